Context: an optimization exercise on an open-source flow, tuned for small area, a short achievable clock period and few clock cycles. The choices shown serve that exercise and are no tape-out recipe.
At most, simulation tests tie the RTL to the original design; equivalence was not proved.
Runs are listed by start time; runs that overlapped did not see each other's results, and the first one shown may already differ from the original design.
The series may have gaps, and a smaller design here may also do less where the tests do not look.
The RTL of runs 8, 10, 13, 15, 17, 19, 20 and 24 was laid out without a check of its function.
No driver is modelled on the clock port, so clocking that relies on it looks cheaper here than on a real chip.
No activity file was given, so power comes from the tool's default toggle rates.

[flow/design.v]
module ram_dp_async_read
#(parameter WIDTH = 8, 
  parameter DEPTH = 16, 
  parameter DEPTH_LOG = $clog2(DEPTH))
(
 input clk, 
 input wr_n,
 input [DEPTH_LOG-1:0] addr_wr, 
 input [DEPTH_LOG-1:0] addr_rd,
 input [WIDTH-1:0] data_wr, 
 output [WIDTH-1:0] data_rd 
);
    reg [WIDTH-1:0] ram [0:DEPTH-1];
    always @(posedge clk) begin 
        if(wr_n) begin
            ram[addr_wr] <= data_wr;
        end
    end
    assign data_rd = ram[addr_rd];
endmodule
module top_fsm(
        input clk,
        input rst_n,
		input        ram_in_we,
		input [4 :0] ram_in_addr_wr, 
		input [7 :0] ram_in_data_wr,
		input [3 :0] ram_out_addr_rd, 
		output [15:0] ram_out_data_rd,     
        input opmode_in,
        output reg done_out
);
    parameter [3:0]  
                   IDLE           = 4'b0001,
                   READ_BYTE0     = 4'b0010,
	  			   READ_BYTE1     = 4'b0100,
                   WRITE_BYTE12   = 4'b1000;
    reg [3:0] state, next_state;
    reg [4:0] ram_pointer;
    reg [4:0]   fsm_mem_in_addr_rd;
    wire [7:0] fsm_mem_in_data_rd;
    reg [7:0]  read_byte0_buffer, read_byte1_buffer;
    reg [3:0]  fsm_mem_out_addr_wr;
    reg ram_out_we;
    ram_dp_async_read 
        #(.WIDTH(8), .DEPTH(32))
        RAM_IN
        (.clk    (clk), 
		 .wr_n   (ram_in_we), 
		 .addr_wr(ram_in_addr_wr), 
		 .data_wr(ram_in_data_wr),
         .addr_rd(fsm_mem_in_addr_rd),
		 .data_rd(fsm_mem_in_data_rd)
		);
    ram_dp_async_read 
        #(.WIDTH(16), .DEPTH(16))
        RAM_OUT
        (.clk    (clk), 
		 .wr_n   (ram_out_we), 
		 .addr_wr(fsm_mem_out_addr_wr), 
		 .data_wr({read_byte1_buffer, read_byte0_buffer}),
         .addr_rd(ram_out_addr_rd),
		 .data_rd(ram_out_data_rd)
		);
    always @(*)
        begin
        next_state = IDLE;
        fsm_mem_in_addr_rd = 0;
        ram_out_we = 0;
        case(state) 
			IDLE        :begin
						    if (opmode_in == 1'b1)
						        next_state = READ_BYTE0;
						end
			READ_BYTE0  :begin
							fsm_mem_in_addr_rd = ram_pointer;
							next_state = READ_BYTE1;
						end   
			READ_BYTE1  :begin
							fsm_mem_in_addr_rd = ram_pointer;
							next_state = WRITE_BYTE12;
						end 			   
			WRITE_BYTE12: begin
							if (done_out == 1) begin
								next_state = IDLE;
							end else begin
								next_state = READ_BYTE0;                     
							end
							ram_out_we = 1;
						end     
			default: begin 
					   next_state = IDLE;
					end
        endcase
    end
	always @(posedge clk or negedge rst_n)
	begin
		if(!rst_n)
		    state <= IDLE;
		else
		    state <= next_state;
	end    
    always @(posedge clk or negedge rst_n)
    begin
        if (!rst_n)
            ram_pointer <= 0;
        else if ((state == READ_BYTE0) || (state == READ_BYTE1))
            ram_pointer <= ram_pointer + 1'b1;
    end
   always @(posedge clk or negedge rst_n)
    begin
        if (!rst_n)
            fsm_mem_out_addr_wr <= 0;
        else if (state == READ_BYTE0)
		    fsm_mem_out_addr_wr <= (ram_pointer >> 1);
    end 
    always @(posedge clk or negedge rst_n)
    begin
        if(!rst_n)
            done_out <= 0;
	    else if (opmode_in == 1)
		    done_out <= 0;
        else if (ram_pointer == 5'd31)
            done_out <= 1;
    end
    always @(posedge clk or negedge rst_n)
    begin
        if(!rst_n) begin
            read_byte0_buffer <= 0;
	        read_byte1_buffer <= 0;
        end else begin
            read_byte0_buffer <= fsm_mem_in_data_rd;
	        read_byte1_buffer <= read_byte0_buffer;
	    end
    end 
endmodule
[flow/constraint.sdc]
create_clock -name core_clock -period 4.5 [get_ports {clk}]
set_input_delay 0.9000 -clock core_clock [delete_from_list [all_inputs] [get_ports {clk}]]
set_output_delay 0.9000 -clock core_clock [all_outputs]
set_load 0.01 [all_outputs]
[flow/run.sh]
#!/bin/bash
# synth_recipe.tcl (not shown) runs the flow's synth.tcl, then flattens the netlist and writes it again
# the make line also repeats each setting of config.mk as NAME=value (left out here)
make -C /OpenROAD-flow-scripts/flow DESIGN_CONFIG=/design/flow/config.mk WORK_HOME=/design/flow/orfs CLKGATE_MAP_FILE= SYNTH_SCRIPT=/design/flow/synth_recipe.tcl finish
[flow/config.mk]
export PLATFORM = sky130hd
export DESIGN_NAME = top_fsm
export DESIGN_NICKNAME = top_fsm
export VERILOG_FILES = /design/flow/design.v
export SDC_FILE = /design/flow/constraint.sdc
export NUM_CORES = 4
export LEC_CHECK = 0
export CAP_MARGIN = 20
export CORE_MARGIN = 2
export CORE_UTILIZATION = 40
export SLEW_MARGIN = 20
==> load_flow_metrics.sql, run 1 <==
INSERT INTO impl_metrics (metric_group, metric, value, unit) VALUES
('clock_tree', 'hold_buffers', '0', ''),
('layout', 'most-common-layout-cells', '512 x sky130_fd_sc_hd__edfxtp_1, 88 x sky130_fd_sc_hd__mux4_2, 55 x sky130_fd_sc_hd__clkbuf_16', ''),
('placed_design', 'place.port_buffers', '37', ''),
('floorplanning', 'die-area', '54700', 'um^2'),
('grt', 'grt_first_pass_wirelength', '69.3', 'mm'),
('logic_synthesis', 'post_synth_instance_area', '21100', 'um^2'),
('grt', 'grt_max_degree', '65', ''),
('logic_synthesis', 'synth-edff-count', '512', ''),
('clock_tree', 'cts_root_buffer', 'sky130_fd_sc_hd__clkbuf_16', ''),
('sta', 'setup_tns', '0', 'ps'),
('hold_path', 'min-delay-path-class', 'input port to async pin', ''),
('logic_synthesis', 'ys_types', '58', ''),
('floorplanning', 'dieHeight', '234', 'um'),
('floorplanning', 'rows', '84', ''),
('job', 'max_cap_violations', '0', ''),
('clock_tree', 'worst_skew_pair.late_latency', '620', 'ps'),
('detailed_routing', 'routed-via-count', '10600', ''),
('floorplanning', 'core-area', '52400', 'um^2'),
('critical_path', 'critPathCaptureType', 'primary output', ''),
('layout', 'regArea', '16100', 'um^2'),
('critical_path', 'crit_path_max_incr_delay', '540', 'ps'),
('detailed_routing', 'routed_wire_length_per_instance', '24.5', 'um'),
('logic_synthesis', 'yosys_warnings', '3', ''),
('grt', 'global_route.usage.total', '0.173', ''),
('sta', 'finalHoldViolations', '0', ''),
('status', 'status', 'complete, no violations', ''),
('pwr', 'irDropWorstVdd', '364', 'uV'),
('grt', 'grt_pass1_vias', '10600', ''),
('clock_tree', 'numClockSinks', '542', ''),
('clock_tree', 'numCtsBuffers', '54', ''),
('clock_tree', 'cts_htree_levels', '2', ''),
('logic_synthesis', 'synth_seq_cells', '542', ''),
('floorplanning', 'ioPinCount', '38', ''),
('clock_tree', 'post_cts.resized_instances', '0', ''),
('sta', 'timing.slew.headroom', '0.341', ''),
('critical_path', 'number_of_buffers_and_inverters_on_the_critical_path', '3', ''),
('critical_path', 'worst_r2r_path_depth', '6', ''),
('detailed_routing', 'ant_nets', '0', ''),
('critical_path', 'required', '3600', 'ps'),
('pwr', 'power.density', '507', 'nW/um^2'),
('layout', 'post-route-util', '0.463', ''),
('logic_synthesis', 'dominantRegCellSynth', 'sky130_fd_sc_hd__edfxtp_1', ''),
('grt', 'antenna_found_initial', '0', ''),
('sta', 'rsz_0062_raised_after_global_routing', 'false', ''),
('pwr', 'total_leakage_power', '7.64', 'nW'),
('sta', 'fmaxAchievable', '263', 'MHz'),
('logic_synthesis', 'netlist_instances', '1079', ''),
('layout', 'layout-area-overhead-vs-synth', '15.0', '%'),
('critical_path', 'timing.critical_path.from_type', 'input port', ''),
('sta', 'final.setup_skew', '39.5', 'ps'),
('detailed_routing', 'drc', '0', ''),
('sta', 'worst_slew_pin_slew', '983', 'ps'),
('placed_design', 'gp_congestion', '0.832', ''),
('floorplanning', 'start_util', '0.403', ''),
('layout', 'design.final.nets', '1173', ''),
('critical_path', 'critical_path.cell_chain', 'buf_4 -> buf_4 -> mux4_2 -> mux4_2 -> clkdlybuf4s50_1', ''),
('logic_synthesis', 'synth.net_count', '1102', ''),
('detailed_routing', 'detail_route.wirelength', '46.2', 'mm'),
('critical_path', 'worstSetupPathDepth', '5', ''),
('sta', 'final_slew_viol_count', '0', ''),
('detailed_routing', 'drt_first_pass_iters', '5', ''),
('placed_design', 'dp_hpwl', '27.1', 'mm'),
('clock_tree', 'clk_pin_slew', '60', 'ps'),
('logic_synthesis', 'avgSynthCellArea', '19.6', 'um^2'),
('detailed_routing', 'dr.first_iter.drc_count', '985', ''),
('critical_path', 'crit_family', 'multiplexers', ''),
('sta', 'setup_violations', '0', ''),
('layout', 'antenna-diode-count', '0', ''),
('critical_path', 'timing.critical_path.arrival', '2900', 'ps'),
('critical_path', 'criticalPathCategory', 'input port to primary output', ''),
('critical_path', 'critPathSlowestCell', 'sky130_fd_sc_hd__mux4_2', '');
[cells by family (layout without fill, tap and decap cells)]
logic type / after synthesis / count (layout) / share of synthesized area
xor+xnor: 5 / 5 / 0.00331
buf+inv: 64 / 180 / 0.0157
fa+ha+maj: 2 / 2 / 0.00118
mux: 147 / 147 / 0.123
flops: 542 / 542 / 0.763
simple gates: 180 / 180 / 0.0448
compound gates: 139 / 139 / 0.0494
[synthesized netlist by cell type (4+ instances only)]
| library cell | number | area, um^2 |
|---|---|---|
| sky130_fd_sc_hd__nand4_1 | 9 | 56.3 |
| sky130_fd_sc_hd__nor2_1 | 61 | 229 |
| sky130_fd_sc_hd__o21ai_0 | 34 | 170 |
| sky130_fd_sc_hd__dfrtp_1 | 29 | 726 |
| sky130_fd_sc_hd__a32oi_1 | 10 | 87.6 |
| sky130_fd_sc_hd__edfxtp_1 | 512 | 15400 |
| sky130_fd_sc_hd__nor3_1 | 16 | 80.1 |
| sky130_fd_sc_hd__nand3_1 | 20 | 100 |
| sky130_fd_sc_hd__o32ai_1 | 9 | 78.8 |
| sky130_fd_sc_hd__mux4_2 | 88 | 1980 |
| sky130_fd_sc_hd__o211a_1 | 7 | 70.1 |
| sky130_fd_sc_hd__a31oi_1 | 10 | 62.6 |
| sky130_fd_sc_hd__buf_6 | 4 | 45.0 |
| sky130_fd_sc_hd__mux2_2 | 20 | 225 |
| sky130_fd_sc_hd__buf_2 | 19 | 95.1 |
| sky130_fd_sc_hd__nand2b_1 | 13 | 81.3 |
| sky130_fd_sc_hd__or3b_2 | 4 | 35.0 |
| sky130_fd_sc_hd__nand3b_1 | 6 | 45.0 |
| sky130_fd_sc_hd__a221o_1 | 22 | 220 |
| sky130_fd_sc_hd__o21bai_1 | 7 | 52.6 |
| sky130_fd_sc_hd__mux2i_1 | 39 | 390 |
| sky130_fd_sc_hd__a21o_1 | 7 | 52.6 |
| sky130_fd_sc_hd__a21oi_1 | 8 | 40.0 |
| sky130_fd_sc_hd__a221oi_1 | 7 | 61.3 |
| sky130_fd_sc_hd__o2111ai_1 | 8 | 70.1 |
| sky130_fd_sc_hd__buf_4 | 7 | 52.6 |
| sky130_fd_sc_hd__nand2_1 | 22 | 82.6 |
| sky130_fd_sc_hd__clkbuf_1 | 27 | 101 |
| sky130_fd_sc_hd__and2_1 | 7 | 43.8 |
[area by class of cell]
class / instances / share of cell area
sequential: 542 / 0.664
multi-input combinational: 473 / 0.195
clock buffer: 64 / 0.0593
tap: 688 / 0.0354
timing repair buffer: 76 / 0.0281
clock inverter: 37 / 0.0184
inverter: 3 / 0.000463
[through the flow]
stage / area, um^2 / hold WS, ps / power, mW / worst slack (ps) / instances
after floorplan: 21100 / 528 / 7.18 / 986 / 1079
after global placement: 22400 / 551 / 7.71 / 685 / 1782
after detailed placement: 22400 / 561 / 7.74 / 675 / 1782
after CTS: 24300 / 438 / 12.4 / 673 / 1883
after global routing: 24300 / 475 / 12.8 / 591 / 1883
final: 24300 / 440 / 12.3 / 701 / 1883
[worst register-to-register path, stage by stage (launching register included)]
cell and delay [ps]:
sky130_fd_sc_hd__dfrtp_1 530, sky130_fd_sc_hd__xnor2_4 830, sky130_fd_sc_hd__buf_4 390, sky130_fd_sc_hd__o32ai_1 130, sky130_fd_sc_hd__a221o_1 380, sky130_fd_sc_hd__a221o_1 270
sky130_fd_sc_hd__a32oi_1 380
[state kept, by name (all words and copies together) (netlist names)]
| signal | flops |
|---|---|
| RAM_IN.ram | 256 |
| RAM_OUT.ram | 256 |
| done_out | 1 |
| fsm_mem_out_addr_wr | 4 |
| ram_pointer | 5 |
| read_byte0_buffer | 8 |
| read_byte1_buffer | 8 |
| state | 4 |
[worst paths after layout]
kind | start | endpoint | slack [ps]
worst max-delay path | ram_out_addr_rd[0] | ram_out_data_rd[1] | 700
min in group core_clock | fsm_mem_out_addr_wr[0] | fsm_mem_out_addr_wr[0] | 570
worst min-delay path | rst_n | read_byte0_buffer[2] | 440
worst min register to register | fsm_mem_out_addr_wr[0] | fsm_mem_out_addr_wr[0] | 570
max in group asynchronous | rst_n | ram_pointer[0] | 3350
worst max register to register | state[2] | read_byte0_buffer[0] | 1410
[metal layers]
metal	wire [um]	part of all wire	track usage
met1	20400	0.44	0.248
met2	22100	0.48	0.274
met3	2460	0.053	0.0253
met4	1210	0.026	0.0542
met5	0	0	0
[where the power goes]
part	switching, mW	internal (mW)	leakage, nW	total [mW]
Sequential	0.313	5.86	4.97	6.17
Clock	1.93	2.77	0.907	4.70
Combinational	0.905	0.542	1.76	1.45
Testbench counts, summed over its fixed seeds: cycles 14,607.
==> run 2, diff against run 1 <==
==> flow/design.v (replaced) <==
module ram_dp_async_read
#(parameter WIDTH = 8,
  parameter DEPTH = 16,
  parameter DEPTH_LOG = $clog2(DEPTH))
(
 input clk,
 input wr_n,
 input [DEPTH_LOG-1:0] addr_wr,
 input [DEPTH_LOG-1:0] addr_rd,
 input [WIDTH-1:0] data_wr,
 output [WIDTH-1:0] data_rd
);
    reg [WIDTH-1:0] ram [0:DEPTH-1];
    always @(posedge clk) begin
        if(wr_n) begin
            ram[addr_wr] <= data_wr;
        end
    end
    assign data_rd = ram[addr_rd];
endmodule
module top_fsm(
        input clk,
        input rst_n,
        input        ram_in_we,
        input [4 :0] ram_in_addr_wr,
        input [7 :0] ram_in_data_wr,
        input [3 :0] ram_out_addr_rd,
        output [15:0] ram_out_data_rd,
        input opmode_in,
        output reg done_out
);
    reg [7:0] ram_in [0:31];
    reg [15:0] ram_out [0:15];
    integer i;
    always @(posedge clk) begin
        if (ram_in_we)
            ram_in[ram_in_addr_wr] <= ram_in_data_wr;
    end
    always @(posedge clk) begin
        if (opmode_in)
            for (i = 0; i < 16; i = i + 1)
                ram_out[i] <= {ram_in[2*i], ram_in[2*i+1]};
    end
    assign ram_out_data_rd = ram_out[ram_out_addr_rd];
    always @(posedge clk or negedge rst_n) begin
        if (!rst_n)
            done_out <= 1'b0;
        else if (opmode_in)
            done_out <= 1'b1;
    end
endmodule
==> load_flow_metrics.sql, run 2 <==
INSERT INTO impl_metrics (metric_group, metric, value, unit) VALUES
('clock_tree', 'worst_skew_pair.late_latency', '560', 'ps'),
('detailed_routing', 'route.detailed.vias_per_inst', '5.17', ''),
('placed_design', 'placed_cells', '1567', ''),
('sta', 'finalWorstSetupSlack', '149', 'ps'),
('placed_design', 'gp_congestion', '0.796', ''),
('grt', 'global_route.usage.total', '0.161', ''),
('clock_tree', 'cts.path.max_buffers', '3', ''),
('logic_synthesis', 'synth_top_cell_by_area', 'sky130_fd_sc_hd__edfxtp_1', ''),
('detailed_routing', 'dr.first_iter.drc_count', '887', ''),
('clock_tree', 'cts_htree_levels', '2', ''),
('sta', 'setup_violations', '0', ''),
('floorplanning', 'die_x_extent', '215', 'um'),
('critical_path', 'required', '3600', 'ps'),
('floorplanning', 'start_util', '0.404', ''),
('grt', 'grt_first_pass_wirelength', '54.8', 'mm'),
('sta', 'finalHoldViolations', '0', ''),
('placed_design', 'dp_worst_setup_slack', '25.1', 'ps'),
('logic_synthesis', 'synth.area.top_cells', 'sky130_fd_sc_hd__edfxtp_1 86%, sky130_fd_sc_hd__a22oi_1 1.6%, sky130_fd_sc_hd__nand2_1 1.3%', ''),
('clock_tree', 'hold_buffers', '0', ''),
('status', 'status', 'complete, no violations', ''),
('sta', 'rsz_0062_raised_after_global_routing', 'false', ''),
('critical_path', 'worst_r2r_path_depth', '1', ''),
('logic_synthesis', 'yosys_warnings', '2', ''),
('sta', 'setup_tns', '0', 'ps'),
('sta', 'fmaxAchievable', '230', 'MHz'),
('sta', 'final.min_clock_period', '4350', 'ps'),
('layout', 'antenna-diode-count', '0', ''),
('detailed_routing', 'routed-via-count', '8546', ''),
('grt', 'antenna_found_initial', '0', ''),
('layout', 'most-common-layout-cells', '512 x sky130_fd_sc_hd__edfxtp_1, 61 x sky130_fd_sc_hd__nand2_1, 56 x sky130_fd_sc_hd__buf_4', ''),
('job', 'max_cap_violations', '0', ''),
('layout', 'post-route-util', '0.468', ''),
('layout', 'multiInputGateArea', '2180', 'um^2'),
('critical_path', 'timing.critical_path.from_type', 'input port', ''),
('logic_synthesis', 'synthDominantCellAreaShare', '0.862', ''),
('clock_tree', 'numClockSinks', '513', ''),
('detailed_routing', 'drt_first_pass_iters', '5', ''),
('clock_tree', 'post_cts.resized_instances', '0', ''),
('sta', 'final.setup_skew', '18.0', 'ps'),
('layout', 'finalNonFillerCells', '1653', ''),
('logic_synthesis', 'netlist_instances', '914', ''),
('logic_synthesis', 'post_synth_instance_area', '17800', 'um^2'),
('placed_design', 'dp_hpwl', '23.1', 'mm'),
('sta', 'timing.slew.headroom', '0.288', ''),
('detailed_routing', 'drc', '0', ''),
('layout', 'post_route_cells_drive_above_1_share', '0.138', ''),
('clock_tree', 'cts_root_buffer', 'sky130_fd_sc_hd__clkbuf_16', ''),
('floorplanning', 'rows', '77', ''),
('clock_tree', 'clk_pin_slew', '60', 'ps'),
('pwr', 'irDropWorstVdd', '233', 'uV'),
('sta', 'final_slew_viol_count', '0', ''),
('critical_path', 'critPathCaptureType', 'primary output', ''),
('logic_synthesis', 'avgSynthCellArea', '19.5', 'um^2'),
('layout', 'layout-area-overhead-vs-synth', '15.8', '%'),
('clock_tree', 'tritoncts_clock_tree', 'done', ''),
('floorplanning', 'dieHeight', '215', 'um'),
('sta', 'min_period_over_period', '0.967', ''),
('grt', 'grt_max_degree', '113', ''),
('logic_synthesis', 'dominantRegCellSynth', 'sky130_fd_sc_hd__edfxtp_1', ''),
('hold_path', 'min-delay-path-class', 'flop to flop', ''),
('placed_design', 'place.port_buffers', '37', ''),
('clock_tree', 'numCtsBuffers', '47', ''),
('layout', 'fillers', '3740', ''),
('logic_synthesis', 'synth_async_sr_flop_share', '0.00195', ''),
('pwr', 'power.density', '459', 'nW/um^2'),
('layout', 'design.final.nets', '1045', ''),
('logic_synthesis', 'post-synth-top-count-cell', 'sky130_fd_sc_hd__edfxtp_1', ''),
('logic_synthesis', 'synth_common_cells', '512 x sky130_fd_sc_hd__edfxtp_1, 61 x sky130_fd_sc_hd__nand2_1, 56 x sky130_fd_sc_hd__nor2_1', ''),
('detailed_routing', 'detail_route.wirelength', '37.4', 'mm'),
('layout', 'postLayoutCellArea', '20700', 'um^2'),
('floorplanning', 'core-area', '44100', 'um^2'),
('logic_synthesis', 'seq_area_frac_synth', '0.863', ''),
('detailed_routing', 'routed_wire_length_per_instance', '22.6', 'um'),
('layout', 'regArea', '15400', 'um^2'),
('floorplanning', 'ioPinCount', '38', ''),
('grt', 'grt_pass1_vias', '8557', ''),
('critical_path', 'timing.critical_path.arrival', '3450', 'ps'),
('critical_path', 'worstPathMaxFanout', '13', ''),
('pwr', 'total_leakage_power', '6.65', 'nW'),
('grt', 'globalRoute.totalOverflow', '0', ''),
('logic_synthesis', 'synth_seq_cells', '513', ''),
('clock_tree', 'post_cts_buffers', '0', ''),
('sta', 'worst_slew_pin_slew', '1060', 'ps'),
('detailed_routing', 'ant_nets', '0', ''),
('logic_synthesis', 'synth-edff-count', '512', ''),
('layout', 'reg_top3', 'ram_in x256, ram_out x256, done_out x1', ''),
('placed_design', 'post_dp_cell_area', '19300', 'um^2'),
('layout', 'final_common_cell', 'sky130_fd_sc_hd__edfxtp_1', ''),
('floorplanning', 'die-area', '46300', 'um^2'),
('logic_synthesis', 'ys_types', '51', ''),
('hold_path', 'timing.hold.worst_path_depth', '0', ''),
('critical_path', 'criticalPathCategory', 'input port to primary output', ''),
('logic_synthesis', 'synth.net_count', '935', '');
[run 2: critical path: stages]
cell                              delay [ps]
sky130_fd_sc_hd__clkdlybuf4s50_1         510
sky130_fd_sc_hd__buf_4                   230
sky130_fd_sc_hd__buf_4                   190
sky130_fd_sc_hd__and2_1                  160
sky130_fd_sc_hd__and2_1                  130
sky130_fd_sc_hd__buf_4                   190
sky130_fd_sc_hd__nand2_1                  70
sky130_fd_sc_hd__a32o_1                  290
sky130_fd_sc_hd__a31oi_1                 190
sky130_fd_sc_hd__clkdlybuf4s50_1         570
[run 2: area by class of cell]
| class | count | area share |
|---|---|---|
| Inverter | 11 | 0.00200 |
| Clock buffer | 61 | 0.0605 |
| Timing Repair Buffer | 99 | 0.0438 |
| Multi-Input combinational cell | 352 | 0.105 |
| Clock inverter | 25 | 0.00751 |
| Sequential cell | 513 | 0.745 |
| Tap cell | 592 | 0.0358 |
[run 2: power breakdown]
group          total [mW]  internal (mW)  leakage (nW)  switching [mW]
logic               0.438          0.155          1.15           0.283
clock network        3.66           2.02         0.683            1.64
registers            5.38           5.36          4.82          0.0271
[run 2: logic make-up after synthesis]
group / after synthesis / share of synthesized area
and+or+nand+nor: 170 / 0.0445
buffers and inverters: 49 / 0.0156
DFF: 513 / 0.863
muxes: 11 / 0.00659
AOI/OAI and AO/OA: 171 / 0.0703
[run 2: path summary, 6_finish.rpt]
check,start,endpoint,slack [ps]
max in group asynchronous,rst_n,done_out,3920
worst min register to register,ram_in[15][6],ram_out[7][6],410
min in group asynchronous,rst_n,done_out,480
worst min-delay path,ram_in[15][6],ram_out[7][6],410
worst max register to register,done_out,done_out,3720
worst max-delay path,ram_out_addr_rd[1],ram_out_data_rd[6],150
[run 2: through the flow]
step / hold slack [ps] / power, mW
floorplan: 400 / 5.65
finish: 411 / 9.48
detailed placement: 405 / 5.93
CTS: 415 / 9.55
global route: 420 / 9.76
global placement: 400 / 5.92
[run 2: metal layers]
layer | track usage | share of wire | vias up
met5 | 0 | 0 | -
li1 | - | - | 3869
met1 | 0.218 | 0.43 | 4344
met2 | 0.266 | 0.49 | 276
met3 | 0.0304 | 0.065 | 57
met4 | 0.0485 | 0.021 | 0
Testbench counts for the RTL of run 2, summed over its fixed seeds: cycles 5,207.
==> run 3, diff against run 2 <==
--- a/flow/config.mk
+++ b/flow/config.mk
@@ -8,4 +8,5 @@
 export CAP_MARGIN = 20
 export CORE_MARGIN = 2
 export CORE_UTILIZATION = 40
+export SETUP_SLACK_MARGIN = 1.5
 export SLEW_MARGIN = 20
==> load_flow_metrics.sql, run 3 <==
INSERT INTO impl_metrics (metric_group, metric, value, unit) VALUES
('layout', 'antenna-diode-count', '0', ''),
('logic_synthesis', 'synth.net_count', '935', ''),
('placed_design', 'dp_hpwl', '23.1', 'mm'),
('logic_synthesis', 'synth-edff-count', '512', ''),
('grt', 'gr-usage-met2', '0.275', ''),
('layout', 'layout-area-overhead-vs-synth', '21.3', '%'),
('critical_path', 'criticalPathCategory', 'input port to primary output', ''),
('grt', 'globalRoute.totalOverflow', '0', ''),
('critical_path', 'critPathSlowestCell', 'sky130_fd_sc_hd__a221oi_1', ''),
('hold_path', 'min-delay-path-class', 'flop to flop', ''),
('logic_synthesis', 'synth_common_cells', '512 x sky130_fd_sc_hd__edfxtp_1, 61 x sky130_fd_sc_hd__nand2_1, 56 x sky130_fd_sc_hd__nor2_1', ''),
('placed_design', 'placed_cells', '1567', ''),
('floorplanning', 'ioPinCount', '38', ''),
('clock_tree', 'worst_skew_pair.late_latency', '570', 'ps'),
('grt', 'global_route.usage.total', '0.170', ''),
('grt', 'grt_max_degree', '113', ''),
('layout', 'multiInputGateArea', '2690', 'um^2'),
('sta', 'final.setup_skew', '20.0', 'ps'),
('logic_synthesis', 'avgSynthCellArea', '19.5', 'um^2'),
('clock_tree', 'cts_root_buffer', 'sky130_fd_sc_hd__clkbuf_16', ''),
('sta', 'rsz_0062_raised_after_global_routing', 'true', ''),
('logic_synthesis', 'synth_top_cell_by_area', 'sky130_fd_sc_hd__edfxtp_1', ''),
('critical_path', 'crit_path_max_incr_delay', '250', 'ps'),
('detailed_routing', 'routed_wire_length_per_instance', '23.3', 'um'),
('sta', 'fmaxAchievable', '297', 'MHz'),
('logic_synthesis', 'synthDominantCellAreaShare', '0.862', ''),
('detailed_routing', 'ant_nets', '0', ''),
('clock_tree', 'tritoncts_clock_tree', 'done', ''),
('floorplanning', 'die_x_extent', '215', 'um'),
('logic_synthesis', 'synth.area.top_cells', 'sky130_fd_sc_hd__edfxtp_1 86%, sky130_fd_sc_hd__a22oi_1 1.6%, sky130_fd_sc_hd__nand2_1 1.3%', ''),
('sta', 'final.min_clock_period', '3370', 'ps'),
('sta', 'final_slew_viol_count', '0', ''),
('sta', 'finalHoldViolations', '0', ''),
('detailed_routing', 'drt_first_pass_iters', '5', ''),
('logic_synthesis', 'synth_seq_cells', '513', ''),
('floorplanning', 'start_util', '0.404', ''),
('pwr', 'total_leakage_power', '7.04', 'nW'),
('logic_synthesis', 'dominantRegCellSynth', 'sky130_fd_sc_hd__edfxtp_1', ''),
('grt', 'global_route.usage.met1', '0.229', ''),
('grt', 'globalRoute.busiestLayer', 'met2', ''),
('logic_synthesis', 'synth_async_sr_flop_share', '0.00195', ''),
('logic_synthesis', 'yosys_warnings', '2', ''),
('clock_tree', 'hold_buffers', '0', ''),
('critical_path', 'critical_path.cell_chain', 'buf_8 -> buf_12 -> nor2b_4 -> buf_6 -> buf_6 -> a22oi_2 -> o22ai_1 -> a221oi_1 -> buf_4 -> a31oi_4 -> buf_6', ''),
('status', 'status', 'complete, no violations', ''),
('critical_path', 'required', '3600', 'ps'),
('layout', 'fillers', '3633', ''),
('pwr', 'irDropWorstVdd', '234', 'uV'),
('floorplanning', 'rows', '77', ''),
('layout', 'reg_top3', 'ram_in x256, ram_out x256, done_out x1', ''),
('layout', 'design.final.nets', '1081', ''),
('grt', 'grt_first_pass_wirelength', '57.5', 'mm'),
('layout', 'post_route_cells_drive_above_1_share', '0.249', ''),
('clock_tree', 'cts_htree_levels', '2', ''),
('layout', 'final_common_cell', 'sky130_fd_sc_hd__edfxtp_1', ''),
('sta', 'timing.slew.headroom', '0.273', ''),
('logic_synthesis', 'ys_types', '51', ''),
('detailed_routing', 'route.detailed.vias_per_inst', '5.24', ''),
('placed_design', 'place.port_buffers', '37', ''),
('detailed_routing', 'detail_route.wirelength', '39.4', 'mm'),
('floorplanning', 'core-area', '44100', 'um^2'),
('grt', 'antenna_found_initial', '0', ''),
('clock_tree', 'numClockSinks', '513', ''),
('critical_path', 'critPathCaptureType', 'primary output', ''),
('grt', 'grt_pass1_vias', '8835', ''),
('layout', 'finalNonFillerCells', '1689', ''),
('sta', 'setup_tns', '0', 'ps'),
('sta', 'worst_slew_pin_slew', '1090', 'ps'),
('sta', 'min_period_over_period', '0.749', ''),
('sta', 'setup_violations', '0', ''),
('logic_synthesis', 'post_synth_instance_area', '17800', 'um^2'),
('pwr', 'power.density', '443', 'nW/um^2'),
('floorplanning', 'die-area', '46300', 'um^2'),
('clock_tree', 'clk_pin_slew', '60', 'ps'),
('detailed_routing', 'drc', '0', ''),
('critical_path', 'worstPathMaxFanout', '6', ''),
('logic_synthesis', 'netlist_instances', '914', ''),
('detailed_routing', 'dr.first_iter.drc_count', '954', ''),
('layout', 'most-common-layout-cells', '512 x sky130_fd_sc_hd__edfxtp_1, 60 x sky130_fd_sc_hd__buf_4, 58 x sky130_fd_sc_hd__nand2_1', ''),
('grt', 'global_route.usage.met3', '0.0324', ''),
('placed_design', 'gp_congestion', '0.796', ''),
('clock_tree', 'cts.path.max_buffers', '3', ''),
('critical_path', 'timing.critical_path.from_type', 'input port', ''),
('logic_synthesis', 'post-synth-top-count-cell', 'sky130_fd_sc_hd__edfxtp_1', ''),
('job', 'max_cap_violations', '0', ''),
('logic_synthesis', 'seq_area_frac_synth', '0.863', ''),
('layout', 'regArea', '15400', 'um^2'),
('critical_path', 'crit_path_frequent_cell', 'sky130_fd_sc_hd__buf_6', ''),
('clock_tree', 'numCtsBuffers', '47', ''),
('floorplanning', 'dieHeight', '215', 'um'),
('critical_path', 'timing.critical_path.arrival', '2470', 'ps'),
('detailed_routing', 'routed-via-count', '8846', '');
[run 3: routing by layer]
metal  wire (um)  vias to the layer above  share of wire
li1            -                     3947              -
met1       16400                     4501           0.42
met2       18900                      323           0.48
met3        2760                       75          0.070
met4        1330                        0          0.034
met5           0                        -              0
[run 3: cell type report]
class / instances / share of cell area
timing repair buffer: 132 / 0.0630
sequential: 513 / 0.712
inverter: 11 / 0.00208
tap: 592 / 0.0342
clock buffer: 61 / 0.0578
multi-input combinational: 355 / 0.124
clock inverter: 25 / 0.00717
[run 3: power breakdown]
part,internal [mW],switching (mW)
combinational,0.207,0.322
sequential,5.36,0.0302
clock,2.02,1.65
total,7.58,2.00
[run 3: worst paths after layout]
check                      slack (ps)  depth (start not counted)          startpoint                 end
min in group asynchronous         480                          1               rst_n            done_out
min reg2reg                       410                          0       ram_in[26][2]     ram_out[13][10]
min                               410                          0       ram_in[26][2]     ram_out[13][10]
max reg2reg                      3720                          1            done_out            done_out
max in group asynchronous        3930                          1               rst_n            done_out
max                              1130                         11  ram_out_addr_rd[2]  ram_out_data_rd[9]
[run 3: timing repair]
action                                  CTS  global route
pin swaps                                38            20
endpoints found under the setup margin   16            16
setup buffers                            28             2
gates resized for setup                 201            28
gates cloned                              6             0
[run 3: worst max-delay path, delay by kind of cell]
kind,cells,cell delay [ps]
simple gates,1,130
compound gates,4,630
buf+inv,6,810
[run 3: logic make-up after synthesis]
group | synth area share
DFF | 0.863
and+or+nand+nor | 0.0445
muxes | 0.00659
AOI/OAI and AO/OA | 0.0703
buffers and inverters | 0.0156
[run 3: through the flow]
| stage | power [mW] | hold slack, ps | util | worst slack (ps) | cell area (um^2) |
|---|---|---|---|---|---|
| final | 9.58 | 408 | 0.490 | 1130 | 21600 |
| after global routing | 9.86 | 420 | 0.490 | 1100 | 21600 |
| after CTS | 9.63 | 415 | 0.487 | 1120 | 21500 |
| after detailed placement | 5.93 | 405 | 0.436 | 25.1 | 19300 |
| after global placement | 5.92 | 400 | 0.436 | 66.8 | 19300 |
| after floorplan | 5.65 | 400 | - | 1560 | 17800 |
==> run 4, diff against run 3 <==
--- a/flow/config.mk
+++ b/flow/config.mk
@@ -7,6 +7,7 @@
 export LEC_CHECK = 0
 export CAP_MARGIN = 20
 export CORE_MARGIN = 2
-export CORE_UTILIZATION = 40
+export CORE_UTILIZATION = 60
+export CTS_BUF_LIST = sky130_fd_sc_hd__clkbuf_4 sky130_fd_sc_hd__clkbuf_8
 export SETUP_SLACK_MARGIN = 1.5
 export SLEW_MARGIN = 20
==> load_flow_metrics.sql, run 4 <==
INSERT INTO impl_metrics (metric_group, metric, value, unit) VALUES
('status', 'status', 'complete, no violations', ''),
('floorplanning', 'core-area', '29500', 'um^2'),
('logic_synthesis', 'post_synth_instance_area', '17800', 'um^2'),
('critical_path', 'critical_path.cell_chain', 'buf_8 -> buf_12 -> buf_4 -> nand2b_4 -> nor2_2 -> buf_4 -> and3_4 -> a311oi_2 -> a41oi_2 -> buf_2', ''),
('logic_synthesis', 'synth-edff-count', '512', ''),
('sta', 'finalHoldWorstSlack', '405', 'ps'),
('critical_path', 'r2r_slack', '3730', 'ps'),
('logic_synthesis', 'synth_top_cell_by_area', 'sky130_fd_sc_hd__edfxtp_1', ''),
('clock_tree', 'tritoncts_clock_tree', 'done', ''),
('layout', 'layout-area-overhead-vs-synth', '20.0', '%'),
('sta', 'final.setup_skew', '28.1', 'ps'),
('logic_synthesis', 'netlist_instances', '914', ''),
('pwr', 'power.density', '447', 'nW/um^2'),
('critical_path', 'criticalPathCategory', 'input port to primary output', ''),
('logic_synthesis', 'dominantRegCellSynth', 'sky130_fd_sc_hd__edfxtp_1', ''),
('logic_synthesis', 'synthDominantCellAreaShare', '0.862', ''),
('sta', 'final_slew_viol_count', '0', ''),
('critical_path', 'regToRegEndpoint', 'done_out', ''),
('job', 'max_cap_violations', '0', ''),
('layout', 'postLayoutCellArea', '21400', 'um^2'),
('logic_synthesis', 'seq_area_frac_synth', '0.863', ''),
('sta', 'setup_tns', '0', 'ps'),
('clock_tree', 'numClockSinks', '513', ''),
('sta', 'fmaxAchievable', '298', 'MHz'),
('layout', 'final_common_cell', 'sky130_fd_sc_hd__edfxtp_1', ''),
('floorplanning', 'die_x_extent', '176', 'um'),
('logic_synthesis', 'synth.area.top_cells', 'sky130_fd_sc_hd__edfxtp_1 86%, sky130_fd_sc_hd__a22oi_1 1.6%, sky130_fd_sc_hd__nand2_1 1.3%', ''),
('logic_synthesis', 'synth_common_cells', '512 x sky130_fd_sc_hd__edfxtp_1, 61 x sky130_fd_sc_hd__nand2_1, 56 x sky130_fd_sc_hd__nor2_1', ''),
('layout', 'antenna-diode-count', '0', ''),
('clock_tree', 'cts_root_buffer', 'sky130_fd_sc_hd__clkbuf_8', ''),
('logic_synthesis', 'synth.net_count', '935', ''),
('sta', 'setup_violations', '0', ''),
('critical_path', 'crit_path_max_incr_delay', '280', 'ps'),
('grt', 'grt_first_pass_wirelength', '57.3', 'mm'),
('clock_tree', 'cts_htree_levels', '3', ''),
('grt', 'global_route.usage.total', '0.260', ''),
('logic_synthesis', 'synth.mux.area_fraction', '0.00659', ''),
('layout', 'design.final.nets', '1098', ''),
('logic_synthesis', 'yosys.area_share.simple', '0.0445', ''),
('logic_synthesis', 'ys_types', '51', ''),
('pwr', 'total_leakage_power', '7.10', 'nW'),
('clock_tree', 'hold_buffers', '0', ''),
('logic_synthesis', 'avgSynthCellArea', '19.5', 'um^2'),
('placed_design', 'post_dp_cell_area', '19000', 'um^2'),
('clock_tree', 'clk_pin_slew', '60', 'ps'),
('detailed_routing', 'detail_route.wirelength', '39.6', 'mm'),
('pwr', 'irDropWorstVdd', '308', 'uV'),
('critical_path', 'r2r_start', 'done_out', ''),
('placed_design', 'gp_congestion', '0.820', ''),
('placed_design', 'dp_worst_setup_slack', '140', 'ps'),
('layout', 'post_route_cells_drive_above_1_share', '0.302', ''),
('floorplanning', 'dieHeight', '176', 'um'),
('sta', 'timing.slew.headroom', '0.278', ''),
('clock_tree', 'cts.path.max_buffers', '3', ''),
('logic_synthesis', 'synth-adder-area-share', '0', ''),
('grt', 'grt_pass1_vias', '9339', ''),
('critical_path', 'worstPathMaxFanout', '7', ''),
('detailed_routing', 'ant_nets', '0', ''),
('floorplanning', 'start_util', '0.605', ''),
('sta', 'worst_slew_pin_slew', '1080', 'ps'),
('sta', 'min_period_over_period', '0.746', ''),
('critical_path', 'required', '3600', 'ps'),
('critical_path', 'crit_path_frequent_cell', 'sky130_fd_sc_hd__buf_4', ''),
('clock_tree', 'worst_skew_pair.late_latency', '590', 'ps'),
('critical_path', 'critPathSlowestCell', 'sky130_fd_sc_hd__a311oi_2', ''),
('sta', 'rsz_0062_raised_after_global_routing', 'true', ''),
('logic_synthesis', 'post-synth-top-count-cell', 'sky130_fd_sc_hd__edfxtp_1', ''),
('logic_synthesis', 'synth_top_family_by_area', 'compound AO/OA/AOI/OAI gates', ''),
('logic_synthesis', 'synth_seq_cells', '513', ''),
('logic_synthesis', 'synth_async_sr_flop_share', '0.00195', ''),
('placed_design', 'dp_hpwl', '23.5', 'mm'),
('hold_path', 'min-delay-path-class', 'flop to flop', ''),
('logic_synthesis', 'synth-compound-area-share', '0.0703', ''),
('detailed_routing', 'drt_first_pass_iters', '7', ''),
('grt', 'antenna_found_initial', '0', ''),
('floorplanning', 'rows', '63', ''),
('logic_synthesis', 'yosys_warnings', '2', ''),
('floorplanning', 'die-area', '31100', 'um^2'),
('detailed_routing', 'dr.first_iter.drc_count', '949', ''),
('detailed_routing', 'routed-via-count', '9127', ''),
('critical_path', 'critical_path.endpoint', 'ram_out_data_rd[13]', ''),
('detailed_routing', 'route.detailed.vias_per_inst', '5.99', ''),
('layout', 'reg_top3', 'ram_in x256, ram_out x256, done_out x1', ''),
('layout', 'most-common-layout-cells', '512 x sky130_fd_sc_hd__edfxtp_1, 81 x sky130_fd_sc_hd__clkbuf_8, 56 x sky130_fd_sc_hd__nand2_1', ''),
('critical_path', 'worst_r2r_path_depth', '1', ''),
('sta', 'finalWorstSetupSlack', '1140', 'ps'),
('critical_path', 'crit_path_start', 'ram_out_addr_rd[2]', ''),
('detailed_routing', 'drc', '0', ''),
('critical_path', 'critPathCaptureType', 'primary output', ''),
('grt', 'globalRoute.totalOverflow', '0', ''),
('grt', 'grt_max_degree', '108', ''),
('hold_path', 'worst_hold_startpoint', 'ram_in[28][6]', ''),
('critical_path', 'timing.critical_path.arrival', '2460', 'ps'),
('sta', 'finalHoldViolations', '0', ''),
('detailed_routing', 'routed_wire_length_per_instance', '26.0', 'um'),
('placed_design', 'place.port_buffers', '37', ''),
('sta', 'final.min_clock_period', '3360', 'ps'),
('floorplanning', 'ioPinCount', '38', ''),
('clock_tree', 'numCtsBuffers', '79', ''),
('logic_synthesis', 'post_synth_xor_area_fraction', '0', ''),
('critical_path', 'timing.critical_path.from_type', 'input port', '');
## run 4: cell counts after synthesis
Identical to the previous run, type by type.
## run 4: logic make-up (layout without fill, tap and decap cells)
group | Yosys count | after routing
DFF | 513 | 513
muxes | 11 | 11
and+or+nand+nor | 170 | 171
AOI/OAI and AO/OA | 171 | 171
buffers and inverters | 49 | 267
## run 4: repair_timing
item                                    CTS  global route
endpoints found under the setup margin   16            16
gates resized for setup                 173            70
pin swaps                                31            34
setup buffers                            16             5
gates cloned                              4             1
## run 4: cell type report
| class | count | area [um^2] |
|---|---|---|
| multi-input combinational | 353 | 2760 |
| inverter | 11 | 45.0 |
| sequential | 513 | 15400 |
| timing repair buffer | 119 | 1230 |
| clock buffer | 104 | 1290 |
| clock inverter | 33 | 200 |
| tap | 390 | 488 |
| fill | 1808 | 8070 |
## run 4: where the power goes
group	internal [mW]	leakage, nW	switching (mW)
Sequential	5.36	4.82	0.0330
Combinational	0.204	1.48	0.330
Clock	1.93	0.801	1.71
Total	7.50	7.10	2.07
## run 4: how the worst min path moves through the flow
stage / to / slack (ps) / depth (start not counted)
floorplan: ram_out[0][0] / 400 / 0
global placement: ram_out[5][12] / 400 / 0
detailed placement: ram_out[0][9] / 400 / 0
CTS: ram_out[3][6] / 390 / 0
global route: ram_out[6][2] / 400 / 0
finish: ram_out[14][14] / 410 / 0
## run 4: worst max-delay path, delay by kind of cell
kind | cells | cell delay [ps]
buffers and inverters | 5 | 740
AND/OR/NAND/NOR | 3 | 330
AO/OA/AOI/OAI | 2 | 480
## run 4: stage by stage
stage                      util  power, mW  cells
after floorplan               -       5.65    914
after global placement    0.643       5.92   1360
after detailed placement  0.643       5.93   1360
after CTS                 0.712       9.59   1517
after global routing      0.726       9.88   1523
final                     0.726       9.57   1523
## run 4: layer usage
layer	routed length (um)	share of wire	track usage	up-vias
met3	2890	0.073	0.0444	75
li1	-	-	-	3998
met5	0	0	0	-
met2	19400	0.49	0.419	414
met1	16000	0.41	0.356	4640
met4	1280	0.032	0.110	0
==> run 5, diff against run 4 <==
==> flow/config.mk (replaced) <==
export PLATFORM = sky130hd
export DESIGN_NAME = top_fsm
export DESIGN_NICKNAME = top_fsm
export VERILOG_FILES = /design/flow/design.v
export SDC_FILE = /design/flow/constraint.sdc
export NUM_CORES = 4
export LEC_CHECK = 0
export ABC_CLOCK_PERIOD_IN_PS = 1000
export CAP_MARGIN = 20
export CORE_MARGIN = 2
export CORE_UTILIZATION = 60
export SETUP_SLACK_MARGIN = 2.5
export SLEW_MARGIN = 20
==> load_flow_metrics.sql, run 5 <==
INSERT INTO impl_metrics (metric_group, metric, value, unit) VALUES
('logic_synthesis', 'yosys_warnings', '2', ''),
('detailed_routing', 'route.detailed.vias_per_inst', '6.19', ''),
('critical_path', 'required', '3600', 'ps'),
('detailed_routing', 'drc', '0', ''),
('sta', 'finalHoldViolations', '0', ''),
('critical_path', 'critPathSlowestCell', 'sky130_fd_sc_hd__a221oi_4', ''),
('sta', 'final.min_clock_period', '3360', 'ps'),
('grt', 'global_route.usage.total', '0.282', ''),
('layout', 'postLayoutCellArea', '22500', 'um^2'),
('floorplanning', 'die_x_extent', '176', 'um'),
('layout', 'antenna-diode-count', '0', ''),
('clock_tree', 'numClockSinks', '513', ''),
('logic_synthesis', 'synth_async_sr_flop_share', '0.00195', ''),
('detailed_routing', 'top_layer_used', 'met4', ''),
('detailed_routing', 'met2_length', '21.6', 'mm'),
('critical_path', 'critPathCaptureType', 'primary output', ''),
('sta', 'final_slew_viol_count', '0', ''),
('clock_tree', 'worst_skew_pair.late_latency', '560', 'ps'),
('pwr', 'irDropWorstVdd', '473', 'uV'),
('logic_synthesis', 'post_synth_instance_area', '17800', 'um^2'),
('detailed_routing', 'detail_route.wirelength', '43.4', 'mm'),
('detailed_routing', 'ant_nets', '0', ''),
('critical_path', 'r2r_slack', '3720', 'ps'),
('logic_synthesis', 'synth_common_cells', '512 x sky130_fd_sc_hd__edfxtp_1, 61 x sky130_fd_sc_hd__nand2_1, 56 x sky130_fd_sc_hd__nor2_1', ''),
('logic_synthesis', 'dominantRegCellSynth', 'sky130_fd_sc_hd__edfxtp_1', ''),
('floorplanning', 'ioPinCount', '38', ''),
('critical_path', 'worstPathMaxFanout', '6', ''),
('sta', 'final.setup_skew', '19.6', 'ps'),
('placed_design', 'place.port_buffers', '37', ''),
('sta', 'min_period_over_period', '0.747', ''),
('sta', 'rsz_0062_raised_after_global_routing', 'true', ''),
('floorplanning', 'core-area', '29500', 'um^2'),
('pwr', 'total_leakage_power', '7.40', 'nW'),
('logic_synthesis', 'seq_area_frac_synth', '0.863', ''),
('detailed_routing', 'm1WireLength', '16.7', 'mm'),
('logic_synthesis', 'synthDominantCellAreaShare', '0.862', ''),
('pwr', 'report.power.total', '10.0', 'mW'),
('critical_path', 'worst_r2r_path_depth', '1', ''),
('logic_synthesis', 'synth_seq_cells', '513', ''),
('placed_design', 'placed_cells', '1351', ''),
('logic_synthesis', 'synth_top_cell_by_area', 'sky130_fd_sc_hd__edfxtp_1', ''),
('sta', 'timing.slew.headroom', '0.487', ''),
('clock_tree', 'tritoncts_clock_tree', 'done', ''),
('detailed_routing', 'drt_first_pass_iters', '5', ''),
('critical_path', 'regToRegEndpoint', 'done_out', ''),
('layout', 'finalNonFillerCells', '1518', ''),
('detailed_routing', 'routed-via-count', '9397', ''),
('grt', 'grt_first_pass_wirelength', '61.3', 'mm'),
('layout', 'post_route_cells_drive_above_1_share', '0.340', ''),
('logic_synthesis', 'avgSynthCellArea', '19.5', 'um^2'),
('grt', 'globalRoute.totalOverflow', '0', ''),
('logic_synthesis', 'ys_types', '51', ''),
('critical_path', 'crit_path_start', 'ram_out_addr_rd[2]', ''),
('sta', 'fmaxAchievable', '298', 'MHz'),
('critical_path', 'criticalPathCategory', 'input port to primary output', ''),
('sta', 'finalHoldWorstSlack', '407', 'ps'),
('layout', 'most-common-layout-cells', '512 x sky130_fd_sc_hd__edfxtp_1, 66 x sky130_fd_sc_hd__buf_4, 59 x sky130_fd_sc_hd__nand2_1', ''),
('critical_path', 'critical_path.cell_chain', 'buf_8 -> buf_12 -> nor2b_4 -> buf_6 -> a22oi_2 -> o22ai_2 -> a221oi_4 -> buf_4 -> a31oi_2 -> buf_2', ''),
('logic_synthesis', 'netlist_instances', '914', ''),
('detailed_routing', 'dr.first_iter.drc_count', '985', ''),
('floorplanning', 'rows', '63', ''),
('clock_tree', 'cts.path.max_buffers', '3', ''),
('detailed_routing', 'met3_layer_wire_length_in_the_routed_design', '3.31', 'mm'),
('grt', 'antenna_found_initial', '0', ''),
('logic_synthesis', 'synth-edff-count', '512', ''),
('critical_path', 'critical_path.endpoint', 'ram_out_data_rd[11]', ''),
('logic_synthesis', 'synth.net_count', '935', ''),
('layout', 'fillers', '1638', ''),
('grt', 'grt_pass1_vias', '9309', ''),
('critical_path', 'timing.critical_path.from_type', 'input port', ''),
('placed_design', 'dp_hpwl', '24.6', 'mm'),
('floorplanning', 'start_util', '0.605', ''),
('critical_path', 'r2r_start', 'done_out', ''),
('critical_path', 'timing.critical_path.arrival', '2460', 'ps'),
('sta', 'worst_slew_pin_slew', '769', 'ps'),
('layout', 'reg_top3', 'ram_in x256, ram_out x256, done_out x1', ''),
('logic_synthesis', 'post-synth-top-count-cell', 'sky130_fd_sc_hd__edfxtp_1', ''),
('clock_tree', 'numCtsBuffers', '49', ''),
('detailed_routing', 'routed_wire_length_per_instance', '28.6', 'um'),
('critical_path', 'crit_path_max_incr_delay', '270', 'ps'),
('clock_tree', 'cts_root_buffer', 'sky130_fd_sc_hd__clkbuf_16', ''),
('floorplanning', 'die-area', '31100', 'um^2'),
('layout', 'final_common_cell', 'sky130_fd_sc_hd__edfxtp_1', ''),
('layout', 'layout-area-overhead-vs-synth', '26.2', '%'),
('floorplanning', 'dieHeight', '176', 'um'),
('placed_design', 'post_dp_cell_area', '19200', 'um^2'),
('status', 'status', 'complete, no violations', ''),
('logic_synthesis', 'synth.area.top_cells', 'sky130_fd_sc_hd__edfxtp_1 86%, sky130_fd_sc_hd__a22oi_1 1.6%, sky130_fd_sc_hd__nand2_1 1.3%', ''),
('grt', 'grt_max_degree', '126', ''),
('job', 'max_cap_violations', '0', ''),
('pwr', 'power.density', '446', 'nW/um^2'),
('sta', 'setup_violations', '0', ''),
('layout', 'design.final.nets', '1109', ''),
('clock_tree', 'clk_pin_slew', '60', 'ps'),
('clock_tree', 'cts_htree_levels', '2', ''),
('placed_design', 'gp_congestion', '0.847', ''),
('clock_tree', 'hold_buffers', '0', ''),
('hold_path', 'min-delay-path-class', 'flop to flop', '');
==> run 5: cell counts after synthesis <==
No cell type changed its count.
==> run 5: power breakdown <==
part | total [mW] | switching, mW | internal [mW]
combinational | 0.621 | 0.374 | 0.247
clock | 4.03 | 1.68 | 2.34
sequential | 5.39 | 0.0367 | 5.36
==> run 5: routing by layer <==
layer  vias up  track usage
met5         -            0
met4         0        0.106
met3       123       0.0500
met2       487        0.472
met1      4766        0.375
li1       4021            -
==> run 5: worst max-delay path: cells and delay by family <==
family / cells / cell delay, ps
AO/OA/AOI/OAI: 4 / 740
AND/OR/NAND/NOR: 1 / 130
buffers and inverters: 5 / 690
==> run 5: metrics by stage <==
step                      TNS, ps   util  setup WS, ps
after global placement          0  0.651          51.7
final                           0  0.764          1140
after detailed placement    -28.0  0.651         -28.0
after CTS                       0  0.754          1140
after global routing            0  0.764          1120
after floorplan                 0      -          1600
==> run 5: final cells by class <==
| cell class | count | area [um^2] | area share |
|---|---|---|---|
| tap | 390 | 488 | 0.0217 |
| timing repair buffer | 159 | 1780 | 0.0790 |
| clock buffer | 61 | 1300 | 0.0579 |
| clock inverter | 30 | 292 | 0.0130 |
| inverter | 11 | 45.0 | 0.00200 |
| sequential | 513 | 15400 | 0.684 |
| multi-input combinational | 354 | 3210 | 0.142 |
==> run 5: cells by family after synthesis <==
| logic type | after synthesis | synth area share |
|---|---|---|
| AOI/OAI and AO/OA | 171 | 0.0703 |
| buffers and inverters | 49 | 0.0156 |
| DFF | 513 | 0.863 |
| muxes | 11 | 0.00659 |
| and+or+nand+nor | 170 | 0.0445 |
==> run 5: worst min-delay path by stage <==
stage / startpoint / to / slack (ps) / depth (start not counted)
after floorplan: ram_in[1][0] / ram_out[0][0] / 400 / 0
after global placement: ram_in[13][7] / ram_out[6][7] / 400 / 0
after detailed placement: ram_in[0][0] / ram_out[0][8] / 400 / 0
after CTS: ram_in[16][3] / ram_out[8][11] / 420 / 0
after global routing: ram_in[0][2] / ram_out[0][10] / 420 / 0
final: ram_in[16][3] / ram_out[8][11] / 410 / 0
==> run 5: what timing repair did <==
action | in CTS | in global routing
setup buffers | 58 | 7
pin swaps | 69 | 34
endpoints found under the setup margin | 273 | 119
resized for setup | 264 | 42
gates cloned | 9 | 2
==> run 6, diff against run 5 <==
==> flow/config.mk (replaced) <==
export PLATFORM = sky130hd
export DESIGN_NAME = top_fsm
export DESIGN_NICKNAME = top_fsm
export VERILOG_FILES = /design/flow/design.v
export SDC_FILE = /design/flow/constraint.sdc
export NUM_CORES = 4
export LEC_CHECK = 0
export CAP_MARGIN = 20
export CORE_MARGIN = 2
export CORE_UTILIZATION = 60
export CTS_CLUSTER_DIAMETER = 60
export CTS_CLUSTER_SIZE = 24
export SETUP_SLACK_MARGIN = 1.5
export SLEW_MARGIN = 20
==> load_flow_metrics.sql, run 6 <==
INSERT INTO impl_metrics (metric_group, metric, value, unit) VALUES
('grt', 'grt_pass1_vias', '9053', ''),
('sta', 'rsz_0062_raised_after_global_routing', 'true', ''),
('sta', 'worst_slew_pin_slew', '1040', 'ps'),
('clock_tree', 'numClockSinks', '513', ''),
('grt', 'antenna_found_initial', '0', ''),
('hold_path', 'timing.hold.worst_path_depth', '0', ''),
('logic_synthesis', 'avgSynthCellArea', '19.5', 'um^2'),
('status', 'status', 'complete, no violations', ''),
('critical_path', 'criticalPathCategory', 'input port to primary output', ''),
('detailed_routing', 'detail_route.wirelength', '39.2', 'mm'),
('logic_synthesis', 'ys_types', '51', ''),
('floorplanning', 'ioPinCount', '38', ''),
('grt', 'global_route.usage.total', '0.257', ''),
('detailed_routing', 'dr.first_iter.drc_count', '1000', ''),
('detailed_routing', 'ant_nets', '0', ''),
('pwr', 'report.power.total', '9.30', 'mW'),
('logic_synthesis', 'seq_area_frac_synth', '0.863', ''),
('critical_path', 'timing.critical_path.arrival', '2440', 'ps'),
('placed_design', 'place.port_buffers', '37', ''),
('clock_tree', 'cts.path.max_buffers', '3', ''),
('floorplanning', 'core-area', '29500', 'um^2'),
('sta', 'final.setup_skew', '16.3', 'ps'),
('clock_tree', 'clk_pin_slew', '80', 'ps'),
('pwr', 'power.density', '439', 'nW/um^2'),
('sta', 'fmaxAchievable', '299', 'MHz'),
('floorplanning', 'die-area', '31100', 'um^2'),
('detailed_routing', 'route.detailed.vias_per_inst', '6.12', ''),
('layout', 'layout-area-overhead-vs-synth', '18.7', '%'),
('logic_synthesis', 'dominantRegCellSynth', 'sky130_fd_sc_hd__edfxtp_1', ''),
('detailed_routing', 'drc', '0', ''),
('logic_synthesis', 'synth.area.top_cells', 'sky130_fd_sc_hd__edfxtp_1 86%, sky130_fd_sc_hd__a22oi_1 1.6%, sky130_fd_sc_hd__nand2_1 1.3%', ''),
('floorplanning', 'start_util', '0.605', ''),
('sta', 'min_period_over_period', '0.743', ''),
('sta', 'final_slew_viol_count', '0', ''),
('grt', 'globalRoute.totalOverflow', '0', ''),
('detailed_routing', 'routed-via-count', '8885', ''),
('critical_path', 'r2r_slack', '3720', 'ps'),
('logic_synthesis', 'synth_common_cells', '512 x sky130_fd_sc_hd__edfxtp_1, 61 x sky130_fd_sc_hd__nand2_1, 56 x sky130_fd_sc_hd__nor2_1', ''),
('clock_tree', 'cts_root_buffer', 'sky130_fd_sc_hd__clkbuf_16', ''),
('clock_tree', 'cts_htree_levels', '2', ''),
('layout', 'fillers', '1820', ''),
('critical_path', 'worst_r2r_path_depth', '1', ''),
('layout', 'post_route_cells_drive_above_1_share', '0.263', ''),
('pwr', 'irDropWorstVdd', '390', 'uV'),
('layout', 'most-common-layout-cells', '512 x sky130_fd_sc_hd__edfxtp_1, 57 x sky130_fd_sc_hd__nand2_1, 53 x sky130_fd_sc_hd__nor2_1, 53 x sky130_fd_sc_hd__buf_4, 38 x sky130_fd_sc_hd__clkbuf_16', ''),
('clock_tree', 'hold_buffers', '0', ''),
('logic_synthesis', 'yosys_warnings', '2', ''),
('detailed_routing', 'drt_first_pass_iters', '5', ''),
('logic_synthesis', 'netlist_instances', '914', ''),
('grt', 'grt_max_degree', '108', ''),
('sta', 'setup_violations', '0', ''),
('sta', 'final.min_clock_period', '3340', 'ps'),
('logic_synthesis', 'synth_async_sr_flop_share', '0.00195', ''),
('pwr', 'total_leakage_power', '6.92', 'nW'),
('critical_path', 'worstPathMaxFanout', '6', ''),
('placed_design', 'gp_congestion', '0.820', ''),
('sta', 'timing.slew.headroom', '0.307', ''),
('clock_tree', 'tritoncts_clock_tree', 'done', ''),
('floorplanning', 'dieHeight', '176', 'um'),
('clock_tree', 'worst_skew_pair.late_latency', '540', 'ps'),
('sta', 'finalHoldViolations', '0', ''),
('logic_synthesis', 'synthDominantCellAreaShare', '0.862', ''),
('clock_tree', 'numCtsBuffers', '35', ''),
('layout', 'reg_top3', 'ram_in x256, ram_out x256, done_out x1', ''),
('job', 'max_cap_violations', '0', ''),
('logic_synthesis', 'synth-edff-count', '512', ''),
('logic_synthesis', 'synth.net_count', '935', ''),
('floorplanning', 'die_x_extent', '176', 'um'),
('logic_synthesis', 'post_synth_instance_area', '17800', 'um^2'),
('logic_synthesis', 'synth_top_cell_by_area', 'sky130_fd_sc_hd__edfxtp_1', ''),
('layout', 'final_common_cell', 'sky130_fd_sc_hd__edfxtp_1', ''),
('critical_path', 'critPathCaptureType', 'primary output', ''),
('hold_path', 'min-delay-path-class', 'flop to flop', ''),
('critical_path', 'timing.critical_path.from_type', 'input port', ''),
('sta', 'setup_tns', '0', 'ps'),
('layout', 'design.final.nets', '1057', ''),
('placed_design', 'dp_hpwl', '23.5', 'mm'),
('logic_synthesis', 'synth_seq_cells', '513', ''),
('logic_synthesis', 'post-synth-top-count-cell', 'sky130_fd_sc_hd__edfxtp_1', ''),
('critical_path', 'required', '3600', 'ps'),
('detailed_routing', 'routed_wire_length_per_instance', '27.0', 'um'),
('grt', 'grt_first_pass_wirelength', '56.6', 'mm'),
('floorplanning', 'rows', '63', '');
==> run 6: power breakdown <==
| part | internal [mW] | switching (mW) |
|---|---|---|
| clock | 1.71 | 1.67 |
| combinational | 0.208 | 0.330 |
| sequential | 5.35 | 0.0337 |
==> run 6: cells by family (layout without fill, tap and decap cells) <==
family                 count (synthesis)  in the layout  synth area share
other                                  0              1                 0
DFF                                  513            513             0.863
buffers and inverters                 49            194            0.0156
and+or+nand+nor                      170            172            0.0445
AOI/OAI and AO/OA                    171            171            0.0703
muxes                                 11             11           0.00659
==> run 6: worst paths after layout <==
check | start | end
setup / recovery | ram_out_addr_rd[2] | ram_out_data_rd[2]
hold / removal | ram_in[13][6] | ram_out[6][6]
setup reg to reg | done_out | done_out
hold reg to reg | ram_in[13][6] | ram_out[6][6]
max in group asynchronous | rst_n | done_out
min in group asynchronous | rst_n | done_out
==> run 6: worst max-delay path: stages <==
cell and delay (ps):
sky130_fd_sc_hd__buf_8 110, sky130_fd_sc_hd__buf_12 120, sky130_fd_sc_hd__and2_4 190, sky130_fd_sc_hd__buf_12 150, sky130_fd_sc_hd__a22oi_2 190, sky130_fd_sc_hd__o22ai_2 100, sky130_fd_sc_hd__a221oi_2 230, sky130_fd_sc_hd__buf_4 180
sky130_fd_sc_hd__a31oi_1 100, sky130_fd_sc_hd__buf_2 150
==> run 6: repair_timing <==
| action | 4_1_cts | 5_1_grt |
|---|---|---|
| gates resized for setup | 197 | 51 |
| setup endpoints to repair | 16 | 16 |
| pin swaps | 38 | 29 |
| buffers inserted | 15 | 8 |
| gates cloned | 5 | 1 |
==> run 6: layout make-up <==
type / count / area (um^2) / area share
flip-flops and latches: 513 / 15400 / 0.727
well taps: 390 / 488 / 0.0230
clock inverters: 24 / 295 / 0.0139
diodes: 1 / 2.50 / 0.000118
multi-input cells: 354 / 2770 / 0.131
repair buffers: 121 / 1250 / 0.0592
inverters: 11 / 45.0 / 0.00213
clock buffers: 38 / 930 / 0.0439
==> run 6: metrics by stage <==
stage                     hold WS (ps)  utilization  setup WS, ps  std cells  cell area (um^2)
after floorplan                    400            -          1560        914             17800
after global placement             401        0.643           188       1360             19000
after detailed placement           405        0.643           140       1360             19000
after CTS                          415        0.707          1150       1442             20800
after global routing               422        0.719          1100       1451             21200
final                              413        0.719          1160       1452             21200
==> run 6: per-layer routing <==
metal,up-vias,share of wire,global-route usage
met5,-,0,0
met3,69,0.063,0.0362
li1,3905,-,-
met4,0,0.034,0.0961
met1,4570,0.41,0.361
met2,341,0.49,0.419
==> run 7, diff against run 6 <==
--- a/flow/design.v
+++ b/flow/design.v
@@ -31,7 +31,7 @@
 );
     reg [7:0] ram_in [0:31];
     reg [15:0] ram_out [0:15];
-    integer i;
+    integer i, j;
     always @(posedge clk) begin
         if (ram_in_we)
             ram_in[ram_in_addr_wr] <= ram_in_data_wr;
@@ -41,7 +41,24 @@
             for (i = 0; i < 16; i = i + 1)
                 ram_out[i] <= {ram_in[2*i], ram_in[2*i+1]};
     end
-    assign ram_out_data_rd = ram_out[ram_out_addr_rd];
+    reg [3:0]  sel_lo, sel_hi;
+    reg [15:0] grp [0:3];
+    reg [15:0] rd;
+    always @(*) begin
+        for (j = 0; j < 4; j = j + 1) begin
+            sel_lo[j] = (ram_out_addr_rd[1:0] == j);
+            sel_hi[j] = (ram_out_addr_rd[3:2] == j);
+        end
+        for (i = 0; i < 4; i = i + 1) begin
+            grp[i] = 16'd0;
+            for (j = 0; j < 4; j = j + 1)
+                grp[i] = grp[i] | ({16{sel_lo[j]}} & ram_out[4*i+j]);
+        end
+        rd = 16'd0;
+        for (i = 0; i < 4; i = i + 1)
+            rd = rd | ({16{sel_hi[i]}} & grp[i]);
+    end
+    assign ram_out_data_rd = rd;
     always @(posedge clk or negedge rst_n) begin
         if (!rst_n)
             done_out <= 1'b0;
--- a/flow/config.mk
+++ b/flow/config.mk
@@ -8,7 +8,5 @@
 export CAP_MARGIN = 20
 export CORE_MARGIN = 2
 export CORE_UTILIZATION = 60
-export CTS_CLUSTER_DIAMETER = 60
-export CTS_CLUSTER_SIZE = 24
 export SETUP_SLACK_MARGIN = 1.5
 export SLEW_MARGIN = 20
==> load_flow_metrics.sql, run 7 <==
INSERT INTO impl_metrics (metric_group, metric, value, unit) VALUES
('status', 'status', 'complete, no violations', ''),
('detailed_routing', 'drt_first_pass_iters', '4', ''),
('logic_synthesis', 'synth-adder-area-share', '0', ''),
('clock_tree', 'tritoncts_clock_tree', 'done', ''),
('pwr', 'clkPwrFrac', '0.406', ''),
('clock_tree', 'numClockSinks', '513', ''),
('layout', 'reg_top3', 'ram_in x256, ram_out x256, done_out x1', ''),
('placed_design', 'dp_worst_setup_slack', '551', 'ps'),
('logic_synthesis', 'seq_area_frac_synth', '0.876', ''),
('sta', 'timing.slew.headroom', '0.313', ''),
('pwr', 'cellInternalPower', '7.89', 'mW'),
('logic_synthesis', 'synth_top_family_by_area', 'multiplexers', ''),
('layout', 'final_common_cell', 'sky130_fd_sc_hd__edfxtp_1', ''),
('logic_synthesis', 'post_synth_instance_area', '17600', 'um^2'),
('sta', 'finalHoldWorstSlack', '404', 'ps'),
('floorplanning', 'ioPinCount', '38', ''),
('placed_design', 'dp_hpwl', '17.6', 'mm'),
('layout', 'post_route_cells_drive_above_1_share', '0.271', ''),
('pwr', 'switching_power', '1.89', 'mW'),
('sta', 'rsz_0062_raised_after_global_routing', 'true', ''),
('layout', 'layout-area-overhead-vs-synth', '16.9', '%'),
('floorplanning', 'rows', '62', ''),
('layout', 'most-common-layout-cells', '512 x sky130_fd_sc_hd__edfxtp_1, 59 x sky130_fd_sc_hd__mux4_2, 51 x sky130_fd_sc_hd__clkbuf_16', ''),
('sta', 'final.min_clock_period', '3250', 'ps'),
('detailed_routing', 'drc', '0', ''),
('logic_synthesis', 'netlist_instances', '697', ''),
('logic_synthesis', 'synth-compound-area-share', '0.0137', ''),
('logic_synthesis', 'synth.mux.area_fraction', '0.0841', ''),
('logic_synthesis', 'dominantRegCellSynth', 'sky130_fd_sc_hd__edfxtp_1', ''),
('clock_tree', 'hold_buffers', '0', ''),
('logic_synthesis', 'yosys_warnings', '3', ''),
('floorplanning', 'die_x_extent', '175', 'um'),
('logic_synthesis', 'avgSynthCellArea', '25.2', 'um^2'),
('critical_path', 'timing.critical_path.from_type', 'input port', ''),
('logic_synthesis', 'synth-edff-count', '512', ''),
('detailed_routing', 'ant_nets', '0', ''),
('detailed_routing', 'routed_wire_length_per_instance', '26.2', 'um'),
('clock_tree', 'numCtsBuffers', '49', ''),
('detailed_routing', 'detail_route.wirelength', '32.5', 'mm'),
('sta', 'worst_slew_pin_slew', '1030', 'ps'),
('clock_tree', 'clk_pin_slew', '60', 'ps'),
('logic_synthesis', 'synth_common_cells', '512 x sky130_fd_sc_hd__edfxtp_1, 54 x sky130_fd_sc_hd__mux4_2, 34 x sky130_fd_sc_hd__nor2_1', ''),
('clock_tree', 'cts_htree_levels', '2', ''),
('layout', 'postLayoutCellArea', '20600', 'um^2'),
('pwr', 'share_seq_of_total_power', '0.551', ''),
('floorplanning', 'core-area', '28800', 'um^2'),
('layout', 'antenna-diode-count', '0', ''),
('logic_synthesis', 'synth_seq_cells', '513', ''),
('placed_design', 'placed_cells', '1117', ''),
('floorplanning', 'die-area', '30700', 'um^2'),
('floorplanning', 'start_util', '0.611', ''),
('grt', 'antenna_found_initial', '0', ''),
('logic_synthesis', 'yosys.area_share.simple', '0.0169', ''),
('grt', 'globalRoute.totalOverflow', '0', ''),
('sta', 'finalWorstSetupSlack', '1250', 'ps'),
('clock_tree', 'cts_root_buffer', 'sky130_fd_sc_hd__clkbuf_16', ''),
('sta', 'setup_tns', '0', 'ps'),
('logic_synthesis', 'synth_async_sr_flop_share', '0.00195', ''),
('critical_path', 'timing.critical_path.arrival', '2350', 'ps'),
('logic_synthesis', 'synth_top_cell_by_area', 'sky130_fd_sc_hd__edfxtp_1', ''),
('pwr', 'report.power.total', '9.78', 'mW'),
('layout', 'finalNonFillerCells', '1240', ''),
('logic_synthesis', 'synth.area.top_cells', 'sky130_fd_sc_hd__edfxtp_1 87%, sky130_fd_sc_hd__mux4_2 6.9%, sky130_fd_sc_hd__mux4_1 1.5%', ''),
('placed_design', 'post_dp_cell_area', '18500', 'um^2'),
('hold_path', 'min-delay-path-class', 'flop to flop', ''),
('pwr', 'irDropWorstVdd', '483', 'uV'),
('critical_path', 'criticalPathCategory', 'input port to primary output', ''),
('placed_design', 'place.port_buffers', '37', ''),
('job', 'max_cap_violations', '0', ''),
('critical_path', 'required', '3600', 'ps'),
('grt', 'grt_max_degree', '135', ''),
('pwr', 'total_leakage_power', '6.76', 'nW'),
('layout', 'post-route-util', '0.714', ''),
('detailed_routing', 'routed-via-count', '7238', ''),
('logic_synthesis', 'synth.net_count', '718', ''),
('sta', 'final.setup_skew', '21.4', 'ps'),
('logic_synthesis', 'post-synth-top-count-cell', 'sky130_fd_sc_hd__edfxtp_1', ''),
('grt', 'global_route.usage.total', '0.221', ''),
('clock_tree', 'worst_skew_pair.late_latency', '550', 'ps'),
('placed_design', 'gp_congestion', '0.723', ''),
('sta', 'finalHoldViolations', '0', ''),
('logic_synthesis', 'post_synth_xor_area_fraction', '0', ''),
('grt', 'grt_pass1_vias', '7628', ''),
('critical_path', 'critPathCaptureType', 'primary output', ''),
('sta', 'final_slew_viol_count', '0', ''),
('sta', 'fmaxAchievable', '308', 'MHz'),
('logic_synthesis', 'synthDominantCellAreaShare', '0.874', ''),
('clock_tree', 'cts.path.max_buffers', '3', ''),
('layout', 'design.final.nets', '840', ''),
('detailed_routing', 'dr.first_iter.drc_count', '739', ''),
('grt', 'grt_first_pass_wirelength', '48.2', 'mm'),
('floorplanning', 'dieHeight', '175', 'um'),
('logic_synthesis', 'ys_types', '22', ''),
('pwr', 'power.density', '476', 'nW/um^2'),
('detailed_routing', 'route.detailed.vias_per_inst', '5.84', ''),
('pwr', 'power.switching_fraction', '0.193', ''),
('pwr', 'power.share.combinational', '0.044', ''),
('sta', 'setup_violations', '0', ''),
('critical_path', 'worstPathMaxFanout', '7', ''),
('sta', 'min_period_over_period', '0.722', '');
==> run 7: kinds of logic after synthesis <==
| kind of cell | count (synthesis) |
|---|---|
| simple gates | 66 |
| mux | 64 |
| compound gates | 32 |
| flops | 513 |
| buf+inv | 22 |
==> run 7: worst max-delay path: stages <==
cell and delay, ps:
sky130_fd_sc_hd__buf_16 160, sky130_fd_sc_hd__buf_16 140, sky130_fd_sc_hd__buf_8 100, sky130_fd_sc_hd__mux4_2 510, sky130_fd_sc_hd__a22oi_2 240, sky130_fd_sc_hd__nand2_1 130, sky130_fd_sc_hd__buf_2 150
==> run 7: power by group through the flow <==
| stage | Sequential (mW) | Clock, mW | Combinational [mW] |
|---|---|---|---|
| finish | 5.38 | 3.97 | 0.430 |
| global route | 5.39 | 4.24 | 0.459 |
| CTS | 5.38 | 4.04 | 0.432 |
| detailed placement | 5.48 | 0 | 0.381 |
| global placement | 5.48 | 0 | 0.375 |
| floorplan | 5.47 | 0 | 0.166 |
==> run 7: path summary, 6_finish.rpt <==
| path | cells after the start | start | slack (ps) | to |
|---|---|---|---|---|
| setup / recovery | 7 | ram_out_addr_rd[0] | 1250 | ram_out_data_rd[10] |
| hold / removal | 0 | ram_in[18][3] | 400 | ram_out[9][11] |
| setup reg to reg | 1 | done_out | 3710 | done_out |
| hold reg to reg | 0 | ram_in[18][3] | 400 | ram_out[9][11] |
| max in group asynchronous | 1 | rst_n | 3900 | done_out |
| min in group asynchronous | 1 | rst_n | 500 | done_out |
==> run 7: layout make-up <==
class	instances	area (um^2)
timing repair buffer	93	996
clock buffer	63	1320
sequential	513	15400
fill	1698	8220
multi-input combinational	162	2110
clock inverter	25	246
tap	384	480
==> run 7: layer usage <==
layer	vias to the layer above	global-route usage	routed length [um]
met2	207	0.361	16300
met4	0	0.0580	606
met5	-	0	0
li1	3159	-	-
met1	3826	0.319	14100
met3	46	0.0372	1540
==> run 7: timing repair <==
item                                    4_1_cts  5_1_grt
hold endpoints to repair                      0        0
buffers inserted                             26        4
endpoints found under the setup margin       16       16
pin swaps                                    26        6
gates resized for setup                     107       10
cloned                                        5        0
Testbench counts for the RTL of run 7, summed over its fixed seeds: cycles 5,207.
==> run 8, diff against run 7 <==
==> flow/design.v (replaced) <==
module ram_dp_async_read
#(parameter WIDTH = 8,
  parameter DEPTH = 16,
  parameter DEPTH_LOG = $clog2(DEPTH))
(
 input clk,
 input wr_n,
 input [DEPTH_LOG-1:0] addr_wr,
 input [DEPTH_LOG-1:0] addr_rd,
 input [WIDTH-1:0] data_wr,
 output [WIDTH-1:0] data_rd
);
    reg [WIDTH-1:0] ram [0:DEPTH-1];
    always @(posedge clk) begin
        if(wr_n) begin
            ram[addr_wr] <= data_wr;
        end
    end
    assign data_rd = ram[addr_rd];
endmodule
module dec2to4(
        input  [1:0] a,
        output [3:0] y
);
    assign y[0] = ~a[1] & ~a[0];
    assign y[1] = ~a[1] &  a[0];
    assign y[2] =  a[1] & ~a[0];
    assign y[3] =  a[1] &  a[0];
endmodule
module sel4x16(
        input  [3:0]  s,
        input  [15:0] d0,
        input  [15:0] d1,
        input  [15:0] d2,
        input  [15:0] d3,
        output [15:0] y
);
    assign y = ({16{s[0]}} & d0) | ({16{s[1]}} & d1) |
               ({16{s[2]}} & d2) | ({16{s[3]}} & d3);
endmodule
module top_fsm(
        input clk,
        input rst_n,
        input        ram_in_we,
        input [4 :0] ram_in_addr_wr,
        input [7 :0] ram_in_data_wr,
        input [3 :0] ram_out_addr_rd,
        output [15:0] ram_out_data_rd,
        input opmode_in,
        output reg done_out
);
    reg [7:0] ram_in [0:31];
    reg [15:0] ram_out [0:15];
    integer i;
    always @(posedge clk) begin
        if (ram_in_we)
            ram_in[ram_in_addr_wr] <= ram_in_data_wr;
    end
    always @(posedge clk) begin
        if (opmode_in)
            for (i = 0; i < 16; i = i + 1)
                ram_out[i] <= {ram_in[2*i], ram_in[2*i+1]};
    end
    wire [3:0]  sel_lo, sel_hi;
    wire [15:0] grp0, grp1, grp2, grp3;
    dec2to4 u_dec_lo (.a(ram_out_addr_rd[1:0]), .y(sel_lo));
    dec2to4 u_dec_hi (.a(ram_out_addr_rd[3:2]), .y(sel_hi));
    sel4x16 u_grp0 (.s(sel_lo), .d0(ram_out[0]),  .d1(ram_out[1]),  .d2(ram_out[2]),  .d3(ram_out[3]),  .y(grp0));
    sel4x16 u_grp1 (.s(sel_lo), .d0(ram_out[4]),  .d1(ram_out[5]),  .d2(ram_out[6]),  .d3(ram_out[7]),  .y(grp1));
    sel4x16 u_grp2 (.s(sel_lo), .d0(ram_out[8]),  .d1(ram_out[9]),  .d2(ram_out[10]), .d3(ram_out[11]), .y(grp2));
    sel4x16 u_grp3 (.s(sel_lo), .d0(ram_out[12]), .d1(ram_out[13]), .d2(ram_out[14]), .d3(ram_out[15]), .y(grp3));
    sel4x16 u_word (.s(sel_hi), .d0(grp0), .d1(grp1), .d2(grp2), .d3(grp3), .y(ram_out_data_rd));
    always @(posedge clk or negedge rst_n) begin
        if (!rst_n)
            done_out <= 1'b0;
        else if (opmode_in)
            done_out <= 1'b1;
    end
endmodule
--- a/flow/config.mk
+++ b/flow/config.mk
@@ -10,3 +10,4 @@
 export CORE_UTILIZATION = 60
 export SETUP_SLACK_MARGIN = 1.5
 export SLEW_MARGIN = 20
+export SYNTH_HIERARCHICAL = 1
==> load_flow_metrics.sql, run 8 <==
INSERT INTO impl_metrics (metric_group, metric, value, unit) VALUES
('clock_tree', 'numClockSinks', '513', ''),
('critical_path', 'timing.critical_path.from_type', 'input port', ''),
('clock_tree', 'cts_htree_levels', '2', ''),
('clock_tree', 'worst_skew_pair.late_latency', '550', 'ps'),
('hold_path', 'worst_hold_startpoint', 'ram_in[15][0]', ''),
('placed_design', 'place.port_buffers', '37', ''),
('logic_synthesis', 'seq_area_frac_synth', '0.853', ''),
('detailed_routing', 'drt_first_pass_iters', '5', ''),
('logic_synthesis', 'post-synth-top-count-cell', 'sky130_fd_sc_hd__edfxtp_1', ''),
('critical_path', 'critPathCaptureType', 'primary output', ''),
('grt', 'grt_max_degree', '96', ''),
('logic_synthesis', 'dominantRegCellSynth', 'sky130_fd_sc_hd__edfxtp_1', ''),
('grt', 'grt_first_pass_wirelength', '55.4', 'mm'),
('sta', 'finalWorstSetupSlack', '1240', 'ps'),
('critical_path', 'worst_r2r_path_depth', '1', ''),
('logic_synthesis', 'synth_async_sr_flop_share', '0.00195', ''),
('sta', 'setup_tns', '0', 'ps'),
('grt', 'antenna_found_initial', '0', ''),
('sta', 'rsz_0062_raised_after_global_routing', 'true', ''),
('sta', 'finalHoldWorstSlack', '410', 'ps'),
('pwr', 'total_leakage_power', '7.04', 'nW'),
('clock_tree', 'numCtsBuffers', '49', ''),
('logic_synthesis', 'synth_seq_cells', '513', ''),
('sta', 'min_period_over_period', '0.725', ''),
('floorplanning', 'dieHeight', '177', 'um'),
('floorplanning', 'die_x_extent', '177', 'um'),
('critical_path', 'r2r_start', 'done_out', ''),
('detailed_routing', 'detail_route.wirelength', '38.8', 'mm'),
('floorplanning', 'start_util', '0.609', ''),
('hold_path', 'min-delay-path-class', 'flop to flop', ''),
('status', 'status', 'complete, no violations', ''),
('grt', 'globalRoute.totalOverflow', '0', ''),
('placed_design', 'dp_hpwl', '19.5', 'mm'),
('pwr', 'power.density', '462', 'nW/um^2'),
('floorplanning', 'ioPinCount', '38', ''),
('placed_design', 'post_dp_cell_area', '18800', 'um^2'),
('layout', 'reg_top3', 'ram_in x256, ram_out x256, done_out x1', ''),
('grt', 'grt_pass1_vias', '8454', ''),
('logic_synthesis', 'synth_top_cell_by_area', 'sky130_fd_sc_hd__edfxtp_1', ''),
('detailed_routing', 'ant_nets', '0', ''),
('logic_synthesis', 'yosys_warnings', '9', ''),
('layout', 'most-common-layout-cells', '512 x sky130_fd_sc_hd__edfxtp_1, 114 x sky130_fd_sc_hd__a22oi_2, 76 x sky130_fd_sc_hd__nand2_1', ''),
('critical_path', 'timing.critical_path.arrival', '2360', 'ps'),
('detailed_routing', 'routed_wire_length_per_instance', '27.8', 'um'),
('placed_design', 'gp_congestion', '0.761', ''),
('sta', 'worst_slew_pin_slew', '1070', 'ps'),
('logic_synthesis', 'synth_common_cells', '512 x sky130_fd_sc_hd__edfxtp_1, 90 x sky130_fd_sc_hd__a22oi_1, 82 x sky130_fd_sc_hd__nand2_1', ''),
('clock_tree', 'cts.path.max_buffers', '3', ''),
('detailed_routing', 'route.detailed.vias_per_inst', '6.08', ''),
('sta', 'final_slew_viol_count', '0', ''),
('logic_synthesis', 'ys_types', '21', ''),
('critical_path', 'regToRegEndpoint', 'done_out', ''),
('floorplanning', 'rows', '63', ''),
('detailed_routing', 'drc', '0', ''),
('grt', 'global_route.usage.total', '0.252', ''),
('sta', 'finalHoldViolations', '0', ''),
('logic_synthesis', 'synth-edff-count', '512', ''),
('floorplanning', 'die-area', '31500', 'um^2'),
('logic_synthesis', 'avgSynthCellArea', '21.2', 'um^2'),
('logic_synthesis', 'post_synth_instance_area', '18100', 'um^2'),
('logic_synthesis', 'netlist_instances', '852', ''),
('critical_path', 'r2r_slack', '3730', 'ps'),
('floorplanning', 'core-area', '29600', 'um^2'),
('logic_synthesis', 'synth.net_count', '873', ''),
('logic_synthesis', 'synth.area.top_cells', 'sky130_fd_sc_hd__edfxtp_1 85%, sky130_fd_sc_hd__a22oi_2 4.9%, sky130_fd_sc_hd__a22oi_1 3.7%', ''),
('pwr', 'irDropWorstVdd', '405', 'uV'),
('layout', 'postLayoutCellArea', '21200', 'um^2'),
('job', 'max_cap_violations', '0', ''),
('clock_tree', 'hold_buffers', '0', ''),
('layout', 'antenna-diode-count', '0', ''),
('sta', 'final.setup_skew', '12.2', 'ps'),
('clock_tree', 'tritoncts_clock_tree', 'done', ''),
('sta', 'timing.slew.headroom', '0.283', ''),
('clock_tree', 'clk_pin_slew', '60', 'ps'),
('layout', 'fillers', '1791', ''),
('layout', 'design.final.nets', '992', ''),
('critical_path', 'worstPathMaxFanout', '6', ''),
('detailed_routing', 'dr.first_iter.drc_count', '935', ''),
('hold_path', 'hold_end', 'ram_out[7][0]', ''),
('detailed_routing', 'routed-via-count', '8463', ''),
('sta', 'fmaxAchievable', '306', 'MHz'),
('clock_tree', 'cts_root_buffer', 'sky130_fd_sc_hd__clkbuf_16', ''),
('layout', 'final_common_cell', 'sky130_fd_sc_hd__edfxtp_1', ''),
('critical_path', 'required', '3600', 'ps'),
('hold_path', 'timing.hold.worst_path_depth', '0', ''),
('layout', 'layout-area-overhead-vs-synth', '17.2', '%'),
('sta', 'final.min_clock_period', '3260', 'ps'),
('critical_path', 'criticalPathCategory', 'input port to primary output', ''),
('sta', 'setup_violations', '0', ''),
('layout', 'post_route_cells_drive_above_1_share', '0.286', ''),
('placed_design', 'dp_worst_setup_slack', '323', 'ps'),
('logic_synthesis', 'synthDominantCellAreaShare', '0.852', '');
-- run 8: cell count changes in the layout (fill, tap and decap cells not counted), sizes merged, moves of 4 or more --
cell    before  now
nor3         0    8
nand3b       5    0
buf         76   88
a22oi       32  160
clkbuf      64   69
nand2b       0    4
mux4        64    0
nor2        34   26
clkinv      18   13
nand2       17   82
-- run 8: power by group --
part           total, mW  internal (mW)  switching (mW)
clock network       3.85           2.25            1.60
logic              0.537          0.202           0.335
registers           5.39           5.36          0.0350
total               9.78           7.81            1.97
-- run 8: kinds of logic after synthesis --
family	after synthesis	share of synthesized area
simple gates	135	0.0336
buf+inv	44	0.0273
flops	513	0.853
compound gates	160	0.0860
-- run 8: final cells by class --
cell class / count / area, um^2 / area share
Timing Repair Buffer: 109 / 1330 / 0.0627
Tap cell: 390 / 488 / 0.0231
Clock inverter: 16 / 124 / 0.00585
Sequential cell: 513 / 15400 / 0.728
Clock buffer: 66 / 1380 / 0.0653
Multi-Input combinational cell: 298 / 2440 / 0.115
-- run 8: layer usage --
layer  global-route usage  vias up  routed length [um]  share of wire
met5                    0        -                   0              0
met4               0.0915        0                1140          0.029
met3               0.0518       59                2940          0.076
met2                0.402      327               19100           0.49
met1                0.349     4393               15600           0.40
li1                     -     3684                   -              -
-- run 8: worst max path at each step --
stage / to / slack [ps] / startpoint / cells after the start
after global routing: ram_out_data_rd[14] / 1190 / ram_out_addr_rd[1] / 9
after global placement: ram_out_data_rd[8] / 350 / ram_out_addr_rd[0] / 8
after detailed placement: ram_out_data_rd[10] / 320 / ram_out_addr_rd[0] / 8
final: ram_out_data_rd[14] / 1240 / ram_out_addr_rd[1] / 9
after CTS: ram_out_data_rd[4] / 1250 / ram_out_addr_rd[1] / 9
after floorplan: ram_out_data_rd[10] / 1720 / ram_out_addr_rd[1] / 7
-- run 8: worst max-delay path, cell delays in order --
cell	delay, ps
sky130_fd_sc_hd__buf_12	110
sky130_fd_sc_hd__nor2b_4	150
sky130_fd_sc_hd__buf_6	150
sky130_fd_sc_hd__buf_16	140
sky130_fd_sc_hd__a22oi_2	180
sky130_fd_sc_hd__nand2_1	90
sky130_fd_sc_hd__a22oi_2	330
sky130_fd_sc_hd__nand2_1	140
sky130_fd_sc_hd__buf_2	170
-- run 8: through the flow --
stage	total power, mW	util	std cells
after floorplan	5.70	-	852
after global placement	5.91	0.634	1270
after detailed placement	5.93	0.634	1270
after CTS	9.82	0.709	1385
after global routing	10.1	0.714	1392
final	9.78	0.714	1392
-- run 8: what timing repair did --
action / in CTS / in global routing
hold endpoints to repair: 0 / 0
pin swaps: 68 / 29
gates resized for setup: 152 / 19
setup buffers: 20 / 3
cloned: 13 / 3
setup endpoints to repair: 16 / 16
-- run 8: Yosys stat by module, one instance, submodules excluded --
module,flip-flops and latches,cells,copies in the design,cell area (um^2)
dec2to4,0,4,2,26.3
sel4x16,0,56,5,464
top_fsm,513,564,1,15700
==> run 9, diff against run 8 <==
==> flow/design.v (replaced) <==
module ram_dp_async_read
#(parameter WIDTH = 8,
  parameter DEPTH = 16,
  parameter DEPTH_LOG = $clog2(DEPTH))
(
 input clk,
 input wr_n,
 input [DEPTH_LOG-1:0] addr_wr,
 input [DEPTH_LOG-1:0] addr_rd,
 input [WIDTH-1:0] data_wr,
 output [WIDTH-1:0] data_rd
);
    reg [WIDTH-1:0] ram [0:DEPTH-1];
    always @(posedge clk) begin
        if(wr_n) begin
            ram[addr_wr] <= data_wr;
        end
    end
    assign data_rd = ram[addr_rd];
endmodule
module top_fsm(
        input clk,
        input rst_n,
        input        ram_in_we,
        input [4 :0] ram_in_addr_wr,
        input [7 :0] ram_in_data_wr,
        input [3 :0] ram_out_addr_rd,
        output [15:0] ram_out_data_rd,
        input opmode_in,
        output reg done_out
);
    reg [7:0] ram_in [0:31];
    reg [15:0] ram_out [0:15];
    integer i, j;
    always @(posedge clk) begin
        if (ram_in_we)
            ram_in[ram_in_addr_wr] <= ram_in_data_wr;
    end
    always @(posedge clk) begin
        if (opmode_in)
            for (i = 0; i < 16; i = i + 1)
                ram_out[i] <= {ram_in[2*i], ram_in[2*i+1]};
    end
    reg [3:0]  sel_lo, sel_hi;
    reg [15:0] grp [0:3];
    reg [15:0] rd;
    always @(*) begin
        for (j = 0; j < 4; j = j + 1) begin
            sel_lo[j] = (ram_out_addr_rd[1:0] == j);
            sel_hi[j] = (ram_out_addr_rd[3:2] == j);
        end
        for (i = 0; i < 4; i = i + 1) begin
            grp[i] = 16'd0;
            for (j = 0; j < 4; j = j + 1)
                grp[i] = grp[i] | ({16{sel_lo[j]}} & ram_out[4*i+j]);
        end
        rd = 16'd0;
        for (i = 0; i < 4; i = i + 1)
            rd = rd | ({16{sel_hi[i]}} & grp[i]);
    end
    assign ram_out_data_rd = rd;
    always @(posedge clk or negedge rst_n) begin
        if (!rst_n)
            done_out <= 1'b0;
        else if (opmode_in)
            done_out <= 1'b1;
    end
endmodule
--- a/flow/config.mk
+++ b/flow/config.mk
@@ -8,6 +8,7 @@
 export CAP_MARGIN = 20
 export CORE_MARGIN = 2
 export CORE_UTILIZATION = 60
+export CTS_CLUSTER_DIAMETER = 80
+export CTS_CLUSTER_SIZE = 30
 export SETUP_SLACK_MARGIN = 1.5
 export SLEW_MARGIN = 20
-export SYNTH_HIERARCHICAL = 1
==> load_flow_metrics.sql, run 9 <==
INSERT INTO impl_metrics (metric_group, metric, value, unit) VALUES
('sta', 'timing.slew.headroom', '0.298', ''),
('layout', 'layout-area-overhead-vs-synth', '12.0', '%'),
('layout', 'design.final.nets', '815', ''),
('floorplanning', 'die-area', '30700', 'um^2'),
('grt', 'grt_pass1_vias', '7255', ''),
('logic_synthesis', 'synth-edff-count', '512', ''),
('clock_tree', 'worst_skew_pair.late_latency', '550', 'ps'),
('hold_path', 'min-delay-path-class', 'flop to flop', ''),
('logic_synthesis', 'synth.area.top_cells', 'sky130_fd_sc_hd__edfxtp_1 87%, sky130_fd_sc_hd__mux4_2 6.9%, sky130_fd_sc_hd__mux4_1 1.5%', ''),
('sta', 'setup_violations', '0', ''),
('critical_path', 'timing.critical_path.from_type', 'input port', ''),
('pwr', 'irDropWorstVdd', '338', 'uV'),
('clock_tree', 'clk_pin_slew', '110', 'ps'),
('grt', 'grt_first_pass_wirelength', '47.0', 'mm'),
('detailed_routing', 'drt_first_pass_iters', '5', ''),
('logic_synthesis', 'post_synth_instance_area', '17600', 'um^2'),
('logic_synthesis', 'dominantRegCellSynth', 'sky130_fd_sc_hd__edfxtp_1', ''),
('logic_synthesis', 'ys_types', '22', ''),
('detailed_routing', 'ant_nets', '0', ''),
('critical_path', 'required', '3600', 'ps'),
('sta', 'min_period_over_period', '0.730', ''),
('clock_tree', 'tritoncts_clock_tree', 'done', ''),
('floorplanning', 'core-area', '28800', 'um^2'),
('grt', 'globalRoute.totalOverflow', '0', ''),
('layout', 'most-common-layout-cells', '512 x sky130_fd_sc_hd__edfxtp_1, 60 x sky130_fd_sc_hd__mux4_2, 33 x sky130_fd_sc_hd__nor2_1', ''),
('logic_synthesis', 'synth_common_cells', '512 x sky130_fd_sc_hd__edfxtp_1, 54 x sky130_fd_sc_hd__mux4_2, 34 x sky130_fd_sc_hd__nor2_1', ''),
('critical_path', 'timing.critical_path.arrival', '2380', 'ps'),
('sta', 'final_slew_viol_count', '0', ''),
('logic_synthesis', 'synth_top_cell_by_area', 'sky130_fd_sc_hd__edfxtp_1', ''),
('logic_synthesis', 'netlist_instances', '697', ''),
('clock_tree', 'numClockSinks', '513', ''),
('detailed_routing', 'dr.first_iter.drc_count', '757', ''),
('sta', 'finalHoldViolations', '0', ''),
('floorplanning', 'die_x_extent', '175', 'um'),
('floorplanning', 'dieHeight', '175', 'um'),
('placed_design', 'gp_congestion', '0.723', ''),
('grt', 'grt_max_degree', '135', ''),
('pwr', 'total_leakage_power', '6.31', 'nW'),
('clock_tree', 'cts_htree_levels', '1', ''),
('logic_synthesis', 'post-synth-top-count-cell', 'sky130_fd_sc_hd__edfxtp_1', ''),
('grt', 'antenna_found_initial', '0', ''),
('placed_design', 'placed_cells', '1117', ''),
('logic_synthesis', 'synth_async_sr_flop_share', '0.00195', ''),
('logic_synthesis', 'avgSynthCellArea', '25.2', 'um^2'),
('clock_tree', 'numCtsBuffers', '21', ''),
('sta', 'finalHoldWorstSlack', '421', 'ps'),
('layout', 'finalNonFillerCells', '1186', ''),
('grt', 'global_route.usage.total', '0.216', ''),
('detailed_routing', 'route.detailed.vias_per_inst', '5.91', ''),
('pwr', 'report.power.total', '8.05', 'mW'),
('floorplanning', 'start_util', '0.611', ''),
('detailed_routing', 'detail_route.wirelength', '32.0', 'mm'),
('sta', 'fmaxAchievable', '304', 'MHz'),
('sta', 'worst_slew_pin_slew', '1050', 'ps'),
('logic_synthesis', 'synth.net_count', '718', ''),
('logic_synthesis', 'seq_area_frac_synth', '0.876', ''),
('sta', 'setup_tns', '0', 'ps'),
('sta', 'rsz_0062_raised_after_global_routing', 'true', ''),
('floorplanning', 'ioPinCount', '38', ''),
('critical_path', 'worstPathMaxFanout', '7', ''),
('detailed_routing', 'routed_wire_length_per_instance', '27.0', 'um'),
('detailed_routing', 'routed-via-count', '7007', ''),
('placed_design', 'dp_hpwl', '17.6', 'mm'),
('placed_design', 'place.port_buffers', '37', ''),
('clock_tree', 'cts.path.max_buffers', '3', ''),
('pwr', 'power.density', '409', 'nW/um^2'),
('status', 'status', 'complete, no violations', ''),
('layout', 'final_common_cell', 'sky130_fd_sc_hd__edfxtp_1', ''),
('logic_synthesis', 'yosys_warnings', '3', ''),
('sta', 'final.setup_skew', '14.3', 'ps'),
('layout', 'antenna-diode-count', '0', ''),
('clock_tree', 'cts_root_buffer', 'sky130_fd_sc_hd__clkbuf_16', ''),
('job', 'max_cap_violations', '0', ''),
('floorplanning', 'rows', '62', ''),
('critical_path', 'criticalPathCategory', 'input port to primary output', ''),
('layout', 'post_route_cells_drive_above_1_share', '0.248', ''),
('logic_synthesis', 'synthDominantCellAreaShare', '0.874', ''),
('logic_synthesis', 'synth_seq_cells', '513', ''),
('clock_tree', 'hold_buffers', '0', ''),
('layout', 'reg_top3', 'ram_in x256, ram_out x256, done_out x1', ''),
('critical_path', 'critPathCaptureType', 'primary output', ''),
('sta', 'final.min_clock_period', '3280', 'ps'),
('detailed_routing', 'drc', '0', '');
run 9: changes by cell type after synthesis, moves of 7 or more:
cell | previous run | this run
sky130_fd_sc_hd__nor3_1 | 7 | 0
sky130_fd_sc_hd__nand2_1 | 82 | 17
sky130_fd_sc_hd__mux4_1 | 0 | 10
sky130_fd_sc_hd__a22oi_1 | 90 | 32
sky130_fd_sc_hd__nor2_1 | 26 | 34
sky130_fd_sc_hd__buf_6 | 36 | 4
sky130_fd_sc_hd__a22oi_2 | 70 | 0
sky130_fd_sc_hd__mux4_2 | 0 | 54
run 9: path summary, 6_finish.rpt:
kind | end | start | slack, ps | depth (start not counted)
hold / removal | ram_out[7][4] | ram_in[15][4] | 420 | 0
setup reg to reg | done_out | done_out | 3700 | 1
setup / recovery | ram_out_data_rd[10] | ram_out_addr_rd[0] | 1220 | 7
hold reg to reg | ram_out[7][4] | ram_in[15][4] | 420 | 0
max in group asynchronous | done_out | rst_n | 3910 | 1
min in group asynchronous | done_out | rst_n | 490 | 1
run 9: repair_timing:
| action | in CTS | in global routing |
|---|---|---|
| resized for setup | 120 | 11 |
| pin swaps | 32 | 6 |
| setup endpoints to repair | 16 | 16 |
| setup buffers | 24 | 7 |
| cloned | 7 | 0 |
run 9: layer usage:
metal	vias up	GRT usage	wire, um
met2	169	0.355	16000
met4	0	0.0385	473
met1	3725	0.317	14000
met3	37	0.0342	1600
li1	3076	-	-
met5	-	0	0
run 9: stage by stage:
step / utilization / setup WS (ps) / area (um^2)
floorplan: - / 1570 / 17600
global placement: 0.642 / 623 / 18500
detailed placement: 0.642 / 551 / 18500
CTS: 0.681 / 1210 / 19600
global route: 0.684 / 1170 / 19700
finish: 0.684 / 1220 / 19700
run 9: cells by family (layout without fill, tap and decap cells):
group / Yosys count / count (layout) / share of synthesized area
flops: 513 / 513 / 0.876
simple gates: 66 / 66 / 0.0169
mux: 64 / 64 / 0.0841
compound gates: 32 / 32 / 0.0137
buf+inv: 22 / 127 / 0.00968
run 9: report_power, final:
part / switching (mW) / total [mW] / internal [mW]
Combinational: 0.254 / 0.445 / 0.191
Clock: 1.33 / 2.23 / 0.899
Sequential: 0.0254 / 5.37 / 5.35
run 9: critical path, stage by stage:
cell and delay [ps]:
sky130_fd_sc_hd__buf_16 160, sky130_fd_sc_hd__buf_16 140, sky130_fd_sc_hd__buf_6 100, sky130_fd_sc_hd__mux4_2 510
sky130_fd_sc_hd__a22oi_2 270, sky130_fd_sc_hd__nand2_1 130, sky130_fd_sc_hd__buf_2 160
run 9: area by class of cell:
type,instances,area [um^2]
Sequential cell,513,15400
Fill cell,1779,9090
Multi-Input combinational cell,162,2140
Timing Repair Buffer,96,1080
Clock buffer,28,562
Tap cell,384,480
Clock inverter,3,32.5
Testbench counts for the RTL of run 9, summed over its fixed seeds: cycles 5,207.
==> run 10, diff against run 9 <==
==> flow/design.v: back to that of run 8 <==
--- a/flow/config.mk
+++ b/flow/config.mk
@@ -7,8 +7,9 @@
 export LEC_CHECK = 0
 export CAP_MARGIN = 20
 export CORE_MARGIN = 2
-export CORE_UTILIZATION = 60
+export CORE_UTILIZATION = 75
 export CTS_CLUSTER_DIAMETER = 80
 export CTS_CLUSTER_SIZE = 30
 export SETUP_SLACK_MARGIN = 1.5
 export SLEW_MARGIN = 20
+export SYNTH_HIERARCHICAL = 1
==> load_flow_metrics.sql, run 10 <==
INSERT INTO impl_metrics (metric_group, metric, value, unit) VALUES
('status', 'status', 'complete, no violations', ''),
('sta', 'rsz_0062_raised_after_global_routing', 'true', ''),
('pwr', 'share_seq_of_total_power', '0.667', ''),
('critical_path', 'critPathCaptureType', 'primary output', ''),
('sta', 'final.min_clock_period', '3310', 'ps'),
('detailed_routing', 'detail_route.wirelength', '36.9', 'mm'),
('logic_synthesis', 'synth_async_sr_flop_share', '0.00195', ''),
('grt', 'global_route.usage.total', '0.294', ''),
('pwr', 'power.switching_fraction', '0.206', ''),
('pwr', 'power.density', '407', 'nW/um^2'),
('logic_synthesis', 'synth_common_cells', '512 x sky130_fd_sc_hd__edfxtp_1, 90 x sky130_fd_sc_hd__a22oi_1, 82 x sky130_fd_sc_hd__nand2_1', ''),
('sta', 'finalHoldViolations', '0', ''),
('critical_path', 'worstPathMaxFanout', '8', ''),
('grt', 'grt_max_degree', '113', ''),
('clock_tree', 'numCtsBuffers', '21', ''),
('clock_tree', 'numClockSinks', '513', ''),
('logic_synthesis', 'netlist_instances', '852', ''),
('clock_tree', 'hold_buffers', '0', ''),
('logic_synthesis', 'ys_types', '21', ''),
('critical_path', 'timing.critical_path.arrival', '2410', 'ps'),
('clock_tree', 'clk_pin_slew', '100', 'ps'),
('detailed_routing', 'dr.first_iter.drc_count', '1113', ''),
('grt', 'global_route.usage.met3', '0.0498', ''),
('placed_design', 'place.port_buffers', '37', ''),
('clock_tree', 'cts_root_buffer', 'sky130_fd_sc_hd__clkbuf_16', ''),
('layout', 'layout-area-overhead-vs-synth', '10.1', '%'),
('detailed_routing', 'ant_nets', '0', ''),
('job', 'max_cap_violations', '0', ''),
('layout', 'post_route_cells_drive_above_1_share', '0.251', ''),
('floorplanning', 'start_util', '0.767', ''),
('pwr', 'power.share.combinational', '0.063', ''),
('pwr', 'cellInternalPower', '6.41', 'mW'),
('logic_synthesis', 'synth_top_cell_by_area', 'sky130_fd_sc_hd__edfxtp_1', ''),
('sta', 'final_slew_viol_count', '0', ''),
('clock_tree', 'cts.path.max_buffers', '3', ''),
('grt', 'antenna_found_initial', '1', ''),
('logic_synthesis', 'seq_area_frac_synth', '0.853', ''),
('logic_synthesis', 'avgSynthCellArea', '21.2', 'um^2'),
('logic_synthesis', 'synth.area.top_cells', 'sky130_fd_sc_hd__edfxtp_1 85%, sky130_fd_sc_hd__a22oi_2 4.9%, sky130_fd_sc_hd__a22oi_1 3.7%', ''),
('clock_tree', 'cts_htree_levels', '1', ''),
('logic_synthesis', 'synth-edff-count', '512', ''),
('sta', 'timing.slew.headroom', '0.289', ''),
('sta', 'setup_violations', '0', ''),
('floorplanning', 'die_x_extent', '159', 'um'),
('sta', 'min_period_over_period', '0.735', ''),
('floorplanning', 'die-area', '25300', 'um^2'),
('floorplanning', 'rows', '56', ''),
('layout', 'final_common_cell', 'sky130_fd_sc_hd__edfxtp_1', ''),
('hold_path', 'min-delay-path-class', 'flop to flop', ''),
('detailed_routing', 'route.detailed.vias_per_inst', '6.74', ''),
('logic_synthesis', 'synthDominantCellAreaShare', '0.852', ''),
('grt', 'globalRoute.busiestLayer', 'met2', ''),
('grt', 'globalRoute.totalOverflow', '0', ''),
('placed_design', 'dp_hpwl', '19.9', 'mm'),
('critical_path', 'timing.critical_path.from_type', 'input port', ''),
('grt', 'gr-usage-met2', '0.486', ''),
('detailed_routing', 'drc', '0', ''),
('layout', 'design.final.nets', '940', ''),
('pwr', 'total_leakage_power', '6.43', 'nW'),
('floorplanning', 'core-area', '23500', 'um^2'),
('sta', 'final.setup_skew', '27.9', 'ps'),
('grt', 'grt_pass1_vias', '8419', ''),
('layout', 'most-common-layout-cells', '512 x sky130_fd_sc_hd__edfxtp_1, 111 x sky130_fd_sc_hd__a22oi_2, 65 x sky130_fd_sc_hd__nand2_1', ''),
('pwr', 'clkPwrFrac', '0.270', ''),
('sta', 'worst_slew_pin_slew', '1060', 'ps'),
('critical_path', 'required', '3600', 'ps'),
('grt', 'global_route.usage.met1', '0.424', ''),
('placed_design', 'gp_congestion', '0.881', ''),
('floorplanning', 'dieHeight', '159', 'um'),
('floorplanning', 'ioPinCount', '38', ''),
('layout', 'fillers', '1018', ''),
('sta', 'finalHoldWorstSlack', '423', 'ps'),
('detailed_routing', 'routed_wire_length_per_instance', '29.7', 'um'),
('pwr', 'report.power.total', '8.08', 'mW'),
('logic_synthesis', 'synth_seq_cells', '513', ''),
('critical_path', 'criticalPathCategory', 'input port to primary output', ''),
('logic_synthesis', 'dominantRegCellSynth', 'sky130_fd_sc_hd__edfxtp_1', ''),
('logic_synthesis', 'synth.net_count', '873', ''),
('clock_tree', 'worst_skew_pair.late_latency', '540', 'ps'),
('sta', 'setup_tns', '0', 'ps'),
('pwr', 'irDropWorstVdd', '601', 'uV'),
('detailed_routing', 'drt_first_pass_iters', '5', ''),
('layout', 'reg_top3', 'ram_in x256, ram_out x256, done_out x1', ''),
('logic_synthesis', 'yosys_warnings', '9', ''),
('clock_tree', 'tritoncts_clock_tree', 'done', ''),
('logic_synthesis', 'post-synth-top-count-cell', 'sky130_fd_sc_hd__edfxtp_1', ''),
('sta', 'fmaxAchievable', '303', 'MHz'),
('logic_synthesis', 'post_synth_instance_area', '18100', 'um^2'),
('detailed_routing', 'routed-via-count', '8397', ''),
('grt', 'grt_first_pass_wirelength', '53.6', 'mm'),
('pwr', 'switching_power', '1.67', 'mW');
## run 10: worst paths after layout
kind | startpoint | endpoint | slack (ps) | depth (start not counted)
min in group asynchronous | rst_n | done_out | 490 | 1
worst min register to register | ram_in[31][0] | ram_out[15][0] | 420 | 0
worst min-delay path | ram_in[31][0] | ram_out[15][0] | 420 | 0
max in group asynchronous | rst_n | done_out | 3910 | 1
worst max register to register | done_out | done_out | 3720 | 1
worst max-delay path | ram_out_addr_rd[1] | ram_out_data_rd[14] | 1190 | 10
## run 10: power groups by stage
stage               logic, mW  registers, mW  clock network, mW
floorplan               0.218           5.48                  0
global placement        0.405           5.48                  0
detailed placement      0.420           5.49                  0
CTS                     0.490           5.39               2.19
global route            0.531           5.40               2.33
finish                  0.507           5.39               2.18
## run 10: final cells by class
| type | instances | area [um^2] | share of cell area |
|---|---|---|---|
| Clock buffer | 28 | 552 | 0.0278 |
| Sequential cell | 513 | 15400 | 0.775 |
| Clock inverter | 1 | 30.0 | 0.00151 |
| Timing Repair Buffer | 88 | 1060 | 0.0532 |
| Antenna cell | 1 | 2.50 | 0.000126 |
| Tap cell | 319 | 399 | 0.0201 |
| Multi-Input combinational cell | 295 | 2430 | 0.122 |
## run 10: repair_timing
item,CTS,global route
setup endpoints to repair,16,16
resized for setup,139,17
endpoints found under the hold margin,0,0
cloned,9,0
buffers inserted,14,4
pin swaps,56,30
## run 10: metrics by stage
step	setup slack [ps]	cell area [um^2]	util	instances
6_report	1190	19900	0.844	1245
5_1_grt	1200	19900	0.844	1245
4_1_cts	1270	19800	0.839	1240
3_5_place_dp	277	18600	0.790	1188
3_3_place_gp	365	18600	0.790	1188
2_1_floorplan	1720	18100	-	852
## run 10: kinds of logic (layout without fill, tap and decap cells)
logic type	after synthesis	count (layout)	share of synthesized area
buffers and inverters	44	117	0.0273
AOI/OAI and AO/OA	160	160	0.0860
and+or+nand+nor	135	135	0.0336
DFF	513	513	0.853
other	0	1	0
## run 10: routing by layer
layer / part of all wire / wire length [um]
met3: 0.11 / 4040
met2: 0.50 / 18400
met1: 0.37 / 13500
met5: 0 / 0
met4: 0.027 / 1010
## run 10: worst max-delay path: stages
cell and delay, ps:
sky130_fd_sc_hd__buf_8 100, sky130_fd_sc_hd__nor2b_4 130, sky130_fd_sc_hd__buf_12 150, sky130_fd_sc_hd__buf_6 130
sky130_fd_sc_hd__buf_16 150, sky130_fd_sc_hd__a22oi_2 200, sky130_fd_sc_hd__nand2_1 130, sky130_fd_sc_hd__a22oi_1 210
sky130_fd_sc_hd__nand2_1 130, sky130_fd_sc_hd__buf_2 160
## run 10: Yosys stat by module, one instance, submodules excluded
module   area, um^2  times used  flops+latches
top_fsm       15700           1            513
dec2to4        26.3           2              0
sel4x16         464           5              0
==> run 11, diff against run 10 <==
==> flow/design.v (replaced) <==
module ram_dp_async_read
#(parameter WIDTH = 8,
  parameter DEPTH = 16,
  parameter DEPTH_LOG = $clog2(DEPTH))
(
 input clk,
 input wr_n,
 input [DEPTH_LOG-1:0] addr_wr,
 input [DEPTH_LOG-1:0] addr_rd,
 input [WIDTH-1:0] data_wr,
 output [WIDTH-1:0] data_rd
);
    reg [WIDTH-1:0] ram [0:DEPTH-1];
    always @(posedge clk) begin
        if(wr_n) begin
            ram[addr_wr] <= data_wr;
        end
    end
    assign data_rd = ram[addr_rd];
endmodule
module top_fsm(
        input clk,
        input rst_n,
        input        ram_in_we,
        input [4 :0] ram_in_addr_wr,
        input [7 :0] ram_in_data_wr,
        input [3 :0] ram_out_addr_rd,
        output [15:0] ram_out_data_rd,
        input opmode_in,
        output reg done_out
);
    reg [7:0] ram_in [0:31];
    reg [15:0] ram_out [0:15];
    integer i, j;
    always @(posedge clk) begin
        if (ram_in_we)
            ram_in[ram_in_addr_wr] <= ram_in_data_wr;
    end
    always @(posedge clk) begin
        if (opmode_in)
            for (i = 0; i < 16; i = i + 1)
                ram_out[i] <= {ram_in[2*i], ram_in[2*i+1]};
    end
    reg [3:0]  sel_lo, sel_hi;
    reg [15:0] grp [0:3];
    reg [15:0] rd;
    always @(*) begin
        for (j = 0; j < 4; j = j + 1) begin
            sel_lo[j] = (ram_out_addr_rd[1:0] == j);
            sel_hi[j] = (ram_out_addr_rd[3:2] == j);
        end
        for (i = 0; i < 4; i = i + 1) begin
            grp[i] = 16'd0;
            for (j = 0; j < 4; j = j + 1)
                grp[i] = grp[i] | ({16{sel_lo[j]}} & ram_out[4*i+j]);
        end
        rd = 16'd0;
        for (i = 0; i < 4; i = i + 1)
            rd = rd | ({16{sel_hi[i]}} & grp[i]);
    end
    assign ram_out_data_rd = rd;
    always @(posedge clk or negedge rst_n) begin
        if (!rst_n)
            done_out <= 1'b0;
        else if (opmode_in)
            done_out <= 1'b1;
    end
endmodule
--- a/flow/config.mk
+++ b/flow/config.mk
@@ -12,4 +12,3 @@
 export CTS_CLUSTER_SIZE = 30
 export SETUP_SLACK_MARGIN = 1.5
 export SLEW_MARGIN = 20
-export SYNTH_HIERARCHICAL = 1
==> load_flow_metrics.sql, run 11 <==
INSERT INTO impl_metrics (metric_group, metric, value, unit) VALUES
('sta', 'finalHoldWorstSlack', '424', 'ps'),
('detailed_routing', 'drt_first_pass_iters', '5', ''),
('floorplanning', 'dieHeight', '157', 'um'),
('layout', 'design.final.nets', '806', ''),
('clock_tree', 'tritoncts_clock_tree', 'done', ''),
('sta', 'setup_tns', '0', 'ps'),
('detailed_routing', 'routed_wire_length_per_instance', '30.8', 'um'),
('clock_tree', 'cts.path.max_buffers', '3', ''),
('critical_path', 'criticalPathCategory', 'input port to primary output', ''),
('pwr', 'clkPwrFrac', '0.274', ''),
('status', 'status', 'complete, no violations', ''),
('clock_tree', 'hold_buffers', '0', ''),
('layout', 'post-route-util', '0.839', ''),
('detailed_routing', 'drc', '0', ''),
('logic_synthesis', 'synth.net_count', '718', ''),
('grt', 'globalRoute.totalOverflow', '0', ''),
('logic_synthesis', 'seq_area_frac_synth', '0.876', ''),
('floorplanning', 'die-area', '24700', 'um^2'),
('logic_synthesis', 'synth_top_cell_by_area', 'sky130_fd_sc_hd__edfxtp_1', ''),
('layout', 'most-common-layout-cells', '512 x sky130_fd_sc_hd__edfxtp_1, 63 x sky130_fd_sc_hd__mux4_2, 34 x sky130_fd_sc_hd__nor2_1', ''),
('pwr', 'power.switching_fraction', '0.199', ''),
('layout', 'layout-area-overhead-vs-synth', '10.9', '%'),
('sta', 'fmaxAchievable', '310', 'MHz'),
('detailed_routing', 'detail_route.wirelength', '34.2', 'mm'),
('placed_design', 'gp_congestion', '0.739', ''),
('critical_path', 'timing.critical_path.from_type', 'input port', ''),
('grt', 'global_route.usage.total', '0.290', ''),
('sta', 'rsz_0062_raised_after_global_routing', 'true', ''),
('clock_tree', 'cts_htree_levels', '1', ''),
('logic_synthesis', 'dominantRegCellSynth', 'sky130_fd_sc_hd__edfxtp_1', ''),
('critical_path', 'critPathSlowestCell', 'sky130_fd_sc_hd__mux4_2', ''),
('layout', 'final_common_cell', 'sky130_fd_sc_hd__edfxtp_1', ''),
('critical_path', 'worstPathMaxFanout', '8', ''),
('grt', 'grt_max_degree', '128', ''),
('pwr', 'power.density', '411', 'nW/um^2'),
('detailed_routing', 'dr.first_iter.drc_count', '951', ''),
('pwr', 'report.power.total', '8.02', 'mW'),
('logic_synthesis', 'synth_async_sr_flop_share', '0.00195', ''),
('pwr', 'cellInternalPower', '6.42', 'mW'),
('sta', 'final.setup_skew', '33.6', 'ps'),
('floorplanning', 'rows', '56', ''),
('logic_synthesis', 'yosys_warnings', '3', ''),
('logic_synthesis', 'netlist_instances', '697', ''),
('clock_tree', 'numClockSinks', '513', ''),
('sta', 'setup_violations', '0', ''),
('critical_path', 'critPathCaptureType', 'primary output', ''),
('pwr', 'power.share.combinational', '0.055', ''),
('clock_tree', 'worst_skew_pair.late_latency', '560', 'ps'),
('logic_synthesis', 'ys_types', '22', ''),
('pwr', 'irDropWorstVdd', '473', 'uV'),
('floorplanning', 'die_x_extent', '157', 'um'),
('layout', 'post_route_cells_drive_above_1_share', '0.243', ''),
('sta', 'timing.slew.headroom', '0.311', ''),
('grt', 'grt_first_pass_wirelength', '49.8', 'mm'),
('detailed_routing', 'routed-via-count', '7382', ''),
('sta', 'finalHoldViolations', '0', ''),
('sta', 'final_slew_viol_count', '0', ''),
('critical_path', 'critical_path.cell_chain', 'buf_16 -> buf_16 -> buf_12 -> mux4_2 -> a22oi_2 -> nand2_1 -> buf_2', ''),
('placed_design', 'dp_hpwl', '17.7', 'mm'),
('floorplanning', 'ioPinCount', '38', ''),
('logic_synthesis', 'synth_common_cells', '512 x sky130_fd_sc_hd__edfxtp_1, 54 x sky130_fd_sc_hd__mux4_2, 34 x sky130_fd_sc_hd__nor2_1', ''),
('logic_synthesis', 'synth-edff-count', '512', ''),
('sta', 'final.min_clock_period', '3220', 'ps'),
('logic_synthesis', 'synth_seq_cells', '513', ''),
('logic_synthesis', 'post-synth-top-count-cell', 'sky130_fd_sc_hd__edfxtp_1', ''),
('critical_path', 'crit_path_max_incr_delay', '550', 'ps'),
('floorplanning', 'start_util', '0.756', ''),
('placed_design', 'place.port_buffers', '37', ''),
('grt', 'antenna_found_initial', '0', ''),
('layout', 'antenna-diode-count', '0', ''),
('logic_synthesis', 'avgSynthCellArea', '25.2', 'um^2'),
('floorplanning', 'core-area', '23300', 'um^2'),
('pwr', 'share_seq_of_total_power', '0.671', ''),
('detailed_routing', 'route.detailed.vias_per_inst', '6.64', ''),
('clock_tree', 'numCtsBuffers', '21', ''),
('logic_synthesis', 'post_synth_instance_area', '17600', 'um^2'),
('critical_path', 'crit_path_frequent_cell', 'sky130_fd_sc_hd__buf_16', ''),
('logic_synthesis', 'synth.area.top_cells', 'sky130_fd_sc_hd__edfxtp_1 87%, sky130_fd_sc_hd__mux4_2 6.9%, sky130_fd_sc_hd__mux4_1 1.5%', ''),
('clock_tree', 'clk_pin_slew', '100', 'ps'),
('pwr', 'switching_power', '1.60', 'mW'),
('logic_synthesis', 'synthDominantCellAreaShare', '0.874', ''),
('hold_path', 'min-delay-path-class', 'flop to flop', ''),
('pwr', 'total_leakage_power', '6.25', 'nW'),
('job', 'max_cap_violations', '0', ''),
('critical_path', 'required', '3600', 'ps'),
('grt', 'grt_pass1_vias', '7448', ''),
('sta', 'min_period_over_period', '0.717', ''),
('layout', 'reg_top3', 'ram_in x256, ram_out x256, done_out x1', ''),
('detailed_routing', 'ant_nets', '0', ''),
('clock_tree', 'cts_root_buffer', 'sky130_fd_sc_hd__clkbuf_16', ''),
('critical_path', 'timing.critical_path.arrival', '2320', 'ps'),
('sta', 'worst_slew_pin_slew', '1030', 'ps');
run 11: cell type report:
type / count / area [um^2]
Sequential cell: 513 / 15400
Tap cell: 319 / 399
Timing Repair Buffer: 87 / 986
Multi-Input combinational cell: 162 / 2130
Fill cell: 984 / 3750
Clock inverter: 2 / 38.8
Clock buffer: 29 / 556
run 11: what timing repair did:
item                                    4_1_cts  5_1_grt
pin swaps                                    31        2
resized for setup                           131        3
gates cloned                                  6        0
endpoints found under the setup margin       16       16
buffers inserted                             26        1
run 11: through the flow:
stage / worst slack (ps) / std cells / instance area [um^2]
after global routing: 1250 / 1112 / 19500
after global placement: 488 / 1048 / 18400
after floorplan: 1570 / 697 / 17600
after CTS: 1300 / 1111 / 19500
final: 1280 / 1112 / 19500
after detailed placement: 493 / 1048 / 18400
run 11: cells by family (layout without fill, tap and decap cells):
kind of cell           Yosys count  in the layout  share of synthesized area
AOI/OAI and AO/OA               32             32                     0.0137
buffers and inverters           22            118                    0.00968
DFF                            513            513                      0.876
muxes                           64             64                     0.0841
and+or+nand+nor                 66             66                     0.0169
run 11: path summary, 6_finish.rpt:
| kind | to | from | slack, ps | depth (start not counted) |
|---|---|---|---|---|
| min in group asynchronous | done_out | rst_n | 480 | 1 |
| min | ram_out[0][1] | ram_in[1][1] | 420 | 0 |
| min reg2reg | ram_out[0][1] | ram_in[1][1] | 420 | 0 |
| max | ram_out_data_rd[5] | ram_out_addr_rd[0] | 1280 | 7 |
| max in group asynchronous | done_out | rst_n | 3920 | 1 |
| max reg2reg | done_out | done_out | 3680 | 1 |
run 11: per-layer routing:
metal / GRT usage / vias up / share of wire / routed length [um]
met3: 0.0416 / 57 / 0.084 / 2870
met2: 0.489 / 460 / 0.51 / 17500
met5: 0 / - / 0 / 0
li1: - / 3054 / - / -
met1: 0.423 / 3811 / 0.38 / 13000
met4: 0.0623 / 0 / 0.024 / 830
run 11: worst max-delay path, delay by kind of cell:
| kind | cells | cell delay [ps] |
|---|---|---|
| AOI/OAI and AO/OA | 1 | 170 |
| muxes | 1 | 550 |
| and+or+nand+nor | 1 | 110 |
| buffers and inverters | 4 | 570 |
run 11: power groups by stage:
| stage | clock network, mW | logic [mW] | registers [mW] |
|---|---|---|---|
| after floorplan | 0 | 0.166 | 5.47 |
| after global placement | 0 | 0.360 | 5.48 |
| after detailed placement | 0 | 0.371 | 5.49 |
| final | 2.20 | 0.444 | 5.38 |
| after CTS | 2.22 | 0.436 | 5.38 |
| after global routing | 2.35 | 0.466 | 5.39 |
Testbench counts for the RTL of run 11, summed over its fixed seeds: cycles 5,207.
==> run 12, diff against run 11 <==
--- a/flow/config.mk
+++ b/flow/config.mk
@@ -7,7 +7,7 @@
 export LEC_CHECK = 0
 export CAP_MARGIN = 20
 export CORE_MARGIN = 2
-export CORE_UTILIZATION = 75
+export CORE_UTILIZATION = 88
 export CTS_CLUSTER_DIAMETER = 80
 export CTS_CLUSTER_SIZE = 30
 export SETUP_SLACK_MARGIN = 1.5
==> load_flow_metrics.sql, run 12 <==
INSERT INTO impl_metrics (metric_group, metric, value, unit) VALUES
('logic_synthesis', 'synth-edff-count', '512', ''),
('logic_synthesis', 'synth_async_sr_flop_share', '0.00195', ''),
('logic_synthesis', 'seq_area_frac_synth', '0.876', ''),
('logic_synthesis', 'post-synth-top-count-cell', 'sky130_fd_sc_hd__edfxtp_1', ''),
('logic_synthesis', 'synth_common_cells', '512 x sky130_fd_sc_hd__edfxtp_1, 54 x sky130_fd_sc_hd__mux4_2, 34 x sky130_fd_sc_hd__nor2_1', ''),
('logic_synthesis', 'netlist_instances', '697', ''),
('logic_synthesis', 'synthDominantCellAreaShare', '0.874', ''),
('logic_synthesis', 'dominantRegCellSynth', 'sky130_fd_sc_hd__edfxtp_1', ''),
('placed_design', 'gp_congestion', '0.772', ''),
('logic_synthesis', 'ys_types', '22', ''),
('logic_synthesis', 'synth_top_cell_by_area', 'sky130_fd_sc_hd__edfxtp_1', ''),
('placed_design', 'place.port_buffers', '37', ''),
('placed_design', 'dp_hpwl', '25.3', 'mm'),
('status', 'stop_stage', '3_5_place_dp', ''),
('logic_synthesis', 'synth.net_count', '718', ''),
('floorplanning', 'ioPinCount', '38', ''),
('floorplanning', 'rows', '51', ''),
('logic_synthesis', 'synth_seq_cells', '513', ''),
('floorplanning', 'start_util', '0.901', ''),
('logic_synthesis', 'avgSynthCellArea', '25.2', 'um^2'),
('floorplanning', 'dieHeight', '145', 'um'),
('logic_synthesis', 'post_synth_instance_area', '17600', 'um^2'),
('logic_synthesis', 'yosys_warnings', '3', ''),
('logic_synthesis', 'synth.area.top_cells', 'sky130_fd_sc_hd__edfxtp_1 87%, sky130_fd_sc_hd__mux4_2 6.9%, sky130_fd_sc_hd__mux4_1 1.5%', ''),
('floorplanning', 'die_x_extent', '145', 'um'),
('status', 'status', 'aborted with a tool error', ''),
('status', 'run.stop_error', '[ERROR DPL-0033] detailed placement checks failed during check placement.', '');
[run 12: cell counts after synthesis]
Identical to the previous run, type by type.
[run 12: cell families after synthesis]
group                  Yosys count  synth area share
buffers and inverters           22           0.00968
AO/OA/AOI/OAI                   32            0.0137
flip-flops                     513             0.876
multiplexers                    64            0.0841
AND/OR/NAND/NOR                 66            0.0169
[run 12: how the worst min path moves through the flow]
stage / startpoint / to / slack (ps)
after floorplan: ram_in[1][0] / ram_out[0][0] / 400
after global placement: ram_in[25][6] / ram_out[12][6] / 400
[run 12: metrics by stage]
stage / std cells / hold WS [ps]
global placement: 993 / 400
floorplan: 697 / 400
[run 12: power by group through the flow]
stage | Combinational, mW | Sequential (mW) | Clock (mW)
3_3_place_gp | 0.348 | 5.48 | 0
2_1_floorplan | 0.166 | 5.47 | 0
==> run 13, diff against run 12 <==
--- a/flow/design.v
+++ b/flow/design.v
@@ -18,6 +18,24 @@
     end
     assign data_rd = ram[addr_rd];
 endmodule
+module dec4to16(
+        input  [3:0]  a,
+        output [15:0] y
+);
+    genvar k;
+    generate
+        for (k = 0; k < 16; k = k + 1) begin : g_dec
+            assign y[k] = (a == k);
+        end
+    endgenerate
+endmodule
+module andor16(
+        input  [15:0] s,
+        input  [15:0] d,
+        output        y
+);
+    assign y = |(s & d);
+endmodule
 module top_fsm(
         input clk,
         input rst_n,
@@ -31,7 +49,7 @@
 );
     reg [7:0] ram_in [0:31];
     reg [15:0] ram_out [0:15];
-    integer i, j;
+    integer i;
     always @(posedge clk) begin
         if (ram_in_we)
             ram_in[ram_in_addr_wr] <= ram_in_data_wr;
@@ -41,24 +59,18 @@
             for (i = 0; i < 16; i = i + 1)
                 ram_out[i] <= {ram_in[2*i], ram_in[2*i+1]};
     end
-    reg [3:0]  sel_lo, sel_hi;
-    reg [15:0] grp [0:3];
-    reg [15:0] rd;
-    always @(*) begin
-        for (j = 0; j < 4; j = j + 1) begin
-            sel_lo[j] = (ram_out_addr_rd[1:0] == j);
-            sel_hi[j] = (ram_out_addr_rd[3:2] == j);
+    wire [15:0] sel;
+    dec4to16 u_dec (.a(ram_out_addr_rd), .y(sel));
+    genvar b, w;
+    generate
+        for (b = 0; b < 16; b = b + 1) begin : g_bit
+            wire [15:0] col;
+            for (w = 0; w < 16; w = w + 1) begin : g_word
+                assign col[w] = ram_out[w][b];
+            end
+            andor16 u_bit (.s(sel), .d(col), .y(ram_out_data_rd[b]));
         end
-        for (i = 0; i < 4; i = i + 1) begin
-            grp[i] = 16'd0;
-            for (j = 0; j < 4; j = j + 1)
-                grp[i] = grp[i] | ({16{sel_lo[j]}} & ram_out[4*i+j]);
-        end
-        rd = 16'd0;
-        for (i = 0; i < 4; i = i + 1)
-            rd = rd | ({16{sel_hi[i]}} & grp[i]);
-    end
-    assign ram_out_data_rd = rd;
+    endgenerate
     always @(posedge clk or negedge rst_n) begin
         if (!rst_n)
             done_out <= 1'b0;
--- a/flow/config.mk
+++ b/flow/config.mk
@@ -7,8 +7,9 @@
 export LEC_CHECK = 0
 export CAP_MARGIN = 20
 export CORE_MARGIN = 2
-export CORE_UTILIZATION = 88
+export CORE_UTILIZATION = 75
 export CTS_CLUSTER_DIAMETER = 80
 export CTS_CLUSTER_SIZE = 30
 export SETUP_SLACK_MARGIN = 1.5
 export SLEW_MARGIN = 20
+export SYNTH_HIERARCHICAL = 1
==> load_flow_metrics.sql, run 13 <==
INSERT INTO impl_metrics (metric_group, metric, value, unit) VALUES
('pwr', 'power.switching_fraction', '0.204', ''),
('detailed_routing', 'routed_wire_length_per_instance', '32.4', 'um'),
('grt', 'global_route.usage.total', '0.313', ''),
('logic_synthesis', 'seq_area_frac_synth', '0.876', ''),
('layout', 'post-route-util', '0.865', ''),
('hold_path', 'timing.hold.worst_path_depth', '0', ''),
('pwr', 'clkPwrFrac', '0.276', ''),
('critical_path', 'worstPathMaxFanout', '8', ''),
('detailed_routing', 'route.detailed.vias_per_inst', '6.94', ''),
('logic_synthesis', 'ys_types', '23', ''),
('layout', 'fillers', '917', ''),
('clock_tree', 'clk_pin_slew', '100', 'ps'),
('pwr', 'switching_power', '1.64', 'mW'),
('grt', 'grt_first_pass_wirelength', '53.9', 'mm'),
('logic_synthesis', 'synth.net_count', '749', ''),
('critical_path', 'worst_r2r_path_depth', '1', ''),
('layout', 'most-common-layout-cells', '512 x sky130_fd_sc_hd__edfxtp_1, 54 x sky130_fd_sc_hd__a22o_1, 38 x sky130_fd_sc_hd__a221oi_2', ''),
('pwr', 'cellInternalPower', '6.39', 'mW'),
('logic_synthesis', 'synthDominantCellAreaShare', '0.875', ''),
('placed_design', 'placed_cells', '1114', ''),
('clock_tree', 'cts_htree_levels', '1', ''),
('critical_path', 'r2r_start', 'done_out', ''),
('critical_path', 'crit_path_frequent_cell', 'sky130_fd_sc_hd__buf_8', ''),
('sta', 'finalWorstSetupSlack', '1110', 'ps'),
('hold_path', 'min-delay-path-class', 'flop to flop', ''),
('logic_synthesis', 'post-synth-top-count-cell', 'sky130_fd_sc_hd__edfxtp_1', ''),
('floorplanning', 'ioPinCount', '38', ''),
('critical_path', 'number_of_buffers_and_inverters_on_the_critical_path', '5', ''),
('layout', 'final_common_cell', 'sky130_fd_sc_hd__edfxtp_1', ''),
('critical_path', 'required', '3600', 'ps'),
('logic_synthesis', 'synth_common_cells', '512 x sky130_fd_sc_hd__edfxtp_1, 64 x sky130_fd_sc_hd__a221oi_2, 64 x sky130_fd_sc_hd__a22o_1', ''),
('layout', 'regArea', '15400', 'um^2'),
('grt', 'grt_max_degree', '96', ''),
('critical_path', 'timing.critical_path.arrival', '2490', 'ps'),
('critical_path', 'critPathSlowestCell', 'sky130_fd_sc_hd__nor4_4', ''),
('pwr', 'power.density', '399', 'nW/um^2'),
('detailed_routing', 'drc', '0', ''),
('logic_synthesis', 'synth.area.top_cells', 'sky130_fd_sc_hd__edfxtp_1 87%, sky130_fd_sc_hd__a221oi_2 5.5%, sky130_fd_sc_hd__a22o_1 3.2%', ''),
('critical_path', 'critPathCaptureType', 'primary output', ''),
('critical_path', 'critical_path.cell_chain', 'buf_8 -> buf_8 -> buf_6 -> nor4_4 -> buf_12 -> a22o_1 -> a221oi_2 -> nand4_1 -> buf_2', ''),
('grt', 'grt_pass1_vias', '8098', ''),
('sta', 'worst_slew_pin_slew', '986', 'ps'),
('floorplanning', 'die_x_extent', '157', 'um'),
('sta', 'final_slew_viol_count', '0', ''),
('job', 'max_cap_violations', '0', ''),
('critical_path', 'timing.critical_path.from_type', 'input port', ''),
('detailed_routing', 'ant_nets', '0', ''),
('sta', 'rsz_0062_raised_after_global_routing', 'true', ''),
('pwr', 'total_leakage_power', '6.49', 'nW'),
('critical_path', 'crit_path_max_incr_delay', '450', 'ps'),
('hold_path', 'worst_hold_startpoint', 'ram_in[14][5]', ''),
('critical_path', 'criticalPathCategory', 'input port to primary output', ''),
('logic_synthesis', 'dominantRegCellSynth', 'sky130_fd_sc_hd__edfxtp_1', ''),
('logic_synthesis', 'post_synth_instance_area', '17600', 'um^2'),
('sta', 'final.min_clock_period', '3390', 'ps'),
('layout', 'reg_top3', 'ram_in x256, ram_out x256, done_out x1', ''),
('floorplanning', 'start_util', '0.756', ''),
('logic_synthesis', 'synth_async_sr_flop_share', '0.00195', ''),
('floorplanning', 'die-area', '24700', 'um^2'),
('clock_tree', 'worst_skew_pair.late_latency', '550', 'ps'),
('critical_path', 'regToRegEndpoint', 'done_out', ''),
('layout', 'multiInputGateArea', '2570', 'um^2'),
('logic_synthesis', 'synth-edff-count', '512', ''),
('detailed_routing', 'routed-via-count', '8178', ''),
('sta', 'finalHoldViolations', '0', ''),
('clock_tree', 'cts_root_buffer', 'sky130_fd_sc_hd__clkbuf_16', ''),
('layout', 'design.final.nets', '874', ''),
('placed_design', 'dp_hpwl', '19.8', 'mm'),
('placed_design', 'place.port_buffers', '37', ''),
('floorplanning', 'dieHeight', '157', 'um'),
('sta', 'fmaxAchievable', '295', 'MHz'),
('logic_synthesis', 'synth_top_cell_by_area', 'sky130_fd_sc_hd__edfxtp_1', ''),
('detailed_routing', 'drt_first_pass_iters', '6', ''),
('layout', 'post_route_cells_drive_above_1_share', '0.247', ''),
('layout', 'postLayoutCellArea', '20100', 'um^2'),
('grt', 'antenna_found_initial', '1', ''),
('placed_design', 'dp_worst_setup_slack', '-40.7', 'ps'),
('logic_synthesis', 'avgSynthCellArea', '24.1', 'um^2'),
('clock_tree', 'tritoncts_clock_tree', 'done', ''),
('clock_tree', 'numCtsBuffers', '21', ''),
('pwr', 'report.power.total', '8.03', 'mW'),
('critical_path', 'r2r_slack', '3670', 'ps'),
('status', 'status', 'complete, no violations', ''),
('clock_tree', 'numClockSinks', '513', ''),
('layout', 'finalNonFillerCells', '1179', ''),
('critical_path', 'crit_family', 'buffers and inverters', ''),
('sta', 'setup_violations', '0', ''),
('layout', 'layout-area-overhead-vs-synth', '14.5', '%'),
('placed_design', 'gp_congestion', '0.793', ''),
('sta', 'final.setup_skew', '21.8', 'ps'),
('floorplanning', 'rows', '56', ''),
('floorplanning', 'core-area', '23300', 'um^2'),
('detailed_routing', 'detail_route.wirelength', '38.2', 'mm'),
('pwr', 'share_seq_of_total_power', '0.672', ''),
('logic_synthesis', 'synth_seq_cells', '513', ''),
('grt', 'globalRoute.totalOverflow', '0', ''),
('pwr', 'power.share.combinational', '0.052', ''),
('clock_tree', 'cts.path.max_buffers', '3', ''),
('logic_synthesis', 'netlist_instances', '728', ''),
('sta', 'timing.slew.headroom', '0.340', ''),
('sta', 'min_period_over_period', '0.752', ''),
('pwr', 'irDropWorstVdd', '420', 'uV'),
('hold_path', 'hold_end', 'ram_out[7][13]', ''),
('logic_synthesis', 'yosys_warnings', '8', ''),
('placed_design', 'post_dp_cell_area', '18600', 'um^2'),
('detailed_routing', 'dr.first_iter.drc_count', '1031', '');
[run 13: cell count changes after synthesis, moves of 5 or more]
cell                       previous run  this run
sky130_fd_sc_hd__a221oi_2             0        64
sky130_fd_sc_hd__a22o_1               0        64
sky130_fd_sc_hd__a22oi_1             32         0
sky130_fd_sc_hd__and4bb_1             0         5
sky130_fd_sc_hd__mux4_1              10         0
sky130_fd_sc_hd__mux4_2              54         0
sky130_fd_sc_hd__nand2_1             17         2
sky130_fd_sc_hd__nand3b_1             5         0
sky130_fd_sc_hd__nand4_1              0        17
sky130_fd_sc_hd__nor2_1              34        24
sky130_fd_sc_hd__nor3_1               0         7
[run 13: metrics by stage]
| stage | TNS (ps) | hold WS (ps) |
|---|---|---|
| 2_1_floorplan | 0 | 400 |
| 3_3_place_gp | -0.191 | 400 |
| 3_5_place_dp | -89.6 | 405 |
| 4_1_cts | 0 | 412 |
| 5_1_grt | 0 | 428 |
| 6_report | 0 | 407 |
[run 13: worst max-delay path by stage]
stage	from	end	depth (start not counted)
floorplan	ram_out_addr_rd[2]	ram_out_data_rd[0]	4
detailed placement	ram_out_addr_rd[3]	ram_out_data_rd[12]	7
finish	ram_out_addr_rd[0]	ram_out_data_rd[12]	9
CTS	ram_out_addr_rd[0]	ram_out_data_rd[12]	8
global route	ram_out_addr_rd[0]	ram_out_data_rd[1]	10
global placement	ram_out_addr_rd[3]	ram_out_data_rd[12]	7
[run 13: timing repair]
action | in CTS | in global routing
pin swaps | 43 | 18
hold buffers | 0 | 0
setup endpoints to repair | 16 | 16
gates resized for setup | 168 | 22
cloned | 11 | 1
setup buffers | 19 | 4
[run 13: power by group through the flow]
stage                     Combinational, mW  Clock, mW  Sequential, mW
final                                 0.415       2.22            5.40
after global routing                  0.432       2.35            5.41
after CTS                             0.389       2.21            5.39
after detailed placement              0.344          0            5.50
after global placement                0.331          0            5.49
after floorplan                       0.129          0            5.48
[run 13: modules after synthesis, one instance, submodules excluded]
| module | flip-flops and latches | cell area (um^2) | cells inside |
|---|---|---|---|
| andor16 | 0 | 101 | 9 |
| top_fsm | 513 | 15700 | 564 |
| dec4to16 | 0 | 277 | 20 |
[run 13: metal layers]
layer	routed length [um]	share of wire	GRT usage
met3	3540	0.092	0.0559
met1	14300	0.37	0.441
met2	19400	0.51	0.523
met5	0	0	0
met4	955	0.025	0.0823
[run 13: final cells by class]
cell class / instances / area share
Tap cell: 319 / 0.0198
Timing Repair Buffer: 107 / 0.0579
Antenna cell: 1 / 0.000124
Sequential cell: 513 / 0.765
Clock inverter: 2 / 0.00174
Multi-Input combinational cell: 210 / 0.128
Clock buffer: 27 / 0.0272
[run 13: logic make-up (layout without fill, tap and decap cells)]
kind of cell | Yosys count | after routing | share of synthesized area
other cells | 0 | 1 | 0
compound gates | 128 | 128 | 0.0866
buf+inv | 8 | 136 | 0.00392
simple gates | 79 | 82 | 0.0333
flops | 513 | 513 | 0.876
==> run 14, diff against run 13 <==
==> flow/design.v (replaced) <==
module ram_dp_async_read
#(parameter WIDTH = 8,
  parameter DEPTH = 16,
  parameter DEPTH_LOG = $clog2(DEPTH))
(
 input clk,
 input wr_n,
 input [DEPTH_LOG-1:0] addr_wr,
 input [DEPTH_LOG-1:0] addr_rd,
 input [WIDTH-1:0] data_wr,
 output [WIDTH-1:0] data_rd
);
    reg [WIDTH-1:0] ram [0:DEPTH-1];
    always @(posedge clk) begin
        if(wr_n) begin
            ram[addr_wr] <= data_wr;
        end
    end
    assign data_rd = ram[addr_rd];
endmodule
module top_fsm(
        input clk,
        input rst_n,
        input        ram_in_we,
        input [4 :0] ram_in_addr_wr,
        input [7 :0] ram_in_data_wr,
        input [3 :0] ram_out_addr_rd,
        output [15:0] ram_out_data_rd,
        input opmode_in,
        output reg done_out
);
    reg [7:0] ram_in [0:31];
    reg [15:0] ram_out [0:15];
    integer i, j;
    always @(posedge clk) begin
        if (ram_in_we)
            ram_in[ram_in_addr_wr] <= ram_in_data_wr;
    end
    always @(posedge clk) begin
        if (opmode_in)
            for (i = 0; i < 16; i = i + 1)
                ram_out[i] <= {ram_in[2*i], ram_in[2*i+1]};
    end
    reg [3:0]  sel_lo, sel_hi;
    reg [15:0] grp [0:3];
    reg [15:0] rd;
    always @(*) begin
        for (j = 0; j < 4; j = j + 1) begin
            sel_lo[j] = (ram_out_addr_rd[1:0] == j);
            sel_hi[j] = (ram_out_addr_rd[3:2] == j);
        end
        for (i = 0; i < 4; i = i + 1) begin
            grp[i] = 16'd0;
            for (j = 0; j < 4; j = j + 1)
                grp[i] = grp[i] | ({16{sel_lo[j]}} & ram_out[4*i+j]);
        end
        rd = 16'd0;
        for (i = 0; i < 4; i = i + 1)
            rd = rd | ({16{sel_hi[i]}} & grp[i]);
    end
    assign ram_out_data_rd = rd;
    always @(posedge clk or negedge rst_n) begin
        if (!rst_n)
            done_out <= 1'b0;
        else if (opmode_in)
            done_out <= 1'b1;
    end
endmodule
==> flow/config.mk (replaced) <==
export PLATFORM = sky130hd
export DESIGN_NAME = top_fsm
export DESIGN_NICKNAME = top_fsm
export VERILOG_FILES = /design/flow/design.v
export SDC_FILE = /design/flow/constraint.sdc
export NUM_CORES = 4
export LEC_CHECK = 0
export CAP_MARGIN = 0
export CORE_MARGIN = 2
export CORE_UTILIZATION = 75
export CTS_CLUSTER_DIAMETER = 80
export CTS_CLUSTER_SIZE = 30
export SETUP_SLACK_MARGIN = 1.5
export SLEW_MARGIN = 0
==> load_flow_metrics.sql, run 14 <==
INSERT INTO impl_metrics (metric_group, metric, value, unit) VALUES
('status', 'status', 'complete, no violations', ''),
('critical_path', 'worstPathMaxFanout', '8', ''),
('clock_tree', 'cts.path.max_buffers', '3', ''),
('layout', 'post_route_cells_drive_above_1_share', '0.238', ''),
('clock_tree', 'tritoncts_clock_tree', 'done', ''),
('logic_synthesis', 'synth_seq_cells', '513', ''),
('sta', 'final.min_clock_period', '3220', 'ps'),
('critical_path', 'criticalPathCategory', 'input port to primary output', ''),
('logic_synthesis', 'synth.net_count', '718', ''),
('logic_synthesis', 'dominantRegCellSynth', 'sky130_fd_sc_hd__edfxtp_1', ''),
('floorplanning', 'rows', '56', ''),
('grt', 'global_route.usage.total', '0.290', ''),
('sta', 'fmaxAchievable', '310', 'MHz'),
('detailed_routing', 'routed-via-count', '7438', ''),
('critical_path', 'number_of_buffers_and_inverters_on_the_critical_path', '4', ''),
('detailed_routing', 'ant_nets', '0', ''),
('clock_tree', 'worst_skew_pair.late_latency', '560', 'ps'),
('detailed_routing', 'drt_first_pass_iters', '6', ''),
('logic_synthesis', 'netlist_instances', '697', ''),
('logic_synthesis', 'synthDominantCellAreaShare', '0.874', ''),
('grt', 'grt_pass1_vias', '7448', ''),
('critical_path', 'crit_family', 'buffers and inverters', ''),
('pwr', 'power.density', '411', 'nW/um^2'),
('sta', 'min_period_over_period', '0.716', ''),
('logic_synthesis', 'post-synth-top-count-cell', 'sky130_fd_sc_hd__edfxtp_1', ''),
('critical_path', 'critical_path.cell_chain', 'buf_16 -> buf_16 -> buf_12 -> mux4_2 -> a22oi_2 -> nand2_1 -> buf_2', ''),
('floorplanning', 'die_x_extent', '157', 'um'),
('detailed_routing', 'drc', '0', ''),
('pwr', 'total_leakage_power', '6.25', 'nW'),
('critical_path', 'crit_path_frequent_cell', 'sky130_fd_sc_hd__buf_16', ''),
('layout', 'layout-area-overhead-vs-synth', '11.0', '%'),
('clock_tree', 'numCtsBuffers', '21', ''),
('critical_path', 'required', '3600', 'ps'),
('sta', 'setup_tns', '0', 'ps'),
('layout', 'design.final.nets', '806', ''),
('logic_synthesis', 'ys_types', '22', ''),
('floorplanning', 'die-area', '24700', 'um^2'),
('placed_design', 'placed_cells', '1048', ''),
('clock_tree', 'cts_htree_levels', '1', ''),
('detailed_routing', 'route.detailed.vias_per_inst', '6.69', ''),
('detailed_routing', 'detail_route.wirelength', '34.2', 'mm'),
('logic_synthesis', 'yosys_warnings', '3', ''),
('floorplanning', 'ioPinCount', '38', ''),
('layout', 'post-route-util', '0.840', ''),
('sta', 'finalHoldViolations', '0', ''),
('detailed_routing', 'routed_wire_length_per_instance', '30.7', 'um'),
('logic_synthesis', 'post_synth_instance_area', '17600', 'um^2'),
('critical_path', 'timing.critical_path.arrival', '2320', 'ps'),
('clock_tree', 'cts_root_buffer', 'sky130_fd_sc_hd__clkbuf_16', ''),
('grt', 'grt_max_degree', '128', ''),
('hold_path', 'hold_end', 'ram_out[0][1]', ''),
('sta', 'final.setup_skew', '34.7', 'ps'),
('hold_path', 'worst_hold_startpoint', 'ram_in[1][1]', ''),
('sta', 'timing.slew.headroom', '0.161', ''),
('logic_synthesis', 'avgSynthCellArea', '25.2', 'um^2'),
('layout', 'antenna-diode-count', '0', ''),
('critical_path', 'regToRegEndpoint', 'done_out', ''),
('layout', 'final_common_cell', 'sky130_fd_sc_hd__edfxtp_1', ''),
('pwr', 'irDropWorstVdd', '468', 'uV'),
('critical_path', 'critPathCaptureType', 'primary output', ''),
('layout', 'reg_top3', 'ram_in x256, ram_out x256, done_out x1', ''),
('sta', 'rsz_0062_raised_after_global_routing', 'true', ''),
('sta', 'setup_violations', '0', ''),
('grt', 'grt_first_pass_wirelength', '49.8', 'mm'),
('floorplanning', 'core-area', '23300', 'um^2'),
('logic_synthesis', 'synth_common_cells', '512 x sky130_fd_sc_hd__edfxtp_1, 54 x sky130_fd_sc_hd__mux4_2, 34 x sky130_fd_sc_hd__nor2_1', ''),
('critical_path', 'r2r_start', 'done_out', ''),
('sta', 'final_slew_viol_count', '0', ''),
('placed_design', 'gp_congestion', '0.739', ''),
('logic_synthesis', 'synth_async_sr_flop_share', '0.00195', ''),
('layout', 'fillers', '981', ''),
('hold_path', 'timing.hold.worst_path_depth', '0', ''),
('logic_synthesis', 'seq_area_frac_synth', '0.876', ''),
('logic_synthesis', 'synth_top_cell_by_area', 'sky130_fd_sc_hd__edfxtp_1', ''),
('critical_path', 'timing.critical_path.from_type', 'input port', ''),
('placed_design', 'place.port_buffers', '37', ''),
('hold_path', 'min-delay-path-class', 'flop to flop', ''),
('logic_synthesis', 'synth-edff-count', '512', ''),
('detailed_routing', 'dr.first_iter.drc_count', '934', ''),
('job', 'max_cap_violations', '0', ''),
('logic_synthesis', 'synth.area.top_cells', 'sky130_fd_sc_hd__edfxtp_1 87%, sky130_fd_sc_hd__mux4_2 6.9%, sky130_fd_sc_hd__mux4_1 1.5%', ''),
('floorplanning', 'dieHeight', '157', 'um'),
('clock_tree', 'clk_pin_slew', '100', 'ps'),
('critical_path', 'critPathSlowestCell', 'sky130_fd_sc_hd__mux4_2', ''),
('placed_design', 'dp_hpwl', '17.7', 'mm'),
('critical_path', 'r2r_slack', '3670', 'ps'),
('grt', 'antenna_found_initial', '0', ''),
('layout', 'most-common-layout-cells', '512 x sky130_fd_sc_hd__edfxtp_1, 63 x sky130_fd_sc_hd__mux4_2, 34 x sky130_fd_sc_hd__nor2_1', ''),
('grt', 'globalRoute.totalOverflow', '0', ''),
('floorplanning', 'start_util', '0.756', ''),
('layout', 'finalNonFillerCells', '1112', ''),
('sta', 'worst_slew_pin_slew', '1250', 'ps'),
('critical_path', 'worst_r2r_path_depth', '1', ''),
('clock_tree', 'numClockSinks', '513', ''),
('critical_path', 'crit_path_max_incr_delay', '540', 'ps');
[run 14: cell count changes in the layout (fill, tap and decap cells not counted), sizes merged, moves of 10 or more]
cell    delta
a221oi    -64
nor2      +10
a22oi     +32
buf       -23
nand2     +15
mux4      +64
nand4     -17
a22o      -64
[run 14: cell families (layout without fill, tap and decap cells)]
kind of cell           count (synthesis)  after routing  synth area share
AO/OA/AOI/OAI                         32             32            0.0137
buffers and inverters                 22            118           0.00968
flip-flops                           513            513             0.876
multiplexers                          64             64            0.0841
AND/OR/NAND/NOR                       66             66            0.0169
[run 14: layout make-up]
type,instances,area [um^2],share of cell area
clock buffer,29,556,0.0284
tap,319,399,0.0204
clock inverter,2,38.8,0.00199
timing repair buffer,87,1010,0.0515
multi-input combinational,162,2130,0.109
sequential,513,15400,0.789
[run 14: stage by stage]
step / hold slack (ps) / instance area [um^2] / power, mW / setup slack, ps
2_1_floorplan: 400 / 17600 / 5.64 / 1570
3_3_place_gp: 400 / 18400 / 5.84 / 488
3_5_place_dp: 405 / 18400 / 5.86 / 493
4_1_cts: 424 / 19500 / 8.04 / 1300
5_1_grt: 432 / 19500 / 8.21 / 1250
6_report: 423 / 19500 / 8.03 / 1280
[run 14: repair_timing]
| action | in CTS | in global routing |
|---|---|---|
| endpoints found under the setup margin | 16 | 16 |
| resized for setup | 131 | 3 |
| pin swaps | 31 | 2 |
| cloned | 6 | 0 |
| buffers inserted | 26 | 1 |
| endpoints found under the hold margin | 0 | 0 |
| hold buffers | 0 | 0 |
[run 14: worst max-delay path by stage]
stage / from / end / slack (ps) / cells after the start
after CTS: ram_out_addr_rd[0] / ram_out_data_rd[9] / 1300 / 7
after global placement: ram_out_addr_rd[0] / ram_out_data_rd[1] / 490 / 6
final: ram_out_addr_rd[0] / ram_out_data_rd[5] / 1280 / 7
after global routing: ram_out_addr_rd[0] / ram_out_data_rd[5] / 1250 / 7
after detailed placement: ram_out_addr_rd[0] / ram_out_data_rd[11] / 490 / 6
after floorplan: ram_out_addr_rd[0] / ram_out_data_rd[10] / 1570 / 5
[run 14: per-layer routing]
metal | GRT usage | vias up | share of wire
li1 | - | 3048 | -
met1 | 0.423 | 3872 | 0.39
met2 | 0.489 | 451 | 0.51
met3 | 0.0416 | 67 | 0.078
met4 | 0.0623 | 0 | 0.026
met5 | 0 | - | 0
[run 14: report_power, final]
part	switching, mW	internal [mW]	total, mW
clock	1.31	0.889	2.20
combinational	0.258	0.187	0.445
sequential	0.0337	5.35	5.38
Testbench counts for the RTL of run 14, summed over its fixed seeds: cycles 5,207.
==> run 15, diff against run 14 <==
==> flow/design.v (replaced) <==
module ram_dp_async_read
#(parameter WIDTH = 8,
  parameter DEPTH = 16,
  parameter DEPTH_LOG = $clog2(DEPTH))
(
 input clk,
 input wr_n,
 input [DEPTH_LOG-1:0] addr_wr,
 input [DEPTH_LOG-1:0] addr_rd,
 input [WIDTH-1:0] data_wr,
 output [WIDTH-1:0] data_rd
);
    reg [WIDTH-1:0] ram [0:DEPTH-1];
    always @(posedge clk) begin
        if(wr_n) begin
            ram[addr_wr] <= data_wr;
        end
    end
    assign data_rd = ram[addr_rd];
endmodule
module dec2to4(
        input  [1:0] a,
        output [3:0] y
);
    assign y[0] = ~a[1] & ~a[0];
    assign y[1] = ~a[1] &  a[0];
    assign y[2] =  a[1] & ~a[0];
    assign y[3] =  a[1] &  a[0];
endmodule
module sel4(
        input  [3:0] s,
        input  [3:0] d,
        output       y
);
    assign y = |(s & d);
endmodule
module top_fsm(
        input clk,
        input rst_n,
        input        ram_in_we,
        input [4 :0] ram_in_addr_wr,
        input [7 :0] ram_in_data_wr,
        input [3 :0] ram_out_addr_rd,
        output [15:0] ram_out_data_rd,
        input opmode_in,
        output reg done_out
);
    reg [7:0] ram_in [0:31];
    reg [15:0] ram_out [0:15];
    integer i;
    always @(posedge clk) begin
        if (ram_in_we)
            ram_in[ram_in_addr_wr] <= ram_in_data_wr;
    end
    always @(posedge clk) begin
        if (opmode_in)
            for (i = 0; i < 16; i = i + 1)
                ram_out[i] <= {ram_in[2*i], ram_in[2*i+1]};
    end
    wire [3:0] sel_lo, sel_hi;
    dec2to4 u_dec_lo (.a(ram_out_addr_rd[1:0]), .y(sel_lo));
    dec2to4 u_dec_hi (.a(ram_out_addr_rd[3:2]), .y(sel_hi));
    genvar b, g;
    generate
        for (b = 0; b < 16; b = b + 1) begin : g_bit
            wire [3:0] grp;
            for (g = 0; g < 4; g = g + 1) begin : g_grp
                sel4 u_lo (.s(sel_lo),
                           .d({ram_out[4*g+3][b], ram_out[4*g+2][b],
                               ram_out[4*g+1][b], ram_out[4*g][b]}),
                           .y(grp[g]));
            end
            sel4 u_hi (.s(sel_hi), .d(grp), .y(ram_out_data_rd[b]));
        end
    endgenerate
    always @(posedge clk or negedge rst_n) begin
        if (!rst_n)
            done_out <= 1'b0;
        else if (opmode_in)
            done_out <= 1'b1;
    end
endmodule
--- a/flow/config.mk
+++ b/flow/config.mk
@@ -5,10 +5,11 @@
 export SDC_FILE = /design/flow/constraint.sdc
 export NUM_CORES = 4
 export LEC_CHECK = 0
-export CAP_MARGIN = 0
+export CAP_MARGIN = 20
 export CORE_MARGIN = 2
 export CORE_UTILIZATION = 75
 export CTS_CLUSTER_DIAMETER = 80
 export CTS_CLUSTER_SIZE = 30
 export SETUP_SLACK_MARGIN = 1.5
-export SLEW_MARGIN = 0
+export SLEW_MARGIN = 20
+export SYNTH_HIERARCHICAL = 1
==> load_flow_metrics.sql, run 15 <==
INSERT INTO impl_metrics (metric_group, metric, value, unit) VALUES
('critical_path', 'crit_path_frequent_cell', 'sky130_fd_sc_hd__buf_12', ''),
('grt', 'grt_max_degree', '105', ''),
('pwr', 'irDropWorstVdd', '458', 'uV'),
('detailed_routing', 'drt_first_pass_iters', '5', ''),
('pwr', 'total_leakage_power', '6.38', 'nW'),
('detailed_routing', 'detail_route.wirelength', '36.5', 'mm'),
('sta', 'final.setup_skew', '24.7', 'ps'),
('layout', 'most-common-layout-cells', '512 x sky130_fd_sc_hd__edfxtp_1, 97 x sky130_fd_sc_hd__a22oi_1, 75 x sky130_fd_sc_hd__nand2_1', ''),
('critical_path', 'regToRegEndpoint', 'done_out', ''),
('critical_path', 'crit_family', 'buffers and inverters', ''),
('critical_path', 'criticalPathCategory', 'input port to primary output', ''),
('layout', 'final_common_cell', 'sky130_fd_sc_hd__edfxtp_1', ''),
('hold_path', 'worst_hold_startpoint', 'ram_in[0][6]', ''),
('placed_design', 'post_dp_cell_area', '18200', 'um^2'),
('logic_synthesis', 'avgSynthCellArea', '21.2', 'um^2'),
('critical_path', 'r2r_start', 'done_out', ''),
('critical_path', 'critPathCaptureType', 'primary output', ''),
('pwr', 'power.density', '413', 'nW/um^2'),
('layout', 'postLayoutCellArea', '19500', 'um^2'),
('grt', 'global_route.usage.total', '0.308', ''),
('pwr', 'clkPwrFrac', '0.272', ''),
('clock_tree', 'numCtsBuffers', '21', ''),
('sta', 'fmaxAchievable', '304', 'MHz'),
('floorplanning', 'die_x_extent', '156', 'um'),
('critical_path', 'crit_path_max_incr_delay', '230', 'ps'),
('logic_synthesis', 'synth_async_sr_flop_share', '0.00195', ''),
('critical_path', 'number_of_buffers_and_inverters_on_the_critical_path', '5', ''),
('placed_design', 'dp_hpwl', '18.4', 'mm'),
('sta', 'final_slew_viol_count', '0', ''),
('clock_tree', 'cts_htree_levels', '1', ''),
('floorplanning', 'dieHeight', '156', 'um'),
('pwr', 'share_seq_of_total_power', '0.669', ''),
('grt', 'antenna_found_initial', '0', ''),
('layout', 'post_route_cells_drive_above_1_share', '0.181', ''),
('floorplanning', 'die-area', '24200', 'um^2'),
('critical_path', 'r2r_slack', '3730', 'ps'),
('critical_path', 'critical_path.cell_chain', 'buf_12 -> and2b_4 -> buf_12 -> buf_12 -> buf_16 -> a22oi_2 -> nand2_1 -> a22oi_1 -> nand2_1 -> buf_2', ''),
('critical_path', 'worstPathMaxFanout', '8', ''),
('detailed_routing', 'ant_nets', '0', ''),
('logic_synthesis', 'netlist_instances', '812', ''),
('hold_path', 'hold_end', 'ram_out[0][14]', ''),
('hold_path', 'timing.hold.worst_path_depth', '0', ''),
('sta', 'rsz_0062_raised_after_global_routing', 'true', ''),
('logic_synthesis', 'ys_types', '19', ''),
('logic_synthesis', 'post_synth_instance_area', '17200', 'um^2'),
('logic_synthesis', 'synth_common_cells', '512 x sky130_fd_sc_hd__edfxtp_1, 160 x sky130_fd_sc_hd__a22oi_1, 82 x sky130_fd_sc_hd__nand2_1', ''),
('clock_tree', 'cts_root_buffer', 'sky130_fd_sc_hd__clkbuf_16', ''),
('floorplanning', 'start_util', '0.763', ''),
('pwr', 'power.switching_fraction', '0.205', ''),
('sta', 'setup_tns', '0', 'ps'),
('detailed_routing', 'dr.first_iter.drc_count', '1170', ''),
('detailed_routing', 'route.detailed.vias_per_inst', '6.97', ''),
('placed_design', 'gp_congestion', '0.781', ''),
('sta', 'setup_violations', '0', ''),
('sta', 'min_period_over_period', '0.731', ''),
('grt', 'grt_first_pass_wirelength', '52.4', 'mm'),
('job', 'max_cap_violations', '0', ''),
('critical_path', 'worst_r2r_path_depth', '1', ''),
('layout', 'antenna-diode-count', '0', ''),
('clock_tree', 'clk_pin_slew', '100', 'ps'),
('hold_path', 'min-delay-path-class', 'flop to flop', ''),
('grt', 'grt_pass1_vias', '8242', ''),
('logic_synthesis', 'synth_top_cell_by_area', 'sky130_fd_sc_hd__edfxtp_1', ''),
('sta', 'final.min_clock_period', '3290', 'ps'),
('floorplanning', 'rows', '55', ''),
('sta', 'timing.slew.headroom', '0.296', ''),
('critical_path', 'critPathSlowestCell', 'sky130_fd_sc_hd__and2b_4', ''),
('grt', 'globalRoute.totalOverflow', '0', ''),
('critical_path', 'worstSetupPathDepth', '10', ''),
('layout', 'design.final.nets', '936', ''),
('logic_synthesis', 'synthDominantCellAreaShare', '0.892', ''),
('pwr', 'switching_power', '1.65', 'mW'),
('logic_synthesis', 'synth-edff-count', '512', ''),
('logic_synthesis', 'seq_area_frac_synth', '0.894', ''),
('critical_path', 'timing.critical_path.from_type', 'input port', ''),
('pwr', 'report.power.total', '8.05', 'mW'),
('layout', 'reg_top3', 'ram_in x256, ram_out x256, done_out x1', ''),
('clock_tree', 'cts.path.max_buffers', '3', ''),
('sta', 'worst_slew_pin_slew', '1050', 'ps'),
('status', 'status', 'complete, no violations', ''),
('clock_tree', 'hold_buffers', '0', ''),
('layout', 'layout-area-overhead-vs-synth', '13.1', '%'),
('logic_synthesis', 'yosys_warnings', '8', ''),
('detailed_routing', 'routed_wire_length_per_instance', '30.2', 'um'),
('clock_tree', 'worst_skew_pair.late_latency', '530', 'ps'),
('logic_synthesis', 'synth.area.top_cells', 'sky130_fd_sc_hd__edfxtp_1 89%, sky130_fd_sc_hd__a22oi_1 7.0%, sky130_fd_sc_hd__nand2_1 1.8%', ''),
('clock_tree', 'numClockSinks', '513', ''),
('sta', 'finalHoldViolations', '0', ''),
('clock_tree', 'tritoncts_clock_tree', 'done', ''),
('logic_synthesis', 'synth_seq_cells', '513', ''),
('detailed_routing', 'drc', '0', ''),
('detailed_routing', 'routed-via-count', '8409', ''),
('logic_synthesis', 'dominantRegCellSynth', 'sky130_fd_sc_hd__edfxtp_1', ''),
('pwr', 'power.share.combinational', '0.059', ''),
('logic_synthesis', 'synth.net_count', '833', ''),
('logic_synthesis', 'post-synth-top-count-cell', 'sky130_fd_sc_hd__edfxtp_1', ''),
('pwr', 'cellInternalPower', '6.40', 'mW'),
('critical_path', 'timing.critical_path.arrival', '2390', 'ps'),
('floorplanning', 'core-area', '22600', 'um^2'),
('critical_path', 'required', '3600', 'ps'),
('placed_design', 'place.port_buffers', '37', ''),
('floorplanning', 'ioPinCount', '38', '');
==> run 15: cell types whose count changed after synthesis, sizes merged, moves of 5 or more <==
| cell | delta |
|---|---|
| a22oi | +128 |
| buf | -10 |
| mux4 | -64 |
| nand2 | +65 |
| nand3b | -5 |
| nor2 | -8 |
| nor3 | +8 |
==> run 15: per-module statistics from Yosys (local to each module, per instance) <==
module | cells | cell area, um^2 | times used | flip-flops and latches
dec2to4 | 4 | 26.3 | 2 | 0
sel4 | 3 | 18.8 | 80 | 0
top_fsm | 564 | 15700 | 1 | 513
==> run 15: how the worst max path moves through the flow <==
stage / startpoint / endpoint / slack (ps)
after CTS: ram_out_addr_rd[0] / ram_out_data_rd[7] / 1240
final: ram_out_addr_rd[0] / ram_out_data_rd[11] / 1210
after global placement: ram_out_addr_rd[1] / ram_out_data_rd[1] / 390
after detailed placement: ram_out_addr_rd[1] / ram_out_data_rd[1] / 310
after floorplan: ram_out_addr_rd[1] / ram_out_data_rd[0] / 1440
after global routing: ram_out_addr_rd[1] / ram_out_data_rd[7] / 1150
==> run 15: layout make-up <==
cell class	instances	area, um^2
Fill cell	868	3080
Tap cell	285	357
Multi-Input combinational cell	295	2160
Clock buffer	29	556
Clock inverter	1	30.0
Timing Repair Buffer	84	991
Sequential cell	513	15400
==> run 15: kinds of logic (layout without fill, tap and decap cells) <==
logic type / after synthesis / in the layout / synth area share
AOI/OAI and AO/OA: 160 / 160 / 0.0697
buffers and inverters: 4 / 114 / 0.00138
DFF: 513 / 513 / 0.894
and+or+nand+nor: 135 / 135 / 0.0352
==> run 15: power by group through the flow <==
stage          logic (mW)  registers [mW]  clock network (mW)
2_1_floorplan       0.147            5.48                   0
3_3_place_gp        0.371            5.48                   0
3_5_place_dp        0.384            5.49                   0
4_1_cts             0.458            5.38                2.19
5_1_grt             0.498            5.39                2.34
6_report            0.474            5.39                2.19
==> run 15: layer usage <==
layer	vias to the layer above	routed length (um)	global-route usage
li1	3522	-	-
met1	4242	13700	0.452
met2	585	18000	0.495
met3	60	3740	0.0542
met4	0	981	0.0900
met5	-	0	0
==> run 15: repair_timing <==
| action | in CTS | in global routing |
|---|---|---|
| pin swaps | 62 | 37 |
| setup buffers | 12 | 2 |
| cloned | 8 | 0 |
| endpoints found under the hold margin | 0 | 0 |
| gates resized for setup | 157 | 8 |
| setup endpoints to repair | 16 | 16 |
==> run 15: metrics by stage <==
step / setup WS (ps) / instances / hold slack (ps) / util
5_1_grt: 1150 / 1207 / 406 / 0.864
6_report: 1210 / 1207 / 399 / 0.864
3_3_place_gp: 394 / 1155 / 400 / 0.807
4_1_cts: 1240 / 1205 / 401 / 0.861
3_5_place_dp: 313 / 1155 / 405 / 0.806
2_1_floorplan: 1440 / 812 / 400 / -
==> run 16, diff against run 15 <==
==> flow/design.v (replaced) <==
module ram_dp_async_read
#(parameter WIDTH = 8,
  parameter DEPTH = 16,
  parameter DEPTH_LOG = $clog2(DEPTH))
(
 input clk,
 input wr_n,
 input [DEPTH_LOG-1:0] addr_wr,
 input [DEPTH_LOG-1:0] addr_rd,
 input [WIDTH-1:0] data_wr,
 output [WIDTH-1:0] data_rd
);
    reg [WIDTH-1:0] ram [0:DEPTH-1];
    always @(posedge clk) begin
        if(wr_n) begin
            ram[addr_wr] <= data_wr;
        end
    end
    assign data_rd = ram[addr_rd];
endmodule
module top_fsm(
        input clk,
        input rst_n,
        input        ram_in_we,
        input [4 :0] ram_in_addr_wr,
        input [7 :0] ram_in_data_wr,
        input [3 :0] ram_out_addr_rd,
        output [15:0] ram_out_data_rd,
        input opmode_in,
        output reg done_out
);
    reg [7:0] ram_in [0:31];
    reg [15:0] ram_out [0:15];
    integer i, j;
    always @(posedge clk) begin
        if (ram_in_we)
            ram_in[ram_in_addr_wr] <= ram_in_data_wr;
    end
    always @(posedge clk) begin
        if (opmode_in)
            for (i = 0; i < 16; i = i + 1)
                ram_out[i] <= {ram_in[2*i], ram_in[2*i+1]};
    end
    reg [3:0]  sel_lo, sel_hi;
    reg [15:0] grp [0:3];
    reg [15:0] rd;
    always @(*) begin
        for (j = 0; j < 4; j = j + 1) begin
            sel_lo[j] = (ram_out_addr_rd[1:0] == j);
            sel_hi[j] = (ram_out_addr_rd[3:2] == j);
        end
        for (i = 0; i < 4; i = i + 1) begin
            grp[i] = 16'd0;
            for (j = 0; j < 4; j = j + 1)
                grp[i] = grp[i] | ({16{sel_lo[j]}} & ram_out[4*i+j]);
        end
        rd = 16'd0;
        for (i = 0; i < 4; i = i + 1)
            rd = rd | ({16{sel_hi[i]}} & grp[i]);
    end
    assign ram_out_data_rd = rd;
    always @(posedge clk or negedge rst_n) begin
        if (!rst_n)
            done_out <= 1'b0;
        else if (opmode_in)
            done_out <= 1'b1;
    end
endmodule
--- a/flow/config.mk
+++ b/flow/config.mk
@@ -10,6 +10,6 @@
 export CORE_UTILIZATION = 75
 export CTS_CLUSTER_DIAMETER = 80
 export CTS_CLUSTER_SIZE = 30
+export PLACE_DENSITY = 0.88
 export SETUP_SLACK_MARGIN = 1.5
 export SLEW_MARGIN = 20
-export SYNTH_HIERARCHICAL = 1
==> load_flow_metrics.sql, run 16 <==
INSERT INTO impl_metrics (metric_group, metric, value, unit) VALUES
('layout', 'final_common_cell', 'sky130_fd_sc_hd__edfxtp_1', ''),
('clock_tree', 'tritoncts_clock_tree', 'done', ''),
('detailed_routing', 'met3_layer_wire_length_in_the_routed_design', '4.08', 'mm'),
('logic_synthesis', 'post_synth_instance_area', '17600', 'um^2'),
('critical_path', 'criticalPathCategory', 'input port to primary output', ''),
('pwr', 'power.share.combinational', '0.059', ''),
('layout', 'most-common-layout-cells', '512 x sky130_fd_sc_hd__edfxtp_1, 61 x sky130_fd_sc_hd__mux4_2, 34 x sky130_fd_sc_hd__nor2_1', ''),
('critical_path', 'crit_family', 'buffers and inverters', ''),
('floorplanning', 'die-area', '24700', 'um^2'),
('sta', 'finalHoldWorstSlack', '427', 'ps'),
('layout', 'antenna-diode-count', '0', ''),
('logic_synthesis', 'synth_top_cell_by_area', 'sky130_fd_sc_hd__edfxtp_1', ''),
('layout', 'layout-area-overhead-vs-synth', '11.7', '%'),
('floorplanning', 'die_x_extent', '157', 'um'),
('clock_tree', 'cts_root_buffer', 'sky130_fd_sc_hd__clkbuf_16', ''),
('placed_design', 'place.port_buffers', '37', ''),
('logic_synthesis', 'synth.area.top_cells', 'sky130_fd_sc_hd__edfxtp_1 87%, sky130_fd_sc_hd__mux4_2 6.9%, sky130_fd_sc_hd__mux4_1 1.5%', ''),
('critical_path', 'timing.critical_path.from_type', 'input port', ''),
('clock_tree', 'numCtsBuffers', '21', ''),
('critical_path', 'crit_path_max_incr_delay', '530', 'ps'),
('grt', 'antenna_found_initial', '0', ''),
('logic_synthesis', 'synth_async_sr_flop_share', '0.00195', ''),
('detailed_routing', 'drc', '0', ''),
('sta', 'setup_violations', '0', ''),
('floorplanning', 'core-area', '23300', 'um^2'),
('critical_path', 'critPathCaptureType', 'primary output', ''),
('grt', 'grt_max_degree', '107', ''),
('floorplanning', 'dieHeight', '157', 'um'),
('critical_path', 'critPathSlowestCell', 'sky130_fd_sc_hd__mux4_2', ''),
('logic_synthesis', 'dominantRegCellSynth', 'sky130_fd_sc_hd__edfxtp_1', ''),
('logic_synthesis', 'seq_area_frac_synth', '0.876', ''),
('sta', 'worst_slew_pin_slew', '1190', 'ps'),
('pwr', 'clkPwrFrac', '0.277', ''),
('sta', 'final.setup_skew', '28.3', 'ps'),
('detailed_routing', 'drt_first_pass_iters', '5', ''),
('sta', 'rsz_0062_raised_after_global_routing', 'true', ''),
('critical_path', 'critical_path.cell_chain', 'buf_16 -> buf_16 -> buf_12 -> buf_16 -> mux4_2 -> a22oi_2 -> nand2_1 -> buf_2', ''),
('detailed_routing', 'dr.first_iter.drc_count', '1129', ''),
('detailed_routing', 'routed_wire_length_per_instance', '35.9', 'um'),
('sta', 'final_slew_viol_count', '0', ''),
('sta', 'fmaxAchievable', '296', 'MHz'),
('grt', 'globalRoute.totalOverflow', '0', ''),
('floorplanning', 'rows', '56', ''),
('sta', 'setup_tns', '0', 'ps'),
('logic_synthesis', 'synth.net_count', '718', ''),
('sta', 'finalHoldViolations', '0', ''),
('clock_tree', 'worst_skew_pair.late_latency', '540', 'ps'),
('logic_synthesis', 'post-synth-top-count-cell', 'sky130_fd_sc_hd__edfxtp_1', ''),
('clock_tree', 'numClockSinks', '513', ''),
('critical_path', 'worstPathMaxFanout', '7', ''),
('logic_synthesis', 'netlist_instances', '697', ''),
('grt', 'global_route.usage.total', '0.345', ''),
('pwr', 'switching_power', '1.69', 'mW'),
('pwr', 'power.switching_fraction', '0.208', ''),
('floorplanning', 'start_util', '0.756', ''),
('detailed_routing', 'ant_nets', '0', ''),
('status', 'status', 'complete, no violations', ''),
('detailed_routing', 'detail_route.wirelength', '40.4', 'mm'),
('layout', 'post_route_cells_drive_above_1_share', '0.259', ''),
('floorplanning', 'ioPinCount', '38', ''),
('clock_tree', 'clk_pin_slew', '110', 'ps'),
('logic_synthesis', 'synth_seq_cells', '513', ''),
('detailed_routing', 'top_layer_used', 'met4', ''),
('placed_design', 'dp_hpwl', '19.6', 'mm'),
('clock_tree', 'cts.path.max_buffers', '3', ''),
('detailed_routing', 'routed-via-count', '8097', ''),
('pwr', 'irDropWorstVdd', '458', 'uV'),
('logic_synthesis', 'synth-edff-count', '512', ''),
('detailed_routing', 'm1WireLength', '13.7', 'mm'),
('logic_synthesis', 'avgSynthCellArea', '25.2', 'um^2'),
('logic_synthesis', 'ys_types', '22', ''),
('layout', 'reg_top3', 'ram_in x256, ram_out x256, done_out x1', ''),
('grt', 'grt_pass1_vias', '7863', ''),
('pwr', 'power.density', '414', 'nW/um^2'),
('detailed_routing', 'route.detailed.vias_per_inst', '7.19', ''),
('detailed_routing', 'met2_length', '21.0', 'mm'),
('logic_synthesis', 'synth_common_cells', '512 x sky130_fd_sc_hd__edfxtp_1, 54 x sky130_fd_sc_hd__mux4_2, 34 x sky130_fd_sc_hd__nor2_1', ''),
('logic_synthesis', 'synthDominantCellAreaShare', '0.874', ''),
('placed_design', 'gp_congestion', '0.741', ''),
('logic_synthesis', 'yosys_warnings', '3', ''),
('grt', 'grt_first_pass_wirelength', '57.5', 'mm'),
('clock_tree', 'hold_buffers', '0', ''),
('pwr', 'share_seq_of_total_power', '0.664', ''),
('critical_path', 'timing.critical_path.arrival', '2480', 'ps'),
('layout', 'design.final.nets', '822', ''),
('pwr', 'report.power.total', '8.12', 'mW'),
('critical_path', 'number_of_buffers_and_inverters_on_the_critical_path', '5', ''),
('critical_path', 'crit_path_frequent_cell', 'sky130_fd_sc_hd__buf_16', ''),
('pwr', 'cellInternalPower', '6.43', 'mW'),
('clock_tree', 'cts_htree_levels', '1', ''),
('critical_path', 'required', '3600', 'ps'),
('sta', 'min_period_over_period', '0.751', ''),
('sta', 'finalWorstSetupSlack', '1120', 'ps'),
('pwr', 'total_leakage_power', '6.33', 'nW'),
('hold_path', 'min-delay-path-class', 'flop to flop', ''),
('job', 'max_cap_violations', '0', ''),
('sta', 'final.min_clock_period', '3380', 'ps'),
('placed_design', 'dp_worst_setup_slack', '721', 'ps'),
('sta', 'timing.slew.headroom', '0.207', '');
-- run 16: changes by cell type in the layout (fill, tap and decap cells not counted), sizes merged, moves of 5 or more --
cell	delta
nand2	-65
mux4	+64
buf	+24
nor2	+8
a22oi	-128
nand3b	+5
nor3	-8
-- run 16: path summary, 6_finish.rpt --
kind	cells after the start	slack [ps]	start	to
worst max-delay path	8	1120	ram_out_addr_rd[0]	ram_out_data_rd[11]
worst min-delay path	0	430	ram_in[7][0]	ram_out[3][0]
worst max register to register	1	3630	done_out	done_out
worst min register to register	0	430	ram_in[7][0]	ram_out[3][0]
max in group asynchronous	1	3840	rst_n	done_out
min in group asynchronous	1	520	rst_n	done_out
-- run 16: cell families after synthesis --
| family | Yosys count | synth area share |
|---|---|---|
| simple gates | 66 | 0.0169 |
| mux | 64 | 0.0841 |
| buf+inv | 22 | 0.00968 |
| flops | 513 | 0.876 |
| compound gates | 32 | 0.0137 |
-- run 16: area by class of cell --
class | count | area (um^2)
Sequential cell | 513 | 15400
Fill cell | 883 | 3620
Multi-Input combinational cell | 162 | 2140
Timing Repair Buffer | 103 | 1120
Clock buffer | 28 | 552
Tap cell | 319 | 399
Clock inverter | 1 | 30.0
-- run 16: power by group through the flow --
stage	combinational (mW)	clock (mW)	sequential (mW)
after global placement	0.352	0	5.48
after detailed placement	0.373	0	5.49
after global routing	0.493	2.38	5.40
final	0.478	2.25	5.40
after floorplan	0.166	0	5.47
after CTS	0.458	2.23	5.39
-- run 16: repair_timing --
action / CTS / global route
endpoints found under the setup margin: 16 / 16
resized for setup: 135 / 11
setup buffers: 42 / 4
cloned: 4 / 0
pin swaps: 27 / 15
-- run 16: through the flow --
stage                      util  area (um^2)  instances
after floorplan               -        17600        697
after global placement    0.789        18400       1047
after detailed placement  0.789        18300       1047
after CTS                 0.842        19600       1122
after global routing      0.845        19600       1126
final                     0.845        19600       1126
-- run 16: metal layers --
metal,vias to the layer above,global-route usage
li1,3083,-
met1,4163,0.482
met2,736,0.588
met3,115,0.0507
met4,0,0.106
met5,-,0
Testbench counts for the RTL of run 16, summed over its fixed seeds: cycles 5,207.
==> run 17, diff against run 16 <==
==> flow/design.v (replaced) <==
module ram_dp_async_read
#(parameter WIDTH = 8,
  parameter DEPTH = 16,
  parameter DEPTH_LOG = $clog2(DEPTH))
(
 input clk,
 input wr_n,
 input [DEPTH_LOG-1:0] addr_wr,
 input [DEPTH_LOG-1:0] addr_rd,
 input [WIDTH-1:0] data_wr,
 output [WIDTH-1:0] data_rd
);
    reg [WIDTH-1:0] ram [0:DEPTH-1];
    always @(posedge clk) begin
        if(wr_n) begin
            ram[addr_wr] <= data_wr;
        end
    end
    assign data_rd = ram[addr_rd];
endmodule
module dec2to4(
        input  [1:0] a,
        output [3:0] y
);
    assign y[0] = ~a[1] & ~a[0];
    assign y[1] = ~a[1] &  a[0];
    assign y[2] =  a[1] & ~a[0];
    assign y[3] =  a[1] &  a[0];
endmodule
module sel4(
        input  [3:0] s,
        input  [3:0] d,
        output       y
);
    assign y = |(s & d);
endmodule
module top_fsm(
        input clk,
        input rst_n,
        input        ram_in_we,
        input [4 :0] ram_in_addr_wr,
        input [7 :0] ram_in_data_wr,
        input [3 :0] ram_out_addr_rd,
        output [15:0] ram_out_data_rd,
        input opmode_in,
        output reg done_out
);
    reg [7:0] ram_in [0:31];
    reg [15:0] ram_out [0:15];
    integer i;
    always @(posedge clk) begin
        if (ram_in_we)
            ram_in[ram_in_addr_wr] <= ram_in_data_wr;
    end
    always @(posedge clk) begin
        if (opmode_in)
            for (i = 0; i < 16; i = i + 1)
                ram_out[i] <= {ram_in[2*i], ram_in[2*i+1]};
    end
    genvar b, g, q;
    generate
        for (q = 0; q < 4; q = q + 1) begin : g_quad
            wire [3:0] sel_lo, sel_hi;
            dec2to4 u_dec_lo (.a(ram_out_addr_rd[1:0]), .y(sel_lo));
            dec2to4 u_dec_hi (.a(ram_out_addr_rd[3:2]), .y(sel_hi));
            for (b = 4*q; b < 4*q + 4; b = b + 1) begin : g_bit
                wire [3:0] grp;
                for (g = 0; g < 4; g = g + 1) begin : g_grp
                    sel4 u_lo (.s(sel_lo),
                               .d({ram_out[4*g+3][b], ram_out[4*g+2][b],
                                   ram_out[4*g+1][b], ram_out[4*g][b]}),
                               .y(grp[g]));
                end
                sel4 u_hi (.s(sel_hi), .d(grp), .y(ram_out_data_rd[b]));
            end
        end
    endgenerate
    always @(posedge clk or negedge rst_n) begin
        if (!rst_n)
            done_out <= 1'b0;
        else if (opmode_in)
            done_out <= 1'b1;
    end
endmodule
--- a/flow/config.mk
+++ b/flow/config.mk
@@ -10,6 +10,6 @@
 export CORE_UTILIZATION = 75
 export CTS_CLUSTER_DIAMETER = 80
 export CTS_CLUSTER_SIZE = 30
-export PLACE_DENSITY = 0.88
 export SETUP_SLACK_MARGIN = 1.5
 export SLEW_MARGIN = 20
+export SYNTH_HIERARCHICAL = 1
==> load_flow_metrics.sql, run 17 <==
INSERT INTO impl_metrics (metric_group, metric, value, unit) VALUES
('detailed_routing', 'ant_nets', '0', ''),
('floorplanning', 'dieHeight', '156', 'um'),
('clock_tree', 'worst_skew_pair.late_latency', '550', 'ps'),
('sta', 'setup_tns', '0', 'ps'),
('layout', 'fillers', '834', ''),
('layout', 'antenna-diode-count', '0', ''),
('layout', 'reg_top3', 'ram_in x256, ram_out x256, done_out x1', ''),
('logic_synthesis', 'synth.area.top_cells', 'sky130_fd_sc_hd__edfxtp_1 88%, sky130_fd_sc_hd__a22oi_1 6.9%, sky130_fd_sc_hd__nand2_1 1.8%', ''),
('logic_synthesis', 'synth.mux.area_fraction', '0', ''),
('clock_tree', 'numCtsBuffers', '21', ''),
('clock_tree', 'hold_buffers', '0', ''),
('floorplanning', 'start_util', '0.766', ''),
('logic_synthesis', 'synth_seq_cells', '513', ''),
('detailed_routing', 'dr.first_iter.drc_count', '1189', ''),
('logic_synthesis', 'post_synth_instance_area', '17400', 'um^2'),
('placed_design', 'dp_hpwl', '19.7', 'mm'),
('grt', 'grt_pass1_vias', '8392', ''),
('placed_design', 'dp_worst_setup_slack', '-164', 'ps'),
('clock_tree', 'cts.path.max_buffers', '3', ''),
('logic_synthesis', 'dominantRegCellSynth', 'sky130_fd_sc_hd__edfxtp_1', ''),
('floorplanning', 'die_x_extent', '156', 'um'),
('critical_path', 'critical_path.cell_chain', 'buf_16 -> buf_16 -> buf_4 -> nor2_4 -> buf_12 -> a22oi_1 -> nand2_1 -> a22oi_2 -> nand2_1 -> buf_2', ''),
('critical_path', 'crit_path_max_incr_delay', '350', 'ps'),
('critical_path', 'timing.critical_path.from_type', 'input port', ''),
('clock_tree', 'clk_pin_slew', '110', 'ps'),
('logic_synthesis', 'synth_async_sr_flop_share', '0.00195', ''),
('sta', 'timing.slew.headroom', '0.273', ''),
('grt', 'antenna_found_initial', '0', ''),
('logic_synthesis', 'post-synth-top-count-cell', 'sky130_fd_sc_hd__edfxtp_1', ''),
('sta', 'setup_violations', '0', ''),
('grt', 'globalRoute.totalOverflow', '0', ''),
('clock_tree', 'cts_htree_levels', '1', ''),
('logic_synthesis', 'synth.net_count', '857', ''),
('sta', 'final_slew_viol_count', '0', ''),
('logic_synthesis', 'netlist_instances', '836', ''),
('floorplanning', 'core-area', '22700', 'um^2'),
('layout', 'finalNonFillerCells', '1237', ''),
('sta', 'rsz_0062_raised_after_global_routing', 'true', ''),
('detailed_routing', 'routed-via-count', '8588', ''),
('sta', 'finalHoldViolations', '0', ''),
('clock_tree', 'tritoncts_clock_tree', 'done', ''),
('grt', 'global_route.usage.total', '0.299', ''),
('detailed_routing', 'routed_wire_length_per_instance', '29.4', 'um'),
('logic_synthesis', 'post_synth_xor_area_fraction', '0', ''),
('pwr', 'total_leakage_power', '6.52', 'nW'),
('logic_synthesis', 'seq_area_frac_synth', '0.886', ''),
('layout', 'design.final.nets', '965', ''),
('sta', 'finalWorstSetupSlack', '1190', 'ps'),
('status', 'status', 'complete, no violations', ''),
('critical_path', 'criticalPathCategory', 'input port to primary output', ''),
('layout', 'post_route_cells_drive_above_1_share', '0.246', ''),
('hold_path', 'min-delay-path-class', 'flop to flop', ''),
('job', 'max_cap_violations', '0', ''),
('logic_synthesis', 'synth-adder-area-share', '0', ''),
('pwr', 'power.density', '406', 'nW/um^2'),
('layout', 'layout-area-overhead-vs-synth', '14.5', '%'),
('logic_synthesis', 'synth_common_cells', '512 x sky130_fd_sc_hd__edfxtp_1, 160 x sky130_fd_sc_hd__a22oi_1, 82 x sky130_fd_sc_hd__nand2_1', ''),
('critical_path', 'critPathSlowestCell', 'sky130_fd_sc_hd__a22oi_1', ''),
('critical_path', 'worstPathMaxFanout', '16', ''),
('pwr', 'irDropWorstVdd', '635', 'uV'),
('grt', 'grt_first_pass_wirelength', '52.0', 'mm'),
('floorplanning', 'die-area', '24400', 'um^2'),
('grt', 'grt_max_degree', '119', ''),
('logic_synthesis', 'synth_top_family_by_area', 'compound AO/OA/AOI/OAI gates', ''),
('logic_synthesis', 'yosys.area_share.simple', '0.0440', ''),
('placed_design', 'placed_cells', '1172', ''),
('sta', 'final.min_clock_period', '3310', 'ps'),
('critical_path', 'required', '3600', 'ps'),
('detailed_routing', 'route.detailed.vias_per_inst', '6.94', ''),
('logic_synthesis', 'synth-edff-count', '512', ''),
('logic_synthesis', 'yosys_warnings', '8', ''),
('logic_synthesis', 'synthDominantCellAreaShare', '0.884', ''),
('clock_tree', 'numClockSinks', '513', ''),
('logic_synthesis', 'synth-compound-area-share', '0.0691', ''),
('detailed_routing', 'drc', '0', ''),
('detailed_routing', 'detail_route.wirelength', '36.4', 'mm'),
('floorplanning', 'ioPinCount', '38', ''),
('logic_synthesis', 'synth_top_cell_by_area', 'sky130_fd_sc_hd__edfxtp_1', ''),
('sta', 'final.setup_skew', '25.4', 'ps'),
('placed_design', 'place.port_buffers', '37', ''),
('critical_path', 'critPathCaptureType', 'primary output', ''),
('placed_design', 'gp_congestion', '0.891', ''),
('sta', 'worst_slew_pin_slew', '1090', 'ps'),
('layout', 'final_common_cell', 'sky130_fd_sc_hd__edfxtp_1', ''),
('detailed_routing', 'drt_first_pass_iters', '5', ''),
('critical_path', 'timing.critical_path.arrival', '2410', 'ps'),
('clock_tree', 'cts_root_buffer', 'sky130_fd_sc_hd__clkbuf_16', ''),
('layout', 'most-common-layout-cells', '512 x sky130_fd_sc_hd__edfxtp_1, 97 x sky130_fd_sc_hd__a22oi_2, 80 x sky130_fd_sc_hd__nand2_1', ''),
('floorplanning', 'rows', '55', ''),
('sta', 'min_period_over_period', '0.735', ''),
('logic_synthesis', 'avgSynthCellArea', '20.8', 'um^2'),
('sta', 'fmaxAchievable', '302', 'MHz'),
('logic_synthesis', 'ys_types', '19', '');
## run 17: cells by family after synthesis
group	Yosys count
simple gates	159
compound gates	160
flops	513
buf+inv	4
## run 17: per-layer routing
layer  wire (um)  track usage  share of wire
met1       13500        0.426           0.37
met5           0            0              0
met3        3360       0.0432          0.092
met4        1130       0.0799          0.031
met2       18400        0.506           0.51
## run 17: path summary, 6_finish.rpt
kind                                      end  cells after the start  slack, ps                from
max reg2reg                          done_out                      1       3720            done_out
min reg2reg                    ram_out[12][4]                      0        410       ram_in[25][4]
min                            ram_out[12][4]                      0        410       ram_in[25][4]
min in group asynchronous            done_out                      1        480               rst_n
max in group asynchronous            done_out                      1       3930               rst_n
max                        ram_out_data_rd[5]                     10       1190  ram_out_addr_rd[1]
## run 17: power by group
group	internal [mW]	switching, mW	leakage, nW
Combinational	0.184	0.307	1.42
Clock	0.889	1.31	0.284
Sequential	5.35	0.0436	4.82
Total	6.42	1.66	6.52
## run 17: final cells by class
class / count / area (um^2) / area share
Tap cell: 285 / 357 / 0.0179
Sequential cell: 513 / 15400 / 0.773
Clock inverter: 2 / 38.8 / 0.00195
Multi-Input combinational cell: 325 / 2600 / 0.130
Clock buffer: 29 / 556 / 0.0279
Timing Repair Buffer: 83 / 966 / 0.0485
## run 17: metrics by stage
step           utilization  hold slack [ps]  cell area, um^2  power [mW]
2_1_floorplan            -              400            17400        5.63
3_3_place_gp         0.805              400            18300        5.84
3_5_place_dp         0.804              405            18300        5.86
4_1_cts              0.868              409            19700        8.05
5_1_grt              0.877              423            19900        8.28
6_report             0.877              413            19900        8.08
## run 17: modules after synthesis, one instance, submodules excluded
module,flops+latches,cells,times used,area (um^2)
top_fsm,513,564,1,15700
dec2to4,0,4,8,26.3
sel4,0,3,80,18.8
## run 17: timing repair
item                                    CTS  global route
endpoints found under the setup margin   16            16
pin swaps                                61            59
setup buffers                            20             1
cloned                                   12             1
resized for setup                       202            42
## run 17: worst max-delay path: cells and delay by family
family / cells / cell delay (ps)
and+or+nand+nor: 3 / 280
buffers and inverters: 5 / 670
AOI/OAI and AO/OA: 2 / 560
==> run 18, diff against run 17 <==
==> flow/design.v (replaced) <==
module ram_dp_async_read
#(parameter WIDTH = 8,
  parameter DEPTH = 16,
  parameter DEPTH_LOG = $clog2(DEPTH))
(
 input clk,
 input wr_n,
 input [DEPTH_LOG-1:0] addr_wr,
 input [DEPTH_LOG-1:0] addr_rd,
 input [WIDTH-1:0] data_wr,
 output [WIDTH-1:0] data_rd
);
    reg [WIDTH-1:0] ram [0:DEPTH-1];
    always @(posedge clk) begin
        if(wr_n) begin
            ram[addr_wr] <= data_wr;
        end
    end
    assign data_rd = ram[addr_rd];
endmodule
module top_fsm(
        input clk,
        input rst_n,
        input        ram_in_we,
        input [4 :0] ram_in_addr_wr,
        input [7 :0] ram_in_data_wr,
        input [3 :0] ram_out_addr_rd,
        output [15:0] ram_out_data_rd,
        input opmode_in,
        output reg done_out
);
    reg [7:0] ram_in [0:31];
    reg [15:0] ram_out [0:15];
    integer i, j;
    always @(posedge clk) begin
        if (ram_in_we)
            ram_in[ram_in_addr_wr] <= ram_in_data_wr;
    end
    always @(posedge clk) begin
        if (opmode_in)
            for (i = 0; i < 16; i = i + 1)
                ram_out[i] <= {ram_in[2*i], ram_in[2*i+1]};
    end
    reg [3:0]  sel_lo, sel_hi;
    reg [15:0] grp [0:3];
    reg [15:0] rd;
    always @(*) begin
        for (j = 0; j < 4; j = j + 1) begin
            sel_lo[j] = (ram_out_addr_rd[1:0] == j);
            sel_hi[j] = (ram_out_addr_rd[3:2] == j);
        end
        for (i = 0; i < 4; i = i + 1) begin
            grp[i] = 16'd0;
            for (j = 0; j < 4; j = j + 1)
                grp[i] = grp[i] | ({16{sel_lo[j]}} & ram_out[4*i+j]);
        end
        rd = 16'd0;
        for (i = 0; i < 4; i = i + 1)
            rd = rd | ({16{sel_hi[i]}} & grp[i]);
    end
    assign ram_out_data_rd = rd;
    always @(posedge clk or negedge rst_n) begin
        if (!rst_n)
            done_out <= 1'b0;
        else if (opmode_in)
            done_out <= 1'b1;
    end
endmodule
==> flow/flow/run.sh (new file) <==
#!/bin/bash
# The standard layout (standard synthesis included), with the read port's
# pins grouped by flow/io.tcl. Make's full output goes to flow_make.log.
set -euo pipefail
W=$(pwd)
bash standard.sh IO_CONSTRAINTS="$W/flow/io.tcl" finish > "$W/flow_make.log" 2>&1
==> flow/flow/io.tcl (new file) <==
# Keep the read port's address inputs and data outputs together in the
# middle of the top edge, so that the combinational read path is short.
set names {}
for {set i 0} {$i < 4} {incr i} { lappend names "ram_out_addr_rd\[$i\]" }
for {set i 0} {$i < 16} {incr i} { lappend names "ram_out_data_rd\[$i\]" }
set_io_pin_constraint -pin_names $names -region top:60-100
==> flow/standard.sh (new file) <==
#!/bin/bash
# synth_recipe.tcl (not shown) runs the flow's synth.tcl, then flattens the netlist and writes it again
# the make line also repeats each setting of config.mk as NAME=value (left out here)
make -C /OpenROAD-flow-scripts/flow DESIGN_CONFIG=/design/flow/config.mk WORK_HOME=/design/flow/orfs CLKGATE_MAP_FILE= SYNTH_SCRIPT=/design/flow/synth_recipe.tcl "${@:-finish}"
--- a/flow/config.mk
+++ b/flow/config.mk
@@ -12,4 +12,3 @@
 export CTS_CLUSTER_SIZE = 30
 export SETUP_SLACK_MARGIN = 1.5
 export SLEW_MARGIN = 20
-export SYNTH_HIERARCHICAL = 1
removed: flow/run.sh
==> load_flow_metrics.sql, run 18 <==
INSERT INTO impl_metrics (metric_group, metric, value, unit) VALUES
('logic_synthesis', 'synth-edff-count', '512', ''),
('clock_tree', 'numClockSinks', '513', ''),
('layout', 'postLayoutCellArea', '19700', 'um^2'),
('detailed_routing', 'dr.first_iter.drc_count', '1095', ''),
('sta', 'final.setup_skew', '36.2', 'ps'),
('layout', 'most-common-layout-cells', '512 x sky130_fd_sc_hd__edfxtp_1, 61 x sky130_fd_sc_hd__mux4_2, 34 x sky130_fd_sc_hd__nor2_1', ''),
('layout', 'post_route_cells_drive_above_1_share', '0.252', ''),
('layout', 'fillers', '985', ''),
('grt', 'global_route.usage.total', '0.334', ''),
('sta', 'fmaxAchievable', '304', 'MHz'),
('layout', 'reg_top3', 'ram_in x256, ram_out x256, done_out x1', ''),
('sta', 'min_period_over_period', '0.730', ''),
('detailed_routing', 'drc', '0', ''),
('logic_synthesis', 'yosys_warnings', '3', ''),
('critical_path', 'crit_path_max_incr_delay', '570', 'ps'),
('sta', 'worst_slew_pin_slew', '1110', 'ps'),
('critical_path', 'timing.critical_path.arrival', '2390', 'ps'),
('logic_synthesis', 'seq_area_frac_synth', '0.876', ''),
('clock_tree', 'cts.path.max_buffers', '3', ''),
('grt', 'grt_first_pass_wirelength', '55.5', 'mm'),
('critical_path', 'crit_family', 'buffers and inverters', ''),
('logic_synthesis', 'netlist_instances', '697', ''),
('critical_path', 'critPathCaptureType', 'primary output', ''),
('pwr', 'report.power.total', '8.11', 'mW'),
('critical_path', 'crit_path_frequent_cell', 'sky130_fd_sc_hd__buf_16', ''),
('job', 'max_cap_violations', '0', ''),
('sta', 'setup_violations', '0', ''),
('clock_tree', 'numCtsBuffers', '21', ''),
('placed_design', 'place.port_buffers', '37', ''),
('critical_path', 'worstPathMaxFanout', '8', ''),
('logic_synthesis', 'dominantRegCellSynth', 'sky130_fd_sc_hd__edfxtp_1', ''),
('detailed_routing', 'ant_nets', '0', ''),
('logic_synthesis', 'synth_common_cells', '512 x sky130_fd_sc_hd__edfxtp_1, 54 x sky130_fd_sc_hd__mux4_2, 34 x sky130_fd_sc_hd__nor2_1', ''),
('clock_tree', 'worst_skew_pair.late_latency', '560', 'ps'),
('placed_design', 'placed_cells', '1049', ''),
('layout', 'layout-area-overhead-vs-synth', '11.8', '%'),
('critical_path', 'timing.critical_path.from_type', 'input port', ''),
('floorplanning', 'start_util', '0.756', ''),
('critical_path', 'critical_path.cell_chain', 'buf_16 -> buf_16 -> buf_12 -> mux4_2 -> a22oi_2 -> nand2_1 -> buf_2', ''),
('placed_design', 'gp_congestion', '0.782', ''),
('logic_synthesis', 'synth.area.top_cells', 'sky130_fd_sc_hd__edfxtp_1 87%, sky130_fd_sc_hd__mux4_2 6.9%, sky130_fd_sc_hd__mux4_1 1.5%', ''),
('floorplanning', 'die-area', '24700', 'um^2'),
('detailed_routing', 'drt_first_pass_iters', '5', ''),
('sta', 'rsz_0062_raised_after_global_routing', 'true', ''),
('floorplanning', 'dieHeight', '157', 'um'),
('detailed_routing', 'routed-via-count', '7703', ''),
('grt', 'antenna_found_initial', '0', ''),
('layout', 'final_common_cell', 'sky130_fd_sc_hd__edfxtp_1', ''),
('floorplanning', 'core-area', '23300', 'um^2'),
('pwr', 'total_leakage_power', '6.30', 'nW'),
('placed_design', 'dp_worst_setup_slack', '659', 'ps'),
('logic_synthesis', 'synth_seq_cells', '513', ''),
('layout', 'design.final.nets', '810', ''),
('floorplanning', 'rows', '56', ''),
('status', 'status', 'complete, no violations', ''),
('grt', 'grt_pass1_vias', '7862', ''),
('sta', 'final_slew_viol_count', '0', ''),
('clock_tree', 'hold_buffers', '0', ''),
('critical_path', 'required', '3600', 'ps'),
('placed_design', 'post_dp_cell_area', '18400', 'um^2'),
('pwr', 'irDropWorstVdd', '389', 'uV'),
('critical_path', 'number_of_buffers_and_inverters_on_the_critical_path', '4', ''),
('logic_synthesis', 'avgSynthCellArea', '25.2', 'um^2'),
('critical_path', 'criticalPathCategory', 'input port to primary output', ''),
('pwr', 'power.density', '413', 'nW/um^2'),
('layout', 'finalNonFillerCells', '1116', ''),
('clock_tree', 'cts_htree_levels', '1', ''),
('detailed_routing', 'routed_wire_length_per_instance', '34.8', 'um'),
('clock_tree', 'cts_root_buffer', 'sky130_fd_sc_hd__clkbuf_16', ''),
('critical_path', 'critPathSlowestCell', 'sky130_fd_sc_hd__mux4_2', ''),
('sta', 'setup_tns', '0', 'ps'),
('logic_synthesis', 'post_synth_instance_area', '17600', 'um^2'),
('logic_synthesis', 'synth_top_cell_by_area', 'sky130_fd_sc_hd__edfxtp_1', ''),
('layout', 'regArea', '15400', 'um^2'),
('hold_path', 'min-delay-path-class', 'flop to flop', ''),
('clock_tree', 'tritoncts_clock_tree', 'done', ''),
('grt', 'grt_max_degree', '98', ''),
('detailed_routing', 'route.detailed.vias_per_inst', '6.90', ''),
('logic_synthesis', 'synthDominantCellAreaShare', '0.874', ''),
('placed_design', 'dp_hpwl', '19.6', 'mm'),
('logic_synthesis', 'ys_types', '22', ''),
('floorplanning', 'ioPinCount', '38', ''),
('grt', 'globalRoute.totalOverflow', '0', ''),
('logic_synthesis', 'synth_async_sr_flop_share', '0.00195', ''),
('floorplanning', 'die_x_extent', '157', 'um'),
('detailed_routing', 'detail_route.wirelength', '38.8', 'mm'),
('logic_synthesis', 'post-synth-top-count-cell', 'sky130_fd_sc_hd__edfxtp_1', ''),
('layout', 'antenna-diode-count', '0', ''),
('sta', 'final.min_clock_period', '3290', 'ps'),
('sta', 'timing.slew.headroom', '0.259', ''),
('clock_tree', 'clk_pin_slew', '110', 'ps'),
('layout', 'multiInputGateArea', '2160', 'um^2'),
('sta', 'finalHoldViolations', '0', ''),
('sta', 'finalWorstSetupSlack', '1210', 'ps'),
('logic_synthesis', 'synth.net_count', '718', '');
-- run 18: cell type report --
| type | instances | area share |
|---|---|---|
| Tap cell | 319 | 0.0203 |
| Timing Repair Buffer | 91 | 0.0561 |
| Sequential cell | 513 | 0.783 |
| Multi-Input combinational cell | 162 | 0.110 |
| Clock inverter | 2 | 0.00197 |
| Clock buffer | 29 | 0.0283 |
-- run 18: logic make-up (layout without fill, tap and decap cells) --
kind of cell | after synthesis | count (layout) | synth area share
AO/OA/AOI/OAI | 32 | 32 | 0.0137
buffers and inverters | 22 | 122 | 0.00968
AND/OR/NAND/NOR | 66 | 66 | 0.0169
multiplexers | 64 | 64 | 0.0841
flip-flops | 513 | 513 | 0.876
-- run 18: worst paths after layout --
check,cells past startpoint,slack [ps],startpoint,to
min,0,390,ram_in[10][4],ram_out[5][12]
min in group asynchronous,1,480,rst_n,done_out
max reg2reg,1,3690,done_out,done_out
max in group asynchronous,1,3920,rst_n,done_out
max,7,1210,ram_out_addr_rd[0],ram_out_data_rd[8]
min reg2reg,0,390,ram_in[10][4],ram_out[5][12]
-- run 18: per-layer routing --
metal	GRT usage	wire [um]
met2	0.577	20500
met4	0.148	2010
met3	0.0452	3100
met5	0	0
met1	0.435	13200
-- run 18: timing repair --
action | 4_1_cts | 5_1_grt
buffers inserted | 27 | 2
resized for setup | 138 | 8
pin swaps | 35 | 12
cloned | 7 | 0
endpoints found under the setup margin | 16 | 16
-- run 18: metrics by stage --
step                 util  hold slack [ps]
global placement    0.790              400
finish              0.845              395
CTS                 0.843              402
floorplan               -              400
detailed placement  0.790              405
global route        0.845              394
-- run 18: report_power, final --
group	total, mW	internal, mW	switching [mW]
clock network	2.23	0.890	1.34
registers	5.39	5.35	0.0400
logic	0.490	0.202	0.288
Testbench counts for the RTL of run 18, summed over its fixed seeds: cycles 5,207.
==> run 19, diff against run 18 <==
==> flow/design.v (replaced) <==
module ram_dp_async_read
#(parameter WIDTH = 8,
  parameter DEPTH = 16,
  parameter DEPTH_LOG = $clog2(DEPTH))
(
 input clk,
 input wr_n,
 input [DEPTH_LOG-1:0] addr_wr,
 input [DEPTH_LOG-1:0] addr_rd,
 input [WIDTH-1:0] data_wr,
 output [WIDTH-1:0] data_rd
);
    reg [WIDTH-1:0] ram [0:DEPTH-1];
    always @(posedge clk) begin
        if(wr_n) begin
            ram[addr_wr] <= data_wr;
        end
    end
    assign data_rd = ram[addr_rd];
endmodule
module rd_inv(input a, output y);
    assign y = ~a;
endmodule
module rd_nand2(input a, input b, output y);
    assign y = ~(a & b);
endmodule
module rd_nor2(input a, input b, output y);
    assign y = ~(a | b);
endmodule
module rd_aoi22(input a1, input a2, input b1, input b2, output y);
    assign y = ~((a1 & a2) | (b1 & b2));
endmodule
module rd_nand4(input a, input b, input c, input d, output y);
    assign y = ~(a & b & c & d);
endmodule
module rd_or2(input a, input b, output y);
    assign y = a | b;
endmodule
module top_fsm(
        input clk,
        input rst_n,
        input        ram_in_we,
        input [4 :0] ram_in_addr_wr,
        input [7 :0] ram_in_data_wr,
        input [3 :0] ram_out_addr_rd,
        output [15:0] ram_out_data_rd,
        input opmode_in,
        output reg done_out
);
    reg [7:0] ram_in [0:31];
    reg [15:0] ram_out [0:15];
    integer i;
    always @(posedge clk) begin
        if (ram_in_we)
            ram_in[ram_in_addr_wr] <= ram_in_data_wr;
    end
    always @(posedge clk) begin
        if (opmode_in)
            for (i = 0; i < 16; i = i + 1)
                ram_out[i] <= {ram_in[2*i], ram_in[2*i+1]};
    end
    wire [3:0]  a = ram_out_addr_rd;
    wire [3:0]  an;
    wire [3:0]  pre_lo_n, pre_hi_n;
    wire [15:0] sel;
    genvar k, b, p;
    generate
        for (k = 0; k < 4; k = k + 1) begin : g_inv
            rd_inv u_inv (.a(a[k]), .y(an[k]));
        end
        for (k = 0; k < 4; k = k + 1) begin : g_pre
            rd_nand2 u_lo (.a(k[1] ? a[1] : an[1]), .b(k[0] ? a[0] : an[0]), .y(pre_lo_n[k]));
            rd_nand2 u_hi (.a(k[1] ? a[3] : an[3]), .b(k[0] ? a[2] : an[2]), .y(pre_hi_n[k]));
        end
        for (k = 0; k < 16; k = k + 1) begin : g_sel
            rd_nor2 u_sel (.a(pre_hi_n[k / 4]), .b(pre_lo_n[k % 4]), .y(sel[k]));
        end
        for (b = 0; b < 16; b = b + 1) begin : g_bit
            wire [7:0] pair_n;
            wire [1:0] half;
            for (p = 0; p < 8; p = p + 1) begin : g_pair
                rd_aoi22 u_pair (.a1(sel[2*p]),   .a2(ram_out[2*p][b]),
                                 .b1(sel[2*p+1]), .b2(ram_out[2*p+1][b]),
                                 .y(pair_n[p]));
            end
            rd_nand4 u_h0 (.a(pair_n[0]), .b(pair_n[1]), .c(pair_n[2]), .d(pair_n[3]), .y(half[0]));
            rd_nand4 u_h1 (.a(pair_n[4]), .b(pair_n[5]), .c(pair_n[6]), .d(pair_n[7]), .y(half[1]));
            rd_or2   u_out (.a(half[0]), .b(half[1]), .y(ram_out_data_rd[b]));
        end
    endgenerate
    always @(posedge clk or negedge rst_n) begin
        if (!rst_n)
            done_out <= 1'b0;
        else if (opmode_in)
            done_out <= 1'b1;
    end
endmodule
==> flow/run.sh (new file) <==
#!/bin/bash
# synth_recipe.tcl (not shown) runs the flow's synth.tcl, then flattens the netlist and writes it again
# the make line also repeats each setting of config.mk as NAME=value (left out here)
make -C /OpenROAD-flow-scripts/flow DESIGN_CONFIG=/design/flow/config.mk WORK_HOME=/design/flow/orfs CLKGATE_MAP_FILE= SYNTH_SCRIPT=/design/flow/synth_recipe.tcl finish
--- a/flow/config.mk
+++ b/flow/config.mk
@@ -12,3 +12,4 @@
 export CTS_CLUSTER_SIZE = 30
 export SETUP_SLACK_MARGIN = 1.5
 export SLEW_MARGIN = 20
+export SYNTH_HIERARCHICAL = 1
removed: flow/flow/run.sh
removed: flow/flow/io.tcl
removed: flow/standard.sh
==> load_flow_metrics.sql, run 19 <==
INSERT INTO impl_metrics (metric_group, metric, value, unit) VALUES
('clock_tree', 'cts_htree_levels', '1', ''),
('floorplanning', 'start_util', '0.758', ''),
('sta', 'finalWorstSetupSlack', '1250', 'ps'),
('critical_path', 'critical_path.cell_chain', 'buf_12 -> inv_8 -> nand2_8 -> buf_12 -> nor2_4 -> buf_6 -> a22oi_2 -> nand4_1 -> or2_1 -> buf_2', ''),
('sta', 'final.setup_skew', '27.8', 'ps'),
('critical_path', 'timing.critical_path.arrival', '2350', 'ps'),
('critical_path', 'crit_path_start', 'ram_out_addr_rd[0]', ''),
('detailed_routing', 'ant_nets', '0', ''),
('logic_synthesis', 'dominantRegCellSynth', 'sky130_fd_sc_hd__edfxtp_1', ''),
('logic_synthesis', 'synth.area.top_cells', 'sky130_fd_sc_hd__edfxtp_1 87%, sky130_fd_sc_hd__a22oi_2 9.1%, sky130_fd_sc_hd__nand4_1 1.2%', ''),
('sta', 'timing.slew.headroom', '0.232', ''),
('clock_tree', 'numClockSinks', '513', ''),
('sta', 'setup_violations', '0', ''),
('layout', 'reg_top3', 'ram_in x256, ram_out x256, done_out x1', ''),
('placed_design', 'post_dp_cell_area', '18700', 'um^2'),
('detailed_routing', 'drt_first_pass_iters', '8', ''),
('logic_synthesis', 'synth_top_cell_by_area', 'sky130_fd_sc_hd__edfxtp_1', ''),
('layout', 'layout-area-overhead-vs-synth', '13.2', '%'),
('hold_path', 'min-delay-path-class', 'flop to flop', ''),
('sta', 'final.min_clock_period', '3250', 'ps'),
('critical_path', 'crit_path_frequent_cell', 'sky130_fd_sc_hd__buf_12', ''),
('logic_synthesis', 'post_synth_instance_area', '17700', 'um^2'),
('pwr', 'power.density', '399', 'nW/um^2'),
('critical_path', 'critPathSlowestCell', 'sky130_fd_sc_hd__or2_1', ''),
('layout', 'post_route_cells_drive_above_1_share', '0.304', ''),
('sta', 'finalHoldViolations', '0', ''),
('placed_design', 'dp_hpwl', '19.8', 'mm'),
('pwr', 'total_leakage_power', '6.23', 'nW'),
('status', 'status', 'complete, no violations', ''),
('pwr', 'irDropWorstVdd', '404', 'uV'),
('logic_synthesis', 'seq_area_frac_synth', '0.871', ''),
('floorplanning', 'ioPinCount', '38', ''),
('layout', 'most-common-layout-cells', '512 x sky130_fd_sc_hd__edfxtp_1, 128 x sky130_fd_sc_hd__a22oi_2, 33 x sky130_fd_sc_hd__nand4_1', ''),
('detailed_routing', 'drc', '0', ''),
('critical_path', 'r2r_start', 'done_out', ''),
('floorplanning', 'die-area', '24800', 'um^2'),
('critical_path', 'criticalPathCategory', 'input port to primary output', ''),
('clock_tree', 'numCtsBuffers', '21', ''),
('critical_path', 'worstPathMaxFanout', '5', ''),
('hold_path', 'worst_hold_startpoint', 'ram_in[14][5]', ''),
('floorplanning', 'die_x_extent', '158', 'um'),
('logic_synthesis', 'avgSynthCellArea', '23.0', 'um^2'),
('logic_synthesis', 'synth.net_count', '789', ''),
('layout', 'finalNonFillerCells', '1214', ''),
('sta', 'rsz_0062_raised_after_global_routing', 'true', ''),
('grt', 'grt_first_pass_wirelength', '53.5', 'mm'),
('critical_path', 'timing.critical_path.from_type', 'input port', ''),
('clock_tree', 'tritoncts_clock_tree', 'done', ''),
('clock_tree', 'worst_skew_pair.late_latency', '530', 'ps'),
('sta', 'worst_slew_pin_slew', '1150', 'ps'),
('grt', 'grt_pass1_vias', '8164', ''),
('grt', 'global_route.usage.total', '0.310', ''),
('clock_tree', 'cts.path.max_buffers', '3', ''),
('placed_design', 'gp_congestion', '0.821', ''),
('layout', 'multiInputGateArea', '2430', 'um^2'),
('floorplanning', 'dieHeight', '158', 'um'),
('detailed_routing', 'routed_wire_length_per_instance', '30.4', 'um'),
('sta', 'fmaxAchievable', '307', 'MHz'),
('layout', 'postLayoutCellArea', '20000', 'um^2'),
('critical_path', 'crit_path_max_incr_delay', '290', 'ps'),
('floorplanning', 'rows', '56', ''),
('layout', 'design.final.nets', '909', ''),
('placed_design', 'dp_worst_setup_slack', '57.7', 'ps'),
('logic_synthesis', 'synth_seq_cells', '513', ''),
('layout', 'fillers', '903', ''),
('floorplanning', 'core-area', '23300', 'um^2'),
('grt', 'grt_max_degree', '97', ''),
('placed_design', 'place.port_buffers', '37', ''),
('detailed_routing', 'dr.first_iter.drc_count', '942', ''),
('logic_synthesis', 'yosys_warnings', '9', ''),
('grt', 'globalRoute.totalOverflow', '0', ''),
('critical_path', 'required', '3600', 'ps'),
('logic_synthesis', 'post-synth-top-count-cell', 'sky130_fd_sc_hd__edfxtp_1', ''),
('layout', 'regArea', '15400', 'um^2'),
('sta', 'final_slew_viol_count', '0', ''),
('layout', 'antenna-diode-count', '0', ''),
('logic_synthesis', 'synth_async_sr_flop_share', '0.00195', ''),
('detailed_routing', 'detail_route.wirelength', '36.9', 'mm'),
('logic_synthesis', 'synth_common_cells', '512 x sky130_fd_sc_hd__edfxtp_1, 128 x sky130_fd_sc_hd__a22oi_2, 40 x sky130_fd_sc_hd__nor2_1', ''),
('detailed_routing', 'routed-via-count', '8153', ''),
('layout', 'final_common_cell', 'sky130_fd_sc_hd__edfxtp_1', ''),
('clock_tree', 'cts_root_buffer', 'sky130_fd_sc_hd__clkbuf_16', ''),
('logic_synthesis', 'synth-edff-count', '512', ''),
('detailed_routing', 'route.detailed.vias_per_inst', '6.72', ''),
('logic_synthesis', 'synthDominantCellAreaShare', '0.869', ''),
('critical_path', 'critPathCaptureType', 'primary output', ''),
('clock_tree', 'clk_pin_slew', '100', 'ps'),
('placed_design', 'placed_cells', '1144', ''),
('grt', 'antenna_found_initial', '1', ''),
('logic_synthesis', 'ys_types', '18', ''),
('sta', 'min_period_over_period', '0.723', ''),
('logic_synthesis', 'netlist_instances', '768', ''),
('job', 'max_cap_violations', '0', '');
[run 19: cell count changes after synthesis, moves of 10 or more]
cell,change
sky130_fd_sc_hd__mux4_2,-54
sky130_fd_sc_hd__or2_1,+16
sky130_fd_sc_hd__nand4_1,+33
sky130_fd_sc_hd__mux4_1,-10
sky130_fd_sc_hd__a22oi_1,-32
sky130_fd_sc_hd__a22oi_2,+128
[run 19: critical path, delay by kind of cell]
| family | cells | cell delay (ps) |
|---|---|---|
| AOI/OAI and AO/OA | 1 | 210 |
| and+or+nand+nor | 4 | 690 |
| buffers and inverters | 5 | 530 |
[run 19: area by class of cell]
cell class / count / share of cell area
clock buffer: 29 / 0.0278
timing repair buffer: 101 / 0.0584
tap: 319 / 0.0199
multi-input combinational: 247 / 0.121
clock inverter: 1 / 0.00150
inverter: 4 / 0.00163
sequential: 513 / 0.769
[run 19: kinds of logic (layout without fill, tap and decap cells)]
family | after synthesis | after routing | share of synthesized area
flip-flops | 513 | 513 | 0.871
AO/OA/AOI/OAI | 128 | 128 | 0.0906
AND/OR/NAND/NOR | 119 | 119 | 0.0364
buffers and inverters | 8 | 135 | 0.00219
[run 19: final timing paths]
check	depth (start not counted)	end	slack, ps
max in group asynchronous	1	done_out	3920
worst min-delay path	0	ram_out[7][13]	390
worst max register to register	1	done_out	3720
worst max-delay path	10	ram_out_data_rd[4]	1250
worst min register to register	0	ram_out[7][13]	390
min in group asynchronous	1	done_out	490
[run 19: routing by layer]
metal | vias up | wire (um) | GRT usage
li1 | 3421 | - | -
met1 | 4188 | 14200 | 0.442
met2 | 468 | 18900 | 0.527
met3 | 76 | 2900 | 0.0352
met4 | 0 | 919 | 0.0779
met5 | - | 0 | 0
[run 19: what timing repair did]
| action | CTS | global route |
|---|---|---|
| endpoints found under the hold margin | 0 | 0 |
| cloned | 6 | 0 |
| buffers inserted | 34 | 0 |
| setup endpoints to repair | 16 | 16 |
| pin swaps | 95 | 21 |
| hold buffers | 0 | 0 |
| gates resized for setup | 149 | 4 |
[run 19: Yosys stat by module (local to each module, per instance)]
module / flip-flops and latches / cells inside
rd_aoi22: 0 / 1
rd_inv: 0 / 1
rd_nand2: 0 / 1
rd_nand4: 0 / 1
rd_nor2: 0 / 1
rd_or2: 0 / 1
top_fsm: 513 / 564
[run 19: power by group]
part	leakage (nW)	switching, mW	internal (mW)
Clock	0.280	1.31	0.886
Combinational	1.13	0.253	0.136
Sequential	4.82	0.0434	5.35
[run 19: through the flow]
step	setup TNS (ps)	hold WS, ps	power [mW]	util
after detailed placement	0	405	5.84	0.802
after global routing	0	407	8.16	0.858
final	0	392	7.98	0.858
after floorplan	0	400	5.62	-
after CTS	0	392	7.97	0.858
after global placement	-5.08	400	5.82	0.802
==> run 20, diff against run 19 <==
==> flow/flow/run.sh (new file) <==
#!/bin/bash
# The standard layout (standard synthesis included), with an extra gate
# sizing pass on the worst setup paths after CTS and after global routing
# (flow/post_cts.tcl, flow/post_grt.tcl, flow/sizeopt.tcl). Make's full
# output goes to flow_make.log; each step's own log is under orfs/logs.
set -euo pipefail
W=$(pwd)
bash standard.sh POST_CTS_TCL="$W/flow/post_cts.tcl" POST_GLOBAL_ROUTE_TCL="$W/flow/post_grt.tcl" finish > "$W/flow_make.log" 2>&1
==> flow/flow/post_cts.tcl (new file) <==
# After CTS: greedy sizing of the cells on the worst setup paths, then
# legalize the placement again.
source [file join [file dirname [info script]] sizeopt.tcl]
log_cmd estimate_parasitics -placement
so_run 8 40
log_cmd detailed_placement
check_placement -verbose
log_cmd estimate_parasitics -placement
report_worst_slack -max
report_design_area
==> flow/flow/post_grt.tcl (new file) <==
# After global routing: the same sizing with global-route parasitics, then
# legalize, update the global routes and rewrite the route guides.
source [file join [file dirname [info script]] sizeopt.tcl]
log_cmd global_route -start_incremental
log_cmd estimate_parasitics -global_routing
so_run 6 40
log_cmd detailed_placement
log_cmd global_route -end_incremental \
  -congestion_report_file $::env(REPORTS_DIR)/congestion_post_sizeopt.rpt
log_cmd estimate_parasitics -global_routing
report_worst_slack -max
report_design_area
write_guides $::env(RESULTS_DIR)/route.guide
==> flow/flow/sizeopt.tcl (new file) <==
# Greedy gate sizing on the worst paths: try each same-function size of
# every cell on the worst paths and keep the one that helps most.
proc so_metric {} {
  set ws [sta::worst_slack_cmd max]
  set tot 0.0
  foreach p [get_ports -filter "direction == output"] {
    set s [get_property $p slack_max]
    if {$s ne "" && $s < 1e10} { set tot [expr {$tot + $s}] }
  }
  return [expr {$ws + 0.02 * $tot}]
}
proc so_candidates {master} {
  if {![regexp {^(sky130_fd_sc_hd__[a-z0-9]+)_([0-9]+)$} $master -> base drv]} { return {} }
  set out {}
  foreach lc [get_lib_cells ${base}_*] {
    set n [get_name $lc]
    if {[regexp "^${base}_\[0-9\]+\$" $n]} { lappend out $n }
  }
  return $out
}
proc so_run {passes npaths} {
  for {set pass 0} {$pass < $passes} {incr pass} {
    set insts {}
    foreach path [find_timing_paths -path_delay max -group_path_count $npaths -endpoint_path_count 4 -unique_paths_to_endpoint] {
      foreach pt [get_property $path points] {
        set pname [get_full_name [get_property $pt pin]]
        set k [string last "/" $pname]
        if {$k < 0} continue
        set iname [string range $pname 0 [expr {$k - 1}]]
        if {[regexp {[\[\]$\\]} $iname]} continue
        if {[lsearch -exact $insts $iname] < 0} { lappend insts $iname }
      }
    }
    set changed 0
    foreach iname $insts {
      set inst [get_cells $iname]
      set master [get_property $inst ref_name]
      if {[string match "*df*" $master] || [string match "*clkbuf*" $master]} continue
      set cands [so_candidates $master]
      if {[llength $cands] < 2} continue
      set best $master
      set bestm [so_metric]
      foreach c $cands {
        if {$c eq $master} continue
        replace_cell $iname $c
        set m [so_metric]
        if {$m > $bestm + 1e-4} { set bestm $m; set best $c }
      }
      replace_cell $iname $best
      if {$best ne $master} { incr changed }
    }
    puts "sizeopt pass $pass: [llength $insts] cells, $changed changed, worst slack [sta::worst_slack_cmd max]"
    if {$changed == 0} break
  }
}
==> flow/standard.sh (new file) <==
#!/bin/bash
# synth_recipe.tcl (not shown) runs the flow's synth.tcl, then flattens the netlist and writes it again
# the make line also repeats each setting of config.mk as NAME=value (left out here)
make -C /OpenROAD-flow-scripts/flow DESIGN_CONFIG=/design/flow/config.mk WORK_HOME=/design/flow/orfs CLKGATE_MAP_FILE= SYNTH_SCRIPT=/design/flow/synth_recipe.tcl "${@:-finish}"
removed: flow/run.sh
==> load_flow_metrics.sql, run 20 <==
INSERT INTO impl_metrics (metric_group, metric, value, unit) VALUES
('detailed_routing', 'top_layer_used', 'met4', ''),
('sta', 'min_period_over_period', '0.748', ''),
('critical_path', 'timing.critical_path.from_type', 'input port', ''),
('clock_tree', 'worst_skew_pair.late_latency', '560', 'ps'),
('floorplanning', 'die-area', '24800', 'um^2'),
('detailed_routing', 'ant_nets', '0', ''),
('detailed_routing', 'drt_first_pass_iters', '5', ''),
('layout', 'post_route_cells_drive_above_1_share', '0.313', ''),
('sta', 'timing.slew.headroom', '0.235', ''),
('detailed_routing', 'routed_wire_length_per_instance', '32.0', 'um'),
('grt', 'grt_max_degree', '97', ''),
('layout', 'reg_top3', 'ram_in x256, ram_out x256, done_out x1', ''),
('critical_path', 'r2r_start', 'done_out', ''),
('logic_synthesis', 'synth_async_sr_flop_share', '0.00195', ''),
('layout', 'layout-area-overhead-vs-synth', '14.7', '%'),
('sta', 'setup_violations', '0', ''),
('detailed_routing', 'm1WireLength', '14.1', 'mm'),
('pwr', 'power.density', '396', 'nW/um^2'),
('detailed_routing', 'drc', '0', ''),
('pwr', 'report.power.total', '8.03', 'mW'),
('layout', 'antenna-diode-count', '0', ''),
('detailed_routing', 'routed-via-count', '8357', ''),
('grt', 'global_route.usage.total', '0.313', ''),
('detailed_routing', 'met3_layer_wire_length_in_the_routed_design', '3.46', 'mm'),
('sta', 'finalWorstSetupSlack', '1130', 'ps'),
('critical_path', 'critPathCaptureType', 'primary output', ''),
('critical_path', 'required', '3600', 'ps'),
('logic_synthesis', 'yosys_warnings', '9', ''),
('grt', 'grt_first_pass_wirelength', '54.0', 'mm'),
('status', 'status', 'complete, no violations', ''),
('logic_synthesis', 'post-synth-top-count-cell', 'sky130_fd_sc_hd__edfxtp_1', ''),
('logic_synthesis', 'netlist_instances', '768', ''),
('logic_synthesis', 'synth.net_count', '789', ''),
('detailed_routing', 'met2_length', '20.3', 'mm'),
('logic_synthesis', 'synth.area.top_cells', 'sky130_fd_sc_hd__edfxtp_1 87%, sky130_fd_sc_hd__a22oi_2 9.1%, sky130_fd_sc_hd__nand4_1 1.2%', ''),
('grt', 'globalRoute.totalOverflow', '0', ''),
('pwr', 'total_leakage_power', '6.51', 'nW'),
('grt', 'grt_pass1_vias', '8217', ''),
('clock_tree', 'clk_pin_slew', '100', 'ps'),
('layout', 'final_common_cell', 'sky130_fd_sc_hd__edfxtp_1', ''),
('critical_path', 'worstPathMaxFanout', '6', ''),
('logic_synthesis', 'seq_area_frac_synth', '0.871', ''),
('logic_synthesis', 'synth_common_cells', '512 x sky130_fd_sc_hd__edfxtp_1, 128 x sky130_fd_sc_hd__a22oi_2, 40 x sky130_fd_sc_hd__nor2_1', ''),
('job', 'max_cap_violations', '0', ''),
('layout', 'regArea', '15400', 'um^2'),
('layout', 'most-common-layout-cells', '512 x sky130_fd_sc_hd__edfxtp_1, 109 x sky130_fd_sc_hd__a22oi_2, 23 x sky130_fd_sc_hd__nor2_1, 23 x sky130_fd_sc_hd__nand4_1, 23 x sky130_fd_sc_hd__buf_6', ''),
('sta', 'worst_slew_pin_slew', '1140', 'ps'),
('logic_synthesis', 'avgSynthCellArea', '23.0', 'um^2'),
('layout', 'multiInputGateArea', '2630', 'um^2'),
('layout', 'design.final.nets', '916', ''),
('placed_design', 'dp_hpwl', '19.8', 'mm'),
('detailed_routing', 'route.detailed.vias_per_inst', '6.84', ''),
('logic_synthesis', 'synth-edff-count', '512', ''),
('layout', 'post-route-util', '0.869', ''),
('sta', 'final_slew_viol_count', '0', ''),
('critical_path', 'criticalPathCategory', 'input port to primary output', ''),
('sta', 'fmaxAchievable', '297', 'MHz'),
('critical_path', 'crit_path_start', 'ram_out_addr_rd[2]', ''),
('hold_path', 'min-delay-path-class', 'flop to flop', ''),
('hold_path', 'worst_hold_startpoint', 'ram_in[14][5]', ''),
('logic_synthesis', 'ys_types', '18', ''),
('sta', 'final.setup_skew', '31.2', 'ps'),
('logic_synthesis', 'post_synth_instance_area', '17700', 'um^2'),
('detailed_routing', 'dr.first_iter.drc_count', '1010', ''),
('floorplanning', 'dieHeight', '158', 'um'),
('logic_synthesis', 'synth_top_cell_by_area', 'sky130_fd_sc_hd__edfxtp_1', ''),
('placed_design', 'place.port_buffers', '37', ''),
('floorplanning', 'start_util', '0.758', ''),
('placed_design', 'gp_congestion', '0.821', ''),
('sta', 'finalHoldViolations', '0', ''),
('clock_tree', 'numClockSinks', '513', ''),
('detailed_routing', 'detail_route.wirelength', '39.1', 'mm'),
('floorplanning', 'ioPinCount', '38', ''),
('floorplanning', 'rows', '56', ''),
('logic_synthesis', 'dominantRegCellSynth', 'sky130_fd_sc_hd__edfxtp_1', ''),
('floorplanning', 'core-area', '23300', 'um^2'),
('layout', 'fillers', '860', ''),
('grt', 'antenna_found_initial', '1', ''),
('logic_synthesis', 'synthDominantCellAreaShare', '0.869', ''),
('clock_tree', 'tritoncts_clock_tree', 'done', ''),
('sta', 'final.min_clock_period', '3370', 'ps'),
('pwr', 'irDropWorstVdd', '390', 'uV'),
('placed_design', 'dp_worst_setup_slack', '57.7', 'ps'),
('floorplanning', 'die_x_extent', '158', 'um'),
('critical_path', 'timing.critical_path.arrival', '2470', 'ps'),
('logic_synthesis', 'synth_seq_cells', '513', '');
-- run 20: cell types whose count changed in the layout (fill, tap and decap cells not counted), sizes merged --
| cell | before | now |
|---|---|---|
| clkbuf | 30 | 37 |
-- run 20: worst max-delay path, cell delays in order --
cell,delay [ps]
sky130_fd_sc_hd__buf_12,120
sky130_fd_sc_hd__inv_6,60
sky130_fd_sc_hd__nand2_4,50
sky130_fd_sc_hd__buf_8,120
sky130_fd_sc_hd__nor2_2,310
sky130_fd_sc_hd__buf_8,210
sky130_fd_sc_hd__a22oi_2,120
sky130_fd_sc_hd__nand4_1,150
sky130_fd_sc_hd__or2_0,200
sky130_fd_sc_hd__buf_1,210
-- run 20: final timing paths --
kind                       cells after the start  slack [ps]                 end
hold reg to reg                                0         390      ram_out[7][13]
hold / removal                                 0         390      ram_out[7][13]
setup / recovery                              10        1130  ram_out_data_rd[1]
max in group asynchronous                      1        3910            done_out
min in group asynchronous                      1         490            done_out
setup reg to reg                               1        3710            done_out
-- run 20: final cells by class --
type	instances	share of cell area
clock buffers	29	0.0274
clock inverters	1	0.00148
inverters	4	0.00210
multi-input cells	247	0.130
flip-flops and latches	513	0.759
well taps	319	0.0197
repair buffers	108	0.0604
-- run 20: where the power goes --
group	internal, mW	switching (mW)	leakage [nW]
Sequential	5.35	0.0485	4.82
Combinational	0.144	0.265	1.41
Clock	0.886	1.33	0.280
Total	6.38	1.64	6.51
-- run 20: through the flow --
step | hold slack (ps) | instance area (um^2) | instances | setup TNS [ps]
2_1_floorplan | 400 | 17800 | 768 | 0
3_3_place_gp | 400 | 18700 | 1144 | -5.08
3_5_place_dp | 405 | 18700 | 1144 | 0
6_report | 393 | 20300 | 1221 | 0
-- run 20: cells by family (layout without fill, tap and decap cells) --
family          Yosys count  after routing  synth area share
flops                   513            513             0.871
simple gates            119            119            0.0364
compound gates          128            128            0.0906
buf+inv                   8            142           0.00219
-- run 20: Yosys stat by module (local to each module, per instance) --
| module | times used | flops+latches | cells |
|---|---|---|---|
| rd_inv | 4 | 0 | 1 |
| rd_or2 | 16 | 0 | 1 |
| top_fsm | 1 | 513 | 564 |
| rd_aoi22 | 128 | 0 | 1 |
| rd_nand2 | 8 | 0 | 1 |
| rd_nand4 | 32 | 0 | 1 |
| rd_nor2 | 16 | 0 | 1 |
-- run 20: metal layers --
metal | up-vias | global-route usage
met5 | - | 0
met4 | 0 | 0.0810
met3 | 92 | 0.0427
met2 | 568 | 0.540
met1 | 4268 | 0.434
li1 | 3429 | -
==> run 21, diff against run 20 <==
==> flow/design.v (replaced) <==
module ram_dp_async_read
#(parameter WIDTH = 8,
  parameter DEPTH = 16,
  parameter DEPTH_LOG = $clog2(DEPTH))
(
 input clk,
 input wr_n,
 input [DEPTH_LOG-1:0] addr_wr,
 input [DEPTH_LOG-1:0] addr_rd,
 input [WIDTH-1:0] data_wr,
 output [WIDTH-1:0] data_rd
);
    reg [WIDTH-1:0] ram [0:DEPTH-1];
    always @(posedge clk) begin
        if(wr_n) begin
            ram[addr_wr] <= data_wr;
        end
    end
    assign data_rd = ram[addr_rd];
endmodule
module top_fsm(
        input clk,
        input rst_n,
        input        ram_in_we,
        input [4 :0] ram_in_addr_wr,
        input [7 :0] ram_in_data_wr,
        input [3 :0] ram_out_addr_rd,
        output [15:0] ram_out_data_rd,
        input opmode_in,
        output reg done_out
);
    reg [7:0] ram_in [0:31];
    reg [15:0] ram_out [0:15];
    integer i, j;
    always @(posedge clk) begin
        if (ram_in_we)
            ram_in[ram_in_addr_wr] <= ram_in_data_wr;
    end
    always @(posedge clk) begin
        if (opmode_in)
            for (i = 0; i < 16; i = i + 1)
                ram_out[i] <= {ram_in[2*i], ram_in[2*i+1]};
    end
    reg [3:0]  sel_lo, sel_hi;
    reg [15:0] grp [0:3];
    reg [15:0] rd;
    always @(*) begin
        for (j = 0; j < 4; j = j + 1) begin
            sel_lo[j] = (ram_out_addr_rd[1:0] == j);
            sel_hi[j] = (ram_out_addr_rd[3:2] == j);
        end
        for (i = 0; i < 4; i = i + 1) begin
            grp[i] = 16'd0;
            for (j = 0; j < 4; j = j + 1)
                grp[i] = grp[i] | ({16{sel_lo[j]}} & ram_out[4*i+j]);
        end
        rd = 16'd0;
        for (i = 0; i < 4; i = i + 1)
            rd = rd | ({16{sel_hi[i]}} & grp[i]);
    end
    assign ram_out_data_rd = rd;
    always @(posedge clk or negedge rst_n) begin
        if (!rst_n)
            done_out <= 1'b0;
        else if (opmode_in)
            done_out <= 1'b1;
    end
endmodule
--- a/flow/config.mk
+++ b/flow/config.mk
@@ -12,4 +12,3 @@
 export CTS_CLUSTER_SIZE = 30
 export SETUP_SLACK_MARGIN = 1.5
 export SLEW_MARGIN = 20
-export SYNTH_HIERARCHICAL = 1
==> load_flow_metrics.sql, run 21 <==
INSERT INTO impl_metrics (metric_group, metric, value, unit) VALUES
('detailed_routing', 'dr.first_iter.drc_count', '945', ''),
('placed_design', 'place.port_buffers', '37', ''),
('grt', 'globalRoute.totalOverflow', '0', ''),
('sta', 'fmaxAchievable', '310', 'MHz'),
('sta', 'setup_violations', '0', ''),
('detailed_routing', 'route.detailed.vias_per_inst', '6.72', ''),
('logic_synthesis', 'avgSynthCellArea', '25.2', 'um^2'),
('detailed_routing', 'routed_wire_length_per_instance', '30.9', 'um'),
('critical_path', 'critical_path.endpoint', 'ram_out_data_rd[15]', ''),
('floorplanning', 'rows', '56', ''),
('logic_synthesis', 'ys_types', '22', ''),
('pwr', 'power.switching_fraction', '0.200', ''),
('critical_path', 'timing.critical_path.from_type', 'input port', ''),
('job', 'max_cap_violations', '0', ''),
('critical_path', 'criticalPathCategory', 'input port to primary output', ''),
('detailed_routing', 'routed-via-count', '7461', ''),
('critical_path', 'crit_path_start', 'ram_out_addr_rd[0]', ''),
('critical_path', 'worstPathMaxFanout', '8', ''),
('sta', 'finalHoldViolations', '0', ''),
('grt', 'antenna_found_initial', '0', ''),
('floorplanning', 'die_x_extent', '157', 'um'),
('layout', 'antenna-diode-count', '0', ''),
('clock_tree', 'worst_skew_pair.late_latency', '560', 'ps'),
('grt', 'global_route.usage.met1', '0.427', ''),
('logic_synthesis', 'yosys_warnings', '3', ''),
('floorplanning', 'die-area', '24700', 'um^2'),
('logic_synthesis', 'synthDominantCellAreaShare', '0.874', ''),
('sta', 'final.min_clock_period', '3230', 'ps'),
('clock_tree', 'clk_pin_slew', '100', 'ps'),
('critical_path', 'r2r_start', 'done_out', ''),
('logic_synthesis', 'post-synth-top-count-cell', 'sky130_fd_sc_hd__edfxtp_1', ''),
('logic_synthesis', 'yosys.area_share.simple', '0.0169', ''),
('grt', 'global_route.usage.total', '0.292', ''),
('logic_synthesis', 'synth-compound-area-share', '0.0137', ''),
('detailed_routing', 'drc', '0', ''),
('detailed_routing', 'drt_first_pass_iters', '5', ''),
('logic_synthesis', 'post_synth_xor_area_fraction', '0', ''),
('pwr', 'irDropWorstVdd', '470', 'uV'),
('hold_path', 'min-delay-path-class', 'flop to flop', ''),
('layout', 'final_common_cell', 'sky130_fd_sc_hd__edfxtp_1', ''),
('detailed_routing', 'detail_route.wirelength', '34.3', 'mm'),
('grt', 'grt_first_pass_wirelength', '50.1', 'mm'),
('floorplanning', 'start_util', '0.756', ''),
('grt', 'global_route.usage.met3', '0.0380', ''),
('grt', 'gr-usage-met2', '0.485', ''),
('sta', 'timing.slew.headroom', '0.309', ''),
('floorplanning', 'core-area', '23300', 'um^2'),
('pwr', 'power.density', '413', 'nW/um^2'),
('logic_synthesis', 'seq_area_frac_synth', '0.876', ''),
('status', 'status', 'complete, no violations', ''),
('sta', 'worst_slew_pin_slew', '1030', 'ps'),
('pwr', 'share_seq_of_total_power', '0.672', ''),
('logic_synthesis', 'post_synth_instance_area', '17600', 'um^2'),
('logic_synthesis', 'synth_common_cells', '512 x sky130_fd_sc_hd__edfxtp_1, 54 x sky130_fd_sc_hd__mux4_2, 34 x sky130_fd_sc_hd__nor2_1', ''),
('floorplanning', 'dieHeight', '157', 'um'),
('layout', 'post_route_cells_drive_above_1_share', '0.223', ''),
('critical_path', 'timing.critical_path.arrival', '2330', 'ps'),
('critical_path', 'r2r_slack', '3670', 'ps'),
('logic_synthesis', 'synth_async_sr_flop_share', '0.00195', ''),
('logic_synthesis', 'netlist_instances', '697', ''),
('layout', 'fillers', '1005', ''),
('grt', 'grt_max_degree', '128', ''),
('sta', 'finalHoldWorstSlack', '424', 'ps'),
('placed_design', 'gp_congestion', '0.739', ''),
('pwr', 'cellInternalPower', '6.41', 'mW'),
('grt', 'grt_pass1_vias', '7500', ''),
('pwr', 'clkPwrFrac', '0.274', ''),
('pwr', 'total_leakage_power', '6.18', 'nW'),
('pwr', 'power.share.combinational', '0.054', ''),
('critical_path', 'regToRegEndpoint', 'done_out', ''),
('floorplanning', 'ioPinCount', '38', ''),
('layout', 'layout-area-overhead-vs-synth', '10.2', '%'),
('clock_tree', 'tritoncts_clock_tree', 'done', ''),
('logic_synthesis', 'synth-adder-area-share', '0', ''),
('grt', 'globalRoute.busiestLayer', 'met2', ''),
('placed_design', 'dp_hpwl', '17.7', 'mm'),
('layout', 'design.final.nets', '805', ''),
('layout', 'most-common-layout-cells', '512 x sky130_fd_sc_hd__edfxtp_1, 60 x sky130_fd_sc_hd__mux4_2, 34 x sky130_fd_sc_hd__nor2_1', ''),
('logic_synthesis', 'synth.mux.area_fraction', '0.0841', ''),
('logic_synthesis', 'synth_top_family_by_area', 'multiplexers', ''),
('sta', 'final.setup_skew', '33.2', 'ps'),
('sta', 'setup_tns', '0', 'ps'),
('sta', 'min_period_over_period', '0.718', ''),
('layout', 'reg_top3', 'ram_in x256, ram_out x256, done_out x1', ''),
('critical_path', 'critPathCaptureType', 'primary output', ''),
('logic_synthesis', 'synth_top_cell_by_area', 'sky130_fd_sc_hd__edfxtp_1', ''),
('logic_synthesis', 'synth.net_count', '718', ''),
('logic_synthesis', 'synth_seq_cells', '513', ''),
('critical_path', 'worst_r2r_path_depth', '1', ''),
('clock_tree', 'numClockSinks', '513', ''),
('logic_synthesis', 'synth.area.top_cells', 'sky130_fd_sc_hd__edfxtp_1 87%, sky130_fd_sc_hd__mux4_2 6.9%, sky130_fd_sc_hd__mux4_1 1.5%', ''),
('detailed_routing', 'ant_nets', '0', ''),
('pwr', 'switching_power', '1.60', 'mW'),
('critical_path', 'required', '3600', 'ps'),
('logic_synthesis', 'synth-edff-count', '512', ''),
('sta', 'final_slew_viol_count', '0', ''),
('logic_synthesis', 'dominantRegCellSynth', 'sky130_fd_sc_hd__edfxtp_1', '');
==> run 21: layer usage <==
layer / vias up / part of all wire
met5: - / 0
met4: 0 / 0.031
met3: 71 / 0.082
met2: 481 / 0.51
met1: 3861 / 0.38
li1: 3048 / -
==> run 21: final cells by class <==
class                           count  area (um^2)  share of cell area
Clock buffer                       29          556              0.0287
Tap cell                          319          399              0.0206
Timing Repair Buffer               86          860              0.0444
Sequential cell                   513        15400               0.795
Clock inverter                      2         38.8             0.00200
Multi-Input combinational cell    162         2130               0.110
==> run 21: cells by family (layout without fill, tap and decap cells) <==
kind of cell / count (synthesis) / after routing
simple gates: 66 / 66
compound gates: 32 / 32
mux: 64 / 64
buf+inv: 22 / 117
flops: 513 / 513
==> run 21: how the worst min path moves through the flow <==
stage	cells after the start	end	startpoint
detailed placement	0	ram_out[0][1]	ram_in[1][1]
floorplan	0	ram_out[0][0]	ram_in[1][0]
finish	0	ram_out[0][1]	ram_in[1][1]
global placement	0	ram_out[4][8]	ram_in[8][0]
==> run 21: critical path, stage by stage <==
cell,delay [ps]
sky130_fd_sc_hd__buf_12,120
sky130_fd_sc_hd__buf_4,190
sky130_fd_sc_hd__mux4_2,540
sky130_fd_sc_hd__a22oi_1,320
sky130_fd_sc_hd__nand2_1,100
sky130_fd_sc_hd__buf_1,140
==> run 21: power by group through the flow <==
stage	clock network [mW]	logic, mW	registers, mW
2_1_floorplan	0	0.166	5.47
3_3_place_gp	0	0.360	5.48
3_5_place_dp	0	0.371	5.49
6_report	2.20	0.429	5.38
==> run 21: per-stage QoR <==
step	instances	setup slack, ps	utilization	power [mW]	area (um^2)
2_1_floorplan	697	1570	-	5.64	17600
3_5_place_dp	1048	493	0.790	5.86	18400
3_3_place_gp	1048	488	0.790	5.84	18400
6_report	1111	1270	0.833	8.01	19400
Testbench counts for the RTL of run 21, summed over its fixed seeds: cycles 5,207.
==> run 22, diff against run 21 <==
==> flow/design.v (replaced) <==
module ram_dp_async_read
#(parameter WIDTH = 8,
  parameter DEPTH = 16,
  parameter DEPTH_LOG = $clog2(DEPTH))
(
 input clk,
 input wr_n,
 input [DEPTH_LOG-1:0] addr_wr,
 input [DEPTH_LOG-1:0] addr_rd,
 input [WIDTH-1:0] data_wr,
 output [WIDTH-1:0] data_rd
);
    reg [WIDTH-1:0] ram [0:DEPTH-1];
    always @(posedge clk) begin
        if(wr_n) begin
            ram[addr_wr] <= data_wr;
        end
    end
    assign data_rd = ram[addr_rd];
endmodule
module rd_inv(input a, output y);
    assign y = ~a;
endmodule
module rd_nand2(input a, input b, output y);
    assign y = ~(a & b);
endmodule
module rd_nor2(input a, input b, output y);
    assign y = ~(a | b);
endmodule
module rd_aoi22(input a1, input a2, input b1, input b2, output y);
    assign y = ~((a1 & a2) | (b1 & b2));
endmodule
module top_fsm(
        input clk,
        input rst_n,
        input        ram_in_we,
        input [4 :0] ram_in_addr_wr,
        input [7 :0] ram_in_data_wr,
        input [3 :0] ram_out_addr_rd,
        output [15:0] ram_out_data_rd,
        input opmode_in,
        output reg done_out
);
    reg [7:0] ram_in [0:31];
    reg [15:0] ram_out [0:15];
    integer i;
    always @(posedge clk) begin
        if (ram_in_we)
            ram_in[ram_in_addr_wr] <= ram_in_data_wr;
    end
    always @(posedge clk) begin
        if (opmode_in)
            for (i = 0; i < 16; i = i + 1)
                ram_out[i] <= {ram_in[2*i], ram_in[2*i+1]};
    end
    wire [3:0]  a = ram_out_addr_rd;
    wire [3:0]  an;
    wire [3:0]  pre_lo_n, pre_hi_n;
    wire [15:0] sel;
    genvar k, b, p;
    generate
        for (k = 0; k < 4; k = k + 1) begin : g_inv
            rd_inv u_inv (.a(a[k]), .y(an[k]));
        end
        for (k = 0; k < 4; k = k + 1) begin : g_pre
            rd_nand2 u_lo (.a(k[1] ? a[1] : an[1]), .b(k[0] ? a[0] : an[0]), .y(pre_lo_n[k]));
            rd_nand2 u_hi (.a(k[1] ? a[3] : an[3]), .b(k[0] ? a[2] : an[2]), .y(pre_hi_n[k]));
        end
        for (k = 0; k < 16; k = k + 1) begin : g_sel
            rd_nor2 u_sel (.a(pre_hi_n[k / 4]), .b(pre_lo_n[k % 4]), .y(sel[k]));
        end
        for (b = 0; b < 16; b = b + 1) begin : g_bit
            wire [7:0] pair_n;
            wire [3:0] quad;
            wire [1:0] half_n;
            for (p = 0; p < 8; p = p + 1) begin : g_pair
                rd_aoi22 u_pair (.a1(sel[2*p]),   .a2(ram_out[2*p][b]),
                                 .b1(sel[2*p+1]), .b2(ram_out[2*p+1][b]),
                                 .y(pair_n[p]));
            end
            for (p = 0; p < 4; p = p + 1) begin : g_quad
                rd_nand2 u_quad (.a(pair_n[2*p]), .b(pair_n[2*p+1]), .y(quad[p]));
            end
            for (p = 0; p < 2; p = p + 1) begin : g_half
                rd_nor2 u_half (.a(quad[2*p]), .b(quad[2*p+1]), .y(half_n[p]));
            end
            rd_nand2 u_out (.a(half_n[0]), .b(half_n[1]), .y(ram_out_data_rd[b]));
        end
    endgenerate
    always @(posedge clk or negedge rst_n) begin
        if (!rst_n)
            done_out <= 1'b0;
        else if (opmode_in)
            done_out <= 1'b1;
    end
endmodule
==> flow/run.sh (new file) <==
#!/bin/bash
# synth_recipe.tcl (not shown) runs the flow's synth.tcl, then flattens the netlist and writes it again
# the make line also repeats each setting of config.mk as NAME=value (left out here)
make -C /OpenROAD-flow-scripts/flow DESIGN_CONFIG=/design/flow/config.mk WORK_HOME=/design/flow/orfs CLKGATE_MAP_FILE= SYNTH_SCRIPT=/design/flow/synth_recipe.tcl finish
--- a/flow/config.mk
+++ b/flow/config.mk
@@ -12,3 +12,4 @@
 export CTS_CLUSTER_SIZE = 30
 export SETUP_SLACK_MARGIN = 1.5
 export SLEW_MARGIN = 20
+export SYNTH_HIERARCHICAL = 1
removed: flow/flow/run.sh
removed: flow/flow/post_cts.tcl
removed: flow/flow/post_grt.tcl
removed: flow/flow/sizeopt.tcl
removed: flow/standard.sh
==> load_flow_metrics.sql, run 22 <==
INSERT INTO impl_metrics (metric_group, metric, value, unit) VALUES
('placed_design', 'post_dp_cell_area', '18900', 'um^2'),
('critical_path', 'timing.critical_path.from_type', 'input port', ''),
('pwr', 'cellInternalPower', '6.38', 'mW'),
('job', 'max_cap_violations', '0', ''),
('critical_path', 'crit_path_max_incr_delay', '280', 'ps'),
('layout', 'postLayoutCellArea', '20400', 'um^2'),
('grt', 'global_route.usage.total', '0.296', ''),
('logic_synthesis', 'synth.net_count', '853', ''),
('layout', 'most-common-layout-cells', '512 x sky130_fd_sc_hd__edfxtp_1, 128 x sky130_fd_sc_hd__a22oi_2, 65 x sky130_fd_sc_hd__nand2_1', ''),
('detailed_routing', 'detail_route.wirelength', '36.3', 'mm'),
('clock_tree', 'worst_skew_pair.late_latency', '550', 'ps'),
('floorplanning', 'core-area', '23400', 'um^2'),
('logic_synthesis', 'synth-edff-count', '512', ''),
('sta', 'finalHoldViolations', '0', ''),
('logic_synthesis', 'yosys_warnings', '9', ''),
('critical_path', 'critical_path.cell_chain', 'buf_12 -> inv_8 -> nand2_4 -> buf_6 -> nor2_4 -> bufbuf_16 -> a22oi_2 -> nand2_1 -> nor2_2 -> nand2_1 -> buf_6', ''),
('pwr', 'clkPwrFrac', '0.275', ''),
('logic_synthesis', 'post-synth-top-count-cell', 'sky130_fd_sc_hd__edfxtp_1', ''),
('sta', 'timing.slew.headroom', '0.280', ''),
('pwr', 'power.switching_fraction', '0.204', ''),
('detailed_routing', 'routed_wire_length_per_instance', '28.2', 'um'),
('pwr', 'power.density', '393', 'nW/um^2'),
('floorplanning', 'die_x_extent', '158', 'um'),
('clock_tree', 'cts_root_buffer', 'sky130_fd_sc_hd__clkbuf_16', ''),
('critical_path', 'critPathSlowestCell', 'sky130_fd_sc_hd__bufbuf_16', ''),
('critical_path', 'timing.critical_path.arrival', '2260', 'ps'),
('grt', 'antenna_found_initial', '0', ''),
('layout', 'design.final.nets', '982', ''),
('critical_path', 'required', '3600', 'ps'),
('floorplanning', 'die-area', '25000', 'um^2'),
('sta', 'rsz_0062_raised_after_global_routing', 'true', ''),
('sta', 'final_slew_viol_count', '0', ''),
('status', 'status', 'complete, no violations', ''),
('critical_path', 'criticalPathCategory', 'input port to primary output', ''),
('logic_synthesis', 'dominantRegCellSynth', 'sky130_fd_sc_hd__edfxtp_1', ''),
('clock_tree', 'clk_pin_slew', '70', 'ps'),
('pwr', 'switching_power', '1.63', 'mW'),
('floorplanning', 'rows', '56', ''),
('logic_synthesis', 'netlist_instances', '832', ''),
('sta', 'final.min_clock_period', '3160', 'ps'),
('clock_tree', 'cts_htree_levels', '1', ''),
('detailed_routing', 'drc', '0', ''),
('logic_synthesis', 'synth.area.top_cells', 'sky130_fd_sc_hd__edfxtp_1 86%, sky130_fd_sc_hd__a22oi_2 9.0%, sky130_fd_sc_hd__nand2_1 1.9%', ''),
('detailed_routing', 'ant_nets', '0', ''),
('detailed_routing', 'drt_first_pass_iters', '5', ''),
('placed_design', 'place.port_buffers', '37', ''),
('floorplanning', 'dieHeight', '158', 'um'),
('critical_path', 'critPathCaptureType', 'primary output', ''),
('clock_tree', 'numClockSinks', '513', ''),
('pwr', 'irDropWorstVdd', '500', 'uV'),
('pwr', 'share_seq_of_total_power', '0.673', ''),
('detailed_routing', 'route.detailed.vias_per_inst', '6.51', ''),
('layout', 'final_common_cell', 'sky130_fd_sc_hd__edfxtp_1', ''),
('sta', 'final.setup_skew', '30.6', 'ps'),
('critical_path', 'crit_family', 'buffers and inverters', ''),
('logic_synthesis', 'synth_seq_cells', '513', ''),
('sta', 'setup_violations', '0', ''),
('logic_synthesis', 'synth_async_sr_flop_share', '0.00195', ''),
('grt', 'globalRoute.totalOverflow', '0', ''),
('grt', 'grt_first_pass_wirelength', '52.2', 'mm'),
('layout', 'reg_top3', 'ram_in x256, ram_out x256, done_out x1', ''),
('placed_design', 'dp_hpwl', '21.1', 'mm'),
('placed_design', 'gp_congestion', '0.850', ''),
('logic_synthesis', 'seq_area_frac_synth', '0.865', ''),
('grt', 'grt_pass1_vias', '8408', ''),
('critical_path', 'worstPathMaxFanout', '6', ''),
('floorplanning', 'ioPinCount', '38', ''),
('floorplanning', 'start_util', '0.761', ''),
('hold_path', 'min-delay-path-class', 'flop to flop', ''),
('sta', 'worst_slew_pin_slew', '1080', 'ps'),
('pwr', 'total_leakage_power', '6.64', 'nW'),
('layout', 'antenna-diode-count', '0', ''),
('layout', 'fillers', '922', ''),
('clock_tree', 'cts.path.max_buffers', '3', ''),
('detailed_routing', 'routed-via-count', '8381', ''),
('sta', 'finalHoldWorstSlack', '422', 'ps'),
('logic_synthesis', 'synth_top_cell_by_area', 'sky130_fd_sc_hd__edfxtp_1', ''),
('clock_tree', 'numCtsBuffers', '21', ''),
('logic_synthesis', 'avgSynthCellArea', '21.4', 'um^2'),
('placed_design', 'placed_cells', '1210', ''),
('sta', 'fmaxAchievable', '316', 'MHz'),
('logic_synthesis', 'synthDominantCellAreaShare', '0.864', ''),
('sta', 'min_period_over_period', '0.702', ''),
('layout', 'layout-area-overhead-vs-synth', '14.5', '%'),
('logic_synthesis', 'ys_types', '17', ''),
('clock_tree', 'tritoncts_clock_tree', 'done', ''),
('layout', 'post_route_cells_drive_above_1_share', '0.323', ''),
('grt', 'grt_max_degree', '100', ''),
('detailed_routing', 'dr.first_iter.drc_count', '1108', ''),
('logic_synthesis', 'synth_common_cells', '512 x sky130_fd_sc_hd__edfxtp_1, 128 x sky130_fd_sc_hd__a22oi_2, 90 x sky130_fd_sc_hd__nand2_1', ''),
('layout', 'post-route-util', '0.871', ''),
('layout', 'finalNonFillerCells', '1287', ''),
('pwr', 'power.share.combinational', '0.052', ''),
('logic_synthesis', 'post_synth_instance_area', '17800', 'um^2'),
('critical_path', 'number_of_buffers_and_inverters_on_the_critical_path', '5', '');
## run 22: changes by cell type after synthesis, moves of 5 or more
cell	delta
sky130_fd_sc_hd__a22oi_2	+128
sky130_fd_sc_hd__nand2_1	+73
sky130_fd_sc_hd__mux4_2	-54
sky130_fd_sc_hd__nor3_1	+7
sky130_fd_sc_hd__a22oi_1	-32
sky130_fd_sc_hd__nor2_1	+38
sky130_fd_sc_hd__mux4_1	-10
sky130_fd_sc_hd__nand3b_1	-5
## run 22: path summary, 6_finish.rpt
kind	startpoint	to	slack, ps	depth (start not counted)
min	ram_in[2][3]	ram_out[1][11]	420	0
max	ram_out_addr_rd[2]	ram_out_data_rd[5]	1340	11
max in group asynchronous	rst_n	done_out	3890	1
min in group asynchronous	rst_n	done_out	510	1
min reg2reg	ram_in[2][3]	ram_out[1][11]	420	0
max reg2reg	done_out	done_out	3720	1
## run 22: metrics by stage
| step | setup slack, ps | TNS (ps) | power (mW) |
|---|---|---|---|
| after floorplan | 1530 | 0 | 5.62 |
| after global placement | -20.0 | -20.0 | 5.83 |
| after detailed placement | 0.655 | 0 | 5.85 |
| after CTS | 1400 | 0 | 7.99 |
| after global routing | 1320 | 0 | 8.20 |
| final | 1340 | 0 | 8.02 |
## run 22: cells by family (layout without fill, tap and decap cells)
| logic type | Yosys count | count (layout) | share of synthesized area |
|---|---|---|---|
| AO/OA/AOI/OAI | 128 | 128 | 0.0900 |
| buffers and inverters | 8 | 144 | 0.00218 |
| flip-flops | 513 | 513 | 0.865 |
| AND/OR/NAND/NOR | 183 | 183 | 0.0429 |
## run 22: what timing repair did
item	4_1_cts	5_1_grt
hold buffers	0	0
setup buffers	42	3
gates cloned	1	1
gates resized for setup	179	25
endpoints found under the setup margin	16	16
pin swaps	79	39
## run 22: final cells by class
cell class,count,area [um^2],share of cell area
Sequential cell,513,15400,0.756
Multi-Input combinational cell,311,2680,0.132
Timing Repair Buffer,110,1270,0.0624
Clock buffer,28,552,0.0271
Tap cell,319,399,0.0196
Clock inverter,2,38.8,0.00190
Inverter,4,35.0,0.00172
## run 22: metal layers
metal  routed length, um  part of all wire  track usage  vias to the layer above
met5                   0                 0            0                        -
met4                 956             0.026       0.0905                        0
met3                3110             0.086       0.0285                       59
met2               18700              0.52        0.500                      485
met1               13500              0.37        0.425                     4265
li1                    -                 -            -                     3572
## run 22: power groups by stage
stage                     logic [mW]  registers [mW]  clock network (mW)
after floorplan                0.133            5.49                   0
after global placement         0.341            5.49                   0
after detailed placement       0.353            5.50                   0
after CTS                      0.393            5.39                2.21
after global routing           0.439            5.40                2.36
final                          0.416            5.39                2.21
## run 22: per-module statistics from Yosys (local to each module, per instance)
| module | times used | cells |
|---|---|---|
| top_fsm | 1 | 564 |
| rd_aoi22 | 128 | 1 |
| rd_inv | 4 | 1 |
| rd_nand2 | 88 | 1 |
| rd_nor2 | 48 | 1 |
Testbench counts for the RTL of run 22, summed over its fixed seeds: cycles 5,207.
==> run 23, diff against run 22 <==
==> flow/design.v (replaced) <==
module ram_dp_async_read
#(parameter WIDTH = 8,
  parameter DEPTH = 16,
  parameter DEPTH_LOG = $clog2(DEPTH))
(
 input clk,
 input wr_n,
 input [DEPTH_LOG-1:0] addr_wr,
 input [DEPTH_LOG-1:0] addr_rd,
 input [WIDTH-1:0] data_wr,
 output [WIDTH-1:0] data_rd
);
    reg [WIDTH-1:0] ram [0:DEPTH-1];
    always @(posedge clk) begin
        if(wr_n) begin
            ram[addr_wr] <= data_wr;
        end
    end
    assign data_rd = ram[addr_rd];
endmodule
module top_fsm(
        input clk,
        input rst_n,
        input        ram_in_we,
        input [4 :0] ram_in_addr_wr,
        input [7 :0] ram_in_data_wr,
        input [3 :0] ram_out_addr_rd,
        output [15:0] ram_out_data_rd,
        input opmode_in,
        output reg done_out
);
    reg [7:0] ram_in [0:31];
    reg [15:0] ram_out [0:15];
    integer i, j;
    always @(posedge clk) begin
        if (ram_in_we)
            ram_in[ram_in_addr_wr] <= ram_in_data_wr;
    end
    always @(posedge clk) begin
        if (opmode_in)
            for (i = 0; i < 16; i = i + 1)
                ram_out[i] <= {ram_in[2*i], ram_in[2*i+1]};
    end
    reg [3:0]  sel_lo, sel_hi;
    reg [15:0] grp [0:3];
    reg [15:0] rd;
    always @(*) begin
        for (j = 0; j < 4; j = j + 1) begin
            sel_lo[j] = (ram_out_addr_rd[1:0] == j);
            sel_hi[j] = (ram_out_addr_rd[3:2] == j);
        end
        for (i = 0; i < 4; i = i + 1) begin
            grp[i] = 16'd0;
            for (j = 0; j < 4; j = j + 1)
                grp[i] = grp[i] | ({16{sel_lo[j]}} & ram_out[4*i+j]);
        end
        rd = 16'd0;
        for (i = 0; i < 4; i = i + 1)
            rd = rd | ({16{sel_hi[i]}} & grp[i]);
    end
    assign ram_out_data_rd = rd;
    always @(posedge clk or negedge rst_n) begin
        if (!rst_n)
            done_out <= 1'b0;
        else if (opmode_in)
            done_out <= 1'b1;
    end
endmodule
==> flow/flow/run.sh (new file) <==
#!/bin/bash
# The standard layout (standard synthesis included), with one extra step
# after floorplan (flow/downsize.tcl): every logic cell starts from the
# smallest size of its function before placement and timing repair.
# Make's full output goes to flow_make.log; each step's own log is under
# orfs/logs.
set -euo pipefail
W=$(pwd)
bash standard.sh POST_FLOORPLAN_TCL="$W/flow/downsize.tcl" finish > "$W/flow_make.log" 2>&1
==> flow/flow/downsize.tcl (new file) <==
# After floorplan: move every logic cell (not the flip-flops) to the
# smallest-area cell of the same function, so that the timing repair that
# follows starts from minimum sizes and upsizes only where timing needs it.
set n 0
set saved 0.0
foreach inst [get_cells *] {
  set master [get_property $inst ref_name]
  if {[string match "*df*" $master]} continue
  if {![regexp {^(sky130_fd_sc_hd__[a-z0-9]+)_([0-9]+)$} $master -> base drv]} continue
  set a0 [get_property [get_lib_cells $master] area]
  set best $master
  set besta $a0
  foreach lc [get_lib_cells ${base}_*] {
    set c [get_name $lc]
    if {![regexp "^${base}_\[0-9\]+\$" $c]} continue
    set a [get_property $lc area]
    if {$a < $besta} { set besta $a; set best $c }
  }
  if {$best ne $master} {
    replace_cell [get_full_name $inst] $best
    incr n
    set saved [expr {$saved + $a0 - $besta}]
  }
}
puts "downsize: $n cells moved to their smallest size, [format %.1f $saved] um2"
==> flow/standard.sh (new file) <==
#!/bin/bash
# synth_recipe.tcl (not shown) runs the flow's synth.tcl, then flattens the netlist and writes it again
# the make line also repeats each setting of config.mk as NAME=value (left out here)
make -C /OpenROAD-flow-scripts/flow DESIGN_CONFIG=/design/flow/config.mk WORK_HOME=/design/flow/orfs CLKGATE_MAP_FILE= SYNTH_SCRIPT=/design/flow/synth_recipe.tcl "${@:-finish}"
--- a/flow/config.mk
+++ b/flow/config.mk
@@ -12,4 +12,3 @@
 export CTS_CLUSTER_SIZE = 30
 export SETUP_SLACK_MARGIN = 1.5
 export SLEW_MARGIN = 20
-export SYNTH_HIERARCHICAL = 1
removed: flow/run.sh
==> load_flow_metrics.sql, run 23 <==
INSERT INTO impl_metrics (metric_group, metric, value, unit) VALUES
('status', 'status', 'complete, no violations', ''),
('grt', 'globalRoute.totalOverflow', '0', ''),
('logic_synthesis', 'synth_common_cells', '512 x sky130_fd_sc_hd__edfxtp_1, 54 x sky130_fd_sc_hd__mux4_2, 34 x sky130_fd_sc_hd__nor2_1', ''),
('critical_path', 'criticalPathCategory', 'input port to primary output', ''),
('floorplanning', 'die-area', '24700', 'um^2'),
('sta', 'rsz_0062_raised_after_global_routing', 'true', ''),
('critical_path', 'worstPathMaxFanout', '8', ''),
('layout', 'antenna-diode-count', '0', ''),
('layout', 'most-common-layout-cells', '512 x sky130_fd_sc_hd__edfxtp_1, 64 x sky130_fd_sc_hd__mux4_2, 34 x sky130_fd_sc_hd__nor2_1', ''),
('sta', 'final.setup_skew', '29.0', 'ps'),
('critical_path', 'critPathCaptureType', 'primary output', ''),
('pwr', 'irDropWorstVdd', '464', 'uV'),
('layout', 'reg_top3', 'ram_in x256, ram_out x256, done_out x1', ''),
('logic_synthesis', 'yosys_warnings', '3', ''),
('clock_tree', 'cts_root_buffer', 'sky130_fd_sc_hd__clkbuf_16', ''),
('floorplanning', 'die_x_extent', '157', 'um'),
('sta', 'timing.slew.headroom', '0.262', ''),
('hold_path', 'min-delay-path-class', 'flop to flop', ''),
('critical_path', 'timing.critical_path.arrival', '2390', 'ps'),
('floorplanning', 'dieHeight', '157', 'um'),
('detailed_routing', 'drc', '0', ''),
('detailed_routing', 'dr.first_iter.drc_count', '851', ''),
('sta', 'final.min_clock_period', '3290', 'ps'),
('pwr', 'power.density', '412', 'nW/um^2'),
('sta', 'finalHoldViolations', '0', ''),
('logic_synthesis', 'netlist_instances', '697', ''),
('grt', 'grt_first_pass_wirelength', '49.5', 'mm'),
('grt', 'grt_max_degree', '135', ''),
('pwr', 'total_leakage_power', '6.20', 'nW'),
('critical_path', 'number_of_buffers_and_inverters_on_the_critical_path', '3', ''),
('clock_tree', 'clk_pin_slew', '100', 'ps'),
('critical_path', 'crit_path_max_incr_delay', '520', 'ps'),
('detailed_routing', 'met3_layer_wire_length_in_the_routed_design', '3.07', 'mm'),
('logic_synthesis', 'synth.area.top_cells', 'sky130_fd_sc_hd__edfxtp_1 87%, sky130_fd_sc_hd__mux4_2 6.9%, sky130_fd_sc_hd__mux4_1 1.5%', ''),
('detailed_routing', 'routed-via-count', '7377', ''),
('sta', 'finalWorstSetupSlack', '1210', 'ps'),
('sta', 'fmaxAchievable', '304', 'MHz'),
('logic_synthesis', 'ys_types', '22', ''),
('clock_tree', 'numClockSinks', '513', ''),
('clock_tree', 'tritoncts_clock_tree', 'done', ''),
('logic_synthesis', 'post-synth-top-count-cell', 'sky130_fd_sc_hd__edfxtp_1', ''),
('sta', 'min_period_over_period', '0.730', ''),
('grt', 'antenna_found_initial', '0', ''),
('critical_path', 'critPathSlowestCell', 'sky130_fd_sc_hd__mux4_2', ''),
('critical_path', 'crit_family', 'multiplexers', ''),
('clock_tree', 'numCtsBuffers', '21', ''),
('logic_synthesis', 'synth_seq_cells', '513', ''),
('logic_synthesis', 'synthDominantCellAreaShare', '0.874', ''),
('job', 'max_cap_violations', '0', ''),
('detailed_routing', 'm1WireLength', '12.3', 'mm'),
('critical_path', 'required', '3600', 'ps'),
('placed_design', 'dp_hpwl', '17.2', 'mm'),
('critical_path', 'timing.critical_path.from_type', 'input port', ''),
('sta', 'setup_violations', '0', ''),
('logic_synthesis', 'avgSynthCellArea', '25.2', 'um^2'),
('placed_design', 'place.port_buffers', '37', ''),
('logic_synthesis', 'synth.net_count', '718', ''),
('logic_synthesis', 'dominantRegCellSynth', 'sky130_fd_sc_hd__edfxtp_1', ''),
('sta', 'final_slew_viol_count', '0', ''),
('sta', 'finalHoldWorstSlack', '410', 'ps'),
('layout', 'design.final.nets', '801', ''),
('logic_synthesis', 'synth_top_cell_by_area', 'sky130_fd_sc_hd__edfxtp_1', ''),
('floorplanning', 'core-area', '23300', 'um^2'),
('critical_path', 'critical_path.cell_chain', 'buf_16 -> buf_12 -> mux4_2 -> a22oi_2 -> nand2_1 -> buf_2', ''),
('detailed_routing', 'ant_nets', '0', ''),
('detailed_routing', 'detail_route.wirelength', '34.0', 'mm'),
('layout', 'final_common_cell', 'sky130_fd_sc_hd__edfxtp_1', ''),
('layout', 'layout-area-overhead-vs-synth', '10.3', '%'),
('grt', 'global_route.usage.total', '0.289', ''),
('floorplanning', 'rows', '56', ''),
('clock_tree', 'cts_htree_levels', '1', ''),
('pwr', 'report.power.total', '7.99', 'mW'),
('logic_synthesis', 'synth-edff-count', '512', ''),
('detailed_routing', 'routed_wire_length_per_instance', '30.8', 'um'),
('floorplanning', 'ioPinCount', '38', ''),
('grt', 'grt_pass1_vias', '7489', ''),
('placed_design', 'dp_worst_setup_slack', '541', 'ps'),
('detailed_routing', 'drt_first_pass_iters', '6', ''),
('clock_tree', 'worst_skew_pair.late_latency', '540', 'ps'),
('logic_synthesis', 'post_synth_instance_area', '17600', 'um^2'),
('layout', 'post_route_cells_drive_above_1_share', '0.233', ''),
('sta', 'worst_slew_pin_slew', '1100', 'ps'),
('detailed_routing', 'met2_length', '17.6', 'mm'),
('clock_tree', 'cts.path.max_buffers', '3', ''),
('detailed_routing', 'route.detailed.vias_per_inst', '6.68', ''),
('floorplanning', 'start_util', '0.756', ''),
('sta', 'setup_tns', '0', 'ps'),
('logic_synthesis', 'seq_area_frac_synth', '0.876', ''),
('logic_synthesis', 'synth_async_sr_flop_share', '0.00195', ''),
('detailed_routing', 'top_layer_used', 'met4', ''),
('placed_design', 'gp_congestion', '0.757', '');
==> run 23: area by class of cell <==
type                            instances  area (um^2)
Fill cell                            1018         3870
Timing Repair Buffer                   82          910
Clock inverter                          1         30.0
Multi-Input combinational cell        162         2100
Tap cell                              319          399
Clock buffer                           28          552
Sequential cell                       513        15400
==> run 23: logic make-up after synthesis <==
group	synth area share
AOI/OAI and AO/OA	0.0137
buffers and inverters	0.00968
and+or+nand+nor	0.0169
muxes	0.0841
DFF	0.876
==> run 23: layer usage <==
layer  vias to the layer above  GRT usage
met2                       464      0.494
met1                      3805      0.407
met5                         -          0
met4                         0     0.0801
li1                       3036          -
met3                        72     0.0427
==> run 23: through the flow <==
step / cells / utilization / area, um^2
after floorplan: 697 / - / 17600
after global placement: 1052 / 0.789 / 18400
after detailed placement: 1052 / 0.789 / 18400
after CTS: 1100 / 0.831 / 19300
after global routing: 1105 / 0.834 / 19400
final: 1105 / 0.834 / 19400
==> run 23: where the power goes <==
group | switching, mW | internal (mW)
clock network | 1.30 | 0.882
registers | 0.0345 | 5.35
logic | 0.249 | 0.178
total | 1.58 | 6.41
==> run 23: worst paths after layout <==
path                                         start            endpoint  slack (ps)  cells after the start
worst max register to register            done_out            done_out        3640                      1
worst min register to register       ram_in[12][0]       ram_out[6][8]         410                      0
min in group asynchronous                    rst_n            done_out         500                      1
max in group asynchronous                    rst_n            done_out        3890                      1
worst min-delay path                 ram_in[12][0]       ram_out[6][8]         410                      0
worst max-delay path            ram_out_addr_rd[0]  ram_out_data_rd[6]        1210                      6
==> run 23: repair_timing <==
action,in CTS,in global routing
endpoints found under the setup margin,16,16
hold buffers,0,0
setup buffers,14,5
resized for setup,107,7
cloned,5,0
pin swaps,26,12
Testbench counts for the RTL of run 23, summed over its fixed seeds: cycles 5,207.
==> run 24, diff against run 23 <==
==> flow/design.v (replaced) <==
module ram_dp_async_read
#(parameter WIDTH = 8,
  parameter DEPTH = 16,
  parameter DEPTH_LOG = $clog2(DEPTH))
(
 input clk,
 input wr_n,
 input [DEPTH_LOG-1:0] addr_wr,
 input [DEPTH_LOG-1:0] addr_rd,
 input [WIDTH-1:0] data_wr,
 output [WIDTH-1:0] data_rd
);
    reg [WIDTH-1:0] ram [0:DEPTH-1];
    always @(posedge clk) begin
        if(wr_n) begin
            ram[addr_wr] <= data_wr;
        end
    end
    assign data_rd = ram[addr_rd];
endmodule
module rd_inv(input a, output y);
    assign y = ~a;
endmodule
module rd_nand2(input a, input b, output y);
    assign y = ~(a & b);
endmodule
module rd_nor2(input a, input b, output y);
    assign y = ~(a | b);
endmodule
module rd_aoi22(input a1, input a2, input b1, input b2, output y);
    assign y = ~((a1 & a2) | (b1 & b2));
endmodule
module top_fsm(
        input clk,
        input rst_n,
        input        ram_in_we,
        input [4 :0] ram_in_addr_wr,
        input [7 :0] ram_in_data_wr,
        input [3 :0] ram_out_addr_rd,
        output [15:0] ram_out_data_rd,
        input opmode_in,
        output reg done_out
);
    reg [7:0] ram_in [0:31];
    reg [15:0] ram_out [0:15];
    integer i;
    always @(posedge clk) begin
        if (ram_in_we)
            ram_in[ram_in_addr_wr] <= ram_in_data_wr;
    end
    always @(posedge clk) begin
        if (opmode_in)
            for (i = 0; i < 16; i = i + 1)
                ram_out[i] <= {ram_in[2*i], ram_in[2*i+1]};
    end
    wire [3:0]  a = ram_out_addr_rd;
    wire [3:0]  an;
    wire [3:0]  pre_lo_n, pre_hi_n;
    wire [15:0] sel, sel_b;
    genvar k, b, p;
    generate
        for (k = 0; k < 4; k = k + 1) begin : g_inv
            rd_inv u_inv (.a(a[k]), .y(an[k]));
        end
        for (k = 0; k < 4; k = k + 1) begin : g_pre
            rd_nand2 u_lo (.a(k[1] ? a[1] : an[1]), .b(k[0] ? a[0] : an[0]), .y(pre_lo_n[k]));
            rd_nand2 u_hi (.a(k[1] ? a[3] : an[3]), .b(k[0] ? a[2] : an[2]), .y(pre_hi_n[k]));
        end
        for (k = 0; k < 16; k = k + 1) begin : g_sel
            rd_nor2 u_sel0 (.a(pre_hi_n[k / 4]), .b(pre_lo_n[k % 4]), .y(sel[k]));
            rd_nor2 u_sel1 (.a(pre_hi_n[k / 4]), .b(pre_lo_n[k % 4]), .y(sel_b[k]));
        end
        for (b = 0; b < 16; b = b + 1) begin : g_bit
            wire [7:0] pair_n;
            wire [3:0] quad;
            wire [1:0] half_n;
            for (p = 0; p < 8; p = p + 1) begin : g_pair
                rd_aoi22 u_pair (.a1(b < 8 ? sel[2*p] : sel_b[2*p]),     .a2(ram_out[2*p][b]),
                                 .b1(b < 8 ? sel[2*p+1] : sel_b[2*p+1]), .b2(ram_out[2*p+1][b]),
                                 .y(pair_n[p]));
            end
            for (p = 0; p < 4; p = p + 1) begin : g_quad
                rd_nand2 u_quad (.a(pair_n[2*p]), .b(pair_n[2*p+1]), .y(quad[p]));
            end
            for (p = 0; p < 2; p = p + 1) begin : g_half
                rd_nor2 u_half (.a(quad[2*p]), .b(quad[2*p+1]), .y(half_n[p]));
            end
            rd_nand2 u_out (.a(half_n[0]), .b(half_n[1]), .y(ram_out_data_rd[b]));
        end
    endgenerate
    always @(posedge clk or negedge rst_n) begin
        if (!rst_n)
            done_out <= 1'b0;
        else if (opmode_in)
            done_out <= 1'b1;
    end
endmodule
--- a/flow/config.mk
+++ b/flow/config.mk
@@ -12,3 +12,4 @@
 export CTS_CLUSTER_SIZE = 30
 export SETUP_SLACK_MARGIN = 1.5
 export SLEW_MARGIN = 20
+export SYNTH_HIERARCHICAL = 1
==> load_flow_metrics.sql, run 24 <==
INSERT INTO impl_metrics (metric_group, metric, value, unit) VALUES
('critical_path', 'crit_path_max_incr_delay', '220', 'ps'),
('logic_synthesis', 'yosys.area_share.simple', '0.0462', ''),
('placed_design', 'gp_congestion', '0.966', ''),
('critical_path', 'timing.critical_path.arrival', '2170', 'ps'),
('clock_tree', 'tritoncts_clock_tree', 'done', ''),
('detailed_routing', 'drt_first_pass_iters', '5', ''),
('logic_synthesis', 'synth-adder-area-share', '0', ''),
('sta', 'min_period_over_period', '0.682', ''),
('floorplanning', 'core-area', '23400', 'um^2'),
('detailed_routing', 'routed-via-count', '8468', ''),
('critical_path', 'criticalPathCategory', 'input port to primary output', ''),
('clock_tree', 'cts_htree_levels', '1', ''),
('grt', 'globalRoute.busiestLayer', 'met2', ''),
('detailed_routing', 'drc', '0', ''),
('logic_synthesis', 'synth_top_cell_by_area', 'sky130_fd_sc_hd__edfxtp_1', ''),
('logic_synthesis', 'synth.net_count', '869', ''),
('grt', 'globalRoute.totalOverflow', '0', ''),
('logic_synthesis', 'post-synth-top-count-cell', 'sky130_fd_sc_hd__edfxtp_1', ''),
('status', 'status', 'complete, no violations', ''),
('grt', 'gr-usage-met2', '0.464', ''),
('logic_synthesis', 'synth_seq_cells', '513', ''),
('sta', 'fmaxAchievable', '326', 'MHz'),
('sta', 'final_slew_viol_count', '0', ''),
('critical_path', 'worst_r2r_path_depth', '1', ''),
('placed_design', 'dp_hpwl', '20.7', 'mm'),
('clock_tree', 'worst_skew_pair.late_latency', '550', 'ps'),
('placed_design', 'place.port_buffers', '37', ''),
('critical_path', 'critPathCaptureType', 'primary output', ''),
('grt', 'global_route.usage.total', '0.284', ''),
('grt', 'antenna_found_initial', '0', ''),
('sta', 'final.setup_skew', '28.0', 'ps'),
('sta', 'worst_slew_pin_slew', '1200', 'ps'),
('logic_synthesis', 'netlist_instances', '848', ''),
('logic_synthesis', 'post_synth_instance_area', '17900', 'um^2'),
('layout', 'reg_top3', 'ram_in x256, ram_out x256, done_out x1', ''),
('logic_synthesis', 'post_synth_xor_area_fraction', '0', ''),
('detailed_routing', 'ant_nets', '0', ''),
('logic_synthesis', 'yosys_warnings', '9', ''),
('logic_synthesis', 'synth_async_sr_flop_share', '0.00195', ''),
('critical_path', 'required', '3600', 'ps'),
('grt', 'global_route.usage.met3', '0.0547', ''),
('logic_synthesis', 'synth_common_cells', '512 x sky130_fd_sc_hd__edfxtp_1, 128 x sky130_fd_sc_hd__a22oi_2, 90 x sky130_fd_sc_hd__nand2_1', ''),
('layout', 'most-common-layout-cells', '512 x sky130_fd_sc_hd__edfxtp_1, 88 x sky130_fd_sc_hd__a22oi_2, 63 x sky130_fd_sc_hd__nand2_1', ''),
('floorplanning', 'start_util', '0.763', ''),
('layout', 'postLayoutCellArea', '20000', 'um^2'),
('job', 'max_cap_violations', '0', ''),
('layout', 'final_common_cell', 'sky130_fd_sc_hd__edfxtp_1', ''),
('sta', 'final.min_clock_period', '3070', 'ps'),
('critical_path', 'timing.critical_path.from_type', 'input port', ''),
('floorplanning', 'ioPinCount', '38', ''),
('clock_tree', 'numClockSinks', '513', ''),
('logic_synthesis', 'synth_top_family_by_area', 'compound AO/OA/AOI/OAI gates', ''),
('pwr', 'power.density', '400', 'nW/um^2'),
('grt', 'grt_pass1_vias', '8144', ''),
('layout', 'fillers', '957', ''),
('floorplanning', 'dieHeight', '158', 'um'),
('grt', 'grt_max_degree', '117', ''),
('critical_path', 'worstPathMaxFanout', '8', ''),
('grt', 'grt_first_pass_wirelength', '49.9', 'mm'),
('logic_synthesis', 'synth-compound-area-share', '0.0896', ''),
('logic_synthesis', 'dominantRegCellSynth', 'sky130_fd_sc_hd__edfxtp_1', ''),
('logic_synthesis', 'ys_types', '17', ''),
('sta', 'timing.slew.headroom', '0.200', ''),
('logic_synthesis', 'avgSynthCellArea', '21.1', 'um^2'),
('layout', 'layout-area-overhead-vs-synth', '12.1', '%'),
('pwr', 'total_leakage_power', '6.55', 'nW'),
('logic_synthesis', 'synth-edff-count', '512', ''),
('floorplanning', 'die-area', '25100', 'um^2'),
('logic_synthesis', 'synthDominantCellAreaShare', '0.861', ''),
('sta', 'finalHoldViolations', '0', ''),
('pwr', 'irDropWorstVdd', '557', 'uV'),
('logic_synthesis', 'synth.mux.area_fraction', '0', ''),
('logic_synthesis', 'seq_area_frac_synth', '0.862', ''),
('sta', 'rsz_0062_raised_after_global_routing', 'true', ''),
('detailed_routing', 'routed_wire_length_per_instance', '27.8', 'um'),
('detailed_routing', 'dr.first_iter.drc_count', '1111', ''),
('sta', 'setup_tns', '0', 'ps'),
('hold_path', 'min-delay-path-class', 'flop to flop', ''),
('sta', 'setup_violations', '0', ''),
('detailed_routing', 'detail_route.wirelength', '36.0', 'mm'),
('logic_synthesis', 'synth.area.top_cells', 'sky130_fd_sc_hd__edfxtp_1 86%, sky130_fd_sc_hd__a22oi_2 9.0%, sky130_fd_sc_hd__nand2_1 1.9%', ''),
('critical_path', 'critical_path.cell_chain', 'buf_12 -> inv_8 -> nand2_8 -> buf_6 -> nor2_2 -> buf_6 -> a22oi_2 -> nand2_2 -> nor2_2 -> nand2_1 -> buf_2', ''),
('critical_path', 'critPathSlowestCell', 'sky130_fd_sc_hd__a22oi_2', ''),
('placed_design', 'post_dp_cell_area', '18300', 'um^2'),
('hold_path', 'timing.hold.worst_path_depth', '0', ''),
('clock_tree', 'cts.path.max_buffers', '3', ''),
('clock_tree', 'numCtsBuffers', '21', ''),
('clock_tree', 'clk_pin_slew', '100', 'ps'),
('layout', 'antenna-diode-count', '0', ''),
('floorplanning', 'die_x_extent', '158', 'um'),
('clock_tree', 'cts_root_buffer', 'sky130_fd_sc_hd__clkbuf_16', ''),
('layout', 'design.final.nets', '991', ''),
('layout', 'post_route_cells_drive_above_1_share', '0.281', ''),
('grt', 'global_route.usage.met1', '0.400', ''),
('detailed_routing', 'route.detailed.vias_per_inst', '6.53', ''),
('floorplanning', 'rows', '56', '');
-- run 24: cell types whose count changed after synthesis, sizes merged, moves of 4 or more --
cell	change
a22oi	+96
nand2	+73
mux4	-64
nor2	+54
buf	-10
nor3	+8
nand3b	-5
clkbuf	-4
inv	+4
nand2b	+4
-- run 24: area by class of cell --
type	instances	area [um^2]	area share
clock buffers	28	552	0.0276
clock inverters	2	38.8	0.00194
inverters	4	40.0	0.00200
multi-input cells	327	2600	0.130
flip-flops and latches	513	15400	0.769
well taps	319	399	0.0199
repair buffers	103	993	0.0496
-- run 24: final timing paths --
path / from / to / slack (ps)
max: ram_out_addr_rd[0] / ram_out_data_rd[3] / 1430
min: ram_in[8][1] / ram_out[4][9] / 420
max reg2reg: done_out / done_out / 3720
min reg2reg: ram_in[8][1] / ram_out[4][9] / 420
max in group asynchronous: rst_n / done_out / 3910
min in group asynchronous: rst_n / done_out / 490
-- run 24: power by group --
| group | internal, mW | switching [mW] | leakage, nW |
|---|---|---|---|
| sequential | 5.35 | 0.0428 | 4.82 |
| combinational | 0.133 | 0.273 | 1.45 |
| clock | 0.887 | 1.31 | 0.283 |
-- run 24: modules after synthesis (local to each module, per instance) --
module,flops+latches,cells
rd_aoi22,0,1
rd_nand2,0,1
top_fsm,513,564
rd_nor2,0,1
rd_inv,0,1
-- run 24: per-stage QoR --
step	power (mW)	hold WS [ps]	instances	worst slack, ps	utilization
5_1_grt	8.17	409	1296	1380	0.855
6_report	8.00	421	1296	1430	0.855
3_5_place_dp	5.82	405	1248	181	0.783
3_3_place_gp	5.81	400	1248	278	0.783
2_1_floorplan	5.62	400	848	1600	-
4_1_cts	7.96	424	1294	1440	0.839
-- run 24: what timing repair did --
item                                    4_1_cts  5_1_grt
pin swaps                                    74       79
hold buffers                                  0        0
buffers inserted                             16        2
endpoints found under the setup margin       16       20
resized for setup                           256       82
-- run 24: kinds of logic after synthesis --
logic type | after synthesis
flip-flops | 513
AO/OA/AOI/OAI | 128
buffers and inverters | 8
AND/OR/NAND/NOR | 199
-- run 24: critical path: cells and delay by family --
kind	cells	cell delay, ps
AO/OA/AOI/OAI	1	220
buffers and inverters	5	570
AND/OR/NAND/NOR	5	470
-- run 24: layer usage --
metal / up-vias / part of all wire / wire length, um
met1: 4286 / 0.38 / 13500
met3: 96 / 0.092 / 3320
met5: - / 0 / 0
li1: 3597 / - / -
met4: 0 / 0.036 / 1300
met2: 489 / 0.50 / 17900
==> run 25, diff against run 24 <==
--- a/flow/design.v
+++ b/flow/design.v
@@ -56,7 +56,7 @@
     wire [3:0]  a = ram_out_addr_rd;
     wire [3:0]  an;
     wire [3:0]  pre_lo_n, pre_hi_n;
-    wire [15:0] sel, sel_b;
+    wire [15:0] sel;
     genvar k, b, p;
     generate
         for (k = 0; k < 4; k = k + 1) begin : g_inv
@@ -67,16 +67,15 @@
             rd_nand2 u_hi (.a(k[1] ? a[3] : an[3]), .b(k[0] ? a[2] : an[2]), .y(pre_hi_n[k]));
         end
         for (k = 0; k < 16; k = k + 1) begin : g_sel
-            rd_nor2 u_sel0 (.a(pre_hi_n[k / 4]), .b(pre_lo_n[k % 4]), .y(sel[k]));
-            rd_nor2 u_sel1 (.a(pre_hi_n[k / 4]), .b(pre_lo_n[k % 4]), .y(sel_b[k]));
+            rd_nor2 u_sel (.a(pre_hi_n[k / 4]), .b(pre_lo_n[k % 4]), .y(sel[k]));
         end
         for (b = 0; b < 16; b = b + 1) begin : g_bit
             wire [7:0] pair_n;
             wire [3:0] quad;
             wire [1:0] half_n;
             for (p = 0; p < 8; p = p + 1) begin : g_pair
-                rd_aoi22 u_pair (.a1(b < 8 ? sel[2*p] : sel_b[2*p]),     .a2(ram_out[2*p][b]),
-                                 .b1(b < 8 ? sel[2*p+1] : sel_b[2*p+1]), .b2(ram_out[2*p+1][b]),
+                rd_aoi22 u_pair (.a1(sel[2*p]),   .a2(ram_out[2*p][b]),
+                                 .b1(sel[2*p+1]), .b2(ram_out[2*p+1][b]),
                                  .y(pair_n[p]));
             end
             for (p = 0; p < 4; p = p + 1) begin : g_quad
==> load_flow_metrics.sql, run 25 <==
INSERT INTO impl_metrics (metric_group, metric, value, unit) VALUES
('status', 'status', 'complete, no violations', ''),
('pwr', 'irDropWorstVdd', '416', 'uV'),
('logic_synthesis', 'synthDominantCellAreaShare', '0.864', ''),
('floorplanning', 'rows', '56', ''),
('sta', 'setup_violations', '0', ''),
('clock_tree', 'cts_root_buffer', 'sky130_fd_sc_hd__clkbuf_16', ''),
('clock_tree', 'cts_htree_levels', '1', ''),
('critical_path', 'criticalPathCategory', 'input port to primary output', ''),
('detailed_routing', 'drc', '0', ''),
('sta', 'rsz_0062_raised_after_global_routing', 'true', ''),
('critical_path', 'timing.critical_path.from_type', 'input port', ''),
('job', 'max_cap_violations', '0', ''),
('critical_path', 'critPathCaptureType', 'primary output', ''),
('logic_synthesis', 'synth_common_cells', '512 x sky130_fd_sc_hd__edfxtp_1, 128 x sky130_fd_sc_hd__a22oi_2, 90 x sky130_fd_sc_hd__nand2_1', ''),
('hold_path', 'worst_hold_startpoint', 'ram_in[2][6]', ''),
('layout', 'fillers', '1013', ''),
('logic_synthesis', 'synth.mux.area_fraction', '0', ''),
('critical_path', 'critical_path.endpoint', 'ram_out_data_rd[2]', ''),
('logic_synthesis', 'yosys.area_share.simple', '0.0429', ''),
('layout', 'antenna-diode-count', '0', ''),
('sta', 'worst_slew_pin_slew', '1020', 'ps'),
('pwr', 'cellInternalPower', '6.36', 'mW'),
('logic_synthesis', 'synth_seq_cells', '513', ''),
('logic_synthesis', 'synth-edff-count', '512', ''),
('layout', 'layout-area-overhead-vs-synth', '12.0', '%'),
('floorplanning', 'core-area', '23400', 'um^2'),
('detailed_routing', 'route.detailed.vias_per_inst', '6.38', ''),
('logic_synthesis', 'post_synth_xor_area_fraction', '0', ''),
('floorplanning', 'ioPinCount', '38', ''),
('logic_synthesis', 'seq_area_frac_synth', '0.865', ''),
('grt', 'global_route.usage.total', '0.284', ''),
('pwr', 'total_leakage_power', '6.60', 'nW'),
('critical_path', 'timing.critical_path.arrival', '2180', 'ps'),
('grt', 'grt_first_pass_wirelength', '49.7', 'mm'),
('sta', 'fmaxAchievable', '325', 'MHz'),
('sta', 'finalWorstSetupSlack', '1420', 'ps'),
('detailed_routing', 'drt_first_pass_iters', '7', ''),
('logic_synthesis', 'synth.area.top_cells', 'sky130_fd_sc_hd__edfxtp_1 86%, sky130_fd_sc_hd__a22oi_2 9.0%, sky130_fd_sc_hd__nand2_1 1.9%', ''),
('logic_synthesis', 'ys_types', '17', ''),
('detailed_routing', 'detail_route.wirelength', '34.9', 'mm'),
('grt', 'antenna_found_initial', '0', ''),
('logic_synthesis', 'synth_top_cell_by_area', 'sky130_fd_sc_hd__edfxtp_1', ''),
('clock_tree', 'numClockSinks', '513', ''),
('pwr', 'switching_power', '1.60', 'mW'),
('sta', 'final.min_clock_period', '3080', 'ps'),
('detailed_routing', 'routed_wire_length_per_instance', '27.0', 'um'),
('critical_path', 'worst_r2r_path_depth', '1', ''),
('clock_tree', 'clk_pin_slew', '100', 'ps'),
('sta', 'final_slew_viol_count', '0', ''),
('clock_tree', 'hold_buffers', '0', ''),
('layout', 'post_route_cells_drive_above_1_share', '0.265', ''),
('sta', 'timing.slew.headroom', '0.320', ''),
('placed_design', 'dp_hpwl', '19.4', 'mm'),
('logic_synthesis', 'synth_top_family_by_area', 'compound AO/OA/AOI/OAI gates', ''),
('layout', 'reg_top3', 'ram_in x256, ram_out x256, done_out x1', ''),
('pwr', 'share_seq_of_total_power', '0.676', ''),
('logic_synthesis', 'post-synth-top-count-cell', 'sky130_fd_sc_hd__edfxtp_1', ''),
('placed_design', 'gp_congestion', '0.798', ''),
('sta', 'finalHoldViolations', '0', ''),
('clock_tree', 'tritoncts_clock_tree', 'done', ''),
('logic_synthesis', 'synth-adder-area-share', '0', ''),
('detailed_routing', 'dr.first_iter.drc_count', '932', ''),
('logic_synthesis', 'netlist_instances', '832', ''),
('floorplanning', 'dieHeight', '158', 'um'),
('critical_path', 'crit_path_start', 'ram_out_addr_rd[0]', ''),
('detailed_routing', 'ant_nets', '0', ''),
('critical_path', 'regToRegEndpoint', 'done_out', ''),
('logic_synthesis', 'synth-compound-area-share', '0.0900', ''),
('floorplanning', 'die-area', '25000', 'um^2'),
('layout', 'final_common_cell', 'sky130_fd_sc_hd__edfxtp_1', ''),
('floorplanning', 'start_util', '0.761', ''),
('logic_synthesis', 'dominantRegCellSynth', 'sky130_fd_sc_hd__edfxtp_1', ''),
('hold_path', 'min-delay-path-class', 'flop to flop', ''),
('logic_synthesis', 'synth_async_sr_flop_share', '0.00195', ''),
('clock_tree', 'cts.path.max_buffers', '3', ''),
('detailed_routing', 'routed-via-count', '8262', ''),
('logic_synthesis', 'yosys_warnings', '9', ''),
('logic_synthesis', 'synth.net_count', '853', ''),
('clock_tree', 'numCtsBuffers', '21', ''),
('sta', 'finalHoldWorstSlack', '404', 'ps'),
('layout', 'design.final.nets', '990', ''),
('grt', 'grt_max_degree', '138', ''),
('critical_path', 'r2r_start', 'done_out', ''),
('pwr', 'power.density', '399', 'nW/um^2'),
('placed_design', 'dp_worst_setup_slack', '-97.4', 'ps'),
('grt', 'globalRoute.totalOverflow', '0', ''),
('pwr', 'power.share.combinational', '0.049', ''),
('grt', 'grt_pass1_vias', '8217', ''),
('critical_path', 'worstPathMaxFanout', '8', ''),
('placed_design', 'place.port_buffers', '37', ''),
('sta', 'min_period_over_period', '0.683', ''),
('critical_path', 'r2r_slack', '3680', 'ps'),
('pwr', 'clkPwrFrac', '0.275', ''),
('sta', 'final.setup_skew', '28.2', 'ps'),
('pwr', 'power.switching_fraction', '0.201', ''),
('floorplanning', 'die_x_extent', '158', 'um'),
('critical_path', 'required', '3600', 'ps'),
('logic_synthesis', 'post_synth_instance_area', '17800', 'um^2'),
('clock_tree', 'worst_skew_pair.late_latency', '540', 'ps'),
('layout', 'most-common-layout-cells', '512 x sky130_fd_sc_hd__edfxtp_1, 67 x sky130_fd_sc_hd__a22oi_2, 66 x sky130_fd_sc_hd__nand2_1', ''),
('logic_synthesis', 'avgSynthCellArea', '21.4', 'um^2');
[run 25: timing repair]
action	4_1_cts	5_1_grt
gates cloned	2	0
buffers inserted	48	0
endpoints found under the setup margin	16	16
gates resized for setup	229	59
pin swaps	70	49
[run 25: power by group through the flow]
stage,Sequential (mW),Combinational [mW],Clock [mW]
floorplan,5.49,0.133,0
global placement,5.48,0.309,0
detailed placement,5.49,0.319,0
CTS,5.38,0.368,2.18
global route,5.40,0.414,2.33
finish,5.39,0.390,2.19
[run 25: layout make-up]
| cell class | instances | area [um^2] | area share |
|---|---|---|---|
| Clock buffer | 28 | 552 | 0.0277 |
| Clock inverter | 1 | 30.0 | 0.00151 |
| Inverter | 4 | 35.0 | 0.00176 |
| Multi-Input combinational cell | 311 | 2390 | 0.120 |
| Sequential cell | 513 | 15400 | 0.772 |
| Tap cell | 319 | 399 | 0.0200 |
| Timing Repair Buffer | 118 | 1130 | 0.0568 |
[run 25: worst min path at each step]
stage | to | slack (ps) | depth (start not counted)
3_3_place_gp | ram_out[4][12] | 400 | 0
2_1_floorplan | ram_out[0][0] | 400 | 0
6_report | ram_out[1][14] | 400 | 0
4_1_cts | ram_out[1][14] | 420 | 0
3_5_place_dp | ram_out[0][5] | 400 | 0
5_1_grt | ram_out[1][14] | 410 | 0
[run 25: per-layer routing]
layer / global-route usage / routed length [um] / part of all wire
met3: 0.0345 / 2500 / 0.072
met4: 0.0699 / 707 / 0.020
met1: 0.409 / 13900 / 0.40
met2: 0.481 / 17900 / 0.51
met5: 0 / 0 / 0
[run 25: worst max-delay path: stages]
cell and delay, ps:
sky130_fd_sc_hd__buf_12 120, sky130_fd_sc_hd__inv_8 50, sky130_fd_sc_hd__nand2_8 90, sky130_fd_sc_hd__nor2_2 60, sky130_fd_sc_hd__buf_6 150, sky130_fd_sc_hd__buf_4 140
sky130_fd_sc_hd__a22oi_2 230, sky130_fd_sc_hd__nand2_2 110, sky130_fd_sc_hd__nor2_4 110, sky130_fd_sc_hd__nand2_1 60, sky130_fd_sc_hd__buf_2 140
[run 25: cell families after synthesis]
group | after synthesis
buffers and inverters | 8
flip-flops | 513
AND/OR/NAND/NOR | 183
AO/OA/AOI/OAI | 128
[run 25: Yosys stat by module (local to each module, per instance)]
module    times used  cells
rd_inv             4      1
top_fsm            1    564
rd_aoi22         128      1
rd_nor2           48      1
rd_nand2          88      1
[run 25: stage by stage]
stage | power [mW] | std cells | util | setup TNS, ps | area [um^2]
finish | 7.96 | 1294 | 0.852 | 0 | 19900
global route | 8.14 | 1294 | 0.852 | 0 | 19900
CTS | 7.93 | 1294 | 0.842 | 0 | 19700
detailed placement | 5.81 | 1215 | 0.776 | -393 | 18200
global placement | 5.79 | 1214 | 0.775 | -1040 | 18100
floorplan | 5.62 | 832 | - | 0 | 17900
Testbench counts for the RTL of run 25, summed over its fixed seeds: cycles 5,207.
==> run 26, diff against run 25 <==
--- a/flow/config.mk
+++ b/flow/config.mk
@@ -7,7 +7,7 @@
 export LEC_CHECK = 0
 export CAP_MARGIN = 20
 export CORE_MARGIN = 2
-export CORE_UTILIZATION = 75
+export CORE_UTILIZATION = 65
 export CTS_CLUSTER_DIAMETER = 80
 export CTS_CLUSTER_SIZE = 30
 export SETUP_SLACK_MARGIN = 1.5
==> load_flow_metrics.sql, run 26 <==
INSERT INTO impl_metrics (metric_group, metric, value, unit) VALUES
('status', 'status', 'complete, no violations', ''),
('sta', 'finalHoldWorstSlack', '408', 'ps'),
('logic_synthesis', 'dominantRegCellSynth', 'sky130_fd_sc_hd__edfxtp_1', ''),
('placed_design', 'gp_congestion', '0.784', ''),
('critical_path', 'critical_path.endpoint', 'ram_out_data_rd[3]', ''),
('logic_synthesis', 'avgSynthCellArea', '21.4', 'um^2'),
('pwr', 'power.density', '399', 'nW/um^2'),
('sta', 'fmaxAchievable', '321', 'MHz'),
('grt', 'antenna_found_initial', '0', ''),
('layout', 'design.final.nets', '995', ''),
('sta', 'timing.slew.headroom', '0.325', ''),
('critical_path', 'r2r_slack', '3720', 'ps'),
('logic_synthesis', 'synth_top_cell_by_area', 'sky130_fd_sc_hd__edfxtp_1', ''),
('logic_synthesis', 'ys_types', '17', ''),
('hold_path', 'min-delay-path-class', 'flop to flop', ''),
('logic_synthesis', 'synth.area.top_cells', 'sky130_fd_sc_hd__edfxtp_1 86%, sky130_fd_sc_hd__a22oi_2 9.0%, sky130_fd_sc_hd__nand2_1 1.9%', ''),
('clock_tree', 'worst_skew_pair.late_latency', '550', 'ps'),
('clock_tree', 'numCtsBuffers', '21', ''),
('floorplanning', 'rows', '60', ''),
('logic_synthesis', 'netlist_instances', '832', ''),
('layout', 'post_route_cells_drive_above_1_share', '0.257', ''),
('critical_path', 'crit_family', 'buffers and inverters', ''),
('critical_path', 'critPathSlowestCell', 'sky130_fd_sc_hd__a22oi_2', ''),
('grt', 'global_route.usage.total', '0.245', ''),
('clock_tree', 'tritoncts_clock_tree', 'done', ''),
('critical_path', 'worstSetupPathDepth', '11', ''),
('sta', 'final.min_clock_period', '3110', 'ps'),
('logic_synthesis', 'synthDominantCellAreaShare', '0.864', ''),
('placed_design', 'dp_worst_setup_slack', '-4.52', 'ps'),
('layout', 'layout-area-overhead-vs-synth', '12.4', '%'),
('detailed_routing', 'dr.first_iter.drc_count', '862', ''),
('layout', 'postLayoutCellArea', '20000', 'um^2'),
('critical_path', 'worstPathMaxFanout', '5', ''),
('clock_tree', 'numClockSinks', '513', ''),
('critical_path', 'crit_path_start', 'ram_out_addr_rd[1]', ''),
('placed_design', 'place.port_buffers', '37', ''),
('layout', 'most-common-layout-cells', '512 x sky130_fd_sc_hd__edfxtp_1, 70 x sky130_fd_sc_hd__nand2_1, 69 x sky130_fd_sc_hd__a22oi_1', ''),
('critical_path', 'timing.critical_path.from_type', 'input port', ''),
('critical_path', 'number_of_buffers_and_inverters_on_the_critical_path', '5', ''),
('layout', 'reg_top3', 'ram_in x256, ram_out x256, done_out x1', ''),
('sta', 'rsz_0062_raised_after_global_routing', 'true', ''),
('layout', 'fillers', '1505', ''),
('clock_tree', 'clk_pin_slew', '110', 'ps'),
('clock_tree', 'hold_buffers', '0', ''),
('placed_design', 'dp_hpwl', '20.7', 'mm'),
('critical_path', 'critical_path.cell_chain', 'buf_12 -> inv_8 -> nand2_8 -> nor2_4 -> buf_12 -> buf_6 -> a22oi_2 -> nand2_1 -> nor2_1 -> nand2_1 -> buf_2', ''),
('floorplanning', 'die-area', '28700', 'um^2'),
('logic_synthesis', 'synth_seq_cells', '513', ''),
('detailed_routing', 'detail_route.wirelength', '34.3', 'mm'),
('critical_path', 'r2r_start', 'done_out', ''),
('floorplanning', 'core-area', '27000', 'um^2'),
('logic_synthesis', 'synth-edff-count', '512', ''),
('detailed_routing', 'route.detailed.vias_per_inst', '6.09', ''),
('detailed_routing', 'ant_nets', '0', ''),
('critical_path', 'worst_r2r_path_depth', '1', ''),
('critical_path', 'timing.critical_path.arrival', '2210', 'ps'),
('detailed_routing', 'drt_first_pass_iters', '5', ''),
('logic_synthesis', 'post_synth_instance_area', '17800', 'um^2'),
('sta', 'finalWorstSetupSlack', '1390', 'ps'),
('sta', 'finalHoldViolations', '0', ''),
('pwr', 'total_leakage_power', '6.65', 'nW'),
('pwr', 'irDropWorstVdd', '407', 'uV'),
('grt', 'globalRoute.totalOverflow', '0', ''),
('detailed_routing', 'routed-via-count', '8071', ''),
('logic_synthesis', 'seq_area_frac_synth', '0.865', ''),
('grt', 'grt_pass1_vias', '8152', ''),
('critical_path', 'required', '3600', 'ps'),
('logic_synthesis', 'synth_common_cells', '512 x sky130_fd_sc_hd__edfxtp_1, 128 x sky130_fd_sc_hd__a22oi_2, 90 x sky130_fd_sc_hd__nand2_1', ''),
('layout', 'final_common_cell', 'sky130_fd_sc_hd__edfxtp_1', ''),
('floorplanning', 'dieHeight', '170', 'um'),
('sta', 'setup_violations', '0', ''),
('logic_synthesis', 'synth.net_count', '853', ''),
('clock_tree', 'cts_htree_levels', '1', ''),
('logic_synthesis', 'yosys_warnings', '9', ''),
('clock_tree', 'cts_root_buffer', 'sky130_fd_sc_hd__clkbuf_16', ''),
('job', 'max_cap_violations', '0', ''),
('sta', 'final_slew_viol_count', '0', ''),
('logic_synthesis', 'synth_async_sr_flop_share', '0.00195', ''),
('sta', 'worst_slew_pin_slew', '1010', 'ps'),
('grt', 'grt_max_degree', '118', ''),
('grt', 'grt_first_pass_wirelength', '50.5', 'mm'),
('sta', 'final.setup_skew', '29.7', 'ps'),
('floorplanning', 'start_util', '0.661', ''),
('logic_synthesis', 'post-synth-top-count-cell', 'sky130_fd_sc_hd__edfxtp_1', ''),
('critical_path', 'crit_path_max_incr_delay', '270', 'ps'),
('floorplanning', 'die_x_extent', '170', 'um'),
('clock_tree', 'cts.path.max_buffers', '3', ''),
('critical_path', 'critPathCaptureType', 'primary output', ''),
('placed_design', 'post_dp_cell_area', '18200', 'um^2'),
('critical_path', 'criticalPathCategory', 'input port to primary output', ''),
('detailed_routing', 'drc', '0', ''),
('detailed_routing', 'routed_wire_length_per_instance', '25.9', 'um'),
('floorplanning', 'ioPinCount', '38', ''),
('critical_path', 'regToRegEndpoint', 'done_out', ''),
('sta', 'min_period_over_period', '0.691', '');
==> run 26: worst min path at each step <==
| stage | start | to | cells after the start |
|---|---|---|---|
| 2_1_floorplan | ram_in[1][0] | ram_out[0][0] | 0 |
| 5_1_grt | ram_in[10][0] | ram_out[5][8] | 0 |
| 3_5_place_dp | ram_in[0][2] | ram_out[0][10] | 0 |
| 3_3_place_gp | ram_in[8][5] | ram_out[4][13] | 0 |
| 4_1_cts | ram_in[10][0] | ram_out[5][8] | 0 |
| 6_report | ram_in[10][0] | ram_out[5][8] | 0 |
==> run 26: metrics by stage <==
step                      utilization  TNS (ps)  cells  total power [mW]
after global placement          0.676         0   1243              5.80
final                           0.742         0   1325              7.99
after floorplan                     -         0    832              5.62
after CTS                       0.740         0   1322              8.03
after detailed placement        0.676     -4.52   1243              5.81
after global routing            0.742         0   1324              8.23
==> run 26: routing by layer <==
metal	routed length, um	up-vias	GRT usage
met5	0	-	0
met4	631	0	0.0613
met3	2430	50	0.0478
met2	17000	270	0.400
met1	14200	4157	0.351
li1	-	3594	-
==> run 26: layout make-up <==
cell class	instances	area, um^2	area share
well taps	341	427	0.0213
flip-flops and latches	513	15400	0.770
clock inverters	3	42.5	0.00213
inverters	4	45.0	0.00225
repair buffers	123	1190	0.0594
clock buffers	29	556	0.0278
diodes	1	2.50	0.000125
multi-input cells	311	2350	0.117
==> run 26: report_power, final <==
| part | switching (mW) | internal [mW] | total (mW) | leakage, nW |
|---|---|---|---|---|
| clock | 1.32 | 0.891 | 2.21 | 0.286 |
| sequential | 0.0342 | 5.35 | 5.38 | 4.82 |
| combinational | 0.261 | 0.131 | 0.392 | 1.54 |
==> run 26: cell families after synthesis <==
kind of cell	after synthesis	share of synthesized area
flip-flops	513	0.865
AND/OR/NAND/NOR	183	0.0429
AO/OA/AOI/OAI	128	0.0900
buffers and inverters	8	0.00218
==> run 26: timing repair <==
action / in CTS / in global routing
pin swaps: 88 / 18
buffers inserted: 46 / 2
endpoints found under the setup margin: 16 / 16
cloned: 1 / 0
gates resized for setup: 283 / 11
==> run 26: Yosys stat by module, one instance, submodules excluded <==
module,cell area [um^2],flops+latches
rd_aoi22,12.5,0
rd_inv,3.75,0
rd_nand2,3.75,0
rd_nor2,3.75,0
top_fsm,15700,513
==> run 27, diff against run 26 <==
--- a/flow/config.mk
+++ b/flow/config.mk
@@ -7,9 +7,10 @@
 export LEC_CHECK = 0
 export CAP_MARGIN = 20
 export CORE_MARGIN = 2
-export CORE_UTILIZATION = 65
+export CORE_UTILIZATION = 75
 export CTS_CLUSTER_DIAMETER = 80
 export CTS_CLUSTER_SIZE = 30
+export GPL_TIMING_DRIVEN = 0
 export SETUP_SLACK_MARGIN = 1.5
 export SLEW_MARGIN = 20
 export SYNTH_HIERARCHICAL = 1
==> load_flow_metrics.sql, run 27 <==
INSERT INTO impl_metrics (metric_group, metric, value, unit) VALUES
('status', 'status', 'complete, no violations', ''),
('layout', 'fillers', '1058', ''),
('logic_synthesis', 'yosys.area_share.simple', '0.0429', ''),
('sta', 'final.min_clock_period', '3090', 'ps'),
('detailed_routing', 'route.detailed.vias_per_inst', '6.41', ''),
('critical_path', 'critPathCaptureType', 'primary output', ''),
('placed_design', 'dp_hpwl', '18.7', 'mm'),
('critical_path', 'timing.critical_path.arrival', '2190', 'ps'),
('layout', 'reg_top3', 'ram_in x256, ram_out x256, done_out x1', ''),
('floorplanning', 'die_x_extent', '158', 'um'),
('logic_synthesis', 'synth.net_count', '853', ''),
('detailed_routing', 'm1WireLength', '12.9', 'mm'),
('sta', 'finalWorstSetupSlack', '1410', 'ps'),
('detailed_routing', 'drt_first_pass_iters', '5', ''),
('floorplanning', 'rows', '56', ''),
('placed_design', 'gp_congestion', '0.800', ''),
('critical_path', 'worstPathMaxFanout', '4', ''),
('floorplanning', 'start_util', '0.761', ''),
('hold_path', 'timing.hold.worst_path_depth', '0', ''),
('layout', 'antenna-diode-count', '0', ''),
('grt', 'globalRoute.totalOverflow', '0', ''),
('logic_synthesis', 'synth-edff-count', '512', ''),
('detailed_routing', 'drc', '0', ''),
('logic_synthesis', 'avgSynthCellArea', '21.4', 'um^2'),
('pwr', 'power.density', '402', 'nW/um^2'),
('floorplanning', 'core-area', '23400', 'um^2'),
('logic_synthesis', 'synth.area.top_cells', 'sky130_fd_sc_hd__edfxtp_1 86%, sky130_fd_sc_hd__a22oi_2 9.0%, sky130_fd_sc_hd__nand2_1 1.9%', ''),
('floorplanning', 'ioPinCount', '38', ''),
('logic_synthesis', 'seq_area_frac_synth', '0.865', ''),
('job', 'max_cap_violations', '0', ''),
('logic_synthesis', 'synth_common_cells', '512 x sky130_fd_sc_hd__edfxtp_1, 128 x sky130_fd_sc_hd__a22oi_2, 90 x sky130_fd_sc_hd__nand2_1', ''),
('floorplanning', 'die-area', '25000', 'um^2'),
('placed_design', 'place.port_buffers', '37', ''),
('hold_path', 'worst_hold_startpoint', 'ram_in[4][0]', ''),
('hold_path', 'min-delay-path-class', 'flop to flop', ''),
('grt', 'grt_first_pass_wirelength', '48.9', 'mm'),
('logic_synthesis', 'synth_seq_cells', '513', ''),
('clock_tree', 'hold_buffers', '0', ''),
('detailed_routing', 'met3_layer_wire_length_in_the_routed_design', '2.57', 'mm'),
('clock_tree', 'numClockSinks', '513', ''),
('logic_synthesis', 'synth-adder-area-share', '0', ''),
('layout', 'post_route_cells_drive_above_1_share', '0.240', ''),
('sta', 'worst_slew_pin_slew', '1140', 'ps'),
('sta', 'finalHoldViolations', '0', ''),
('grt', 'global_route.usage.total', '0.277', ''),
('critical_path', 'worst_r2r_path_depth', '1', ''),
('detailed_routing', 'routed_wire_length_per_instance', '26.9', 'um'),
('sta', 'final.setup_skew', '28.1', 'ps'),
('grt', 'grt_max_degree', '111', ''),
('layout', 'layout-area-overhead-vs-synth', '11.1', '%'),
('detailed_routing', 'ant_nets', '0', ''),
('logic_synthesis', 'yosys_warnings', '9', ''),
('floorplanning', 'dieHeight', '158', 'um'),
('clock_tree', 'worst_skew_pair.late_latency', '540', 'ps'),
('hold_path', 'hold_end', 'ram_out[2][8]', ''),
('logic_synthesis', 'post_synth_instance_area', '17800', 'um^2'),
('logic_synthesis', 'synthDominantCellAreaShare', '0.864', ''),
('clock_tree', 'cts_htree_levels', '1', ''),
('sta', 'fmaxAchievable', '324', 'MHz'),
('sta', 'timing.slew.headroom', '0.238', ''),
('logic_synthesis', 'netlist_instances', '832', ''),
('sta', 'setup_violations', '0', ''),
('logic_synthesis', 'synth-compound-area-share', '0.0900', ''),
('sta', 'min_period_over_period', '0.686', ''),
('detailed_routing', 'dr.first_iter.drc_count', '847', ''),
('sta', 'final_slew_viol_count', '0', ''),
('critical_path', 'r2r_slack', '3720', 'ps'),
('layout', 'post-route-util', '0.845', ''),
('critical_path', 'regToRegEndpoint', 'done_out', ''),
('logic_synthesis', 'synth.mux.area_fraction', '0', ''),
('pwr', 'irDropWorstVdd', '399', 'uV'),
('detailed_routing', 'routed-via-count', '8107', ''),
('logic_synthesis', 'post-synth-top-count-cell', 'sky130_fd_sc_hd__edfxtp_1', ''),
('clock_tree', 'cts_root_buffer', 'sky130_fd_sc_hd__clkbuf_16', ''),
('logic_synthesis', 'dominantRegCellSynth', 'sky130_fd_sc_hd__edfxtp_1', ''),
('detailed_routing', 'top_layer_used', 'met4', ''),
('clock_tree', 'clk_pin_slew', '100', 'ps'),
('critical_path', 'required', '3600', 'ps'),
('logic_synthesis', 'synth_top_family_by_area', 'compound AO/OA/AOI/OAI gates', ''),
('clock_tree', 'numCtsBuffers', '21', ''),
('layout', 'most-common-layout-cells', '512 x sky130_fd_sc_hd__edfxtp_1, 74 x sky130_fd_sc_hd__a22oi_1, 70 x sky130_fd_sc_hd__nand2_1', ''),
('grt', 'antenna_found_initial', '0', ''),
('critical_path', 'timing.critical_path.from_type', 'input port', ''),
('detailed_routing', 'met2_length', '17.6', 'mm'),
('clock_tree', 'cts.path.max_buffers', '3', ''),
('layout', 'design.final.nets', '958', ''),
('detailed_routing', 'detail_route.wirelength', '34.0', 'mm'),
('critical_path', 'r2r_start', 'done_out', ''),
('logic_synthesis', 'ys_types', '17', ''),
('layout', 'final_common_cell', 'sky130_fd_sc_hd__edfxtp_1', ''),
('placed_design', 'dp_worst_setup_slack', '-21.8', 'ps'),
('logic_synthesis', 'synth_top_cell_by_area', 'sky130_fd_sc_hd__edfxtp_1', ''),
('pwr', 'total_leakage_power', '6.46', 'nW'),
('clock_tree', 'tritoncts_clock_tree', 'done', ''),
('sta', 'rsz_0062_raised_after_global_routing', 'true', ''),
('logic_synthesis', 'synth_async_sr_flop_share', '0.00195', ''),
('critical_path', 'criticalPathCategory', 'input port to primary output', ''),
('grt', 'grt_pass1_vias', '8186', ''),
('logic_synthesis', 'post_synth_xor_area_fraction', '0', '');
## run 27: cell counts after synthesis
Identical to the previous run, type by type.
## run 27: modules after synthesis (local to each module, per instance)
module    times used  flops+latches
rd_inv             4              0
rd_nor2           48              0
rd_nand2          88              0
top_fsm            1            513
rd_aoi22         128              0
## run 27: final cells by class
type	count	area, um^2	area share
Buffer	4	15.0	0.000759
Timing Repair Buffer	82	947	0.0479
Inverter	4	37.5	0.00190
Tap cell	319	399	0.0202
Multi-Input combinational cell	311	2390	0.121
Clock inverter	2	38.8	0.00196
Clock buffer	29	556	0.0281
Sequential cell	513	15400	0.779
## run 27: kinds of logic (layout without fill, tap and decap cells)
family	after synthesis	in the layout
and+or+nand+nor	183	183
AOI/OAI and AO/OA	128	128
DFF	513	513
buffers and inverters	8	121
## run 27: stage by stage
step           instance area (um^2)  setup TNS [ps]  instances  hold slack, ps  total power, mW
2_1_floorplan                 17900               0        832             400             5.62
3_3_place_gp                  17900        -1260100       1188             400             5.81
3_5_place_dp                  18000           -21.8       1191             405             5.80
4_1_cts                       19600               0       1263             391             7.94
5_1_grt                       19800               0       1264             387             8.16
6_report                      19800               0       1264             394             7.96
## run 27: how the worst max path moves through the flow
stage / slack, ps / end / start
finish: 1410 / ram_out_data_rd[5] / ram_out_addr_rd[0]
global route: 1370 / ram_out_data_rd[5] / ram_out_addr_rd[1]
CTS: 1460 / ram_out_data_rd[5] / ram_out_addr_rd[0]
detailed placement: -20 / ram_out_data_rd[5] / ram_out_addr_rd[0]
global placement: -5130 / done_out / opmode_in
floorplan: 1530 / ram_out_data_rd[0] / ram_out_addr_rd[3]
## run 27: power breakdown
group	total, mW	internal, mW	leakage [nW]	switching, mW
logic	0.387	0.123	1.36	0.264
registers	5.38	5.35	4.82	0.0352
clock network	2.19	0.890	0.284	1.30
total	7.96	6.36	6.46	1.60
## run 27: repair_timing
action,CTS,global route
pin swaps,69,31
gates resized for setup,218,44
buffers inserted,41,1
setup endpoints to repair,24,16
## run 27: worst max-delay path, cell delays in order
cell	delay, ps
sky130_fd_sc_hd__buf_12	100
sky130_fd_sc_hd__inv_8	50
sky130_fd_sc_hd__nand2_8	90
sky130_fd_sc_hd__buf_6	100
sky130_fd_sc_hd__nor2_4	40
sky130_fd_sc_hd__buf_4	170
sky130_fd_sc_hd__a22oi_2	190
sky130_fd_sc_hd__nand2_1	120
sky130_fd_sc_hd__nor2_4	160
sky130_fd_sc_hd__nand2_1	90
sky130_fd_sc_hd__buf_2	160
## run 27: layer usage
| layer | up-vias | track usage |
|---|---|---|
| li1 | 3512 | - |
| met1 | 4146 | 0.379 |
| met2 | 389 | 0.479 |
| met3 | 60 | 0.0389 |
| met4 | 0 | 0.0832 |
| met5 | - | 0 |
==> run 28, diff against run 27 <==
--- a/flow/config.mk
+++ b/flow/config.mk
@@ -8,9 +8,9 @@
 export CAP_MARGIN = 20
 export CORE_MARGIN = 2
 export CORE_UTILIZATION = 75
-export CTS_CLUSTER_DIAMETER = 80
-export CTS_CLUSTER_SIZE = 30
-export GPL_TIMING_DRIVEN = 0
+export CTS_BUF_LIST = sky130_fd_sc_hd__clkbuf_8
+export CTS_CLUSTER_DIAMETER = 60
+export CTS_CLUSTER_SIZE = 20
 export SETUP_SLACK_MARGIN = 1.5
 export SLEW_MARGIN = 20
 export SYNTH_HIERARCHICAL = 1
==> load_flow_metrics.sql, run 28 <==
INSERT INTO impl_metrics (metric_group, metric, value, unit) VALUES
('floorplanning', 'rows', '56', ''),
('critical_path', 'crit_family', 'buffers and inverters', ''),
('detailed_routing', 'drt_first_pass_iters', '5', ''),
('placed_design', 'dp_worst_setup_slack', '-97.4', 'ps'),
('pwr', 'switching_power', '1.66', 'mW'),
('sta', 'rsz_0062_raised_after_global_routing', 'true', ''),
('sta', 'min_period_over_period', '0.702', ''),
('placed_design', 'place.port_buffers', '37', ''),
('detailed_routing', 'drc', '0', ''),
('logic_synthesis', 'post_synth_instance_area', '17800', 'um^2'),
('floorplanning', 'core-area', '23400', 'um^2'),
('sta', 'final.setup_skew', '24.2', 'ps'),
('logic_synthesis', 'yosys_warnings', '9', ''),
('layout', 'reg_top3', 'ram_in x256, ram_out x256, done_out x1', ''),
('sta', 'finalHoldViolations', '0', ''),
('critical_path', 'critPathSlowestCell', 'sky130_fd_sc_hd__buf_2', ''),
('critical_path', 'timing.critical_path.from_type', 'input port', ''),
('pwr', 'clkPwrFrac', '0.287', ''),
('sta', 'final.min_clock_period', '3160', 'ps'),
('pwr', 'power.switching_fraction', '0.206', ''),
('critical_path', 'timing.critical_path.arrival', '2260', 'ps'),
('clock_tree', 'hold_buffers', '0', ''),
('sta', 'worst_slew_pin_slew', '1010', 'ps'),
('critical_path', 'regToRegEndpoint', 'done_out', ''),
('clock_tree', 'numCtsBuffers', '34', ''),
('clock_tree', 'cts_root_buffer', 'sky130_fd_sc_hd__clkbuf_8', ''),
('pwr', 'report.power.total', '8.09', 'mW'),
('logic_synthesis', 'synth_common_cells', '512 x sky130_fd_sc_hd__edfxtp_1, 128 x sky130_fd_sc_hd__a22oi_2, 90 x sky130_fd_sc_hd__nand2_1', ''),
('sta', 'timing.slew.headroom', '0.328', ''),
('hold_path', 'min-delay-path-class', 'flop to flop', ''),
('pwr', 'total_leakage_power', '6.66', 'nW'),
('clock_tree', 'worst_skew_pair.late_latency', '580', 'ps'),
('critical_path', 'r2r_slack', '3710', 'ps'),
('critical_path', 'required', '3600', 'ps'),
('detailed_routing', 'routed_wire_length_per_instance', '26.6', 'um'),
('grt', 'grt_pass1_vias', '8330', ''),
('grt', 'grt_max_degree', '138', ''),
('logic_synthesis', 'synth_async_sr_flop_share', '0.00195', ''),
('logic_synthesis', 'synth_seq_cells', '513', ''),
('pwr', 'irDropWorstVdd', '386', 'uV'),
('layout', 'postLayoutCellArea', '19900', 'um^2'),
('status', 'status', 'complete, no violations', ''),
('logic_synthesis', 'synth.area.top_cells', 'sky130_fd_sc_hd__edfxtp_1 86%, sky130_fd_sc_hd__a22oi_2 9.0%, sky130_fd_sc_hd__nand2_1 1.9%', ''),
('clock_tree', 'cts_htree_levels', '2', ''),
('logic_synthesis', 'synth-edff-count', '512', ''),
('critical_path', 'crit_path_max_incr_delay', '170', 'ps'),
('layout', 'fillers', '1025', ''),
('logic_synthesis', 'synth_top_cell_by_area', 'sky130_fd_sc_hd__edfxtp_1', ''),
('grt', 'grt_first_pass_wirelength', '50.4', 'mm'),
('hold_path', 'timing.hold.worst_path_depth', '0', ''),
('logic_synthesis', 'netlist_instances', '832', ''),
('critical_path', 'worstPathMaxFanout', '7', ''),
('layout', 'post_route_cells_drive_above_1_share', '0.258', ''),
('critical_path', 'critPathCaptureType', 'primary output', ''),
('clock_tree', 'numClockSinks', '513', ''),
('floorplanning', 'ioPinCount', '38', ''),
('logic_synthesis', 'avgSynthCellArea', '21.4', 'um^2'),
('critical_path', 'r2r_start', 'done_out', ''),
('critical_path', 'critical_path.cell_chain', 'buf_12 -> inv_8 -> nand2_8 -> buf_12 -> nor2_4 -> buf_8 -> buf_12 -> a22oi_2 -> nand2_1 -> nor2_1 -> nand2_1 -> buf_2', ''),
('sta', 'finalWorstSetupSlack', '1340', 'ps'),
('placed_design', 'post_dp_cell_area', '18200', 'um^2'),
('detailed_routing', 'ant_nets', '0', ''),
('logic_synthesis', 'post-synth-top-count-cell', 'sky130_fd_sc_hd__edfxtp_1', ''),
('layout', 'most-common-layout-cells', '512 x sky130_fd_sc_hd__edfxtp_1, 80 x sky130_fd_sc_hd__a22oi_1, 72 x sky130_fd_sc_hd__nand2_1', ''),
('job', 'max_cap_violations', '0', ''),
('sta', 'final_slew_viol_count', '0', ''),
('sta', 'finalHoldWorstSlack', '415', 'ps'),
('clock_tree', 'clk_pin_slew', '120', 'ps'),
('layout', 'design.final.nets', '1004', ''),
('pwr', 'share_seq_of_total_power', '0.666', ''),
('clock_tree', 'tritoncts_clock_tree', 'done', ''),
('grt', 'antenna_found_initial', '1', ''),
('grt', 'globalRoute.totalOverflow', '0', ''),
('hold_path', 'hold_end', 'ram_out[5][14]', ''),
('sta', 'fmaxAchievable', '316', 'MHz'),
('detailed_routing', 'detail_route.wirelength', '35.1', 'mm'),
('pwr', 'cellInternalPower', '6.42', 'mW'),
('sta', 'setup_violations', '0', ''),
('layout', 'post-route-util', '0.850', ''),
('critical_path', 'number_of_buffers_and_inverters_on_the_critical_path', '6', ''),
('detailed_routing', 'dr.first_iter.drc_count', '955', ''),
('placed_design', 'dp_hpwl', '19.4', 'mm'),
('logic_synthesis', 'synth.net_count', '853', ''),
('floorplanning', 'dieHeight', '158', 'um'),
('hold_path', 'worst_hold_startpoint', 'ram_in[10][6]', ''),
('layout', 'layout-area-overhead-vs-synth', '11.7', '%'),
('critical_path', 'criticalPathCategory', 'input port to primary output', ''),
('floorplanning', 'start_util', '0.761', ''),
('clock_tree', 'cts.path.max_buffers', '3', ''),
('critical_path', 'worst_r2r_path_depth', '1', ''),
('floorplanning', 'die-area', '25000', 'um^2'),
('layout', 'final_common_cell', 'sky130_fd_sc_hd__edfxtp_1', ''),
('pwr', 'power.share.combinational', '0.047', ''),
('logic_synthesis', 'ys_types', '17', ''),
('placed_design', 'gp_congestion', '0.798', ''),
('logic_synthesis', 'seq_area_frac_synth', '0.865', ''),
('logic_synthesis', 'dominantRegCellSynth', 'sky130_fd_sc_hd__edfxtp_1', ''),
('critical_path', 'crit_path_frequent_cell', 'sky130_fd_sc_hd__buf_12', ''),
('detailed_routing', 'routed-via-count', '8346', ''),
('layout', 'antenna-diode-count', '0', ''),
('detailed_routing', 'route.detailed.vias_per_inst', '6.33', ''),
('pwr', 'power.density', '407', 'nW/um^2'),
('grt', 'global_route.usage.total', '0.290', ''),
('logic_synthesis', 'synthDominantCellAreaShare', '0.864', ''),
('floorplanning', 'die_x_extent', '158', 'um');
-- run 28: cell counts after synthesis --
Identical to the previous run, type by type.
-- run 28: cells by family after synthesis --
family / synth area share
buffers and inverters: 0.00218
DFF: 0.865
AOI/OAI and AO/OA: 0.0900
and+or+nand+nor: 0.0429
-- run 28: per-layer routing --
layer / global-route usage / wire, um / vias to the layer above
li1: - / - / 3614
met2: 0.466 / 17500 / 405
met1: 0.399 / 13600 / 4243
met5: 0 / 0 / -
met3: 0.0704 / 3030 / 84
met4: 0.108 / 1020 / 0
-- run 28: how the worst max path moves through the flow --
stage / from / endpoint / slack, ps / cells past startpoint
2_1_floorplan: ram_out_addr_rd[3] / ram_out_data_rd[0] / 1530 / 7
3_3_place_gp: ram_out_addr_rd[1] / ram_out_data_rd[15] / -120 / 9
3_5_place_dp: ram_out_addr_rd[1] / ram_out_data_rd[1] / -100 / 9
4_1_cts: ram_out_addr_rd[2] / ram_out_data_rd[2] / 1400 / 12
5_1_grt: ram_out_addr_rd[1] / ram_out_data_rd[15] / 1310 / 10
6_report: ram_out_addr_rd[3] / ram_out_data_rd[15] / 1340 / 12
-- run 28: Yosys stat by module (local to each module, per instance) --
module / area [um^2] / times used / flops+latches
rd_aoi22: 12.5 / 128 / 0
rd_inv: 3.75 / 4 / 0
rd_nand2: 3.75 / 88 / 0
rd_nor2: 3.75 / 48 / 0
top_fsm: 15700 / 1 / 513
-- run 28: through the flow --
stage	TNS [ps]	std cells
2_1_floorplan	0	832
3_3_place_gp	-1040	1214
6_report	0	1319
5_1_grt	0	1319
4_1_cts	0	1315
3_5_place_dp	-393	1215
-- run 28: layout make-up --
| cell class | count | area [um^2] | share of cell area |
|---|---|---|---|
| inverters | 4 | 40.0 | 0.00201 |
| clock buffers | 37 | 509 | 0.0256 |
| clock inverters | 16 | 174 | 0.00874 |
| multi-input cells | 311 | 2240 | 0.112 |
| repair buffers | 119 | 1130 | 0.0570 |
| well taps | 319 | 399 | 0.0201 |
| flip-flops and latches | 513 | 15400 | 0.774 |
-- run 28: power by group through the flow --
stage	combinational, mW	clock (mW)	sequential [mW]
5_1_grt	0.407	2.51	5.39
3_5_place_dp	0.319	0	5.49
3_3_place_gp	0.309	0	5.48
4_1_cts	0.367	2.33	5.38
2_1_floorplan	0.133	0	5.49
6_report	0.383	2.32	5.38
-- run 28: what timing repair did --
item / 4_1_cts / 5_1_grt
setup endpoints to repair: 16 / 16
buffers inserted: 44 / 4
gates cloned: 3 / 0
pin swaps: 67 / 32
endpoints found under the hold margin: 0 / 0
resized for setup: 233 / 29
==> run 29, diff against run 28 <==
==> flow/flow/run.sh (replaced) <==
#!/bin/bash
# The standard layout (standard synthesis included), with one extra step
# after floorplan (flow/downsize.tcl): every logic cell starts from the
# smallest size of its function before placement and timing repair, and
# the ports are buffered with buf_2 cells.
# Make's full output goes to flow_make.log; each step's own log is under
# orfs/logs.
set -euo pipefail
W=$(pwd)
bash standard.sh POST_FLOORPLAN_TCL="$W/flow/downsize.tcl" BUFFER_PORTS_ARGS="-buffer_cell sky130_fd_sc_hd__buf_2" finish > "$W/flow_make.log" 2>&1
--- a/flow/config.mk
+++ b/flow/config.mk
@@ -8,9 +8,8 @@
 export CAP_MARGIN = 20
 export CORE_MARGIN = 2
 export CORE_UTILIZATION = 75
-export CTS_BUF_LIST = sky130_fd_sc_hd__clkbuf_8
-export CTS_CLUSTER_DIAMETER = 60
-export CTS_CLUSTER_SIZE = 20
+export CTS_CLUSTER_DIAMETER = 80
+export CTS_CLUSTER_SIZE = 30
 export SETUP_SLACK_MARGIN = 1.5
 export SLEW_MARGIN = 20
 export SYNTH_HIERARCHICAL = 1
==> load_flow_metrics.sql, run 29 <==
INSERT INTO impl_metrics (metric_group, metric, value, unit) VALUES
('status', 'status', 'complete, no violations', ''),
('grt', 'grt_max_degree', '122', ''),
('logic_synthesis', 'synth_common_cells', '512 x sky130_fd_sc_hd__edfxtp_1, 128 x sky130_fd_sc_hd__a22oi_2, 90 x sky130_fd_sc_hd__nand2_1', ''),
('critical_path', 'timing.critical_path.from_type', 'input port', ''),
('layout', 'most-common-layout-cells', '512 x sky130_fd_sc_hd__edfxtp_1, 81 x sky130_fd_sc_hd__a22oi_2, 69 x sky130_fd_sc_hd__nand2_1', ''),
('critical_path', 'worstPathMaxFanout', '8', ''),
('logic_synthesis', 'synth_async_sr_flop_share', '0.00195', ''),
('floorplanning', 'die_x_extent', '158', 'um'),
('logic_synthesis', 'dominantRegCellSynth', 'sky130_fd_sc_hd__edfxtp_1', ''),
('layout', 'layout-area-overhead-vs-synth', '10.9', '%'),
('detailed_routing', 'routed_wire_length_per_instance', '29.6', 'um'),
('grt', 'grt_first_pass_wirelength', '50.7', 'mm'),
('floorplanning', 'rows', '56', ''),
('critical_path', 'r2r_slack', '3610', 'ps'),
('detailed_routing', 'ant_nets', '0', ''),
('layout', 'post_route_cells_drive_above_1_share', '0.271', ''),
('logic_synthesis', 'ys_types', '17', ''),
('sta', 'finalWorstSetupSlack', '1410', 'ps'),
('grt', 'grt_pass1_vias', '8225', ''),
('sta', 'final_slew_viol_count', '0', ''),
('sta', 'worst_slew_pin_slew', '964', 'ps'),
('logic_synthesis', 'synth.net_count', '853', ''),
('logic_synthesis', 'yosys_warnings', '9', ''),
('sta', 'timing.slew.headroom', '0.355', ''),
('grt', 'antenna_found_initial', '0', ''),
('placed_design', 'dp_worst_setup_slack', '758', 'ps'),
('clock_tree', 'numClockSinks', '513', ''),
('logic_synthesis', 'netlist_instances', '832', ''),
('sta', 'final.min_clock_period', '3090', 'ps'),
('layout', 'antenna-diode-count', '0', ''),
('layout', 'post-route-util', '0.844', ''),
('placed_design', 'dp_hpwl', '19.5', 'mm'),
('sta', 'setup_tns', '0', 'ps'),
('critical_path', 'criticalPathCategory', 'input port to primary output', ''),
('sta', 'finalHoldViolations', '0', ''),
('layout', 'fillers', '1054', ''),
('layout', 'design.final.nets', '954', ''),
('critical_path', 'critPathCaptureType', 'primary output', ''),
('clock_tree', 'clk_pin_slew', '110', 'ps'),
('critical_path', 'required', '3600', 'ps'),
('pwr', 'irDropWorstVdd', '538', 'uV'),
('detailed_routing', 'drc', '0', ''),
('clock_tree', 'numCtsBuffers', '21', ''),
('logic_synthesis', 'synth-edff-count', '512', ''),
('floorplanning', 'start_util', '0.761', ''),
('placed_design', 'place.port_buffers', '37', ''),
('floorplanning', 'dieHeight', '158', 'um'),
('hold_path', 'min-delay-path-class', 'input port to async pin', ''),
('logic_synthesis', 'synth_seq_cells', '513', ''),
('clock_tree', 'cts.path.max_buffers', '3', ''),
('logic_synthesis', 'post_synth_instance_area', '17800', 'um^2'),
('sta', 'rsz_0062_raised_after_global_routing', 'true', ''),
('clock_tree', 'worst_skew_pair.late_latency', '540', 'ps'),
('pwr', 'power.density', '404', 'nW/um^2'),
('logic_synthesis', 'seq_area_frac_synth', '0.865', ''),
('detailed_routing', 'detail_route.wirelength', '37.3', 'mm'),
('logic_synthesis', 'synthDominantCellAreaShare', '0.864', ''),
('sta', 'setup_violations', '0', ''),
('layout', 'final_common_cell', 'sky130_fd_sc_hd__edfxtp_1', ''),
('clock_tree', 'cts_htree_levels', '1', ''),
('logic_synthesis', 'post-synth-top-count-cell', 'sky130_fd_sc_hd__edfxtp_1', ''),
('detailed_routing', 'dr.first_iter.drc_count', '1046', ''),
('clock_tree', 'tritoncts_clock_tree', 'done', ''),
('logic_synthesis', 'avgSynthCellArea', '21.4', 'um^2'),
('logic_synthesis', 'synth.area.top_cells', 'sky130_fd_sc_hd__edfxtp_1 86%, sky130_fd_sc_hd__a22oi_2 9.0%, sky130_fd_sc_hd__nand2_1 1.9%', ''),
('grt', 'globalRoute.totalOverflow', '0', ''),
('placed_design', 'gp_congestion', '0.798', ''),
('floorplanning', 'core-area', '23400', 'um^2'),
('floorplanning', 'ioPinCount', '38', ''),
('detailed_routing', 'drt_first_pass_iters', '8', ''),
('sta', 'min_period_over_period', '0.687', ''),
('sta', 'fmaxAchievable', '323', 'MHz'),
('detailed_routing', 'route.detailed.vias_per_inst', '6.62', ''),
('logic_synthesis', 'synth_top_cell_by_area', 'sky130_fd_sc_hd__edfxtp_1', ''),
('critical_path', 'timing.critical_path.arrival', '2190', 'ps'),
('clock_tree', 'cts_root_buffer', 'sky130_fd_sc_hd__clkbuf_16', ''),
('pwr', 'total_leakage_power', '6.42', 'nW'),
('layout', 'reg_top3', 'ram_in x256, ram_out x256, done_out x1', ''),
('sta', 'final.setup_skew', '27.3', 'ps'),
('grt', 'global_route.usage.total', '0.291', ''),
('floorplanning', 'die-area', '25000', 'um^2'),
('job', 'max_cap_violations', '0', ''),
('detailed_routing', 'routed-via-count', '8345', '');
-- run 29: changes by cell type in the layout (fill, tap and decap cells not counted), moves of 5 or more --
cell and delta:
sky130_fd_sc_hd__nor2_1 -6, sky130_fd_sc_hd__clkbuf_8 -37, sky130_fd_sc_hd__buf_2 +13, sky130_fd_sc_hd__a22oi_1 -33, sky130_fd_sc_hd__nand2_4 -5, sky130_fd_sc_hd__clkbuf_1 +8, sky130_fd_sc_hd__clkbuf_16 +21, sky130_fd_sc_hd__a22oi_2 +33
sky130_fd_sc_hd__buf_4 -36, sky130_fd_sc_hd__clkinvlp_4 -6, sky130_fd_sc_hd__nand2_8 +5, sky130_fd_sc_hd__clkdlybuf4s50_1 -15
-- run 29: layer usage --
metal | share of wire | GRT usage | vias up
met3 | 0.086 | 0.0405 | 69
li1 | - | - | 3511
met1 | 0.37 | 0.408 | 4281
met5 | 0 | 0 | -
met2 | 0.51 | 0.490 | 484
met4 | 0.029 | 0.0935 | 0
-- run 29: area by class of cell --
cell class              instances  area, um^2  area share
inverters                       4        42.5     0.00215
repair buffers                 82         805      0.0407
multi-input cells             311        2510       0.127
clock inverters                 2        38.8     0.00196
well taps                     319         399      0.0202
flip-flops and latches        513       15400       0.780
clock buffers                  29         556      0.0281
-- run 29: Yosys stat by module (local to each module, per instance) --
module	flip-flops and latches	cells inside	copies in the design	area [um^2]
rd_nand2	0	1	88	3.75
top_fsm	513	564	1	15700
rd_aoi22	0	1	128	12.5
rd_inv	0	1	4	3.75
rd_nor2	0	1	48	3.75
-- run 29: cells by family after synthesis --
group                  Yosys count  share of synthesized area
AO/OA/AOI/OAI                  128                     0.0900
buffers and inverters            8                    0.00218
flip-flops                     513                      0.865
AND/OR/NAND/NOR                183                     0.0429
-- run 29: worst paths after layout --
path	start	endpoint	depth (start not counted)
max in group asynchronous	rst_n	done_out	1
min in group core_clock	ram_in[0][2]	ram_out[0][10]	0
hold reg to reg	ram_in[0][2]	ram_out[0][10]	0
setup reg to reg	done_out	done_out	1
setup / recovery	ram_out_addr_rd[2]	ram_out_data_rd[7]	10
hold / removal	rst_n	done_out	1
-- run 29: what timing repair did --
action | in CTS | in global routing
gates cloned | 7 | 2
setup endpoints to repair | 16 | 16
setup buffers | 13 | 0
pin swaps | 43 | 68
hold buffers | 0 | 0
gates resized for setup | 163 | 89
-- run 29: power by group --
part           internal (mW)  switching [mW]  total, mW
clock                  0.890            1.31       2.20
sequential              5.35          0.0396       5.39
combinational          0.117           0.274      0.391
-- run 29: through the flow --
step	std cells	hold WS, ps	area (um^2)	total power [mW]
floorplan	832	400	17900	5.62
global placement	1206	400	17900	5.76
detailed placement	1206	405	17900	5.77
CTS	1257	88.0	19300	7.94
global route	1260	109	19700	8.17
finish	1260	115	19700	7.98
-- run 29: critical path: stages --
cell	delay, ps
sky130_fd_sc_hd__buf_12	120
sky130_fd_sc_hd__inv_8	60
sky130_fd_sc_hd__nand2_8	100
sky130_fd_sc_hd__nor2_4	70
sky130_fd_sc_hd__buf_8	150
sky130_fd_sc_hd__a22oi_2	230
sky130_fd_sc_hd__nand2_1	130
sky130_fd_sc_hd__nor2_2	160
sky130_fd_sc_hd__nand2_1	110
sky130_fd_sc_hd__buf_2	150
==> run 30, diff against run 29 <==
--- a/flow/config.mk
+++ b/flow/config.mk
@@ -10,6 +10,7 @@
 export CORE_UTILIZATION = 75
 export CTS_CLUSTER_DIAMETER = 80
 export CTS_CLUSTER_SIZE = 30
+export GPL_TIMING_DRIVEN = 0
 export SETUP_SLACK_MARGIN = 1.5
 export SLEW_MARGIN = 20
 export SYNTH_HIERARCHICAL = 1
==> load_flow_metrics.sql, run 30 <==
INSERT INTO impl_metrics (metric_group, metric, value, unit) VALUES
('logic_synthesis', 'synth-compound-area-share', '0.0900', ''),
('clock_tree', 'clk_pin_slew', '100', 'ps'),
('logic_synthesis', 'synth_top_cell_by_area', 'sky130_fd_sc_hd__edfxtp_1', ''),
('clock_tree', 'cts.path.max_buffers', '3', ''),
('placed_design', 'post_dp_cell_area', '17900', 'um^2'),
('detailed_routing', 'dr.first_iter.drc_count', '912', ''),
('logic_synthesis', 'post-synth-top-count-cell', 'sky130_fd_sc_hd__edfxtp_1', ''),
('detailed_routing', 'drc', '0', ''),
('clock_tree', 'tritoncts_clock_tree', 'done', ''),
('pwr', 'irDropWorstVdd', '509', 'uV'),
('hold_path', 'min-delay-path-class', 'input port to async pin', ''),
('detailed_routing', 'routed-via-count', '8191', ''),
('logic_synthesis', 'netlist_instances', '832', ''),
('logic_synthesis', 'dominantRegCellSynth', 'sky130_fd_sc_hd__edfxtp_1', ''),
('grt', 'globalRoute.totalOverflow', '0', ''),
('detailed_routing', 'drt_first_pass_iters', '5', ''),
('grt', 'antenna_found_initial', '0', ''),
('floorplanning', 'core-area', '23400', 'um^2'),
('grt', 'grt_first_pass_wirelength', '49.3', 'mm'),
('sta', 'final.min_clock_period', '3090', 'ps'),
('critical_path', 'timing.critical_path.arrival', '2190', 'ps'),
('logic_synthesis', 'synthDominantCellAreaShare', '0.864', ''),
('logic_synthesis', 'post_synth_xor_area_fraction', '0', ''),
('grt', 'global_route.usage.total', '0.281', ''),
('placed_design', 'dp_hpwl', '18.5', 'mm'),
('logic_synthesis', 'synth-adder-area-share', '0', ''),
('detailed_routing', 'route.detailed.vias_per_inst', '6.43', ''),
('critical_path', 'required', '3600', 'ps'),
('pwr', 'power.density', '405', 'nW/um^2'),
('clock_tree', 'cts_root_buffer', 'sky130_fd_sc_hd__clkbuf_16', ''),
('clock_tree', 'worst_skew_pair.late_latency', '540', 'ps'),
('placed_design', 'gp_congestion', '0.791', ''),
('critical_path', 'crit_path_max_incr_delay', '340', 'ps'),
('sta', 'timing.slew.headroom', '0.363', ''),
('logic_synthesis', 'yosys_warnings', '9', ''),
('critical_path', 'critPathSlowestCell', 'sky130_fd_sc_hd__nor2_4', ''),
('floorplanning', 'die_x_extent', '158', 'um'),
('logic_synthesis', 'synth-edff-count', '512', ''),
('pwr', 'total_leakage_power', '6.48', 'nW'),
('logic_synthesis', 'yosys.area_share.simple', '0.0429', ''),
('floorplanning', 'ioPinCount', '38', ''),
('layout', 'design.final.nets', '968', ''),
('logic_synthesis', 'post_synth_instance_area', '17800', 'um^2'),
('placed_design', 'place.port_buffers', '37', ''),
('logic_synthesis', 'synth.area.top_cells', 'sky130_fd_sc_hd__edfxtp_1 86%, sky130_fd_sc_hd__a22oi_2 9.0%, sky130_fd_sc_hd__nand2_1 1.9%', ''),
('layout', 'final_common_cell', 'sky130_fd_sc_hd__edfxtp_1', ''),
('clock_tree', 'numCtsBuffers', '21', ''),
('critical_path', 'crit_path_frequent_cell', 'sky130_fd_sc_hd__nand2_1', ''),
('layout', 'postLayoutCellArea', '19700', 'um^2'),
('layout', 'post_route_cells_drive_above_1_share', '0.242', ''),
('logic_synthesis', 'synth_seq_cells', '513', ''),
('critical_path', 'timing.critical_path.from_type', 'input port', ''),
('status', 'status', 'complete, no violations', ''),
('sta', 'min_period_over_period', '0.688', ''),
('sta', 'finalHoldViolations', '0', ''),
('job', 'max_cap_violations', '0', ''),
('clock_tree', 'numClockSinks', '513', ''),
('critical_path', 'critical_path.cell_chain', 'buf_12 -> inv_6 -> nand2_4 -> nor2_4 -> buf_4 -> a22oi_2 -> nand2_1 -> nor2_2 -> nand2_1 -> buf_2', ''),
('logic_synthesis', 'synth_top_family_by_area', 'compound AO/OA/AOI/OAI gates', ''),
('logic_synthesis', 'ys_types', '17', ''),
('sta', 'setup_violations', '0', ''),
('floorplanning', 'rows', '56', ''),
('layout', 'reg_top3', 'ram_in x256, ram_out x256, done_out x1', ''),
('floorplanning', 'start_util', '0.761', ''),
('detailed_routing', 'routed_wire_length_per_instance', '27.2', 'um'),
('sta', 'rsz_0062_raised_after_global_routing', 'true', ''),
('sta', 'finalHoldWorstSlack', '106', 'ps'),
('layout', 'layout-area-overhead-vs-synth', '10.8', '%'),
('critical_path', 'number_of_buffers_and_inverters_on_the_critical_path', '4', ''),
('clock_tree', 'cts_htree_levels', '1', ''),
('logic_synthesis', 'synth_async_sr_flop_share', '0.00195', ''),
('sta', 'final_slew_viol_count', '0', ''),
('floorplanning', 'die-area', '25000', 'um^2'),
('critical_path', 'criticalPathCategory', 'input port to primary output', ''),
('sta', 'fmaxAchievable', '323', 'MHz'),
('clock_tree', 'hold_buffers', '0', ''),
('critical_path', 'worstPathMaxFanout', '8', ''),
('logic_synthesis', 'synth.mux.area_fraction', '0', ''),
('detailed_routing', 'ant_nets', '0', ''),
('critical_path', 'crit_family', 'simple AND/OR/NAND/NOR gates', ''),
('layout', 'most-common-layout-cells', '512 x sky130_fd_sc_hd__edfxtp_1, 75 x sky130_fd_sc_hd__a22oi_1, 73 x sky130_fd_sc_hd__nand2_1', ''),
('layout', 'antenna-diode-count', '0', ''),
('critical_path', 'critPathCaptureType', 'primary output', ''),
('floorplanning', 'dieHeight', '158', 'um'),
('sta', 'final.setup_skew', '27.3', 'ps'),
('logic_synthesis', 'synth.net_count', '853', ''),
('logic_synthesis', 'avgSynthCellArea', '21.4', 'um^2'),
('grt', 'grt_max_degree', '109', ''),
('grt', 'grt_pass1_vias', '8094', ''),
('detailed_routing', 'detail_route.wirelength', '34.6', 'mm'),
('logic_synthesis', 'synth_common_cells', '512 x sky130_fd_sc_hd__edfxtp_1, 128 x sky130_fd_sc_hd__a22oi_2, 90 x sky130_fd_sc_hd__nand2_1', ''),
('logic_synthesis', 'seq_area_frac_synth', '0.865', ''),
('sta', 'worst_slew_pin_slew', '952', 'ps');
run 30: cell count changes in the layout (fill, tap and decap cells not counted), sizes merged:
cell / before / now
clkbuf: 29 / 31
buf: 82 / 89
nor2: 72 / 77
run 30: what timing repair did:
item,CTS,global route
pin swaps,61,11
setup buffers,43,1
resized for setup,138,26
cloned,6,0
endpoints found under the setup margin,16,16
run 30: report_power, final:
group | switching (mW) | internal (mW) | leakage (nW)
combinational | 0.264 | 0.122 | 1.38
clock | 1.33 | 0.890 | 0.284
sequential | 0.0347 | 5.35 | 4.82
run 30: metal layers:
metal,vias up,global-route usage,share of wire
met2,436,0.481,0.52
li1,3545,-,-
met5,-,0,0
met1,4154,0.392,0.38
met3,56,0.0370,0.083
met4,0,0.0776,0.021
run 30: cell families after synthesis:
family,Yosys count
DFF,513
and+or+nand+nor,183
buffers and inverters,8
AOI/OAI and AO/OA,128
run 30: per-module statistics from Yosys, one instance, submodules excluded:
module,cell area [um^2],times used,cells inside
rd_inv,3.75,4,1
rd_nor2,3.75,48,1
rd_nand2,3.75,88,1
rd_aoi22,12.5,128,1
top_fsm,15700,1,564
run 30: metrics by stage:
stage | TNS [ps] | cells | power [mW] | utilization | setup slack, ps
floorplan | 0 | 832 | 5.62 | - | 1530
global placement | -156920 | 1188 | 5.75 | 0.758 | -640
detailed placement | 0 | 1193 | 5.77 | 0.765 | 807
CTS | 0 | 1273 | 7.96 | 0.838 | 1460
global route | 0 | 1274 | 8.16 | 0.843 | 1350
finish | 0 | 1274 | 7.99 | 0.843 | 1410
run 30: final timing paths:
path,slack [ps],depth (start not counted),start,endpoint
worst max register to register,3720,1,done_out,done_out
max in group asynchronous,4310,1,rst_n,done_out
worst max-delay path,1410,10,ram_out_addr_rd[1],ram_out_data_rd[11]
min in group core_clock,410,0,ram_in[6][5],ram_out[3][13]
worst min register to register,410,0,ram_in[6][5],ram_out[3][13]
worst min-delay path,110,1,rst_n,done_out
run 30: final cells by class:
type | instances | area (um^2)
multi-input combinational | 316 | 2390
buffer | 4 | 15.0
timing repair buffer | 87 | 898
clock inverter | 2 | 38.8
sequential | 513 | 15400
clock buffer | 29 | 556
tap | 319 | 399
fill | 1084 | 3680
inverter | 4 | 32.5
==> run 31, diff against run 30 <==
--- a/flow/config.mk
+++ b/flow/config.mk
@@ -10,7 +10,6 @@
 export CORE_UTILIZATION = 75
 export CTS_CLUSTER_DIAMETER = 80
 export CTS_CLUSTER_SIZE = 30
-export GPL_TIMING_DRIVEN = 0
-export SETUP_SLACK_MARGIN = 1.5
+export SETUP_SLACK_MARGIN = 1.2
 export SLEW_MARGIN = 20
 export SYNTH_HIERARCHICAL = 1
==> load_flow_metrics.sql, run 31 <==
INSERT INTO impl_metrics (metric_group, metric, value, unit) VALUES
('sta', 'final.setup_skew', '28.3', 'ps'),
('clock_tree', 'cts_root_buffer', 'sky130_fd_sc_hd__clkbuf_16', ''),
('critical_path', 'criticalPathCategory', 'input port to primary output', ''),
('grt', 'globalRoute.totalOverflow', '0', ''),
('sta', 'setup_tns', '0', 'ps'),
('floorplanning', 'rows', '56', ''),
('logic_synthesis', 'synth-compound-area-share', '0.0900', ''),
('logic_synthesis', 'synth.mux.area_fraction', '0', ''),
('critical_path', 'required', '3600', 'ps'),
('sta', 'finalHoldWorstSlack', '105', 'ps'),
('logic_synthesis', 'yosys.area_share.simple', '0.0429', ''),
('status', 'status', 'complete, no violations', ''),
('logic_synthesis', 'avgSynthCellArea', '21.4', 'um^2'),
('logic_synthesis', 'synth_top_family_by_area', 'compound AO/OA/AOI/OAI gates', ''),
('pwr', 'share_seq_of_total_power', '0.685', ''),
('logic_synthesis', 'synth_async_sr_flop_share', '0.00195', ''),
('logic_synthesis', 'dominantRegCellSynth', 'sky130_fd_sc_hd__edfxtp_1', ''),
('placed_design', 'placed_cells', '1206', ''),
('detailed_routing', 'routed_wire_length_per_instance', '25.7', 'um'),
('pwr', 'power.density', '421', 'nW/um^2'),
('sta', 'worst_slew_pin_slew', '1040', 'ps'),
('sta', 'finalHoldViolations', '0', ''),
('pwr', 'cellInternalPower', '6.31', 'mW'),
('layout', 'antenna-diode-count', '0', ''),
('critical_path', 'critPathCaptureType', 'primary output', ''),
('placed_design', 'place.port_buffers', '37', ''),
('grt', 'antenna_found_initial', '0', ''),
('clock_tree', 'numCtsBuffers', '21', ''),
('logic_synthesis', 'synth_seq_cells', '513', ''),
('grt', 'grt_max_degree', '122', ''),
('floorplanning', 'die_x_extent', '158', 'um'),
('pwr', 'irDropWorstVdd', '509', 'uV'),
('logic_synthesis', 'post_synth_instance_area', '17800', 'um^2'),
('detailed_routing', 'dr.first_iter.drc_count', '939', ''),
('clock_tree', 'clk_pin_slew', '100', 'ps'),
('floorplanning', 'core-area', '23400', 'um^2'),
('pwr', 'total_leakage_power', '6.17', 'nW'),
('clock_tree', 'cts_htree_levels', '1', ''),
('detailed_routing', 'drc', '0', ''),
('layout', 'post_route_cells_drive_above_1_share', '0.124', ''),
('logic_synthesis', 'yosys_warnings', '9', ''),
('logic_synthesis', 'post-synth-top-count-cell', 'sky130_fd_sc_hd__edfxtp_1', ''),
('layout', 'most-common-layout-cells', '512 x sky130_fd_sc_hd__edfxtp_1, 122 x sky130_fd_sc_hd__a22oi_1, 82 x sky130_fd_sc_hd__nand2_1', ''),
('detailed_routing', 'routed-via-count', '7858', ''),
('logic_synthesis', 'synthDominantCellAreaShare', '0.864', ''),
('sta', 'min_period_over_period', '0.721', ''),
('critical_path', 'timing.critical_path.from_type', 'input port', ''),
('floorplanning', 'dieHeight', '158', 'um'),
('logic_synthesis', 'synth_top_cell_by_area', 'sky130_fd_sc_hd__edfxtp_1', ''),
('sta', 'timing.slew.headroom', '0.305', ''),
('sta', 'final.min_clock_period', '3250', 'ps'),
('logic_synthesis', 'post_synth_xor_area_fraction', '0', ''),
('floorplanning', 'die-area', '25000', 'um^2'),
('layout', 'design.final.nets', '932', ''),
('sta', 'setup_violations', '0', ''),
('layout', 'reg_top3', 'ram_in x256, ram_out x256, done_out x1', ''),
('logic_synthesis', 'synth-edff-count', '512', ''),
('pwr', 'power.switching_fraction', '0.196', ''),
('hold_path', 'min-delay-path-class', 'input port to async pin', ''),
('grt', 'grt_first_pass_wirelength', '45.7', 'mm'),
('detailed_routing', 'detail_route.wirelength', '31.8', 'mm'),
('detailed_routing', 'route.detailed.vias_per_inst', '6.35', ''),
('clock_tree', 'tritoncts_clock_tree', 'done', ''),
('sta', 'rsz_0062_raised_after_global_routing', 'false', ''),
('grt', 'grt_pass1_vias', '7706', ''),
('logic_synthesis', 'synth-adder-area-share', '0', ''),
('logic_synthesis', 'synth.net_count', '853', ''),
('sta', 'fmaxAchievable', '308', 'MHz'),
('floorplanning', 'start_util', '0.761', ''),
('logic_synthesis', 'synth_common_cells', '512 x sky130_fd_sc_hd__edfxtp_1, 128 x sky130_fd_sc_hd__a22oi_2, 90 x sky130_fd_sc_hd__nand2_1', ''),
('sta', 'final_slew_viol_count', '0', ''),
('layout', 'post-route-util', '0.797', ''),
('logic_synthesis', 'netlist_instances', '832', ''),
('critical_path', 'timing.critical_path.arrival', '2350', 'ps'),
('placed_design', 'gp_congestion', '0.798', ''),
('logic_synthesis', 'synth.area.top_cells', 'sky130_fd_sc_hd__edfxtp_1 86%, sky130_fd_sc_hd__a22oi_2 9.0%, sky130_fd_sc_hd__nand2_1 1.9%', ''),
('detailed_routing', 'ant_nets', '0', ''),
('floorplanning', 'ioPinCount', '38', ''),
('layout', 'layout-area-overhead-vs-synth', '4.69', '%'),
('layout', 'final_common_cell', 'sky130_fd_sc_hd__edfxtp_1', ''),
('clock_tree', 'numClockSinks', '513', ''),
('logic_synthesis', 'seq_area_frac_synth', '0.865', ''),
('critical_path', 'worst_r2r_path_depth', '1', ''),
('layout', 'finalNonFillerCells', '1238', ''),
('placed_design', 'dp_hpwl', '19.5', 'mm'),
('job', 'max_cap_violations', '0', ''),
('pwr', 'switching_power', '1.54', 'mW'),
('pwr', 'clkPwrFrac', '0.277', ''),
('clock_tree', 'cts.path.max_buffers', '3', ''),
('clock_tree', 'worst_skew_pair.late_latency', '550', 'ps'),
('detailed_routing', 'drt_first_pass_iters', '6', ''),
('grt', 'global_route.usage.total', '0.258', ''),
('critical_path', 'worstPathMaxFanout', '16', ''),
('pwr', 'power.share.combinational', '0.038', ''),
('logic_synthesis', 'ys_types', '17', '');
[run 31: path summary, 6_finish.rpt]
| path | start | end | slack (ps) |
|---|---|---|---|
| worst max-delay path | ram_out_addr_rd[3] | ram_out_data_rd[7] | 1250 |
| worst min-delay path | rst_n | done_out | 110 |
| worst max register to register | done_out | done_out | 3730 |
| worst min register to register | ram_in[12][3] | ram_out[6][11] | 410 |
| max in group asynchronous | rst_n | done_out | 4310 |
| min in group core_clock | ram_in[12][3] | ram_out[6][11] | 410 |
[run 31: timing repair]
item,CTS,global route
hold endpoints to repair,0,0
pin swaps,1,1
setup buffers,1,0
resized for setup,14,17
endpoints found under the setup margin,16,14
hold buffers,0,0
[run 31: logic make-up (layout without fill, tap and decap cells)]
kind of cell | Yosys count | after routing
buffers and inverters | 8 | 95
DFF | 513 | 513
and+or+nand+nor | 183 | 183
AOI/OAI and AO/OA | 128 | 128
[run 31: critical path, stage by stage]
cell and delay (ps):
sky130_fd_sc_hd__buf_2 130, sky130_fd_sc_hd__inv_1 80, sky130_fd_sc_hd__nand2_2 130, sky130_fd_sc_hd__nor2_1 60, sky130_fd_sc_hd__buf_4 220, sky130_fd_sc_hd__a22oi_1 350
sky130_fd_sc_hd__nand2_1 100, sky130_fd_sc_hd__nor2_1 110, sky130_fd_sc_hd__nand2_1 90, sky130_fd_sc_hd__buf_2 160
[run 31: power groups by stage]
stage	clock network, mW	logic, mW	registers [mW]
6_report	2.17	0.299	5.38
5_1_grt	2.35	0.319	5.39
4_1_cts	2.20	0.294	5.38
3_5_place_dp	0	0.288	5.49
3_3_place_gp	0	0.278	5.48
2_1_floorplan	0	0.128	5.49
[run 31: per-stage QoR]
stage	area [um^2]	setup slack [ps]	power [mW]
global route	18600	1200	8.06
detailed placement	17900	758	5.77
floorplan	17800	1270	5.62
finish	18600	1250	7.85
CTS	18600	1210	7.87
global placement	17900	745	5.76
[run 31: cell type report]
| type | count | area (um^2) |
|---|---|---|
| flip-flops and latches | 513 | 15400 |
| repair buffers | 60 | 380 |
| fillers | 1252 | 4760 |
| clock inverters | 2 | 38.8 |
| well taps | 319 | 399 |
| multi-input cells | 311 | 1850 |
| inverters | 4 | 15.0 |
| clock buffers | 29 | 556 |
[run 31: per-module statistics from Yosys, one instance, submodules excluded]
module    cells  flops+latches  cell area, um^2
rd_nor2       1              0             3.75
rd_inv        1              0             3.75
top_fsm     564            513            15700
rd_nand2      1              0             3.75
rd_aoi22      1              0             12.5
[run 31: per-layer routing]
metal,track usage,up-vias,part of all wire
met5,0,-,0
met4,0.0678,0,0.017
met3,0.0337,41,0.091
met2,0.427,355,0.50
met1,0.377,3998,0.39
li1,-,3464,-
==> run 32, diff against run 31 <==
--- a/flow/config.mk
+++ b/flow/config.mk
@@ -10,6 +10,6 @@
 export CORE_UTILIZATION = 75
 export CTS_CLUSTER_DIAMETER = 80
 export CTS_CLUSTER_SIZE = 30
-export SETUP_SLACK_MARGIN = 1.2
+export SETUP_SLACK_MARGIN = 2.5
 export SLEW_MARGIN = 20
 export SYNTH_HIERARCHICAL = 1
==> load_flow_metrics.sql, run 32 <==
INSERT INTO impl_metrics (metric_group, metric, value, unit) VALUES
('logic_synthesis', 'netlist_instances', '832', ''),
('detailed_routing', 'drc', '0', ''),
('logic_synthesis', 'synth_common_cells', '512 x sky130_fd_sc_hd__edfxtp_1, 128 x sky130_fd_sc_hd__a22oi_2, 90 x sky130_fd_sc_hd__nand2_1', ''),
('sta', 'worst_slew_pin_slew', '856', 'ps'),
('sta', 'finalWorstSetupSlack', '1310', 'ps'),
('floorplanning', 'rows', '56', ''),
('sta', 'min_period_over_period', '0.709', ''),
('grt', 'grt_first_pass_wirelength', '49.3', 'mm'),
('layout', 'finalNonFillerCells', '1250', ''),
('layout', 'postLayoutCellArea', '19500', 'um^2'),
('floorplanning', 'die-area', '25000', 'um^2'),
('status', 'status', 'complete, no violations', ''),
('layout', 'post_route_cells_drive_above_1_share', '0.263', ''),
('sta', 'finalHoldWorstSlack', '112', 'ps'),
('sta', 'finalHoldViolations', '0', ''),
('placed_design', 'dp_hpwl', '19.6', 'mm'),
('logic_synthesis', 'synth-edff-count', '512', ''),
('logic_synthesis', 'synth_top_cell_by_area', 'sky130_fd_sc_hd__edfxtp_1', ''),
('clock_tree', 'worst_skew_pair.late_latency', '540', 'ps'),
('placed_design', 'place.port_buffers', '37', ''),
('logic_synthesis', 'post_synth_instance_area', '17800', 'um^2'),
('critical_path', 'worst_r2r_path_depth', '1', ''),
('clock_tree', 'tritoncts_clock_tree', 'done', ''),
('detailed_routing', 'drt_first_pass_iters', '7', ''),
('grt', 'grt_pass1_vias', '7960', ''),
('sta', 'setup_tns', '0', 'ps'),
('critical_path', 'critPathCaptureType', 'primary output', ''),
('detailed_routing', 'routed_wire_length_per_instance', '27.7', 'um'),
('detailed_routing', 'dr.first_iter.drc_count', '1114', ''),
('layout', 'design.final.nets', '946', ''),
('logic_synthesis', 'dominantRegCellSynth', 'sky130_fd_sc_hd__edfxtp_1', ''),
('clock_tree', 'numClockSinks', '513', ''),
('grt', 'grt_max_degree', '111', ''),
('hold_path', 'min-delay-path-class', 'input port to async pin', ''),
('placed_design', 'dp_worst_setup_slack', '651', 'ps'),
('detailed_routing', 'routed-via-count', '8121', ''),
('clock_tree', 'cts_htree_levels', '1', ''),
('clock_tree', 'cts.path.max_buffers', '3', ''),
('sta', 'final.min_clock_period', '3190', 'ps'),
('clock_tree', 'numCtsBuffers', '21', ''),
('logic_synthesis', 'synth_seq_cells', '513', ''),
('logic_synthesis', 'seq_area_frac_synth', '0.865', ''),
('logic_synthesis', 'avgSynthCellArea', '21.4', 'um^2'),
('layout', 'post-route-util', '0.835', ''),
('layout', 'final_common_cell', 'sky130_fd_sc_hd__edfxtp_1', ''),
('grt', 'globalRoute.totalOverflow', '0', ''),
('floorplanning', 'core-area', '23400', 'um^2'),
('logic_synthesis', 'synth.area.top_cells', 'sky130_fd_sc_hd__edfxtp_1 86%, sky130_fd_sc_hd__a22oi_2 9.0%, sky130_fd_sc_hd__nand2_1 1.9%', ''),
('sta', 'final.setup_skew', '25.7', 'ps');
run 32: cell counts after synthesis:
No cell type changed its count.
run 32: path summary, 6_finish.rpt:
| path | startpoint | end | slack (ps) |
|---|---|---|---|
| setup / recovery | ram_out_addr_rd[2] | ram_out_data_rd[0] | 1310 |
| hold / removal | rst_n | done_out | 110 |
| setup reg to reg | done_out | done_out | 3720 |
| hold reg to reg | ram_in[1][7] | ram_out[0][7] | 400 |
| max in group asynchronous | rst_n | done_out | 4310 |
| min in group core_clock | ram_in[1][7] | ram_out[0][7] | 400 |
run 32: critical path, stage by stage:
cell	delay, ps
sky130_fd_sc_hd__buf_12	100
sky130_fd_sc_hd__clkinvlp_4	160
sky130_fd_sc_hd__nand2_4	190
sky130_fd_sc_hd__nor2_4	90
sky130_fd_sc_hd__buf_8	160
sky130_fd_sc_hd__a22oi_2	160
sky130_fd_sc_hd__nand2_1	120
sky130_fd_sc_hd__nor2_1	130
sky130_fd_sc_hd__nand2_1	110
sky130_fd_sc_hd__buf_2	160
run 32: repair_timing:
item | 4_1_cts | 5_1_grt
gates cloned | 7 | 0
setup endpoints to repair | 104 | 136
gates resized for setup | 185 | 38
buffers inserted | 9 | 1
endpoints found under the hold margin | 0 | 0
pin swaps | 80 | 24
hold buffers | 0 | 0
run 32: power breakdown:
part / switching, mW / total (mW) / internal, mW / leakage (nW)
clock network: 1.29 / 2.17 / 0.881 / 0.278
registers: 0.0357 / 5.39 / 5.35 / 4.82
logic: 0.261 / 0.371 / 0.110 / 1.26
run 32: layer usage:
layer	wire [um]	global-route usage	share of wire
met4	797	0.0712	0.023
met5	0	0	0
met1	13000	0.418	0.37
met3	3500	0.0394	0.10
met2	17300	0.465	0.50
run 32: cell families after synthesis:
logic type / share of synthesized area
AO/OA/AOI/OAI: 0.0900
AND/OR/NAND/NOR: 0.0429
buffers and inverters: 0.00218
flip-flops: 0.865
run 32: Yosys stat by module, one instance, submodules excluded:
module,times used,cells,flip-flops and latches
rd_inv,4,1,0
top_fsm,1,564,513
rd_nand2,88,1,0
rd_aoi22,128,1,0
rd_nor2,48,1,0
run 32: area by class of cell:
type	count	area (um^2)	area share
Sequential cell	513	15400	0.788
Multi-Input combinational cell	312	2400	0.123
Timing Repair Buffer	73	721	0.0369
Clock buffer	28	552	0.0282
Tap cell	319	399	0.0204
Clock inverter	1	30.0	0.00154
Inverter	4	30.0	0.00154

==> port drivers added, routing unchanged <==
The results above use ideal ports. As a check the final layouts listed here were re-extracted and re-timed, cells and wires unchanged.
Step 1 assumes that a clkbuf_16 drives the clock port and a buf_2 every other input.
Step 2, shift: input delay + t, output delay - t, t = (earliest + latest rising clock arrival at the registers) / 2. This alone moves slack from input paths to output paths.
a / b / c = ideal ports / drivers / drivers and shift; a / b = the first two.
run	t (ns)	setup slack, ns	hold slack, ns
run 1	0.649	0.701 / 0.668 / 0.668	0.440 / 0.413 / 0.573
run 2	0.603	0.149 / 0.126 / 0.126	0.411 / 0.411 / 0.411
run 3	0.605	1.131 / 1.060 / 1.060	0.408 / 0.408 / 0.408
run 4	0.632	1.144 / 1.096 / 1.096	0.405 / 0.405 / 0.405
run 5	0.603	1.140 / 1.083 / 1.083	0.407 / 0.407 / 0.407
run 6	0.581	1.156 / 1.102 / 1.102	0.413 / 0.413 / 0.413
run 7	0.595	1.253 / 1.160 / 1.155	0.404 / 0.404 / 0.404
run 8	0.598	1.237 / 1.182 / 1.146	0.410 / 0.410 / 0.410
run 9	0.587	1.215 / 1.122 / 1.122	0.421 / 0.421 / 0.421
run 10	0.574	1.195 / 1.149 / 1.149	0.423 / 0.423 / 0.423
run 11	0.592	1.275 / 1.051 / 1.051	0.424 / 0.424 / 0.424
run 13	0.585	1.114 / 1.069 / 1.069	0.407 / 0.407 / 0.407
run 14	0.591	1.278 / 1.052 / 1.052	0.423 / 0.423 / 0.423
run 15	0.567	1.211 / 1.152 / 1.063	0.399 / 0.399 / 0.399
run 16	0.581	1.121 / 1.038 / 0.982	0.427 / 0.427 / 0.427
run 17	0.583	1.192 / 1.021 / 1.021	0.413 / 0.413 / 0.413
run 18	0.597	1.215 / 1.129 / 1.088	0.395 / 0.395 / 0.395
run 19	0.576	1.246 / 1.168 / 1.033	0.392 / 0.392 / 0.392
run 20	0.577	1.132 / 1.076 / 1.051	0.393 / 0.393 / 0.393
run 21	0.590	1.269 / 1.057 / 1.057	0.424 / 0.424 / 0.424
run 22	0.589	1.340 / 1.268 / 1.145	0.422 / 0.422 / 0.422
run 23	0.576	1.215 / 1.097 / 1.097	0.410 / 0.410 / 0.410
run 24	0.584	1.429 / 1.341 / 1.020	0.421 / 0.421 / 0.421
run 25	0.574	1.425 / 1.361 / 1.148	0.404 / 0.404 / 0.404
run 26	0.587	1.389 / 1.317 / 1.024	0.408 / 0.408 / 0.408
run 27	0.580	1.413 / 1.340 / 0.985	0.394 / 0.394 / 0.394
run 28	0.606	1.340 / 1.261 / 1.140	0.415 / 0.415 / 0.415
run 29	0.581	1.407 / 1.343 / 1.343	0.115 / 0.089 / 0.411
run 30	0.583	1.406 / 1.339 / 1.297	0.106 / 0.081 / 0.405
run 31	0.583	1.254 / 1.228 / 1.228	0.105 / 0.081 / 0.408
run 32	0.575	1.310 / 1.236 / 1.236	0.112 / 0.092 / 0.404
After both steps every run listed still meets setup and hold. The setup slack of run 27, which loses most, moves by -0.073 ns with the drivers and by -0.428 ns with both steps.
